Background: an optimization exercise with open tools, aiming at small area and a short achievable clock period. Do not read the settings as production practice.
Where RTL was checked, it was by simulation tests only, not by an equivalence proof against the original.
The runs stand in the order in which they began. Some may have run side by side, so a run need not build on the results above it, and the first need not be the original design.
Not every run is shown, and edits may drop behaviour that the tests do not exercise.
For runs 2 to 27, only the layout was checked, not whether the RTL still works.
Power and IR drop assume default switching activity.

<file path="design/flow/run.sh">
#!/bin/bash
# synth_recipe.tcl (not shown) runs the flow's synth.tcl, then flattens the netlist and writes it again
# the make line also repeats each setting of config.mk as NAME=value (left out here)
make -C /OpenROAD-flow-scripts/flow DESIGN_CONFIG=/design/flow/config.mk WORK_HOME=/design/flow/orfs CLKGATE_MAP_FILE= SYNTH_SCRIPT=/design/flow/synth_recipe.tcl finish
</file>
<file path="design/flow/config.mk">
export PLATFORM = sky130hd
export DESIGN_NAME = alu_reg
export DESIGN_NICKNAME = alu_reg
export VERILOG_FILES = /design/flow/design.v
export SDC_FILE = /design/flow/constraint.sdc
export NUM_CORES = 8
export LEC_CHECK = 0
export CAP_MARGIN = 20
export CORE_MARGIN = 2
export CORE_UTILIZATION = 40
export SLEW_MARGIN = 20
</file>
<file path="design/flow/constraint.sdc">
create_clock -name core_clock -period 4.5 [get_ports {clk}]
set_input_delay 0.9000 -clock core_clock [delete_from_list [all_inputs] [get_ports {clk}]]
set_output_delay 0.9000 -clock core_clock [all_outputs]
set_load 0.01 [all_outputs]
</file>
<file path="design/flow/design.v">
module ALU
(  
  input [2:0] Op_code,
  input [31:0] A, B,
  output reg [31:0] Y
);
always@(Op_code or A or B )
 begin
  case(Op_code)
    3'b000: Y = A;
    3'b001: Y = A + B;
    3'b010: Y = A - B;
    3'b011: Y = A & B;
    3'b100: Y = A | B;
    3'b101: Y = A + 1;
    3'b110: Y = A - 1;
    3'b111: Y = B;
    default:  Y = 8'h00000000;
  endcase
 end
endmodule
module alu_reg
( input         clk,
  input  [2:0]  Op_code,
  input  [31:0] A, B,
  output [31:0] Y
);
  reg  [2:0]  op_r;
  reg  [31:0] a_r, b_r, y_r;
  wire [31:0] y_c;
  ALU u_alu (.Op_code(op_r), .A(a_r), .B(b_r), .Y(y_c));
  always @(posedge clk) begin
    op_r <= Op_code;
    a_r  <= A;
    b_r  <= B;
    y_r  <= y_c;
  end
  assign Y = y_r;
endmodule
</file>
==> results by group, run 1 <==
Outcome
  – Status: no timing/DRC/antenna violations

Clocking
  – CTS sink cnt: about 100
  – Clock root cell: clkbuf_16
  – CTS tree: done
  – Clock Path Buffers: 2
  – Clk latency of the worst-skew pair: 360 ps
  – Htree depth: 3
  – Total CTS buffers: 9
  – Clock transition at the registers of the reported paths: ~80 ps

Yosys
  – Cell Area, Synth: ~0.0055 mm²
  – Cells after Synth: roughly 670
  – Count leader, synth: dfxtp_1
  – Largest family of logic cells by synthesized area: compound AO/OA/AOI/OAI gates
  – Post-synth top flop: dfxtp_1
  – Area fraction of the dominant cell type after synthesis: a little over a third
  – Mux share of post-synthesis cell area: 0.1836%
  – Adder-cell area share of the yosys netlist: 8.630%
  – YS warnings: 2
  – Syn_nets: between 700 and 800
  – Xor and xnor area share after synthesis: roughly 4.3%
  – Most frequent cells after synthesis: dfxtp_1 (99), nand2_1 (86), nor2_1 (50), o21ai_0 (50), a21oi_1 (44)
  – Synthesized flop and latch total: a little under 100
  – Library cells used by synthesis: 54
  – Synth area leaders: dfxtp_1 (36%), ha_1 (8.3%), nand2_1 (5.9%), o21ai_0 (4.6%), a221oi_1 (4.2%)
  – EDFF count, synth: 0
  – Synth Area in Simple Gates: approximately a fifth
  – Leading area contributor after synthesis: dfxtp_1
  – Compound-Gate Fraction of Synth Area: about a quarter
  – Seq/Total Area, Yosys: a little over a third
  – Syn_area_per_cell: around 8 µm²
  – FFs w/ async S/R, synth: 0%

Cells and area
  – Nets: 878
  – N_diodes: 0
  – Area Overhead vs Synth: 30.46%
  – Area occupied by multi-input gates: 0.003257 mm²
  – Post-route insts no fill: 953
  – Fill count: 1247
  – Layout cells sized above 1: 8.752%
  – Register area: 0.001984 mm²

GRT
  – Largest net degree at the start of global routing: 36
  – Grt total ovfl: 0
  – Gr usage total: between 20% and 30%
  – Vias in the first global route: ~5200
  – First-pass GRT wire length: ~27 mm
  – Antenna violations before repair: 0

STA
  – Setup ws final: approximately 220 ps
  – Setup TNS: 0 ps
  – Period utilisation layout: between 90% and 100%
  – Final period demand of the worst path: about 4300 ps
  – Endpoints failing setup: 0
  – Slew Limit Fails: 0
  – Final Hold Violating Endpoints: 0
  – RSZ-0062 raised after global routing: false
  – Clock Skews: between 15 and 20 ps
  – Slew @ Worst Pin: 1084 ps
  – Slew Limit Headroom: between 20% and 30%
  – Max Freq: 0.2337 GHz

Place
  – DP HPWL: around 12 mm
  – Port bufs: 99
  – Setup WS pre-CTS: approximately 110 ps
  – Placed insts: between 900 and 1000
  – Placer Congestion: 0.9224

Critical path
  – Crit Path Max Fanout: 6
  – Arrival time worst endpoint: around 4500 ps
  – Worst Setup End Kind: flop
  – Crit path top cell by count: or3_4
  – Critical path cell sequence: nor4_4, nand2_1, or3_4, or3_4, or3_4, o21ai_2, a221oi_2, ha_1, and2_4, a21o_1, a31o_1, a221o_1, a211oi_4, buf_4, o31ai_1, xnor2_1, a32oi_1
  – Critical-path top delay cell: dfxtp_2
  – WS Path Type: reg2reg
  – Req. time, crit path: 4720 ps
  – Crit-path max cell delay: ~360 ps
  – CP startpoint kind: flop

Pwr
  – Worst vdd ir: ~0.23 mV
  – Pwr Total: between 2 and 3 mW
  – Cell leakage power: ~2.9 nW
  – PD cells: ~370 mW/mm²

Floorplanning
  – Cell row count: 42
  – Initial core utilization: about two fifths
  – Core box area: 0.01330 mm²
  – Die height: 120.7 µm
  – I/O pins: 100
  – Die Width: between 100 and 150 µm
  – Die area: around 0.015 mm²

Route
  – WL/cell: roughly 18 µm
  – DRC viols: 0
  – Iteration-0 DRC Markers: between 500 and 600
  – Routed via count: roughly 5400
  – First-pass DRT Iterations: 7
  – ANT nets after route: 0
  – Via density per instance: 5.688
  – Post-Route WL: about 17 mm

Flow run
  – Max-Cap Viols: 0

Worst hold path
  – Hold Crit Class: reg2reg
-- routing by layer --
| layer | track usage (%) | vias up | part of all wire (%) |
|---|---|---|---|
| met2 | 35.84 | 224 | 44 |
| li1 | - | 2660 | - |
| met4 | 9.230 | 0 | 2.3 |
| met3 | 4.198 | 29 | 7.0 |
| met1 | 32.94 | 2508 | 47 |
| met5 | 0 | - | 0 |
-- cells by family after synthesis --
logic type,count (synthesis)
buffers and inverters,76
adder cells (fa/ha/maj),37
AND/OR/NAND/NOR,220
XOR/XNOR,27
AO/OA/AOI/OAI,212
flip-flops,99
multiplexers,1
-- layout make-up --
type | count | area share [%]
Sequential cell | 99 | 27.90
Clock inverter | 6 | 0.9324
Clock buffer | 9 | 3.167
Multi-Input combinational cell | 497 | 45.80
Tap cell | 176 | 3.096
Timing Repair Buffer | 130 | 17.21
Inverter | 36 | 1.900
-- critical path, delay by kind of cell (launching register included) --
kind                       cells  cell delay [ps]
AOI/OAI and AO/OA              8             1400
adders and majority gates      1              350
DFF                            1              360
buffers and inverters          1              160
xor gates and xnor gates       1              170
and+or+nand+nor                6             1700
-- report_power, final --
part           leakage, nW  switching [mW]  internal, mW  total [mW]
combinational         1.98           0.414         0.411       0.825
sequential           0.835          0.0601         0.973        1.03
clock                0.134           0.339         0.428       0.767
-- timing repair --
action                                 in CTS  in global routing
setup buffers                               0                  1
setup endpoints to repair                   0                  8
resized for setup                           0                 15
endpoints found under the hold margin       0                  0
hold buffers                                0                  0
-- layout by cell type (no fill, tap or decap), types with 3 or more instances in the layout --
| cell | instances |
|---|---|
| nor3_1 | 16 |
| a21oi_1 | 44 |
| inv_1 | 35 |
| or3_4 | 3 |
| nor2_1 | 50 |
| a222oi_1 | 19 |
| xnor2_1 | 21 |
| o21ai_0 | 49 |
| o21ai_1 | 4 |
| dfxtp_1 | 97 |
| o31ai_1 | 4 |
| clkinvlp_4 | 3 |
| a21o_1 | 15 |
| a31oi_1 | 3 |
| nor4_1 | 4 |
| a22oi_1 | 8 |
| nand3_1 | 20 |
| o21a_1 | 4 |
| clkdlybuf4s50_1 | 99 |
| buf_4 | 31 |
| nand2b_1 | 5 |
| clkbuf_16 | 9 |
| o21bai_1 | 7 |
| or3_1 | 10 |
| a211oi_1 | 8 |
| nand4_1 | 10 |
| xor2_1 | 6 |
| a221oi_1 | 25 |
| ha_1 | 34 |
| nand2_1 | 86 |
-- path summary, 6_finish.rpt --
check / from / slack (ps) / depth (start not counted) / endpoint
max: b_r[3]$_DFF_P_ / 220 / 17 / y_r[31]$_DFF_P_
min: a_r[0]$_DFF_P_ / 500 / 2 / y_r[0]$_DFF_P_
max reg2reg: b_r[3]$_DFF_P_ / 220 / 17 / y_r[31]$_DFF_P_
min reg2reg: a_r[0]$_DFF_P_ / 500 / 2 / y_r[0]$_DFF_P_
-- sequential cells by signal (all words and copies together) (netlist names) --
name / count
a_r: 32
b_r: 32
y_r: 32
op_r: 3
-- through the flow --
| stage | utilization [%] | hold WS, ps | area (µm²) |
|---|---|---|---|
| 2_1_floorplan | - | 458.7 | 5451 |
| 3_3_place_gp | 50.80 | 493.6 | 6754 |
| 3_5_place_dp | 50.80 | 482.3 | 6754 |
| 4_1_cts | 52.99 | 499.4 | 7046 |
| 5_1_grt | 53.49 | 525.6 | 7112 |
| 6_report | 53.49 | 495.1 | 7112 |
==> run 2, diff against run 1 <==
==> design/flow/design.v (replaced) <==
module ALU_pre
( input  [2:0]  Op_code,
  input  [31:0] A, B,
  output [31:0] U,
  output [2:0] G
);
  wire cin   = (Op_code == 3'b010) | (Op_code == 3'b101);
  reg  [31:0] x, y;
  always @(*) begin
    case (Op_code)
      3'b011:  x = A & B;
      3'b100:  x = A | B;
      3'b111:  x = B;
      default: x = A;
    endcase
    case (Op_code)
      3'b001:  y = B;
      3'b010:  y = ~B;
      3'b110:  y = 32'hFFFFFFFF;
      default: y = 32'd0;
    endcase
  end
  assign {G[0], U[7:0]} = {1'b0, x[7:0]} + {1'b0, y[7:0]} + cin;
  assign {G[1], U[15:8]} = {1'b0, x[15:8]} + {1'b0, y[15:8]} + 1'b0;
  assign {G[2], U[23:16]} = {1'b0, x[23:16]} + {1'b0, y[23:16]} + 1'b0;
  assign U[31:24] = x[31:24] + y[31:24] + 1'b0;
endmodule
module ALU_post
( input  [31:0] U,
  input  [2:0] G,
  output [31:0] Y
);
  wire p0 = &U[7:0];
  wire p1 = &U[15:8];
  wire p2 = &U[23:16];
  wire p3 = &U[31:24];
  wire [3:0] c;
  assign c[0] = 1'b0;
  assign c[1] = (G[0]);
  assign c[2] = (G[0] & p1) | (G[1]);
  assign c[3] = (G[0] & p1 & p2) | (G[1] & p2) | (G[2]);
  assign Y[7:0] = U[7:0] + c[0];
  assign Y[15:8] = U[15:8] + c[1];
  assign Y[23:16] = U[23:16] + c[2];
  assign Y[31:24] = U[31:24] + c[3];
endmodule
module alu_reg
( input         clk,
  input  [2:0]  Op_code,
  input  [31:0] A, B,
  output [31:0] Y
);
  wire [31:0] u_c, y_c;
  wire [2:0]  g_c;
  reg  [31:0] u_r, y_r;
  reg  [2:0]  g_r;
  ALU_pre  u_pre  (.Op_code(Op_code), .A(A), .B(B), .U(u_c), .G(g_c));
  ALU_post u_post (.U(u_r), .G(g_r), .Y(y_c));
  always @(posedge clk) begin
    u_r <= u_c;
    g_r <= g_c;
    y_r <= y_c;
  end
  assign Y = y_r;
endmodule
==> results by group, run 2 <==
Place
  – Placer Congestion: 0.8522 (-7.6%)
  – DP Area: 0.005318 mm² (-21%)
  – DP HPWL: 7.576 mm (-38%)
  – Port bufs: 99 (unchanged)
  – Setup WS pre-CTS: 428.8 ps (+315.5 ps)

STA
  – Endpoints failing setup: 0 (unchanged)
  – Setup TNS: 0 ps (unchanged)
  – Max Freq: 0.2701 GHz (+16%)
  – Final period demand of the worst path: 3703 ps (-576.5 ps)
  – Setup ws final: 797.1 ps (+576.5 ps)
  – Slew Limit Fails: 0 (unchanged)
  – Clock Skews: 15.09 ps (-0.8137 ps)
  – Slew Limit Headroom: 66.33% (+39 points)
  – RSZ-0062 raised after global routing: false
  – Final Hold Violating Endpoints: 0 (unchanged)
  – Period utilisation layout: 82.29% (-13 points)
  – Slew @ Worst Pin: 503.5 ps (-580.3 ps)

Yosys
  – Post-synth top flop: dfxtp_1
  – Synth Area in Simple Gates: 12.26% (-6.4 points)
  – Seq/Total Area, Yosys: 31.98% (-4.4 points)
  – EDFF count, synth: 0 (unchanged)
  – Area fraction of the dominant cell type after synthesis: 31.98% (-4.4 points)
  – Library cells used by synthesis: 41 (-24%)
  – Synth area leaders: dfxtp_1 (32%), mux2i_1 (15%), ha_1 (11%), a21oi_1 (9.2%), xnor2_1 (6.5%)
  – Xor and xnor area share after synthesis: 7.936% (+3.6 points)
  – Count leader, synth: a21oi_1
  – Compound-Gate Fraction of Synth Area: 15.78% (-11 points)
  – Mux share of post-synthesis cell area: 15.10% (+15 points)
  – Leading area contributor after synthesis: dfxtp_1
  – FFs w/ async S/R, synth: 0% (unchanged)
  – Cells after Synth: 457 (-32%)
  – Syn_nets: 566 (-27%)
  – Largest family of logic cells by synthesized area: compound AO/OA/AOI/OAI gates
  – Adder-cell area share of the yosys netlist: 13.13% (+4.5 points)
  – Syn_area_per_cell: 9.177 µm² (+13%)
  – YS warnings: 2 (unchanged)
  – Synthesized flop and latch total: 67 (-32%)
  – Most frequent cells after synthesis: a21oi_1 (77), dfxtp_1 (67), mux2i_1 (61)
  – Cell Area, Synth: 0.004194 mm² (-23%)

Floorplanning
  – Cell row count: 37 (-12%)
  – Die height: 106.4 µm (-12%)
  – Die area: 0.01132 mm² (-22%)
  – I/O pins: 100 (unchanged)
  – Initial core utilization: 40.99% (about the same)
  – Core box area: 0.01023 mm² (-23%)
  – Die Width: 106.4 µm (-12%)

GRT
  – Antenna violations before repair: 0 (unchanged)
  – Grt total ovfl: 0 (unchanged)
  – Gr usage total: 18.15% (-5.4 points)
  – Vias in the first global route: 3518 (-32%)
  – First-pass GRT wire length: 16.26 mm (-39%)
  – Largest net degree at the start of global routing: 24 (-33%)

Clocking
  – CTS sink cnt: 67 (-32%)
  – Total CTS buffers: 9 (unchanged)
  – Clock Path Buffers: 2 (unchanged)
  – Post-CTS sizing: 0 (unchanged)
  – CTS tree: done
  – Clock root cell: clkbuf_8
  – Clk latency of the worst-skew pair: 350 ps (about the same)
  – Clock transition at the registers of the reported paths: 80 ps (about the same)
  – Hold Buf Count CTS: 0 (unchanged)
  – Post-CTS setup buffers: 0 (unchanged)
  – Htree depth: 3 (unchanged)

Critical path
  – Reg-to-Reg Start: u_r[10]$_DFF_P_
  – Cells on worst reg2reg path: 9 (-8)
  – CP startpoint kind: primary input
  – Crit Path Max Fanout: 16 (+10)
  – CP Launch Point: Op_code[2]
  – WS Path Type: in2reg
  – Critical path cell sequence: clkdlybuf4s50_1, nand2b_1, mux2_2, fa_1, fa_1, nor2b_1, o21ai_0, a21boi_0, o21ai_0, a21oi_1
  – Critical-path top delay cell: clkdlybuf4s50_1
  – Crit-path max cell delay: 780 ps (+420 ps)
  – Worst Setup End Kind: flop
  – Req. time, crit path: 4770 ps (+50 ps)
  – Arrival time worst endpoint: 3970 ps (-530 ps)

Outcome
  – Status: no timing/DRC/antenna violations

Worst hold path
  – Hold Crit Class: reg2reg
  – Cell depth of the worst hold path: 0 (-2)
  – Hold path start: u_r[3]$_DFF_P_

Cells and area
  – Biggest regs: u_r: 32 flops, y_r: 32 flops, g_r: 3 flops
  – Layout cells sized above 1: 5.914% (-2.8 points)
  – Commonest non-fill, non-tap cells in the layout: clkdlybuf4s50_1 (98), a21oi_1 (77), dfxtp_1 (67)
  – Final core utilization: 53.53% (about the same)
  – N_diodes: 0 (unchanged)
  – Nets: 663 (-24%)
  – Design Area, Final: 0.005477 mm² (-23%)
  – Area Overhead vs Synth: 30.58% (about the same)
  – Commonest non-fill, non-tap cell in the layout: clkdlybuf4s50_1

Route
  – Routed via count: 3554 (-34%)
  – Post-Route WL: 9.765 mm (-42%)
  – First-pass DRT Iterations: 4 (-3)
  – Iteration-0 DRC Markers: 62 (-88%)
  – DRC viols: 0 (unchanged)
  – ANT nets after route: 0 (unchanged)
  – Via density per instance: 5.121 (-10%)
  – WL/cell: 14.07 µm (-20%)

Pwr
  – Cell leakage power: 2.444 nW (-17%)
  – PD cells: 348.5 mW/mm² (-5.6%)
  – Worst vdd ir: 0.1628 mV (-30%)

Flow run
  – Max-Cap Viols: 0 (unchanged)
==> run 2: cell types whose count changed in the layout (fill, tap and decap cells not counted), moves of 30 or more <==
cell / previous run / this run
a21oi_1: 44 / 77
o21ai_0: 49 / 9
mux2i_1: 1 / 61
dfxtp_1: 97 / 67
nand2_1: 86 / 9
==> run 2: through the flow <==
| stage | cells | power (mW) | hold slack, ps |
|---|---|---|---|
| detailed placement | 679 | 1.500 | 316.4 |
| CTS | 694 | 1.934 | 325.6 |
| global route | 694 | 2.033 | 338.0 |
| global placement | 679 | 1.493 | 315.1 |
| finish | 694 | 1.909 | 322.1 |
| floorplan | 457 | 1.189 | 309.6 |
==> run 2: path summary, 6_finish.rpt <==
path                                         to  slack [ps]
worst max register to register  y_r[31]$_DFF_P_        2390
worst min-delay path             y_r[3]$_DFF_P_         320
worst max-delay path             u_r[6]$_DFF_P_         800
worst min register to register   y_r[3]$_DFF_P_         320
==> run 2: layer usage <==
metal / vias to the layer above / wire length, µm / GRT usage, %
met5: - / 0 / 0
met4: 0 / 190 / 7.049
met3: 15 / 474 / 4.660
met2: 89 / 4865 / 31.96
met1: 1644 / 4234 / 20.97
li1: 1806 / - / -
==> run 2: power breakdown <==
| group | internal, mW | total [mW] | switching [mW] |
|---|---|---|---|
| Combinational | 0.375 | 0.656 | 0.281 |
| Clock | 0.195 | 0.427 | 0.232 |
| Sequential | 0.756 | 0.826 | 0.0694 |
==> run 2: final cells by class <==
cell class                      count  area (µm²)
Sequential cell                    67        1341
Fill cell                         954        4755
Multi-Input combinational cell    354        2693
Tap cell                          136       170.2
Timing Repair Buffer              110        1069
Clock inverter                      5       31.28
Clock buffer                       10       127.6
Inverter                           12       45.04
==> run 2: critical path, delay by kind of cell <==
kind                     cells  cell delay, ps
AO/OA/AOI/OAI                4             760
adder cells (fa/ha/maj)      2             870
buffers and inverters        1             780
multiplexers                 1             350
AND/OR/NAND/NOR              2             310
==> run 2: cell families after synthesis <==
group           after synthesis
flops                        67
compound gates              116
xor+xnor                     38
fa+ha+maj                    41
simple gates                 96
buf+inv                      36
mux                          63
==> run 3, diff against run 2 <==
==> design/flow/design.v (replaced) <==
module ALU_pre
( input  [2:0]  Op_code,
  input  [31:0] A, B,
  output [31:0] U,
  output [6:0] G
);
  wire cin   = (Op_code == 3'b010) | (Op_code == 3'b101);
  reg  [31:0] x, y;
  always @(*) begin
    case (Op_code)
      3'b011:  x = A & B;
      3'b100:  x = A | B;
      3'b111:  x = B;
      default: x = A;
    endcase
    case (Op_code)
      3'b001:  y = B;
      3'b010:  y = ~B;
      3'b110:  y = 32'hFFFFFFFF;
      default: y = 32'd0;
    endcase
  end
  assign {G[0], U[3:0]} = {1'b0, x[3:0]} + {1'b0, y[3:0]} + cin;
  assign {G[1], U[7:4]} = {1'b0, x[7:4]} + {1'b0, y[7:4]} + 1'b0;
  assign {G[2], U[11:8]} = {1'b0, x[11:8]} + {1'b0, y[11:8]} + 1'b0;
  assign {G[3], U[15:12]} = {1'b0, x[15:12]} + {1'b0, y[15:12]} + 1'b0;
  assign {G[4], U[19:16]} = {1'b0, x[19:16]} + {1'b0, y[19:16]} + 1'b0;
  assign {G[5], U[23:20]} = {1'b0, x[23:20]} + {1'b0, y[23:20]} + 1'b0;
  assign {G[6], U[27:24]} = {1'b0, x[27:24]} + {1'b0, y[27:24]} + 1'b0;
  assign U[31:28] = x[31:28] + y[31:28] + 1'b0;
endmodule
module ALU_post
( input  [31:0] U,
  input  [6:0] G,
  output [31:0] Y
);
  wire p0 = &U[3:0];
  wire p1 = &U[7:4];
  wire p2 = &U[11:8];
  wire p3 = &U[15:12];
  wire p4 = &U[19:16];
  wire p5 = &U[23:20];
  wire p6 = &U[27:24];
  wire p7 = &U[31:28];
  wire [7:0] c;
  assign c[0] = 1'b0;
  assign c[1] = (G[0]);
  assign c[2] = (G[0] & p1) | (G[1]);
  assign c[3] = (G[0] & p1 & p2) | (G[1] & p2) | (G[2]);
  assign c[4] = (G[0] & p1 & p2 & p3) | (G[1] & p2 & p3) | (G[2] & p3) | (G[3]);
  assign c[5] = (G[0] & p1 & p2 & p3 & p4) | (G[1] & p2 & p3 & p4) | (G[2] & p3 & p4) | (G[3] & p4) | (G[4]);
  assign c[6] = (G[0] & p1 & p2 & p3 & p4 & p5) | (G[1] & p2 & p3 & p4 & p5) | (G[2] & p3 & p4 & p5) | (G[3] & p4 & p5) | (G[4] & p5) | (G[5]);
  assign c[7] = (G[0] & p1 & p2 & p3 & p4 & p5 & p6) | (G[1] & p2 & p3 & p4 & p5 & p6) | (G[2] & p3 & p4 & p5 & p6) | (G[3] & p4 & p5 & p6) | (G[4] & p5 & p6) | (G[5] & p6) | (G[6]);
  assign Y[3:0] = U[3:0] + c[0];
  assign Y[7:4] = U[7:4] + c[1];
  assign Y[11:8] = U[11:8] + c[2];
  assign Y[15:12] = U[15:12] + c[3];
  assign Y[19:16] = U[19:16] + c[4];
  assign Y[23:20] = U[23:20] + c[5];
  assign Y[27:24] = U[27:24] + c[6];
  assign Y[31:28] = U[31:28] + c[7];
endmodule
module alu_reg
( input         clk,
  input  [2:0]  Op_code,
  input  [31:0] A, B,
  output [31:0] Y
);
  wire [31:0] u_c, y_c;
  wire [6:0]  g_c;
  reg  [31:0] u_r, y_r;
  reg  [6:0]  g_r;
  ALU_pre  u_pre  (.Op_code(Op_code), .A(A), .B(B), .U(u_c), .G(g_c));
  ALU_post u_post (.U(u_r), .G(g_r), .Y(y_c));
  always @(posedge clk) begin
    u_r <= u_c;
    g_r <= g_c;
    y_r <= y_c;
  end
  assign Y = y_r;
endmodule
==> results by group, run 3 <==
Outcome
  – Status: no timing/DRC/antenna violations

STA
  – Final Hold Violating Endpoints: 0 (unchanged)
  – Slew @ Worst Pin: 788.2 ps (+284.7 ps)
  – Endpoints failing setup: 0 (unchanged)
  – Max Freq: 0.3206 GHz (+19%)
  – Slew Limit Headroom: 46.62% (-20 points)
  – Clock Skews: 9.613 ps (-5.475 ps)
  – Slew Limit Fails: 0 (unchanged)
  – Final period demand of the worst path: 3120 ps (-583.4 ps)
  – RSZ-0062 raised after global routing: false
  – Period utilisation layout: 69.32% (-13 points)
  – Setup TNS: 0 ps (unchanged)

Clocking
  – Htree depth: 3 (unchanged)
  – CTS sink cnt: 71 (+6.0%)
  – Clock Path Buffers: 2 (unchanged)
  – Total CTS buffers: 9 (unchanged)
  – Post-CTS setup buffers: 0 (unchanged)
  – Post-CTS sizing: 0 (unchanged)
  – Clock root cell: clkbuf_8
  – Hold Buf Count CTS: 0 (unchanged)
  – Clk latency of the worst-skew pair: 350 ps (about the same)
  – Clock transition at the registers of the reported paths: 70 ps (about the same)
  – CTS tree: done

Worst hold path
  – Cell depth of the worst hold path: 0 (unchanged)
  – Hold path start: u_r[1]$_DFF_P_
  – Hold Path End: y_r[1]$_DFF_P_
  – Hold Crit Class: reg2reg

Place
  – Port bufs: 99 (unchanged)
  – Placer Congestion: 0.7882 (-7.5%)
  – DP HPWL: 7.628 mm (+0.69%)

Critical path
  – Crit Path Max Fanout: 21 (+5)
  – CP startpoint kind: primary input
  – Cells on worst reg2reg path: 6 (-3)
  – Worst Setup End Kind: flop
  – R2r endpoint: y_r[30]$_DFF_P_
  – CP Launch Point: Op_code[0]
  – R2r setup slk: 2190 ps (-200 ps)
  – Req. time, crit path: 4740 ps (-30 ps)
  – Arrival time worst endpoint: 3360 ps (-610 ps)
  – Reg-to-Reg Start: u_r[10]$_DFF_P_
  – WS Path Type: in2reg

Pwr
  – Pwr Total: 1.989 mW (+4.2%)
  – PD cells: 360.1 mW/mm² (+3.3%)
  – Worst vdd ir: 0.1906 mV (+17%)
  – Cell leakage power: 2.644 nW (+8.2%)

GRT
  – Grt total ovfl: 0 (unchanged)
  – Gr usage total: 18.01% (-0.14 points)
  – Antenna violations before repair: 0 (unchanged)
  – First-pass GRT wire length: 16.02 mm (-1.5%)
  – Largest net degree at the start of global routing: 37 (+54%)
  – Vias in the first global route: 3270 (-7.0%)

Floorplanning
  – Die height: 106.9 µm (+0.52%)
  – I/O pins: 100 (unchanged)
  – Die Width: 106.9 µm (+0.52%)
  – Core box area: 0.01032 mm² (+0.91%)
  – Initial core utilization: 41.06% (+0.069 points)
  – Cell row count: 37 (unchanged)
  – Die area: 0.01144 mm² (+1.0%)

Cells and area
  – Nets: 648 (-2.3%)
  – Commonest non-fill, non-tap cells in the layout: clkdlybuf4s50_1 (97), a21oi_1 (71), dfxtp_1 (71)
  – Biggest regs: u_r: 32 flops, y_r: 32 flops, g_r: 7 flops
  – N_diodes: 0 (unchanged)
  – Layout cells sized above 1: 4.887% (-1.0 points)
  – Final core utilization: 53.51% (about the same)
  – Commonest non-fill, non-tap cell in the layout: clkdlybuf4s50_1
  – Area Overhead vs Synth: 30.31%

Yosys
  – YS warnings: 2 (unchanged)
  – Synthesized flop and latch total: 71 (+6.0%)
  – FFs w/ async S/R, synth: 0% (unchanged)
  – Library cells used by synthesis: 35 (-15%)
  – Area fraction of the dominant cell type after synthesis: 33.53% (+1.5 points)
  – Cells after Synth: 433 (-5.3%)
  – Synth area leaders: dfxtp_1 (34%), mux2i_1 (14%), ha_1 (13%), a21oi_1 (8.4%), nand2b_1 (5.3%)
  – Cell Area, Synth: 0.004239 mm² (+1.1%)
  – Syn_nets: 554 (-2.1%)
  – Post-synth top flop: dfxtp_1
  – Seq/Total Area, Yosys: 33.53% (+1.5 points)
  – Most frequent cells after synthesis: a21oi_1 (71), dfxtp_1 (71), mux2i_1 (61)
  – Syn_area_per_cell: 9.790 µm² (+6.7%)
  – Leading area contributor after synthesis: dfxtp_1
  – EDFF count, synth: 0 (unchanged)

Route
  – ANT nets after route: 0 (unchanged)
  – Post-Route WL: 9.938 mm (+1.8%)
  – Via density per instance: 5.009 (-2.2%)
  – Routed via count: 3346 (-5.9%)
  – DRC viols: 0 (unchanged)
  – Iteration-0 DRC Markers: 119 (+92%)
  – First-pass DRT Iterations: 4 (unchanged)
  – WL/cell: 14.88 µm (+5.7%)

Flow run
  – Max-Cap Viols: 0 (unchanged)
run 3: cell types whose count changed after synthesis, moves of 7 or more:
| cell | delta |
|---|---|
| nor2_1 | -20 |
| a21o_1 | +16 |
| xnor2_1 | -12 |
| ha_1 | +8 |
| inv_1 | +7 |
| o21a_1 | -7 |
run 3: final cells by class:
cell class                      count  area [µm²]
Sequential cell                    71        1421
Tap cell                          136       170.2
Timing Repair Buffer              106        1033
Clock buffer                       10       127.6
Clock inverter                      6       61.31
Multi-Input combinational cell    320        2639
Inverter                           19       71.32
Fill cell                         944        4800
run 3: cell families after synthesis:
family,Yosys count,synth area share [%]
compound gates,107,14.43
xor+xnor,30,6.198
fa+ha+maj,53,17.24
buf+inv,42,4.221
flops,71,33.53
mux,61,14.40
simple gates,69,9.976
run 3: worst max-delay path: stages:
cell	delay, ps
buf_2	450
nand2b_4	70
and2_1	290
buf_4	230
a21oi_1	140
a21oi_1	70
fa_1	450
fa_1	410
a21o_1	170
a21o_1	160
run 3: metal layers:
metal	up-vias	track usage, %	wire length (µm)
li1	1706	-	-
met1	1557	23.95	4789
met2	71	29.12	4578
met3	12	4.195	443
met4	0	5.380	127
met5	-	0	0
run 3: metrics by stage:
stage	worst slack (ps)	cells	hold slack, ps	cell area [µm²]
after floorplan	1513	433	309.6	4239
after global placement	1055	652	317.0	5335
after detailed placement	1014	652	319.6	5335
after CTS	1391	668	330.5	5524
after global routing	1261	668	331.6	5524
final	1381	668	328.1	5524
run 3: how the worst max path moves through the flow:
| stage | slack [ps] | endpoint | cells past startpoint |
|---|---|---|---|
| after floorplan | 1510 | g_r[0]$_DFF_P_ | 9 |
| after global placement | 1060 | g_r[0]$_DFF_P_ | 10 |
| after detailed placement | 1010 | g_r[0]$_DFF_P_ | 10 |
| after CTS | 1390 | g_r[0]$_DFF_P_ | 10 |
| after global routing | 1260 | g_r[4]$_DFF_P_ | 8 |
| final | 1380 | g_r[0]$_DFF_P_ | 10 |
run 3: where the power goes:
group / total, mW / internal (mW) / switching (mW)
combinational: 0.624 / 0.355 / 0.269
clock: 0.500 / 0.254 / 0.246
sequential: 0.865 / 0.792 / 0.0733
total: 1.99 / 1.40 / 0.588
==> run 4, diff against run 3 <==
--- a/design/flow/config.mk
+++ b/design/flow/config.mk
@@ -7,2 +7,3 @@
 export LEC_CHECK = 0
+export ABC_CLOCK_PERIOD_IN_PS = 1500
 export CAP_MARGIN = 20
@@ -10,2 +11,3 @@
 export CORE_UTILIZATION = 40
+export SETUP_SLACK_MARGIN = 2.9
 export SLEW_MARGIN = 20
==> results by group, run 4 <==
Outcome
  – Status: no timing/DRC/antenna violations

Clocking
  – Clock transition at the registers of the reported paths: 80 ps (about the same)
  – CTS tree: done
  – Clock Path Buffers: 2 (unchanged)
  – CTS sink cnt: 71 (unchanged)
  – Clk latency of the worst-skew pair: 340 ps (about the same)
  – Clock root cell: clkbuf_8
  – Total CTS buffers: 9 (unchanged)
  – Htree depth: 3 (unchanged)

Floorplanning
  – Initial core utilization: 41.06% (unchanged)
  – Core box area: 0.01032 mm² (unchanged)
  – I/O pins: 100 (unchanged)
  – Cell row count: 37 (unchanged)
  – Die height: 106.9 µm (unchanged)
  – Die area: 0.01144 mm² (unchanged)
  – Die Width: 106.9 µm (unchanged)

STA
  – Slew @ Worst Pin: 310.7 ps (-477.5 ps)
  – Max Freq: 0.4137 GHz (+29%)
  – Setup TNS: 0 ps (unchanged)
  – RSZ-0062 raised after global routing: true
  – Slew Limit Fails: 0 (unchanged)
  – Final Hold Violating Endpoints: 0 (unchanged)
  – Final period demand of the worst path: 2417 ps (-702.1 ps)
  – Period utilisation layout: 53.72% (-16 points)
  – Clock Skews: 6.505 ps (-3.109 ps)
  – Slew Limit Headroom: 79.24% (+33 points)
  – Endpoints failing setup: 0 (unchanged)

Place
  – DP Area: 0.005421 mm² (+1.6%)
  – Placed insts: 649 (-0.46%)
  – DP HPWL: 7.273 mm (-4.7%)
  – Placer Congestion: 0.8048 (+2.1%)
  – Port bufs: 99 (unchanged)

Critical path
  – Req. time, crit path: 4740 ps (about the same)
  – CP delay by family, top: adder cells
  – Critical path cell sequence: buf_8, nand2b_4, and2_4, buf_12, buf_8, a21oi_4, a21oi_2, ha_2, fa_2, a21o_1, a21o_1
  – Arrival time worst endpoint: 2660 ps (-700 ps)
  – Critical-path top delay cell: fa_2
  – Crit-path max cell delay: 390 ps (-60 ps)
  – WS Path Type: in2reg
  – Worst Setup End Kind: flop
  – CP startpoint kind: primary input
  – Worst path bufs/invs: 3 (+1)
  – Crit Path Max Fanout: 4 (-81%)

Worst hold path
  – Hold Crit Class: reg2reg

Yosys
  – Area fraction of the dominant cell type after synthesis: 33.53% (unchanged)
  – Synthesized flop and latch total: 71 (unchanged)
  – Cell Area, Synth: 0.004239 mm² (unchanged)
  – Synth area leaders: dfxtp_1 (34%), mux2i_1 (14%), ha_1 (13%), a21oi_1 (8.4%), nand2b_1 (5.3%)
  – Mux share of post-synthesis cell area: 14.40% (unchanged)
  – EDFF count, synth: 0 (unchanged)
  – Post-synth top flop: dfxtp_1
  – Xor and xnor area share after synthesis: 6.198% (unchanged)
  – Leading area contributor after synthesis: dfxtp_1
  – Cells after Synth: 433 (unchanged)
  – Compound-Gate Fraction of Synth Area: 14.43% (unchanged)
  – YS warnings: 2 (unchanged)
  – Largest family of logic cells by synthesized area: adder cells
  – Library cells used by synthesis: 35 (unchanged)
  – Synth Area in Simple Gates: 9.976% (unchanged)
  – Seq/Total Area, Yosys: 33.53% (unchanged)
  – Most frequent cells after synthesis: a21oi_1 (71), dfxtp_1 (71), mux2i_1 (61)
  – Syn_area_per_cell: 9.790 µm² (unchanged)
  – FFs w/ async S/R, synth: 0% (unchanged)
  – Adder-cell area share of the yosys netlist: 17.24% (unchanged)
  – Syn_nets: 554 (unchanged)

GRT
  – Largest net degree at the start of global routing: 31 (-16%)
  – Antenna violations before repair: 0 (unchanged)
  – Gr usage total: 21.58% (+3.6 points)
  – Vias in the first global route: 3797 (+16%)
  – Grt total ovfl: 0 (unchanged)
  – First-pass GRT wire length: 19.00 mm (+19%)

Cells and area
  – Post-route insts no fill: 718 (+7.5%)
  – Nets: 698 (+7.7%)
  – Area occupied by multi-input gates: 0.003164 mm² (+20%)
  – Commonest non-fill, non-tap cells in the layout: dfxtp_1 (54), clkdlybuf4s50_1 (54), mux2i_1 (53)
  – Layout cells sized above 1: 36.94% (+32 points)
  – N_diodes: 0 (unchanged)
  – Fill count: 854 (-9.5%)
  – Design Area, Final: 0.006540 mm² (+18%)
  – Biggest regs: u_r: 32 flops, y_r: 32 flops, g_r: 7 flops
  – Register area: 0.001443 mm² (+1.5%)
  – Area Overhead vs Synth: 54.28%

Route
  – DRC viols: 0 (unchanged)
  – ANT nets after route: 0 (unchanged)
  – WL/cell: 16.92 µm (+14%)
  – First-pass DRT Iterations: 4 (unchanged)
  – Routed via count: 3631 (+8.5%)
  – Iteration-0 DRC Markers: 125 (+5.0%)
  – Post-Route WL: 12.15 mm (+22%)
  – Via density per instance: 5.057 (+0.96%)

Flow run
  – Max-Cap Viols: 0 (unchanged)

Pwr
  – PD cells: 325.4 mW/mm² (-9.6%)
  – Cell leakage power: 3.076 nW (+16%)
  – Worst vdd ir: 0.1924 mV (+0.95%)
==> run 4: through the flow <==
step           total power, mW  utilization [%]  setup slack, ps  hold slack, ps
6_report                 2.128            63.35             2083           345.2
5_1_grt                  2.249            63.35             2051           351.0
4_1_cts                  2.074            60.24             2089           349.5
3_5_place_dp             1.520            52.51             1126           316.4
3_3_place_gp             1.511            52.51             1198           315.8
2_1_floorplan            1.204                -             1755           309.6
==> run 4: what timing repair did <==
| item | CTS | global route |
|---|---|---|
| gates cloned | 5 | 0 |
| setup endpoints to repair | 87 | 87 |
| gates resized for setup | 235 | 57 |
| setup buffers | 37 | 11 |
| pin swaps | 44 | 39 |
| hold buffers | 0 | 0 |
==> run 4: kinds of logic (layout without fill, tap and decap cells) <==
kind of cell             Yosys count  after routing
flip-flops                        71             71
multiplexers                      61             61
XOR/XNOR                          30             30
AND/OR/NAND/NOR                   69             72
AO/OA/AOI/OAI                    107            107
adder cells (fa/ha/maj)           53             53
buffers and inverters             42            188
==> run 4: metal layers <==
layer / share of wire (%) / vias up / wire length (µm) / GRT usage [%]
met4: 1.1 / 0 / 136 / 5.937
met1: 45 / 1724 / 5462 / 27.93
met3: 5.9 / 12 / 720 / 4.742
met2: 48 / 85 / 5832 / 36.31
li1: - / 1810 / - / -
met5: 0 / - / 0 / 0
==> run 4: worst register-to-register path, stage by stage, from the launching register on <==
cell and delay [ps]:
dfxtp_2 360, nand3_2 80, o21ai_2 180, o311ai_4 120, buf_12 160, o311ai_4 350, ha_4 220, ha_4 130
xor2_1 130
==> run 4: final cells by class <==
class                      instances  share of cell area [%]
multi-input combinational        323                   48.38
timing repair buffer             153                   22.86
sequential                        71                   22.06
tap                              136                   2.602
clock buffer                       9                   1.894
clock inverter                     7                   1.110
inverter                          19                   1.090
==> run 4: report_power, final <==
group          switching (mW)  internal, mW  leakage, nW  total, mW
combinational           0.336         0.396         2.38      0.732
clock                   0.257         0.257       0.0956      0.514
sequential             0.0823         0.800        0.599      0.882
total                   0.676          1.45         3.08       2.13
==> run 4: final timing paths <==
kind,startpoint,endpoint,slack [ps],cells after the start
setup / recovery,Op_code[1],g_r[4]$_DFF_P_,2080,11
hold / removal,u_r[3]$_DFF_P_,y_r[3]$_DFF_P_,350,0
setup reg to reg,g_r[0]$_DFF_P_,y_r[30]$_DFF_P_,2700,8
hold reg to reg,u_r[3]$_DFF_P_,y_r[3]$_DFF_P_,350,0
==> run 5, diff against run 4 <==
--- a/design/flow/config.mk
+++ b/design/flow/config.mk
@@ -7,3 +7,3 @@
 export LEC_CHECK = 0
-export ABC_CLOCK_PERIOD_IN_PS = 1500
+export ABC_CLOCK_PERIOD_IN_PS = 2000
 export CAP_MARGIN = 20
@@ -11,3 +11,3 @@
 export CORE_UTILIZATION = 40
-export SETUP_SLACK_MARGIN = 2.9
+export SETUP_SLACK_MARGIN = 2.5
 export SLEW_MARGIN = 20
==> results by group, run 5 <==
Outcome
  – Status: no timing/DRC/antenna violations

Route
  – Post-Route WL: 11.64 mm (-4.3%)
  – Via density per instance: 5.039 (-0.36%)
  – DRC viols: 0 (unchanged)
  – Routed via count: 3633 (+0.055%)
  – ANT nets after route: 0 (unchanged)
  – WL/cell: 16.14 µm (-4.7%)
  – Iteration-0 DRC Markers: 83 (-34%)
  – First-pass DRT Iterations: 4 (unchanged)

Clocking
  – CTS sink cnt: 71 (unchanged)
  – Clock root cell: clkbuf_8
  – Hold Buf Count CTS: 0 (unchanged)
  – Total CTS buffers: 9 (unchanged)
  – Clock transition at the registers of the reported paths: 80 ps (about the same)
  – Clk latency of the worst-skew pair: 350 ps (about the same)
  – Clock Path Buffers: 2 (unchanged)
  – Htree depth: 3 (unchanged)
  – CTS tree: done

Critical path
  – Req. time, crit path: 4740 ps (about the same)
  – CP startpoint kind: primary input
  – Crit Path Max Fanout: 7 (+3)
  – Reg-to-Reg Start: g_r[0]$_DFF_P_
  – R2r setup slk: 2630 ps (-70 ps)
  – Worst Setup End Kind: flop
  – Arrival time worst endpoint: 2650 ps (about the same)
  – WS Path Type: in2reg
  – CP Launch Point: Op_code[1]
  – Cells on worst reg2reg path: 7 (-1)
  – R2r endpoint: y_r[30]$_DFF_P_

Yosys
  – Syn_nets: 554 (unchanged)
  – Library cells used by synthesis: 35 (unchanged)
  – Leading area contributor after synthesis: dfxtp_1
  – Cell Area, Synth: 0.004239 mm² (unchanged)
  – Synthesized flop and latch total: 71 (unchanged)
  – YS warnings: 2 (unchanged)
  – EDFF count, synth: 0 (unchanged)
  – Post-synth top flop: dfxtp_1
  – Most frequent cells after synthesis: a21oi_1 (71), dfxtp_1 (71), mux2i_1 (61)
  – Seq/Total Area, Yosys: 33.53% (unchanged)
  – Area fraction of the dominant cell type after synthesis: 33.53% (unchanged)
  – Cells after Synth: 433 (unchanged)
  – Syn_area_per_cell: 9.790 µm² (unchanged)
  – Synth area leaders: dfxtp_1 (34%), mux2i_1 (14%), ha_1 (13%), a21oi_1 (8.4%), nand2b_1 (5.3%)
  – FFs w/ async S/R, synth: 0% (unchanged)

Worst hold path
  – Hold Path End: y_r[3]$_DFF_P_
  – Cell depth of the worst hold path: 0 (unchanged)
  – Hold path start: u_r[3]$_DFF_P_
  – Hold Crit Class: reg2reg

Cells and area
  – N_diodes: 0 (unchanged)
  – Nets: 701 (+0.43%)
  – Biggest regs: u_r: 32 flops, y_r: 32 flops, g_r: 7 flops
  – Design Area, Final: 0.006586 mm² (+0.71%)
  – Commonest non-fill, non-tap cell in the layout: dfxtp_1
  – Commonest non-fill, non-tap cells in the layout: dfxtp_1 (71), mux2i_1 (51), clkdlybuf4s50_1 (51)
  – Final core utilization: 63.80% (+0.45 points)
  – Area Overhead vs Synth: 55.37%
  – Fill count: 853 (-0.12%)
  – Layout cells sized above 1: 26.50% (-10 points)
  – Post-route insts no fill: 721 (+0.42%)

Floorplanning
  – I/O pins: 100 (unchanged)
  – Die height: 106.9 µm (unchanged)
  – Initial core utilization: 41.06% (unchanged)
  – Die Width: 106.9 µm (unchanged)
  – Cell row count: 37 (unchanged)
  – Core box area: 0.01032 mm² (unchanged)
  – Die area: 0.01144 mm² (unchanged)

STA
  – Slew @ Worst Pin: 392.6 ps (+81.89 ps)
  – Setup ws final: 2084 ps (+1.300 ps)
  – Slew Limit Fails: 0 (unchanged)
  – RSZ-0062 raised after global routing: true
  – Clock Skews: 9.619 ps (+3.114 ps)
  – Worst hold slack: 330.3 ps (-14.81 ps)
  – Final Hold Violating Endpoints: 0 (unchanged)
  – Endpoints failing setup: 0 (unchanged)
  – Max Freq: 0.4139 GHz (about the same)
  – Slew Limit Headroom: 73.76% (-5.5 points)
  – Setup TNS: 0 ps (unchanged)
  – Final period demand of the worst path: 2416 ps (-1.300 ps)
  – Period utilisation layout: 53.69% (about the same)

GRT
  – Vias in the first global route: 3681 (-3.1%)
  – First-pass GRT wire length: 18.03 mm (-5.1%)
  – Gr usage total: 20.42% (-1.2 points)
  – Grt total ovfl: 0 (unchanged)
  – Largest net degree at the start of global routing: 27 (-13%)
  – Antenna violations before repair: 0 (unchanged)

Pwr
  – Cell leakage power: 3.161 nW (+2.8%)
  – PD cells: 342.3 mW/mm² (+5.2%)
  – Pwr Total: 2.255 mW (+5.9%)
  – Worst vdd ir: 0.1965 mV (+2.1%)

Place
  – Placed insts: 649 (unchanged)
  – DP HPWL: 7.248 mm (-0.35%)
  – Placer Congestion: 0.8360 (+3.9%)
  – Setup WS pre-CTS: 1018 ps (-108.2 ps)
  – Port bufs: 99 (unchanged)
  – DP Area: 0.005406 mm² (-0.28%)

Flow run
  – Max-Cap Viols: 0 (unchanged)
-- run 5: cell counts after synthesis --
No cell type changed its count.
-- run 5: critical path, cell delays in order --
cell and delay (ps):
buf_8 80, nand2b_4 140, buf_6 110, buf_4 180, mux2i_2 100, fa_2 420, fa_2 380, a21o_1 160
a21o_1 180
-- run 5: worst max path at each step --
stage / slack, ps / depth (start not counted) / endpoint
after global routing: 2050 / 13 / g_r[3]$_DFF_P_
after global placement: 1080 / 9 / g_r[0]$_DFF_P_
after detailed placement: 1020 / 9 / g_r[0]$_DFF_P_
final: 2080 / 9 / g_r[0]$_DFF_P_
after floorplan: 1760 / 11 / g_r[0]$_DFF_P_
after CTS: 2080 / 9 / g_r[0]$_DFF_P_
-- run 5: layout make-up --
| cell class | instances | area [µm²] | share of cell area, % |
|---|---|---|---|
| Multi-Input combinational cell | 322 | 3009 | 45.69 |
| Timing Repair Buffer | 157 | 1648 | 25.02 |
| Sequential cell | 71 | 1421 | 21.58 |
| Tap cell | 136 | 170.2 | 2.584 |
| Clock inverter | 7 | 142.6 | 2.166 |
| Clock buffer | 9 | 123.9 | 1.881 |
| Inverter | 19 | 71.32 | 1.083 |
-- run 5: report_power, final --
part / leakage, nW / internal, mW / total [mW] / switching, mW
clock: 0.134 / 0.426 / 0.691 / 0.265
combinational: 2.43 / 0.384 / 0.704 / 0.320
sequential: 0.598 / 0.791 / 0.859 / 0.0682
-- run 5: repair_timing --
action	in CTS	in global routing
gates cloned	4	1
setup endpoints to repair	83	36
resized for setup	119	44
pin swaps	49	38
setup buffers	42	9
-- run 5: logic make-up after synthesis --
group / synth area share, %
simple gates: 9.976
flops: 33.53
compound gates: 14.43
fa+ha+maj: 17.24
buf+inv: 4.221
xor+xnor: 6.198
mux: 14.40
-- run 5: layer usage --
layer / track usage, % / vias up / part of all wire (%)
met5: 0 / - / 0
met4: 6.679 / 0 / 1.2
met3: 5.289 / 13 / 5.9
met2: 32.03 / 94 / 46
met1: 27.41 / 1707 / 47
li1: - / 1819 / -
==> run 6, diff against run 5 <==
--- a/design/flow/config.mk
+++ b/design/flow/config.mk
@@ -7,3 +7,2 @@
 export LEC_CHECK = 0
-export ABC_CLOCK_PERIOD_IN_PS = 2000
 export CAP_MARGIN = 20
@@ -11,3 +10,3 @@
 export CORE_UTILIZATION = 40
-export SETUP_SLACK_MARGIN = 2.5
+export SETUP_SLACK_MARGIN = 2.0
 export SLEW_MARGIN = 20
==> results by group, run 6 <==
GRT
  – First-pass GRT wire length: 17.07 mm (-5.3%)
  – Grt total ovfl: 0 (unchanged)
  – GR Util met1: 26.51% (-0.91 points)
  – Vias in the first global route: 3409 (-7.4%)
  – Antenna violations before repair: 0 (unchanged)
  – Largest net degree at the start of global routing: 43 (+59%)
  – Most crowded layer after global routing: met2
  – Met2 usage: 30.71% (-1.3 points)
  – M3 GR Usage: 3.465% (-1.8 points)
  – Gr usage total: 19.61% (-0.81 points)

Yosys
  – Syn_nets: 554 (unchanged)
  – Syn_area_per_cell: 9.790 µm² (unchanged)
  – Post-synth top flop: dfxtp_1
  – Most frequent cells after synthesis: a21oi_1 (71), dfxtp_1 (71), mux2i_1 (61)
  – Seq/Total Area, Yosys: 33.53% (unchanged)
  – Synthesized flop and latch total: 71 (unchanged)
  – FFs w/ async S/R, synth: 0% (unchanged)
  – Cells after Synth: 433 (unchanged)
  – Cell Area, Synth: 0.004239 mm² (unchanged)
  – Area fraction of the dominant cell type after synthesis: 33.53% (unchanged)
  – Leading area contributor after synthesis: dfxtp_1
  – Synth area leaders: dfxtp_1 (34%), mux2i_1 (14%), ha_1 (13%), a21oi_1 (8.4%), nand2b_1 (5.3%)
  – EDFF count, synth: 0 (unchanged)
  – YS warnings: 2 (unchanged)
  – Library cells used by synthesis: 35 (unchanged)

Worst hold path
  – Hold Crit Class: reg2reg

Clocking
  – Clock transition at the registers of the reported paths: 70 ps (about the same)
  – Clk latency of the worst-skew pair: 360 ps (about the same)
  – CTS tree: done
  – CTS sink cnt: 71 (unchanged)
  – Htree depth: 3 (unchanged)
  – Total CTS buffers: 9 (unchanged)
  – Clock root cell: clkbuf_8
  – Clock Path Buffers: 2 (unchanged)
  – Hold Buf Count CTS: 0 (unchanged)

Critical path
  – R2r setup slk: 2230 ps (-400 ps)
  – Crit Path Max Fanout: 36 (+29)
  – CP startpoint kind: primary input
  – Arrival time worst endpoint: 2720 ps (+70 ps)
  – Req. time, crit path: 4760 ps (+20 ps)
  – Worst Setup End Kind: flop
  – WS Path Type: in2reg

Route
  – WL/cell: 15.95 µm (-1.1%)
  – Routed via count: 3484 (-4.1%)
  – ANT nets after route: 0 (unchanged)
  – Via density per instance: 5.094 (+1.1%)
  – Iteration-0 DRC Markers: 130 (+57%)
  – First-pass DRT Iterations: 4 (unchanged)
  – Post-Route WL: 10.91 mm (-6.2%)
  – DRC viols: 0 (unchanged)

Floorplanning
  – I/O pins: 100 (unchanged)
  – Die area: 0.01144 mm² (unchanged)
  – Core box area: 0.01032 mm² (unchanged)
  – Cell row count: 37 (unchanged)
  – Die height: 106.9 µm (unchanged)
  – Initial core utilization: 41.06% (unchanged)
  – Die Width: 106.9 µm (unchanged)

Pwr
  – Cell leakage power: 2.797 nW (-12%)
  – PD cells: 352.3 mW/mm² (+2.9%)
  – Worst vdd ir: 0.1665 mV (-15%)

Cells and area
  – Commonest non-fill, non-tap cells in the layout: clkdlybuf4s50_1 (94), dfxtp_1 (71), a21oi_1 (62)
  – Biggest regs: u_r: 32 flops, y_r: 32 flops, g_r: 7 flops
  – Layout cells sized above 1: 12.59% (-14 points)
  – N_diodes: 0 (unchanged)
  – Nets: 664 (-5.3%)
  – Area Overhead vs Synth: 39.05%
  – Fill count: 924 (+8.3%)
  – Commonest non-fill, non-tap cell in the layout: clkdlybuf4s50_1

STA
  – Worst hold slack: 330.7 ps (+0.4010 ps)
  – Endpoints failing setup: 0 (unchanged)
  – Final Hold Violating Endpoints: 0 (unchanged)
  – Slew @ Worst Pin: 733.6 ps (+341.1 ps)
  – Final period demand of the worst path: 2465 ps (+48.50 ps)
  – Slew Limit Fails: 0 (unchanged)
  – Slew Limit Headroom: 50.32% (-23 points)
  – Clock Skews: 6.466 ps (-3.153 ps)
  – Period utilisation layout: 54.77% (+1.1 points)
  – Setup TNS: 0 ps (unchanged)
  – RSZ-0062 raised after global routing: true
  – Max Freq: 0.4057 GHz (-2.0%)

Flow run
  – Max-Cap Viols: 0 (unchanged)

Outcome
  – Status: no timing/DRC/antenna violations

Place
  – Port bufs: 99 (unchanged)
  – Placer Congestion: 0.8662 (+3.6%)
  – DP HPWL: 7.520 mm (+3.8%)
[run 6: where the power goes]
group	leakage (nW)	internal [mW]	total (mW)	switching (mW)
Sequential	0.598	0.792	0.865	0.0727
Combinational	2.09	0.386	0.671	0.285
Clock	0.107	0.289	0.541	0.252
Total	2.80	1.47	2.08	0.610
[run 6: layout make-up]
class	count	area, µm²	area share, %
sequential	71	1421	24.11
timing repair buffer	121	1284	21.78
multi-input combinational	321	2740	46.49
clock inverter	4	52.55	0.8915
inverter	19	71.32	1.210
clock buffer	12	155.1	2.632
tap	136	170.2	2.887
[run 6: per-layer routing]
metal | up-vias | part of all wire (%)
met5 | - | 0
met1 | 1639 | 49
met3 | 13 | 4.7
met2 | 85 | 44
met4 | 0 | 1.7
li1 | 1747 | -
[run 6: worst max-delay path, stage by stage]
cell and delay (ps):
clkdlybuf4s15_2 230, buf_12 180, nand2b_1 160, mux2i_1 150, fa_2 420, fa_2 350
a21o_1 180, a21o_1 150
[run 6: cell families after synthesis]
| group | after synthesis | synth area share (%) |
|---|---|---|
| multiplexers | 61 | 14.40 |
| AND/OR/NAND/NOR | 69 | 9.976 |
| adder cells (fa/ha/maj) | 53 | 17.24 |
| buffers and inverters | 42 | 4.221 |
| AO/OA/AOI/OAI | 107 | 14.43 |
| flip-flops | 71 | 33.53 |
| XOR/XNOR | 30 | 6.198 |
[run 6: repair_timing]
item | CTS | global route
gates resized for setup | 20 | 17
buffers inserted | 6 | 8
endpoints found under the setup margin | 32 | 11
hold endpoints to repair | 0 | 0
cloned | 3 | 1
pin swaps | 4 | 3
[run 6: path summary, 6_finish.rpt]
kind,start,end,cells after the start
max,Op_code[2],g_r[0]$_DFF_P_,8
max reg2reg,u_r[10]$_DFF_P_,y_r[26]$_DFF_P_,6
min reg2reg,u_r[2]$_DFF_P_,y_r[2]$_DFF_P_,0
min,u_r[2]$_DFF_P_,y_r[2]$_DFF_P_,0
[run 6: per-stage QoR]
step	std cells	total power [mW]	cell area, µm²	setup WS, ps	utilization, %
finish	684	2.076	5894	2035	57.10
global route	684	2.199	5894	1975	57.10
CTS	675	2.085	5757	2014	55.76
detailed placement	650	1.511	5361	1101	51.93
global placement	650	1.504	5361	1176	51.93
floorplan	433	1.190	4298	1727	-
==> run 7, diff against run 6 <==
==> design/flow/design.v (replaced) <==
module ALU_pre
( input  [2:0]  Op_code,
  input  [31:0] A, B,
  output [31:0] U,
  output [6:0] G
);
  wire eb  = (Op_code == 3'b001) | (Op_code == 3'b010);
  wire inv = (Op_code == 3'b010) | (Op_code == 3'b110);
  wire cin = (Op_code == 3'b010) | (Op_code == 3'b101);
  wire s_and = (Op_code == 3'b011);
  wire s_or  = (Op_code == 3'b100);
  wire s_b   = (Op_code == 3'b111);
  wire [31:0] y = ({32{eb}} & B) ^ {32{inv}};
  wire [31:0] x = s_b ? B : s_and ? (A & B) : s_or ? (A | B) : A;
  wire [31:0] p = x ^ y;
  wire [31:0] g = A & y;
  assign U[0] = p[0] ^ ((cin));
  assign U[1] = p[1] ^ ((g[0]) | (cin & p[0]));
  assign U[2] = p[2] ^ ((g[0] & p[1]) | (g[1]) | (cin & p[0] & p[1]));
  assign U[3] = p[3] ^ ((g[0] & p[1] & p[2]) | (g[1] & p[2]) | (g[2]) | (cin & p[0] & p[1] & p[2]));
  assign G[0] = (g[0] & p[1] & p[2] & p[3]) | (g[1] & p[2] & p[3]) | (g[2] & p[3]) | (g[3]) | (cin & p[0] & p[1] & p[2] & p[3]);
  assign U[4] = p[4] ^ (1'b0);
  assign U[5] = p[5] ^ ((g[4]));
  assign U[6] = p[6] ^ ((g[4] & p[5]) | (g[5]));
  assign U[7] = p[7] ^ ((g[4] & p[5] & p[6]) | (g[5] & p[6]) | (g[6]));
  assign G[1] = (g[4] & p[5] & p[6] & p[7]) | (g[5] & p[6] & p[7]) | (g[6] & p[7]) | (g[7]);
  assign U[8] = p[8] ^ (1'b0);
  assign U[9] = p[9] ^ ((g[8]));
  assign U[10] = p[10] ^ ((g[8] & p[9]) | (g[9]));
  assign U[11] = p[11] ^ ((g[8] & p[9] & p[10]) | (g[9] & p[10]) | (g[10]));
  assign G[2] = (g[8] & p[9] & p[10] & p[11]) | (g[9] & p[10] & p[11]) | (g[10] & p[11]) | (g[11]);
  assign U[12] = p[12] ^ (1'b0);
  assign U[13] = p[13] ^ ((g[12]));
  assign U[14] = p[14] ^ ((g[12] & p[13]) | (g[13]));
  assign U[15] = p[15] ^ ((g[12] & p[13] & p[14]) | (g[13] & p[14]) | (g[14]));
  assign G[3] = (g[12] & p[13] & p[14] & p[15]) | (g[13] & p[14] & p[15]) | (g[14] & p[15]) | (g[15]);
  assign U[16] = p[16] ^ (1'b0);
  assign U[17] = p[17] ^ ((g[16]));
  assign U[18] = p[18] ^ ((g[16] & p[17]) | (g[17]));
  assign U[19] = p[19] ^ ((g[16] & p[17] & p[18]) | (g[17] & p[18]) | (g[18]));
  assign G[4] = (g[16] & p[17] & p[18] & p[19]) | (g[17] & p[18] & p[19]) | (g[18] & p[19]) | (g[19]);
  assign U[20] = p[20] ^ (1'b0);
  assign U[21] = p[21] ^ ((g[20]));
  assign U[22] = p[22] ^ ((g[20] & p[21]) | (g[21]));
  assign U[23] = p[23] ^ ((g[20] & p[21] & p[22]) | (g[21] & p[22]) | (g[22]));
  assign G[5] = (g[20] & p[21] & p[22] & p[23]) | (g[21] & p[22] & p[23]) | (g[22] & p[23]) | (g[23]);
  assign U[24] = p[24] ^ (1'b0);
  assign U[25] = p[25] ^ ((g[24]));
  assign U[26] = p[26] ^ ((g[24] & p[25]) | (g[25]));
  assign U[27] = p[27] ^ ((g[24] & p[25] & p[26]) | (g[25] & p[26]) | (g[26]));
  assign G[6] = (g[24] & p[25] & p[26] & p[27]) | (g[25] & p[26] & p[27]) | (g[26] & p[27]) | (g[27]);
  assign U[28] = p[28] ^ (1'b0);
  assign U[29] = p[29] ^ ((g[28]));
  assign U[30] = p[30] ^ ((g[28] & p[29]) | (g[29]));
  assign U[31] = p[31] ^ ((g[28] & p[29] & p[30]) | (g[29] & p[30]) | (g[30]));
endmodule
module ALU_post
( input  [31:0] U,
  input  [6:0] G,
  output [31:0] Y
);
  wire p0 = &U[3:0];
  wire p1 = &U[7:4];
  wire p2 = &U[11:8];
  wire p3 = &U[15:12];
  wire p4 = &U[19:16];
  wire p5 = &U[23:20];
  wire p6 = &U[27:24];
  wire p7 = &U[31:28];
  wire [7:0] c;
  assign c[0] = 1'b0;
  assign c[1] = (G[0]);
  assign c[2] = (G[0] & p1) | (G[1]);
  assign c[3] = (G[0] & p1 & p2) | (G[1] & p2) | (G[2]);
  assign c[4] = (G[0] & p1 & p2 & p3) | (G[1] & p2 & p3) | (G[2] & p3) | (G[3]);
  assign c[5] = (G[0] & p1 & p2 & p3 & p4) | (G[1] & p2 & p3 & p4) | (G[2] & p3 & p4) | (G[3] & p4) | (G[4]);
  assign c[6] = (G[0] & p1 & p2 & p3 & p4 & p5) | (G[1] & p2 & p3 & p4 & p5) | (G[2] & p3 & p4 & p5) | (G[3] & p4 & p5) | (G[4] & p5) | (G[5]);
  assign c[7] = (G[0] & p1 & p2 & p3 & p4 & p5 & p6) | (G[1] & p2 & p3 & p4 & p5 & p6) | (G[2] & p3 & p4 & p5 & p6) | (G[3] & p4 & p5 & p6) | (G[4] & p5 & p6) | (G[5] & p6) | (G[6]);
  assign Y[0] = U[0];
  assign Y[1] = U[1];
  assign Y[2] = U[2];
  assign Y[3] = U[3];
  assign Y[4] = U[4] ^ c[1];
  assign Y[5] = U[5] ^ (c[1] & (&U[4:4]));
  assign Y[6] = U[6] ^ (c[1] & (&U[5:4]));
  assign Y[7] = U[7] ^ (c[1] & (&U[6:4]));
  assign Y[8] = U[8] ^ c[2];
  assign Y[9] = U[9] ^ (c[2] & (&U[8:8]));
  assign Y[10] = U[10] ^ (c[2] & (&U[9:8]));
  assign Y[11] = U[11] ^ (c[2] & (&U[10:8]));
  assign Y[12] = U[12] ^ c[3];
  assign Y[13] = U[13] ^ (c[3] & (&U[12:12]));
  assign Y[14] = U[14] ^ (c[3] & (&U[13:12]));
  assign Y[15] = U[15] ^ (c[3] & (&U[14:12]));
  assign Y[16] = U[16] ^ c[4];
  assign Y[17] = U[17] ^ (c[4] & (&U[16:16]));
  assign Y[18] = U[18] ^ (c[4] & (&U[17:16]));
  assign Y[19] = U[19] ^ (c[4] & (&U[18:16]));
  assign Y[20] = U[20] ^ c[5];
  assign Y[21] = U[21] ^ (c[5] & (&U[20:20]));
  assign Y[22] = U[22] ^ (c[5] & (&U[21:20]));
  assign Y[23] = U[23] ^ (c[5] & (&U[22:20]));
  assign Y[24] = U[24] ^ c[6];
  assign Y[25] = U[25] ^ (c[6] & (&U[24:24]));
  assign Y[26] = U[26] ^ (c[6] & (&U[25:24]));
  assign Y[27] = U[27] ^ (c[6] & (&U[26:24]));
  assign Y[28] = U[28] ^ c[7];
  assign Y[29] = U[29] ^ (c[7] & (&U[28:28]));
  assign Y[30] = U[30] ^ (c[7] & (&U[29:28]));
  assign Y[31] = U[31] ^ (c[7] & (&U[30:28]));
endmodule
module alu_reg
( input         clk,
  input  [2:0]  Op_code,
  input  [31:0] A, B,
  output [31:0] Y
);
  wire [31:0] u_c, y_c;
  wire [6:0]  g_c;
  reg  [31:0] u_r, y_r;
  reg  [6:0]  g_r;
  ALU_pre  u_pre  (.Op_code(Op_code), .A(A), .B(B), .U(u_c), .G(g_c));
  ALU_post u_post (.U(u_r), .G(g_r), .Y(y_c));
  always @(posedge clk) begin
    u_r <= u_c;
    g_r <= g_c;
    y_r <= y_c;
  end
  assign Y = y_r;
endmodule
--- a/design/flow/config.mk
+++ b/design/flow/config.mk
@@ -7,2 +7,3 @@
 export LEC_CHECK = 0
+export ABC_AREA = 1
 export CAP_MARGIN = 20
@@ -10,3 +11,3 @@
 export CORE_UTILIZATION = 40
-export SETUP_SLACK_MARGIN = 2.0
+export SETUP_SLACK_MARGIN = 2.7
 export SLEW_MARGIN = 20
==> results by group, run 7 <==
Outcome
  – Status: no timing/DRC/antenna violations

Yosys
  – Library cells used by synthesis: 27 (-23%)
  – Seq/Total Area, Yosys: 37.43% (+3.9 points)
  – Leading area contributor after synthesis: dfxtp_1
  – Synthesized flop and latch total: 71 (unchanged)
  – FFs w/ async S/R, synth: 0% (unchanged)
  – Post-synth top flop: dfxtp_1
  – EDFF count, synth: 0 (unchanged)
  – Most frequent cells after synthesis: nand2_1 (109), dfxtp_1 (71), o21ai_0 (68)
  – Area fraction of the dominant cell type after synthesis: 37.43% (+3.9 points)
  – Syn_area_per_cell: 7.388 µm² (-25%)
  – Cell Area, Synth: 0.003797 mm² (-10%)
  – Count leader, synth: nand2_1
  – Cells after Synth: 514 (+19%)
  – Syn_nets: 597 (+7.8%)
  – YS warnings: 1 (-1)
  – Synth area leaders: dfxtp_1 (37%), nand2_1 (11%), o21ai_0 (9.0%), xor2_1 (7.1%), inv_1 (5.2%)

Cells and area
  – Area Overhead vs Synth: 51.73%
  – N_diodes: 0 (unchanged)
  – Final core utilization: 62.36% (+5.3 points)
  – Fill count: 844 (-8.7%)
  – Commonest non-fill, non-tap cells in the layout: nand2_1 (76), dfxtp_1 (65), clkdlybuf4s50_1 (53)
  – Design Area, Final: 0.005762 mm² (-2.2%)
  – Layout cells sized above 1: 30.77% (+18 points)
  – Nets: 741 (+12%)
  – Commonest non-fill, non-tap cell in the layout: nand2_1
  – Biggest regs: u_r: 32 flops, y_r: 32 flops, g_r: 7 flops

Pwr
  – Cell leakage power: 2.717 nW (-2.9%)
  – PD cells: 344.5 mW/mm² (-2.2%)
  – Register share of total power: 42.2% (+0.6 points)
  – P_int: 1.351 mW (-7.9%)
  – Pwr Total: 1.985 mW (-4.4%)
  – Net Sw Frac: 31.97% (+2.6 points)
  – Clock Power Share: 26.3% (+0.3 points)
  – Sw power: 0.6346 mW (+4.0%)
  – Logic gate share of total power: 31.5% (-0.8 points)
  – Worst vdd ir: 0.1710 mV (+2.7%)

STA
  – Slew @ Worst Pin: 281.5 ps (-452.2 ps)
  – Clock Skews: 12.07 ps (+5.609 ps)
  – Slew Limit Fails: 0 (unchanged)
  – Setup TNS: 0 ps (unchanged)
  – Max Freq: 0.4364 GHz (+7.6%)
  – Worst hold slack: 331.7 ps (+0.9680 ps)
  – Period utilisation layout: 50.92% (-3.8 points)
  – Final Hold Violating Endpoints: 0 (unchanged)
  – Endpoints failing setup: 0 (unchanged)
  – RSZ-0062 raised after global routing: true
  – Final period demand of the worst path: 2292 ps (-173.0 ps)
  – Slew Limit Headroom: 81.04% (+31 points)

Floorplanning
  – Cell row count: 35 (-5.4%)
  – I/O pins: 100 (unchanged)
  – Initial core utilization: 41.10% (about the same)
  – Die area: 0.01029 mm² (-10%)
  – Die height: 101.4 µm (-5.2%)
  – Core box area: 0.009240 mm² (-10%)
  – Die Width: 101.4 µm (-5.2%)

Worst hold path
  – Hold Crit Class: reg2reg

GRT
  – First-pass GRT wire length: 17.17 mm (+0.61%)
  – Largest net degree at the start of global routing: 34 (-21%)
  – Grt total ovfl: 0 (unchanged)
  – Vias in the first global route: 3809 (+12%)
  – Antenna violations before repair: 0 (unchanged)
  – Gr usage total: 21.19% (+1.6 points)

Route
  – Via density per instance: 4.905 (-3.7%)
  – Routed via count: 3885 (+12%)
  – First-pass DRT Iterations: 5 (+1)
  – Iteration-0 DRC Markers: 93 (-28%)
  – Post-Route WL: 10.45 mm (-4.3%)
  – DRC viols: 0 (unchanged)
  – ANT nets after route: 0 (unchanged)
  – WL/cell: 13.19 µm (-17%)

Clocking
  – Clk latency of the worst-skew pair: 350 ps (about the same)
  – Clock root cell: clkbuf_8
  – Clock Path Buffers: 2 (unchanged)
  – CTS sink cnt: 71 (unchanged)
  – Hold Buf Count CTS: 0 (unchanged)
  – Clock transition at the registers of the reported paths: 80 ps (about the same)
  – CTS tree: done
  – Htree depth: 3 (unchanged)
  – Total CTS buffers: 9 (unchanged)

Place
  – Port bufs: 99 (unchanged)
  – DP HPWL: 6.845 mm (-9.0%)
  – Placer Congestion: 0.7543 (-13%)
  – DP Area: 0.004972 mm² (-7.3%)

Critical path
  – Crit Path Max Fanout: 6 (-83%)
  – CP startpoint kind: primary input
  – Arrival time worst endpoint: 2520 ps (-200 ps)
  – Req. time, crit path: 4730 ps (-30 ps)
  – Worst Setup End Kind: flop
  – WS Path Type: in2reg

Flow run
  – Max-Cap Viols: 0 (unchanged)
## run 7: layer usage
metal | vias up | share of wire, % | routed length, µm | GRT usage, %
met2 | 94 | 52 | 5467 | 40.40
met4 | 0 | 0.77 | 80 | 5.301
met3 | 8 | 5.4 | 563 | 4.417
met1 | 1792 | 41 | 4335 | 23.86
met5 | - | 0 | 0 | 0
li1 | 1991 | - | - | -
## run 7: layout make-up
cell class	count	area, µm²	area share [%]
clock inverter	5	57.56	0.9989
timing repair buffer	148	1321	22.93
inverter	55	219.0	3.800
multi-input combinational	373	2432	42.21
clock buffer	11	141.4	2.454
sequential	71	1429	24.80
tap	129	161.4	2.801
## run 7: power by group through the flow
stage / combinational [mW] / sequential [mW] / clock (mW)
after floorplan: 0.266 / 0.884 / 0
final: 0.626 / 0.837 / 0.522
after CTS: 0.626 / 0.836 / 0.537
after global placement: 0.584 / 0.846 / 0
after global routing: 0.699 / 0.852 / 0.566
after detailed placement: 0.592 / 0.848 / 0
## run 7: cell families after synthesis
group                    share of synthesized area [%]
adder cells (fa/ha/maj)                          4.942
buffers and inverters                            7.842
AND/OR/NAND/NOR                                  18.39
AO/OA/AOI/OAI                                    24.02
flip-flops                                       37.43
XOR/XNOR                                         7.381
## run 7: worst paths after layout
check	start	to	slack (ps)	cells past startpoint
setup / recovery	Op_code[0]	g_r[2]$_DFF_P_	2210	14
hold / removal	u_r[2]$_DFF_P_	y_r[2]$_DFF_P_	330	0
setup reg to reg	u_r[5]$_DFF_P_	y_r[27]$_DFF_P_	2850	14
hold reg to reg	u_r[2]$_DFF_P_	y_r[2]$_DFF_P_	330	0
## run 7: timing repair
| item | 4_1_cts | 5_1_grt |
|---|---|---|
| setup buffers | 34 | 10 |
| resized for setup | 176 | 76 |
| pin swaps | 28 | 23 |
| endpoints found under the setup margin | 79 | 70 |
| cloned | 1 | 0 |
## run 7: critical path: stages
cell and delay (ps):
buf_12 110, a21oi_4 180, buf_12 150, buf_12 140, nand2_4 60, nand2_2 60
o21ai_2 80, nor2_1 150, a21oi_2 50, ha_2 160, a21o_1 160, nand2_1 70
nand2_2 60, a22o_1 180
## run 7: per-stage QoR
step	worst slack, ps	instances
floorplan	2046	514
global placement	945.8	731
detailed placement	817.7	731
CTS	2290	782
global route	2139	792
finish	2208	792
==> run 8, diff against run 7 <==
==> design/flow/design.v (replaced) <==
module ALU_pre
( input  [2:0]  Op_code,
  input  [31:0] A, B,
  output [31:0] U,
  output [14:0] G
);
  wire eb  = (Op_code == 3'b001) | (Op_code == 3'b010);
  wire inv = (Op_code == 3'b010) | (Op_code == 3'b110);
  wire cin = (Op_code == 3'b010) | (Op_code == 3'b101);
  wire s_and = (Op_code == 3'b011);
  wire s_or  = (Op_code == 3'b100);
  wire s_b   = (Op_code == 3'b111);
  wire [31:0] y = ({32{eb}} & B) ^ {32{inv}};
  wire [31:0] x = s_b ? B : s_and ? (A & B) : s_or ? (A | B) : A;
  wire [31:0] p = x ^ y;
  wire [31:0] g = A & y;
  assign U[0] = p[0] ^ ((cin));
  assign U[1] = p[1] ^ ((g[0]) | (cin & p[0]));
  assign G[0] = (g[0] & p[1]) | (g[1]) | (cin & p[0] & p[1]);
  assign U[2] = p[2] ^ (1'b0);
  assign U[3] = p[3] ^ ((g[2]));
  assign G[1] = (g[2] & p[3]) | (g[3]);
  assign U[4] = p[4] ^ (1'b0);
  assign U[5] = p[5] ^ ((g[4]));
  assign G[2] = (g[4] & p[5]) | (g[5]);
  assign U[6] = p[6] ^ (1'b0);
  assign U[7] = p[7] ^ ((g[6]));
  assign G[3] = (g[6] & p[7]) | (g[7]);
  assign U[8] = p[8] ^ (1'b0);
  assign U[9] = p[9] ^ ((g[8]));
  assign G[4] = (g[8] & p[9]) | (g[9]);
  assign U[10] = p[10] ^ (1'b0);
  assign U[11] = p[11] ^ ((g[10]));
  assign G[5] = (g[10] & p[11]) | (g[11]);
  assign U[12] = p[12] ^ (1'b0);
  assign U[13] = p[13] ^ ((g[12]));
  assign G[6] = (g[12] & p[13]) | (g[13]);
  assign U[14] = p[14] ^ (1'b0);
  assign U[15] = p[15] ^ ((g[14]));
  assign G[7] = (g[14] & p[15]) | (g[15]);
  assign U[16] = p[16] ^ (1'b0);
  assign U[17] = p[17] ^ ((g[16]));
  assign G[8] = (g[16] & p[17]) | (g[17]);
  assign U[18] = p[18] ^ (1'b0);
  assign U[19] = p[19] ^ ((g[18]));
  assign G[9] = (g[18] & p[19]) | (g[19]);
  assign U[20] = p[20] ^ (1'b0);
  assign U[21] = p[21] ^ ((g[20]));
  assign G[10] = (g[20] & p[21]) | (g[21]);
  assign U[22] = p[22] ^ (1'b0);
  assign U[23] = p[23] ^ ((g[22]));
  assign G[11] = (g[22] & p[23]) | (g[23]);
  assign U[24] = p[24] ^ (1'b0);
  assign U[25] = p[25] ^ ((g[24]));
  assign G[12] = (g[24] & p[25]) | (g[25]);
  assign U[26] = p[26] ^ (1'b0);
  assign U[27] = p[27] ^ ((g[26]));
  assign G[13] = (g[26] & p[27]) | (g[27]);
  assign U[28] = p[28] ^ (1'b0);
  assign U[29] = p[29] ^ ((g[28]));
  assign G[14] = (g[28] & p[29]) | (g[29]);
  assign U[30] = p[30] ^ (1'b0);
  assign U[31] = p[31] ^ ((g[30]));
endmodule
module ALU_post
( input  [31:0] U,
  input  [14:0] G,
  output [31:0] Y
);
  wire p0 = &U[1:0];
  wire p1 = &U[3:2];
  wire p2 = &U[5:4];
  wire p3 = &U[7:6];
  wire p4 = &U[9:8];
  wire p5 = &U[11:10];
  wire p6 = &U[13:12];
  wire p7 = &U[15:14];
  wire p8 = &U[17:16];
  wire p9 = &U[19:18];
  wire p10 = &U[21:20];
  wire p11 = &U[23:22];
  wire p12 = &U[25:24];
  wire p13 = &U[27:26];
  wire p14 = &U[29:28];
  wire p15 = &U[31:30];
  wire [15:0] c;
  assign c[0] = 1'b0;
  assign c[1] = (G[0]);
  assign c[2] = (G[0] & p1) | (G[1]);
  assign c[3] = (G[0] & p1 & p2) | (G[1] & p2) | (G[2]);
  assign c[4] = (G[0] & p1 & p2 & p3) | (G[1] & p2 & p3) | (G[2] & p3) | (G[3]);
  assign c[5] = (G[0] & p1 & p2 & p3 & p4) | (G[1] & p2 & p3 & p4) | (G[2] & p3 & p4) | (G[3] & p4) | (G[4]);
  assign c[6] = (G[0] & p1 & p2 & p3 & p4 & p5) | (G[1] & p2 & p3 & p4 & p5) | (G[2] & p3 & p4 & p5) | (G[3] & p4 & p5) | (G[4] & p5) | (G[5]);
  assign c[7] = (G[0] & p1 & p2 & p3 & p4 & p5 & p6) | (G[1] & p2 & p3 & p4 & p5 & p6) | (G[2] & p3 & p4 & p5 & p6) | (G[3] & p4 & p5 & p6) | (G[4] & p5 & p6) | (G[5] & p6) | (G[6]);
  assign c[8] = (G[0] & p1 & p2 & p3 & p4 & p5 & p6 & p7) | (G[1] & p2 & p3 & p4 & p5 & p6 & p7) | (G[2] & p3 & p4 & p5 & p6 & p7) | (G[3] & p4 & p5 & p6 & p7) | (G[4] & p5 & p6 & p7) | (G[5] & p6 & p7) | (G[6] & p7) | (G[7]);
  assign c[9] = (G[0] & p1 & p2 & p3 & p4 & p5 & p6 & p7 & p8) | (G[1] & p2 & p3 & p4 & p5 & p6 & p7 & p8) | (G[2] & p3 & p4 & p5 & p6 & p7 & p8) | (G[3] & p4 & p5 & p6 & p7 & p8) | (G[4] & p5 & p6 & p7 & p8) | (G[5] & p6 & p7 & p8) | (G[6] & p7 & p8) | (G[7] & p8) | (G[8]);
  assign c[10] = (G[0] & p1 & p2 & p3 & p4 & p5 & p6 & p7 & p8 & p9) | (G[1] & p2 & p3 & p4 & p5 & p6 & p7 & p8 & p9) | (G[2] & p3 & p4 & p5 & p6 & p7 & p8 & p9) | (G[3] & p4 & p5 & p6 & p7 & p8 & p9) | (G[4] & p5 & p6 & p7 & p8 & p9) | (G[5] & p6 & p7 & p8 & p9) | (G[6] & p7 & p8 & p9) | (G[7] & p8 & p9) | (G[8] & p9) | (G[9]);
  assign c[11] = (G[0] & p1 & p2 & p3 & p4 & p5 & p6 & p7 & p8 & p9 & p10) | (G[1] & p2 & p3 & p4 & p5 & p6 & p7 & p8 & p9 & p10) | (G[2] & p3 & p4 & p5 & p6 & p7 & p8 & p9 & p10) | (G[3] & p4 & p5 & p6 & p7 & p8 & p9 & p10) | (G[4] & p5 & p6 & p7 & p8 & p9 & p10) | (G[5] & p6 & p7 & p8 & p9 & p10) | (G[6] & p7 & p8 & p9 & p10) | (G[7] & p8 & p9 & p10) | (G[8] & p9 & p10) | (G[9] & p10) | (G[10]);
  assign c[12] = (G[0] & p1 & p2 & p3 & p4 & p5 & p6 & p7 & p8 & p9 & p10 & p11) | (G[1] & p2 & p3 & p4 & p5 & p6 & p7 & p8 & p9 & p10 & p11) | (G[2] & p3 & p4 & p5 & p6 & p7 & p8 & p9 & p10 & p11) | (G[3] & p4 & p5 & p6 & p7 & p8 & p9 & p10 & p11) | (G[4] & p5 & p6 & p7 & p8 & p9 & p10 & p11) | (G[5] & p6 & p7 & p8 & p9 & p10 & p11) | (G[6] & p7 & p8 & p9 & p10 & p11) | (G[7] & p8 & p9 & p10 & p11) | (G[8] & p9 & p10 & p11) | (G[9] & p10 & p11) | (G[10] & p11) | (G[11]);
  assign c[13] = (G[0] & p1 & p2 & p3 & p4 & p5 & p6 & p7 & p8 & p9 & p10 & p11 & p12) | (G[1] & p2 & p3 & p4 & p5 & p6 & p7 & p8 & p9 & p10 & p11 & p12) | (G[2] & p3 & p4 & p5 & p6 & p7 & p8 & p9 & p10 & p11 & p12) | (G[3] & p4 & p5 & p6 & p7 & p8 & p9 & p10 & p11 & p12) | (G[4] & p5 & p6 & p7 & p8 & p9 & p10 & p11 & p12) | (G[5] & p6 & p7 & p8 & p9 & p10 & p11 & p12) | (G[6] & p7 & p8 & p9 & p10 & p11 & p12) | (G[7] & p8 & p9 & p10 & p11 & p12) | (G[8] & p9 & p10 & p11 & p12) | (G[9] & p10 & p11 & p12) | (G[10] & p11 & p12) | (G[11] & p12) | (G[12]);
  assign c[14] = (G[0] & p1 & p2 & p3 & p4 & p5 & p6 & p7 & p8 & p9 & p10 & p11 & p12 & p13) | (G[1] & p2 & p3 & p4 & p5 & p6 & p7 & p8 & p9 & p10 & p11 & p12 & p13) | (G[2] & p3 & p4 & p5 & p6 & p7 & p8 & p9 & p10 & p11 & p12 & p13) | (G[3] & p4 & p5 & p6 & p7 & p8 & p9 & p10 & p11 & p12 & p13) | (G[4] & p5 & p6 & p7 & p8 & p9 & p10 & p11 & p12 & p13) | (G[5] & p6 & p7 & p8 & p9 & p10 & p11 & p12 & p13) | (G[6] & p7 & p8 & p9 & p10 & p11 & p12 & p13) | (G[7] & p8 & p9 & p10 & p11 & p12 & p13) | (G[8] & p9 & p10 & p11 & p12 & p13) | (G[9] & p10 & p11 & p12 & p13) | (G[10] & p11 & p12 & p13) | (G[11] & p12 & p13) | (G[12] & p13) | (G[13]);
  assign c[15] = (G[0] & p1 & p2 & p3 & p4 & p5 & p6 & p7 & p8 & p9 & p10 & p11 & p12 & p13 & p14) | (G[1] & p2 & p3 & p4 & p5 & p6 & p7 & p8 & p9 & p10 & p11 & p12 & p13 & p14) | (G[2] & p3 & p4 & p5 & p6 & p7 & p8 & p9 & p10 & p11 & p12 & p13 & p14) | (G[3] & p4 & p5 & p6 & p7 & p8 & p9 & p10 & p11 & p12 & p13 & p14) | (G[4] & p5 & p6 & p7 & p8 & p9 & p10 & p11 & p12 & p13 & p14) | (G[5] & p6 & p7 & p8 & p9 & p10 & p11 & p12 & p13 & p14) | (G[6] & p7 & p8 & p9 & p10 & p11 & p12 & p13 & p14) | (G[7] & p8 & p9 & p10 & p11 & p12 & p13 & p14) | (G[8] & p9 & p10 & p11 & p12 & p13 & p14) | (G[9] & p10 & p11 & p12 & p13 & p14) | (G[10] & p11 & p12 & p13 & p14) | (G[11] & p12 & p13 & p14) | (G[12] & p13 & p14) | (G[13] & p14) | (G[14]);
  assign Y[0] = U[0];
  assign Y[1] = U[1];
  assign Y[2] = U[2] ^ c[1];
  assign Y[3] = U[3] ^ (c[1] & (&U[2:2]));
  assign Y[4] = U[4] ^ c[2];
  assign Y[5] = U[5] ^ (c[2] & (&U[4:4]));
  assign Y[6] = U[6] ^ c[3];
  assign Y[7] = U[7] ^ (c[3] & (&U[6:6]));
  assign Y[8] = U[8] ^ c[4];
  assign Y[9] = U[9] ^ (c[4] & (&U[8:8]));
  assign Y[10] = U[10] ^ c[5];
  assign Y[11] = U[11] ^ (c[5] & (&U[10:10]));
  assign Y[12] = U[12] ^ c[6];
  assign Y[13] = U[13] ^ (c[6] & (&U[12:12]));
  assign Y[14] = U[14] ^ c[7];
  assign Y[15] = U[15] ^ (c[7] & (&U[14:14]));
  assign Y[16] = U[16] ^ c[8];
  assign Y[17] = U[17] ^ (c[8] & (&U[16:16]));
  assign Y[18] = U[18] ^ c[9];
  assign Y[19] = U[19] ^ (c[9] & (&U[18:18]));
  assign Y[20] = U[20] ^ c[10];
  assign Y[21] = U[21] ^ (c[10] & (&U[20:20]));
  assign Y[22] = U[22] ^ c[11];
  assign Y[23] = U[23] ^ (c[11] & (&U[22:22]));
  assign Y[24] = U[24] ^ c[12];
  assign Y[25] = U[25] ^ (c[12] & (&U[24:24]));
  assign Y[26] = U[26] ^ c[13];
  assign Y[27] = U[27] ^ (c[13] & (&U[26:26]));
  assign Y[28] = U[28] ^ c[14];
  assign Y[29] = U[29] ^ (c[14] & (&U[28:28]));
  assign Y[30] = U[30] ^ c[15];
  assign Y[31] = U[31] ^ (c[15] & (&U[30:30]));
endmodule
module alu_reg
( input         clk,
  input  [2:0]  Op_code,
  input  [31:0] A, B,
  output [31:0] Y
);
  wire [31:0] u_c, y_c;
  wire [14:0]  g_c;
  reg  [31:0] u_r, y_r;
  reg  [14:0]  g_r;
  ALU_pre  u_pre  (.Op_code(Op_code), .A(A), .B(B), .U(u_c), .G(g_c));
  ALU_post u_post (.U(u_r), .G(g_r), .Y(y_c));
  always @(posedge clk) begin
    u_r <= u_c;
    g_r <= g_c;
    y_r <= y_c;
  end
  assign Y = y_r;
endmodule
==> results by group, run 8 <==
STA
  – Setup ws final: 2398 ps (+189.5 ps)
  – Final Hold Violating Endpoints: 0 (unchanged)
  – Slew @ Worst Pin: 339.3 ps (+57.81 ps)
  – Slew Limit Headroom: 77.14% (-3.9 points)
  – Setup TNS: 0 ps (unchanged)
  – Max Freq: 0.4757 GHz (+9.0%)
  – Period utilisation layout: 46.71% (-4.2 points)
  – Endpoints failing setup: 0 (unchanged)
  – RSZ-0062 raised after global routing: true
  – Clock Skews: 9.056 ps (-3.019 ps)
  – Slew Limit Fails: 0 (unchanged)
  – Worst hold slack: 335.2 ps (+3.453 ps)
  – Final period demand of the worst path: 2102 ps (-189.5 ps)

Yosys
  – Xor and xnor area share after synthesis: 10.35% (+3.0 points)
  – Syn_nets: 608 (+1.8%)
  – Compound-Gate Fraction of Synth Area: 19.61% (-4.4 points)
  – Count leader, synth: o21ai_0
  – Area fraction of the dominant cell type after synthesis: 38.13% (+0.70 points)
  – YS warnings: 1 (unchanged)
  – Synthesized flop and latch total: 79 (+11%)
  – Mux share of post-synthesis cell area: 0% (unchanged)
  – Synth area leaders: dfxtp_1 (38%), o21ai_0 (13%), xor2_1 (9.9%), ha_1 (9.0%), inv_1 (6.9%)
  – Syn_area_per_cell: 8.133 µm² (+10%)
  – Synth Area in Simple Gates: 13.88% (-4.5 points)
  – Leading area contributor after synthesis: dfxtp_1
  – Adder-cell area share of the yosys netlist: 9.050% (+4.1 points)
  – Largest family of logic cells by synthesized area: compound AO/OA/AOI/OAI gates
  – Library cells used by synthesis: 40 (+48%)
  – Post-synth top flop: dfxtp_1
  – FFs w/ async S/R, synth: 0% (unchanged)
  – Cell Area, Synth: 0.004148 mm² (+9.2%)
  – EDFF count, synth: 0 (unchanged)
  – Seq/Total Area, Yosys: 38.13% (+0.70 points)
  – Most frequent cells after synthesis: o21ai_0 (109), dfxtp_1 (79), inv_1 (76)
  – Cells after Synth: 510 (-0.78%)

Place
  – Placer Congestion: 0.8940 (+19%)
  – DP HPWL: 7.411 mm (+8.3%)
  – Setup WS pre-CTS: 1148 ps (+330.2 ps)
  – DP Area: 0.005353 mm² (+7.6%)
  – Port bufs: 99 (unchanged)

Pwr
  – Clock Power Share: 25.9% (-0.4 points)
  – Logic gate share of total power: 31.8% (+0.3 points)
  – P_int: 1.539 mW (+14%)
  – Sw power: 0.7372 mW (+16%)
  – Cell leakage power: 2.976 nW (+9.5%)
  – Worst vdd ir: 0.2004 mV (+17%)
  – Register share of total power: 42.4% (+0.2 points)
  – PD cells: 347.2 mW/mm² (+0.77%)
  – Net Sw Frac: 32.39% (+0.43 points)

Worst hold path
  – Cell depth of the worst hold path: 0 (unchanged)
  – Hold Path End: y_r[0]$_DFF_P_
  – Hold path start: u_r[0]$_DFF_P_
  – Hold Crit Class: reg2reg

Cells and area
  – Area Overhead vs Synth: 58.04%
  – Commonest non-fill, non-tap cells in the layout: inv_1 (70), dfxtp_1 (64), clkdlybuf4s50_1 (62)
  – Design Area, Final: 0.006555 mm² (+14%)
  – Nets: 758 (+2.3%)
  – Layout cells sized above 1: 38.50% (+7.7 points)
  – Final core utilization: 64.36% (+2.0 points)
  – N_diodes: 0 (unchanged)
  – Commonest non-fill, non-tap cell in the layout: inv_1
  – Fill count: 843 (-0.12%)
  – Biggest regs: u_r: 32 flops, y_r: 32 flops, g_r: 15 flops

Clocking
  – Clk latency of the worst-skew pair: 350 ps (about the same)
  – CTS sink cnt: 79 (+11%)
  – Clock Path Buffers: 2 (unchanged)
  – Clock root cell: clkbuf_8
  – CTS tree: done
  – Htree depth: 3 (unchanged)
  – Clock transition at the registers of the reported paths: 80 ps (about the same)
  – Total CTS buffers: 9 (unchanged)

Floorplanning
  – Die area: 0.01120 mm² (+8.9%)
  – Initial core utilization: 40.72% (-0.37 points)
  – Die height: 105.8 µm (+4.3%)
  – Die Width: 105.8 µm (+4.3%)
  – Core box area: 0.01018 mm² (+10%)
  – Cell row count: 37 (+5.7%)
  – I/O pins: 100 (unchanged)

Critical path
  – Arrival time worst endpoint: 2340 ps (-180 ps)
  – R2r endpoint: y_r[31]$_DFF_P_
  – Worst Setup End Kind: flop
  – Req. time, crit path: 4740 ps (about the same)
  – Cells on worst reg2reg path: 14 (unchanged)
  – WS Path Type: in2reg
  – R2r setup slk: 2560 ps (-290 ps)
  – Crit Path Max Fanout: 2 (-4)
  – CP startpoint kind: primary input
  – Reg-to-Reg Start: u_r[5]$_DFF_P_

Route
  – Iteration-0 DRC Markers: 185 (+99%)
  – ANT nets after route: 0 (unchanged)
  – WL/cell: 15.65 µm (+19%)
  – Post-Route WL: 12.53 mm (+20%)
  – Via density per instance: 5.054 (+3.0%)
  – First-pass DRT Iterations: 4 (-1)
  – Routed via count: 4048 (+4.2%)
  – DRC viols: 0 (unchanged)

GRT
  – Antenna violations before repair: 0 (unchanged)
  – First-pass GRT wire length: 18.59 mm (+8.2%)
  – Grt total ovfl: 0 (unchanged)
  – Largest net degree at the start of global routing: 17 (-50%)
  – Gr usage total: 21.16% (-0.036 points)
  – Vias in the first global route: 3969 (+4.2%)

Outcome
  – Status: no timing/DRC/antenna violations

Flow run
  – Max-Cap Viols: 0 (unchanged)
## run 8: cell count changes after synthesis, moves of 8 or more
| cell | change |
|---|---|
| nand2_1 | -73 |
| o21ai_0 | +41 |
| inv_1 | +23 |
| a21oi_1 | -22 |
| nor2_1 | -18 |
| xor2_1 | +16 |
| ha_1 | +15 |
| o21ai_1 | -15 |
| o21bai_1 | +14 |
| dfxtp_1 | +8 |
## run 8: layer usage
metal | vias to the layer above | share of wire (%) | track usage (%)
met2 | 121 | 50 | 36.64
met3 | 34 | 6.2 | 5.071
met1 | 1894 | 41 | 24.73
li1 | 1999 | - | -
met4 | 0 | 2.7 | 9.398
met5 | - | 0 | 0
## run 8: layout make-up
type / instances / area, µm² / share of cell area [%]
Clock buffer: 10 / 127.6 / 1.947
Clock inverter: 6 / 92.59 / 1.412
Inverter: 81 / 326.6 / 4.982
Multi-Input combinational cell: 338 / 2756 / 42.05
Sequential cell: 79 / 1600 / 24.41
Tap cell: 136 / 170.2 / 2.596
Timing Repair Buffer: 150 / 1474 / 22.49
Timing Repair inverter: 1 / 7.507 / 0.1145
## run 8: how the worst max path moves through the flow
| stage | start | to | slack (ps) | cells past startpoint |
|---|---|---|---|---|
| 2_1_floorplan | Op_code[1] | g_r[0]$_DFF_P_ | 2300 | 11 |
| 3_3_place_gp | Op_code[1] | u_r[7]$_DFF_P_ | 1210 | 8 |
| 3_5_place_dp | Op_code[1] | u_r[7]$_DFF_P_ | 1150 | 8 |
| 4_1_cts | Op_code[0] | u_r[7]$_DFF_P_ | 2460 | 10 |
| 5_1_grt | Op_code[1] | g_r[0]$_DFF_P_ | 2350 | 12 |
| 6_report | A[17] | g_r[8]$_DFF_P_ | 2400 | 7 |
## run 8: what timing repair did
action,CTS,global route
endpoints found under the setup margin,85,82
pin swaps,29,36
hold buffers,0,0
setup buffers,30,13
cloned,6,3
gates resized for setup,190,120
## run 8: power groups by stage
stage,registers [mW],clock network [mW],logic (mW)
final,0.964,0.589,0.723
after global routing,0.983,0.633,0.789
after CTS,0.960,0.597,0.693
after detailed placement,0.971,0,0.654
after global placement,0.967,0,0.647
after floorplan,1.01,0,0.284
## run 8: kinds of logic (layout without fill, tap and decap cells)
kind of cell | after synthesis | in the layout
fa+ha+maj | 30 | 30
buf+inv | 96 | 248
xor+xnor | 49 | 49
flops | 79 | 79
compound gates | 146 | 146
simple gates | 110 | 113
## run 8: critical path, stage by stage
cell and delay, ps:
clkdlybuf4s50_1 550, inv_1 110, o21ai_2 200, o21ai_4 80, xor2_1 150, ha_2 190, o21bai_1 160
## run 8: stage by stage
step	total power, mW	instances
after floorplan	1.289	510
after global placement	1.614	733
after detailed placement	1.626	733
after CTS	2.251	785
after global routing	2.405	801
final	2.276	801
==> run 9, diff against run 8 <==
==> design/flow/design.v: back to that of run 3 <==
==> results by group, run 9 <==
GRT
  – First-pass GRT wire length: 18.44 mm (-0.82%)
  – Largest net degree at the start of global routing: 32 (+15)
  – Gr usage total: 21.36% (+0.20 points)
  – Grt total ovfl: 0 (unchanged)
  – Antenna violations before repair: 0 (unchanged)
  – Vias in the first global route: 3755 (-5.4%)

STA
  – Final period demand of the worst path: 2277 ps (+175.4 ps)
  – Slew Limit Headroom: 71.48% (-5.7 points)
  – Worst hold slack: 331.6 ps (-3.608 ps)
  – Slew Limit Fails: 0 (unchanged)
  – Slew @ Worst Pin: 427.3 ps (+88.04 ps)
  – Clock Skews: 7.516 ps (-1.540 ps)
  – Final Hold Violating Endpoints: 0 (unchanged)
  – Max Freq: 0.4391 GHz (-7.7%)
  – RSZ-0062 raised after global routing: true
  – Endpoints failing setup: 0 (unchanged)
  – Setup TNS: 0 ps (unchanged)
  – Period utilisation layout: 50.61% (+3.9 points)
  – Setup ws final: 2223 ps (-175.4 ps)

Pwr
  – Net Sw Frac: 31.45% (-0.94 points)
  – PD cells: 338.0 mW/mm² (-2.7%)
  – Sw power: 0.6702 mW (-9.1%)
  – Register share of total power: 40.9% (-1.5 points)
  – Cell leakage power: 3.075 nW (+3.3%)
  – Worst vdd ir: 0.2432 mV (+21%)
  – Logic gate share of total power: 33.5% (+1.7 points)
  – P_int: 1.461 mW (-5.1%)
  – Pwr Total: 2.131 mW (-6.4%)
  – Clock Power Share: 25.6% (-0.3 points)

Cells and area
  – Commonest non-fill, non-tap cells in the layout: inv_1 (74), dfxtp_1 (67), nand2_1 (66)
  – Commonest non-fill, non-tap cell in the layout: inv_1
  – N_diodes: 0 (unchanged)
  – Post-route insts no fill: 807 (+0.75%)
  – Fill count: 858 (+1.8%)
  – Area Overhead vs Synth: 53.02%
  – Biggest regs: u_r: 32 flops, y_r: 32 flops, g_r: 7 flops
  – Layout cells sized above 1: 33.38% (-5.1 points)
  – Nets: 788 (+4.0%)

Clocking
  – Clk latency of the worst-skew pair: 340 ps (about the same)
  – Clock Path Buffers: 2 (unchanged)
  – Clock root cell: clkbuf_8
  – CTS tree: done
  – Clock transition at the registers of the reported paths: 70 ps (about the same)
  – Total CTS buffers: 9 (unchanged)
  – CTS sink cnt: 71 (-10%)
  – Hold Buf Count CTS: 0 (unchanged)
  – Htree depth: 3 (unchanged)

Place
  – DP HPWL: 7.429 mm (+0.24%)
  – Placer Congestion: 0.8737 (-2.3%)
  – Placed insts: 742 (+1.2%)
  – Setup WS pre-CTS: 961.3 ps (-186.5 ps)
  – Port bufs: 99 (unchanged)

Critical path
  – Arrival time worst endpoint: 2520 ps (+180 ps)
  – Cells on worst reg2reg path: 10 (-4)
  – Critical path cell sequence: buf_12, clkinv_8, nand2_8, nand3_4, buf_8, buf_6, buf_6, nand2_4, a22oi_2, buf_4, fa_2, inv_2
  – WS Path Type: in2reg
  – Crit Path Max Fanout: 4 (+2)
  – Crit-path max cell delay: 520 ps (-30 ps)
  – Crit path top cell by count: buf_6
  – Critical-path top delay cell: fa_2
  – R2r endpoint: y_r[29]$_DFF_P_
  – CP startpoint kind: primary input
  – Req. time, crit path: 4740 ps (about the same)
  – Worst path bufs/invs: 7 (+5)
  – Worst Setup End Kind: flop
  – Reg-to-Reg Start: g_r[0]$_DFF_P_
  – R2r setup slk: 2780 ps (+220 ps)
  – CP delay by family, top: buffers and inverters

Floorplanning
  – Die height: 105.5 µm (-0.32%)
  – Die area: 0.01113 mm² (-0.64%)
  – I/O pins: 100 (unchanged)
  – Die Width: 105.5 µm (-0.32%)
  – Core box area: 0.01014 mm² (-0.45%)
  – Cell row count: 37 (unchanged)
  – Initial core utilization: 40.64% (-0.086 points)

Yosys
  – Most frequent cells after synthesis: a21oi_1 (94), inv_1 (83), nand2_1 (77)
  – Syn_area_per_cell: 7.908 µm² (-2.8%)
  – Library cells used by synthesis: 30 (-25%)
  – Seq/Total Area, Yosys: 34.50% (-3.6 points)
  – Count leader, synth: a21oi_1
  – EDFF count, synth: 0 (unchanged)
  – Post-synth top flop: dfxtp_1
  – Syn_nets: 642 (+5.6%)
  – Cells after Synth: 521 (+2.2%)
  – Area fraction of the dominant cell type after synthesis: 34.50% (-3.6 points)
  – YS warnings: 2 (+1)
  – Leading area contributor after synthesis: dfxtp_1
  – FFs w/ async S/R, synth: 0% (unchanged)
  – Synthesized flop and latch total: 71 (-10%)
  – Cell Area, Synth: 0.004120 mm² (-0.66%)
  – Synth area leaders: dfxtp_1 (34%), ha_1 (13%), a21oi_1 (11%), inv_1 (7.6%), nand2_1 (7.0%)

Flow run
  – Max-Cap Viols: 0 (unchanged)

Worst hold path
  – Hold Crit Class: reg2reg
  – Hold path start: u_r[0]$_DFF_P_
  – Hold Path End: y_r[0]$_DFF_P_
  – Cell depth of the worst hold path: 0 (unchanged)

Route
  – WL/cell: 14.73 µm (-5.9%)
  – DRC viols: 0 (unchanged)
  – Routed via count: 3897 (-3.7%)
  – ANT nets after route: 0 (unchanged)
  – Iteration-0 DRC Markers: 139 (-25%)
  – First-pass DRT Iterations: 4 (unchanged)
  – Post-Route WL: 11.89 mm (-5.1%)
  – Via density per instance: 4.829 (-4.4%)

Outcome
  – Status: no timing/DRC/antenna violations
## run 9: changes by cell type after synthesis, sizes merged, moves of 9 or more
cell | before | now
a21oi | 3 | 95
fa | 0 | 9
ha | 30 | 44
inv | 81 | 92
nand2 | 45 | 80
nand3 | 13 | 22
nor2 | 35 | 13
o21ai | 113 | 38
o21bai | 14 | 3
xnor2 | 2 | 12
xor2 | 47 | 17
## run 9: power groups by stage
stage	registers, mW	clock network, mW	logic (mW)
6_report	0.873	0.546	0.713
3_5_place_dp	0.884	0	0.653
4_1_cts	0.871	0.558	0.694
3_3_place_gp	0.882	0	0.645
5_1_grt	0.891	0.587	0.786
2_1_floorplan	0.923	0	0.292
## run 9: cells by family (layout without fill, tap and decap cells)
logic type / after synthesis / count (layout) / synth area share [%]
AO/OA/AOI/OAI: 143 / 143 / 18.55
XOR/XNOR: 29 / 29 / 6.165
adder cells (fa/ha/maj): 53 / 53 / 17.73
buffers and inverters: 108 / 256 / 10.81
flip-flops: 71 / 71 / 34.50
AND/OR/NAND/NOR: 117 / 119 / 12.24
## run 9: worst register-to-register path: cells and delay by family (launching register included)
kind            cells  cell delay, ps
flops               1             380
fa+ha+maj           2             440
compound gates      1             160
simple gates        7             650
## run 9: per-layer routing
metal	GRT usage (%)	vias up	part of all wire (%)
li1	-	1985	-
met4	10.90	0	4.1
met1	26.42	1765	42
met3	3.092	36	4.4
met5	0	-	0
met2	36.13	111	49
## run 9: how the worst max path moves through the flow
stage / depth (start not counted) / endpoint / from / slack [ps]
after global routing: 14 / u_r[27]$_DFF_P_ / Op_code[0] / 2190
final: 12 / u_r[25]$_DFF_P_ / Op_code[0] / 2220
after detailed placement: 9 / u_r[2]$_DFF_P_ / Op_code[2] / 960
after global placement: 9 / u_r[2]$_DFF_P_ / Op_code[2] / 1030
after floorplan: 9 / u_r[2]$_DFF_P_ / Op_code[2] / 1990
after CTS: 11 / u_r[2]$_DFF_P_ / Op_code[0] / 2260
## run 9: stage by stage
stage	utilization [%]	area (µm²)
6_report	62.19	6305
5_1_grt	62.19	6305
4_1_cts	59.90	6073
3_5_place_dp	52.08	5280
3_3_place_gp	52.08	5280
2_1_floorplan	-	4248
## run 9: final cells by class
class | instances | area, µm² | share of cell area (%)
Sequential cell | 71 | 1429 | 22.66
Clock buffer | 9 | 123.9 | 1.965
Clock inverter | 6 | 86.33 | 1.369
Inverter | 92 | 400.4 | 6.350
Tap cell | 136 | 170.2 | 2.699
Multi-Input combinational cell | 344 | 2719 | 43.12
Timing Repair inverter | 4 | 32.53 | 0.5160
Timing Repair Buffer | 145 | 1344 | 21.31
## run 9: repair_timing
| action | CTS | global route |
|---|---|---|
| pin swaps | 44 | 54 |
| endpoints found under the setup margin | 75 | 62 |
| gates resized for setup | 178 | 90 |
| buffers inserted | 29 | 14 |
| cloned | 6 | 1 |
==> run 10, diff against run 9 <==
==> design/flow/design.v: back to that of run 7 <==
--- a/design/flow/config.mk
+++ b/design/flow/config.mk
@@ -11,3 +11,3 @@
 export CORE_UTILIZATION = 40
-export SETUP_SLACK_MARGIN = 2.7
+export SETUP_SLACK_MARGIN = 2.3
 export SLEW_MARGIN = 20
==> results by group, run 10 <==
Yosys
  – Post-synth top flop: dfxtp_1
  – Library cells used by synthesis: 27 (-10%)
  – Cell Area, Synth: 0.003797 mm² (-7.8%)
  – Synth area leaders: dfxtp_1 (37%), nand2_1 (11%), o21ai_0 (9.0%), xor2_1 (7.1%), inv_1 (5.2%)
  – EDFF count, synth: 0 (unchanged)
  – Leading area contributor after synthesis: dfxtp_1
  – Cells after Synth: 514 (-1.3%)
  – Area fraction of the dominant cell type after synthesis: 37.43% (+2.9 points)
  – Syn_nets: 597 (-7.0%)
  – Seq/Total Area, Yosys: 37.43% (+2.9 points)
  – Most frequent cells after synthesis: nand2_1 (109), dfxtp_1 (71), o21ai_0 (68)
  – Synthesized flop and latch total: 71 (unchanged)
  – YS warnings: 1 (-1)
  – Syn_area_per_cell: 7.388 µm² (-6.6%)
  – Count leader, synth: nand2_1
  – FFs w/ async S/R, synth: 0% (unchanged)

STA
  – Final Hold Violating Endpoints: 0 (unchanged)
  – Setup ws final: 2284 ps (+60.92 ps)
  – Setup TNS: 0 ps (unchanged)
  – RSZ-0062 raised after global routing: true
  – Clock Skews: 7.306 ps (-0.2099 ps)
  – Slew Limit Fails: 0 (unchanged)
  – Final period demand of the worst path: 2216 ps (-60.92 ps)
  – Endpoints failing setup: 0 (unchanged)
  – Period utilisation layout: 49.26% (-1.4 points)
  – Worst hold slack: 340.0 ps (+8.481 ps)
  – Slew @ Worst Pin: 326.6 ps (-100.7 ps)
  – Max Freq: 0.4512 GHz (+2.7%)
  – Slew Limit Headroom: 78.00% (+6.5 points)

Floorplanning
  – Die height: 101.4 µm (-3.8%)
  – Die Width: 101.4 µm (-3.8%)
  – Initial core utilization: 41.10% (+0.46 points)
  – Core box area: 0.009240 mm² (-8.9%)
  – I/O pins: 100 (unchanged)
  – Die area: 0.01029 mm² (-7.5%)
  – Cell row count: 35 (-5.4%)

Route
  – Post-Route WL: 10.45 mm (-12%)
  – Iteration-0 DRC Markers: 118 (-15%)
  – WL/cell: 13.33 µm (-9.5%)
  – ANT nets after route: 0 (unchanged)
  – Via density per instance: 4.895 (+1.4%)
  – First-pass DRT Iterations: 4 (unchanged)
  – Routed via count: 3838 (-1.5%)
  – DRC viols: 0 (unchanged)

Cells and area
  – Commonest non-fill, non-tap cells in the layout: nand2_1 (87), clkdlybuf4s50_1 (83), dfxtp_1 (71)
  – Area occupied by multi-input gates: 0.002311 mm² (-15%)
  – Area Overhead vs Synth: 51.40%
  – Register area: 0.001421 mm² (-0.53%)
  – Commonest non-fill, non-tap cell in the layout: nand2_1
  – Fill count: 822 (-4.2%)
  – Layout cells sized above 1: 20.64% (-13 points)
  – Nets: 732 (-7.1%)
  – Biggest regs: u_r: 32 flops, y_r: 32 flops, g_r: 7 flops
  – Final core utilization: 62.22% (about the same)

Critical path
  – Critical path cell sequence: buf_12, a21oi_4, buf_6, buf_6, nand2_4, nand2_4, o21ai_4, nor2_1, a21oi_1, ha_2, a21o_1, nand2_1, nand2_1, xor2_1
  – Crit Path Max Fanout: 6 (+2)
  – CP Launch Point: Op_code[1]
  – Crit-path max cell delay: 200 ps (-320 ps)
  – Arrival time worst endpoint: 2460 ps (-60 ps)
  – Worst path bufs/invs: 3 (-4)
  – R2r setup slk: 2560 ps (-220 ps)
  – Reg-to-Reg Start: u_r[5]$_DFF_P_
  – CP delay by family, top: compound AO/OA/AOI/OAI gates
  – CP startpoint kind: primary input
  – Critical-path top delay cell: a21oi_4
  – Req. time, crit path: 4740 ps (about the same)
  – WS Path Type: in2reg
  – Worst Setup End Kind: flop

Outcome
  – Status: no timing/DRC/antenna violations

Pwr
  – Cell leakage power: 2.715 nW (-12%)
  – Worst vdd ir: 0.1907 mV (-22%)
  – Pwr Total: 2.141 mW (+0.47%)
  – PD cells: 372.4 mW/mm² (+10%)

Place
  – Port bufs: 99 (unchanged)
  – DP HPWL: 7.265 mm (-2.2%)
  – Setup WS pre-CTS: 868.7 ps (-92.63 ps)
  – Placer Congestion: 0.8240 (-5.7%)

Clocking
  – CTS tree: done
  – Total CTS buffers: 9 (unchanged)
  – Clock Path Buffers: 2 (unchanged)
  – Htree depth: 3 (unchanged)
  – CTS sink cnt: 71 (unchanged)
  – Clk latency of the worst-skew pair: 350 ps (about the same)
  – Clock root cell: clkbuf_8
  – Clock transition at the registers of the reported paths: 80 ps (about the same)
  – Hold Buf Count CTS: 0 (unchanged)

GRT
  – Vias in the first global route: 3582 (-4.6%)
  – Largest net degree at the start of global routing: 26 (-19%)
  – First-pass GRT wire length: 16.48 mm (-11%)
  – Antenna violations before repair: 1 (+1)
  – Grt total ovfl: 0 (unchanged)
  – Gr usage total: 20.42% (-0.94 points)

Flow run
  – Max-Cap Viols: 0 (unchanged)

Worst hold path
  – Hold Crit Class: reg2reg
  – Hold path start: u_r[2]$_DFF_P_
==> run 10: cells by family (layout without fill, tap and decap cells) <==
kind of cell	Yosys count	after routing	share of synthesized area, %
adder cells (fa/ha/maj)	15	15	4.942
buffers and inverters	70	210	7.842
XOR/XNOR	32	32	7.381
flip-flops	71	71	37.43
AO/OA/AOI/OAI	151	151	24.02
AND/OR/NAND/NOR	175	175	18.39
other	0	1	0
==> run 10: metrics by stage <==
stage / cells / area, µm²
6_report: 784 / 5749
5_1_grt: 784 / 5749
3_3_place_gp: 734 / 4955
2_1_floorplan: 514 / 3852
4_1_cts: 769 / 5451
3_5_place_dp: 734 / 4955
==> run 10: worst reg2reg max path: cells and delay by family, from the launching register on <==
family                   cells  cell delay, ps
XOR/XNOR                     1             130
flip-flops                   1             340
adder cells (fa/ha/maj)      1             170
AND/OR/NAND/NOR             12            1200
==> run 10: metal layers <==
layer,routed length [µm],track usage [%],part of all wire [%],vias to the layer above
met1,4585,24.60,44,1752
met3,555,5.038,5.3,19
li1,-,-,-,1975
met5,0,0,0,-
met2,5132,35.30,49,92
met4,176,7.380,1.7,0
==> run 10: worst paths after layout <==
check                    endpoint  depth (start not counted)
setup / recovery  u_r[31]$_DFF_P_                         14
hold / removal     y_r[2]$_DFF_P_                          0
setup reg to reg  y_r[29]$_DFF_P_                         14
hold reg to reg    y_r[2]$_DFF_P_                          0
==> run 10: repair_timing <==
item / in CTS / in global routing
endpoints found under the hold margin: 0 / 0
pin swaps: 3 / 18
setup buffers: 18 / 14
gates cloned: 1 / 0
setup endpoints to repair: 39 / 22
gates resized for setup: 52 / 67
==> run 10: area by class of cell <==
| type | count | share of cell area (%) |
|---|---|---|
| Multi-Input combinational cell | 373 | 40.20 |
| Sequential cell | 71 | 24.72 |
| Timing Repair Buffer | 138 | 23.76 |
| Inverter | 55 | 3.874 |
| Tap cell | 129 | 2.807 |
| Clock buffer | 11 | 2.633 |
| Clock inverter | 5 | 1.806 |
| Timing Repair inverter | 1 | 0.1523 |
| Antenna cell | 1 | 0.04353 |
==> run 10: power breakdown <==
part | switching [mW] | internal, mW
Combinational | 0.309 | 0.349
Clock | 0.250 | 0.399
Sequential | 0.0562 | 0.778
Total | 0.616 | 1.53
==> run 11, diff against run 10 <==
==> design/flow/flow/run.sh (new file) <==
#!/bin/bash
# Own flow: the standard layout (standard.sh), with the ports buffered by
# the smallest buffer rather than the one buffer_ports picks by itself.
set -euo pipefail
bash standard.sh "BUFFER_PORTS_ARGS=-buffer_cell sky130_fd_sc_hd__buf_1" finish > standard_make.log 2>&1
==> design/flow/standard.sh (new file) <==
#!/bin/bash
# synth_recipe.tcl (not shown) runs the flow's synth.tcl, then flattens the netlist and writes it again
# the make line also repeats each setting of config.mk as NAME=value (left out here)
make -C /OpenROAD-flow-scripts/flow DESIGN_CONFIG=/design/flow/config.mk WORK_HOME=/design/flow/orfs CLKGATE_MAP_FILE= SYNTH_SCRIPT=/design/flow/synth_recipe.tcl "${@:-finish}"
removed: design/flow/run.sh
==> results by group, run 11 <==
Yosys
  – Cell Area, Synth: 0.003797 mm² (unchanged)
  – Library cells used by synthesis: 27 (unchanged)
  – YS warnings: 1 (unchanged)
  – EDFF count, synth: 0 (unchanged)
  – Syn_area_per_cell: 7.388 µm² (unchanged)
  – Area fraction of the dominant cell type after synthesis: 37.43% (unchanged)
  – Seq/Total Area, Yosys: 37.43% (unchanged)
  – Synthesized flop and latch total: 71 (unchanged)
  – Count leader, synth: nand2_1
  – Synth area leaders: dfxtp_1 (37%), nand2_1 (11%), o21ai_0 (9.0%), xor2_1 (7.1%), inv_1 (5.2%)
  – FFs w/ async S/R, synth: 0% (unchanged)
  – Most frequent cells after synthesis: nand2_1 (109), dfxtp_1 (71), o21ai_0 (68)
  – Syn_nets: 597 (unchanged)
  – Cells after Synth: 514 (unchanged)
  – Post-synth top flop: dfxtp_1
  – Leading area contributor after synthesis: dfxtp_1

Pwr
  – PD cells: 362.3 mW/mm² (-2.7%)
  – Cell leakage power: 2.370 nW (-13%)
  – P_int: 1.266 mW (-17%)
  – Sw power: 0.6167 mW (+0.16%)
  – Logic gate share of total power: 28.6% (-2.1 points)
  – Register share of total power: 44.2% (+5.3 points)
  – Net Sw Frac: 32.75% (+4.0 points)
  – Worst vdd ir: 0.1740 mV (-8.7%)
  – Clock Power Share: 27.2% (-3.1 points)

Place
  – DP HPWL: 6.703 mm (-7.7%)
  – Placer Congestion: 0.8327 (+1.1%)
  – Port bufs: 99 (unchanged)

Floorplanning
  – Die Width: 101.4 µm (unchanged)
  – I/O pins: 100 (unchanged)
  – Die area: 0.01029 mm² (unchanged)
  – Die height: 101.4 µm (unchanged)
  – Core box area: 0.009240 mm² (unchanged)
  – Cell row count: 35 (unchanged)
  – Initial core utilization: 41.10% (unchanged)

Clocking
  – CTS tree: done
  – Clock transition at the registers of the reported paths: 80 ps (about the same)
  – Total CTS buffers: 9 (unchanged)
  – Hold Buf Count CTS: 0 (unchanged)
  – CTS sink cnt: 71 (unchanged)
  – Clock root cell: clkbuf_8
  – Clk latency of the worst-skew pair: 350 ps (about the same)
  – Clock Path Buffers: 2 (unchanged)
  – Htree depth: 3 (unchanged)

Outcome
  – Status: no timing/DRC/antenna violations

Critical path
  – Crit Path Max Fanout: 17 (+11)
  – Worst path bufs/invs: 3 (unchanged)
  – Worst Setup End Kind: flop
  – Crit path top cell by count: buf_12
  – WS Path Type: in2reg
  – Req. time, crit path: 4730 ps (about the same)
  – Arrival time worst endpoint: 2500 ps (+40 ps)
  – CP startpoint kind: primary input
  – Critical-path top delay cell: a22o_1
  – Crit-path max cell delay: 190 ps (about the same)
  – Critical path cell sequence: buf_12, buf_12, nand2_8, buf_12, o21ai_1, o21ai_2, nor2_1, a21oi_1, ha_2, a21o_1, nand2_1, nand2_2, a22o_1
  – CP delay by family, top: compound AO/OA/AOI/OAI gates

Cells and area
  – Biggest regs: u_r: 32 flops, y_r: 32 flops, g_r: 7 flops
  – Layout cells sized above 1: 21.66% (+1.0 points)
  – Area Overhead vs Synth: 36.87%
  – N_diodes: 0 (-1)
  – Final core utilization: 56.25% (-6.0 points)
  – Nets: 729 (-0.41%)
  – Commonest non-fill, non-tap cells in the layout: buf_1 (96), nand2_1 (80), dfxtp_1 (71)
  – Commonest non-fill, non-tap cell in the layout: buf_1

STA
  – Final Hold Violating Endpoints: 0 (unchanged)
  – Slew Limit Fails: 0 (unchanged)
  – Slew @ Worst Pin: 427.1 ps (+100.5 ps)
  – Setup TNS: 0 ps (unchanged)
  – Final period demand of the worst path: 2266 ps (+49.92 ps)
  – Endpoints failing setup: 0 (unchanged)
  – Slew Limit Headroom: 71.46% (-6.5 points)
  – Clock Skews: 7.919 ps (+0.6135 ps)
  – Max Freq: 0.4412 GHz (-2.2%)
  – RSZ-0062 raised after global routing: true
  – Period utilisation layout: 50.36% (+1.1 points)

GRT
  – Largest net degree at the start of global routing: 18 (-31%)
  – Grt total ovfl: 0 (unchanged)
  – Antenna violations before repair: 0 (-1)
  – First-pass GRT wire length: 16.28 mm (-1.2%)
  – Gr usage total: 20.15% (-0.27 points)
  – Vias in the first global route: 3556 (-0.73%)

Route
  – Iteration-0 DRC Markers: 99 (-16%)
  – Highest metal used: met4
  – DR WL met3: 565 µm (+1.8%)
  – WL/cell: 13.18 µm (-1.1%)
  – ANT nets after route: 0 (unchanged)
  – First-pass DRT Iterations: 4 (unchanged)
  – DRC viols: 0 (unchanged)
  – Via density per instance: 4.904 (+0.17%)
  – Routed via count: 3825 (-0.34%)
  – Met1 Wirelength: 4.306 mm (-6.1%)
  – Post-Route WL: 10.28 mm (-1.6%)
  – WL met2: 5.215 mm (+1.6%)

Flow run
  – Max-Cap Viols: 0 (unchanged)

Worst hold path
  – Hold Crit Class: reg2reg
-- run 11: area by class of cell --
class	instances	area [µm²]
flip-flops and latches	71	1421
repair buffers	132	759.5
clock inverters	6	60.06
inverters	55	216.5
repair inverters	1	6.256
multi-input cells	376	2435
clock buffers	10	137.6
fillers	913	4043
well taps	129	161.4
-- run 11: logic make-up (layout without fill, tap and decap cells) --
family          count (synthesis)  after routing  share of synthesized area [%]
simple gates                  175            177                          18.39
fa+ha+maj                      15             15                          4.942
flops                          71             71                          37.43
xor+xnor                       32             32                          7.381
compound gates                151            152                          24.02
buf+inv                        70            204                          7.842
-- run 11: worst paths after layout --
path                                     start  slack, ps  depth (start not counted)         endpoint
worst max-delay path                Op_code[0]       2230                         13   g_r[2]$_DFF_P_
worst min-delay path            u_r[1]$_DFF_P_        340                          0   y_r[1]$_DFF_P_
worst max register to register  u_r[5]$_DFF_P_       2600                         14  y_r[29]$_DFF_P_
worst min register to register  u_r[1]$_DFF_P_        340                          0   y_r[1]$_DFF_P_
-- run 11: power groups by stage --
stage,logic [mW],clock network (mW),registers (mW)
floorplan,0.262,0,0.884
global placement,0.438,0,0.844
detailed placement,0.448,0,0.846
CTS,0.502,0.528,0.832
global route,0.604,0.550,0.848
finish,0.538,0.513,0.832
-- run 11: metal layers --
layer	vias up	global-route usage [%]
met5	-	0
met4	0	7.069
met3	16	4.969
met2	89	35.05
met1	1746	24.18
li1	1974	-
-- run 11: through the flow --
stage / hold slack [ps] / total power, mW / std cells / instance area (µm²) / setup slack, ps
2_1_floorplan: 309.6 / 1.147 / 514 / 3852 / 2046
3_3_place_gp: 320.6 / 1.282 / 730 / 4305 / 845.5
3_5_place_dp: 318.7 / 1.294 / 730 / 4305 / 774.3
4_1_cts: 343.7 / 1.862 / 769 / 4905 / 2270
5_1_grt: 358.8 / 2.002 / 780 / 5197 / 2121
6_report: 339.9 / 1.883 / 780 / 5197 / 2234
-- run 11: worst register-to-register path, cell delays in order (launching register included) --
cell	delay (ps)
dfxtp_1	350
nand2_1	100
nor2_2	140
nand2_1	100
nand2_1	90
nand3_1	120
nand2_2	110
nand2_1	50
nand2_1	110
nand2_1	80
nand2_2	100
nand2_1	70
nand2_2	110
ha_1	170
xor2_1	130
-- run 11: what timing repair did --
item                       4_1_cts  5_1_grt
cloned                           5        0
setup buffers                   18       11
setup endpoints to repair       39       24
pin swaps                       12       16
gates resized for setup         59       56
==> run 12, diff against run 11 <==
==> design/flow/design.v (replaced) <==
module ALU_mux2i
( input s, a1, a0,
  output y
);
  assign y = ~(s ? a1 : a0);
endmodule
module ALU_ctl
( input  [2:0] op,
  output y1, y0, w1, w0, cin
);
  reg [3:0] t;
  always @(*)
    case (op)            
      3'b000: t = 4'b0011;
      3'b001: t = 4'b1001;
      3'b010: t = 4'b0110;
      3'b011: t = 4'b0010;
      3'b100: t = 4'b1011;
      3'b101: t = 4'b0011;
      3'b110: t = 4'b1100;
      default: t = 4'b1010;
    endcase
  assign {y1, y0, w1, w0} = t;
  assign cin = (op == 3'b010) | (op == 3'b101);
endmodule
module ALU_bit
( input  a, b, y1, y0, w1, w0,
  output p, yn
);
  wire wn;
  ALU_mux2i my (.s(b), .a1(y1), .a0(y0), .y(yn));
  ALU_mux2i mw (.s(b), .a1(w1), .a0(w0), .y(wn));
  ALU_mux2i mp (.s(a), .a1(wn), .a0(yn), .y(p));
endmodule
module ALU_grp2c
( input  [1:0] p, yn, input ci,
  output [1:0] u,
  output con
);
  wire [1:0] g = ~p & ~yn;
  wire [2:0] c;
  assign c[0] = ci;
  assign c[1] = (g[0]) | (ci & p[0]);
  assign c[2] = (g[0] & p[1]) | (g[1]) | (ci & p[0] & p[1]);
  assign u = p[1:0] ^ c[1:0];
  assign con = ~c[2];
endmodule
module ALU_grp2
( input  [1:0] p, yn,
  output [1:1] u,
  output con
);
  wire [1:0] g = ~p & ~yn;
  wire [2:0] c;
  assign c[0] = 1'b0;
  assign c[1] = (g[0]);
  assign c[2] = (g[0] & p[1]) | (g[1]);
  assign u = p[1:1] ^ c[1:1];
  assign con = ~c[2];
endmodule
module ALU_alln2
( input  [1:0] u,
  output qn
);
  assign qn = ~&u;
endmodule
module ALU_dot000
( input  gh, qh, gl,
  output g
);
  wire G = ~gh | (~qh & ~gl);
  assign g = G;
endmodule
module ALU_dot000q0
( input  gh, qh, gl, ql,
  output g, q
);
  wire G = ~gh | (~qh & ~gl);
  assign g = G;
  assign q = (~qh & ~ql);
endmodule
module ALU_dot111
( input  gh, qh, gl,
  output g
);
  wire G = gh | (qh & gl);
  assign g = ~G;
endmodule
module ALU_dot111q1
( input  gh, qh, gl, ql,
  output g, q
);
  wire G = gh | (qh & gl);
  assign g = ~G;
  assign q = ~(qh & ql);
endmodule
module ALU_dot001
( input  gh, qh, gl,
  output g
);
  wire G = ~gh | (~qh & gl);
  assign g = G;
endmodule
module ALU_dot110
( input  gh, qh, gl,
  output g
);
  wire G = gh | (qh & ~gl);
  assign g = ~G;
endmodule
module ALU_inc2n
( input  [1:0] u,
  input  ci,
  output [1:0] y
);
  wire c = ~ci;
  assign y[0] = u[0] ^ c;
  assign y[1] = u[1] ^ (c & (&u[0:0]));
endmodule
module ALU_inc2
( input  [1:0] u,
  input  ci,
  output [1:0] y
);
  wire c = ci;
  assign y[0] = u[0] ^ c;
  assign y[1] = u[1] ^ (c & (&u[0:0]));
endmodule
module alu_reg
( input         clk,
  input  [2:0]  Op_code,
  input  [31:0] A, B,
  output [31:0] Y
);
  wire [1:0] y1, y0, w1, w0, cin;
  wire [31:0] p, yn, u_c, y_c;
  wire [14:0] gn_c;
  ALU_ctl ctl0 (.op(Op_code), .y1(y1[0]), .y0(y0[0]), .w1(w1[0]), .w0(w0[0]), .cin(cin[0]));
  ALU_ctl ctl1 (.op(Op_code), .y1(y1[1]), .y0(y0[1]), .w1(w1[1]), .w0(w0[1]), .cin(cin[1]));
  ALU_bit b0 (.a(A[0]), .b(B[0]), .y1(y1[0]), .y0(y0[0]), .w1(w1[0]), .w0(w0[0]), .p(p[0]), .yn(yn[0]));
  ALU_bit b1 (.a(A[1]), .b(B[1]), .y1(y1[0]), .y0(y0[0]), .w1(w1[0]), .w0(w0[0]), .p(p[1]), .yn(yn[1]));
  ALU_bit b2 (.a(A[2]), .b(B[2]), .y1(y1[0]), .y0(y0[0]), .w1(w1[0]), .w0(w0[0]), .p(p[2]), .yn(yn[2]));
  ALU_bit b3 (.a(A[3]), .b(B[3]), .y1(y1[0]), .y0(y0[0]), .w1(w1[0]), .w0(w0[0]), .p(p[3]), .yn(yn[3]));
  ALU_bit b4 (.a(A[4]), .b(B[4]), .y1(y1[0]), .y0(y0[0]), .w1(w1[0]), .w0(w0[0]), .p(p[4]), .yn(yn[4]));
  ALU_bit b5 (.a(A[5]), .b(B[5]), .y1(y1[0]), .y0(y0[0]), .w1(w1[0]), .w0(w0[0]), .p(p[5]), .yn(yn[5]));
  ALU_bit b6 (.a(A[6]), .b(B[6]), .y1(y1[0]), .y0(y0[0]), .w1(w1[0]), .w0(w0[0]), .p(p[6]), .yn(yn[6]));
  ALU_bit b7 (.a(A[7]), .b(B[7]), .y1(y1[0]), .y0(y0[0]), .w1(w1[0]), .w0(w0[0]), .p(p[7]), .yn(yn[7]));
  ALU_bit b8 (.a(A[8]), .b(B[8]), .y1(y1[0]), .y0(y0[0]), .w1(w1[0]), .w0(w0[0]), .p(p[8]), .yn(yn[8]));
  ALU_bit b9 (.a(A[9]), .b(B[9]), .y1(y1[0]), .y0(y0[0]), .w1(w1[0]), .w0(w0[0]), .p(p[9]), .yn(yn[9]));
  ALU_bit b10 (.a(A[10]), .b(B[10]), .y1(y1[0]), .y0(y0[0]), .w1(w1[0]), .w0(w0[0]), .p(p[10]), .yn(yn[10]));
  ALU_bit b11 (.a(A[11]), .b(B[11]), .y1(y1[0]), .y0(y0[0]), .w1(w1[0]), .w0(w0[0]), .p(p[11]), .yn(yn[11]));
  ALU_bit b12 (.a(A[12]), .b(B[12]), .y1(y1[0]), .y0(y0[0]), .w1(w1[0]), .w0(w0[0]), .p(p[12]), .yn(yn[12]));
  ALU_bit b13 (.a(A[13]), .b(B[13]), .y1(y1[0]), .y0(y0[0]), .w1(w1[0]), .w0(w0[0]), .p(p[13]), .yn(yn[13]));
  ALU_bit b14 (.a(A[14]), .b(B[14]), .y1(y1[0]), .y0(y0[0]), .w1(w1[0]), .w0(w0[0]), .p(p[14]), .yn(yn[14]));
  ALU_bit b15 (.a(A[15]), .b(B[15]), .y1(y1[0]), .y0(y0[0]), .w1(w1[0]), .w0(w0[0]), .p(p[15]), .yn(yn[15]));
  ALU_bit b16 (.a(A[16]), .b(B[16]), .y1(y1[1]), .y0(y0[1]), .w1(w1[1]), .w0(w0[1]), .p(p[16]), .yn(yn[16]));
  ALU_bit b17 (.a(A[17]), .b(B[17]), .y1(y1[1]), .y0(y0[1]), .w1(w1[1]), .w0(w0[1]), .p(p[17]), .yn(yn[17]));
  ALU_bit b18 (.a(A[18]), .b(B[18]), .y1(y1[1]), .y0(y0[1]), .w1(w1[1]), .w0(w0[1]), .p(p[18]), .yn(yn[18]));
  ALU_bit b19 (.a(A[19]), .b(B[19]), .y1(y1[1]), .y0(y0[1]), .w1(w1[1]), .w0(w0[1]), .p(p[19]), .yn(yn[19]));
  ALU_bit b20 (.a(A[20]), .b(B[20]), .y1(y1[1]), .y0(y0[1]), .w1(w1[1]), .w0(w0[1]), .p(p[20]), .yn(yn[20]));
  ALU_bit b21 (.a(A[21]), .b(B[21]), .y1(y1[1]), .y0(y0[1]), .w1(w1[1]), .w0(w0[1]), .p(p[21]), .yn(yn[21]));
  ALU_bit b22 (.a(A[22]), .b(B[22]), .y1(y1[1]), .y0(y0[1]), .w1(w1[1]), .w0(w0[1]), .p(p[22]), .yn(yn[22]));
  ALU_bit b23 (.a(A[23]), .b(B[23]), .y1(y1[1]), .y0(y0[1]), .w1(w1[1]), .w0(w0[1]), .p(p[23]), .yn(yn[23]));
  ALU_bit b24 (.a(A[24]), .b(B[24]), .y1(y1[1]), .y0(y0[1]), .w1(w1[1]), .w0(w0[1]), .p(p[24]), .yn(yn[24]));
  ALU_bit b25 (.a(A[25]), .b(B[25]), .y1(y1[1]), .y0(y0[1]), .w1(w1[1]), .w0(w0[1]), .p(p[25]), .yn(yn[25]));
  ALU_bit b26 (.a(A[26]), .b(B[26]), .y1(y1[1]), .y0(y0[1]), .w1(w1[1]), .w0(w0[1]), .p(p[26]), .yn(yn[26]));
  ALU_bit b27 (.a(A[27]), .b(B[27]), .y1(y1[1]), .y0(y0[1]), .w1(w1[1]), .w0(w0[1]), .p(p[27]), .yn(yn[27]));
  ALU_bit b28 (.a(A[28]), .b(B[28]), .y1(y1[1]), .y0(y0[1]), .w1(w1[1]), .w0(w0[1]), .p(p[28]), .yn(yn[28]));
  ALU_bit b29 (.a(A[29]), .b(B[29]), .y1(y1[1]), .y0(y0[1]), .w1(w1[1]), .w0(w0[1]), .p(p[29]), .yn(yn[29]));
  ALU_bit b30 (.a(A[30]), .b(B[30]), .y1(y1[1]), .y0(y0[1]), .w1(w1[1]), .w0(w0[1]), .p(p[30]), .yn(yn[30]));
  ALU_bit b31 (.a(A[31]), .b(B[31]), .y1(y1[1]), .y0(y0[1]), .w1(w1[1]), .w0(w0[1]), .p(p[31]), .yn(yn[31]));
  ALU_grp2c s0 (.p(p[1:0]), .yn(yn[1:0]), .ci(cin[0]), .u(u_c[1:0]), .con(gn_c[0]));
  assign u_c[2] = p[2];
  ALU_grp2 s1 (.p(p[3:2]), .yn(yn[3:2]), .u(u_c[3:3]), .con(gn_c[1]));
  assign u_c[4] = p[4];
  ALU_grp2 s2 (.p(p[5:4]), .yn(yn[5:4]), .u(u_c[5:5]), .con(gn_c[2]));
  assign u_c[6] = p[6];
  ALU_grp2 s3 (.p(p[7:6]), .yn(yn[7:6]), .u(u_c[7:7]), .con(gn_c[3]));
  assign u_c[8] = p[8];
  ALU_grp2 s4 (.p(p[9:8]), .yn(yn[9:8]), .u(u_c[9:9]), .con(gn_c[4]));
  assign u_c[10] = p[10];
  ALU_grp2 s5 (.p(p[11:10]), .yn(yn[11:10]), .u(u_c[11:11]), .con(gn_c[5]));
  assign u_c[12] = p[12];
  ALU_grp2 s6 (.p(p[13:12]), .yn(yn[13:12]), .u(u_c[13:13]), .con(gn_c[6]));
  assign u_c[14] = p[14];
  ALU_grp2 s7 (.p(p[15:14]), .yn(yn[15:14]), .u(u_c[15:15]), .con(gn_c[7]));
  assign u_c[16] = p[16];
  ALU_grp2 s8 (.p(p[17:16]), .yn(yn[17:16]), .u(u_c[17:17]), .con(gn_c[8]));
  assign u_c[18] = p[18];
  ALU_grp2 s9 (.p(p[19:18]), .yn(yn[19:18]), .u(u_c[19:19]), .con(gn_c[9]));
  assign u_c[20] = p[20];
  ALU_grp2 s10 (.p(p[21:20]), .yn(yn[21:20]), .u(u_c[21:21]), .con(gn_c[10]));
  assign u_c[22] = p[22];
  ALU_grp2 s11 (.p(p[23:22]), .yn(yn[23:22]), .u(u_c[23:23]), .con(gn_c[11]));
  assign u_c[24] = p[24];
  ALU_grp2 s12 (.p(p[25:24]), .yn(yn[25:24]), .u(u_c[25:25]), .con(gn_c[12]));
  assign u_c[26] = p[26];
  ALU_grp2 s13 (.p(p[27:26]), .yn(yn[27:26]), .u(u_c[27:27]), .con(gn_c[13]));
  assign u_c[28] = p[28];
  ALU_grp2 s14 (.p(p[29:28]), .yn(yn[29:28]), .u(u_c[29:29]), .con(gn_c[14]));
  assign u_c[30] = p[30];
  ALU_grp2 s15 (.p(p[31:30]), .yn(yn[31:30]), .u(u_c[31:31]), .con());
  assign y_c[1:0] = u_r[1:0];
  reg  [31:0] u_r, y_r;
  reg  [14:0] gn_r;
  wire qn1;
  wire qn2;
  wire qn3;
  wire qn4;
  wire qn5;
  wire qn6;
  wire qn7;
  wire qn8;
  wire qn9;
  wire qn10;
  wire qn11;
  wire qn12;
  wire qn13;
  wire qn14;
  wire pg1;
  wire pg2;
  wire pq3;
  wire pg4;
  wire pq5;
  wire pg6;
  wire pq7;
  wire pg8;
  wire pq9;
  wire pg10;
  wire pq11;
  wire pg12;
  wire pq13;
  wire pg14;
  wire pg15;
  wire pq16;
  wire pg17;
  wire pq18;
  wire pg19;
  wire pg20;
  wire pg21;
  wire pg22;
  wire pg23;
  wire pg24;
  wire pg25;
  wire pg26;
  wire pg27;
  wire pg28;
  wire pg29;
  wire pg30;
  ALU_alln2 a1 (.u(u_r[3:2]), .qn(qn1));
  ALU_alln2 a2 (.u(u_r[5:4]), .qn(qn2));
  ALU_alln2 a3 (.u(u_r[7:6]), .qn(qn3));
  ALU_alln2 a4 (.u(u_r[9:8]), .qn(qn4));
  ALU_alln2 a5 (.u(u_r[11:10]), .qn(qn5));
  ALU_alln2 a6 (.u(u_r[13:12]), .qn(qn6));
  ALU_alln2 a7 (.u(u_r[15:14]), .qn(qn7));
  ALU_alln2 a8 (.u(u_r[17:16]), .qn(qn8));
  ALU_alln2 a9 (.u(u_r[19:18]), .qn(qn9));
  ALU_alln2 a10 (.u(u_r[21:20]), .qn(qn10));
  ALU_alln2 a11 (.u(u_r[23:22]), .qn(qn11));
  ALU_alln2 a12 (.u(u_r[25:24]), .qn(qn12));
  ALU_alln2 a13 (.u(u_r[27:26]), .qn(qn13));
  ALU_alln2 a14 (.u(u_r[29:28]), .qn(qn14));
  ALU_dot000 d1 (.gh(gn_r[1]), .qh(qn1), .gl(gn_r[0]), .g(pg1));
  ALU_dot000q0 d3 (.gh(gn_r[3]), .qh(qn3), .gl(gn_r[2]), .ql(qn2), .g(pg2), .q(pq3));
  ALU_dot000q0 d5 (.gh(gn_r[5]), .qh(qn5), .gl(gn_r[4]), .ql(qn4), .g(pg4), .q(pq5));
  ALU_dot000q0 d7 (.gh(gn_r[7]), .qh(qn7), .gl(gn_r[6]), .ql(qn6), .g(pg6), .q(pq7));
  ALU_dot000q0 d9 (.gh(gn_r[9]), .qh(qn9), .gl(gn_r[8]), .ql(qn8), .g(pg8), .q(pq9));
  ALU_dot000q0 d11 (.gh(gn_r[11]), .qh(qn11), .gl(gn_r[10]), .ql(qn10), .g(pg10), .q(pq11));
  ALU_dot000q0 d13 (.gh(gn_r[13]), .qh(qn13), .gl(gn_r[12]), .ql(qn12), .g(pg12), .q(pq13));
  ALU_dot111 d14 (.gh(pg2), .qh(pq3), .gl(pg1), .g(pg14));
  ALU_dot111q1 d16 (.gh(pg6), .qh(pq7), .gl(pg4), .ql(pq5), .g(pg15), .q(pq16));
  ALU_dot111q1 d18 (.gh(pg10), .qh(pq11), .gl(pg8), .ql(pq9), .g(pg17), .q(pq18));
  ALU_dot000 d19 (.gh(pg15), .qh(pq16), .gl(pg14), .g(pg19));
  ALU_dot001 d20 (.gh(pg17), .qh(pq18), .gl(pg19), .g(pg20));
  ALU_dot110 d21 (.gh(pg4), .qh(pq5), .gl(pg14), .g(pg21));
  ALU_dot111 d22 (.gh(pg8), .qh(pq9), .gl(pg19), .g(pg22));
  ALU_dot111 d23 (.gh(pg12), .qh(pq13), .gl(pg20), .g(pg23));
  ALU_dot001 d24 (.gh(gn_r[2]), .qh(qn2), .gl(pg1), .g(pg24));
  ALU_dot000 d25 (.gh(gn_r[4]), .qh(qn4), .gl(pg14), .g(pg25));
  ALU_dot000 d26 (.gh(gn_r[6]), .qh(qn6), .gl(pg21), .g(pg26));
  ALU_dot001 d27 (.gh(gn_r[8]), .qh(qn8), .gl(pg19), .g(pg27));
  ALU_dot000 d28 (.gh(gn_r[10]), .qh(qn10), .gl(pg22), .g(pg28));
  ALU_dot001 d29 (.gh(gn_r[12]), .qh(qn12), .gl(pg20), .g(pg29));
  ALU_dot000 d30 (.gh(gn_r[14]), .qh(qn14), .gl(pg23), .g(pg30));
  ALU_inc2n i1 (.u(u_r[3:2]), .ci(gn_r[0]), .y(y_c[3:2]));
  ALU_inc2 i2 (.u(u_r[5:4]), .ci(pg1), .y(y_c[5:4]));
  ALU_inc2 i3 (.u(u_r[7:6]), .ci(pg24), .y(y_c[7:6]));
  ALU_inc2n i4 (.u(u_r[9:8]), .ci(pg14), .y(y_c[9:8]));
  ALU_inc2 i5 (.u(u_r[11:10]), .ci(pg25), .y(y_c[11:10]));
  ALU_inc2n i6 (.u(u_r[13:12]), .ci(pg21), .y(y_c[13:12]));
  ALU_inc2 i7 (.u(u_r[15:14]), .ci(pg26), .y(y_c[15:14]));
  ALU_inc2 i8 (.u(u_r[17:16]), .ci(pg19), .y(y_c[17:16]));
  ALU_inc2 i9 (.u(u_r[19:18]), .ci(pg27), .y(y_c[19:18]));
  ALU_inc2n i10 (.u(u_r[21:20]), .ci(pg22), .y(y_c[21:20]));
  ALU_inc2 i11 (.u(u_r[23:22]), .ci(pg28), .y(y_c[23:22]));
  ALU_inc2 i12 (.u(u_r[25:24]), .ci(pg20), .y(y_c[25:24]));
  ALU_inc2 i13 (.u(u_r[27:26]), .ci(pg29), .y(y_c[27:26]));
  ALU_inc2n i14 (.u(u_r[29:28]), .ci(pg23), .y(y_c[29:28]));
  ALU_inc2 i15 (.u(u_r[31:30]), .ci(pg30), .y(y_c[31:30]));
  always @(posedge clk) begin
    u_r  <= u_c;
    gn_r <= gn_c;
    y_r  <= y_c;
  end
  assign Y = y_r;
endmodule
--- a/design/flow/config.mk
+++ b/design/flow/config.mk
@@ -7,3 +7,2 @@
 export LEC_CHECK = 0
-export ABC_AREA = 1
 export CAP_MARGIN = 20
@@ -11,3 +10,4 @@
 export CORE_UTILIZATION = 40
-export SETUP_SLACK_MARGIN = 2.3
+export SETUP_SLACK_MARGIN = 2.9
 export SLEW_MARGIN = 20
+export SYNTH_HIERARCHICAL = 1
==> results by group, run 12 <==
Outcome
  – Status: no timing/DRC/antenna violations

Cells and area
  – Biggest regs: u_r: 32 flops, y_r: 32 flops, gn_r: 15 flops
  – Area Overhead vs Synth: 64.35%
  – Commonest non-fill, non-tap cell in the layout: buf_1
  – Register area: 0.001604 mm² (+13%)
  – Layout cells sized above 1: 51.25% (+30 points)
  – Area occupied by multi-input gates: 0.002736 mm² (+12%)
  – Fill count: 638 (-30%)
  – Nets: 600 (-18%)
  – N_diodes: 0 (unchanged)
  – Commonest non-fill, non-tap cells in the layout: buf_1 (64), dfxtp_1 (61), buf_4 (42)

GRT
  – Gr usage total: 17.62% (-2.5 points)
  – Vias in the first global route: 3003 (-16%)
  – Antenna violations before repair: 0 (unchanged)
  – Largest net degree at the start of global routing: 17 (-1)
  – First-pass GRT wire length: 13.51 mm (-17%)
  – Grt total ovfl: 0 (unchanged)

Route
  – First-pass DRT Iterations: 4 (unchanged)
  – WL/cell: 14.61 µm (+11%)
  – Iteration-0 DRC Markers: 27 (-73%)
  – DRC viols: 0 (unchanged)
  – Via density per instance: 4.798 (-2.2%)
  – Post-Route WL: 9.188 mm (-11%)
  – Routed via count: 3018 (-21%)
  – ANT nets after route: 0 (unchanged)

STA
  – Period utilisation layout: 43.72% (-6.6 points)
  – Clock Skews: 8.942 ps (+1.022 ps)
  – Slew @ Worst Pin: 447.3 ps (+20.21 ps)
  – Slew Limit Headroom: 70.12% (-1.3 points)
  – RSZ-0062 raised after global routing: true
  – Setup TNS: 0 ps (unchanged)
  – Final Hold Violating Endpoints: 0 (unchanged)
  – Max Freq: 0.5082 GHz (+15%)
  – Final period demand of the worst path: 1968 ps (-298.9 ps)
  – Endpoints failing setup: 0 (unchanged)
  – Slew Limit Fails: 0 (unchanged)

Pwr
  – Pwr Total: 2.422 mW (+29%)
  – Net Sw Frac: 29.46% (-3.3 points)
  – Clock Power Share: 25.9% (-1.3 points)
  – PD cells: 404.5 mW/mm² (+12%)
  – Sw power: 0.7136 mW (+16%)
  – Logic gate share of total power: 34.6% (+6.0 points)
  – Register share of total power: 39.5% (-4.7 points)
  – Worst vdd ir: 0.2508 mV (+44%)
  – P_int: 1.709 mW (+35%)
  – Cell leakage power: 2.512 nW (+6.0%)

Critical path
  – Crit path top cell by count: mux2i_4
  – WS Path Type: in2reg
  – Crit Path Max Fanout: 6 (-11)
  – CP Launch Point: Op_code[1]
  – Req. time, crit path: 4730 ps (about the same)
  – R2r setup slk: 2730 ps (+130 ps)
  – Critical-path top delay cell: mux2i_2
  – WP depth: 9 (-4)
  – Critical path cell sequence: buf_12, nor2b_4, buf_6, mux2i_4, mux2i_2, mux2i_4, ha_4, o21bai_4, xor2_1
  – Worst Setup End Kind: flop
  – Critical Path End: u_r[1]$_DFF_P_
  – Reg-to-Reg Start: u_r[10]$_DFF_P_
  – CP delay by family, top: multiplexers
  – Crit-path max cell delay: 210 ps (+20 ps)
  – CP startpoint kind: primary input
  – R2r endpoint: y_r[27]$_DFF_P_
  – Cells on worst reg2reg path: 11 (-3)
  – Arrival time worst endpoint: 2200 ps (-300 ps)
  – Worst path bufs/invs: 2 (-1)

Yosys
  – YS warnings: 8 (+7)
  – Syn_area_per_cell: 10.88 µm² (+47%)
  – Syn_nets: 419 (-30%)
  – Cells after Synth: 335 (-35%)
  – Cell Area, Synth: 0.003643 mm² (-4.1%)

Floorplanning
  – Core box area: 0.008763 mm² (-5.2%)
  – I/O pins: 100 (unchanged)
  – Die area: 0.009888 mm² (-3.9%)
  – Die height: 99.44 µm (-2.0%)
  – Cell row count: 34 (-2.9%)
  – Die Width: 99.44 µm (-2.0%)
  – Initial core utilization: 41.58% (+0.48 points)

Clocking
  – Htree depth: 3 (unchanged)
  – Total CTS buffers: 9 (unchanged)
  – Clock root cell: clkbuf_8
  – CTS tree: done
  – Clock Path Buffers: 2 (unchanged)
  – Clk latency of the worst-skew pair: 340 ps (about the same)
  – Hold Buf Count CTS: 0 (unchanged)
  – Clock transition at the registers of the reported paths: 70 ps (about the same)
  – CTS sink cnt: 79 (+11%)

Worst hold path
  – Hold path start: u_r[0]$_DFF_P_
  – Hold Crit Class: reg2reg
  – Cell depth of the worst hold path: 0 (unchanged)

Flow run
  – Max-Cap Viols: 0 (unchanged)

Place
  – Placer Congestion: 0.9016 (+8.3%)
  – DP HPWL: 5.627 mm (-16%)
  – Port bufs: 99 (unchanged)
==> run 12: cell types whose count changed in the layout (fill, tap and decap cells not counted), sizes merged, moves of 6 or more <==
cell	before	now
a21o	8	0
inv	56	11
a22o	6	0
a21oi	32	20
o2111a	7	0
mux2i	0	99
o21ai	92	16
a21boi	7	0
nand2	115	16
nand3	16	0
nor2	44	35
buf	131	169
dfxtp	71	79
==> run 12: metal layers <==
layer | track usage, % | up-vias | wire length, µm
li1 | - | 1522 | -
met1 | 20.01 | 1422 | 3758
met2 | 32.33 | 58 | 5010
met3 | 3.443 | 16 | 228
met4 | 6.955 | 0 | 191
met5 | 0 | - | 0
==> run 12: timing repair <==
item                       CTS  global route
gates resized for setup    122           108
gates cloned                 3             0
pin swaps                   25            26
buffers inserted            52            16
setup endpoints to repair   89            98
==> run 12: stage by stage <==
stage	setup slack, ps	hold WS, ps	instance area [µm²]	instances	util (%)
after floorplan	2195	309.6	3741	335	-
after global placement	1625	326.8	4248	542	48.47
after detailed placement	1517	318.3	4248	542	48.47
after CTS	2560	345.3	5410	613	61.74
after global routing	2457	355.7	5988	629	68.33
final	2532	342.6	5988	629	68.33
==> run 12: worst min path at each step <==
stage / endpoint / slack [ps]
2_1_floorplan: y_r[0]$_DFF_P_ / 310
3_3_place_gp: y_r[0]$_DFF_P_ / 330
3_5_place_dp: y_r[0]$_DFF_P_ / 320
4_1_cts: y_r[0]$_DFF_P_ / 350
5_1_grt: y_r[0]$_DFF_P_ / 360
6_report: y_r[0]$_DFF_P_ / 340
==> run 12: power groups by stage <==
stage | combinational [mW] | sequential, mW | clock, mW
global route | 0.903 | 0.969 | 0.674
CTS | 0.702 | 0.944 | 0.639
floorplan | 0.279 | 1.00 | 0
detailed placement | 0.502 | 0.953 | 0
finish | 0.838 | 0.957 | 0.627
global placement | 0.489 | 0.950 | 0
==> run 12: area by class of cell <==
| class | count | area share, % |
|---|---|---|
| multi-input combinational | 241 | 45.70 |
| sequential | 79 | 26.79 |
| timing repair buffer | 170 | 20.04 |
| clock buffer | 13 | 2.486 |
| tap | 108 | 2.257 |
| clock inverter | 3 | 1.504 |
| inverter | 15 | 1.233 |
==> run 13, diff against run 12 <==
--- a/design/flow/config.mk
+++ b/design/flow/config.mk
@@ -10,3 +10,3 @@
 export CORE_UTILIZATION = 40
-export SETUP_SLACK_MARGIN = 2.9
+export SETUP_SLACK_MARGIN = 2.6
 export SLEW_MARGIN = 20
==> results by group, run 13 <==
Worst hold path
  – Hold Crit Class: reg2reg

Critical path
  – Critical-path top delay cell: nor2b_4
  – Critical path cell sequence: buf_8, nor2b_4, xnor2_4, buf_6, mux2i_2, mux2i_1, nor2_2, xor2_1
  – WP depth: 8 (-1)
  – Reg-to-Reg Start: u_r[3]$_DFF_P_
  – CP startpoint kind: primary input
  – Cells on worst reg2reg path: 10 (-1)
  – Arrival time worst endpoint: 2160 ps (-40 ps)
  – WS Path Type: in2reg
  – Critical Path End: u_r[17]$_DFF_P_
  – Req. time, crit path: 4720 ps (about the same)
  – Crit-path max cell delay: 270 ps (+60 ps)
  – R2r setup slk: 2700 ps (-30 ps)
  – Worst path bufs/invs: 2 (unchanged)
  – CP delay by family, top: simple AND/OR/NAND/NOR gates
  – R2r endpoint: y_r[31]$_DFF_P_
  – Crit Path Max Fanout: 8 (+2)
  – Worst Setup End Kind: flop
  – CP Launch Point: Op_code[0]

Clocking
  – Clock transition at the registers of the reported paths: 80 ps (about the same)
  – Clock root cell: clkbuf_8
  – Clock Path Buffers: 2 (unchanged)
  – CTS tree: done
  – Htree depth: 3 (unchanged)
  – Total CTS buffers: 9 (unchanged)
  – CTS sink cnt: 79 (unchanged)
  – Clk latency of the worst-skew pair: 340 ps (about the same)

Route
  – First-pass DRT Iterations: 4 (unchanged)
  – WL/cell: 13.39 µm (-8.3%)
  – Via density per instance: 4.789 (-0.20%)
  – ANT nets after route: 0 (unchanged)
  – Iteration-0 DRC Markers: 16 (-41%)
  – DRC viols: 0 (unchanged)
  – Routed via count: 2854 (-5.4%)
  – Post-Route WL: 7.981 mm (-13%)

GRT
  – Largest net degree at the start of global routing: 17 (unchanged)
  – Grt total ovfl: 0 (unchanged)
  – Vias in the first global route: 2774 (-7.6%)
  – First-pass GRT wire length: 12.34 mm (-8.6%)
  – Antenna violations before repair: 0 (unchanged)
  – Gr usage total: 15.88% (-1.7 points)

STA
  – Setup TNS: 0 ps (unchanged)
  – Slew Limit Fails: 0 (unchanged)
  – Endpoints failing setup: 0 (unchanged)
  – Clock Skews: 10.67 ps (+1.725 ps)
  – Final Hold Violating Endpoints: 0 (unchanged)
  – Max Freq: 0.5144 GHz (+1.2%)
  – Slew Limit Headroom: 63.48% (-6.6 points)
  – Slew @ Worst Pin: 547.3 ps (+99.95 ps)
  – RSZ-0062 raised after global routing: true
  – Period utilisation layout: 43.20% (-0.52 points)
  – Final period demand of the worst path: 1944 ps (-23.61 ps)

Cells and area
  – N_diodes: 0 (unchanged)
  – Post-route insts no fill: 596 (-5.2%)
  – Register area: 0.001584 mm² (-1.2%)
  – Layout cells sized above 1: 29.10% (-22 points)
  – Nets: 568 (-5.3%)
  – Biggest regs: u_r: 32 flops, y_r: 32 flops, gn_r: 15 flops
  – Commonest non-fill, non-tap cells in the layout: buf_1 (96), dfxtp_1 (77), mux2i_1 (66)
  – Area occupied by multi-input gates: 0.002381 mm² (-13%)
  – Commonest non-fill, non-tap cell in the layout: buf_1
  – Design Area, Final: 0.005145 mm² (-14%)
  – Final core utilization: 58.71% (-9.6 points)
  – Area Overhead vs Synth: 41.21%
  – Fill count: 781 (+22%)

Yosys
  – Cells after Synth: 335 (unchanged)
  – Cell Area, Synth: 0.003643 mm² (unchanged)
  – YS warnings: 8 (unchanged)
  – Syn_nets: 419 (unchanged)
  – Syn_area_per_cell: 10.88 µm² (unchanged)

Pwr
  – Cell leakage power: 2.241 nW (-11%)
  – PD cells: 419.7 mW/mm² (+3.8%)
  – Worst vdd ir: 0.1748 mV (-30%)

Place
  – DP HPWL: 5.417 mm (-3.7%)
  – Port bufs: 99 (unchanged)
  – Placer Congestion: 0.9356 (+3.8%)
  – DP Area: 0.004240 mm² (-0.18%)
  – Placed insts: 542 (unchanged)

Flow run
  – Max-Cap Viols: 0 (unchanged)

Floorplanning
  – I/O pins: 100 (unchanged)
  – Die area: 0.009888 mm² (unchanged)
  – Die height: 99.44 µm (unchanged)
  – Cell row count: 34 (unchanged)
  – Core box area: 0.008763 mm² (unchanged)
  – Initial core utilization: 41.58% (unchanged)
  – Die Width: 99.44 µm (unchanged)

Outcome
  – Status: no timing/DRC/antenna violations
==> run 13: how the worst min path moves through the flow <==
stage / start / to / slack [ps] / cells past startpoint
floorplan: u_r[0]$_DFF_P_ / y_r[0]$_DFF_P_ / 310 / 0
global placement: u_r[0]$_DFF_P_ / y_r[0]$_DFF_P_ / 330 / 0
detailed placement: u_r[1]$_DFF_P_ / y_r[1]$_DFF_P_ / 320 / 0
CTS: u_r[1]$_DFF_P_ / y_r[1]$_DFF_P_ / 330 / 0
global route: u_r[1]$_DFF_P_ / y_r[1]$_DFF_P_ / 340 / 0
finish: u_r[1]$_DFF_P_ / y_r[1]$_DFF_P_ / 330 / 0
==> run 13: power breakdown <==
group          switching (mW)  internal, mW
clock network           0.239         0.365
registers              0.0628         0.875
logic                   0.335         0.283
total                   0.636          1.52
==> run 13: layer usage <==
| metal | track usage [%] | share of wire [%] | vias up |
|---|---|---|---|
| li1 | - | - | 1456 |
| met1 | 18.35 | 43 | 1340 |
| met2 | 28.27 | 52 | 47 |
| met3 | 3.373 | 3.4 | 11 |
| met4 | 6.849 | 1.5 | 0 |
| met5 | 0 | 0 | - |
==> run 13: final cells by class <==
type / count / share of cell area, %
Multi-Input combinational cell: 242 / 46.28
Sequential cell: 79 / 30.79
Timing Repair Buffer: 137 / 14.59
Tap cell: 108 / 2.626
Clock buffer: 11 / 2.554
Clock inverter: 4 / 1.848
Inverter: 15 / 1.313
==> run 13: worst register-to-register path, delay by kind of cell, from the launching register on <==
| kind | cells | cell delay, ps |
|---|---|---|
| buf+inv | 1 | 60 |
| flops | 1 | 340 |
| compound gates | 6 | 940 |
| fa+ha+maj | 1 | 190 |
| xor+xnor | 1 | 140 |
| simple gates | 1 | 60 |
==> run 13: stage by stage <==
stage	power, mW	setup slack, ps	hold slack (ps)
after floorplan	1.276	2195	309.6
after global placement	1.435	1626	326.6
after detailed placement	1.448	1529	318.2
after CTS	2.112	2573	333.4
after global routing	2.287	2482	339.0
final	2.160	2556	330.8
==> run 13: what timing repair did <==
item,4_1_cts,5_1_grt
cloned,2,0
pin swaps,4,11
resized for setup,33,54
buffers inserted,24,13
endpoints found under the setup margin,55,35
hold buffers,0,0
==> run 14, diff against run 13 <==
--- a/design/flow/design.v
+++ b/design/flow/design.v
@@ -34,9 +34,9 @@
 endmodule
-module ALU_grp2c
-( input  [1:0] p, yn, input ci,
-  output [1:0] u,
+module ALU_grp3c
+( input  [2:0] p, yn, input ci,
+  output [2:0] u,
   output con
 );
-  wire [1:0] g = ~p & ~yn;
-  wire [2:0] c;
+  wire [2:0] g = ~p & ~yn;
+  wire [3:0] c;
   assign c[0] = ci;
@@ -44,4 +44,19 @@
   assign c[2] = (g[0] & p[1]) | (g[1]) | (ci & p[0] & p[1]);
-  assign u = p[1:0] ^ c[1:0];
-  assign con = ~c[2];
+  assign c[3] = (g[0] & p[1] & p[2]) | (g[1] & p[2]) | (g[2]) | (ci & p[0] & p[1] & p[2]);
+  assign u = p[2:0] ^ c[2:0];
+  assign con = ~c[3];
+endmodule
+module ALU_grp3
+( input  [2:0] p, yn,
+  output [2:1] u,
+  output con
+);
+  wire [2:0] g = ~p & ~yn;
+  wire [3:0] c;
+  assign c[0] = 1'b0;
+  assign c[1] = (g[0]);
+  assign c[2] = (g[0] & p[1]) | (g[1]);
+  assign c[3] = (g[0] & p[1] & p[2]) | (g[1] & p[2]) | (g[2]);
+  assign u = p[2:1] ^ c[2:1];
+  assign con = ~c[3];
 endmodule
@@ -60,4 +75,4 @@
 endmodule
-module ALU_alln2
-( input  [1:0] u,
+module ALU_alln3
+( input  [2:0] u,
   output qn
@@ -96,2 +111,9 @@
 endmodule
+module ALU_dot110
+( input  gh, qh, gl,
+  output g
+);
+  wire G = gh | (qh & ~gl);
+  assign g = ~G;
+endmodule
 module ALU_dot001
@@ -103,8 +125,21 @@
 endmodule
-module ALU_dot110
-( input  gh, qh, gl,
-  output g
-);
-  wire G = gh | (qh & ~gl);
-  assign g = ~G;
+module ALU_inc3n
+( input  [2:0] u,
+  input  ci,
+  output [2:0] y
+);
+  wire c = ~ci;
+  assign y[0] = u[0] ^ c;
+  assign y[1] = u[1] ^ (c & (&u[0:0]));
+  assign y[2] = u[2] ^ (c & (&u[1:0]));
+endmodule
+module ALU_inc3
+( input  [2:0] u,
+  input  ci,
+  output [2:0] y
+);
+  wire c = ci;
+  assign y[0] = u[0] ^ c;
+  assign y[1] = u[1] ^ (c & (&u[0:0]));
+  assign y[2] = u[2] ^ (c & (&u[1:0]));
 endmodule
@@ -116,11 +151,2 @@
   wire c = ~ci;
-  assign y[0] = u[0] ^ c;
-  assign y[1] = u[1] ^ (c & (&u[0:0]));
-endmodule
-module ALU_inc2
-( input  [1:0] u,
-  input  ci,
-  output [1:0] y
-);
-  wire c = ci;
   assign y[0] = u[0] ^ c;
@@ -136,3 +162,3 @@
   wire [31:0] p, yn, u_c, y_c;
-  wire [14:0] gn_c;
+  wire [9:0] gn_c;
   ALU_ctl ctl0 (.op(Op_code), .y1(y1[0]), .y0(y0[0]), .w1(w1[0]), .w0(w0[0]), .cin(cin[0]));
@@ -171,36 +197,26 @@
   ALU_bit b31 (.a(A[31]), .b(B[31]), .y1(y1[1]), .y0(y0[1]), .w1(w1[1]), .w0(w0[1]), .p(p[31]), .yn(yn[31]));
-  ALU_grp2c s0 (.p(p[1:0]), .yn(yn[1:0]), .ci(cin[0]), .u(u_c[1:0]), .con(gn_c[0]));
-  assign u_c[2] = p[2];
-  ALU_grp2 s1 (.p(p[3:2]), .yn(yn[3:2]), .u(u_c[3:3]), .con(gn_c[1]));
-  assign u_c[4] = p[4];
-  ALU_grp2 s2 (.p(p[5:4]), .yn(yn[5:4]), .u(u_c[5:5]), .con(gn_c[2]));
+  ALU_grp3c s0 (.p(p[2:0]), .yn(yn[2:0]), .ci(cin[0]), .u(u_c[2:0]), .con(gn_c[0]));
+  assign u_c[3] = p[3];
+  ALU_grp3 s1 (.p(p[5:3]), .yn(yn[5:3]), .u(u_c[5:4]), .con(gn_c[1]));
   assign u_c[6] = p[6];
-  ALU_grp2 s3 (.p(p[7:6]), .yn(yn[7:6]), .u(u_c[7:7]), .con(gn_c[3]));
-  assign u_c[8] = p[8];
-  ALU_grp2 s4 (.p(p[9:8]), .yn(yn[9:8]), .u(u_c[9:9]), .con(gn_c[4]));
-  assign u_c[10] = p[10];
-  ALU_grp2 s5 (.p(p[11:10]), .yn(yn[11:10]), .u(u_c[11:11]), .con(gn_c[5]));
+  ALU_grp3 s2 (.p(p[8:6]), .yn(yn[8:6]), .u(u_c[8:7]), .con(gn_c[2]));
+  assign u_c[9] = p[9];
+  ALU_grp3 s3 (.p(p[11:9]), .yn(yn[11:9]), .u(u_c[11:10]), .con(gn_c[3]));
   assign u_c[12] = p[12];
-  ALU_grp2 s6 (.p(p[13:12]), .yn(yn[13:12]), .u(u_c[13:13]), .con(gn_c[6]));
-  assign u_c[14] = p[14];
-  ALU_grp2 s7 (.p(p[15:14]), .yn(yn[15:14]), .u(u_c[15:15]), .con(gn_c[7]));
-  assign u_c[16] = p[16];
-  ALU_grp2 s8 (.p(p[17:16]), .yn(yn[17:16]), .u(u_c[17:17]), .con(gn_c[8]));
+  ALU_grp3 s4 (.p(p[14:12]), .yn(yn[14:12]), .u(u_c[14:13]), .con(gn_c[4]));
+  assign u_c[15] = p[15];
+  ALU_grp3 s5 (.p(p[17:15]), .yn(yn[17:15]), .u(u_c[17:16]), .con(gn_c[5]));
   assign u_c[18] = p[18];
-  ALU_grp2 s9 (.p(p[19:18]), .yn(yn[19:18]), .u(u_c[19:19]), .con(gn_c[9]));
-  assign u_c[20] = p[20];
-  ALU_grp2 s10 (.p(p[21:20]), .yn(yn[21:20]), .u(u_c[21:21]), .con(gn_c[10]));
-  assign u_c[22] = p[22];
-  ALU_grp2 s11 (.p(p[23:22]), .yn(yn[23:22]), .u(u_c[23:23]), .con(gn_c[11]));
+  ALU_grp3 s6 (.p(p[20:18]), .yn(yn[20:18]), .u(u_c[20:19]), .con(gn_c[6]));
+  assign u_c[21] = p[21];
+  ALU_grp3 s7 (.p(p[23:21]), .yn(yn[23:21]), .u(u_c[23:22]), .con(gn_c[7]));
   assign u_c[24] = p[24];
-  ALU_grp2 s12 (.p(p[25:24]), .yn(yn[25:24]), .u(u_c[25:25]), .con(gn_c[12]));
-  assign u_c[26] = p[26];
-  ALU_grp2 s13 (.p(p[27:26]), .yn(yn[27:26]), .u(u_c[27:27]), .con(gn_c[13]));
-  assign u_c[28] = p[28];
-  ALU_grp2 s14 (.p(p[29:28]), .yn(yn[29:28]), .u(u_c[29:29]), .con(gn_c[14]));
+  ALU_grp3 s8 (.p(p[26:24]), .yn(yn[26:24]), .u(u_c[26:25]), .con(gn_c[8]));
+  assign u_c[27] = p[27];
+  ALU_grp3 s9 (.p(p[29:27]), .yn(yn[29:27]), .u(u_c[29:28]), .con(gn_c[9]));
   assign u_c[30] = p[30];
-  ALU_grp2 s15 (.p(p[31:30]), .yn(yn[31:30]), .u(u_c[31:31]), .con());
-  assign y_c[1:0] = u_r[1:0];
+  ALU_grp2 s10 (.p(p[31:30]), .yn(yn[31:30]), .u(u_c[31:31]), .con());
+  assign y_c[2:0] = u_r[2:0];
   reg  [31:0] u_r, y_r;
-  reg  [14:0] gn_r;
+  reg  [9:0] gn_r;
   wire qn1;
@@ -214,7 +230,2 @@
   wire qn9;
-  wire qn10;
-  wire qn11;
-  wire qn12;
-  wire qn13;
-  wire qn14;
   wire pg1;
@@ -229,36 +240,20 @@
   wire pg10;
-  wire pq11;
-  wire pg12;
-  wire pq13;
+  wire pg11;
+  wire pq12;
+  wire pg13;
   wire pg14;
   wire pg15;
-  wire pq16;
+  wire pg16;
   wire pg17;
-  wire pq18;
+  wire pg18;
   wire pg19;
-  wire pg20;
-  wire pg21;
-  wire pg22;
-  wire pg23;
-  wire pg24;
-  wire pg25;
-  wire pg26;
-  wire pg27;
-  wire pg28;
-  wire pg29;
-  wire pg30;
-  ALU_alln2 a1 (.u(u_r[3:2]), .qn(qn1));
-  ALU_alln2 a2 (.u(u_r[5:4]), .qn(qn2));
-  ALU_alln2 a3 (.u(u_r[7:6]), .qn(qn3));
-  ALU_alln2 a4 (.u(u_r[9:8]), .qn(qn4));
-  ALU_alln2 a5 (.u(u_r[11:10]), .qn(qn5));
-  ALU_alln2 a6 (.u(u_r[13:12]), .qn(qn6));
-  ALU_alln2 a7 (.u(u_r[15:14]), .qn(qn7));
-  ALU_alln2 a8 (.u(u_r[17:16]), .qn(qn8));
-  ALU_alln2 a9 (.u(u_r[19:18]), .qn(qn9));
-  ALU_alln2 a10 (.u(u_r[21:20]), .qn(qn10));
-  ALU_alln2 a11 (.u(u_r[23:22]), .qn(qn11));
-  ALU_alln2 a12 (.u(u_r[25:24]), .qn(qn12));
-  ALU_alln2 a13 (.u(u_r[27:26]), .qn(qn13));
-  ALU_alln2 a14 (.u(u_r[29:28]), .qn(qn14));
+  ALU_alln3 a1 (.u(u_r[5:3]), .qn(qn1));
+  ALU_alln3 a2 (.u(u_r[8:6]), .qn(qn2));
+  ALU_alln3 a3 (.u(u_r[11:9]), .qn(qn3));
+  ALU_alln3 a4 (.u(u_r[14:12]), .qn(qn4));
+  ALU_alln3 a5 (.u(u_r[17:15]), .qn(qn5));
+  ALU_alln3 a6 (.u(u_r[20:18]), .qn(qn6));
+  ALU_alln3 a7 (.u(u_r[23:21]), .qn(qn7));
+  ALU_alln3 a8 (.u(u_r[26:24]), .qn(qn8));
+  ALU_alln3 a9 (.u(u_r[29:27]), .qn(qn9));
   ALU_dot000 d1 (.gh(gn_r[1]), .qh(qn1), .gl(gn_r[0]), .g(pg1));
@@ -268,34 +263,21 @@
   ALU_dot000q0 d9 (.gh(gn_r[9]), .qh(qn9), .gl(gn_r[8]), .ql(qn8), .g(pg8), .q(pq9));
-  ALU_dot000q0 d11 (.gh(gn_r[11]), .qh(qn11), .gl(gn_r[10]), .ql(qn10), .g(pg10), .q(pq11));
-  ALU_dot000q0 d13 (.gh(gn_r[13]), .qh(qn13), .gl(gn_r[12]), .ql(qn12), .g(pg12), .q(pq13));
-  ALU_dot111 d14 (.gh(pg2), .qh(pq3), .gl(pg1), .g(pg14));
-  ALU_dot111q1 d16 (.gh(pg6), .qh(pq7), .gl(pg4), .ql(pq5), .g(pg15), .q(pq16));
-  ALU_dot111q1 d18 (.gh(pg10), .qh(pq11), .gl(pg8), .ql(pq9), .g(pg17), .q(pq18));
-  ALU_dot000 d19 (.gh(pg15), .qh(pq16), .gl(pg14), .g(pg19));
-  ALU_dot001 d20 (.gh(pg17), .qh(pq18), .gl(pg19), .g(pg20));
-  ALU_dot110 d21 (.gh(pg4), .qh(pq5), .gl(pg14), .g(pg21));
-  ALU_dot111 d22 (.gh(pg8), .qh(pq9), .gl(pg19), .g(pg22));
-  ALU_dot111 d23 (.gh(pg12), .qh(pq13), .gl(pg20), .g(pg23));
-  ALU_dot001 d24 (.gh(gn_r[2]), .qh(qn2), .gl(pg1), .g(pg24));
-  ALU_dot000 d25 (.gh(gn_r[4]), .qh(qn4), .gl(pg14), .g(pg25));
-  ALU_dot000 d26 (.gh(gn_r[6]), .qh(qn6), .gl(pg21), .g(pg26));
-  ALU_dot001 d27 (.gh(gn_r[8]), .qh(qn8), .gl(pg19), .g(pg27));
-  ALU_dot000 d28 (.gh(gn_r[10]), .qh(qn10), .gl(pg22), .g(pg28));
-  ALU_dot001 d29 (.gh(gn_r[12]), .qh(qn12), .gl(pg20), .g(pg29));
-  ALU_dot000 d30 (.gh(gn_r[14]), .qh(qn14), .gl(pg23), .g(pg30));
-  ALU_inc2n i1 (.u(u_r[3:2]), .ci(gn_r[0]), .y(y_c[3:2]));
-  ALU_inc2 i2 (.u(u_r[5:4]), .ci(pg1), .y(y_c[5:4]));
-  ALU_inc2 i3 (.u(u_r[7:6]), .ci(pg24), .y(y_c[7:6]));
-  ALU_inc2n i4 (.u(u_r[9:8]), .ci(pg14), .y(y_c[9:8]));
-  ALU_inc2 i5 (.u(u_r[11:10]), .ci(pg25), .y(y_c[11:10]));
-  ALU_inc2n i6 (.u(u_r[13:12]), .ci(pg21), .y(y_c[13:12]));
-  ALU_inc2 i7 (.u(u_r[15:14]), .ci(pg26), .y(y_c[15:14]));
-  ALU_inc2 i8 (.u(u_r[17:16]), .ci(pg19), .y(y_c[17:16]));
-  ALU_inc2 i9 (.u(u_r[19:18]), .ci(pg27), .y(y_c[19:18]));
-  ALU_inc2n i10 (.u(u_r[21:20]), .ci(pg22), .y(y_c[21:20]));
-  ALU_inc2 i11 (.u(u_r[23:22]), .ci(pg28), .y(y_c[23:22]));
-  ALU_inc2 i12 (.u(u_r[25:24]), .ci(pg20), .y(y_c[25:24]));
-  ALU_inc2 i13 (.u(u_r[27:26]), .ci(pg29), .y(y_c[27:26]));
-  ALU_inc2n i14 (.u(u_r[29:28]), .ci(pg23), .y(y_c[29:28]));
-  ALU_inc2 i15 (.u(u_r[31:30]), .ci(pg30), .y(y_c[31:30]));
+  ALU_dot111 d10 (.gh(pg2), .qh(pq3), .gl(pg1), .g(pg10));
+  ALU_dot111q1 d12 (.gh(pg6), .qh(pq7), .gl(pg4), .ql(pq5), .g(pg11), .q(pq12));
+  ALU_dot000 d13 (.gh(pg11), .qh(pq12), .gl(pg10), .g(pg13));
+  ALU_dot110 d14 (.gh(pg4), .qh(pq5), .gl(pg10), .g(pg14));
+  ALU_dot111 d15 (.gh(pg8), .qh(pq9), .gl(pg13), .g(pg15));
+  ALU_dot001 d16 (.gh(gn_r[2]), .qh(qn2), .gl(pg1), .g(pg16));
+  ALU_dot000 d17 (.gh(gn_r[4]), .qh(qn4), .gl(pg10), .g(pg17));
+  ALU_dot000 d18 (.gh(gn_r[6]), .qh(qn6), .gl(pg14), .g(pg18));
+  ALU_dot001 d19 (.gh(gn_r[8]), .qh(qn8), .gl(pg13), .g(pg19));
+  ALU_inc3n i1 (.u(u_r[5:3]), .ci(gn_r[0]), .y(y_c[5:3]));
+  ALU_inc3 i2 (.u(u_r[8:6]), .ci(pg1), .y(y_c[8:6]));
+  ALU_inc3 i3 (.u(u_r[11:9]), .ci(pg16), .y(y_c[11:9]));
+  ALU_inc3n i4 (.u(u_r[14:12]), .ci(pg10), .y(y_c[14:12]));
+  ALU_inc3 i5 (.u(u_r[17:15]), .ci(pg17), .y(y_c[17:15]));
+  ALU_inc3n i6 (.u(u_r[20:18]), .ci(pg14), .y(y_c[20:18]));
+  ALU_inc3 i7 (.u(u_r[23:21]), .ci(pg18), .y(y_c[23:21]));
+  ALU_inc3 i8 (.u(u_r[26:24]), .ci(pg13), .y(y_c[26:24]));
+  ALU_inc3 i9 (.u(u_r[29:27]), .ci(pg19), .y(y_c[29:27]));
+  ALU_inc2n i10 (.u(u_r[31:30]), .ci(pg15), .y(y_c[31:30]));
   always @(posedge clk) begin
==> results by group, run 14 <==
Place
  – DP HPWL: 6.191 mm (+14%)
  – Port bufs: 99 (unchanged)
  – Placer Congestion: 0.8568 (-8.4%)

Pwr
  – P_int: 1.553 mW (+2.0%)
  – Logic gate share of total power: 34.3% (+5.7 points)
  – PD cells: 384.7 mW/mm² (-8.4%)
  – Cell leakage power: 2.447 nW (+9.2%)
  – Net Sw Frac: 31.67% (+2.2 points)
  – Worst vdd ir: 0.2175 mV (+24%)
  – Sw power: 0.7200 mW (+13%)
  – Register share of total power: 40.1% (-3.3 points)
  – Clock Power Share: 25.6% (-2.4 points)

Critical path
  – R2r endpoint: y_r[22]$_DFF_P_
  – WS Path Type: in2reg
  – CP delay by family, top: simple AND/OR/NAND/NOR gates
  – Reg-to-Reg Start: u_r[6]$_DFF_P_
  – Cells on worst reg2reg path: 8 (-2)
  – Worst path bufs/invs: 3 (+1)
  – Critical-path top delay cell: or3b_4
  – R2r setup slk: 2800 ps (+100 ps)
  – CP startpoint kind: primary input
  – Arrival time worst endpoint: 2580 ps (+420 ps)
  – Crit path top cell by count: buf_12
  – Req. time, crit path: 4770 ps (+50 ps)
  – Crit Path Max Fanout: 8 (unchanged)
  – Critical path cell sequence: buf_12, nor2b_4, xnor2_4, buf_12, buf_6, mux2i_4, mux2i_2, or3b_4, a221oi_2
  – Crit-path max cell delay: 400 ps (+130 ps)
  – Worst Setup End Kind: flop

GRT
  – Largest net degree at the start of global routing: 17 (unchanged)
  – Grt total ovfl: 0 (unchanged)
  – Vias in the first global route: 3231 (+16%)
  – First-pass GRT wire length: 14.55 mm (+18%)
  – Gr usage total: 17.72% (+1.8 points)
  – Antenna violations before repair: 0 (unchanged)

Yosys
  – YS warnings: 8 (unchanged)
  – Syn_area_per_cell: 10.87 µm² (about the same)
  – Cell Area, Synth: 0.003955 mm² (+8.6%)
  – Syn_nets: 452 (+7.9%)
  – Cells after Synth: 364 (+8.7%)

Clocking
  – Htree depth: 3 (unchanged)
  – Clock transition at the registers of the reported paths: 80 ps (about the same)
  – Clock root cell: clkbuf_8
  – CTS sink cnt: 74 (-6.3%)
  – Clk latency of the worst-skew pair: 350 ps (about the same)
  – Clock Path Buffers: 2 (unchanged)
  – CTS tree: done
  – Total CTS buffers: 9 (unchanged)

Cells and area
  – Commonest non-fill, non-tap cell in the layout: buf_1
  – Commonest non-fill, non-tap cells in the layout: buf_1 (96), dfxtp_1 (74), mux2i_1 (55)
  – Nets: 624 (+9.9%)
  – N_diodes: 0 (unchanged)
  – Layout cells sized above 1: 36.60% (+7.5 points)
  – Area Overhead vs Synth: 49.41%
  – Area occupied by multi-input gates: 0.002910 mm² (+22%)
  – Biggest regs: u_r: 32 flops, y_r: 32 flops, gn_r: 10 flops
  – Register area: 0.001481 mm² (-6.5%)
  – Final core utilization: 61.02% (+2.3 points)
  – Fill count: 822 (+5.2%)

STA
  – Period utilisation layout: 51.45% (+8.2 points)
  – Slew Limit Fails: 0 (unchanged)
  – Slew Limit Headroom: 58.35% (-5.1 points)
  – Final Hold Violating Endpoints: 0 (unchanged)
  – Setup TNS: 0 ps (unchanged)
  – RSZ-0062 raised after global routing: true
  – Final period demand of the worst path: 2315 ps (+371.2 ps)
  – Slew @ Worst Pin: 624.0 ps (+76.75 ps)
  – Clock Skews: 8.648 ps (-2.018 ps)
  – Endpoints failing setup: 0 (unchanged)
  – Max Freq: 0.4319 GHz (-16%)

Flow run
  – Max-Cap Viols: 0 (unchanged)

Floorplanning
  – Die area: 0.01070 mm² (+8.2%)
  – Cell row count: 36 (+5.9%)
  – I/O pins: 100 (unchanged)
  – Core box area: 0.009684 mm² (+11%)
  – Initial core utilization: 40.84% (-0.74 points)
  – Die Width: 103.4 µm (+4.0%)
  – Die height: 103.4 µm (+4.0%)

Worst hold path
  – Hold Crit Class: reg2reg
  – Hold path start: u_r[0]$_DFF_P_
  – Cell depth of the worst hold path: 0 (unchanged)
  – Hold Path End: y_r[0]$_DFF_P_

Route
  – WL/cell: 14.05 µm (+4.9%)
  – Iteration-0 DRC Markers: 43 (+27)
  – ANT nets after route: 0 (unchanged)
  – Routed via count: 3297 (+16%)
  – First-pass DRT Iterations: 4 (unchanged)
  – Via density per instance: 4.892 (+2.2%)
  – DRC viols: 0 (unchanged)
  – Post-Route WL: 9.467 mm (+19%)

Outcome
  – Status: no timing/DRC/antenna violations
-- run 14: metal layers --
layer / global-route usage, % / wire length, µm
met4: 6.781 / 178
met3: 5.444 / 597
met1: 20.41 / 3970
met2: 30.77 / 4721
met5: 0 / 0
-- run 14: power by group through the flow --
| stage | sequential [mW] | clock, mW | combinational, mW |
|---|---|---|---|
| 6_report | 0.911 | 0.582 | 0.780 |
| 5_1_grt | 0.934 | 0.634 | 0.861 |
| 4_1_cts | 0.912 | 0.602 | 0.707 |
| 3_5_place_dp | 0.927 | 0 | 0.593 |
| 3_3_place_gp | 0.922 | 0 | 0.587 |
| 2_1_floorplan | 0.972 | 0 | 0.355 |
-- run 14: cell type report --
cell class	instances	area share, %
Sequential cell	74	25.07
Clock buffer	10	2.329
Inverter	20	1.397
Timing Repair Buffer	161	17.64
Multi-Input combinational cell	270	49.25
Tap cell	133	2.816
Clock inverter	6	1.503
-- run 14: repair_timing --
| item | in CTS | in global routing |
|---|---|---|
| setup buffers | 42 | 18 |
| gates cloned | 2 | 0 |
| hold endpoints to repair | 0 | 0 |
| gates resized for setup | 44 | 50 |
| hold buffers | 0 | 0 |
| pin swaps | 14 | 16 |
| setup endpoints to repair | 50 | 38 |
-- run 14: worst register-to-register path, delay by kind of cell, from the launching register on --
kind	cells	cell delay (ps)
DFF	1	340
adders and majority gates	1	220
AOI/OAI and AO/OA	3	560
buffers and inverters	1	80
and+or+nand+nor	2	230
xor gates and xnor gates	1	160
-- run 14: stage by stage --
step	total power, mW	area, µm²	instances	hold WS [ps]	worst slack [ps]
after floorplan	1.327	4103	364	309.6	2022
after global placement	1.509	4641	596	315.1	1409
after detailed placement	1.520	4641	596	315.4	1371
after CTS	2.220	5517	656	346.0	2228
after global routing	2.429	5909	674	357.8	2114
final	2.273	5909	674	341.4	2185
-- run 14: worst max path at each step --
stage | depth (start not counted) | slack (ps) | start | endpoint
after CTS | 9 | 2230 | Op_code[2] | u_r[26]$_DFF_P_
after global routing | 10 | 2110 | Op_code[0] | u_r[2]$_DFF_P_
after global placement | 9 | 1410 | Op_code[1] | u_r[2]$_DFF_P_
final | 9 | 2180 | Op_code[0] | u_r[8]$_DFF_P_
after floorplan | 6 | 2020 | Op_code[2] | u_r[17]$_DFF_P_
after detailed placement | 7 | 1370 | Op_code[2] | u_r[20]$_DFF_P_
==> run 15, diff against run 14 <==
--- a/design/flow/design.v
+++ b/design/flow/design.v
@@ -34,9 +34,9 @@
 endmodule
-module ALU_grp3c
-( input  [2:0] p, yn, input ci,
-  output [2:0] u,
+module ALU_grp4c
+( input  [3:0] p, yn, input ci,
+  output [3:0] u,
   output con
 );
-  wire [2:0] g = ~p & ~yn;
-  wire [3:0] c;
+  wire [3:0] g = ~p & ~yn;
+  wire [4:0] c;
   assign c[0] = ci;
@@ -45,12 +45,13 @@
   assign c[3] = (g[0] & p[1] & p[2]) | (g[1] & p[2]) | (g[2]) | (ci & p[0] & p[1] & p[2]);
-  assign u = p[2:0] ^ c[2:0];
-  assign con = ~c[3];
-endmodule
-module ALU_grp3
-( input  [2:0] p, yn,
-  output [2:1] u,
+  assign c[4] = (g[0] & p[1] & p[2] & p[3]) | (g[1] & p[2] & p[3]) | (g[2] & p[3]) | (g[3]) | (ci & p[0] & p[1] & p[2] & p[3]);
+  assign u = p[3:0] ^ c[3:0];
+  assign con = ~c[4];
+endmodule
+module ALU_grp4
+( input  [3:0] p, yn,
+  output [3:1] u,
   output con
 );
-  wire [2:0] g = ~p & ~yn;
-  wire [3:0] c;
+  wire [3:0] g = ~p & ~yn;
+  wire [4:0] c;
   assign c[0] = 1'b0;
@@ -59,20 +60,8 @@
   assign c[3] = (g[0] & p[1] & p[2]) | (g[1] & p[2]) | (g[2]);
-  assign u = p[2:1] ^ c[2:1];
-  assign con = ~c[3];
-endmodule
-module ALU_grp2
-( input  [1:0] p, yn,
-  output [1:1] u,
-  output con
-);
-  wire [1:0] g = ~p & ~yn;
-  wire [2:0] c;
-  assign c[0] = 1'b0;
-  assign c[1] = (g[0]);
-  assign c[2] = (g[0] & p[1]) | (g[1]);
-  assign u = p[1:1] ^ c[1:1];
-  assign con = ~c[2];
-endmodule
-module ALU_alln3
-( input  [2:0] u,
+  assign c[4] = (g[0] & p[1] & p[2] & p[3]) | (g[1] & p[2] & p[3]) | (g[2] & p[3]) | (g[3]);
+  assign u = p[3:1] ^ c[3:1];
+  assign con = ~c[4];
+endmodule
+module ALU_alln4
+( input  [3:0] u,
   output qn
@@ -103,10 +92,2 @@
 endmodule
-module ALU_dot111q1
-( input  gh, qh, gl, ql,
-  output g, q
-);
-  wire G = gh | (qh & gl);
-  assign g = ~G;
-  assign q = ~(qh & ql);
-endmodule
 module ALU_dot110
@@ -125,6 +106,6 @@
 endmodule
-module ALU_inc3n
-( input  [2:0] u,
+module ALU_inc4n
+( input  [3:0] u,
   input  ci,
-  output [2:0] y
+  output [3:0] y
 );
@@ -134,7 +115,8 @@
   assign y[2] = u[2] ^ (c & (&u[1:0]));
-endmodule
-module ALU_inc3
-( input  [2:0] u,
+  assign y[3] = u[3] ^ (c & (&u[2:0]));
+endmodule
+module ALU_inc4
+( input  [3:0] u,
   input  ci,
-  output [2:0] y
+  output [3:0] y
 );
@@ -144,11 +126,3 @@
   assign y[2] = u[2] ^ (c & (&u[1:0]));
-endmodule
-module ALU_inc2n
-( input  [1:0] u,
-  input  ci,
-  output [1:0] y
-);
-  wire c = ~ci;
-  assign y[0] = u[0] ^ c;
-  assign y[1] = u[1] ^ (c & (&u[0:0]));
+  assign y[3] = u[3] ^ (c & (&u[2:0]));
 endmodule
@@ -162,3 +136,3 @@
   wire [31:0] p, yn, u_c, y_c;
-  wire [9:0] gn_c;
+  wire [6:0] gn_c;
   ALU_ctl ctl0 (.op(Op_code), .y1(y1[0]), .y0(y0[0]), .w1(w1[0]), .w0(w0[0]), .cin(cin[0]));
@@ -197,26 +171,20 @@
   ALU_bit b31 (.a(A[31]), .b(B[31]), .y1(y1[1]), .y0(y0[1]), .w1(w1[1]), .w0(w0[1]), .p(p[31]), .yn(yn[31]));
-  ALU_grp3c s0 (.p(p[2:0]), .yn(yn[2:0]), .ci(cin[0]), .u(u_c[2:0]), .con(gn_c[0]));
-  assign u_c[3] = p[3];
-  ALU_grp3 s1 (.p(p[5:3]), .yn(yn[5:3]), .u(u_c[5:4]), .con(gn_c[1]));
-  assign u_c[6] = p[6];
-  ALU_grp3 s2 (.p(p[8:6]), .yn(yn[8:6]), .u(u_c[8:7]), .con(gn_c[2]));
-  assign u_c[9] = p[9];
-  ALU_grp3 s3 (.p(p[11:9]), .yn(yn[11:9]), .u(u_c[11:10]), .con(gn_c[3]));
+  ALU_grp4c s0 (.p(p[3:0]), .yn(yn[3:0]), .ci(cin[0]), .u(u_c[3:0]), .con(gn_c[0]));
+  assign u_c[4] = p[4];
+  ALU_grp4 s1 (.p(p[7:4]), .yn(yn[7:4]), .u(u_c[7:5]), .con(gn_c[1]));
+  assign u_c[8] = p[8];
+  ALU_grp4 s2 (.p(p[11:8]), .yn(yn[11:8]), .u(u_c[11:9]), .con(gn_c[2]));
   assign u_c[12] = p[12];
-  ALU_grp3 s4 (.p(p[14:12]), .yn(yn[14:12]), .u(u_c[14:13]), .con(gn_c[4]));
-  assign u_c[15] = p[15];
-  ALU_grp3 s5 (.p(p[17:15]), .yn(yn[17:15]), .u(u_c[17:16]), .con(gn_c[5]));
-  assign u_c[18] = p[18];
-  ALU_grp3 s6 (.p(p[20:18]), .yn(yn[20:18]), .u(u_c[20:19]), .con(gn_c[6]));
-  assign u_c[21] = p[21];
-  ALU_grp3 s7 (.p(p[23:21]), .yn(yn[23:21]), .u(u_c[23:22]), .con(gn_c[7]));
+  ALU_grp4 s3 (.p(p[15:12]), .yn(yn[15:12]), .u(u_c[15:13]), .con(gn_c[3]));
+  assign u_c[16] = p[16];
+  ALU_grp4 s4 (.p(p[19:16]), .yn(yn[19:16]), .u(u_c[19:17]), .con(gn_c[4]));
+  assign u_c[20] = p[20];
+  ALU_grp4 s5 (.p(p[23:20]), .yn(yn[23:20]), .u(u_c[23:21]), .con(gn_c[5]));
   assign u_c[24] = p[24];
-  ALU_grp3 s8 (.p(p[26:24]), .yn(yn[26:24]), .u(u_c[26:25]), .con(gn_c[8]));
-  assign u_c[27] = p[27];
-  ALU_grp3 s9 (.p(p[29:27]), .yn(yn[29:27]), .u(u_c[29:28]), .con(gn_c[9]));
-  assign u_c[30] = p[30];
-  ALU_grp2 s10 (.p(p[31:30]), .yn(yn[31:30]), .u(u_c[31:31]), .con());
-  assign y_c[2:0] = u_r[2:0];
+  ALU_grp4 s6 (.p(p[27:24]), .yn(yn[27:24]), .u(u_c[27:25]), .con(gn_c[6]));
+  assign u_c[28] = p[28];
+  ALU_grp4 s7 (.p(p[31:28]), .yn(yn[31:28]), .u(u_c[31:29]), .con());
+  assign y_c[3:0] = u_r[3:0];
   reg  [31:0] u_r, y_r;
-  reg  [9:0] gn_r;
+  reg  [6:0] gn_r;
   wire qn1;
@@ -227,5 +195,2 @@
   wire qn6;
-  wire qn7;
-  wire qn8;
-  wire qn9;
   wire pg1;
@@ -236,24 +201,12 @@
   wire pg6;
-  wire pq7;
+  wire pg7;
   wire pg8;
-  wire pq9;
+  wire pg9;
   wire pg10;
-  wire pg11;
-  wire pq12;
-  wire pg13;
-  wire pg14;
-  wire pg15;
-  wire pg16;
-  wire pg17;
-  wire pg18;
-  wire pg19;
-  ALU_alln3 a1 (.u(u_r[5:3]), .qn(qn1));
-  ALU_alln3 a2 (.u(u_r[8:6]), .qn(qn2));
-  ALU_alln3 a3 (.u(u_r[11:9]), .qn(qn3));
-  ALU_alln3 a4 (.u(u_r[14:12]), .qn(qn4));
-  ALU_alln3 a5 (.u(u_r[17:15]), .qn(qn5));
-  ALU_alln3 a6 (.u(u_r[20:18]), .qn(qn6));
-  ALU_alln3 a7 (.u(u_r[23:21]), .qn(qn7));
-  ALU_alln3 a8 (.u(u_r[26:24]), .qn(qn8));
-  ALU_alln3 a9 (.u(u_r[29:27]), .qn(qn9));
+  ALU_alln4 a1 (.u(u_r[7:4]), .qn(qn1));
+  ALU_alln4 a2 (.u(u_r[11:8]), .qn(qn2));
+  ALU_alln4 a3 (.u(u_r[15:12]), .qn(qn3));
+  ALU_alln4 a4 (.u(u_r[19:16]), .qn(qn4));
+  ALU_alln4 a5 (.u(u_r[23:20]), .qn(qn5));
+  ALU_alln4 a6 (.u(u_r[27:24]), .qn(qn6));
   ALU_dot000 d1 (.gh(gn_r[1]), .qh(qn1), .gl(gn_r[0]), .g(pg1));
@@ -261,23 +214,14 @@
   ALU_dot000q0 d5 (.gh(gn_r[5]), .qh(qn5), .gl(gn_r[4]), .ql(qn4), .g(pg4), .q(pq5));
-  ALU_dot000q0 d7 (.gh(gn_r[7]), .qh(qn7), .gl(gn_r[6]), .ql(qn6), .g(pg6), .q(pq7));
-  ALU_dot000q0 d9 (.gh(gn_r[9]), .qh(qn9), .gl(gn_r[8]), .ql(qn8), .g(pg8), .q(pq9));
-  ALU_dot111 d10 (.gh(pg2), .qh(pq3), .gl(pg1), .g(pg10));
-  ALU_dot111q1 d12 (.gh(pg6), .qh(pq7), .gl(pg4), .ql(pq5), .g(pg11), .q(pq12));
-  ALU_dot000 d13 (.gh(pg11), .qh(pq12), .gl(pg10), .g(pg13));
-  ALU_dot110 d14 (.gh(pg4), .qh(pq5), .gl(pg10), .g(pg14));
-  ALU_dot111 d15 (.gh(pg8), .qh(pq9), .gl(pg13), .g(pg15));
-  ALU_dot001 d16 (.gh(gn_r[2]), .qh(qn2), .gl(pg1), .g(pg16));
-  ALU_dot000 d17 (.gh(gn_r[4]), .qh(qn4), .gl(pg10), .g(pg17));
-  ALU_dot000 d18 (.gh(gn_r[6]), .qh(qn6), .gl(pg14), .g(pg18));
-  ALU_dot001 d19 (.gh(gn_r[8]), .qh(qn8), .gl(pg13), .g(pg19));
-  ALU_inc3n i1 (.u(u_r[5:3]), .ci(gn_r[0]), .y(y_c[5:3]));
-  ALU_inc3 i2 (.u(u_r[8:6]), .ci(pg1), .y(y_c[8:6]));
-  ALU_inc3 i3 (.u(u_r[11:9]), .ci(pg16), .y(y_c[11:9]));
-  ALU_inc3n i4 (.u(u_r[14:12]), .ci(pg10), .y(y_c[14:12]));
-  ALU_inc3 i5 (.u(u_r[17:15]), .ci(pg17), .y(y_c[17:15]));
-  ALU_inc3n i6 (.u(u_r[20:18]), .ci(pg14), .y(y_c[20:18]));
-  ALU_inc3 i7 (.u(u_r[23:21]), .ci(pg18), .y(y_c[23:21]));
-  ALU_inc3 i8 (.u(u_r[26:24]), .ci(pg13), .y(y_c[26:24]));
-  ALU_inc3 i9 (.u(u_r[29:27]), .ci(pg19), .y(y_c[29:27]));
-  ALU_inc2n i10 (.u(u_r[31:30]), .ci(pg15), .y(y_c[31:30]));
+  ALU_dot111 d6 (.gh(pg2), .qh(pq3), .gl(pg1), .g(pg6));
+  ALU_dot110 d7 (.gh(pg4), .qh(pq5), .gl(pg6), .g(pg7));
+  ALU_dot001 d8 (.gh(gn_r[2]), .qh(qn2), .gl(pg1), .g(pg8));
+  ALU_dot000 d9 (.gh(gn_r[4]), .qh(qn4), .gl(pg6), .g(pg9));
+  ALU_dot000 d10 (.gh(gn_r[6]), .qh(qn6), .gl(pg7), .g(pg10));
+  ALU_inc4n i1 (.u(u_r[7:4]), .ci(gn_r[0]), .y(y_c[7:4]));
+  ALU_inc4 i2 (.u(u_r[11:8]), .ci(pg1), .y(y_c[11:8]));
+  ALU_inc4 i3 (.u(u_r[15:12]), .ci(pg8), .y(y_c[15:12]));
+  ALU_inc4n i4 (.u(u_r[19:16]), .ci(pg6), .y(y_c[19:16]));
+  ALU_inc4 i5 (.u(u_r[23:20]), .ci(pg9), .y(y_c[23:20]));
+  ALU_inc4n i6 (.u(u_r[27:24]), .ci(pg7), .y(y_c[27:24]));
+  ALU_inc4 i7 (.u(u_r[31:28]), .ci(pg10), .y(y_c[31:28]));
   always @(posedge clk) begin
==> results by group, run 15 <==
Outcome
  – Status: no timing/DRC/antenna violations

Cells and area
  – N_diodes: 0 (unchanged)
  – Commonest non-fill, non-tap cells in the layout: buf_1 (96), mux2i_1 (77), dfxtp_1 (71)
  – Layout cells sized above 1: 26.76% (-9.8 points)
  – Biggest regs: u_r: 32 flops, y_r: 32 flops, gn_r: 7 flops
  – Area Overhead vs Synth: 47.73%
  – Nets: 590 (-5.4%)
  – Commonest non-fill, non-tap cell in the layout: buf_1

STA
  – Clock Skews: 13.57 ps (+4.924 ps)
  – Slew @ Worst Pin: 587.7 ps (-36.28 ps)
  – Endpoints failing setup: 0 (unchanged)
  – Period utilisation layout: 54.85% (+3.4 points)
  – RSZ-0062 raised after global routing: true
  – Max Freq: 0.4052 GHz (-6.2%)
  – Final period demand of the worst path: 2468 ps (+152.9 ps)
  – Slew Limit Fails: 0 (unchanged)
  – Setup TNS: 0 ps (unchanged)
  – Slew Limit Headroom: 60.78% (+2.4 points)
  – Final Hold Violating Endpoints: 0 (unchanged)

Route
  – First-pass DRT Iterations: 4 (unchanged)
  – Via density per instance: 4.902 (+0.20%)
  – WL/cell: 14.17 µm (+0.88%)
  – Post-Route WL: 8.785 mm (-7.2%)
  – DRC viols: 0 (unchanged)
  – Routed via count: 3039 (-7.8%)
  – Iteration-0 DRC Markers: 65 (+51%)
  – ANT nets after route: 0 (unchanged)

Critical path
  – Worst Setup End Kind: flop
  – CP delay by family, top: multiplexers
  – Req. time, crit path: 4750 ps (-20 ps)
  – WS Path Type: in2reg
  – Arrival time worst endpoint: 2720 ps (+140 ps)
  – Crit-path max cell delay: 320 ps (-80 ps)
  – Crit Path Max Fanout: 6 (-2)
  – CP startpoint kind: primary input
  – Critical-path top delay cell: a221o_1
  – Worst path bufs/invs: 2 (-1)
  – Critical path cell sequence: buf_8, nor2b_4, buf_6, mux2i_4, mux2i_1, mux2i_2, and2b_2, a221o_1, a311oi_2

Yosys
  – YS warnings: 8 (unchanged)
  – Cell Area, Synth: 0.003583 mm² (-9.4%)
  – Syn_nets: 418 (-7.5%)
  – Cells after Synth: 335 (-8.0%)
  – Syn_area_per_cell: 10.70 µm² (-1.6%)

Flow run
  – Max-Cap Viols: 0 (unchanged)

Clocking
  – CTS tree: done
  – Clock transition at the registers of the reported paths: 80 ps (about the same)
  – Htree depth: 3 (unchanged)
  – Hold Buf Count CTS: 0 (unchanged)
  – Clk latency of the worst-skew pair: 340 ps (about the same)
  – CTS sink cnt: 71 (-4.1%)
  – Clock Path Buffers: 2 (unchanged)
  – Clock root cell: clkbuf_8
  – Total CTS buffers: 9 (unchanged)

GRT
  – Antenna violations before repair: 0 (unchanged)
  – Largest net degree at the start of global routing: 17 (unchanged)
  – First-pass GRT wire length: 12.95 mm (-11%)
  – Grt total ovfl: 0 (unchanged)
  – Vias in the first global route: 2896 (-10%)
  – Gr usage total: 16.70% (-1.0 points)

Floorplanning
  – Die area: 0.009732 mm² (-9.0%)
  – Die height: 98.65 µm (-4.6%)
  – Initial core utilization: 41.09% (+0.25 points)
  – Core box area: 0.008721 mm² (-9.9%)
  – Cell row count: 34 (-5.6%)
  – Die Width: 98.65 µm (-4.6%)
  – I/O pins: 100 (unchanged)

Place
  – Port bufs: 99 (unchanged)
  – Placer Congestion: 0.8370 (-2.3%)
  – DP HPWL: 5.605 mm (-9.5%)

Pwr
  – Worst vdd ir: 0.1758 mV (-19%)
  – Pwr Total: 2.277 mW (+0.16%)
  – PD cells: 430.1 mW/mm² (+12%)
  – Cell leakage power: 2.295 nW (-6.2%)

Worst hold path
  – Hold Crit Class: reg2reg
run 15: changes by cell type in the layout (fill, tap and decap cells not counted), sizes merged, moves of 8 or more:
cell / previous run / this run
a221oi: 9 / 0
and2: 9 / 0
nand4: 0 / 10
nor3b: 9 / 1
o22ai: 9 / 0
nand3: 15 / 4
a21oi: 5 / 16
o21ba: 10 / 1
xnor2: 12 / 25
or3b: 9 / 0
run 15: power breakdown:
part / total (mW) / internal (mW) / switching (mW) / leakage, nW
combinational: 0.686 / 0.340 / 0.346 / 1.56
clock: 0.678 / 0.441 / 0.237 / 0.134
sequential: 0.913 / 0.822 / 0.0903 / 0.599
total: 2.28 / 1.60 / 0.673 / 2.30
run 15: metrics by stage:
| step | std cells | worst slack (ps) | utilization [%] | hold slack, ps | area (µm²) |
|---|---|---|---|---|---|
| 2_1_floorplan | 335 | 1875 | - | 309.6 | 3685 |
| 3_3_place_gp | 542 | 1287 | 48.06 | 316.7 | 4192 |
| 3_5_place_dp | 542 | 1156 | 48.06 | 318.6 | 4192 |
| 4_1_cts | 595 | 2082 | 56.01 | 336.6 | 4885 |
| 5_1_grt | 620 | 1940 | 60.70 | 339.3 | 5294 |
| 6_report | 620 | 2032 | 60.70 | 339.8 | 5294 |
run 15: layout make-up:
cell class                      count  area [µm²]
Clock buffer                       11       141.4
Fill cell                         740        3427
Timing Repair Buffer              160       940.9
Inverter                           17       71.32
Sequential cell                    71        1421
Tap cell                          108       135.1
Clock inverter                      5       128.9
Multi-Input combinational cell    248        2455
run 15: path summary, 6_finish.rpt:
check | end | start | slack, ps | cells after the start
max | u_r[3]$_DFF_P_ | Op_code[0] | 2030 | 9
min | y_r[3]$_DFF_P_ | u_r[3]$_DFF_P_ | 340 | 0
max reg2reg | y_r[31]$_DFF_P_ | u_r[5]$_DFF_P_ | 2710 | 8
min reg2reg | y_r[3]$_DFF_P_ | u_r[3]$_DFF_P_ | 340 | 0
run 15: metal layers:
metal	vias up	part of all wire (%)	GRT usage (%)
li1	1542	-	-
met1	1435	43	20.07
met2	56	53	29.88
met3	6	3.1	3.475
met4	0	0.94	5.163
met5	-	0	0
run 15: repair_timing:
item / 4_1_cts / 5_1_grt
cloned: 1 / 1
setup endpoints to repair: 43 / 37
gates resized for setup: 28 / 38
setup buffers: 36 / 24
pin swaps: 16 / 22
==> run 16, diff against run 15 <==
==> design/flow/design.v (replaced) <==
module ALU_inv (input a, output y); assign y = ~a; endmodule
module ALU_nand2 (input a, b, output y); assign y = ~(a & b); endmodule
module ALU_nor2 (input a, b, output y); assign y = ~(a | b); endmodule
module ALU_xor2 (input a, b, output y); assign y = a ^ b; endmodule
module ALU_xnor2 (input a, b, output y); assign y = ~(a ^ b); endmodule
module ALU_andn (input a, bn, output y); assign y = a & ~bn; endmodule
module ALU_mux2 (input s, a1, a0, output y); assign y = s ? a1 : a0; endmodule
module ALU_mux2i (input s, a1, a0, output y); assign y = ~(s ? a1 : a0); endmodule
module ALU_dec
( input  [2:0] op,
  output t, s, cin
);
  ALU_xor2  ut (.a(op[2]), .b(op[0]), .y(t));
  ALU_xnor2 us (.a(op[1]), .b(op[2]), .y(s));
  ALU_nor2  uc (.a(t), .b(s), .y(cin));
endmodule
module ALU_ctl
( input  [2:0] op,
  input  t, s,
  output y1, y0, w1, w0
);
  ALU_mux2  u1 (.s(op[1]), .a1(op[2]), .a0(t), .y(y1));
  ALU_andn  u0 (.a(op[1]), .bn(op[0]), .y(y0));
  ALU_nand2 v1 (.a(t), .b(s), .y(w1));
  ALU_inv   v0 (.a(op[1]), .y(w0));
endmodule
module ALU_bit
( input  a, b, y1, y0, w1, w0,
  output p, yn
);
  wire wn;
  ALU_mux2i my (.s(b), .a1(y1), .a0(y0), .y(yn));
  ALU_mux2i mw (.s(b), .a1(w1), .a0(w0), .y(wn));
  ALU_mux2i mp (.s(a), .a1(wn), .a0(yn), .y(p));
endmodule
module ALU_grp2c
( input  [1:0] p, yn, input ci,
  output [1:0] u,
  output con
);
  wire [1:0] g = ~p & ~yn;
  wire [2:0] c;
  assign c[0] = ci;
  assign c[1] = (g[0]) | (ci & p[0]);
  assign c[2] = (g[0] & p[1]) | (g[1]) | (ci & p[0] & p[1]);
  assign u = p[1:0] ^ c[1:0];
  assign con = ~c[2];
endmodule
module ALU_grp2
( input  [1:0] p, yn,
  output [1:1] u,
  output con
);
  wire [1:0] g = ~p & ~yn;
  wire [2:0] c;
  assign c[0] = 1'b0;
  assign c[1] = (g[0]);
  assign c[2] = (g[0] & p[1]) | (g[1]);
  assign u = p[1:1] ^ c[1:1];
  assign con = ~c[2];
endmodule
module ALU_alln2
( input  [1:0] u,
  output qn
);
  assign qn = ~&u;
endmodule
module ALU_dot000
( input  gh, qh, gl,
  output g
);
  assign g = (~gh | (~qh & ~gl));
endmodule
module ALU_dot000q0
( input  gh, qh, gl, ql,
  output g, q
);
  assign g = (~gh | (~qh & ~gl));
  assign q = (~qh & ~ql);
endmodule
module ALU_dot001
( input  gh, qh, gl,
  output g
);
  assign g = (~gh | (~qh & gl));
endmodule
module ALU_dot111
( input  gh, qh, gl,
  output g
);
  assign g = ~(gh | (qh & gl));
endmodule
module ALU_dot001q1
( input  gh, qh, gl, ql,
  output g, q
);
  assign g = (~gh | (~qh & gl));
  assign q = (~qh & ql);
endmodule
module ALU_dot111q1
( input  gh, qh, gl, ql,
  output g, q
);
  assign g = ~(gh | (qh & gl));
  assign q = ~(qh & ql);
endmodule
module ALU_dot110
( input  gh, qh, gl,
  output g
);
  assign g = ~(gh | (qh & ~gl));
endmodule
module ALU_dot110q0
( input  gh, qh, gl, ql,
  output g, q
);
  assign g = ~(gh | (qh & ~gl));
  assign q = ~(qh & ~ql);
endmodule
module ALU_inc2n
( input  [1:0] u,
  input  ci,
  output [1:0] y
);
  wire c = ~ci;
  assign y[0] = u[0] ^ c;
  assign y[1] = u[1] ^ (c & (&u[0:0]));
endmodule
module ALU_inc2
( input  [1:0] u,
  input  ci,
  output [1:0] y
);
  wire c = ci;
  assign y[0] = u[0] ^ c;
  assign y[1] = u[1] ^ (c & (&u[0:0]));
endmodule
module alu_reg
( input         clk,
  input  [2:0]  Op_code,
  input  [31:0] A, B,
  output [31:0] Y
);
  wire t, s, cin;
  wire [3:0] y1, y0, w1, w0;
  wire [31:0] p, yn, u_c, y_c;
  wire [14:0] gn_c;
  ALU_dec dec (.op(Op_code), .t(t), .s(s), .cin(cin));
  ALU_ctl ctl0 (.op(Op_code), .t(t), .s(s), .y1(y1[0]), .y0(y0[0]), .w1(w1[0]), .w0(w0[0]));
  ALU_ctl ctl1 (.op(Op_code), .t(t), .s(s), .y1(y1[1]), .y0(y0[1]), .w1(w1[1]), .w0(w0[1]));
  ALU_ctl ctl2 (.op(Op_code), .t(t), .s(s), .y1(y1[2]), .y0(y0[2]), .w1(w1[2]), .w0(w0[2]));
  ALU_ctl ctl3 (.op(Op_code), .t(t), .s(s), .y1(y1[3]), .y0(y0[3]), .w1(w1[3]), .w0(w0[3]));
  ALU_bit b0 (.a(A[0]), .b(B[0]), .y1(y1[0]), .y0(y0[0]), .w1(w1[0]), .w0(w0[0]), .p(p[0]), .yn(yn[0]));
  ALU_bit b1 (.a(A[1]), .b(B[1]), .y1(y1[0]), .y0(y0[0]), .w1(w1[0]), .w0(w0[0]), .p(p[1]), .yn(yn[1]));
  ALU_bit b2 (.a(A[2]), .b(B[2]), .y1(y1[0]), .y0(y0[0]), .w1(w1[0]), .w0(w0[0]), .p(p[2]), .yn(yn[2]));
  ALU_bit b3 (.a(A[3]), .b(B[3]), .y1(y1[0]), .y0(y0[0]), .w1(w1[0]), .w0(w0[0]), .p(p[3]), .yn(yn[3]));
  ALU_bit b4 (.a(A[4]), .b(B[4]), .y1(y1[0]), .y0(y0[0]), .w1(w1[0]), .w0(w0[0]), .p(p[4]), .yn(yn[4]));
  ALU_bit b5 (.a(A[5]), .b(B[5]), .y1(y1[0]), .y0(y0[0]), .w1(w1[0]), .w0(w0[0]), .p(p[5]), .yn(yn[5]));
  ALU_bit b6 (.a(A[6]), .b(B[6]), .y1(y1[0]), .y0(y0[0]), .w1(w1[0]), .w0(w0[0]), .p(p[6]), .yn(yn[6]));
  ALU_bit b7 (.a(A[7]), .b(B[7]), .y1(y1[0]), .y0(y0[0]), .w1(w1[0]), .w0(w0[0]), .p(p[7]), .yn(yn[7]));
  ALU_bit b8 (.a(A[8]), .b(B[8]), .y1(y1[1]), .y0(y0[1]), .w1(w1[1]), .w0(w0[1]), .p(p[8]), .yn(yn[8]));
  ALU_bit b9 (.a(A[9]), .b(B[9]), .y1(y1[1]), .y0(y0[1]), .w1(w1[1]), .w0(w0[1]), .p(p[9]), .yn(yn[9]));
  ALU_bit b10 (.a(A[10]), .b(B[10]), .y1(y1[1]), .y0(y0[1]), .w1(w1[1]), .w0(w0[1]), .p(p[10]), .yn(yn[10]));
  ALU_bit b11 (.a(A[11]), .b(B[11]), .y1(y1[1]), .y0(y0[1]), .w1(w1[1]), .w0(w0[1]), .p(p[11]), .yn(yn[11]));
  ALU_bit b12 (.a(A[12]), .b(B[12]), .y1(y1[1]), .y0(y0[1]), .w1(w1[1]), .w0(w0[1]), .p(p[12]), .yn(yn[12]));
  ALU_bit b13 (.a(A[13]), .b(B[13]), .y1(y1[1]), .y0(y0[1]), .w1(w1[1]), .w0(w0[1]), .p(p[13]), .yn(yn[13]));
  ALU_bit b14 (.a(A[14]), .b(B[14]), .y1(y1[1]), .y0(y0[1]), .w1(w1[1]), .w0(w0[1]), .p(p[14]), .yn(yn[14]));
  ALU_bit b15 (.a(A[15]), .b(B[15]), .y1(y1[1]), .y0(y0[1]), .w1(w1[1]), .w0(w0[1]), .p(p[15]), .yn(yn[15]));
  ALU_bit b16 (.a(A[16]), .b(B[16]), .y1(y1[2]), .y0(y0[2]), .w1(w1[2]), .w0(w0[2]), .p(p[16]), .yn(yn[16]));
  ALU_bit b17 (.a(A[17]), .b(B[17]), .y1(y1[2]), .y0(y0[2]), .w1(w1[2]), .w0(w0[2]), .p(p[17]), .yn(yn[17]));
  ALU_bit b18 (.a(A[18]), .b(B[18]), .y1(y1[2]), .y0(y0[2]), .w1(w1[2]), .w0(w0[2]), .p(p[18]), .yn(yn[18]));
  ALU_bit b19 (.a(A[19]), .b(B[19]), .y1(y1[2]), .y0(y0[2]), .w1(w1[2]), .w0(w0[2]), .p(p[19]), .yn(yn[19]));
  ALU_bit b20 (.a(A[20]), .b(B[20]), .y1(y1[2]), .y0(y0[2]), .w1(w1[2]), .w0(w0[2]), .p(p[20]), .yn(yn[20]));
  ALU_bit b21 (.a(A[21]), .b(B[21]), .y1(y1[2]), .y0(y0[2]), .w1(w1[2]), .w0(w0[2]), .p(p[21]), .yn(yn[21]));
  ALU_bit b22 (.a(A[22]), .b(B[22]), .y1(y1[2]), .y0(y0[2]), .w1(w1[2]), .w0(w0[2]), .p(p[22]), .yn(yn[22]));
  ALU_bit b23 (.a(A[23]), .b(B[23]), .y1(y1[2]), .y0(y0[2]), .w1(w1[2]), .w0(w0[2]), .p(p[23]), .yn(yn[23]));
  ALU_bit b24 (.a(A[24]), .b(B[24]), .y1(y1[3]), .y0(y0[3]), .w1(w1[3]), .w0(w0[3]), .p(p[24]), .yn(yn[24]));
  ALU_bit b25 (.a(A[25]), .b(B[25]), .y1(y1[3]), .y0(y0[3]), .w1(w1[3]), .w0(w0[3]), .p(p[25]), .yn(yn[25]));
  ALU_bit b26 (.a(A[26]), .b(B[26]), .y1(y1[3]), .y0(y0[3]), .w1(w1[3]), .w0(w0[3]), .p(p[26]), .yn(yn[26]));
  ALU_bit b27 (.a(A[27]), .b(B[27]), .y1(y1[3]), .y0(y0[3]), .w1(w1[3]), .w0(w0[3]), .p(p[27]), .yn(yn[27]));
  ALU_bit b28 (.a(A[28]), .b(B[28]), .y1(y1[3]), .y0(y0[3]), .w1(w1[3]), .w0(w0[3]), .p(p[28]), .yn(yn[28]));
  ALU_bit b29 (.a(A[29]), .b(B[29]), .y1(y1[3]), .y0(y0[3]), .w1(w1[3]), .w0(w0[3]), .p(p[29]), .yn(yn[29]));
  ALU_bit b30 (.a(A[30]), .b(B[30]), .y1(y1[3]), .y0(y0[3]), .w1(w1[3]), .w0(w0[3]), .p(p[30]), .yn(yn[30]));
  ALU_bit b31 (.a(A[31]), .b(B[31]), .y1(y1[3]), .y0(y0[3]), .w1(w1[3]), .w0(w0[3]), .p(p[31]), .yn(yn[31]));
  ALU_grp2c s0 (.p(p[1:0]), .yn(yn[1:0]), .ci(cin), .u(u_c[1:0]), .con(gn_c[0]));
  assign u_c[2] = p[2];
  ALU_grp2 s1 (.p(p[3:2]), .yn(yn[3:2]), .u(u_c[3:3]), .con(gn_c[1]));
  assign u_c[4] = p[4];
  ALU_grp2 s2 (.p(p[5:4]), .yn(yn[5:4]), .u(u_c[5:5]), .con(gn_c[2]));
  assign u_c[6] = p[6];
  ALU_grp2 s3 (.p(p[7:6]), .yn(yn[7:6]), .u(u_c[7:7]), .con(gn_c[3]));
  assign u_c[8] = p[8];
  ALU_grp2 s4 (.p(p[9:8]), .yn(yn[9:8]), .u(u_c[9:9]), .con(gn_c[4]));
  assign u_c[10] = p[10];
  ALU_grp2 s5 (.p(p[11:10]), .yn(yn[11:10]), .u(u_c[11:11]), .con(gn_c[5]));
  assign u_c[12] = p[12];
  ALU_grp2 s6 (.p(p[13:12]), .yn(yn[13:12]), .u(u_c[13:13]), .con(gn_c[6]));
  assign u_c[14] = p[14];
  ALU_grp2 s7 (.p(p[15:14]), .yn(yn[15:14]), .u(u_c[15:15]), .con(gn_c[7]));
  assign u_c[16] = p[16];
  ALU_grp2 s8 (.p(p[17:16]), .yn(yn[17:16]), .u(u_c[17:17]), .con(gn_c[8]));
  assign u_c[18] = p[18];
  ALU_grp2 s9 (.p(p[19:18]), .yn(yn[19:18]), .u(u_c[19:19]), .con(gn_c[9]));
  assign u_c[20] = p[20];
  ALU_grp2 s10 (.p(p[21:20]), .yn(yn[21:20]), .u(u_c[21:21]), .con(gn_c[10]));
  assign u_c[22] = p[22];
  ALU_grp2 s11 (.p(p[23:22]), .yn(yn[23:22]), .u(u_c[23:23]), .con(gn_c[11]));
  assign u_c[24] = p[24];
  ALU_grp2 s12 (.p(p[25:24]), .yn(yn[25:24]), .u(u_c[25:25]), .con(gn_c[12]));
  assign u_c[26] = p[26];
  ALU_grp2 s13 (.p(p[27:26]), .yn(yn[27:26]), .u(u_c[27:27]), .con(gn_c[13]));
  assign u_c[28] = p[28];
  ALU_grp2 s14 (.p(p[29:28]), .yn(yn[29:28]), .u(u_c[29:29]), .con(gn_c[14]));
  assign u_c[30] = p[30];
  ALU_grp2 s15 (.p(p[31:30]), .yn(yn[31:30]), .u(u_c[31:31]), .con());
  assign y_c[1:0] = u_r[1:0];
  reg  [31:0] u_r, y_r;
  reg  [14:0] gn_r;
  wire qn1;
  wire qn2;
  wire qn3;
  wire qn4;
  wire qn5;
  wire qn6;
  wire qn7;
  wire qn8;
  wire qn9;
  wire qn10;
  wire qn11;
  wire qn12;
  wire qn13;
  wire qn14;
  wire pg1;
  wire pg2;
  wire pq3;
  wire pg4;
  wire pq5;
  wire pg6;
  wire pq7;
  wire pg8;
  wire pq9;
  wire pg10;
  wire pq11;
  wire pg12;
  wire pq13;
  wire pg14;
  wire pg15;
  wire pg16;
  wire pq17;
  wire pg18;
  wire pq19;
  wire pg20;
  wire pq21;
  wire pg22;
  wire pq23;
  wire pg24;
  wire pq25;
  wire pg26;
  wire pg27;
  wire pg28;
  wire pg29;
  wire pg30;
  wire pq31;
  wire pg32;
  wire pq33;
  wire pg34;
  wire pq35;
  wire pg36;
  wire pg37;
  wire pg38;
  wire pg39;
  wire pg40;
  wire pg41;
  wire pg42;
  ALU_alln2 a1 (.u(u_r[3:2]), .qn(qn1));
  ALU_alln2 a2 (.u(u_r[5:4]), .qn(qn2));
  ALU_alln2 a3 (.u(u_r[7:6]), .qn(qn3));
  ALU_alln2 a4 (.u(u_r[9:8]), .qn(qn4));
  ALU_alln2 a5 (.u(u_r[11:10]), .qn(qn5));
  ALU_alln2 a6 (.u(u_r[13:12]), .qn(qn6));
  ALU_alln2 a7 (.u(u_r[15:14]), .qn(qn7));
  ALU_alln2 a8 (.u(u_r[17:16]), .qn(qn8));
  ALU_alln2 a9 (.u(u_r[19:18]), .qn(qn9));
  ALU_alln2 a10 (.u(u_r[21:20]), .qn(qn10));
  ALU_alln2 a11 (.u(u_r[23:22]), .qn(qn11));
  ALU_alln2 a12 (.u(u_r[25:24]), .qn(qn12));
  ALU_alln2 a13 (.u(u_r[27:26]), .qn(qn13));
  ALU_alln2 a14 (.u(u_r[29:28]), .qn(qn14));
  ALU_dot000 d1 (.gh(gn_r[1]), .qh(qn1), .gl(gn_r[0]), .g(pg1));
  ALU_dot000q0 d3 (.gh(gn_r[3]), .qh(qn3), .gl(gn_r[2]), .ql(qn2), .g(pg2), .q(pq3));
  ALU_dot000q0 d5 (.gh(gn_r[5]), .qh(qn5), .gl(gn_r[4]), .ql(qn4), .g(pg4), .q(pq5));
  ALU_dot000q0 d7 (.gh(gn_r[7]), .qh(qn7), .gl(gn_r[6]), .ql(qn6), .g(pg6), .q(pq7));
  ALU_dot000q0 d9 (.gh(gn_r[9]), .qh(qn9), .gl(gn_r[8]), .ql(qn8), .g(pg8), .q(pq9));
  ALU_dot000q0 d11 (.gh(gn_r[11]), .qh(qn11), .gl(gn_r[10]), .ql(qn10), .g(pg10), .q(pq11));
  ALU_dot000q0 d13 (.gh(gn_r[13]), .qh(qn13), .gl(gn_r[12]), .ql(qn12), .g(pg12), .q(pq13));
  ALU_dot001 d14 (.gh(gn_r[2]), .qh(qn2), .gl(pg1), .g(pg14));
  ALU_dot111 d15 (.gh(pg2), .qh(pq3), .gl(pg1), .g(pg15));
  ALU_dot001q1 d17 (.gh(gn_r[6]), .qh(qn6), .gl(pg4), .ql(pq5), .g(pg16), .q(pq17));
  ALU_dot111q1 d19 (.gh(pg6), .qh(pq7), .gl(pg4), .ql(pq5), .g(pg18), .q(pq19));
  ALU_dot001q1 d21 (.gh(gn_r[10]), .qh(qn10), .gl(pg8), .ql(pq9), .g(pg20), .q(pq21));
  ALU_dot111q1 d23 (.gh(pg10), .qh(pq11), .gl(pg8), .ql(pq9), .g(pg22), .q(pq23));
  ALU_dot001q1 d25 (.gh(gn_r[14]), .qh(qn14), .gl(pg12), .ql(pq13), .g(pg24), .q(pq25));
  ALU_dot000 d26 (.gh(gn_r[4]), .qh(qn4), .gl(pg15), .g(pg26));
  ALU_dot110 d27 (.gh(pg4), .qh(pq5), .gl(pg15), .g(pg27));
  ALU_dot110 d28 (.gh(pg16), .qh(pq17), .gl(pg15), .g(pg28));
  ALU_dot000 d29 (.gh(pg18), .qh(pq19), .gl(pg15), .g(pg29));
  ALU_dot000q0 d31 (.gh(gn_r[12]), .qh(qn12), .gl(pg22), .ql(pq23), .g(pg30), .q(pq31));
  ALU_dot110q0 d33 (.gh(pg12), .qh(pq13), .gl(pg22), .ql(pq23), .g(pg32), .q(pq33));
  ALU_dot110q0 d35 (.gh(pg24), .qh(pq25), .gl(pg22), .ql(pq23), .g(pg34), .q(pq35));
  ALU_dot001 d36 (.gh(gn_r[8]), .qh(qn8), .gl(pg29), .g(pg36));
  ALU_dot111 d37 (.gh(pg8), .qh(pq9), .gl(pg29), .g(pg37));
  ALU_dot111 d38 (.gh(pg20), .qh(pq21), .gl(pg29), .g(pg38));
  ALU_dot001 d39 (.gh(pg22), .qh(pq23), .gl(pg29), .g(pg39));
  ALU_dot111 d40 (.gh(pg30), .qh(pq31), .gl(pg29), .g(pg40));
  ALU_dot001 d41 (.gh(pg32), .qh(pq33), .gl(pg29), .g(pg41));
  ALU_dot001 d42 (.gh(pg34), .qh(pq35), .gl(pg29), .g(pg42));
  ALU_inc2n i1 (.u(u_r[3:2]), .ci(gn_r[0]), .y(y_c[3:2]));
  ALU_inc2 i2 (.u(u_r[5:4]), .ci(pg1), .y(y_c[5:4]));
  ALU_inc2 i3 (.u(u_r[7:6]), .ci(pg14), .y(y_c[7:6]));
  ALU_inc2n i4 (.u(u_r[9:8]), .ci(pg15), .y(y_c[9:8]));
  ALU_inc2 i5 (.u(u_r[11:10]), .ci(pg26), .y(y_c[11:10]));
  ALU_inc2n i6 (.u(u_r[13:12]), .ci(pg27), .y(y_c[13:12]));
  ALU_inc2n i7 (.u(u_r[15:14]), .ci(pg28), .y(y_c[15:14]));
  ALU_inc2 i8 (.u(u_r[17:16]), .ci(pg29), .y(y_c[17:16]));
  ALU_inc2 i9 (.u(u_r[19:18]), .ci(pg36), .y(y_c[19:18]));
  ALU_inc2n i10 (.u(u_r[21:20]), .ci(pg37), .y(y_c[21:20]));
  ALU_inc2n i11 (.u(u_r[23:22]), .ci(pg38), .y(y_c[23:22]));
  ALU_inc2 i12 (.u(u_r[25:24]), .ci(pg39), .y(y_c[25:24]));
  ALU_inc2n i13 (.u(u_r[27:26]), .ci(pg40), .y(y_c[27:26]));
  ALU_inc2 i14 (.u(u_r[29:28]), .ci(pg41), .y(y_c[29:28]));
  ALU_inc2 i15 (.u(u_r[31:30]), .ci(pg42), .y(y_c[31:30]));
  always @(posedge clk) begin
    u_r  <= u_c;
    gn_r <= gn_c;
    y_r  <= y_c;
  end
  assign Y = y_r;
endmodule
==> design/flow/flow/run.sh (replaced) <==
#!/bin/bash
# Own flow: the standard layout (standard.sh) with these changes:
#  - ports are buffered with the smallest buffer (buffer_ports -buffer_cell),
#  - before floorplanning every combinational cell is set to drive strength 1
#    (flow/downsize.tcl), so the timing repair starts from the smallest cells,
#  - clock tree synthesis adds no dummy loads.
# The make output goes to standard_make.log; ORFS keeps each step's log under
# orfs/logs/.
set -euo pipefail
here=$(pwd)
bash standard.sh \
  "BUFFER_PORTS_ARGS=-buffer_cell sky130_fd_sc_hd__buf_1" \
  "PRE_FLOORPLAN_TCL=$here/flow/downsize.tcl" \
  "CTS_ARGS=-sink_clustering_enable -repair_clock_nets -dont_use_dummy_load" \
  finish > standard_make.log 2>&1
==> design/flow/flow/downsize.tcl (new file) <==
# Start sizing from the smallest drive: swap every combinational cell that
# synthesis mapped to a larger drive strength for the _1 cell of the same
# function (same pins); the timing repair later sizes up what it needs.
# Flip-flops keep their cells.
set db [ord::get_db]
set block [ord::get_db_block]
set swapped 0
foreach inst [$block getInsts] {
  set m [$inst getMaster]
  set name [$m getName]
  if {![regexp {^(sky130_fd_sc_hd__([a-z0-9]+))_([0-9]+)$} $name -> base kind drive]} { continue }
  if {[string match "df*" $kind] || [string match "conb" $kind] || $drive == 1} { continue }
  set small [$db findMaster ${base}_1]
  if {$small eq "NULL" || $small eq ""} { continue }
  if {[$inst swapMaster $small]} { incr swapped }
}
puts "downsize: swapped $swapped cells to drive 1"
--- a/design/flow/config.mk
+++ b/design/flow/config.mk
@@ -10,3 +10,3 @@
 export CORE_UTILIZATION = 40
-export SETUP_SLACK_MARGIN = 2.6
+export SETUP_SLACK_MARGIN = 2.8
 export SLEW_MARGIN = 20
==> results by group, run 16 <==
Outcome
  – Status: no timing/DRC/antenna violations

Route
  – Iteration-0 DRC Markers: 31 (-52%)
  – ANT nets after route: 0 (unchanged)
  – DRC viols: 0 (unchanged)
  – Via density per instance: 4.697 (-4.2%)
  – First-pass DRT Iterations: 4 (unchanged)
  – Post-Route WL: 7.643 mm (-13%)
  – WL/cell: 12.72 µm (-10%)
  – Routed via count: 2823 (-7.1%)

STA
  – Final Hold Violating Endpoints: 0 (unchanged)
  – Slew @ Worst Pin: 431.4 ps (-156.4 ps)
  – Worst hold slack: 327.8 ps (-12.08 ps)
  – Final period demand of the worst path: 2057 ps (-411.2 ps)
  – Slew Limit Fails: 0 (unchanged)
  – Clock Skews: 19.30 ps (+5.725 ps)
  – Period utilisation layout: 45.71% (-9.1 points)
  – Slew Limit Headroom: 71.11% (+10 points)
  – Max Freq: 0.4862 GHz (+20%)
  – RSZ-0062 raised after global routing: true
  – Setup TNS: 0 ps (unchanged)
  – Setup ws final: 2443 ps (+411.2 ps)
  – Endpoints failing setup: 0 (unchanged)

Pwr
  – Cell leakage power: 2.323 nW (+1.2%)
  – PD cells: 408.2 mW/mm² (-5.1%)
  – Worst vdd ir: 0.1894 mV (+7.7%)
  – Pwr Total: 2.032 mW (-11%)

Clocking
  – CTS tree: done
  – Clock transition at the registers of the reported paths: 60 ps (-20 ps)
  – Clock root cell: clkbuf_8
  – Htree depth: 3 (unchanged)
  – Clk latency of the worst-skew pair: 340 ps (about the same)
  – CTS sink cnt: 79 (+11%)
  – Hold Buf Count CTS: 0 (unchanged)
  – Clock Path Buffers: 2 (unchanged)
  – Total CTS buffers: 9 (unchanged)

Place
  – Placed insts: 569 (+5.0%)
  – Placer Congestion: 0.7480 (-11%)
  – Setup WS pre-CTS: 1605 ps (+449.4 ps)
  – Port bufs: 99 (unchanged)
  – DP HPWL: 5.625 mm (+0.35%)

Critical path
  – Critical path cell sequence: buf_12, xor2_4, mux2_4, mux2i_4, mux2i_1, ha_2, o21bai_4, xor2_1
  – Arrival time worst endpoint: 2270 ps (-450 ps)
  – Crit Path Max Fanout: 5 (-1)
  – Worst path bufs/invs: 1 (-1)
  – Critical-path top delay cell: mux2_4
  – Reg-to-Reg Start: u_r[18]$_DFF_P_
  – CP delay by family, top: multiplexers
  – Cells on worst reg2reg path: 8 (unchanged)
  – WS Path Type: in2reg
  – Req. time, crit path: 4710 ps (-40 ps)
  – R2r setup slk: 2820 ps (+110 ps)
  – CP startpoint kind: primary input
  – R2r endpoint: y_r[29]$_DFF_P_
  – Crit-path max cell delay: 300 ps (-20 ps)
  – Worst Setup End Kind: flop

Yosys
  – Syn_area_per_cell: 10.12 µm² (-5.4%)
  – YS warnings: 7 (-1)
  – Cells after Synth: 362 (+8.1%)
  – Cell Area, Synth: 0.003665 mm² (+2.3%)
  – Syn_nets: 446 (+6.7%)

Worst hold path
  – Hold path start: u_r[1]$_DFF_P_
  – Hold Path End: y_r[1]$_DFF_P_
  – Hold Crit Class: reg2reg
  – Cell depth of the worst hold path: 0 (unchanged)

Cells and area
  – Nets: 579 (-1.9%)
  – Fill count: 809 (+9.3%)
  – Commonest non-fill, non-tap cell in the layout: mux2i_1
  – Biggest regs: u_r: 32 flops, y_r: 32 flops, gn_r: 15 flops
  – Area Overhead vs Synth: 35.81%
  – Post-route insts no fill: 601 (-3.1%)
  – Commonest non-fill, non-tap cells in the layout: mux2i_1 (80), dfxtp_1 (70), buf_1 (64)
  – Layout cells sized above 1: 26.57% (-0.19 points)
  – N_diodes: 0 (unchanged)

Floorplanning
  – Die Width: 99.72 µm (+1.1%)
  – Core box area: 0.008806 mm² (+0.98%)
  – I/O pins: 100 (unchanged)
  – Cell row count: 34 (unchanged)
  – Die area: 0.009943 mm² (+2.2%)
  – Initial core utilization: 41.62% (+0.53 points)
  – Die height: 99.72 µm (+1.1%)

GRT
  – Grt total ovfl: 0 (unchanged)
  – Vias in the first global route: 2740 (-5.4%)
  – First-pass GRT wire length: 12.19 mm (-5.9%)
  – Gr usage total: 15.44% (-1.3 points)
  – Largest net degree at the start of global routing: 14 (-3)
  – Antenna violations before repair: 0 (unchanged)

Flow run
  – Max-Cap Viols: 0 (unchanged)
## run 16: worst max path at each step
stage	startpoint	to	cells after the start
floorplan	Op_code[0]	u_r[1]$_DFF_P_	7
detailed placement	Op_code[1]	u_r[1]$_DFF_P_	8
global route	Op_code[0]	u_r[19]$_DFF_P_	8
finish	Op_code[0]	u_r[1]$_DFF_P_	8
global placement	Op_code[1]	u_r[1]$_DFF_P_	8
CTS	Op_code[2]	u_r[1]$_DFF_P_	8
## run 16: layer usage
metal,global-route usage (%),share of wire [%]
met2,25.57,48
met4,7.271,1.4
met3,3.514,4.2
met5,0,0
met1,19.02,47
## run 16: repair_timing
item | in CTS | in global routing
setup endpoints to repair | 89 | 81
pin swaps | 4 | 22
setup buffers | 7 | 15
gates resized for setup | 58 | 79
cloned | 1 | 0
## run 16: cell type report
| class | instances | area (µm²) | area share [%] |
|---|---|---|---|
| Inverter | 24 | 95.09 | 1.911 |
| Timing Repair Buffer | 121 | 686.9 | 13.80 |
| Clock buffer | 9 | 123.9 | 2.489 |
| Multi-Input combinational cell | 260 | 2344 | 47.08 |
| Sequential cell | 79 | 1593 | 32.00 |
| Tap cell | 108 | 135.1 | 2.715 |
## run 16: worst reg2reg max path, cell delays in order (launching register included)
cell and delay [ps]:
dfxtp_1 330, nand2_1 90, o21ai_1 140, a21oi_2 300, inv_1 70, a21oi_1 230
o21ai_4 100, ha_4 160, xor2_1 150
## run 16: report_power, final
group	switching [mW]	leakage (nW)	internal [mW]	total [mW]
Combinational	0.352	1.59	0.329	0.681
Clock	0.212	0.0647	0.179	0.391
Sequential	0.0697	0.666	0.890	0.960
## run 16: through the flow
stage | util, % | area, µm²
3_3_place_gp | 47.63 | 4194
3_5_place_dp | 47.63 | 4194
5_1_grt | 56.52 | 4977
4_1_cts | 51.46 | 4532
6_report | 56.52 | 4977
2_1_floorplan | - | 3687
==> run 17, diff against run 16 <==
--- a/design/flow/design.v
+++ b/design/flow/design.v
@@ -124,5 +124,7 @@
 );
-  wire c = ~ci;
-  assign y[0] = u[0] ^ c;
-  assign y[1] = u[1] ^ (c & (&u[0:0]));
+  wire [1:0] v;
+  assign v[0] = ~u[0];
+  assign v[1] = u[1] ^ (&u[0:0]);
+  ALU_mux2 m0 (.s(ci), .a1(u[0]), .a0(v[0]), .y(y[0]));
+  ALU_mux2 m1 (.s(ci), .a1(u[1]), .a0(v[1]), .y(y[1]));
 endmodule
@@ -133,5 +135,7 @@
 );
-  wire c = ci;
-  assign y[0] = u[0] ^ c;
-  assign y[1] = u[1] ^ (c & (&u[0:0]));
+  wire [1:0] v;
+  assign v[0] = ~u[0];
+  assign v[1] = u[1] ^ (&u[0:0]);
+  ALU_mux2 m0 (.s(ci), .a1(v[0]), .a0(u[0]), .y(y[0]));
+  ALU_mux2 m1 (.s(ci), .a1(v[1]), .a0(u[1]), .y(y[1]));
 endmodule
==> results by group, run 17 <==
Yosys
  – Syn_nets: 454 (+1.8%)
  – Cells after Synth: 385 (+6.4%)
  – YS warnings: 7 (unchanged)
  – Cell Area, Synth: 0.003845 mm² (+4.9%)
  – Syn_area_per_cell: 9.987 µm² (-1.4%)

Cells and area
  – Design Area, Final: 0.005374 mm² (+8.0%)
  – Biggest regs: u_r: 32 flops, y_r: 32 flops, gn_r: 15 flops
  – N_diodes: 0 (unchanged)
  – Area Overhead vs Synth: 39.77%
  – Nets: 603 (+4.1%)
  – Layout cells sized above 1: 32.71% (+6.1 points)
  – Fill count: 865 (+6.9%)
  – Area occupied by multi-input gates: 0.002537 mm² (+8.3%)
  – Register area: 0.001610 mm² (+1.1%)
  – Commonest non-fill, non-tap cells in the layout: mux2i_1 (76), buf_1 (64), dfxtp_1 (56)
  – Commonest non-fill, non-tap cell in the layout: mux2i_1

Route
  – DRC viols: 0 (unchanged)
  – First-pass DRT Iterations: 4 (unchanged)
  – Routed via count: 3124 (+11%)
  – Iteration-0 DRC Markers: 55 (+77%)
  – Via density per instance: 4.726 (+0.62%)
  – ANT nets after route: 0 (unchanged)
  – Post-Route WL: 8.914 mm (+17%)
  – WL/cell: 13.49 µm (+6.0%)

STA
  – Slew Limit Headroom: 69.38% (-1.7 points)
  – Slew Limit Fails: 0 (unchanged)
  – Slew @ Worst Pin: 457.2 ps (+25.82 ps)
  – Final Hold Violating Endpoints: 0 (unchanged)
  – Setup ws final: 2457 ps (+13.87 ps)
  – RSZ-0062 raised after global routing: true
  – Final period demand of the worst path: 2043 ps (-13.87 ps)
  – Setup TNS: 0 ps (unchanged)
  – Clock Skews: 21.21 ps (+1.918 ps)
  – Max Freq: 0.4895 GHz (+0.68%)
  – Period utilisation layout: 45.40% (-0.31 points)
  – Endpoints failing setup: 0 (unchanged)
  – Worst hold slack: 329.1 ps (+1.353 ps)

Clocking
  – Clk latency of the worst-skew pair: 340 ps (about the same)
  – Clock transition at the registers of the reported paths: 70 ps (about the same)
  – CTS tree: done
  – Hold Buf Count CTS: 0 (unchanged)
  – Total CTS buffers: 9 (unchanged)
  – Clock root cell: clkbuf_8
  – Clock Path Buffers: 2 (unchanged)
  – Htree depth: 3 (unchanged)
  – CTS sink cnt: 79 (unchanged)

GRT
  – Grt total ovfl: 0 (unchanged)
  – Largest net degree at the start of global routing: 14 (unchanged)
  – First-pass GRT wire length: 13.61 mm (+12%)
  – Antenna violations before repair: 0 (unchanged)
  – Gr usage total: 16.91% (+1.5 points)
  – Vias in the first global route: 3004 (+9.6%)

Place
  – DP Area: 0.004419 mm² (+5.4%)
  – DP HPWL: 6.108 mm (+8.6%)
  – Setup WS pre-CTS: 1646 ps (+41.17 ps)
  – Placer Congestion: 0.7931 (+6.0%)
  – Port bufs: 99 (unchanged)

Critical path
  – WP depth: 8 (unchanged)
  – Crit-path max cell delay: 310 ps (about the same)
  – Req. time, crit path: 4720 ps (about the same)
  – Critical-path top delay cell: mux2_4
  – Worst Setup End Kind: flop
  – Cells on worst reg2reg path: 8 (unchanged)
  – CP delay by family, top: multiplexers
  – WS Path Type: in2reg
  – R2r setup slk: 2690 ps (-130 ps)
  – Arrival time worst endpoint: 2260 ps (about the same)
  – Worst path bufs/invs: 1 (unchanged)
  – Critical path cell sequence: buf_12, xor2_4, mux2_4, mux2i_4, mux2i_2, ha_2, o21bai_4, xor2_1
  – CP startpoint kind: primary input
  – Crit Path Max Fanout: 6 (+1)

Floorplanning
  – Die area: 0.01041 mm² (+4.7%)
  – Initial core utilization: 41.42% (-0.20 points)
  – Die Width: 102.0 µm (+2.3%)
  – I/O pins: 100 (unchanged)
  – Cell row count: 35 (+2.9%)
  – Core box area: 0.009284 mm² (+5.4%)
  – Die height: 102.0 µm (+2.3%)

Worst hold path
  – Cell depth of the worst hold path: 0 (unchanged)
  – Hold Crit Class: reg2reg

Flow run
  – Max-Cap Viols: 0 (unchanged)

Pwr
  – Cell leakage power: 2.432 nW (+4.7%)
  – Worst vdd ir: 0.1726 mV (-8.8%)
  – PD cells: 393.7 mW/mm² (-3.6%)

Outcome
  – Status: no timing/DRC/antenna violations
-- run 17: layer usage --
layer / GRT usage, % / part of all wire [%] / up-vias
li1: - / - / 1601
met1: 21.47 / 45 / 1456
met2: 28.64 / 50 / 56
met3: 2.326 / 3.2 / 11
met4: 7.590 / 1.4 / 0
met5: 0 / 0 / -
-- run 17: power breakdown --
part           switching [mW]  internal (mW)
clock                   0.221          0.179
combinational           0.367          0.385
sequential             0.0845          0.880
-- run 17: metrics by stage --
stage | cells | util, % | power [mW]
2_1_floorplan | 385 | - | 1.327
3_3_place_gp | 613 | 47.60 | 1.495
3_5_place_dp | 613 | 47.60 | 1.508
4_1_cts | 646 | 53.81 | 2.047
5_1_grt | 661 | 57.88 | 2.254
6_report | 661 | 57.88 | 2.116
-- run 17: worst paths after layout --
| path | from | end |
|---|---|---|
| worst max-delay path | Op_code[0] | u_r[1]$_DFF_P_ |
| worst min-delay path | u_r[1]$_DFF_P_ | y_r[1]$_DFF_P_ |
| worst max register to register | u_r[8]$_DFF_P_ | y_r[18]$_DFF_P_ |
| worst min register to register | u_r[1]$_DFF_P_ | y_r[1]$_DFF_P_ |
-- run 17: what timing repair did --
item                                    CTS  global route
pin swaps                                21            14
cloned                                    1             0
buffers inserted                         23            15
resized for setup                       100            64
endpoints found under the setup margin   88            90
-- run 17: area by class of cell --
cell class	instances	area share, %
Clock buffer	9	2.305
Inverter	32	2.235
Multi-Input combinational cell	275	47.22
Sequential cell	79	29.97
Tap cell	129	3.003
Timing Repair Buffer	137	15.27
==> run 18, diff against run 17 <==
--- a/design/flow/design.v
+++ b/design/flow/design.v
@@ -80,8 +80,2 @@
 endmodule
-module ALU_dot001
-( input  gh, qh, gl,
-  output g
-);
-  assign g = (~gh | (~qh & gl));
-endmodule
 module ALU_dot111
@@ -92,9 +86,2 @@
 endmodule
-module ALU_dot001q1
-( input  gh, qh, gl, ql,
-  output g, q
-);
-  assign g = (~gh | (~qh & gl));
-  assign q = (~qh & ql);
-endmodule
 module ALU_dot111q1
@@ -106,3 +93,3 @@
 endmodule
-module ALU_dot110
+module ALU_dot001
 ( input  gh, qh, gl,
@@ -110,10 +97,9 @@
 );
-  assign g = ~(gh | (qh & ~gl));
+  assign g = (~gh | (~qh & gl));
 endmodule
-module ALU_dot110q0
-( input  gh, qh, gl, ql,
-  output g, q
+module ALU_dot110
+( input  gh, qh, gl,
+  output g
 );
   assign g = ~(gh | (qh & ~gl));
-  assign q = ~(qh & ~ql);
 endmodule
@@ -251,12 +237,12 @@
   wire pg15;
-  wire pg16;
-  wire pq17;
-  wire pg18;
-  wire pq19;
+  wire pq16;
+  wire pg17;
+  wire pq18;
+  wire pg19;
   wire pg20;
-  wire pq21;
+  wire pg21;
   wire pg22;
-  wire pq23;
+  wire pg23;
   wire pg24;
-  wire pq25;
+  wire pg25;
   wire pg26;
@@ -266,14 +252,2 @@
   wire pg30;
-  wire pq31;
-  wire pg32;
-  wire pq33;
-  wire pg34;
-  wire pq35;
-  wire pg36;
-  wire pg37;
-  wire pg38;
-  wire pg39;
-  wire pg40;
-  wire pg41;
-  wire pg42;
   ALU_alln2 a1 (.u(u_r[3:2]), .qn(qn1));
@@ -299,38 +273,32 @@
   ALU_dot000q0 d13 (.gh(gn_r[13]), .qh(qn13), .gl(gn_r[12]), .ql(qn12), .g(pg12), .q(pq13));
-  ALU_dot001 d14 (.gh(gn_r[2]), .qh(qn2), .gl(pg1), .g(pg14));
-  ALU_dot111 d15 (.gh(pg2), .qh(pq3), .gl(pg1), .g(pg15));
-  ALU_dot001q1 d17 (.gh(gn_r[6]), .qh(qn6), .gl(pg4), .ql(pq5), .g(pg16), .q(pq17));
-  ALU_dot111q1 d19 (.gh(pg6), .qh(pq7), .gl(pg4), .ql(pq5), .g(pg18), .q(pq19));
-  ALU_dot001q1 d21 (.gh(gn_r[10]), .qh(qn10), .gl(pg8), .ql(pq9), .g(pg20), .q(pq21));
-  ALU_dot111q1 d23 (.gh(pg10), .qh(pq11), .gl(pg8), .ql(pq9), .g(pg22), .q(pq23));
-  ALU_dot001q1 d25 (.gh(gn_r[14]), .qh(qn14), .gl(pg12), .ql(pq13), .g(pg24), .q(pq25));
-  ALU_dot000 d26 (.gh(gn_r[4]), .qh(qn4), .gl(pg15), .g(pg26));
-  ALU_dot110 d27 (.gh(pg4), .qh(pq5), .gl(pg15), .g(pg27));
-  ALU_dot110 d28 (.gh(pg16), .qh(pq17), .gl(pg15), .g(pg28));
-  ALU_dot000 d29 (.gh(pg18), .qh(pq19), .gl(pg15), .g(pg29));
-  ALU_dot000q0 d31 (.gh(gn_r[12]), .qh(qn12), .gl(pg22), .ql(pq23), .g(pg30), .q(pq31));
-  ALU_dot110q0 d33 (.gh(pg12), .qh(pq13), .gl(pg22), .ql(pq23), .g(pg32), .q(pq33));
-  ALU_dot110q0 d35 (.gh(pg24), .qh(pq25), .gl(pg22), .ql(pq23), .g(pg34), .q(pq35));
-  ALU_dot001 d36 (.gh(gn_r[8]), .qh(qn8), .gl(pg29), .g(pg36));
-  ALU_dot111 d37 (.gh(pg8), .qh(pq9), .gl(pg29), .g(pg37));
-  ALU_dot111 d38 (.gh(pg20), .qh(pq21), .gl(pg29), .g(pg38));
-  ALU_dot001 d39 (.gh(pg22), .qh(pq23), .gl(pg29), .g(pg39));
-  ALU_dot111 d40 (.gh(pg30), .qh(pq31), .gl(pg29), .g(pg40));
-  ALU_dot001 d41 (.gh(pg32), .qh(pq33), .gl(pg29), .g(pg41));
-  ALU_dot001 d42 (.gh(pg34), .qh(pq35), .gl(pg29), .g(pg42));
+  ALU_dot111 d14 (.gh(pg2), .qh(pq3), .gl(pg1), .g(pg14));
+  ALU_dot111q1 d16 (.gh(pg6), .qh(pq7), .gl(pg4), .ql(pq5), .g(pg15), .q(pq16));
+  ALU_dot111q1 d18 (.gh(pg10), .qh(pq11), .gl(pg8), .ql(pq9), .g(pg17), .q(pq18));
+  ALU_dot000 d19 (.gh(pg15), .qh(pq16), .gl(pg14), .g(pg19));
+  ALU_dot001 d20 (.gh(pg17), .qh(pq18), .gl(pg19), .g(pg20));
+  ALU_dot110 d21 (.gh(pg4), .qh(pq5), .gl(pg14), .g(pg21));
+  ALU_dot111 d22 (.gh(pg8), .qh(pq9), .gl(pg19), .g(pg22));
+  ALU_dot111 d23 (.gh(pg12), .qh(pq13), .gl(pg20), .g(pg23));
+  ALU_dot001 d24 (.gh(gn_r[2]), .qh(qn2), .gl(pg1), .g(pg24));
+  ALU_dot000 d25 (.gh(gn_r[4]), .qh(qn4), .gl(pg14), .g(pg25));
+  ALU_dot000 d26 (.gh(gn_r[6]), .qh(qn6), .gl(pg21), .g(pg26));
+  ALU_dot001 d27 (.gh(gn_r[8]), .qh(qn8), .gl(pg19), .g(pg27));
+  ALU_dot000 d28 (.gh(gn_r[10]), .qh(qn10), .gl(pg22), .g(pg28));
+  ALU_dot001 d29 (.gh(gn_r[12]), .qh(qn12), .gl(pg20), .g(pg29));
+  ALU_dot000 d30 (.gh(gn_r[14]), .qh(qn14), .gl(pg23), .g(pg30));
   ALU_inc2n i1 (.u(u_r[3:2]), .ci(gn_r[0]), .y(y_c[3:2]));
   ALU_inc2 i2 (.u(u_r[5:4]), .ci(pg1), .y(y_c[5:4]));
-  ALU_inc2 i3 (.u(u_r[7:6]), .ci(pg14), .y(y_c[7:6]));
-  ALU_inc2n i4 (.u(u_r[9:8]), .ci(pg15), .y(y_c[9:8]));
-  ALU_inc2 i5 (.u(u_r[11:10]), .ci(pg26), .y(y_c[11:10]));
-  ALU_inc2n i6 (.u(u_r[13:12]), .ci(pg27), .y(y_c[13:12]));
-  ALU_inc2n i7 (.u(u_r[15:14]), .ci(pg28), .y(y_c[15:14]));
-  ALU_inc2 i8 (.u(u_r[17:16]), .ci(pg29), .y(y_c[17:16]));
-  ALU_inc2 i9 (.u(u_r[19:18]), .ci(pg36), .y(y_c[19:18]));
-  ALU_inc2n i10 (.u(u_r[21:20]), .ci(pg37), .y(y_c[21:20]));
-  ALU_inc2n i11 (.u(u_r[23:22]), .ci(pg38), .y(y_c[23:22]));
-  ALU_inc2 i12 (.u(u_r[25:24]), .ci(pg39), .y(y_c[25:24]));
-  ALU_inc2n i13 (.u(u_r[27:26]), .ci(pg40), .y(y_c[27:26]));
-  ALU_inc2 i14 (.u(u_r[29:28]), .ci(pg41), .y(y_c[29:28]));
-  ALU_inc2 i15 (.u(u_r[31:30]), .ci(pg42), .y(y_c[31:30]));
+  ALU_inc2 i3 (.u(u_r[7:6]), .ci(pg24), .y(y_c[7:6]));
+  ALU_inc2n i4 (.u(u_r[9:8]), .ci(pg14), .y(y_c[9:8]));
+  ALU_inc2 i5 (.u(u_r[11:10]), .ci(pg25), .y(y_c[11:10]));
+  ALU_inc2n i6 (.u(u_r[13:12]), .ci(pg21), .y(y_c[13:12]));
+  ALU_inc2 i7 (.u(u_r[15:14]), .ci(pg26), .y(y_c[15:14]));
+  ALU_inc2 i8 (.u(u_r[17:16]), .ci(pg19), .y(y_c[17:16]));
+  ALU_inc2 i9 (.u(u_r[19:18]), .ci(pg27), .y(y_c[19:18]));
+  ALU_inc2n i10 (.u(u_r[21:20]), .ci(pg22), .y(y_c[21:20]));
+  ALU_inc2 i11 (.u(u_r[23:22]), .ci(pg28), .y(y_c[23:22]));
+  ALU_inc2 i12 (.u(u_r[25:24]), .ci(pg20), .y(y_c[25:24]));
+  ALU_inc2 i13 (.u(u_r[27:26]), .ci(pg29), .y(y_c[27:26]));
+  ALU_inc2n i14 (.u(u_r[29:28]), .ci(pg23), .y(y_c[29:28]));
+  ALU_inc2 i15 (.u(u_r[31:30]), .ci(pg30), .y(y_c[31:30]));
   always @(posedge clk) begin
==> results by group, run 18 <==
Outcome
  – Status: no timing/DRC/antenna violations

Route
  – Via density per instance: 4.735 (+0.18%)
  – Routed via count: 2926 (-6.3%)
  – ANT nets after route: 0 (unchanged)
  – Post-Route WL: 8.481 mm (-4.9%)
  – WL/cell: 13.72 µm (+1.8%)
  – DRC viols: 0 (unchanged)
  – Iteration-0 DRC Markers: 16 (-71%)
  – First-pass DRT Iterations: 4 (unchanged)

STA
  – Slew @ Worst Pin: 407.6 ps (-49.55 ps)
  – Period utilisation layout: 46.74% (+1.3 points)
  – Max Freq: 0.4755 GHz (-2.9%)
  – Endpoints failing setup: 0 (unchanged)
  – Final period demand of the worst path: 2103 ps (+60.16 ps)
  – Final Hold Violating Endpoints: 0 (unchanged)
  – RSZ-0062 raised after global routing: true
  – Slew Limit Fails: 0 (unchanged)
  – Clock Skews: 20.64 ps (-0.5700 ps)
  – Slew Limit Headroom: 72.70% (+3.3 points)
  – Setup TNS: 0 ps (unchanged)

Yosys
  – Cells after Synth: 366 (-4.9%)
  – Cell Area, Synth: 0.003754 mm² (-2.4%)
  – Syn_nets: 435 (-4.2%)
  – YS warnings: 7 (unchanged)
  – Syn_area_per_cell: 10.26 µm² (+2.7%)

Cells and area
  – Area Overhead vs Synth: 39.30%
  – Layout cells sized above 1: 34.52% (+1.8 points)
  – Biggest regs: u_r: 32 flops, y_r: 32 flops, gn_r: 15 flops
  – Fill count: 813 (-6.0%)
  – N_diodes: 0 (unchanged)
  – Design Area, Final: 0.005229 mm² (-2.7%)
  – Commonest non-fill, non-tap cell in the layout: mux2i_1
  – Commonest non-fill, non-tap cells in the layout: mux2i_1 (84), buf_1 (64), dfxtp_1 (56)
  – Nets: 578 (-4.1%)

Critical path
  – Worst path bufs/invs: 1 (unchanged)
  – Worst Setup End Kind: flop
  – CP Launch Point: Op_code[0]
  – Critical path cell sequence: buf_12, xor2_4, mux2_4, mux2i_2, mux2i_1, ha_2, o21bai_4, xor2_1
  – Reg-to-Reg Start: u_r[2]$_DFF_P_
  – CP delay by family, top: multiplexers
  – Critical-path top delay cell: mux2_4
  – Crit Path Max Fanout: 5 (-1)
  – WS Path Type: in2reg
  – Crit-path max cell delay: 290 ps (-20 ps)
  – Arrival time worst endpoint: 2320 ps (+60 ps)
  – CP startpoint kind: primary input
  – Req. time, crit path: 4710 ps (about the same)

GRT
  – Largest net degree at the start of global routing: 14 (unchanged)
  – Gr usage total: 16.69% (-0.22 points)
  – Grt total ovfl: 0 (unchanged)
  – Antenna violations before repair: 0 (unchanged)
  – First-pass GRT wire length: 13.16 mm (-3.3%)
  – Vias in the first global route: 2870 (-4.5%)

Place
  – DP Area: 0.004315 mm² (-2.3%)
  – Placer Congestion: 0.7771 (-2.0%)
  – Port bufs: 99 (unchanged)
  – DP HPWL: 5.803 mm (-5.0%)

Floorplanning
  – Die height: 100.9 µm (-1.1%)
  – Core box area: 0.009153 mm² (-1.4%)
  – Cell row count: 35 (unchanged)
  – Initial core utilization: 41.01% (-0.40 points)
  – I/O pins: 100 (unchanged)
  – Die Width: 100.9 µm (-1.1%)
  – Die area: 0.01017 mm² (-2.3%)

Clocking
  – CTS sink cnt: 79 (unchanged)
  – Clk latency of the worst-skew pair: 350 ps (about the same)
  – Htree depth: 3 (unchanged)
  – Clock transition at the registers of the reported paths: 60 ps (about the same)
  – Clock root cell: clkbuf_8
  – Total CTS buffers: 9 (unchanged)
  – Hold Buf Count CTS: 0 (unchanged)
  – Clock Path Buffers: 2 (unchanged)
  – CTS tree: done

Pwr
  – Worst vdd ir: 0.1728 mV (about the same)
  – PD cells: 411.9 mW/mm² (+4.6%)
  – Cell leakage power: 2.399 nW (-1.3%)

Worst hold path
  – Hold path start: u_r[0]$_DFF_P_
  – Hold Crit Class: reg2reg

Flow run
  – Max-Cap Viols: 0 (unchanged)
[run 18: changes by cell type in the layout (fill, tap and decap cells not counted), sizes merged]
cell,before,now
nand2b,2,0
clkbuf,15,14
nor2b,7,4
nor2,37,36
a21oi,24,20
o21ai,18,16
inv,32,25
buf,131,126
[run 18: layout make-up]
class / instances / area (µm²) / share of cell area (%)
clock buffer: 9 / 123.9 / 2.369
sequential: 79 / 1613 / 30.84
timing repair buffer: 131 / 764.5 / 14.62
inverter: 25 / 101.3 / 1.938
multi-input combinational: 263 / 2487 / 47.57
tap: 111 / 138.9 / 2.656
[run 18: power by group]
group | internal [mW] | switching [mW]
registers | 0.880 | 0.0886
logic | 0.415 | 0.371
clock network | 0.179 | 0.219
[run 18: final timing paths]
| kind | to | slack (ps) | cells past startpoint |
|---|---|---|---|
| max | u_r[1]$_DFF_P_ | 2400 | 8 |
| min | y_r[0]$_DFF_P_ | 330 | 0 |
| max reg2reg | y_r[26]$_DFF_P_ | 2610 | 10 |
| min reg2reg | y_r[0]$_DFF_P_ | 330 | 0 |
[run 18: repair_timing]
| action | CTS | global route |
|---|---|---|
| hold endpoints to repair | 0 | 0 |
| gates resized for setup | 100 | 70 |
| gates cloned | 1 | 0 |
| buffers inserted | 18 | 14 |
| pin swaps | 13 | 13 |
| setup endpoints to repair | 90 | 90 |
[run 18: metrics by stage]
step,std cells,power (mW),setup slack (ps),hold WS [ps],util [%]
CTS,604,2.051,2429,332.4,53.42
floorplan,366,1.316,2215,309.6,-
finish,618,2.154,2397,331.2,57.13
global route,618,2.283,2361,333.9,57.13
global placement,576,1.477,1725,312.2,47.15
detailed placement,576,1.491,1554,320.4,47.15
[run 18: routing by layer]
| metal | vias to the layer above | global-route usage (%) | share of wire [%] |
|---|---|---|---|
| met5 | - | 0 | 0 |
| met1 | 1330 | 20.53 | 46 |
| met2 | 54 | 28.72 | 49 |
| li1 | 1533 | - | - |
| met4 | 0 | 6.006 | 1.2 |
| met3 | 9 | 3.537 | 3.9 |
==> run 19, diff against run 18 <==
==> design/flow/design.v: back to that of run 17 <==
--- a/design/flow/config.mk
+++ b/design/flow/config.mk
@@ -9,3 +9,3 @@
 export CORE_MARGIN = 2
-export CORE_UTILIZATION = 40
+export CORE_UTILIZATION = 60
 export SETUP_SLACK_MARGIN = 2.8
==> results by group, run 19 <==
STA
  – Setup TNS: 0 ps (unchanged)
  – RSZ-0062 raised after global routing: true
  – Final Hold Violating Endpoints: 0 (unchanged)
  – Endpoints failing setup: 0 (unchanged)
  – Clock Skews: 15.22 ps (-5.428 ps)
  – Slew Limit Headroom: 73.61% (+0.91 points)
  – Period utilisation layout: 47.93% (+1.2 points)
  – Slew Limit Fails: 0 (unchanged)
  – Final period demand of the worst path: 2157 ps (+53.57 ps)
  – Slew @ Worst Pin: 394.3 ps (-13.30 ps)
  – Max Freq: 0.4637 GHz (-2.5%)
  – Worst hold slack: 336.3 ps (+5.130 ps)

Clocking
  – CTS tree: done
  – Clk latency of the worst-skew pair: 340 ps (about the same)
  – Clock root cell: clkbuf_8
  – CTS sink cnt: 79 (unchanged)
  – Total CTS buffers: 9 (unchanged)
  – Hold Buf Count CTS: 0 (unchanged)
  – Clock transition at the registers of the reported paths: 60 ps (about the same)
  – Htree depth: 3 (unchanged)
  – Clock Path Buffers: 2 (unchanged)

Floorplanning
  – Core box area: 0.006277 mm² (-31%)
  – Die Width: 84.05 µm (-17%)
  – I/O pins: 100 (unchanged)
  – Cell row count: 29 (-17%)
  – Die area: 0.007064 mm² (-31%)
  – Initial core utilization: 61.25% (+20 points)
  – Die height: 84.05 µm (-17%)

Route
  – Via density per instance: 5.395 (+14%)
  – First-pass DRT Iterations: 4 (unchanged)
  – WL/cell: 15.95 µm (+16%)
  – Iteration-0 DRC Markers: 168 (+152)
  – Routed via count: 3248 (+11%)
  – DRC viols: 0 (unchanged)
  – Post-Route WL: 9.604 mm (+13%)
  – ANT nets after route: 0 (unchanged)

Pwr
  – PD cells: 402.6 mW/mm² (-2.2%)
  – Worst vdd ir: 0.2977 mV (+72%)
  – Cell leakage power: 2.417 nW (+0.75%)
  – Clock Power Share: 18.1% (-0.4 points)
  – Sw power: 0.7095 mW (+4.5%)
  – Net Sw Frac: 32.79% (+1.3 points)
  – Logic gate share of total power: 36.9% (+0.4 points)
  – Register share of total power: 45.1% (about the same)
  – P_int: 1.454 mW (-1.4%)

GRT
  – Grt total ovfl: 0 (unchanged)
  – Gr usage total: 23.30% (+6.6 points)
  – First-pass GRT wire length: 13.17 mm (+0.11%)
  – Largest net degree at the start of global routing: 14 (unchanged)
  – Antenna violations before repair: 0 (unchanged)
  – Vias in the first global route: 3049 (+6.2%)

Cells and area
  – Biggest regs: u_r: 32 flops, y_r: 32 flops, gn_r: 15 flops
  – Commonest non-fill, non-tap cells in the layout: mux2i_1 (68), buf_1 (65), dfxtp_1 (58)
  – Fill count: 347 (-57%)
  – N_diodes: 0 (unchanged)
  – Register area: 0.001610 mm² (-0.16%)
  – Area Overhead vs Synth: 39.77%
  – Area occupied by multi-input gates: 0.002660 mm² (+6.9%)
  – Nets: 596 (+3.1%)
  – Commonest non-fill, non-tap cell in the layout: mux2i_1
  – Final core utilization: 85.61% (+28 points)
  – Layout cells sized above 1: 35.24% (+0.72 points)

Critical path
  – CP startpoint kind: primary input
  – Worst Setup End Kind: flop
  – WS Path Type: in2reg
  – Arrival time worst endpoint: 2360 ps (+40 ps)
  – Crit Path Max Fanout: 5 (unchanged)
  – Req. time, crit path: 4710 ps (about the same)

Place
  – Placer Congestion: 0.8486 (+9.2%)
  – DP HPWL: 5.712 mm (-1.6%)
  – Port bufs: 99 (unchanged)

Yosys
  – YS warnings: 7 (unchanged)
  – Cell Area, Synth: 0.003845 mm² (+2.4%)
  – Syn_nets: 454 (+4.4%)
  – Syn_area_per_cell: 9.987 µm² (-2.6%)
  – Cells after Synth: 385 (+5.2%)

Flow run
  – Max-Cap Viols: 0 (unchanged)

Outcome
  – Status: no timing/DRC/antenna violations

Worst hold path
  – Hold Crit Class: reg2reg
==> run 19: path summary, 6_finish.rpt <==
check / from / endpoint / slack, ps / cells past startpoint
worst min-delay path: u_r[1]$_DFF_P_ / y_r[1]$_DFF_P_ / 340 / 0
worst min register to register: u_r[1]$_DFF_P_ / y_r[1]$_DFF_P_ / 340 / 0
worst max register to register: u_r[14]$_DFF_P_ / y_r[31]$_DFF_P_ / 2730 / 7
worst max-delay path: Op_code[2] / u_r[1]$_DFF_P_ / 2340 / 9
==> run 19: power by group through the flow <==
stage	registers [mW]	clock network (mW)	logic, mW
6_report	0.976	0.391	0.797
5_1_grt	0.990	0.427	0.856
4_1_cts	0.954	0.397	0.637
3_5_place_dp	0.966	0	0.538
3_3_place_gp	0.960	0	0.521
2_1_floorplan	1.00	0	0.327
==> run 19: area by class of cell <==
cell class	count	share of cell area, %
clock buffer	9	2.305
inverter	32	2.235
multi-input combinational	274	49.50
sequential	79	29.97
tap	77	1.793
timing repair buffer	131	14.20
==> run 19: through the flow <==
stage	worst slack [ps]	power (mW)	area, µm²	std cells
floorplan	2215	1.327	3886	385
global placement	1775	1.482	4354	561
detailed placement	1653	1.504	4354	561
CTS	2449	1.987	4827	586
global route	2330	2.274	5374	602
finish	2343	2.164	5374	602
==> run 19: routing by layer <==
| layer | vias up | global-route usage (%) | share of wire [%] |
|---|---|---|---|
| met4 | 0 | 9.384 | 1.3 |
| met2 | 100 | 37.95 | 52 |
| met3 | 12 | 6.429 | 5.8 |
| met1 | 1541 | 29.11 | 41 |
| li1 | 1595 | - | - |
| met5 | - | 0 | 0 |
==> run 19: critical path, cell delays in order <==
cell and delay [ps]:
buf_12 110, buf_12 120, xnor2_4 300, nand2_4 110, mux2i_2 190, mux2i_2 120, ha_2 190, o21bai_4 170
xor2_1 150
==> run 19: what timing repair did <==
action	in CTS	in global routing
setup buffers	16	16
resized for setup	83	108
endpoints found under the hold margin	0	0
pin swaps	13	31
endpoints found under the setup margin	86	84
==> run 20, diff against run 19 <==
==> design/flow/design.v (replaced) <==
module ALU_inv (input a, output y); assign y = ~a; endmodule
module ALU_nand2 (input a, b, output y); assign y = ~(a & b); endmodule
module ALU_nor2 (input a, b, output y); assign y = ~(a | b); endmodule
module ALU_xor2 (input a, b, output y); assign y = a ^ b; endmodule
module ALU_xnor2 (input a, b, output y); assign y = ~(a ^ b); endmodule
module ALU_orn (input a, bn, output y); assign y = a | ~bn; endmodule
module ALU_mux2i (input s, a1, a0, output y); assign y = ~(s ? a1 : a0); endmodule
module ALU_o21ai (input a1, a2, b1, output y); assign y = ~((a1 | a2) & b1); endmodule
module ALU_a21oi (input a1, a2, b1, output y); assign y = ~((a1 & a2) | b1); endmodule
module ALU_dec
( input  [2:0] op,
  output t, tn, sn, cin, cinn
);
  wire s;
  ALU_xor2  ut  (.a(op[2]), .b(op[0]), .y(t));
  ALU_xnor2 utn (.a(op[2]), .b(op[0]), .y(tn));
  ALU_xnor2 us  (.a(op[1]), .b(op[2]), .y(s));
  ALU_xor2  usn (.a(op[1]), .b(op[2]), .y(sn));
  ALU_nor2  uc  (.a(t), .b(s), .y(cin));
  ALU_inv   ui  (.a(cin), .y(cinn));
endmodule
module ALU_ctl
( input  [2:0] op,
  input  t, tn, sn,
  output y1n, y0n, w1n, w0n
);
  ALU_mux2i u1 (.s(op[1]), .a1(op[2]), .a0(t), .y(y1n));
  ALU_orn   u0 (.a(op[0]), .bn(op[1]), .y(y0n));
  ALU_nor2  v1 (.a(tn), .b(sn), .y(w1n));
  ALU_inv   vi (.a(op[1]), .y(w0));
  ALU_inv   v0 (.a(w0), .y(w0n));
  wire w0;
endmodule
module ALU_bit
( input  a, b, y1n, y0n, w1n, w0n,
  output pn, y
);
  wire w;
  ALU_mux2i my (.s(b), .a1(y1n), .a0(y0n), .y(y));
  ALU_mux2i mw (.s(b), .a1(w1n), .a0(w0n), .y(w));
  ALU_mux2i mp (.s(a), .a1(w), .a0(y), .y(pn));
endmodule
module ALU_grp2
( input  [1:0] pn, y,
  output u1n, co
);
  wire g0n, g1n;
  ALU_nand2 n0 (.a(pn[0]), .b(y[0]), .y(g0n));
  ALU_nand2 n1 (.a(pn[1]), .b(y[1]), .y(g1n));
  ALU_xnor2 x1 (.a(pn[1]), .b(g0n), .y(u1n));
  ALU_o21ai o1 (.a1(pn[1]), .a2(g0n), .b1(g1n), .y(co));
endmodule
module ALU_grp2c
( input  [1:0] pn, y,
  input  cin, cinn,
  output u0, u1n, co
);
  wire c1n, g1n;
  ALU_xor2  x0 (.a(pn[0]), .b(cinn), .y(u0));
  ALU_mux2i m1 (.s(pn[0]), .a1(y[0]), .a0(cin), .y(c1n));
  ALU_nand2 n1 (.a(pn[1]), .b(y[1]), .y(g1n));
  ALU_xnor2 x1 (.a(pn[1]), .b(c1n), .y(u1n));
  ALU_o21ai o1 (.a1(pn[1]), .a2(c1n), .b1(g1n), .y(co));
endmodule
module ALU_q2
( input  u0n, u1,
  output q
);
  assign q = ~u0n & u1;
endmodule
module ALU_dot111
( input  gh, qh, gl,
  output g
);
  assign g = ~(gh | (qh & gl));
endmodule
module ALU_dot111q1
( input  gh, qh, gl, ql,
  output g, q
);
  assign g = ~(gh | (qh & gl));
  assign q = ~(qh & ql);
endmodule
module ALU_dot000
( input  gh, qh, gl,
  output g
);
  assign g = (~gh | (~qh & ~gl));
endmodule
module ALU_dot000q0
( input  gh, qh, gl, ql,
  output g, q
);
  assign g = (~gh | (~qh & ~gl));
  assign q = (~qh & ~ql);
endmodule
module ALU_dot110
( input  gh, qh, gl,
  output g
);
  assign g = ~(gh | (qh & ~gl));
endmodule
module ALU_dot001
( input  gh, qh, gl,
  output g
);
  assign g = (~gh | (~qh & gl));
endmodule
module ALU_inc2
( input  u0n, u1,
  input  ci,
  output [1:0] y
);
  wire c = ci;
  assign y[0] = ~u0n ^ c;
  assign y[1] = u1 ^ (c & ~u0n);
endmodule
module ALU_inc2n
( input  u0n, u1,
  input  ci,
  output [1:0] y
);
  wire c = ~ci;
  assign y[0] = ~u0n ^ c;
  assign y[1] = u1 ^ (c & ~u0n);
endmodule
module alu_reg
( input         clk,
  input  [2:0]  Op_code,
  input  [31:0] A, B,
  output [31:0] Y
);
  wire t, tn, sn, cin, cinn;
  wire [3:0] y1n, y0n, w1n, w0n;
  wire [31:0] pn, y;
  ALU_dec dec (.op(Op_code), .t(t), .tn(tn), .sn(sn), .cin(cin), .cinn(cinn));
  ALU_ctl ctl0 (.op(Op_code), .t(t), .tn(tn), .sn(sn), .y1n(y1n[0]), .y0n(y0n[0]), .w1n(w1n[0]), .w0n(w0n[0]));
  ALU_ctl ctl1 (.op(Op_code), .t(t), .tn(tn), .sn(sn), .y1n(y1n[1]), .y0n(y0n[1]), .w1n(w1n[1]), .w0n(w0n[1]));
  ALU_ctl ctl2 (.op(Op_code), .t(t), .tn(tn), .sn(sn), .y1n(y1n[2]), .y0n(y0n[2]), .w1n(w1n[2]), .w0n(w0n[2]));
  ALU_ctl ctl3 (.op(Op_code), .t(t), .tn(tn), .sn(sn), .y1n(y1n[3]), .y0n(y0n[3]), .w1n(w1n[3]), .w0n(w0n[3]));
  ALU_bit b0 (.a(A[0]), .b(B[0]), .y1n(y1n[0]), .y0n(y0n[0]), .w1n(w1n[0]), .w0n(w0n[0]), .pn(pn[0]), .y(y[0]));
  ALU_bit b1 (.a(A[1]), .b(B[1]), .y1n(y1n[0]), .y0n(y0n[0]), .w1n(w1n[0]), .w0n(w0n[0]), .pn(pn[1]), .y(y[1]));
  ALU_bit b2 (.a(A[2]), .b(B[2]), .y1n(y1n[0]), .y0n(y0n[0]), .w1n(w1n[0]), .w0n(w0n[0]), .pn(pn[2]), .y(y[2]));
  ALU_bit b3 (.a(A[3]), .b(B[3]), .y1n(y1n[0]), .y0n(y0n[0]), .w1n(w1n[0]), .w0n(w0n[0]), .pn(pn[3]), .y(y[3]));
  ALU_bit b4 (.a(A[4]), .b(B[4]), .y1n(y1n[0]), .y0n(y0n[0]), .w1n(w1n[0]), .w0n(w0n[0]), .pn(pn[4]), .y(y[4]));
  ALU_bit b5 (.a(A[5]), .b(B[5]), .y1n(y1n[0]), .y0n(y0n[0]), .w1n(w1n[0]), .w0n(w0n[0]), .pn(pn[5]), .y(y[5]));
  ALU_bit b6 (.a(A[6]), .b(B[6]), .y1n(y1n[0]), .y0n(y0n[0]), .w1n(w1n[0]), .w0n(w0n[0]), .pn(pn[6]), .y(y[6]));
  ALU_bit b7 (.a(A[7]), .b(B[7]), .y1n(y1n[0]), .y0n(y0n[0]), .w1n(w1n[0]), .w0n(w0n[0]), .pn(pn[7]), .y(y[7]));
  ALU_bit b8 (.a(A[8]), .b(B[8]), .y1n(y1n[1]), .y0n(y0n[1]), .w1n(w1n[1]), .w0n(w0n[1]), .pn(pn[8]), .y(y[8]));
  ALU_bit b9 (.a(A[9]), .b(B[9]), .y1n(y1n[1]), .y0n(y0n[1]), .w1n(w1n[1]), .w0n(w0n[1]), .pn(pn[9]), .y(y[9]));
  ALU_bit b10 (.a(A[10]), .b(B[10]), .y1n(y1n[1]), .y0n(y0n[1]), .w1n(w1n[1]), .w0n(w0n[1]), .pn(pn[10]), .y(y[10]));
  ALU_bit b11 (.a(A[11]), .b(B[11]), .y1n(y1n[1]), .y0n(y0n[1]), .w1n(w1n[1]), .w0n(w0n[1]), .pn(pn[11]), .y(y[11]));
  ALU_bit b12 (.a(A[12]), .b(B[12]), .y1n(y1n[1]), .y0n(y0n[1]), .w1n(w1n[1]), .w0n(w0n[1]), .pn(pn[12]), .y(y[12]));
  ALU_bit b13 (.a(A[13]), .b(B[13]), .y1n(y1n[1]), .y0n(y0n[1]), .w1n(w1n[1]), .w0n(w0n[1]), .pn(pn[13]), .y(y[13]));
  ALU_bit b14 (.a(A[14]), .b(B[14]), .y1n(y1n[1]), .y0n(y0n[1]), .w1n(w1n[1]), .w0n(w0n[1]), .pn(pn[14]), .y(y[14]));
  ALU_bit b15 (.a(A[15]), .b(B[15]), .y1n(y1n[1]), .y0n(y0n[1]), .w1n(w1n[1]), .w0n(w0n[1]), .pn(pn[15]), .y(y[15]));
  ALU_bit b16 (.a(A[16]), .b(B[16]), .y1n(y1n[2]), .y0n(y0n[2]), .w1n(w1n[2]), .w0n(w0n[2]), .pn(pn[16]), .y(y[16]));
  ALU_bit b17 (.a(A[17]), .b(B[17]), .y1n(y1n[2]), .y0n(y0n[2]), .w1n(w1n[2]), .w0n(w0n[2]), .pn(pn[17]), .y(y[17]));
  ALU_bit b18 (.a(A[18]), .b(B[18]), .y1n(y1n[2]), .y0n(y0n[2]), .w1n(w1n[2]), .w0n(w0n[2]), .pn(pn[18]), .y(y[18]));
  ALU_bit b19 (.a(A[19]), .b(B[19]), .y1n(y1n[2]), .y0n(y0n[2]), .w1n(w1n[2]), .w0n(w0n[2]), .pn(pn[19]), .y(y[19]));
  ALU_bit b20 (.a(A[20]), .b(B[20]), .y1n(y1n[2]), .y0n(y0n[2]), .w1n(w1n[2]), .w0n(w0n[2]), .pn(pn[20]), .y(y[20]));
  ALU_bit b21 (.a(A[21]), .b(B[21]), .y1n(y1n[2]), .y0n(y0n[2]), .w1n(w1n[2]), .w0n(w0n[2]), .pn(pn[21]), .y(y[21]));
  ALU_bit b22 (.a(A[22]), .b(B[22]), .y1n(y1n[2]), .y0n(y0n[2]), .w1n(w1n[2]), .w0n(w0n[2]), .pn(pn[22]), .y(y[22]));
  ALU_bit b23 (.a(A[23]), .b(B[23]), .y1n(y1n[2]), .y0n(y0n[2]), .w1n(w1n[2]), .w0n(w0n[2]), .pn(pn[23]), .y(y[23]));
  ALU_bit b24 (.a(A[24]), .b(B[24]), .y1n(y1n[3]), .y0n(y0n[3]), .w1n(w1n[3]), .w0n(w0n[3]), .pn(pn[24]), .y(y[24]));
  ALU_bit b25 (.a(A[25]), .b(B[25]), .y1n(y1n[3]), .y0n(y0n[3]), .w1n(w1n[3]), .w0n(w0n[3]), .pn(pn[25]), .y(y[25]));
  ALU_bit b26 (.a(A[26]), .b(B[26]), .y1n(y1n[3]), .y0n(y0n[3]), .w1n(w1n[3]), .w0n(w0n[3]), .pn(pn[26]), .y(y[26]));
  ALU_bit b27 (.a(A[27]), .b(B[27]), .y1n(y1n[3]), .y0n(y0n[3]), .w1n(w1n[3]), .w0n(w0n[3]), .pn(pn[27]), .y(y[27]));
  ALU_bit b28 (.a(A[28]), .b(B[28]), .y1n(y1n[3]), .y0n(y0n[3]), .w1n(w1n[3]), .w0n(w0n[3]), .pn(pn[28]), .y(y[28]));
  ALU_bit b29 (.a(A[29]), .b(B[29]), .y1n(y1n[3]), .y0n(y0n[3]), .w1n(w1n[3]), .w0n(w0n[3]), .pn(pn[29]), .y(y[29]));
  ALU_bit b30 (.a(A[30]), .b(B[30]), .y1n(y1n[3]), .y0n(y0n[3]), .w1n(w1n[3]), .w0n(w0n[3]), .pn(pn[30]), .y(y[30]));
  ALU_bit b31 (.a(A[31]), .b(B[31]), .y1n(y1n[3]), .y0n(y0n[3]), .w1n(w1n[3]), .w0n(w0n[3]), .pn(pn[31]), .y(y[31]));
  wire [31:0] u_c, y_c;
  wire [14:0] g_c;
  ALU_grp2c s0 (.pn(pn[1:0]), .y(y[1:0]), .cin(cin), .cinn(cinn), .u0(u_c[0]), .u1n(u_c[1]), .co(g_c[0]));
  assign u_c[2] = pn[2];
  ALU_grp2 s1 (.pn(pn[3:2]), .y(y[3:2]), .u1n(u_c[3]), .co(g_c[1]));
  assign u_c[4] = pn[4];
  ALU_grp2 s2 (.pn(pn[5:4]), .y(y[5:4]), .u1n(u_c[5]), .co(g_c[2]));
  assign u_c[6] = pn[6];
  ALU_grp2 s3 (.pn(pn[7:6]), .y(y[7:6]), .u1n(u_c[7]), .co(g_c[3]));
  assign u_c[8] = pn[8];
  ALU_grp2 s4 (.pn(pn[9:8]), .y(y[9:8]), .u1n(u_c[9]), .co(g_c[4]));
  assign u_c[10] = pn[10];
  ALU_grp2 s5 (.pn(pn[11:10]), .y(y[11:10]), .u1n(u_c[11]), .co(g_c[5]));
  assign u_c[12] = pn[12];
  ALU_grp2 s6 (.pn(pn[13:12]), .y(y[13:12]), .u1n(u_c[13]), .co(g_c[6]));
  assign u_c[14] = pn[14];
  ALU_grp2 s7 (.pn(pn[15:14]), .y(y[15:14]), .u1n(u_c[15]), .co(g_c[7]));
  assign u_c[16] = pn[16];
  ALU_grp2 s8 (.pn(pn[17:16]), .y(y[17:16]), .u1n(u_c[17]), .co(g_c[8]));
  assign u_c[18] = pn[18];
  ALU_grp2 s9 (.pn(pn[19:18]), .y(y[19:18]), .u1n(u_c[19]), .co(g_c[9]));
  assign u_c[20] = pn[20];
  ALU_grp2 s10 (.pn(pn[21:20]), .y(y[21:20]), .u1n(u_c[21]), .co(g_c[10]));
  assign u_c[22] = pn[22];
  ALU_grp2 s11 (.pn(pn[23:22]), .y(y[23:22]), .u1n(u_c[23]), .co(g_c[11]));
  assign u_c[24] = pn[24];
  ALU_grp2 s12 (.pn(pn[25:24]), .y(y[25:24]), .u1n(u_c[25]), .co(g_c[12]));
  assign u_c[26] = pn[26];
  ALU_grp2 s13 (.pn(pn[27:26]), .y(y[27:26]), .u1n(u_c[27]), .co(g_c[13]));
  assign u_c[28] = pn[28];
  ALU_grp2 s14 (.pn(pn[29:28]), .y(y[29:28]), .u1n(u_c[29]), .co(g_c[14]));
  assign u_c[30] = pn[30];
  ALU_grp2 s15 (.pn(pn[31:30]), .y(y[31:30]), .u1n(u_c[31]), .co());
  assign y_c[0] = u_r[0];
  assign y_c[1] = ~u_r[1];
  reg  [31:0] u_r, y_r;
  reg  [14:0] g_r;
  wire [15:0] u1_r;
  genvar j;
  generate for (j = 0; j < 16; j = j + 1) begin : odd
    assign u1_r[j] = ~u_r[2 * j + 1];
  end endgenerate
  wire q1;
  wire q2;
  wire q3;
  wire q4;
  wire q5;
  wire q6;
  wire q7;
  wire q8;
  wire q9;
  wire q10;
  wire q11;
  wire q12;
  wire q13;
  wire q14;
  wire pg1;
  wire pg2;
  wire pq3;
  wire pg4;
  wire pq5;
  wire pg6;
  wire pq7;
  wire pg8;
  wire pq9;
  wire pg10;
  wire pq11;
  wire pg12;
  wire pq13;
  wire pg14;
  wire pg15;
  wire pq16;
  wire pg17;
  wire pq18;
  wire pg19;
  wire pg20;
  wire pg21;
  wire pg22;
  wire pg23;
  wire pg24;
  wire pg25;
  wire pg26;
  wire pg27;
  wire pg28;
  wire pg29;
  wire pg30;
  ALU_q2 a1 (.u0n(u_r[2]), .u1(u1_r[1]), .q(q1));
  ALU_q2 a2 (.u0n(u_r[4]), .u1(u1_r[2]), .q(q2));
  ALU_q2 a3 (.u0n(u_r[6]), .u1(u1_r[3]), .q(q3));
  ALU_q2 a4 (.u0n(u_r[8]), .u1(u1_r[4]), .q(q4));
  ALU_q2 a5 (.u0n(u_r[10]), .u1(u1_r[5]), .q(q5));
  ALU_q2 a6 (.u0n(u_r[12]), .u1(u1_r[6]), .q(q6));
  ALU_q2 a7 (.u0n(u_r[14]), .u1(u1_r[7]), .q(q7));
  ALU_q2 a8 (.u0n(u_r[16]), .u1(u1_r[8]), .q(q8));
  ALU_q2 a9 (.u0n(u_r[18]), .u1(u1_r[9]), .q(q9));
  ALU_q2 a10 (.u0n(u_r[20]), .u1(u1_r[10]), .q(q10));
  ALU_q2 a11 (.u0n(u_r[22]), .u1(u1_r[11]), .q(q11));
  ALU_q2 a12 (.u0n(u_r[24]), .u1(u1_r[12]), .q(q12));
  ALU_q2 a13 (.u0n(u_r[26]), .u1(u1_r[13]), .q(q13));
  ALU_q2 a14 (.u0n(u_r[28]), .u1(u1_r[14]), .q(q14));
  ALU_dot111 d1 (.gh(g_r[1]), .qh(q1), .gl(g_r[0]), .g(pg1));
  ALU_dot111q1 d3 (.gh(g_r[3]), .qh(q3), .gl(g_r[2]), .ql(q2), .g(pg2), .q(pq3));
  ALU_dot111q1 d5 (.gh(g_r[5]), .qh(q5), .gl(g_r[4]), .ql(q4), .g(pg4), .q(pq5));
  ALU_dot111q1 d7 (.gh(g_r[7]), .qh(q7), .gl(g_r[6]), .ql(q6), .g(pg6), .q(pq7));
  ALU_dot111q1 d9 (.gh(g_r[9]), .qh(q9), .gl(g_r[8]), .ql(q8), .g(pg8), .q(pq9));
  ALU_dot111q1 d11 (.gh(g_r[11]), .qh(q11), .gl(g_r[10]), .ql(q10), .g(pg10), .q(pq11));
  ALU_dot111q1 d13 (.gh(g_r[13]), .qh(q13), .gl(g_r[12]), .ql(q12), .g(pg12), .q(pq13));
  ALU_dot000 d14 (.gh(pg2), .qh(pq3), .gl(pg1), .g(pg14));
  ALU_dot000q0 d16 (.gh(pg6), .qh(pq7), .gl(pg4), .ql(pq5), .g(pg15), .q(pq16));
  ALU_dot000q0 d18 (.gh(pg10), .qh(pq11), .gl(pg8), .ql(pq9), .g(pg17), .q(pq18));
  ALU_dot111 d19 (.gh(pg15), .qh(pq16), .gl(pg14), .g(pg19));
  ALU_dot110 d20 (.gh(pg17), .qh(pq18), .gl(pg19), .g(pg20));
  ALU_dot001 d21 (.gh(pg4), .qh(pq5), .gl(pg14), .g(pg21));
  ALU_dot000 d22 (.gh(pg8), .qh(pq9), .gl(pg19), .g(pg22));
  ALU_dot000 d23 (.gh(pg12), .qh(pq13), .gl(pg20), .g(pg23));
  ALU_dot110 d24 (.gh(g_r[2]), .qh(q2), .gl(pg1), .g(pg24));
  ALU_dot111 d25 (.gh(g_r[4]), .qh(q4), .gl(pg14), .g(pg25));
  ALU_dot111 d26 (.gh(g_r[6]), .qh(q6), .gl(pg21), .g(pg26));
  ALU_dot110 d27 (.gh(g_r[8]), .qh(q8), .gl(pg19), .g(pg27));
  ALU_dot111 d28 (.gh(g_r[10]), .qh(q10), .gl(pg22), .g(pg28));
  ALU_dot110 d29 (.gh(g_r[12]), .qh(q12), .gl(pg20), .g(pg29));
  ALU_dot111 d30 (.gh(g_r[14]), .qh(q14), .gl(pg23), .g(pg30));
  ALU_inc2 i1 (.u0n(u_r[2]), .u1(u1_r[1]), .ci(g_r[0]), .y(y_c[3:2]));
  ALU_inc2n i2 (.u0n(u_r[4]), .u1(u1_r[2]), .ci(pg1), .y(y_c[5:4]));
  ALU_inc2n i3 (.u0n(u_r[6]), .u1(u1_r[3]), .ci(pg24), .y(y_c[7:6]));
  ALU_inc2 i4 (.u0n(u_r[8]), .u1(u1_r[4]), .ci(pg14), .y(y_c[9:8]));
  ALU_inc2n i5 (.u0n(u_r[10]), .u1(u1_r[5]), .ci(pg25), .y(y_c[11:10]));
  ALU_inc2 i6 (.u0n(u_r[12]), .u1(u1_r[6]), .ci(pg21), .y(y_c[13:12]));
  ALU_inc2n i7 (.u0n(u_r[14]), .u1(u1_r[7]), .ci(pg26), .y(y_c[15:14]));
  ALU_inc2n i8 (.u0n(u_r[16]), .u1(u1_r[8]), .ci(pg19), .y(y_c[17:16]));
  ALU_inc2n i9 (.u0n(u_r[18]), .u1(u1_r[9]), .ci(pg27), .y(y_c[19:18]));
  ALU_inc2 i10 (.u0n(u_r[20]), .u1(u1_r[10]), .ci(pg22), .y(y_c[21:20]));
  ALU_inc2n i11 (.u0n(u_r[22]), .u1(u1_r[11]), .ci(pg28), .y(y_c[23:22]));
  ALU_inc2n i12 (.u0n(u_r[24]), .u1(u1_r[12]), .ci(pg20), .y(y_c[25:24]));
  ALU_inc2n i13 (.u0n(u_r[26]), .u1(u1_r[13]), .ci(pg29), .y(y_c[27:26]));
  ALU_inc2 i14 (.u0n(u_r[28]), .u1(u1_r[14]), .ci(pg23), .y(y_c[29:28]));
  ALU_inc2n i15 (.u0n(u_r[30]), .u1(u1_r[15]), .ci(pg30), .y(y_c[31:30]));
  always @(posedge clk) begin
    u_r <= u_c;
    g_r <= g_c;
    y_r <= y_c;
  end
  assign Y = y_r;
endmodule
--- a/design/flow/config.mk
+++ b/design/flow/config.mk
@@ -9,3 +9,3 @@
 export CORE_MARGIN = 2
-export CORE_UTILIZATION = 60
+export CORE_UTILIZATION = 40
 export SETUP_SLACK_MARGIN = 2.8
==> results by group, run 20 <==
Critical path
  – Reg-to-Reg Start: u_r[7]$_DFF_P_
  – Worst path bufs/invs: 1 (-1)
  – Critical path cell sequence: buf_12, xor2_4, mux2i_4, mux2i_1, mux2i_1, mux2i_1, xnor2_1
  – Arrival time worst endpoint: 2210 ps (-150 ps)
  – Crit-path max cell delay: 330 ps (+30 ps)
  – CP delay by family, top: multiplexers
  – Crit path top cell by count: mux2i_1
  – Crit Path Max Fanout: 5 (unchanged)
  – CP startpoint kind: primary input
  – Req. time, crit path: 4710 ps (about the same)
  – Critical-path top delay cell: mux2i_1
  – Worst Setup End Kind: flop
  – CP Launch Point: Op_code[0]
  – WS Path Type: in2reg

Cells and area
  – Commonest non-fill, non-tap cell in the layout: mux2i_1
  – Layout cells sized above 1: 35.90% (+0.66 points)
  – N_diodes: 0 (unchanged)
  – Design Area, Final: 0.005579 mm² (+3.8%)
  – Biggest regs: u_r: 32 flops, y_r: 32 flops, g_r: 15 flops
  – Area Overhead vs Synth: 48.34%
  – Nets: 631 (+5.9%)
  – Commonest non-fill, non-tap cells in the layout: mux2i_1 (70), dfxtp_1 (68), buf_1 (65)
  – Post-route insts no fill: 657 (+9.1%)
  – Final core utilization: 60.67% (-25 points)

Clocking
  – Total CTS buffers: 9 (unchanged)
  – Htree depth: 3 (unchanged)
  – Hold Buf Count CTS: 0 (unchanged)
  – CTS sink cnt: 79 (unchanged)
  – CTS tree: done
  – Clk latency of the worst-skew pair: 340 ps (about the same)
  – Clock transition at the registers of the reported paths: 60 ps (about the same)
  – Clock root cell: clkbuf_8
  – Clock Path Buffers: 2 (unchanged)

GRT
  – Vias in the first global route: 2944 (-3.4%)
  – First-pass GRT wire length: 12.93 mm (-1.8%)
  – Antenna violations before repair: 0 (unchanged)
  – Largest net degree at the start of global routing: 15 (+1)
  – Grt total ovfl: 0 (unchanged)
  – Gr usage total: 16.04% (-7.3 points)

Place
  – Placed insts: 594 (+5.9%)
  – DP HPWL: 5.744 mm (+0.57%)
  – DP Area: 0.004353 mm² (about the same)
  – Placer Congestion: 0.7373 (-13%)
  – Setup WS pre-CTS: 1409 ps (-243.7 ps)
  – Port bufs: 99 (unchanged)

STA
  – Worst hold slack: 334.9 ps (-1.457 ps)
  – Endpoints failing setup: 0 (unchanged)
  – Slew @ Worst Pin: 388.0 ps (-6.328 ps)
  – Final Hold Violating Endpoints: 0 (unchanged)
  – Period utilisation layout: 44.47% (-3.5 points)
  – Setup TNS: 0 ps (unchanged)
  – Slew Limit Fails: 0 (unchanged)
  – RSZ-0062 raised after global routing: true
  – Final period demand of the worst path: 2001 ps (-155.5 ps)
  – Clock Skews: 17.84 ps (+2.623 ps)
  – Slew Limit Headroom: 74.13% (+0.52 points)
  – Setup ws final: 2499 ps (+155.5 ps)
  – Max Freq: 0.4997 GHz (+7.8%)

Yosys
  – Syn_area_per_cell: 9.795 µm² (-1.9%)
  – Cell Area, Synth: 0.003761 mm² (-2.2%)
  – YS warnings: 7 (unchanged)
  – Cells after Synth: 384 (-0.26%)
  – Syn_nets: 467 (+2.9%)

Route
  – DRC viols: 0 (unchanged)
  – Iteration-0 DRC Markers: 29 (-83%)
  – First-pass DRT Iterations: 4 (unchanged)
  – Post-Route WL: 8.436 mm (-12%)
  – Routed via count: 3069 (-5.5%)
  – WL/cell: 12.84 µm (-20%)
  – ANT nets after route: 0 (unchanged)
  – Via density per instance: 4.671 (-13%)

Floorplanning
  – Cell row count: 35 (+21%)
  – Initial core utilization: 40.90% (-20 points)
  – Die area: 0.01019 mm² (+44%)
  – I/O pins: 100 (unchanged)
  – Die Width: 101.0 µm (+20%)
  – Core box area: 0.009196 mm² (+47%)
  – Die height: 101.0 µm (+20%)

Pwr
  – PD cells: 393.7 mW/mm² (-2.2%)
  – Pwr Total: 2.197 mW (+1.5%)
  – Worst vdd ir: 0.1474 mV (-50%)
  – Cell leakage power: 2.603 nW (+7.7%)

Flow run
  – Max-Cap Viols: 0 (unchanged)

Outcome
  – Status: no timing/DRC/antenna violations

Worst hold path
  – Hold Crit Class: reg2reg
  – Hold path start: u_r[0]$_DFF_P_
## run 20: final cells by class
class,count,area [µm²]
fillers,756,3617
multi-input cells,250,2529
flip-flops and latches,79,1595
repair buffers,153,983.4
inverters,55,209.0
well taps,111,138.9
clock buffers,9,123.9
## run 20: layer usage
metal | global-route usage (%) | wire length, µm
met5 | 0 | 0
met4 | 4.678 | 123
met3 | 3.953 | 366
met2 | 28.46 | 4268
met1 | 19.16 | 3678
## run 20: final timing paths
path	to	cells past startpoint	slack, ps
setup / recovery	u_r[1]$_DFF_P_	7	2500
hold / removal	y_r[0]$_DFF_P_	0	330
setup reg to reg	y_r[31]$_DFF_P_	12	2590
hold reg to reg	y_r[0]$_DFF_P_	0	330
## run 20: report_power, final
| group | switching [mW] | internal, mW | total [mW] | leakage, nW |
|---|---|---|---|---|
| Sequential | 0.0624 | 0.891 | 0.953 | 0.665 |
| Combinational | 0.410 | 0.440 | 0.850 | 1.87 |
| Clock | 0.215 | 0.179 | 0.394 | 0.0647 |
## run 20: repair_timing
item	in CTS	in global routing
gates resized for setup	88	105
pin swaps	38	31
buffers inserted	34	20
setup endpoints to repair	82	89
==> run 21, diff against run 20 <==
--- a/design/flow/design.v
+++ b/design/flow/design.v
@@ -83,2 +83,8 @@
 endmodule
+module ALU_dot001
+( input  gh, qh, gl,
+  output g
+);
+  assign g = (~gh | (~qh & gl));
+endmodule
 module ALU_dot000
@@ -102,8 +108,2 @@
 endmodule
-module ALU_dot001
-( input  gh, qh, gl,
-  output g
-);
-  assign g = (~gh | (~qh & gl));
-endmodule
 module ALU_inc2
@@ -242,15 +242,15 @@
   wire pg14;
-  wire pg15;
-  wire pq16;
-  wire pg17;
-  wire pq18;
-  wire pg19;
+  wire pq15;
+  wire pg16;
+  wire pq17;
+  wire pg18;
+  wire pq19;
   wire pg20;
-  wire pg21;
+  wire pq21;
   wire pg22;
-  wire pg23;
+  wire pq23;
   wire pg24;
-  wire pg25;
+  wire pq25;
   wire pg26;
-  wire pg27;
+  wire pq27;
   wire pg28;
@@ -258,2 +258,48 @@
   wire pg30;
+  wire pq31;
+  wire pg32;
+  wire pq33;
+  wire pg34;
+  wire pq35;
+  wire pg36;
+  wire pq37;
+  wire pg38;
+  wire pq39;
+  wire pg40;
+  wire pq41;
+  wire pg42;
+  wire pq43;
+  wire pg44;
+  wire pq45;
+  wire pg46;
+  wire pq47;
+  wire pg48;
+  wire pq49;
+  wire pg50;
+  wire pq51;
+  wire pg52;
+  wire pg53;
+  wire pg54;
+  wire pg55;
+  wire pg56;
+  wire pq57;
+  wire pg58;
+  wire pq59;
+  wire pg60;
+  wire pq61;
+  wire pg62;
+  wire pq63;
+  wire pg64;
+  wire pq65;
+  wire pg66;
+  wire pq67;
+  wire pg68;
+  wire pq69;
+  wire pg70;
+  wire pg71;
+  wire pg72;
+  wire pg73;
+  wire pg74;
+  wire pg75;
+  wire pg76;
   ALU_q2 a1 (.u0n(u_r[2]), .u1(u1_r[1]), .q(q1));
@@ -273,38 +319,61 @@
   ALU_dot111 d1 (.gh(g_r[1]), .qh(q1), .gl(g_r[0]), .g(pg1));
-  ALU_dot111q1 d3 (.gh(g_r[3]), .qh(q3), .gl(g_r[2]), .ql(q2), .g(pg2), .q(pq3));
-  ALU_dot111q1 d5 (.gh(g_r[5]), .qh(q5), .gl(g_r[4]), .ql(q4), .g(pg4), .q(pq5));
-  ALU_dot111q1 d7 (.gh(g_r[7]), .qh(q7), .gl(g_r[6]), .ql(q6), .g(pg6), .q(pq7));
-  ALU_dot111q1 d9 (.gh(g_r[9]), .qh(q9), .gl(g_r[8]), .ql(q8), .g(pg8), .q(pq9));
-  ALU_dot111q1 d11 (.gh(g_r[11]), .qh(q11), .gl(g_r[10]), .ql(q10), .g(pg10), .q(pq11));
-  ALU_dot111q1 d13 (.gh(g_r[13]), .qh(q13), .gl(g_r[12]), .ql(q12), .g(pg12), .q(pq13));
-  ALU_dot000 d14 (.gh(pg2), .qh(pq3), .gl(pg1), .g(pg14));
-  ALU_dot000q0 d16 (.gh(pg6), .qh(pq7), .gl(pg4), .ql(pq5), .g(pg15), .q(pq16));
-  ALU_dot000q0 d18 (.gh(pg10), .qh(pq11), .gl(pg8), .ql(pq9), .g(pg17), .q(pq18));
-  ALU_dot111 d19 (.gh(pg15), .qh(pq16), .gl(pg14), .g(pg19));
-  ALU_dot110 d20 (.gh(pg17), .qh(pq18), .gl(pg19), .g(pg20));
-  ALU_dot001 d21 (.gh(pg4), .qh(pq5), .gl(pg14), .g(pg21));
-  ALU_dot000 d22 (.gh(pg8), .qh(pq9), .gl(pg19), .g(pg22));
-  ALU_dot000 d23 (.gh(pg12), .qh(pq13), .gl(pg20), .g(pg23));
-  ALU_dot110 d24 (.gh(g_r[2]), .qh(q2), .gl(pg1), .g(pg24));
-  ALU_dot111 d25 (.gh(g_r[4]), .qh(q4), .gl(pg14), .g(pg25));
-  ALU_dot111 d26 (.gh(g_r[6]), .qh(q6), .gl(pg21), .g(pg26));
-  ALU_dot110 d27 (.gh(g_r[8]), .qh(q8), .gl(pg19), .g(pg27));
-  ALU_dot111 d28 (.gh(g_r[10]), .qh(q10), .gl(pg22), .g(pg28));
-  ALU_dot110 d29 (.gh(g_r[12]), .qh(q12), .gl(pg20), .g(pg29));
-  ALU_dot111 d30 (.gh(g_r[14]), .qh(q14), .gl(pg23), .g(pg30));
+  ALU_dot111q1 d3 (.gh(g_r[2]), .qh(q2), .gl(g_r[1]), .ql(q1), .g(pg2), .q(pq3));
+  ALU_dot111q1 d5 (.gh(g_r[3]), .qh(q3), .gl(g_r[2]), .ql(q2), .g(pg4), .q(pq5));
+  ALU_dot111q1 d7 (.gh(g_r[4]), .qh(q4), .gl(g_r[3]), .ql(q3), .g(pg6), .q(pq7));
+  ALU_dot111q1 d9 (.gh(g_r[5]), .qh(q5), .gl(g_r[4]), .ql(q4), .g(pg8), .q(pq9));
+  ALU_dot111q1 d11 (.gh(g_r[6]), .qh(q6), .gl(g_r[5]), .ql(q5), .g(pg10), .q(pq11));
+  ALU_dot111q1 d13 (.gh(g_r[7]), .qh(q7), .gl(g_r[6]), .ql(q6), .g(pg12), .q(pq13));
+  ALU_dot111q1 d15 (.gh(g_r[8]), .qh(q8), .gl(g_r[7]), .ql(q7), .g(pg14), .q(pq15));
+  ALU_dot111q1 d17 (.gh(g_r[9]), .qh(q9), .gl(g_r[8]), .ql(q8), .g(pg16), .q(pq17));
+  ALU_dot111q1 d19 (.gh(g_r[10]), .qh(q10), .gl(g_r[9]), .ql(q9), .g(pg18), .q(pq19));
+  ALU_dot111q1 d21 (.gh(g_r[11]), .qh(q11), .gl(g_r[10]), .ql(q10), .g(pg20), .q(pq21));
+  ALU_dot111q1 d23 (.gh(g_r[12]), .qh(q12), .gl(g_r[11]), .ql(q11), .g(pg22), .q(pq23));
+  ALU_dot111q1 d25 (.gh(g_r[13]), .qh(q13), .gl(g_r[12]), .ql(q12), .g(pg24), .q(pq25));
+  ALU_dot111q1 d27 (.gh(g_r[14]), .qh(q14), .gl(g_r[13]), .ql(q13), .g(pg26), .q(pq27));
+  ALU_dot001 d28 (.gh(pg2), .qh(pq3), .gl(g_r[0]), .g(pg28));
+  ALU_dot000 d29 (.gh(pg4), .qh(pq5), .gl(pg1), .g(pg29));
+  ALU_dot000q0 d31 (.gh(pg6), .qh(pq7), .gl(pg2), .ql(pq3), .g(pg30), .q(pq31));
+  ALU_dot000q0 d33 (.gh(pg8), .qh(pq9), .gl(pg4), .ql(pq5), .g(pg32), .q(pq33));
+  ALU_dot000q0 d35 (.gh(pg10), .qh(pq11), .gl(pg6), .ql(pq7), .g(pg34), .q(pq35));
+  ALU_dot000q0 d37 (.gh(pg12), .qh(pq13), .gl(pg8), .ql(pq9), .g(pg36), .q(pq37));
+  ALU_dot000q0 d39 (.gh(pg14), .qh(pq15), .gl(pg10), .ql(pq11), .g(pg38), .q(pq39));
+  ALU_dot000q0 d41 (.gh(pg16), .qh(pq17), .gl(pg12), .ql(pq13), .g(pg40), .q(pq41));
+  ALU_dot000q0 d43 (.gh(pg18), .qh(pq19), .gl(pg14), .ql(pq15), .g(pg42), .q(pq43));
+  ALU_dot000q0 d45 (.gh(pg20), .qh(pq21), .gl(pg16), .ql(pq17), .g(pg44), .q(pq45));
+  ALU_dot000q0 d47 (.gh(pg22), .qh(pq23), .gl(pg18), .ql(pq19), .g(pg46), .q(pq47));
+  ALU_dot000q0 d49 (.gh(pg24), .qh(pq25), .gl(pg20), .ql(pq21), .g(pg48), .q(pq49));
+  ALU_dot000q0 d51 (.gh(pg26), .qh(pq27), .gl(pg22), .ql(pq23), .g(pg50), .q(pq51));
+  ALU_dot111 d52 (.gh(pg30), .qh(pq31), .gl(g_r[0]), .g(pg52));
+  ALU_dot110 d53 (.gh(pg32), .qh(pq33), .gl(pg1), .g(pg53));
+  ALU_dot111 d54 (.gh(pg34), .qh(pq35), .gl(pg28), .g(pg54));
+  ALU_dot111 d55 (.gh(pg36), .qh(pq37), .gl(pg29), .g(pg55));
+  ALU_dot111q1 d57 (.gh(pg38), .qh(pq39), .gl(pg30), .ql(pq31), .g(pg56), .q(pq57));
+  ALU_dot111q1 d59 (.gh(pg40), .qh(pq41), .gl(pg32), .ql(pq33), .g(pg58), .q(pq59));
+  ALU_dot111q1 d61 (.gh(pg42), .qh(pq43), .gl(pg34), .ql(pq35), .g(pg60), .q(pq61));
+  ALU_dot111q1 d63 (.gh(pg44), .qh(pq45), .gl(pg36), .ql(pq37), .g(pg62), .q(pq63));
+  ALU_dot111q1 d65 (.gh(pg46), .qh(pq47), .gl(pg38), .ql(pq39), .g(pg64), .q(pq65));
+  ALU_dot111q1 d67 (.gh(pg48), .qh(pq49), .gl(pg40), .ql(pq41), .g(pg66), .q(pq67));
+  ALU_dot111q1 d69 (.gh(pg50), .qh(pq51), .gl(pg42), .ql(pq43), .g(pg68), .q(pq69));
+  ALU_dot001 d70 (.gh(pg56), .qh(pq57), .gl(g_r[0]), .g(pg70));
+  ALU_dot000 d71 (.gh(pg58), .qh(pq59), .gl(pg1), .g(pg71));
+  ALU_dot001 d72 (.gh(pg60), .qh(pq61), .gl(pg28), .g(pg72));
+  ALU_dot001 d73 (.gh(pg62), .qh(pq63), .gl(pg29), .g(pg73));
+  ALU_dot000 d74 (.gh(pg64), .qh(pq65), .gl(pg52), .g(pg74));
+  ALU_dot000 d75 (.gh(pg66), .qh(pq67), .gl(pg53), .g(pg75));
+  ALU_dot000 d76 (.gh(pg68), .qh(pq69), .gl(pg54), .g(pg76));
   ALU_inc2 i1 (.u0n(u_r[2]), .u1(u1_r[1]), .ci(g_r[0]), .y(y_c[3:2]));
   ALU_inc2n i2 (.u0n(u_r[4]), .u1(u1_r[2]), .ci(pg1), .y(y_c[5:4]));
-  ALU_inc2n i3 (.u0n(u_r[6]), .u1(u1_r[3]), .ci(pg24), .y(y_c[7:6]));
-  ALU_inc2 i4 (.u0n(u_r[8]), .u1(u1_r[4]), .ci(pg14), .y(y_c[9:8]));
-  ALU_inc2n i5 (.u0n(u_r[10]), .u1(u1_r[5]), .ci(pg25), .y(y_c[11:10]));
-  ALU_inc2 i6 (.u0n(u_r[12]), .u1(u1_r[6]), .ci(pg21), .y(y_c[13:12]));
-  ALU_inc2n i7 (.u0n(u_r[14]), .u1(u1_r[7]), .ci(pg26), .y(y_c[15:14]));
-  ALU_inc2n i8 (.u0n(u_r[16]), .u1(u1_r[8]), .ci(pg19), .y(y_c[17:16]));
-  ALU_inc2n i9 (.u0n(u_r[18]), .u1(u1_r[9]), .ci(pg27), .y(y_c[19:18]));
-  ALU_inc2 i10 (.u0n(u_r[20]), .u1(u1_r[10]), .ci(pg22), .y(y_c[21:20]));
-  ALU_inc2n i11 (.u0n(u_r[22]), .u1(u1_r[11]), .ci(pg28), .y(y_c[23:22]));
-  ALU_inc2n i12 (.u0n(u_r[24]), .u1(u1_r[12]), .ci(pg20), .y(y_c[25:24]));
-  ALU_inc2n i13 (.u0n(u_r[26]), .u1(u1_r[13]), .ci(pg29), .y(y_c[27:26]));
-  ALU_inc2 i14 (.u0n(u_r[28]), .u1(u1_r[14]), .ci(pg23), .y(y_c[29:28]));
-  ALU_inc2n i15 (.u0n(u_r[30]), .u1(u1_r[15]), .ci(pg30), .y(y_c[31:30]));
+  ALU_inc2 i3 (.u0n(u_r[6]), .u1(u1_r[3]), .ci(pg28), .y(y_c[7:6]));
+  ALU_inc2 i4 (.u0n(u_r[8]), .u1(u1_r[4]), .ci(pg29), .y(y_c[9:8]));
+  ALU_inc2n i5 (.u0n(u_r[10]), .u1(u1_r[5]), .ci(pg52), .y(y_c[11:10]));
+  ALU_inc2n i6 (.u0n(u_r[12]), .u1(u1_r[6]), .ci(pg53), .y(y_c[13:12]));
+  ALU_inc2n i7 (.u0n(u_r[14]), .u1(u1_r[7]), .ci(pg54), .y(y_c[15:14]));
+  ALU_inc2n i8 (.u0n(u_r[16]), .u1(u1_r[8]), .ci(pg55), .y(y_c[17:16]));
+  ALU_inc2 i9 (.u0n(u_r[18]), .u1(u1_r[9]), .ci(pg70), .y(y_c[19:18]));
+  ALU_inc2 i10 (.u0n(u_r[20]), .u1(u1_r[10]), .ci(pg71), .y(y_c[21:20]));
+  ALU_inc2 i11 (.u0n(u_r[22]), .u1(u1_r[11]), .ci(pg72), .y(y_c[23:22]));
+  ALU_inc2 i12 (.u0n(u_r[24]), .u1(u1_r[12]), .ci(pg73), .y(y_c[25:24]));
+  ALU_inc2 i13 (.u0n(u_r[26]), .u1(u1_r[13]), .ci(pg74), .y(y_c[27:26]));
+  ALU_inc2 i14 (.u0n(u_r[28]), .u1(u1_r[14]), .ci(pg75), .y(y_c[29:28]));
+  ALU_inc2 i15 (.u0n(u_r[30]), .u1(u1_r[15]), .ci(pg76), .y(y_c[31:30]));
   always @(posedge clk) begin
==> results by group, run 21 <==
GRT
  – Largest net degree at the start of global routing: 15 (unchanged)
  – Vias in the first global route: 3271 (+11%)
  – Grt total ovfl: 0 (unchanged)
  – Antenna violations before repair: 0 (unchanged)
  – First-pass GRT wire length: 14.76 mm (+14%)
  – Gr usage total: 18.04% (+2.0 points)

Clocking
  – Clock transition at the registers of the reported paths: 60 ps (about the same)
  – Clock root cell: clkbuf_8
  – Hold Buf Count CTS: 0 (unchanged)
  – CTS sink cnt: 79 (unchanged)
  – Htree depth: 3 (unchanged)
  – CTS tree: done
  – Clock Path Buffers: 2 (unchanged)
  – Clk latency of the worst-skew pair: 340 ps (about the same)
  – Total CTS buffers: 9 (unchanged)

Cells and area
  – Commonest non-fill, non-tap cell in the layout: mux2i_1
  – Biggest regs: u_r: 32 flops, y_r: 32 flops, g_r: 15 flops
  – Area Overhead vs Synth: 41.53%
  – N_diodes: 0 (unchanged)
  – Commonest non-fill, non-tap cells in the layout: mux2i_1 (69), buf_1 (66), dfxtp_1 (65)
  – Layout cells sized above 1: 29.93% (-6.0 points)
  – Nets: 653 (+3.5%)

Yosys
  – Syn_area_per_cell: 9.279 µm² (-5.3%)
  – Syn_nets: 508 (+8.8%)
  – Cells after Synth: 425 (+11%)
  – Cell Area, Synth: 0.003944 mm² (+4.9%)
  – YS warnings: 7 (unchanged)

STA
  – Setup TNS: 0 ps (unchanged)
  – Final period demand of the worst path: 2034 ps (+32.61 ps)
  – RSZ-0062 raised after global routing: true
  – Slew Limit Fails: 0 (unchanged)
  – Slew @ Worst Pin: 587.5 ps (+199.5 ps)
  – Period utilisation layout: 45.20% (+0.72 points)
  – Endpoints failing setup: 0 (unchanged)
  – Max Freq: 0.4917 GHz (-1.6%)
  – Clock Skews: 28.28 ps (+10.44 ps)
  – Slew Limit Headroom: 60.83% (-13 points)
  – Final Hold Violating Endpoints: 0 (unchanged)
  – Worst hold slack: 335.6 ps (+0.7470 ps)

Worst hold path
  – Hold Crit Class: reg2reg
  – Cell depth of the worst hold path: 0 (unchanged)
  – Hold Path End: y_r[0]$_DFF_P_
  – Hold path start: u_r[0]$_DFF_P_

Critical path
  – Critical path cell sequence: buf_12, xor2_4, mux2i_4, buf_6, mux2i_2, mux2i_2, xnor2_1
  – Reg-to-Reg Start: u_r[15]$_DFF_P_
  – CP startpoint kind: primary input
  – Worst path bufs/invs: 2 (+1)
  – Cells on worst reg2reg path: 8 (-4)
  – R2r setup slk: 2890 ps (+300 ps)
  – R2r endpoint: y_r[25]$_DFF_P_
  – Crit Path Max Fanout: 5 (unchanged)
  – Req. time, crit path: 4730 ps (+20 ps)
  – Crit path top cell by count: mux2i_2
  – Arrival time worst endpoint: 2270 ps (+60 ps)
  – Crit-path max cell delay: 360 ps (+30 ps)
  – CP delay by family, top: XOR/XNOR gates
  – Worst Setup End Kind: flop
  – Critical-path top delay cell: xor2_4
  – WS Path Type: in2reg

Pwr
  – Net Sw Frac: 32.61% (+1.3 points)
  – Cell leakage power: 2.535 nW (-2.6%)
  – Clock Power Share: 17.9% (about the same)
  – Logic gate share of total power: 38.1% (-0.6 points)
  – Worst vdd ir: 0.2294 mV (+56%)
  – PD cells: 395.0 mW/mm² (+0.32%)
  – P_int: 1.486 mW (-1.6%)
  – Register share of total power: 43.9% (+0.5 points)
  – Sw power: 0.7189 mW (+4.7%)

Route
  – ANT nets after route: 0 (unchanged)
  – First-pass DRT Iterations: 4 (unchanged)
  – Iteration-0 DRC Markers: 64 (+120%)
  – Via density per instance: 4.813 (+3.0%)
  – Post-Route WL: 9.837 mm (+17%)
  – Routed via count: 3374 (+9.9%)
  – WL/cell: 14.03 µm (+9.3%)
  – DRC viols: 0 (unchanged)

Place
  – DP HPWL: 7.074 mm (+23%)
  – Port bufs: 99 (unchanged)
  – Placer Congestion: 0.8355 (+13%)

Floorplanning
  – Initial core utilization: 40.72% (-0.17 points)
  – Die height: 103.3 µm (+2.3%)
  – Core box area: 0.009684 mm² (+5.3%)
  – Die area: 0.01067 mm² (+4.7%)
  – Cell row count: 36 (+2.9%)
  – I/O pins: 100 (unchanged)
  – Die Width: 103.3 µm (+2.3%)

Flow run
  – Max-Cap Viols: 0 (unchanged)

Outcome
  – Status: no timing/DRC/antenna violations
[run 21: through the flow]
step / power [mW] / std cells / util [%] / worst slack [ps] / area, µm²
2_1_floorplan: 1.345 / 425 / - / 2380 / 3978
3_3_place_gp: 1.549 / 657 / 46.63 / 1355 / 4516
3_5_place_dp: 1.561 / 657 / 46.63 / 1278 / 4516
4_1_cts: 2.051 / 688 / 52.29 / 2549 / 5064
5_1_grt: 2.356 / 701 / 57.64 / 2398 / 5582
6_report: 2.205 / 701 / 57.64 / 2466 / 5582
[run 21: worst max-delay path by stage]
stage,startpoint,to,slack [ps],cells after the start
5_1_grt,Op_code[0],u_r[15]$_DFF_P_,2400,8
4_1_cts,Op_code[2],g_r[0]$_DFF_P_,2550,7
6_report,Op_code[0],u_r[13]$_DFF_P_,2470,7
3_5_place_dp,Op_code[1],g_r[0]$_DFF_P_,1280,7
3_3_place_gp,Op_code[1],u_r[23]$_DFF_P_,1350,7
2_1_floorplan,Op_code[0],u_r[1]$_DFF_P_,2380,6
[run 21: power groups by stage]
stage,combinational [mW],clock [mW],sequential [mW]
after floorplan,0.338,0,1.01
after CTS,0.703,0.404,0.944
after global routing,0.927,0.439,0.990
after global placement,0.589,0,0.960
final,0.841,0.395,0.968
after detailed placement,0.604,0,0.958
[run 21: layout make-up]
class,count,area (µm²)
Multi-Input combinational cell,296,2666
Tap cell,133,166.4
Clock buffer,9,123.9
Timing Repair Buffer,134,838.3
Sequential cell,79,1599
Fill cell,855,4103
Inverter,50,187.7
[run 21: layer usage]
layer	wire length, µm	GRT usage (%)	vias up
li1	-	-	1703
met1	4185	21.43	1567
met2	4843	31.17	90
met3	634	4.704	14
met4	174	7.085	0
met5	0	0	-
[run 21: repair_timing]
action                                  in CTS  in global routing
pin swaps                                   17                 22
setup buffers                               22                 13
hold endpoints to repair                     0                  0
endpoints found under the setup margin      85                 89
gates resized for setup                     84                103
==> run 22, diff against run 21 <==
--- a/design/flow/design.v
+++ b/design/flow/design.v
@@ -83,3 +83,3 @@
 endmodule
-module ALU_dot001
+module ALU_dot110
 ( input  gh, qh, gl,
@@ -87,3 +87,3 @@
 );
-  assign g = (~gh | (~qh & gl));
+  assign g = ~(gh | (qh & ~gl));
 endmodule
@@ -95,2 +95,9 @@
 endmodule
+module ALU_dot110q0
+( input  gh, qh, gl, ql,
+  output g, q
+);
+  assign g = ~(gh | (qh & ~gl));
+  assign q = ~(qh & ~ql);
+endmodule
 module ALU_dot000q0
@@ -102,3 +109,3 @@
 endmodule
-module ALU_dot110
+module ALU_dot001
 ( input  gh, qh, gl,
@@ -106,3 +113,10 @@
 );
-  assign g = ~(gh | (qh & ~gl));
+  assign g = (~gh | (~qh & gl));
+endmodule
+module ALU_dot001q1
+( input  gh, qh, gl, ql,
+  output g, q
+);
+  assign g = (~gh | (~qh & gl));
+  assign q = (~qh & ql);
 endmodule
@@ -242,3 +256,3 @@
   wire pg14;
-  wire pq15;
+  wire pg15;
   wire pg16;
@@ -254,3 +268,3 @@
   wire pg26;
-  wire pq27;
+  wire pg27;
   wire pg28;
@@ -264,42 +278,8 @@
   wire pg36;
-  wire pq37;
+  wire pg37;
   wire pg38;
-  wire pq39;
+  wire pg39;
   wire pg40;
-  wire pq41;
+  wire pg41;
   wire pg42;
-  wire pq43;
-  wire pg44;
-  wire pq45;
-  wire pg46;
-  wire pq47;
-  wire pg48;
-  wire pq49;
-  wire pg50;
-  wire pq51;
-  wire pg52;
-  wire pg53;
-  wire pg54;
-  wire pg55;
-  wire pg56;
-  wire pq57;
-  wire pg58;
-  wire pq59;
-  wire pg60;
-  wire pq61;
-  wire pg62;
-  wire pq63;
-  wire pg64;
-  wire pq65;
-  wire pg66;
-  wire pq67;
-  wire pg68;
-  wire pq69;
-  wire pg70;
-  wire pg71;
-  wire pg72;
-  wire pg73;
-  wire pg74;
-  wire pg75;
-  wire pg76;
   ALU_q2 a1 (.u0n(u_r[2]), .u1(u1_r[1]), .q(q1));
@@ -319,61 +299,44 @@
   ALU_dot111 d1 (.gh(g_r[1]), .qh(q1), .gl(g_r[0]), .g(pg1));
-  ALU_dot111q1 d3 (.gh(g_r[2]), .qh(q2), .gl(g_r[1]), .ql(q1), .g(pg2), .q(pq3));
-  ALU_dot111q1 d5 (.gh(g_r[3]), .qh(q3), .gl(g_r[2]), .ql(q2), .g(pg4), .q(pq5));
-  ALU_dot111q1 d7 (.gh(g_r[4]), .qh(q4), .gl(g_r[3]), .ql(q3), .g(pg6), .q(pq7));
-  ALU_dot111q1 d9 (.gh(g_r[5]), .qh(q5), .gl(g_r[4]), .ql(q4), .g(pg8), .q(pq9));
-  ALU_dot111q1 d11 (.gh(g_r[6]), .qh(q6), .gl(g_r[5]), .ql(q5), .g(pg10), .q(pq11));
-  ALU_dot111q1 d13 (.gh(g_r[7]), .qh(q7), .gl(g_r[6]), .ql(q6), .g(pg12), .q(pq13));
-  ALU_dot111q1 d15 (.gh(g_r[8]), .qh(q8), .gl(g_r[7]), .ql(q7), .g(pg14), .q(pq15));
-  ALU_dot111q1 d17 (.gh(g_r[9]), .qh(q9), .gl(g_r[8]), .ql(q8), .g(pg16), .q(pq17));
-  ALU_dot111q1 d19 (.gh(g_r[10]), .qh(q10), .gl(g_r[9]), .ql(q9), .g(pg18), .q(pq19));
-  ALU_dot111q1 d21 (.gh(g_r[11]), .qh(q11), .gl(g_r[10]), .ql(q10), .g(pg20), .q(pq21));
-  ALU_dot111q1 d23 (.gh(g_r[12]), .qh(q12), .gl(g_r[11]), .ql(q11), .g(pg22), .q(pq23));
-  ALU_dot111q1 d25 (.gh(g_r[13]), .qh(q13), .gl(g_r[12]), .ql(q12), .g(pg24), .q(pq25));
-  ALU_dot111q1 d27 (.gh(g_r[14]), .qh(q14), .gl(g_r[13]), .ql(q13), .g(pg26), .q(pq27));
-  ALU_dot001 d28 (.gh(pg2), .qh(pq3), .gl(g_r[0]), .g(pg28));
-  ALU_dot000 d29 (.gh(pg4), .qh(pq5), .gl(pg1), .g(pg29));
-  ALU_dot000q0 d31 (.gh(pg6), .qh(pq7), .gl(pg2), .ql(pq3), .g(pg30), .q(pq31));
-  ALU_dot000q0 d33 (.gh(pg8), .qh(pq9), .gl(pg4), .ql(pq5), .g(pg32), .q(pq33));
-  ALU_dot000q0 d35 (.gh(pg10), .qh(pq11), .gl(pg6), .ql(pq7), .g(pg34), .q(pq35));
-  ALU_dot000q0 d37 (.gh(pg12), .qh(pq13), .gl(pg8), .ql(pq9), .g(pg36), .q(pq37));
-  ALU_dot000q0 d39 (.gh(pg14), .qh(pq15), .gl(pg10), .ql(pq11), .g(pg38), .q(pq39));
-  ALU_dot000q0 d41 (.gh(pg16), .qh(pq17), .gl(pg12), .ql(pq13), .g(pg40), .q(pq41));
-  ALU_dot000q0 d43 (.gh(pg18), .qh(pq19), .gl(pg14), .ql(pq15), .g(pg42), .q(pq43));
-  ALU_dot000q0 d45 (.gh(pg20), .qh(pq21), .gl(pg16), .ql(pq17), .g(pg44), .q(pq45));
-  ALU_dot000q0 d47 (.gh(pg22), .qh(pq23), .gl(pg18), .ql(pq19), .g(pg46), .q(pq47));
-  ALU_dot000q0 d49 (.gh(pg24), .qh(pq25), .gl(pg20), .ql(pq21), .g(pg48), .q(pq49));
-  ALU_dot000q0 d51 (.gh(pg26), .qh(pq27), .gl(pg22), .ql(pq23), .g(pg50), .q(pq51));
-  ALU_dot111 d52 (.gh(pg30), .qh(pq31), .gl(g_r[0]), .g(pg52));
-  ALU_dot110 d53 (.gh(pg32), .qh(pq33), .gl(pg1), .g(pg53));
-  ALU_dot111 d54 (.gh(pg34), .qh(pq35), .gl(pg28), .g(pg54));
-  ALU_dot111 d55 (.gh(pg36), .qh(pq37), .gl(pg29), .g(pg55));
-  ALU_dot111q1 d57 (.gh(pg38), .qh(pq39), .gl(pg30), .ql(pq31), .g(pg56), .q(pq57));
-  ALU_dot111q1 d59 (.gh(pg40), .qh(pq41), .gl(pg32), .ql(pq33), .g(pg58), .q(pq59));
-  ALU_dot111q1 d61 (.gh(pg42), .qh(pq43), .gl(pg34), .ql(pq35), .g(pg60), .q(pq61));
-  ALU_dot111q1 d63 (.gh(pg44), .qh(pq45), .gl(pg36), .ql(pq37), .g(pg62), .q(pq63));
-  ALU_dot111q1 d65 (.gh(pg46), .qh(pq47), .gl(pg38), .ql(pq39), .g(pg64), .q(pq65));
-  ALU_dot111q1 d67 (.gh(pg48), .qh(pq49), .gl(pg40), .ql(pq41), .g(pg66), .q(pq67));
-  ALU_dot111q1 d69 (.gh(pg50), .qh(pq51), .gl(pg42), .ql(pq43), .g(pg68), .q(pq69));
-  ALU_dot001 d70 (.gh(pg56), .qh(pq57), .gl(g_r[0]), .g(pg70));
-  ALU_dot000 d71 (.gh(pg58), .qh(pq59), .gl(pg1), .g(pg71));
-  ALU_dot001 d72 (.gh(pg60), .qh(pq61), .gl(pg28), .g(pg72));
-  ALU_dot001 d73 (.gh(pg62), .qh(pq63), .gl(pg29), .g(pg73));
-  ALU_dot000 d74 (.gh(pg64), .qh(pq65), .gl(pg52), .g(pg74));
-  ALU_dot000 d75 (.gh(pg66), .qh(pq67), .gl(pg53), .g(pg75));
-  ALU_dot000 d76 (.gh(pg68), .qh(pq69), .gl(pg54), .g(pg76));
+  ALU_dot111q1 d3 (.gh(g_r[3]), .qh(q3), .gl(g_r[2]), .ql(q2), .g(pg2), .q(pq3));
+  ALU_dot111q1 d5 (.gh(g_r[5]), .qh(q5), .gl(g_r[4]), .ql(q4), .g(pg4), .q(pq5));
+  ALU_dot111q1 d7 (.gh(g_r[7]), .qh(q7), .gl(g_r[6]), .ql(q6), .g(pg6), .q(pq7));
+  ALU_dot111q1 d9 (.gh(g_r[9]), .qh(q9), .gl(g_r[8]), .ql(q8), .g(pg8), .q(pq9));
+  ALU_dot111q1 d11 (.gh(g_r[11]), .qh(q11), .gl(g_r[10]), .ql(q10), .g(pg10), .q(pq11));
+  ALU_dot111q1 d13 (.gh(g_r[13]), .qh(q13), .gl(g_r[12]), .ql(q12), .g(pg12), .q(pq13));
+  ALU_dot110 d14 (.gh(g_r[2]), .qh(q2), .gl(pg1), .g(pg14));
+  ALU_dot000 d15 (.gh(pg2), .qh(pq3), .gl(pg1), .g(pg15));
+  ALU_dot110q0 d17 (.gh(g_r[6]), .qh(q6), .gl(pg4), .ql(pq5), .g(pg16), .q(pq17));
+  ALU_dot000q0 d19 (.gh(pg6), .qh(pq7), .gl(pg4), .ql(pq5), .g(pg18), .q(pq19));
+  ALU_dot110q0 d21 (.gh(g_r[10]), .qh(q10), .gl(pg8), .ql(pq9), .g(pg20), .q(pq21));
+  ALU_dot000q0 d23 (.gh(pg10), .qh(pq11), .gl(pg8), .ql(pq9), .g(pg22), .q(pq23));
+  ALU_dot110q0 d25 (.gh(g_r[14]), .qh(q14), .gl(pg12), .ql(pq13), .g(pg24), .q(pq25));
+  ALU_dot111 d26 (.gh(g_r[4]), .qh(q4), .gl(pg15), .g(pg26));
+  ALU_dot001 d27 (.gh(pg4), .qh(pq5), .gl(pg15), .g(pg27));
+  ALU_dot001 d28 (.gh(pg16), .qh(pq17), .gl(pg15), .g(pg28));
+  ALU_dot111 d29 (.gh(pg18), .qh(pq19), .gl(pg15), .g(pg29));
+  ALU_dot111q1 d31 (.gh(g_r[12]), .qh(q12), .gl(pg22), .ql(pq23), .g(pg30), .q(pq31));
+  ALU_dot001q1 d33 (.gh(pg12), .qh(pq13), .gl(pg22), .ql(pq23), .g(pg32), .q(pq33));
+  ALU_dot001q1 d35 (.gh(pg24), .qh(pq25), .gl(pg22), .ql(pq23), .g(pg34), .q(pq35));
+  ALU_dot110 d36 (.gh(g_r[8]), .qh(q8), .gl(pg29), .g(pg36));
+  ALU_dot000 d37 (.gh(pg8), .qh(pq9), .gl(pg29), .g(pg37));
+  ALU_dot000 d38 (.gh(pg20), .qh(pq21), .gl(pg29), .g(pg38));
+  ALU_dot110 d39 (.gh(pg22), .qh(pq23), .gl(pg29), .g(pg39));
+  ALU_dot000 d40 (.gh(pg30), .qh(pq31), .gl(pg29), .g(pg40));
+  ALU_dot110 d41 (.gh(pg32), .qh(pq33), .gl(pg29), .g(pg41));
+  ALU_dot110 d42 (.gh(pg34), .qh(pq35), .gl(pg29), .g(pg42));
   ALU_inc2 i1 (.u0n(u_r[2]), .u1(u1_r[1]), .ci(g_r[0]), .y(y_c[3:2]));
   ALU_inc2n i2 (.u0n(u_r[4]), .u1(u1_r[2]), .ci(pg1), .y(y_c[5:4]));
-  ALU_inc2 i3 (.u0n(u_r[6]), .u1(u1_r[3]), .ci(pg28), .y(y_c[7:6]));
-  ALU_inc2 i4 (.u0n(u_r[8]), .u1(u1_r[4]), .ci(pg29), .y(y_c[9:8]));
-  ALU_inc2n i5 (.u0n(u_r[10]), .u1(u1_r[5]), .ci(pg52), .y(y_c[11:10]));
-  ALU_inc2n i6 (.u0n(u_r[12]), .u1(u1_r[6]), .ci(pg53), .y(y_c[13:12]));
-  ALU_inc2n i7 (.u0n(u_r[14]), .u1(u1_r[7]), .ci(pg54), .y(y_c[15:14]));
-  ALU_inc2n i8 (.u0n(u_r[16]), .u1(u1_r[8]), .ci(pg55), .y(y_c[17:16]));
-  ALU_inc2 i9 (.u0n(u_r[18]), .u1(u1_r[9]), .ci(pg70), .y(y_c[19:18]));
-  ALU_inc2 i10 (.u0n(u_r[20]), .u1(u1_r[10]), .ci(pg71), .y(y_c[21:20]));
-  ALU_inc2 i11 (.u0n(u_r[22]), .u1(u1_r[11]), .ci(pg72), .y(y_c[23:22]));
-  ALU_inc2 i12 (.u0n(u_r[24]), .u1(u1_r[12]), .ci(pg73), .y(y_c[25:24]));
-  ALU_inc2 i13 (.u0n(u_r[26]), .u1(u1_r[13]), .ci(pg74), .y(y_c[27:26]));
-  ALU_inc2 i14 (.u0n(u_r[28]), .u1(u1_r[14]), .ci(pg75), .y(y_c[29:28]));
-  ALU_inc2 i15 (.u0n(u_r[30]), .u1(u1_r[15]), .ci(pg76), .y(y_c[31:30]));
+  ALU_inc2n i3 (.u0n(u_r[6]), .u1(u1_r[3]), .ci(pg14), .y(y_c[7:6]));
+  ALU_inc2 i4 (.u0n(u_r[8]), .u1(u1_r[4]), .ci(pg15), .y(y_c[9:8]));
+  ALU_inc2n i5 (.u0n(u_r[10]), .u1(u1_r[5]), .ci(pg26), .y(y_c[11:10]));
+  ALU_inc2 i6 (.u0n(u_r[12]), .u1(u1_r[6]), .ci(pg27), .y(y_c[13:12]));
+  ALU_inc2 i7 (.u0n(u_r[14]), .u1(u1_r[7]), .ci(pg28), .y(y_c[15:14]));
+  ALU_inc2n i8 (.u0n(u_r[16]), .u1(u1_r[8]), .ci(pg29), .y(y_c[17:16]));
+  ALU_inc2n i9 (.u0n(u_r[18]), .u1(u1_r[9]), .ci(pg36), .y(y_c[19:18]));
+  ALU_inc2 i10 (.u0n(u_r[20]), .u1(u1_r[10]), .ci(pg37), .y(y_c[21:20]));
+  ALU_inc2 i11 (.u0n(u_r[22]), .u1(u1_r[11]), .ci(pg38), .y(y_c[23:22]));
+  ALU_inc2n i12 (.u0n(u_r[24]), .u1(u1_r[12]), .ci(pg39), .y(y_c[25:24]));
+  ALU_inc2 i13 (.u0n(u_r[26]), .u1(u1_r[13]), .ci(pg40), .y(y_c[27:26]));
+  ALU_inc2n i14 (.u0n(u_r[28]), .u1(u1_r[14]), .ci(pg41), .y(y_c[29:28]));
+  ALU_inc2n i15 (.u0n(u_r[30]), .u1(u1_r[15]), .ci(pg42), .y(y_c[31:30]));
   always @(posedge clk) begin
==> results by group, run 22 <==
Outcome
  – Status: no timing/DRC/antenna violations

Route
  – ANT nets after route: 0 (unchanged)
  – Post-Route WL: 8.836 mm (-10%)
  – Iteration-0 DRC Markers: 25 (-61%)
  – First-pass DRT Iterations: 4 (unchanged)
  – Routed via count: 3173 (-6.0%)
  – Via density per instance: 4.632 (-3.8%)
  – WL/cell: 12.90 µm (-8.1%)
  – DRC viols: 0 (unchanged)

Critical path
  – CP startpoint kind: primary input
  – Cells on worst reg2reg path: 11 (+3)
  – Req. time, crit path: 4730 ps (about the same)
  – WS Path Type: in2reg
  – Worst Setup End Kind: flop
  – Crit Path Max Fanout: 7 (+2)
  – Critical Path End: u_r[25]$_DFF_P_
  – Arrival time worst endpoint: 2180 ps (-90 ps)
  – CP Launch Point: Op_code[0]
  – Reg-to-Reg Start: u_r[3]$_DFF_P_
  – R2r setup slk: 2750 ps (-140 ps)
  – R2r endpoint: y_r[31]$_DFF_P_

STA
  – Max Freq: 0.5111 GHz (+4.0%)
  – Period utilisation layout: 43.48% (-1.7 points)
  – Slew Limit Fails: 0 (unchanged)
  – Final Hold Violating Endpoints: 0 (unchanged)
  – Setup TNS: 0 ps (unchanged)
  – Final period demand of the worst path: 1957 ps (-77.29 ps)
  – Slew @ Worst Pin: 364.5 ps (-223.1 ps)
  – Slew Limit Headroom: 75.70% (+15 points)
  – Clock Skews: 13.39 ps (-14.89 ps)
  – RSZ-0062 raised after global routing: true
  – Endpoints failing setup: 0 (unchanged)

Clocking
  – Total CTS buffers: 9 (unchanged)
  – Htree depth: 3 (unchanged)
  – Hold Buf Count CTS: 0 (unchanged)
  – Clk latency of the worst-skew pair: 350 ps (about the same)
  – CTS tree: done
  – Clock Path Buffers: 2 (unchanged)
  – Clock root cell: clkbuf_8
  – Clock transition at the registers of the reported paths: 70 ps (about the same)
  – CTS sink cnt: 79 (unchanged)

Worst hold path
  – Hold path start: u_r[0]$_DFF_P_
  – Hold Crit Class: reg2reg

Floorplanning
  – Cell row count: 35 (-2.8%)
  – Die area: 0.01041 mm² (-2.4%)
  – Core box area: 0.009284 mm² (-4.1%)
  – Die height: 102.0 µm (-1.2%)
  – Die Width: 102.0 µm (-1.2%)
  – Initial core utilization: 41.42% (+0.69 points)
  – I/O pins: 100 (unchanged)

Place
  – Port bufs: 99 (unchanged)
  – DP HPWL: 6.043 mm (-15%)
  – Placer Congestion: 0.8178 (-2.1%)

Yosys
  – Cells after Synth: 401 (-5.6%)
  – Syn_area_per_cell: 9.588 µm² (+3.3%)
  – Syn_nets: 484 (-4.7%)
  – Cell Area, Synth: 0.003845 mm² (-2.5%)
  – YS warnings: 7 (unchanged)

GRT
  – First-pass GRT wire length: 13.40 mm (-9.2%)
  – Antenna violations before repair: 0 (unchanged)
  – Gr usage total: 16.49% (-1.5 points)
  – Grt total ovfl: 0 (unchanged)
  – Largest net degree at the start of global routing: 15 (unchanged)
  – Vias in the first global route: 2992 (-8.5%)

Cells and area
  – Register area: 0.001590 mm² (-0.55%)
  – Area Overhead vs Synth: 51.06%
  – N_diodes: 0 (unchanged)
  – Commonest non-fill, non-tap cell in the layout: dfxtp_1
  – Biggest regs: u_r: 32 flops, y_r: 32 flops, g_r: 15 flops
  – Commonest non-fill, non-tap cells in the layout: dfxtp_1 (72), buf_1 (64), mux2i_1 (56)
  – Area occupied by multi-input gates: 0.002745 mm² (+3.0%)
  – Fill count: 811 (-5.1%)
  – Layout cells sized above 1: 35.97% (+6.0 points)
  – Nets: 641 (-1.8%)

Pwr
  – Worst vdd ir: 0.1951 mV (-15%)
  – PD cells: 386.4 mW/mm² (-2.2%)
  – Cell leakage power: 2.616 nW (+3.2%)
  – Pwr Total: 2.244 mW (+1.8%)

Flow run
  – Max-Cap Viols: 0 (unchanged)
[run 22: worst min path at each step]
| stage | endpoint | slack [ps] | depth (start not counted) |
|---|---|---|---|
| after detailed placement | y_r[0]$_DFF_P_ | 320 | 0 |
| after global placement | y_r[0]$_DFF_P_ | 310 | 0 |
| after CTS | y_r[0]$_DFF_P_ | 320 | 0 |
| after global routing | y_r[0]$_DFF_P_ | 330 | 0 |
| final | y_r[0]$_DFF_P_ | 320 | 0 |
| after floorplan | y_r[0]$_DFF_P_ | 310 | 0 |
[run 22: metrics by stage]
step / utilization [%] / cells / hold slack (ps) / area, µm² / setup slack (ps)
2_1_floorplan: - / 401 / 309.6 / 3890 / 2380
3_3_place_gp: 47.64 / 629 / 311.6 / 4423 / 1491
3_5_place_dp: 47.64 / 629 / 317.9 / 4423 / 1400
4_1_cts: 56.28 / 677 / 318.3 / 5225 / 2546
5_1_grt: 62.56 / 685 / 327.3 / 5808 / 2452
6_report: 62.56 / 685 / 319.0 / 5808 / 2544
[run 22: layout make-up]
cell class | instances | share of cell area (%)
multi-input combinational | 262 | 47.26
sequential | 79 | 27.38
timing repair buffer | 146 | 16.39
inverter | 60 | 4.050
tap | 129 | 2.779
clock buffer | 9 | 2.133
[run 22: worst max-delay path: stages]
cell and delay [ps]:
buf_12 110, xor2_4 220, mux2i_4 200, buf_6 190, mux2i_4 90, mux2i_1 220
nand2_1 130, xnor2_1 140
[run 22: power by group]
part	leakage, nW	internal (mW)	switching, mW	total, mW
Sequential	0.665	0.889	0.0623	0.951
Clock	0.0647	0.179	0.222	0.401
Combinational	1.89	0.457	0.435	0.892
Total	2.62	1.52	0.720	2.24
[run 22: metal layers]
layer,vias to the layer above,track usage [%],routed length (µm)
met2,62,27.48,4474
met3,12,3.762,408
met1,1477,20.54,3813
met5,-,0,0
met4,0,7.077,139
li1,1622,-,-
[run 22: repair_timing]
item	in CTS	in global routing
buffers inserted	39	8
resized for setup	110	111
setup endpoints to repair	94	86
pin swaps	37	31
cloned	0	0
==> run 23, diff against run 22 <==
==> design/flow/flow/run.sh (replaced) <==
#!/bin/bash
# Own flow: the standard layout (standard.sh), with the ports buffered by
# the smallest buffer rather than the one buffer_ports picks by itself.
set -euo pipefail
bash standard.sh "BUFFER_PORTS_ARGS=-buffer_cell sky130_fd_sc_hd__buf_1" finish > standard_make.log 2>&1
removed: design/flow/flow/downsize.tcl
==> results by group, run 23 <==
Worst hold path
  – Hold path start: u_r[0]$_DFF_P_
  – Hold Crit Class: reg2reg

STA
  – Setup ws final: 2540 ps (-3.330 ps)
  – Slew Limit Headroom: 70.19% (-5.5 points)
  – Max Freq: 0.5102 GHz (-0.17%)
  – Clock Skews: 4.767 ps (-8.620 ps)
  – RSZ-0062 raised after global routing: true
  – Final Hold Violating Endpoints: 0 (unchanged)
  – Setup TNS: 0 ps (unchanged)
  – Endpoints failing setup: 0 (unchanged)
  – Period utilisation layout: 43.55% (+0.074 points)
  – Final period demand of the worst path: 1960 ps (+3.330 ps)
  – Slew @ Worst Pin: 447.2 ps (+82.72 ps)
  – Slew Limit Fails: 0 (unchanged)

Critical path
  – Arrival time worst endpoint: 2210 ps (+30 ps)
  – Reg-to-Reg Start: u_r[13]$_DFF_P_
  – CP Launch Point: Op_code[0]
  – Crit Path Max Fanout: 8 (+1)
  – WS Path Type: in2reg
  – CP startpoint kind: primary input
  – Worst Setup End Kind: flop
  – Req. time, crit path: 4750 ps (+20 ps)

Place
  – DP HPWL: 6.028 mm (-0.25%)
  – Port bufs: 99 (unchanged)
  – Placer Congestion: 0.8107 (-0.87%)
  – DP Area: 0.004601 mm² (+4.0%)
  – Placed insts: 633 (+0.64%)
  – Setup WS pre-CTS: 1325 ps (-75.68 ps)

Cells and area
  – N_diodes: 0 (unchanged)
  – Biggest regs: u_r: 32 flops, y_r: 32 flops, g_r: 15 flops
  – Register area: 0.001594 mm² (+0.24%)
  – Fill count: 831 (+2.5%)
  – Nets: 634 (-1.1%)
  – Commonest non-fill, non-tap cells in the layout: dfxtp_1 (69), mux2i_1 (65), buf_1 (64)
  – Area Overhead vs Synth: 44.45%
  – Post-route insts no fill: 689 (+0.58%)
  – Design Area, Final: 0.005814 mm² (+0.11%)
  – Layout cells sized above 1: 37.05% (+1.1 points)
  – Commonest non-fill, non-tap cell in the layout: dfxtp_1
  – Area occupied by multi-input gates: 0.002721 mm² (-0.87%)

GRT
  – Gr usage total: 15.48% (-1.0 points)
  – Grt total ovfl: 0 (unchanged)
  – Vias in the first global route: 3050 (+1.9%)
  – First-pass GRT wire length: 13.48 mm (+0.62%)
  – Antenna violations before repair: 0 (unchanged)
  – Largest net degree at the start of global routing: 15 (unchanged)

Clocking
  – Clock Path Buffers: 2 (unchanged)
  – Total CTS buffers: 9 (unchanged)
  – Clk latency of the worst-skew pair: 360 ps (about the same)
  – Htree depth: 3 (unchanged)
  – CTS tree: done
  – CTS sink cnt: 79 (unchanged)
  – Clock transition at the registers of the reported paths: 80 ps (about the same)
  – Clock root cell: clkbuf_8
  – Hold Buf Count CTS: 0 (unchanged)

Floorplanning
  – Cell row count: 36 (+2.9%)
  – I/O pins: 100 (unchanged)
  – Initial core utilization: 41.18% (-0.23 points)
  – Die area: 0.01088 mm² (+4.5%)
  – Die Width: 104.3 µm (+2.2%)
  – Core box area: 0.009774 mm² (+5.3%)
  – Die height: 104.3 µm (+2.2%)

Route
  – WL/cell: 13.07 µm (+1.4%)
  – DRC viols: 0 (unchanged)
  – First-pass DRT Iterations: 4 (unchanged)
  – Via density per instance: 4.563 (-1.5%)
  – Routed via count: 3144 (-0.91%)
  – Post-Route WL: 9.008 mm (+1.9%)
  – Iteration-0 DRC Markers: 61 (+140%)
  – ANT nets after route: 0 (unchanged)

Flow run
  – Max-Cap Viols: 0 (unchanged)

Yosys
  – Syn_nets: 484 (unchanged)
  – Cell Area, Synth: 0.004025 mm² (+4.7%)
  – Cells after Synth: 401 (unchanged)
  – Syn_area_per_cell: 10.04 µm² (+4.7%)
  – YS warnings: 7 (unchanged)

Pwr
  – Worst vdd ir: 0.2319 mV (+19%)
  – P_int: 1.698 mW (+11%)
  – Pwr Total: 2.441 mW (+8.8%)
  – Clock Power Share: 25.6% (+7.7 points)
  – Net Sw Frac: 30.43% (-1.7 points)
  – Cell leakage power: 2.683 nW (+2.6%)
  – Register share of total power: 39.4% (-3.0 points)
  – PD cells: 419.8 mW/mm² (+8.6%)
  – Sw power: 0.7427 mW (+3.1%)
  – Logic gate share of total power: 35.0% (-4.7 points)

Outcome
  – Status: no timing/DRC/antenna violations
## run 23: cell types whose count changed in the layout (fill, tap and decap cells not counted), sizes merged
cell    previous run  this run
buf              146       139
inv               58        60
clkinv             2         0
clkbuf             9        14
bufinv             0         2
## run 23: what timing repair did
item / 4_1_cts / 5_1_grt
setup endpoints to repair: 95 / 87
resized for setup: 91 / 82
setup buffers: 25 / 15
pin swaps: 27 / 34
## run 23: routing by layer
layer  track usage (%)  wire [µm]  vias to the layer above
li1                  -          -                     1618
met1             17.58       3583                     1449
met2             27.50       4866                       65
met3             3.258        407                       12
met4             7.336        150                        0
met5                 0          0                        -
## run 23: area by class of cell
class / count / area share (%)
Multi-Input combinational cell: 262 / 46.80
Sequential cell: 79 / 27.42
Timing Repair Buffer: 139 / 14.83
Inverter: 60 / 3.916
Clock buffer: 14 / 3.142
Tap cell: 133 / 2.862
Clock inverter: 2 / 1.033
## run 23: final timing paths
| path | end | slack (ps) | depth (start not counted) |
|---|---|---|---|
| max | u_r[9]$_DFF_P_ | 2540 | 8 |
| max reg2reg | y_r[20]$_DFF_P_ | 2820 | 9 |
| min reg2reg | y_r[0]$_DFF_P_ | 340 | 0 |
| min | y_r[0]$_DFF_P_ | 340 | 0 |
## run 23: power groups by stage
stage	Combinational, mW	Clock, mW	Sequential [mW]
6_report	0.855	0.625	0.961
3_3_place_gp	0.602	0	0.962
2_1_floorplan	0.369	0	1.02
3_5_place_dp	0.610	0	0.964
5_1_grt	0.932	0.674	0.978
4_1_cts	0.743	0.643	0.953
## run 23: critical path: stages
cell and delay (ps):
buf_12 120, xor2_4 220, mux2i_4 190, buf_12 180
mux2i_4 80, mux2i_1 230, nand2_1 130, xnor2_1 140
## run 23: metrics by stage
stage | util, % | hold slack [ps]
2_1_floorplan | - | 309.6
3_3_place_gp | 47.07 | 316.5
3_5_place_dp | 47.07 | 320.7
4_1_cts | 54.62 | 339.3
5_1_grt | 59.49 | 349.2
6_report | 59.49 | 335.1
==> run 24, diff against run 23 <==
--- a/design/flow/design.v
+++ b/design/flow/design.v
@@ -6,2 +6,4 @@
 module ALU_orn (input a, bn, output y); assign y = a | ~bn; endmodule
+module ALU_andn (input a, bn, output y); assign y = a & ~bn; endmodule
+module ALU_buf (input a, output y); assign y = a; endmodule
 module ALU_mux2i (input s, a1, a0, output y); assign y = ~(s ? a1 : a0); endmodule
@@ -9,25 +11,16 @@
 module ALU_a21oi (input a1, a2, b1, output y); assign y = ~((a1 & a2) | b1); endmodule
-module ALU_dec
-( input  [2:0] op,
-  output t, tn, sn, cin, cinn
-);
-  wire s;
-  ALU_xor2  ut  (.a(op[2]), .b(op[0]), .y(t));
-  ALU_xnor2 utn (.a(op[2]), .b(op[0]), .y(tn));
-  ALU_xnor2 us  (.a(op[1]), .b(op[2]), .y(s));
-  ALU_xor2  usn (.a(op[1]), .b(op[2]), .y(sn));
-  ALU_nor2  uc  (.a(t), .b(s), .y(cin));
-  ALU_inv   ui  (.a(cin), .y(cinn));
-endmodule
 module ALU_ctl
 ( input  [2:0] op,
-  input  t, tn, sn,
-  output y1n, y0n, w1n, w0n
+  output y1n, y0n, w1n, w0n, cin, cinn
 );
-  ALU_mux2i u1 (.s(op[1]), .a1(op[2]), .a0(t), .y(y1n));
-  ALU_orn   u0 (.a(op[0]), .bn(op[1]), .y(y0n));
-  ALU_nor2  v1 (.a(tn), .b(sn), .y(w1n));
-  ALU_inv   vi (.a(op[1]), .y(w0));
-  ALU_inv   v0 (.a(w0), .y(w0n));
-  wire w0;
+  wire k, kn, y0;
+  ALU_andn  uk  (.a(op[0]), .bn(op[1]), .y(k));
+  ALU_orn   ukn (.a(op[1]), .bn(op[0]), .y(kn));
+  ALU_andn  uy  (.a(op[1]), .bn(op[0]), .y(y0));
+  ALU_orn   uyn (.a(op[0]), .bn(op[1]), .y(y0n));
+  ALU_mux2i u1  (.s(op[2]), .a1(kn), .a0(k), .y(y1n));
+  ALU_mux2i v1  (.s(op[2]), .a1(y0n), .a0(kn), .y(w1n));
+  ALU_buf   v0  (.a(op[1]), .y(w0n));
+  ALU_mux2i c1  (.s(op[2]), .a1(kn), .a0(y0n), .y(cin));
+  ALU_mux2i c0  (.s(op[2]), .a1(k), .a0(y0), .y(cinn));
 endmodule
@@ -146,10 +139,9 @@
 );
-  wire t, tn, sn, cin, cinn;
+  wire [3:0] cin, cinn;
   wire [3:0] y1n, y0n, w1n, w0n;
   wire [31:0] pn, y;
-  ALU_dec dec (.op(Op_code), .t(t), .tn(tn), .sn(sn), .cin(cin), .cinn(cinn));
-  ALU_ctl ctl0 (.op(Op_code), .t(t), .tn(tn), .sn(sn), .y1n(y1n[0]), .y0n(y0n[0]), .w1n(w1n[0]), .w0n(w0n[0]));
-  ALU_ctl ctl1 (.op(Op_code), .t(t), .tn(tn), .sn(sn), .y1n(y1n[1]), .y0n(y0n[1]), .w1n(w1n[1]), .w0n(w0n[1]));
-  ALU_ctl ctl2 (.op(Op_code), .t(t), .tn(tn), .sn(sn), .y1n(y1n[2]), .y0n(y0n[2]), .w1n(w1n[2]), .w0n(w0n[2]));
-  ALU_ctl ctl3 (.op(Op_code), .t(t), .tn(tn), .sn(sn), .y1n(y1n[3]), .y0n(y0n[3]), .w1n(w1n[3]), .w0n(w0n[3]));
+  ALU_ctl ctl0 (.op(Op_code), .y1n(y1n[0]), .y0n(y0n[0]), .w1n(w1n[0]), .w0n(w0n[0]), .cin(cin[0]), .cinn(cinn[0]));
+  ALU_ctl ctl1 (.op(Op_code), .y1n(y1n[1]), .y0n(y0n[1]), .w1n(w1n[1]), .w0n(w0n[1]), .cin(cin[1]), .cinn(cinn[1]));
+  ALU_ctl ctl2 (.op(Op_code), .y1n(y1n[2]), .y0n(y0n[2]), .w1n(w1n[2]), .w0n(w0n[2]), .cin(cin[2]), .cinn(cinn[2]));
+  ALU_ctl ctl3 (.op(Op_code), .y1n(y1n[3]), .y0n(y0n[3]), .w1n(w1n[3]), .w0n(w0n[3]), .cin(cin[3]), .cinn(cinn[3]));
   ALU_bit b0 (.a(A[0]), .b(B[0]), .y1n(y1n[0]), .y0n(y0n[0]), .w1n(w1n[0]), .w0n(w0n[0]), .pn(pn[0]), .y(y[0]));
@@ -188,3 +180,3 @@
   wire [14:0] g_c;
-  ALU_grp2c s0 (.pn(pn[1:0]), .y(y[1:0]), .cin(cin), .cinn(cinn), .u0(u_c[0]), .u1n(u_c[1]), .co(g_c[0]));
+  ALU_grp2c s0 (.pn(pn[1:0]), .y(y[1:0]), .cin(cin[0]), .cinn(cinn[0]), .u0(u_c[0]), .u1n(u_c[1]), .co(g_c[0]));
   assign u_c[2] = pn[2];
==> design/flow/flow/run.sh (replaced) <==
#!/bin/bash
# Own flow: the standard layout (standard.sh) with these changes:
#  - ports are buffered with the smallest buffer (buffer_ports -buffer_cell),
#  - before floorplanning every combinational cell is set to drive strength 1
#    (flow/downsize.tcl), so the timing repair starts from the smallest cells,
#  - clock tree synthesis adds no dummy loads.
# The make output goes to standard_make.log; ORFS keeps each step's log under
# orfs/logs/.
set -euo pipefail
here=$(pwd)
bash standard.sh \
  "BUFFER_PORTS_ARGS=-buffer_cell sky130_fd_sc_hd__buf_1" \
  "PRE_FLOORPLAN_TCL=$here/flow/downsize.tcl" \
  "CTS_ARGS=-sink_clustering_enable -repair_clock_nets -dont_use_dummy_load" \
  finish > standard_make.log 2>&1
==> design/flow/flow/downsize.tcl (new file) <==
# Start sizing from the smallest drive: swap every combinational cell that
# synthesis mapped to a larger drive strength for the _1 cell of the same
# function (same pins); the timing repair later sizes up what it needs.
# Flip-flops keep their cells.
set db [ord::get_db]
set block [ord::get_db_block]
set swapped 0
foreach inst [$block getInsts] {
  set m [$inst getMaster]
  set name [$m getName]
  if {![regexp {^(sky130_fd_sc_hd__([a-z0-9]+))_([0-9]+)$} $name -> base kind drive]} { continue }
  if {[string match "df*" $kind] || [string match "conb" $kind] || $drive == 1} { continue }
  set small [$db findMaster ${base}_1]
  if {$small eq "NULL" || $small eq ""} { continue }
  if {[$inst swapMaster $small]} { incr swapped }
}
puts "downsize: swapped $swapped cells to drive 1"
--- a/design/flow/config.mk
+++ b/design/flow/config.mk
@@ -10,3 +10,3 @@
 export CORE_UTILIZATION = 40
-export SETUP_SLACK_MARGIN = 2.8
+export SETUP_SLACK_MARGIN = 2.6
 export SLEW_MARGIN = 20
==> results by group, run 24 <==
Floorplanning
  – Core box area: 0.009328 mm² (-4.6%)
  – Die height: 102.6 µm (-1.6%)
  – Initial core utilization: 41.69% (+0.51 points)
  – Die Width: 102.6 µm (-1.6%)
  – Die area: 0.01053 mm² (-3.3%)
  – I/O pins: 100 (unchanged)
  – Cell row count: 35 (-2.8%)

GRT
  – Largest net degree at the start of global routing: 23 (+8)
  – Gr usage total: 16.78% (+1.3 points)
  – Grt total ovfl: 0 (unchanged)
  – Antenna violations before repair: 0 (unchanged)
  – First-pass GRT wire length: 13.57 mm (+0.67%)
  – Vias in the first global route: 2983 (-2.2%)

Route
  – ANT nets after route: 0 (unchanged)
  – Iteration-0 DRC Markers: 63 (+3.3%)
  – Via density per instance: 4.695 (+2.9%)
  – Post-Route WL: 8.884 mm (-1.4%)
  – Routed via count: 3169 (+0.80%)
  – DRC viols: 0 (unchanged)
  – WL/cell: 13.16 µm (+0.67%)
  – First-pass DRT Iterations: 4 (unchanged)

STA
  – Endpoints failing setup: 0 (unchanged)
  – Clock Skews: 23.70 ps (+18.93 ps)
  – Slew Limit Fails: 0 (unchanged)
  – Setup TNS: 0 ps (unchanged)
  – Setup ws final: 2496 ps (-44.64 ps)
  – Period utilisation layout: 44.54% (+0.99 points)
  – Slew @ Worst Pin: 330.1 ps (-117.1 ps)
  – Worst hold slack: 332.2 ps (-2.862 ps)
  – Final period demand of the worst path: 2004 ps (+44.64 ps)
  – Final Hold Violating Endpoints: 0 (unchanged)
  – Max Freq: 0.4989 GHz (-2.2%)
  – RSZ-0062 raised after global routing: true
  – Slew Limit Headroom: 77.36% (+7.2 points)

Clocking
  – Clock Path Buffers: 2 (unchanged)
  – Htree depth: 3 (unchanged)
  – Total CTS buffers: 9 (unchanged)
  – CTS tree: done
  – Hold Buf Count CTS: 0 (unchanged)
  – CTS sink cnt: 79 (unchanged)
  – Clk latency of the worst-skew pair: 350 ps (about the same)
  – Clock root cell: clkbuf_8
  – Clock transition at the registers of the reported paths: 70 ps (about the same)

Cells and area
  – Nets: 631 (-0.47%)
  – Area Overhead vs Synth: 33.82%
  – Commonest non-fill, non-tap cells in the layout: buf_1 (96), mux2i_1 (86), dfxtp_1 (79)
  – N_diodes: 0 (unchanged)
  – Layout cells sized above 1: 16.85% (-20 points)
  – Biggest regs: u_r: 32 flops, y_r: 32 flops, g_r: 15 flops
  – Commonest non-fill, non-tap cell in the layout: buf_1

Yosys
  – Cell Area, Synth: 0.003889 mm² (-3.4%)
  – YS warnings: 7 (unchanged)
  – Syn_area_per_cell: 9.673 µm² (-3.6%)
  – Cells after Synth: 402 (+0.25%)
  – Syn_nets: 485 (+0.21%)

Worst hold path
  – Hold Crit Class: reg2reg

Place
  – DP HPWL: 6.056 mm (+0.46%)
  – Setup WS pre-CTS: 1317 ps (-7.880 ps)
  – Placer Congestion: 0.8625 (+6.4%)
  – Port bufs: 99 (unchanged)

Critical path
  – CP startpoint kind: primary input
  – Crit Path Max Fanout: 6 (-2)
  – Arrival time worst endpoint: 2250 ps (+40 ps)
  – Worst Setup End Kind: flop
  – WS Path Type: in2reg
  – Req. time, crit path: 4750 ps (about the same)

Flow run
  – Max-Cap Viols: 0 (unchanged)

Pwr
  – Cell leakage power: 2.472 nW (-7.9%)
  – Worst vdd ir: 0.1860 mV (-20%)
  – PD cells: 370.5 mW/mm² (-12%)

Outcome
  – Status: no timing/DRC/antenna violations
==> run 24: cell count changes in the layout (fill, tap and decap cells not counted), sizes merged <==
cell    delta
inv        -9
mux2i      +6
nor2       -5
nor2b      +5
buf        -4
nand2b     +4
bufinv     -2
xnor2      -2
xor2       -2
clkbuf     -1
==> run 24: report_power, final <==
| part | total (mW) | internal [mW] | switching (mW) |
|---|---|---|---|
| Combinational | 0.614 | 0.278 | 0.336 |
| Clock | 0.400 | 0.179 | 0.221 |
| Sequential | 0.914 | 0.865 | 0.0489 |
==> run 24: per-layer routing <==
layer	global-route usage (%)	vias up	wire (µm)
met3	3.729	15	462
met4	6.564	0	190
met5	0	-	0
met2	26.80	84	4178
li1	-	1618	-
met1	22.13	1452	4054
==> run 24: worst max-delay path: stages <==
cell       delay [ps]
clkbuf_16         140
nand2b_4          170
mux2i_4           180
buf_4             140
buf_6             100
mux2i_1            80
mux2i_1           200
nand2_1           120
xnor2_1           210
==> run 24: worst paths after layout <==
check / from / endpoint / slack (ps) / cells past startpoint
worst max-delay path: Op_code[1] / u_r[3]$_DFF_P_ / 2500 / 9
worst min-delay path: u_r[0]$_DFF_P_ / y_r[0]$_DFF_P_ / 330 / 0
worst max register to register: u_r[3]$_DFF_P_ / y_r[31]$_DFF_P_ / 2680 / 10
worst min register to register: u_r[0]$_DFF_P_ / y_r[0]$_DFF_P_ / 330 / 0
==> run 24: repair_timing <==
action / in CTS / in global routing
gates resized for setup: 18 / 29
setup buffers: 14 / 23
setup endpoints to repair: 63 / 37
cloned: 2 / 1
endpoints found under the hold margin: 0 / 0
pin swaps: 2 / 15
==> run 24: cell type report <==
class | instances | area, µm²
Sequential cell | 79 | 1582
Fill cell | 864 | 4124
Inverter | 51 | 191.4
Multi-Input combinational cell | 268 | 2384
Clock buffer | 9 | 123.9
Timing Repair Buffer | 139 | 762.0
Tap cell | 129 | 161.4
==> run 24: stage by stage <==
step | std cells | util, % | area (µm²) | power, mW
6_report | 675 | 55.79 | 5204 | 1.928
3_3_place_gp | 626 | 48.99 | 4569 | 1.446
2_1_floorplan | 402 | - | 4049 | 1.276
5_1_grt | 675 | 55.79 | 5204 | 2.061
4_1_cts | 651 | 52.53 | 4900 | 1.892
3_5_place_dp | 626 | 48.99 | 4569 | 1.458
==> run 25, diff against run 24 <==
--- a/design/flow/config.mk
+++ b/design/flow/config.mk
@@ -10,3 +10,3 @@
 export CORE_UTILIZATION = 40
-export SETUP_SLACK_MARGIN = 2.6
+export SETUP_SLACK_MARGIN = 2.85
 export SLEW_MARGIN = 20
==> results by group, run 25 <==
Outcome
  – Status: no timing/DRC/antenna violations

Clocking
  – Hold Buf Count CTS: 0 (unchanged)
  – Total CTS buffers: 9 (unchanged)
  – Clk latency of the worst-skew pair: 340 ps (about the same)
  – CTS tree: done
  – Clock Path Buffers: 2 (unchanged)
  – Htree depth: 3 (unchanged)
  – CTS sink cnt: 79 (unchanged)
  – Clock root cell: clkbuf_8
  – Clock transition at the registers of the reported paths: 70 ps (about the same)

Critical path
  – Crit-path max cell delay: 300 ps (+90 ps)
  – Crit path top cell by count: mux2i_2
  – Crit Path Max Fanout: 5 (-1)
  – Arrival time worst endpoint: 2170 ps (-80 ps)
  – Req. time, crit path: 4770 ps (+20 ps)
  – Reg-to-Reg Start: u_r[7]$_DFF_P_
  – R2r endpoint: y_r[25]$_DFF_P_
  – Critical-path top delay cell: mux2i_2
  – Worst Setup End Kind: flop
  – Cells on worst reg2reg path: 11 (+1)
  – Critical path cell sequence: clkbuf_16, nand2b_4, mux2i_4, mux2i_2, mux2i_2, mux2i_2, xnor2_1
  – WS Path Type: in2reg
  – R2r setup slk: 2800 ps (+120 ps)
  – CP startpoint kind: primary input

STA
  – Slew Limit Headroom: 79.58% (+2.2 points)
  – Clock Skews: 21.80 ps (-1.898 ps)
  – RSZ-0062 raised after global routing: true
  – Slew Limit Fails: 0 (unchanged)
  – Worst hold slack: 326.7 ps (-5.482 ps)
  – Period utilisation layout: 42.29% (-2.3 points)
  – Setup TNS: 0 ps (unchanged)
  – Endpoints failing setup: 0 (unchanged)
  – Max Freq: 0.5255 GHz (+5.3%)
  – Final period demand of the worst path: 1903 ps (-101.4 ps)
  – Slew @ Worst Pin: 297.8 ps (-32.26 ps)
  – Final Hold Violating Endpoints: 0 (unchanged)

Route
  – DRC viols: 0 (unchanged)
  – Met1 Wirelength: 3.971 mm (-2.0%)
  – WL met2: 4.755 mm (+14%)
  – First-pass DRT Iterations: 4 (unchanged)
  – ANT nets after route: 0 (unchanged)
  – Post-Route WL: 9.388 mm (+5.7%)
  – Via density per instance: 4.669 (-0.56%)
  – Iteration-0 DRC Markers: 42 (-33%)
  – Highest metal used: met4
  – WL/cell: 13.24 µm (+0.61%)
  – DR WL met3: 438 µm (-5.2%)
  – Routed via count: 3310 (+4.4%)

Cells and area
  – Commonest non-fill, non-tap cell in the layout: mux2i_1
  – Layout cells sized above 1: 38.97% (+22 points)
  – Area Overhead vs Synth: 51.77%
  – Nets: 665 (+5.4%)
  – Commonest non-fill, non-tap cells in the layout: mux2i_1 (81), dfxtp_1 (64), buf_1 (64)
  – Biggest regs: u_r: 32 flops, y_r: 32 flops, g_r: 15 flops
  – N_diodes: 0 (unchanged)

Floorplanning
  – Die area: 0.01053 mm² (unchanged)
  – I/O pins: 100 (unchanged)
  – Core box area: 0.009328 mm² (unchanged)
  – Initial core utilization: 41.69% (unchanged)
  – Die Width: 102.6 µm (unchanged)
  – Cell row count: 35 (unchanged)
  – Die height: 102.6 µm (unchanged)

Place
  – Port bufs: 99 (unchanged)
  – Placer Congestion: 0.7520 (-13%)
  – DP HPWL: 5.843 mm (-3.5%)

GRT
  – Antenna violations before repair: 0 (unchanged)
  – First-pass GRT wire length: 14.40 mm (+6.1%)
  – Vias in the first global route: 3218 (+7.9%)
  – Grt total ovfl: 0 (unchanged)
  – Largest net degree at the start of global routing: 23 (unchanged)
  – Gr usage total: 17.79% (+1.0 points)

Pwr
  – PD cells: 361.1 mW/mm² (-2.5%)
  – Cell leakage power: 2.809 nW (+14%)
  – Worst vdd ir: 0.1890 mV (+1.6%)

Yosys
  – YS warnings: 7 (unchanged)
  – Cell Area, Synth: 0.003889 mm² (unchanged)
  – Syn_nets: 485 (unchanged)
  – Syn_area_per_cell: 9.673 µm² (unchanged)
  – Cells after Synth: 402 (unchanged)

Flow run
  – Max-Cap Viols: 0 (unchanged)

Worst hold path
  – Hold Crit Class: reg2reg
  – Cell depth of the worst hold path: 0 (unchanged)
  – Hold Path End: y_r[0]$_DFF_P_
  – Hold path start: u_r[0]$_DFF_P_
==> run 25: what timing repair did <==
action	in CTS	in global routing
pin swaps	34	33
buffers inserted	48	22
gates resized for setup	109	78
cloned	3	0
endpoints found under the setup margin	95	94
==> run 25: how the worst max path moves through the flow <==
stage               startpoint              to  slack (ps)  cells after the start
floorplan           Op_code[0]  u_r[1]$_DFF_P_        2410                      6
global placement    Op_code[1]  u_r[1]$_DFF_P_        1470                      7
detailed placement  Op_code[1]  u_r[1]$_DFF_P_        1370                      7
CTS                 Op_code[1]  u_r[1]$_DFF_P_        2620                      7
global route        Op_code[1]  u_r[1]$_DFF_P_        2550                      7
finish              Op_code[1]  u_r[1]$_DFF_P_        2600                      7
==> run 25: worst max-delay path, delay by kind of cell <==
family / cells / cell delay [ps]
buf+inv: 1 / 130
simple gates: 1 / 160
xor+xnor: 1 / 140
mux: 4 / 830
==> run 25: metrics by stage <==
stage	utilization, %	instance area, µm²	power, mW	setup slack [ps]	std cells
finish	63.27	5902	2.131	2597	709
global route	63.27	5902	2.281	2546	709
CTS	58.30	5438	2.022	2620	687
detailed placement	49.18	4587	1.453	1366	627
global placement	49.18	4587	1.445	1471	627
floorplan	-	4060	1.279	2413	402
==> run 25: final cells by class <==
class	count	area (µm²)
clock buffer	9	123.9
fill	797	3426
inverter	51	203.9
multi-input combinational	268	2623
sequential	79	1600
tap	129	161.4
timing repair buffer	173	1190
==> run 25: layer usage <==
layer / up-vias / GRT usage (%)
li1: 1683 / -
met1: 1527 / 20.61
met2: 79 / 30.82
met3: 21 / 4.678
met4: 0 / 7.897
met5: - / 0
==> run 25: report_power, final <==
part | internal [mW] | total [mW] | leakage, nW | switching [mW]
logic | 0.422 | 0.800 | 2.08 | 0.378
clock network | 0.179 | 0.396 | 0.0647 | 0.218
registers | 0.874 | 0.935 | 0.665 | 0.0611
==> run 26, diff against run 25 <==
--- a/design/flow/design.v
+++ b/design/flow/design.v
@@ -139,4 +139,4 @@
 );
-  wire [3:0] cin, cinn;
-  wire [3:0] y1n, y0n, w1n, w0n;
+  wire [7:0] cin, cinn;
+  wire [7:0] y1n, y0n, w1n, w0n;
   wire [31:0] pn, y;
@@ -146,2 +146,6 @@
   ALU_ctl ctl3 (.op(Op_code), .y1n(y1n[3]), .y0n(y0n[3]), .w1n(w1n[3]), .w0n(w0n[3]), .cin(cin[3]), .cinn(cinn[3]));
+  ALU_ctl ctl4 (.op(Op_code), .y1n(y1n[4]), .y0n(y0n[4]), .w1n(w1n[4]), .w0n(w0n[4]), .cin(cin[4]), .cinn(cinn[4]));
+  ALU_ctl ctl5 (.op(Op_code), .y1n(y1n[5]), .y0n(y0n[5]), .w1n(w1n[5]), .w0n(w0n[5]), .cin(cin[5]), .cinn(cinn[5]));
+  ALU_ctl ctl6 (.op(Op_code), .y1n(y1n[6]), .y0n(y0n[6]), .w1n(w1n[6]), .w0n(w0n[6]), .cin(cin[6]), .cinn(cinn[6]));
+  ALU_ctl ctl7 (.op(Op_code), .y1n(y1n[7]), .y0n(y0n[7]), .w1n(w1n[7]), .w0n(w0n[7]), .cin(cin[7]), .cinn(cinn[7]));
   ALU_bit b0 (.a(A[0]), .b(B[0]), .y1n(y1n[0]), .y0n(y0n[0]), .w1n(w1n[0]), .w0n(w0n[0]), .pn(pn[0]), .y(y[0]));
@@ -150,30 +154,30 @@
   ALU_bit b3 (.a(A[3]), .b(B[3]), .y1n(y1n[0]), .y0n(y0n[0]), .w1n(w1n[0]), .w0n(w0n[0]), .pn(pn[3]), .y(y[3]));
-  ALU_bit b4 (.a(A[4]), .b(B[4]), .y1n(y1n[0]), .y0n(y0n[0]), .w1n(w1n[0]), .w0n(w0n[0]), .pn(pn[4]), .y(y[4]));
-  ALU_bit b5 (.a(A[5]), .b(B[5]), .y1n(y1n[0]), .y0n(y0n[0]), .w1n(w1n[0]), .w0n(w0n[0]), .pn(pn[5]), .y(y[5]));
-  ALU_bit b6 (.a(A[6]), .b(B[6]), .y1n(y1n[0]), .y0n(y0n[0]), .w1n(w1n[0]), .w0n(w0n[0]), .pn(pn[6]), .y(y[6]));
-  ALU_bit b7 (.a(A[7]), .b(B[7]), .y1n(y1n[0]), .y0n(y0n[0]), .w1n(w1n[0]), .w0n(w0n[0]), .pn(pn[7]), .y(y[7]));
-  ALU_bit b8 (.a(A[8]), .b(B[8]), .y1n(y1n[1]), .y0n(y0n[1]), .w1n(w1n[1]), .w0n(w0n[1]), .pn(pn[8]), .y(y[8]));
-  ALU_bit b9 (.a(A[9]), .b(B[9]), .y1n(y1n[1]), .y0n(y0n[1]), .w1n(w1n[1]), .w0n(w0n[1]), .pn(pn[9]), .y(y[9]));
-  ALU_bit b10 (.a(A[10]), .b(B[10]), .y1n(y1n[1]), .y0n(y0n[1]), .w1n(w1n[1]), .w0n(w0n[1]), .pn(pn[10]), .y(y[10]));
-  ALU_bit b11 (.a(A[11]), .b(B[11]), .y1n(y1n[1]), .y0n(y0n[1]), .w1n(w1n[1]), .w0n(w0n[1]), .pn(pn[11]), .y(y[11]));
-  ALU_bit b12 (.a(A[12]), .b(B[12]), .y1n(y1n[1]), .y0n(y0n[1]), .w1n(w1n[1]), .w0n(w0n[1]), .pn(pn[12]), .y(y[12]));
-  ALU_bit b13 (.a(A[13]), .b(B[13]), .y1n(y1n[1]), .y0n(y0n[1]), .w1n(w1n[1]), .w0n(w0n[1]), .pn(pn[13]), .y(y[13]));
-  ALU_bit b14 (.a(A[14]), .b(B[14]), .y1n(y1n[1]), .y0n(y0n[1]), .w1n(w1n[1]), .w0n(w0n[1]), .pn(pn[14]), .y(y[14]));
-  ALU_bit b15 (.a(A[15]), .b(B[15]), .y1n(y1n[1]), .y0n(y0n[1]), .w1n(w1n[1]), .w0n(w0n[1]), .pn(pn[15]), .y(y[15]));
-  ALU_bit b16 (.a(A[16]), .b(B[16]), .y1n(y1n[2]), .y0n(y0n[2]), .w1n(w1n[2]), .w0n(w0n[2]), .pn(pn[16]), .y(y[16]));
-  ALU_bit b17 (.a(A[17]), .b(B[17]), .y1n(y1n[2]), .y0n(y0n[2]), .w1n(w1n[2]), .w0n(w0n[2]), .pn(pn[17]), .y(y[17]));
-  ALU_bit b18 (.a(A[18]), .b(B[18]), .y1n(y1n[2]), .y0n(y0n[2]), .w1n(w1n[2]), .w0n(w0n[2]), .pn(pn[18]), .y(y[18]));
-  ALU_bit b19 (.a(A[19]), .b(B[19]), .y1n(y1n[2]), .y0n(y0n[2]), .w1n(w1n[2]), .w0n(w0n[2]), .pn(pn[19]), .y(y[19]));
-  ALU_bit b20 (.a(A[20]), .b(B[20]), .y1n(y1n[2]), .y0n(y0n[2]), .w1n(w1n[2]), .w0n(w0n[2]), .pn(pn[20]), .y(y[20]));
-  ALU_bit b21 (.a(A[21]), .b(B[21]), .y1n(y1n[2]), .y0n(y0n[2]), .w1n(w1n[2]), .w0n(w0n[2]), .pn(pn[21]), .y(y[21]));
-  ALU_bit b22 (.a(A[22]), .b(B[22]), .y1n(y1n[2]), .y0n(y0n[2]), .w1n(w1n[2]), .w0n(w0n[2]), .pn(pn[22]), .y(y[22]));
-  ALU_bit b23 (.a(A[23]), .b(B[23]), .y1n(y1n[2]), .y0n(y0n[2]), .w1n(w1n[2]), .w0n(w0n[2]), .pn(pn[23]), .y(y[23]));
-  ALU_bit b24 (.a(A[24]), .b(B[24]), .y1n(y1n[3]), .y0n(y0n[3]), .w1n(w1n[3]), .w0n(w0n[3]), .pn(pn[24]), .y(y[24]));
-  ALU_bit b25 (.a(A[25]), .b(B[25]), .y1n(y1n[3]), .y0n(y0n[3]), .w1n(w1n[3]), .w0n(w0n[3]), .pn(pn[25]), .y(y[25]));
-  ALU_bit b26 (.a(A[26]), .b(B[26]), .y1n(y1n[3]), .y0n(y0n[3]), .w1n(w1n[3]), .w0n(w0n[3]), .pn(pn[26]), .y(y[26]));
-  ALU_bit b27 (.a(A[27]), .b(B[27]), .y1n(y1n[3]), .y0n(y0n[3]), .w1n(w1n[3]), .w0n(w0n[3]), .pn(pn[27]), .y(y[27]));
-  ALU_bit b28 (.a(A[28]), .b(B[28]), .y1n(y1n[3]), .y0n(y0n[3]), .w1n(w1n[3]), .w0n(w0n[3]), .pn(pn[28]), .y(y[28]));
-  ALU_bit b29 (.a(A[29]), .b(B[29]), .y1n(y1n[3]), .y0n(y0n[3]), .w1n(w1n[3]), .w0n(w0n[3]), .pn(pn[29]), .y(y[29]));
-  ALU_bit b30 (.a(A[30]), .b(B[30]), .y1n(y1n[3]), .y0n(y0n[3]), .w1n(w1n[3]), .w0n(w0n[3]), .pn(pn[30]), .y(y[30]));
-  ALU_bit b31 (.a(A[31]), .b(B[31]), .y1n(y1n[3]), .y0n(y0n[3]), .w1n(w1n[3]), .w0n(w0n[3]), .pn(pn[31]), .y(y[31]));
+  ALU_bit b4 (.a(A[4]), .b(B[4]), .y1n(y1n[1]), .y0n(y0n[1]), .w1n(w1n[1]), .w0n(w0n[1]), .pn(pn[4]), .y(y[4]));
+  ALU_bit b5 (.a(A[5]), .b(B[5]), .y1n(y1n[1]), .y0n(y0n[1]), .w1n(w1n[1]), .w0n(w0n[1]), .pn(pn[5]), .y(y[5]));
+  ALU_bit b6 (.a(A[6]), .b(B[6]), .y1n(y1n[1]), .y0n(y0n[1]), .w1n(w1n[1]), .w0n(w0n[1]), .pn(pn[6]), .y(y[6]));
+  ALU_bit b7 (.a(A[7]), .b(B[7]), .y1n(y1n[1]), .y0n(y0n[1]), .w1n(w1n[1]), .w0n(w0n[1]), .pn(pn[7]), .y(y[7]));
+  ALU_bit b8 (.a(A[8]), .b(B[8]), .y1n(y1n[2]), .y0n(y0n[2]), .w1n(w1n[2]), .w0n(w0n[2]), .pn(pn[8]), .y(y[8]));
+  ALU_bit b9 (.a(A[9]), .b(B[9]), .y1n(y1n[2]), .y0n(y0n[2]), .w1n(w1n[2]), .w0n(w0n[2]), .pn(pn[9]), .y(y[9]));
+  ALU_bit b10 (.a(A[10]), .b(B[10]), .y1n(y1n[2]), .y0n(y0n[2]), .w1n(w1n[2]), .w0n(w0n[2]), .pn(pn[10]), .y(y[10]));
+  ALU_bit b11 (.a(A[11]), .b(B[11]), .y1n(y1n[2]), .y0n(y0n[2]), .w1n(w1n[2]), .w0n(w0n[2]), .pn(pn[11]), .y(y[11]));
+  ALU_bit b12 (.a(A[12]), .b(B[12]), .y1n(y1n[3]), .y0n(y0n[3]), .w1n(w1n[3]), .w0n(w0n[3]), .pn(pn[12]), .y(y[12]));
+  ALU_bit b13 (.a(A[13]), .b(B[13]), .y1n(y1n[3]), .y0n(y0n[3]), .w1n(w1n[3]), .w0n(w0n[3]), .pn(pn[13]), .y(y[13]));
+  ALU_bit b14 (.a(A[14]), .b(B[14]), .y1n(y1n[3]), .y0n(y0n[3]), .w1n(w1n[3]), .w0n(w0n[3]), .pn(pn[14]), .y(y[14]));
+  ALU_bit b15 (.a(A[15]), .b(B[15]), .y1n(y1n[3]), .y0n(y0n[3]), .w1n(w1n[3]), .w0n(w0n[3]), .pn(pn[15]), .y(y[15]));
+  ALU_bit b16 (.a(A[16]), .b(B[16]), .y1n(y1n[4]), .y0n(y0n[4]), .w1n(w1n[4]), .w0n(w0n[4]), .pn(pn[16]), .y(y[16]));
+  ALU_bit b17 (.a(A[17]), .b(B[17]), .y1n(y1n[4]), .y0n(y0n[4]), .w1n(w1n[4]), .w0n(w0n[4]), .pn(pn[17]), .y(y[17]));
+  ALU_bit b18 (.a(A[18]), .b(B[18]), .y1n(y1n[4]), .y0n(y0n[4]), .w1n(w1n[4]), .w0n(w0n[4]), .pn(pn[18]), .y(y[18]));
+  ALU_bit b19 (.a(A[19]), .b(B[19]), .y1n(y1n[4]), .y0n(y0n[4]), .w1n(w1n[4]), .w0n(w0n[4]), .pn(pn[19]), .y(y[19]));
+  ALU_bit b20 (.a(A[20]), .b(B[20]), .y1n(y1n[5]), .y0n(y0n[5]), .w1n(w1n[5]), .w0n(w0n[5]), .pn(pn[20]), .y(y[20]));
+  ALU_bit b21 (.a(A[21]), .b(B[21]), .y1n(y1n[5]), .y0n(y0n[5]), .w1n(w1n[5]), .w0n(w0n[5]), .pn(pn[21]), .y(y[21]));
+  ALU_bit b22 (.a(A[22]), .b(B[22]), .y1n(y1n[5]), .y0n(y0n[5]), .w1n(w1n[5]), .w0n(w0n[5]), .pn(pn[22]), .y(y[22]));
+  ALU_bit b23 (.a(A[23]), .b(B[23]), .y1n(y1n[5]), .y0n(y0n[5]), .w1n(w1n[5]), .w0n(w0n[5]), .pn(pn[23]), .y(y[23]));
+  ALU_bit b24 (.a(A[24]), .b(B[24]), .y1n(y1n[6]), .y0n(y0n[6]), .w1n(w1n[6]), .w0n(w0n[6]), .pn(pn[24]), .y(y[24]));
+  ALU_bit b25 (.a(A[25]), .b(B[25]), .y1n(y1n[6]), .y0n(y0n[6]), .w1n(w1n[6]), .w0n(w0n[6]), .pn(pn[25]), .y(y[25]));
+  ALU_bit b26 (.a(A[26]), .b(B[26]), .y1n(y1n[6]), .y0n(y0n[6]), .w1n(w1n[6]), .w0n(w0n[6]), .pn(pn[26]), .y(y[26]));
+  ALU_bit b27 (.a(A[27]), .b(B[27]), .y1n(y1n[6]), .y0n(y0n[6]), .w1n(w1n[6]), .w0n(w0n[6]), .pn(pn[27]), .y(y[27]));
+  ALU_bit b28 (.a(A[28]), .b(B[28]), .y1n(y1n[7]), .y0n(y0n[7]), .w1n(w1n[7]), .w0n(w0n[7]), .pn(pn[28]), .y(y[28]));
+  ALU_bit b29 (.a(A[29]), .b(B[29]), .y1n(y1n[7]), .y0n(y0n[7]), .w1n(w1n[7]), .w0n(w0n[7]), .pn(pn[29]), .y(y[29]));
+  ALU_bit b30 (.a(A[30]), .b(B[30]), .y1n(y1n[7]), .y0n(y0n[7]), .w1n(w1n[7]), .w0n(w0n[7]), .pn(pn[30]), .y(y[30]));
+  ALU_bit b31 (.a(A[31]), .b(B[31]), .y1n(y1n[7]), .y0n(y0n[7]), .w1n(w1n[7]), .w0n(w0n[7]), .pn(pn[31]), .y(y[31]));
   wire [31:0] u_c, y_c;
==> results by group, run 26 <==
Outcome
  – Status: no timing/DRC/antenna violations

Floorplanning
  – Die area: 0.01097 mm² (+4.2%)
  – I/O pins: 100 (unchanged)
  – Cell row count: 36 (+2.9%)
  – Initial core utilization: 41.34% (-0.35 points)
  – Core box area: 0.009819 mm² (+5.3%)
  – Die Width: 104.7 µm (+2.1%)
  – Die height: 104.7 µm (+2.1%)

Cells and area
  – Layout cells sized above 1: 40.67% (+1.7 points)
  – Biggest regs: u_r: 32 flops, y_r: 32 flops, g_r: 15 flops
  – Final core utilization: 64.46% (+1.2 points)
  – Fill count: 841 (+5.5%)
  – Post-route insts no fill: 728 (+2.7%)
  – N_diodes: 0 (unchanged)
  – Nets: 680 (+2.3%)
  – Commonest non-fill, non-tap cells in the layout: mux2i_1 (81), buf_1 (64), dfxtp_1 (62)
  – Commonest non-fill, non-tap cell in the layout: mux2i_1
  – Area Overhead vs Synth: 55.95%

Pwr
  – P_int: 1.511 mW (+2.5%)
  – Worst vdd ir: 0.1488 mV (-21%)
  – Logic gate share of total power: 38.8% (+1.3 points)
  – Register share of total power: 43.0% (-0.9 points)
  – Cell leakage power: 2.968 nW (+5.6%)
  – Pwr Total: 2.195 mW (+3.0%)
  – Net Sw Frac: 31.16% (+0.34 points)
  – PD cells: 346.8 mW/mm² (-4.0%)
  – Sw power: 0.6840 mW (+4.1%)
  – Clock Power Share: 18.1% (-0.5 points)

Worst hold path
  – Cell depth of the worst hold path: 0 (unchanged)
  – Hold Crit Class: reg2reg

Critical path
  – WS Path Type: in2reg
  – Worst Setup End Kind: flop
  – Cells on worst reg2reg path: 10 (-1)
  – Crit Path Max Fanout: 8 (+3)
  – Req. time, crit path: 4770 ps (about the same)
  – Arrival time worst endpoint: 2210 ps (+40 ps)
  – CP startpoint kind: primary input

STA
  – Final Hold Violating Endpoints: 0 (unchanged)
  – Max Freq: 0.5143 GHz (-2.1%)
  – Slew Limit Fails: 0 (unchanged)
  – Slew Limit Headroom: 77.66% (-1.9 points)
  – RSZ-0062 raised after global routing: true
  – Final period demand of the worst path: 1944 ps (+41.13 ps)
  – Endpoints failing setup: 0 (unchanged)
  – Clock Skews: 27.46 ps (+5.666 ps)
  – Slew @ Worst Pin: 325.8 ps (+27.91 ps)
  – Period utilisation layout: 43.20% (+0.91 points)
  – Setup TNS: 0 ps (unchanged)

GRT
  – Gr usage total: 18.23% (+0.44 points)
  – First-pass GRT wire length: 15.93 mm (+11%)
  – Grt total ovfl: 0 (unchanged)
  – Largest net degree at the start of global routing: 16 (-30%)
  – Antenna violations before repair: 0 (unchanged)
  – Vias in the first global route: 3478 (+8.1%)

Yosys
  – Syn_nets: 509 (+4.9%)
  – Cell Area, Synth: 0.004059 mm² (+4.4%)
  – Syn_area_per_cell: 9.528 µm² (-1.5%)
  – YS warnings: 7 (unchanged)
  – Cells after Synth: 426 (+6.0%)

Route
  – DRC viols: 0 (unchanged)
  – Post-Route WL: 9.930 mm (+5.8%)
  – Routed via count: 3390 (+2.4%)
  – ANT nets after route: 0 (unchanged)
  – Via density per instance: 4.657 (-0.26%)
  – WL/cell: 13.64 µm (+3.0%)
  – First-pass DRT Iterations: 4 (unchanged)
  – Iteration-0 DRC Markers: 54 (+29%)

Clocking
  – Clock Path Buffers: 2 (unchanged)
  – Clock transition at the registers of the reported paths: 80 ps (about the same)
  – Htree depth: 3 (unchanged)
  – CTS sink cnt: 79 (unchanged)
  – Clk latency of the worst-skew pair: 350 ps (about the same)
  – Clock root cell: clkbuf_8
  – Hold Buf Count CTS: 0 (unchanged)
  – Total CTS buffers: 9 (unchanged)
  – CTS tree: done

Place
  – DP HPWL: 6.311 mm (+8.0%)
  – Placed insts: 652 (+4.0%)
  – Placer Congestion: 0.8097 (+7.7%)
  – Port bufs: 99 (unchanged)

Flow run
  – Max-Cap Viols: 0 (unchanged)
==> run 26: path summary, 6_finish.rpt <==
path                                       from         endpoint  slack [ps]
worst max-delay path                 Op_code[1]   g_r[5]$_DFF_P_        2560
worst min-delay path             u_r[0]$_DFF_P_   y_r[0]$_DFF_P_         340
worst max register to register  u_r[13]$_DFF_P_  y_r[23]$_DFF_P_        2810
worst min register to register   u_r[0]$_DFF_P_   y_r[0]$_DFF_P_         340
==> run 26: final cells by class <==
class / instances / area, µm² / share of cell area [%]
sequential: 79 / 1603 / 25.32
inverter: 51 / 201.4 / 3.182
clock buffer: 9 / 123.9 / 1.957
timing repair buffer: 168 / 1240 / 19.59
multi-input combinational: 288 / 2995 / 47.32
tap: 133 / 166.4 / 2.629
==> run 26: stage by stage <==
stage / hold WS, ps / worst slack [ps] / area [µm²]
3_3_place_gp: 318.4 / 1540 / 4925
3_5_place_dp: 312.1 / 1464 / 4925
4_1_cts: 347.6 / 2633 / 5951
6_report: 341.2 / 2556 / 6330
2_1_floorplan: 309.6 / 2491 / 4398
5_1_grt: 363.0 / 2519 / 6330
==> run 26: power by group through the flow <==
stage | clock (mW) | sequential (mW) | combinational (mW)
2_1_floorplan | 0 | 0.974 | 0.330
3_3_place_gp | 0 | 0.929 | 0.549
3_5_place_dp | 0 | 0.932 | 0.559
4_1_cts | 0.410 | 0.931 | 0.754
5_1_grt | 0.440 | 0.963 | 0.928
6_report | 0.398 | 0.945 | 0.852
==> run 26: worst max-delay path: stages <==
cell and delay [ps]:
clkbuf_16 150, buf_16 140, nand2b_4 160, mux2i_4 220, mux2i_1 150, mux2i_1 300
nand2_1 100, o21ai_1 90
==> run 26: metal layers <==
layer	routed length, µm	vias up	GRT usage (%)
met1	4104	1558	20.32
met3	556	10	5.739
li1	-	1749	-
met4	170	0	6.571
met5	0	-	0
met2	5098	73	32.47
==> run 26: what timing repair did <==
action / in CTS / in global routing
cloned: 4 / 0
endpoints found under the setup margin: 95 / 90
pin swaps: 36 / 37
buffers inserted: 50 / 13
gates resized for setup: 124 / 74
==> run 27, diff against run 26 <==
--- a/design/flow/config.mk
+++ b/design/flow/config.mk
@@ -10,3 +10,3 @@
 export CORE_UTILIZATION = 40
-export SETUP_SLACK_MARGIN = 2.85
+export SETUP_SLACK_MARGIN = 2.6
 export SLEW_MARGIN = 20
==> results by group, run 27 <==
Clocking
  – Clock Path Buffers: 2 (unchanged)
  – Total CTS buffers: 9 (unchanged)
  – Clk latency of the worst-skew pair: 350 ps (about the same)
  – Clock transition at the registers of the reported paths: 80 ps (about the same)
  – CTS sink cnt: 79 (unchanged)
  – Clock root cell: clkbuf_8
  – CTS tree: done
  – Htree depth: 3 (unchanged)
  – Hold Buf Count CTS: 0 (unchanged)

Yosys
  – Cells after Synth: 426 (unchanged)
  – Syn_nets: 509 (unchanged)
  – YS warnings: 7 (unchanged)
  – Syn_area_per_cell: 9.528 µm² (unchanged)
  – Cell Area, Synth: 0.004059 mm² (unchanged)

GRT
  – First-pass GRT wire length: 13.01 mm (-18%)
  – Vias in the first global route: 2962 (-15%)
  – Antenna violations before repair: 0 (unchanged)
  – Largest net degree at the start of global routing: 30 (+14)
  – Grt total ovfl: 0 (unchanged)
  – Gr usage total: 14.94% (-3.3 points)

Route
  – Iteration-0 DRC Markers: 46 (-15%)
  – ANT nets after route: 0 (unchanged)
  – DRC viols: 0 (unchanged)
  – WL/cell: 12.95 µm (-5.1%)
  – Routed via count: 3235 (-4.6%)
  – Via density per instance: 4.668 (+0.25%)
  – Post-Route WL: 8.973 mm (-9.6%)
  – First-pass DRT Iterations: 4 (unchanged)

Critical path
  – CP startpoint kind: primary input
  – Cells on worst reg2reg path: 10 (unchanged)
  – WS Path Type: in2reg
  – Req. time, crit path: 4730 ps (-40 ps)
  – Crit Path Max Fanout: 8 (unchanged)
  – Worst Setup End Kind: flop
  – Arrival time worst endpoint: 2120 ps (-90 ps)

STA
  – Max Freq: 0.5291 GHz (+2.9%)
  – Setup ws final: 2610 ps (+54.20 ps)
  – Final period demand of the worst path: 1890 ps (-54.20 ps)
  – RSZ-0062 raised after global routing: true
  – Final Hold Violating Endpoints: 0 (unchanged)
  – Slew Limit Fails: 0 (unchanged)
  – Slew Limit Headroom: 77.52% (-0.14 points)
  – Period utilisation layout: 42.00% (-1.2 points)
  – Slew @ Worst Pin: 334.9 ps (+9.153 ps)
  – Clock Skews: 17.14 ps (-10.33 ps)
  – Setup TNS: 0 ps (unchanged)
  – Endpoints failing setup: 0 (unchanged)

Cells and area
  – Nets: 645 (-5.1%)
  – Biggest regs: u_r: 32 flops, y_r: 32 flops, g_r: 15 flops
  – Area occupied by multi-input gates: 0.002519 mm² (-16%)
  – Fill count: 957 (+14%)
  – Final core utilization: 54.17% (-10 points)
  – Commonest non-fill, non-tap cell in the layout: buf_1
  – Layout cells sized above 1: 15.89% (-25 points)
  – Register area: 0.001582 mm² (-1.3%)
  – Area Overhead vs Synth: 31.04%
  – N_diodes: 0 (unchanged)
  – Commonest non-fill, non-tap cells in the layout: buf_1 (96), mux2i_1 (94), dfxtp_1 (79)

Place
  – Setup WS pre-CTS: 1431 ps (-33.40 ps)
  – DP HPWL: 6.104 mm (-3.3%)
  – Placer Congestion: 0.8265 (+2.1%)
  – Port bufs: 99 (unchanged)

Flow run
  – Max-Cap Viols: 0 (unchanged)

Floorplanning
  – Die Width: 104.7 µm (unchanged)
  – Core box area: 0.009819 mm² (unchanged)
  – Initial core utilization: 41.34% (unchanged)
  – I/O pins: 100 (unchanged)
  – Die height: 104.7 µm (unchanged)
  – Die area: 0.01097 mm² (unchanged)
  – Cell row count: 36 (unchanged)

Pwr
  – Worst vdd ir: 0.1781 mV (+20%)
  – Cell leakage power: 2.489 nW (-16%)
  – PD cells: 361.5 mW/mm² (+4.2%)

Worst hold path
  – Cell depth of the worst hold path: 0 (unchanged)
  – Hold Crit Class: reg2reg

Outcome
  – Status: no timing/DRC/antenna violations
run 27: cell types whose count changed in the layout (fill, tap and decap cells not counted), sizes merged:
| cell | delta |
|---|---|
| clkbuf | -2 |
| buf | -32 |
| bufbuf | -1 |
run 27: final timing paths:
check                       start  slack, ps               to
setup / recovery       Op_code[1]       2610  u_r[31]$_DFF_P_
hold / removal     u_r[0]$_DFF_P_        330   y_r[0]$_DFF_P_
setup reg to reg  u_r[13]$_DFF_P_       2690  y_r[21]$_DFF_P_
hold reg to reg    u_r[0]$_DFF_P_        330   y_r[0]$_DFF_P_
run 27: through the flow:
stage / power [mW] / cells / hold WS (ps) / instance area, µm²
2_1_floorplan: 1.276 / 426 / 309.6 / 4125
3_3_place_gp: 1.441 / 650 / 319.5 / 4636
3_5_place_dp: 1.455 / 650 / 320.7 / 4636
4_1_cts: 1.878 / 665 / 333.4 / 4910
5_1_grt: 2.049 / 693 / 345.3 / 5319
6_report: 1.923 / 693 / 330.4 / 5319
run 27: layout make-up:
type,count,area share (%)
multi-input cells,288,47.35
flip-flops and latches,79,29.73
well taps,133,3.129
inverters,51,3.599
repair buffers,133,13.86
clock buffers,9,2.329
run 27: critical path: stages:
cell and delay, ps:
clkbuf_16 140, nand2b_1 200, mux2i_2 250, mux2i_1 150
mux2i_1 220, nand2_1 120, xnor2_1 140
run 27: layer usage:
layer  global-route usage, %  routed length [µm]  vias to the layer above
met5                       0                   0                        -
met1                   16.95                3809                     1475
met4                   7.429                 200                        0
met2                   26.58                4605                       72
met3                   2.932                 356                       15
li1                        -                   -                     1673
run 27: power by group:
part | internal, mW | switching (mW) | leakage, nW | total (mW)
sequential | 0.866 | 0.0499 | 0.665 | 0.915
combinational | 0.282 | 0.335 | 1.76 | 0.616
clock | 0.179 | 0.213 | 0.0647 | 0.391
run 27: repair_timing:
action / in CTS / in global routing
resized for setup: 24 / 34
gates cloned: 1 / 2
pin swaps: 2 / 4
setup endpoints to repair: 63 / 44
buffers inserted: 5 / 26

## what the ideal ports hide
Ports are ideal in the flow. The routed layouts listed here were re-timed in OpenROAD. Step 1 sets driving cells, clkbuf_16 on the clock port and buf_2 on the other inputs (assumed; they add their load-dependent delay and slew). Step 2 also shifts input and output timing later by t, the mid clock arrival at the registers, as if the neighbouring blocks saw the same clock. Slacks: ideal ports / drivers / drivers and shift; pairs: ideal ports / drivers.
| run | t, ns | setup WS [ns] | worst hold slack (ns) | worst data-port slew with drivers (ns) |
|---|---|---|---|---|
| run 1 | 0.399 | 0.221 / 0.221 / 0.221 | 0.495 / 0.495 / 0.495 | 0.05 |
| run 2 | 0.373 | 0.797 / 0.805 / 0.432 | 0.322 / 0.322 / 0.322 | 0.05 |
| run 3 | 0.375 | 1.381 / 1.394 / 1.019 | 0.328 / 0.328 / 0.328 | 0.04 |
| run 4 | 0.376 | 2.083 / 2.078 / 1.702 | 0.345 / 0.345 / 0.345 | 0.06 |
| run 5 | 0.383 | 2.084 / 2.069 / 1.686 | 0.330 / 0.330 / 0.330 | 0.08 |
| run 6 | 0.395 | 2.035 / 2.049 / 1.655 | 0.331 / 0.331 / 0.331 | 0.05 |
| run 7 | 0.376 | 2.208 / 2.196 / 1.820 | 0.332 / 0.332 / 0.332 | 0.06 |
| run 8 | 0.381 | 2.398 / 2.384 / 2.003 | 0.335 / 0.335 / 0.335 | 0.06 |
| run 9 | 0.372 | 2.223 / 2.181 / 1.809 | 0.332 / 0.332 / 0.332 | 0.07 |
| run 10 | 0.378 | 2.284 / 2.259 / 1.882 | 0.340 / 0.340 / 0.340 | 0.07 |
| run 11 | 0.378 | 2.234 / 2.202 / 1.825 | 0.340 / 0.340 / 0.340 | 0.06 |
| run 12 | 0.368 | 2.532 / 2.517 / 2.148 | 0.343 / 0.343 / 0.343 | 0.06 |
| run 13 | 0.365 | 2.556 / 2.529 / 2.164 | 0.331 / 0.331 / 0.331 | 0.06 |
| run 14 | 0.376 | 2.185 / 2.153 / 1.777 | 0.341 / 0.341 / 0.341 | 0.08 |
| run 15 | 0.361 | 2.032 / 2.024 / 1.663 | 0.340 / 0.340 / 0.340 | 0.06 |
| run 16 | 0.361 | 2.443 / 2.416 / 2.055 | 0.328 / 0.328 / 0.328 | 0.08 |
| run 17 | 0.362 | 2.457 / 2.430 / 2.068 | 0.329 / 0.329 / 0.329 | 0.07 |
| run 18 | 0.366 | 2.397 / 2.381 / 2.014 | 0.331 / 0.331 / 0.331 | 0.06 |
| run 19 | 0.362 | 2.343 / 2.325 / 1.962 | 0.336 / 0.336 / 0.336 | 0.07 |
| run 20 | 0.359 | 2.499 / 2.455 / 2.096 | 0.335 / 0.335 / 0.335 | 0.08 |
| run 21 | 0.362 | 2.466 / 2.408 / 2.046 | 0.336 / 0.336 / 0.336 | 0.10 |
| run 22 | 0.376 | 2.544 / 2.497 / 2.121 | 0.319 / 0.319 / 0.319 | 0.10 |
| run 23 | 0.386 | 2.540 / 2.511 / 2.125 | 0.335 / 0.335 / 0.335 | 0.10 |
| run 24 | 0.367 | 2.496 / 2.422 / 2.055 | 0.332 / 0.332 / 0.332 | 0.16 |
| run 25 | 0.365 | 2.597 / 2.523 / 2.158 | 0.327 / 0.327 / 0.327 | 0.16 |
| run 26 | 0.370 | 2.556 / 2.521 / 2.151 | 0.341 / 0.341 / 0.341 | 0.11 |
| run 27 | 0.366 | 2.610 / 2.522 / 2.155 | 0.330 / 0.330 / 0.330 | 0.17 |
After both steps every run listed still meets setup and hold. For run 27, which loses most, drivers alone change the setup slack by -0.088 ns; drivers and shift together by -0.455 ns.
